This design comes from an exercise in tuning for small area, a short achievable clock period and few clock cycles per item on the open sky130 flow, not from production work.
RTL that was checked went through simulation tests only; none was proved equivalent to the original.
Order is by start time. A run may have started before the one above it ended, and the first run may already hold edits.
The series may have gaps, and a smaller design here may also do less where the tests do not look.
No functional check of the RTL was part of runs 6, 12 to 14, 19, 20, 25 and 32.
Power figures rest on the tool's default switching activity, not on a simulated workload.

<file path="config.mk">
export PLATFORM = sky130hd
export DESIGN_NAME = mini_gpu
export DESIGN_NICKNAME = mini_gpu
export VERILOG_FILES = /design/flow/design.v
export SDC_FILE = /design/flow/constraint.sdc
export NUM_CORES = 4
export LEC_CHECK = 0
export CAP_MARGIN = 20
export CORE_MARGIN = 2
export CORE_UTILIZATION = 25
export SLEW_MARGIN = 20
</file>
<file path="run.sh">
#!/bin/bash
# synth_recipe.tcl (not shown) runs the flow's synth.tcl, then flattens the netlist and writes it again
# the make line also repeats each setting of config.mk as NAME=value (left out here)
make -C /OpenROAD-flow-scripts/flow DESIGN_CONFIG=/design/flow/config.mk WORK_HOME=/design/flow/orfs CLKGATE_MAP_FILE= SYNTH_SCRIPT=/design/flow/synth_recipe.tcl finish
</file>
<file path="constraint.sdc">
create_clock -name core_clock -period 20.0 [get_ports {i_clk}]
set_input_delay 4.0000 -clock core_clock [delete_from_list [all_inputs] [get_ports {i_clk}]]
set_output_delay 4.0000 -clock core_clock [all_outputs]
set_load 0.01 [all_outputs]
</file>
<file path="design.v">
`timescale 1ns / 1ps
module input_buffer #(
    parameter N = 15
)(
    input              i_clk,
    input      [7:0]   i_mem_pixel,
    output reg [N*8-1:0] o_taps
);
    always @(posedge i_clk) begin
        o_taps <= {o_taps[(N-1)*8-1:0], i_mem_pixel};
    end
endmodule
`timescale 1ns / 1ps
module image_filter #(
    parameter H = 6
)(
    input                i_clk,
    input                i_nrst,
    input      [3:0]     i_mode,           
    input                i_valid,
    input      [(2*H+3)*8-1:0] i_taps,
    output reg           o_wstb,
    output reg [7:0]     o_filtered_pixel
);
    wire ident = i_mode[0];
    wire sharp = i_mode[1];
    wire edged = i_mode[2];
    wire blur  = i_mode[3];
    wire [7:0] p00 = i_taps[(2*H+2)*8 +: 8];
    wire [7:0] p01 = i_taps[(  H+2)*8 +: 8];
    wire [7:0] p02 = i_taps[(    2)*8 +: 8];
    wire [7:0] p10 = i_taps[(2*H+1)*8 +: 8];
    wire [7:0] p11 = i_taps[(  H+1)*8 +: 8];
    wire [7:0] p12 = i_taps[(    1)*8 +: 8];
    wire [7:0] p20 = i_taps[(2*H  )*8 +: 8];
    wire [7:0] p21 = i_taps[(  H  )*8 +: 8];
    wire [7:0] p22 = i_taps[(    0)*8 +: 8];
    reg  [9:0]  x1, d1;
    reg  [7:0]  c1;
    reg         v1;
    reg  [12:0] u2;
    reg  [12:0] m2;
    reg         v2;
    reg  [12:0] s3;
    reg         v3;
    wire [12:0] xs = blur ? {2'b0, x1, 1'b0} : ident ? 13'd0 : {3'b0, x1};
    wire [12:0] dm = (blur | edged) ? {3'b0, d1} : sharp ? -{5'b0, c1} : 13'd0;
    wire [12:0] mm = (blur | edged) ? {2'b0, c1, 3'b0} : sharp ? {3'b0, c1, 2'b0} : {5'b0, c1};
    wire [12:0] uop = blur ? u2 : ~u2;
    wire [3:0]  lo  = {1'b0, m2[2:0]} + {1'b0, uop[2:0]} + {3'b0, ~blur};
    wire [9:0]  hi  = m2[12:3] + uop[12:3] + {9'b0, lo[3] | blur};
    reg  [7:0]  clamped;
    always @(*) begin
        if (blur)
            clamped = s3[12] ? 8'hff : s3[11:4];
        else if (s3[12])
            clamped = 8'h00;
        else if (|s3[11:8])
            clamped = 8'hff;
        else
            clamped = s3[7:0];
    end
    always @(posedge i_clk) begin
        x1 <= p01 + p10 + p12 + p21;
        d1 <= p00 + p02 + p20 + p22;
        c1 <= ident ? p22 : p11;
        u2 <= xs + dm;
        m2 <= mm;
        s3 <= {hi, lo[2:0]};
        o_filtered_pixel <= clamped;
    end
    always @(posedge i_clk or negedge i_nrst) begin
        if (!i_nrst) begin
            v1     <= 1'b0;
            v2     <= 1'b0;
            v3     <= 1'b0;
            o_wstb <= 1'b0;
        end else begin
            v1     <= i_valid;
            v2     <= v1;
            v3     <= v2;
            o_wstb <= v3;
        end
    end
endmodule
`timescale 1ns / 1ps
module gpu_arithmetic #(
    parameter PIXEL_WIDTH           = 8,
    parameter H                     = 6
)(
    input                      i_clk,
    input                      i_nrst,
    input   [PIXEL_WIDTH-1:0]  i_mem_pixel,
    input   [3:0]              i_mode,
    input                      i_valid,
    output                     o_wstb,
    output  [PIXEL_WIDTH-1:0]  o_filtered_pixel
);
    localparam N = 2*H + 3;                  
    wire [N*8-1:0] taps;
    input_buffer #(
        .N                  (N                  )
    ) i_input_buffer (
        .i_clk              (i_clk              ),
        .i_mem_pixel        (i_mem_pixel        ),
        .o_taps             (taps               )
    );
    image_filter #(
        .H                  (H                  )
    ) i_image_filter (
        .i_clk              (i_clk              ),
        .i_nrst             (i_nrst             ),
        .i_mode             (i_mode             ),
        .i_valid            (i_valid            ),
        .i_taps             (taps               ),
        .o_wstb             (o_wstb             ),
        .o_filtered_pixel   (o_filtered_pixel   )
    );
endmodule
`timescale 1ns / 1ps
module gpu_controller #(
    parameter ZP_IMAGE_WIDTH        = 34,
    parameter ZP_IMAGE_HEIGHT       = 34,
    parameter H                     = 6
)(
    input               i_clk,
    input               i_nrst,
    input               i_start_pulse,
    input      [1:0]    i_filter_type,
    output     [17:0]   o_mem_addr,
    output reg [3:0]    o_mode,
    output reg          o_win_valid,
    input               i_wstb,
    output reg          o_finish_pulse,
    output     [17:0]   o_filtered_addr
);
    localparam W    = ZP_IMAGE_WIDTH;
    localparam OW   = ZP_IMAGE_WIDTH - 2;
    localparam OH   = ZP_IMAGE_HEIGHT - 2;
    localparam R    = H - 2;                 
    localparam NS   = OH / R;                
    localparam KB   = 3;
    localparam XB   = 6;
    localparam SB   = 3;
    localparam JB   = 2;
    localparam CB   = 5;
    localparam AB   = 11;
    localparam NB   = SB + CB + JB;          
    reg            start_q;
    reg  [1:0]     ft_q;
    reg            running;
    reg  [KB-1:0]  k;
    reg  [XB-1:0]  x;
    reg  [SB-1:0]  s;
    reg  [AB-1:0]  addr;
    reg  [NB-1:0]  cnt;
    wire ident   = o_mode[0];
    wire k_end   = ident ? (k == R-1)  : (k == H-1);
    wire x_end   = ident ? (x == OW-1) : (x == W-1);
    wire s_end   = (s == NS-1);
    localparam [AB-1:0] STEP_ROW   = W;
    localparam [AB-1:0] STEP_COL_N = 1 - (H-1)*W;
    localparam [AB-1:0] STEP_COL_I = 1 - (R-1)*W;
    localparam [AB-1:0] STEP_STR_N = -W - (W-1);
    localparam [AB-1:0] STEP_STR_I = W - (OW-1);
    reg [AB-1:0] step;
    always @(*) begin
        if (!k_end)      step = STEP_ROW;
        else if (!x_end) step = ident ? STEP_COL_I : STEP_COL_N;
        else             step = ident ? STEP_STR_I : STEP_STR_N;
    end
    assign o_mem_addr      = {{(18-AB){1'b0}}, addr};
    assign o_filtered_addr = {{(18-NB){1'b0}}, cnt[NB-1 -: SB], cnt[JB-1:0], cnt[JB +: CB]};
    always @(posedge i_clk or negedge i_nrst) begin
        if (!i_nrst) begin
            start_q        <= 1'b0;
            running        <= 1'b0;
            o_win_valid    <= 1'b0;
            o_finish_pulse <= 1'b0;
        end else begin
            start_q        <= i_start_pulse;
            if (start_q)
                running    <= 1'b1;
            else if (k_end && x_end && s_end)
                running    <= 1'b0;
            o_win_valid    <= running && (ident || (k >= 2 && x >= 2));
            o_finish_pulse <= i_wstb && (&cnt);
        end
    end
    always @(posedge i_clk) begin
        ft_q <= i_filter_type;
        if (start_q) begin
            o_mode <= 4'b0001 << ft_q;
            k      <= 0;
            x      <= 0;
            s      <= 0;
            addr   <= (ft_q == 2'd0) ? W + 1 : 0;
            cnt    <= 0;
        end else begin
            if (running) begin
                addr <= addr + step;
                if (!k_end) begin
                    k <= k + 1'b1;
                end else begin
                    k <= 0;
                    if (!x_end) begin
                        x <= x + 1'b1;
                    end else begin
                        x <= 0;
                        s <= s + 1'b1;
                    end
                end
            end
            if (i_wstb)
                cnt <= cnt + 1'b1;
        end
    end
endmodule
`timescale 1ns / 1ps
module mini_gpu #(
    parameter PIXEL_WIDTH           = 8,
    parameter ADDR_WIDTH            = 18,
    parameter FILTER_WIDTH          = 2,
    parameter ARRAY_WIDTH           = 4,
    parameter ZP_IMAGE_WIDTH        = 34,
    parameter ZP_IMAGE_HEIGHT       = 34
)(
    input                      i_clk,
    input                      i_nrst,
    input   [PIXEL_WIDTH-1:0]  i_mem_pixel,
    output  [ADDR_WIDTH-1 :0]  o_mem_addr,
    input                      i_start_pulse,
    input   [FILTER_WIDTH-1:0] i_filter_type,
    output                     o_finish_pulse,
    output                     o_filtered_wstb,
    output  [ADDR_WIDTH-1 :0]  o_filtered_addr,
    output  [PIXEL_WIDTH-1:0]  o_filtered_pixel
);
    localparam H = 6;                        
    wire       win_valid;
    wire       last_write;
    wire [3:0] mode;                         
    wire [PIXEL_WIDTH-1:0] pixel;
    gpu_controller #(
        .ZP_IMAGE_WIDTH     (ZP_IMAGE_WIDTH     ),
        .ZP_IMAGE_HEIGHT    (ZP_IMAGE_HEIGHT    ),
        .H                  (H                  )
    ) i_gpu_controller (
        .i_clk              (i_clk              ),
        .i_nrst             (i_nrst             ),
        .i_start_pulse      (i_start_pulse      ),
        .i_filter_type      (i_filter_type      ),
        .o_mem_addr         (o_mem_addr         ),
        .o_mode             (mode               ),
        .o_win_valid        (win_valid          ),
        .i_wstb             (o_filtered_wstb    ),
        .o_finish_pulse     (o_finish_pulse     ),
        .o_filtered_addr    (o_filtered_addr    )
    );
    gpu_arithmetic #(
        .PIXEL_WIDTH        (PIXEL_WIDTH        ),
        .H                  (H                  )
    ) i_gpu_arithmetic (
        .i_clk              (i_clk              ),
        .i_nrst             (i_nrst             ),
        .i_mem_pixel        (i_mem_pixel        ),
        .i_mode             (mode               ),
        .i_valid            (win_valid          ),
        .o_wstb             (o_filtered_wstb    ),
        .o_filtered_pixel   (o_filtered_pixel   )
    );
endmodule
</file>
==> metrics.md, run 1 <==
| Metric | Value |
|---|---|
| CTS Buf Count | 26 |
| 1st-pass router iterations | 4 |
| Largest net degree at the start of global routing | 44 |
| Grt total ovfl | 0 |
| Cell family with most CP delay | buffers and inverters |
| Initial antenna violation count | 0 |
| Reg power frac | 0.417 |
| Boundary pin count | between 50 and 60 |
| ANT cells | 0 |
| Hold buffer count at CTS | 0 |
| Buffers added on ports | 43 |
| Starting Density | 0.254 |
| Status | finished clean |
| Internal | between 1 and 1.5 mW |
| Global placer's final weighted congestion | between 0.7 and 0.8 |
| Buffer and inverter count on the worst path | 1 |
| Number of H-tree levels | 1 |
| Final Setup Violations | 0 |
| Register area | between 4000 and 5000 sq um |
| Finished layout cell area | about 11,000 sq um |
| HPWL after DPL | roughly 12 mm |
| Placed cell count | 1,407 |
| Seq/Total Area, Yosys | 0.522 |
| Clk buf depth | 3 |
| CTS Sinks | 240 |
| Clock slew at reported path FFs | 0.07 ns |
| Critical Path AT | 1.66 ns |
| Reg2reg setup slack | around 16 ns |
| Most frequent cells in the layout | 217 x dfxtp_1, 98 x inv_1, 57 x nor2_1, 55 x ha_1, 45 x o21ai_0 |
| Type of the tightest min-delay check | reg -> reg |
| WHS Endpoint | i_gpu_arithmetic.i_input_buffer.o_taps[85] |
| Clock power frac | 0.353 |
| WL/cell | ~11 um |
| RSZ-0062 raised after global routing | no |
| Max-Cap Viols | 0 |
| Most used DFF post-synth | dfxtp_1 |
| Vias in the first global route | 5,691 |
| Drt total wl | around 16 mm |
| Synthesized area per cell | roughly 11 sq um |
| # Post-CTS Setup Buffers | 0 |
| CTS Root Cell | clkbuf_16 |
| Unique masters post-synth | 63 |
| Post-Syn Area | between 9000 and 10,000 sq um |
| Via/cell ratio | slightly below 4 |
| R2r worst-path depth | 13 |
| Most common cell after layout, fill and taps aside | dfxtp_1 |
| Fmax | ~0.18 GHz |
| Hold path depth | 0 |
| # rows | slightly above 70 |
| Worst IR Drop VDD | between 0.00006 and 0.00007 V |
| TNS Setup | 0 ns |
| NetSw | roughly 410 uW |
| Core area | roughly 38,000 sq um |
| Switch share | 0.283 |
| DP Area | between 10,000 and 15,000 sq um |
| Critical path class | reg -> out |
| Drt drc | 0 |
| R2R Path End | i_gpu_controller.addr[9] |
| Die Y-Extent | between 150 and 200 um |
| Area grow syn2layout | 19.5% |
| Cell leakage power | between 5 and 6 nW |
| Area of the multi-input gates | slightly above 4000 sq um |
| Max Slew Vio Count | 0 |
| CP Launch Type | register |
| FF-to-FF Start | i_gpu_controller.o_mode[0] |
| Clock latency (worst-skew pair) | around 0.54 ns |
| Crit path max fanout | 10 |
| Synth async-reset ratio | 0.0333 |
| Final Hold Vio Count | 0 |
| Minimum clock period | between 5 and 6 ns |
| CP max stage cell | clkdlybuf4s50_1 |
| Final net count | 1,029 |
| Die width | approximately 200 um |
| DRT iter0 DRCs | approximately 210 |
| Power density cells | 127 nW/um^2 |
| Gr usage total | 0.0840 |
| Fin crit share | 0.283 |
| Relative slew slack | 0.464 |
| Final ANT Viol Nets | 0 |
| DR vias | ~5,600 |
| Slew @ Worst Pin | approximately 0.8 ns |
| Layout Skew | about 0.020 ns |
| Worst hold start | i_gpu_arithmetic.i_input_buffer.o_taps[77] |
| Mapped Cells | ~870 |
| Fill cells | just under 4,000 |
| Post-synth EDFFs | 15 |
| Peak per-stage delay on the critical path | just over 0.6 ns |
| Comb pwr share | 0.230 |
| Worst setup EP type | output port |
| CTS tree | yes |
| Share of layout cells above drive strength 1 | 0.0773 |
| Finished Layout Cells | between 1,000 and 1,500 |
| Critical path required time | about 16 ns |
| Cells along the critical path | clkdlybuf4s50_1 |
| Count of state elements after synthesis | between 200 and 250 |
| Post-layout util | 0.304 |
| First-pass GRT wire length | 27.3 mm |
| Yosys warns | 3 |
| Die Area | approximately 40,000 sq um |
| # resized after CTS | 0 |
-- power groups by stage --
stage	Combinational [mW]	Sequential, mW	Clock [mW]
floorplan	0.264	0.606	0
global placement	0.333	0.614	0
detailed placement	0.336	0.615	0
CTS	0.339	0.605	0.529
global route	0.386	0.613	0.548
finish	0.334	0.604	0.511
-- how the worst max path moves through the flow --
stage | startpoint | to | slack (ns) | cells after the start
global placement | i_gpu_controller.addr[8] | o_mem_addr[8] | 14.91 | 1
global route | i_gpu_controller.addr[8] | o_mem_addr[8] | 14.27 | 1
floorplan | i_gpu_controller.addr[1] | o_mem_addr[1] | 15.55 | 0
finish | i_gpu_controller.addr[8] | o_mem_addr[8] | 14.34 | 1
detailed placement | i_gpu_controller.addr[8] | o_mem_addr[8] | 14.89 | 1
CTS | i_gpu_controller.addr[8] | o_mem_addr[8] | 14.31 | 1
-- sequential cells by signal, summed over array words and instances (netlist names) --
signal                                            cells
i_gpu_arithmetic.i_image_filter.c1                    8
i_gpu_arithmetic.i_image_filter.d1                   10
i_gpu_arithmetic.i_image_filter.m2                   11
i_gpu_arithmetic.i_image_filter.o_filtered_pixel      8
i_gpu_arithmetic.i_image_filter.o_wstb                1
i_gpu_arithmetic.i_image_filter.s3                   13
i_gpu_arithmetic.i_image_filter.u2                   13
i_gpu_arithmetic.i_image_filter.v1                    1
i_gpu_arithmetic.i_image_filter.v2                    1
i_gpu_arithmetic.i_image_filter.v3                    1
i_gpu_arithmetic.i_image_filter.x1                   10
i_gpu_arithmetic.i_input_buffer.o_taps              120
i_gpu_controller.addr                                11
i_gpu_controller.cnt                                 10
i_gpu_controller.ft_q                                 2
i_gpu_controller.k                                    3
i_gpu_controller.o_finish_pulse                       1
i_gpu_controller.o_mode                               4
i_gpu_controller.o_win_valid                          1
i_gpu_controller.running                              1
i_gpu_controller.s                                    3
i_gpu_controller.start_q                              1
i_gpu_controller.x                                    6
-- Yosys cell counts (2+ instances only) --
master	count	share of area
a211o_1	2	0.0018
a21o_1	15	0.012
fa_1	37	0.077
or2_2	5	0.0033
o31ai_1	11	0.0086
nor2_1	57	0.022
nand2_1	41	0.016
o21ai_0	45	0.024
xor2_1	25	0.023
and3_1	5	0.0033
nand4_1	6	0.0039
a21oi_1	27	0.014
inv_2	2	0.00078
dfrtp_1	8	0.021
o21bai_1	4	0.0031
nor3_1	13	0.0068
or4_1	3	0.0024
clkbuf_1	15	0.0059
mux2_2	8	0.0094
edfxtp_1	15	0.047
nor2b_1	8	0.0052
o21a_1	7	0.0055
inv_1	98	0.038
buf_4	16	0.013
mux2i_1	10	0.010
xnor2_1	43	0.039
ha_1	55	0.072
nand2b_1	10	0.0065
a22o_1	9	0.0082
buf_1	3	0.0012
or3_1	5	0.0033
nand3_1	9	0.0047
dfxtp_1	217	0.45
a211oi_1	4	0.0031
and2_1	7	0.0046
-- logic make-up after synthesis --
group / count (synthesis) / share of synthesized area
DFF: 240 / 0.522
and+or+nand+nor: 182 / 0.0942
buffers and inverters: 136 / 0.0605
other: 1 / 0.000392
AOI/OAI and AO/OA: 135 / 0.0907
muxes: 18 / 0.0199
adders and majority gates: 93 / 0.150
xor gates and xnor gates: 68 / 0.0622
-- layer usage --
metal | global-route usage | part of all wire
met1 | 0.109 | 0.48
met2 | 0.138 | 0.45
met3 | 0.0160 | 0.039
met4 | 0.0321 | 0.030
met5 | 0 | 0
-- through the flow --
stage / power [mW] / hold WS, ns / worst slack, ns
after floorplan: 0.869 / 0.310 / 15.55
after global placement: 0.946 / 0.310 / 14.91
after detailed placement: 0.952 / 0.312 / 14.89
after CTS: 1.47 / 0.319 / 14.31
after global routing: 1.55 / 0.326 / 14.27
final: 1.45 / 0.320 / 14.34
-- layout make-up --
| type | count | area share |
|---|---|---|
| tap | 511 | 0.0559 |
| clock buffer | 31 | 0.0612 |
| timing repair buffer | 45 | 0.0389 |
| multi-input combinational | 511 | 0.354 |
| clock inverter | 17 | 0.0201 |
| inverter | 100 | 0.0328 |
| sequential | 240 | 0.437 |
Testbench counts, summed over its fixed seeds: cycles 35,712, frames 24.
==> run 2, diff against run 1 <==
--- a/config.mk
+++ b/config.mk
@@ -7,5 +7,6 @@
 export LEC_CHECK = 0
 export CAP_MARGIN = 20
 export CORE_MARGIN = 2
-export CORE_UTILIZATION = 25
+export CORE_UTILIZATION = 50
+export CTS_BUF_LIST = sky130_fd_sc_hd__clkbuf_8
 export SLEW_MARGIN = 20
==> metrics.md, run 2 <==
| Metric | Value |
|---|---|
| TNS Setup | 0 ns (unchanged) |
| Die Area | 20,300 sq um (was 39,900 sq um) |
| Crit path max fanout | 10 (unchanged) |
| CP Launch Type | register (unchanged) |
| Top reg by flops | i_gpu_arithmetic.i_input_buffer.o_taps (unchanged) |
| Top cells by count, synth | 217 x dfxtp_1, 98 x inv_1, 57 x nor2_1, 55 x ha_1, 45 x o21ai_0 (unchanged) |
| CP max stage cell | clkdlybuf4s50_1 (unchanged) |
| # Post-CTS Setup Buffers | 0 (unchanged) |
| Yosys top cell by area | dfxtp_1 (unchanged) |
| Most common cell after layout, fill and taps aside | dfxtp_1 (unchanged) |
| Final worst slack | 14.37 ns (was 14.34 ns) |
| Xor-xnor portion of the synthesized cell area | 0.0622 (unchanged) |
| Global placer's final weighted congestion | 0.793 (was 0.782) |
| Cell leakage power | 5.04 nW (was 5.02 nW) |
| Initial antenna violation count | 0 (unchanged) |
| Reg power frac | 0.439 (was 0.417) |
| 1st-pass router iterations | 4 (unchanged) |
| Share of layout cells above drive strength 1 | 0.0900 (was 0.0773) |
| Compound-cell area share of the yosys netlist | 0.0907 (unchanged) |
| Slew @ Worst Pin | 0.640 ns (was 0.804 ns) |
| RSZ-0062 raised after global routing | no (unchanged) |
| Power Total | 1.37 mW (was 1.45 mW) |
| Final ANT Viol Nets | 0 (unchanged) |
| CTS tree | yes (unchanged) |
| Drt total wl | 15.9 mm (was 16.1 mm) |
| Most frequent cells in the layout | 217 x dfxtp_1, 109 x inv_1, 57 x nor2_1, 55 x ha_1, 48 x clkbuf_8 (was 217 x dfxtp_1, 98 x inv_1, 57 x nor2_1, 55 x ha_1, 45 x o21ai_0) |
| Gr usage total | 0.165 (was 0.0840) |
| Unique masters post-synth | 63 (unchanged) |
| Clock slew at reported path FFs | 0.06 ns (was 0.07 ns) |
| Starting Density | 0.510 (was 0.254) |
| DP Worst Slack | 14.92 ns (was 14.89 ns) |
| Layout Skew | 0.0231 ns (was 0.0196 ns) |
| Yosys warns | 3 (unchanged) |
| Mapped Cells | 873 (unchanged) |
| Post-layout util | 0.586 (was 0.304) |
| Worst setup EP type | output port (unchanged) |
| Post-Syn Area | 9570 sq um (unchanged) |
| Synth top area share | 0.454 (unchanged) |
| Type of the tightest min-delay check | reg -> reg (unchanged) |
| # resized after CTS | 0 (unchanged) |
| Seq/Total Area, Yosys | 0.522 (unchanged) |
| Largest family of logic cells by synthesized area | adder cells (unchanged) |
| Post-synth EDFFs | 15 (unchanged) |
| Synthesized area per cell | 11.0 sq um (unchanged) |
| Max FFs per register | 120 (unchanged) |
| Die width | 142 um (was 200 um) |
| Vias in the first global route | 5,958 (was 5,691) |
| CTS Buf Count | 39 (was 26) |
| Comb pwr share | 0.246 (was 0.230) |
| Reg2reg setup slack | 16.51 ns (was 16.41 ns) |
| Peak per-stage delay on the critical path | 0.59 ns (was 0.62 ns) |
| Biggest regs | i_gpu_arithmetic.i_input_buffer.o_taps x120, i_gpu_arithmetic.i_image_filter.s3 x13, i_gpu_arithmetic.i_image_filter.u2 x13 (unchanged) |
| WL/cell | 13.2 um (was 11.1 um) |
| Largest net degree at the start of global routing | 44 (unchanged) |
| Buffer and inverter count on the worst path | 1 (unchanged) |
| Final Hold Vio Count | 0 (unchanged) |
| Crit path from | i_gpu_controller.addr[8] (unchanged) |
| Clk buf depth | 3 (unchanged) |
| Core area | 18,800 sq um (was 37,700 sq um) |
| Minimum clock period | 5.63 ns (was 5.66 ns) |
| Clock power frac | 0.314 (was 0.353) |
| Boundary pin count | 59 (unchanged) |
| Final net count | 1,043 (was 1,029) |
| Number of H-tree levels | 2 (was 1) |
| Critical Path AT | 1.63 ns (was 1.66 ns) |
| Die Y-Extent | 142 um (was 200 um) |
| Max Slew Vio Count | 0 (unchanged) |
| CTS Root Cell | clkbuf_8 (was clkbuf_16) |
| Fin crit share | 0.281 (was 0.283) |
| Fill cells | 1,617 (was 3,870) |
| Most used DFF post-synth | dfxtp_1 (unchanged) |
| Switch share | 0.287 (was 0.283) |
| Status | finished clean (unchanged) |
| Relative slew slack | 0.571 (was 0.464) |
| Critical path class | reg -> out (unchanged) |
| Final Setup Violations | 0 (unchanged) |
| Worst IR Drop VDD | 0.0000807 V (was 0.0000683 V) |
| First-pass GRT wire length | 27.1 mm (was 27.3 mm) |
| DR vias | 5,807 (was 5,633) |
| ANT cells | 0 (unchanged) |
| Max-Cap Viols | 0 (unchanged) |
| Grt total ovfl | 0 (unchanged) |
| Synth async-reset ratio | 0.0333 (unchanged) |
| Count leader, synth | dfxtp_1 (unchanged) |
| Drt drc | 0 (unchanged) |
| Via/cell ratio | 4.84 (was 3.87) |
| NetSw | 394 uW (was 410 uW) |
| # rows | 50 (was 71) |
| Area grow syn2layout | 14.8% (was 19.5%) |
| Synth area leaders | dfxtp_1 45%, fa_1 7.7%, ha_1 7.2% (unchanged) |
| Internal | 978 uW (was 1.04 mW) |
| HPWL after DPL | 11.3 mm (was 11.6 mm) |
| FF-to-FF Start | i_gpu_controller.x[1] (was i_gpu_controller.o_mode[0]) |
| Count of state elements after synthesis | 240 (unchanged) |
| Simple-Gate Fraction of Synth Area | 0.0942 (unchanged) |
| DRT iter0 DRCs | 147 (was 207) |
| Adder-cell share of the synthesized area | 0.150 (unchanged) |
| CTS Sinks | 240 (unchanged) |
| Power density cells | 125 nW/um^2 (was 127 nW/um^2) |
| Worst hold start | i_gpu_arithmetic.i_input_buffer.o_taps[94] (was i_gpu_arithmetic.i_input_buffer.o_taps[77]) |
| Clock latency (worst-skew pair) | 0.53 ns (was 0.54 ns) |
| Cell family with most CP delay | buffers and inverters (unchanged) |
| Post-synthesis mux area share | 0.0199 (unchanged) |
| Hold buffer count at CTS | 0 (unchanged) |
| Cells along the critical path | clkdlybuf4s50_1 (unchanged) |
| Fmax | 0.178 GHz (was 0.177 GHz) |
| Buffers added on ports | 43 (unchanged) |
| Critical path required time | 16.00 ns (about the same) |
[run 2: path summary, 6_finish.rpt]
path / end / depth (start not counted)
hold / removal: i_gpu_arithmetic.i_input_buffer.o_taps[102] / 0
setup / recovery: o_mem_addr[8] / 1
max in group asynchronous: i_gpu_arithmetic.i_image_filter.v3 / 1
min in group asynchronous: i_gpu_controller.o_win_valid / 1
setup reg to reg: i_gpu_controller.addr[10] / 13
hold reg to reg: i_gpu_arithmetic.i_input_buffer.o_taps[102] / 0
[run 2: final cells by class]
class | instances | area (sq um) | area share
clock inverters | 22 | 164 | 0.0149
well taps | 234 | 293 | 0.0266
repair buffers | 46 | 453 | 0.0412
flip-flops and latches | 240 | 4990 | 0.454
inverters | 100 | 375 | 0.0341
multi-input cells | 511 | 4050 | 0.369
clock buffers | 48 | 661 | 0.0601
[run 2: cells by family after synthesis]
family,count (synthesis)
other cells,1
xor+xnor,68
fa+ha+maj,93
simple gates,182
buf+inv,136
mux,18
flops,240
compound gates,135
[run 2: per-stage QoR]
stage | std cells | hold WS [ns] | instance area (sq um)
2_1_floorplan | 887 | 0.310 | 9630
3_3_place_gp | 1131 | 0.311 | 10200
3_5_place_dp | 1131 | 0.312 | 10200
4_1_cts | 1201 | 0.323 | 11000
5_1_grt | 1201 | 0.325 | 11000
6_report | 1201 | 0.316 | 11000
[run 2: power groups by stage]
| stage | clock network, mW | registers [mW] | logic (mW) |
|---|---|---|---|
| after floorplan | 0 | 0.606 | 0.264 |
| after global placement | 0 | 0.612 | 0.335 |
| after detailed placement | 0 | 0.614 | 0.340 |
| after CTS | 0.445 | 0.604 | 0.342 |
| after global routing | 0.467 | 0.612 | 0.389 |
| final | 0.431 | 0.603 | 0.338 |
[run 2: layer usage]
layer  wire (um)  track usage  vias to the layer above
li1            -            -                     2965
met1        7350        0.205                     2699
met2        7570        0.282                      104
met3         545       0.0353                       39
met4         403       0.0625                        0
met5           0            0                        -
==> run 3, diff against run 2 <==
==> flow/run.sh (new file) <==
#!/bin/bash
# Standard layout, with plain buffers on the ports and a lighter clock tree.
set -euo pipefail
bash standard.sh \
  "BUFFER_PORTS_ARGS=-buffer_cell sky130_fd_sc_hd__buf_1" \
  "CTS_ARGS=-sink_clustering_enable -repair_clock_nets -dont_use_dummy_load -buf_list sky130_fd_sc_hd__clkbuf_8 -sink_clustering_size 24" \
  finish > standard.log 2>&1
==> standard.sh (new file) <==
#!/bin/bash
# synth_recipe.tcl (not shown) runs the flow's synth.tcl, then flattens the netlist and writes it again
# the make line also repeats each setting of config.mk as NAME=value (left out here)
make -C /OpenROAD-flow-scripts/flow DESIGN_CONFIG=/design/flow/config.mk WORK_HOME=/design/flow/orfs CLKGATE_MAP_FILE= SYNTH_SCRIPT=/design/flow/synth_recipe.tcl "${@:-finish}"
--- a/config.mk
+++ b/config.mk
@@ -8,5 +8,4 @@
 export CAP_MARGIN = 20
 export CORE_MARGIN = 2
 export CORE_UTILIZATION = 50
-export CTS_BUF_LIST = sky130_fd_sc_hd__clkbuf_8
 export SLEW_MARGIN = 20
removed: run.sh
==> metrics.md, run 3 <==
| Metric | Value |
|---|---|
| Status | finished clean (unchanged) |
| Most used DFF post-synth | dfxtp_1 (unchanged) |
| Drt drc | 0 (unchanged) |
| Fin Hold WS | 0.309 ns (was 0.316 ns) |
| Simple-Gate Fraction of Synth Area | 0.0942 (unchanged) |
| Synth area leaders | dfxtp_1 45%, fa_1 7.7%, ha_1 7.2% (unchanged) |
| 1st-pass router iterations | 4 (unchanged) |
| CTS Sinks | 240 (unchanged) |
| Critical path class | reg -> out (unchanged) |
| Area grow syn2layout | 9.01% (was 14.8%) |
| WL/cell | 13.6 um (was 13.2 um) |
| HPWL after DPL | 11.5 mm (was 11.3 mm) |
| Starting Density | 0.510 (unchanged) |
| # resized after CTS | 0 (unchanged) |
| Initial antenna violation count | 0 (unchanged) |
| Critical Path AT | 1.20 ns (was 1.63 ns) |
| Via/cell ratio | 4.97 (was 4.84) |
| CTS tree | yes (unchanged) |
| Count of state elements after synthesis | 240 (unchanged) |
| Grt total ovfl | 0 (unchanged) |
| Synth async-reset ratio | 0.0333 (unchanged) |
| Max-Cap Viols | 0 (unchanged) |
| R2R Path End | i_gpu_controller.addr[10] (unchanged) |
| Yosys top cell by area | dfxtp_1 (unchanged) |
| Post-Syn Area | 9570 sq um (unchanged) |
| DRT iter0 DRCs | 223 (was 147) |
| Most frequent cells in the layout | 217 x dfxtp_1, 98 x inv_1, 57 x nor2_1, 55 x ha_1, 45 x o21ai_0 (was 217 x dfxtp_1, 109 x inv_1, 57 x nor2_1, 55 x ha_1, 48 x clkbuf_8) |
| Gr usage total | 0.168 (was 0.165) |
| Slew @ Worst Pin | 0.656 ns (was 0.640 ns) |
| Fin crit share | 0.260 (was 0.281) |
| Crit path max fanout | 10 (unchanged) |
| Critical path required time | 16.00 ns (about the same) |
| RSZ-0062 raised after global routing | no (unchanged) |
| Top reg by flops | i_gpu_arithmetic.i_input_buffer.o_taps (unchanged) |
| Core area | 18,800 sq um (unchanged) |
| Largest family of logic cells by synthesized area | adder cells (unchanged) |
| CTS Root Cell | clkbuf_8 (unchanged) |
| Hold buffer count at CTS | 0 (unchanged) |
| Largest net degree at the start of global routing | 44 (unchanged) |
| Mapped Cells | 873 (unchanged) |
| Most common cell after layout, fill and taps aside | dfxtp_1 (unchanged) |
| Relative slew slack | 0.561 (was 0.571) |
| DR vias | 5,814 (was 5,807) |
| Die Y-Extent | 142 um (unchanged) |
| Yosys warns | 3 (unchanged) |
| Post-synthesis mux area share | 0.0199 (unchanged) |
| Register area | 4990 sq um (unchanged) |
| Number of H-tree levels | 2 (unchanged) |
| Vias in the first global route | 6,028 (was 5,958) |
| Reg2reg setup slack | 16.55 ns (was 16.51 ns) |
| First-pass GRT wire length | 27.6 mm (was 27.1 mm) |
| Clock slew at reported path FFs | 0.06 ns (about the same) |
| Share of layout cells above drive strength 1 | 0.0716 (was 0.0900) |
| Count leader, synth | dfxtp_1 (unchanged) |
| Final Hold Vio Count | 0 (unchanged) |
| CP Capture Point | o_mem_addr[8] (unchanged) |
| Final ANT Viol Nets | 0 (unchanged) |
| Buffers added on ports | 43 (unchanged) |
| Crit. path cell count | 1 (unchanged) |
| Max Slew Vio Count | 0 (unchanged) |
| Top cells by count, synth | 217 x dfxtp_1, 98 x inv_1, 57 x nor2_1, 55 x ha_1, 45 x o21ai_0 (unchanged) |
| Buffer and inverter count on the worst path | 1 (unchanged) |
| Max FFs per register | 120 (unchanged) |
| Worst IR Drop VDD | 0.0000635 V (was 0.0000807 V) |
| Final worst slack | 14.80 ns (was 14.37 ns) |
| Seq/Total Area, Yosys | 0.522 (unchanged) |
| Cells along the critical path | buf_1 (was clkdlybuf4s50_1) |
| Final net count | 1,043 (unchanged) |
| Post-layout util | 0.556 (was 0.586) |
| DP Worst Slack | 15.32 ns (was 14.92 ns) |
| ANT cells | 0 (unchanged) |
| CTS Buf Count | 39 (unchanged) |
| Type of the tightest min-delay check | reg -> reg (unchanged) |
| Cell leakage power | 4.74 nW (was 5.04 nW) |
| Post-synth EDFFs | 15 (unchanged) |
| Adder-cell share of the synthesized area | 0.150 (unchanged) |
| Xor-xnor portion of the synthesized cell area | 0.0622 (unchanged) |
| Worst setup EP type | output port (unchanged) |
| Synthesized area per cell | 11.0 sq um (unchanged) |
| Biggest regs | i_gpu_arithmetic.i_input_buffer.o_taps x120, i_gpu_arithmetic.i_image_filter.s3 x13, i_gpu_arithmetic.i_image_filter.u2 x13 (unchanged) |
| Power density cells | 120 nW/um^2 (was 125 nW/um^2) |
| Clock latency (worst-skew pair) | 0.51 ns (was 0.53 ns) |
| # Post-CTS Setup Buffers | 0 (unchanged) |
| CP max stage cell | edfxtp_1 (was clkdlybuf4s50_1) |
| CP Launch Type | register (unchanged) |
| Minimum clock period | 5.20 ns (was 5.63 ns) |
| Die width | 142 um (unchanged) |
| Boundary pin count | 59 (unchanged) |
| Compound-cell area share of the yosys netlist | 0.0907 (unchanged) |
| Clk buf depth | 3 (unchanged) |
| Drt total wl | 15.9 mm (about the same) |
| FF-to-FF Start | i_gpu_controller.x[1] (unchanged) |
| R2r worst-path depth | 13 (unchanged) |
| Final Setup Violations | 0 (unchanged) |
| Peak per-stage delay on the critical path | 0.51 ns (was 0.59 ns) |
| Area of the multi-input gates | 4050 sq um (unchanged) |
| Cell family with most CP delay | flip-flops (was buffers and inverters) |
| Global placer's final weighted congestion | 0.791 (was 0.793) |
| Fill cells | 1,660 (was 1,617) |
| Die Area | 20,300 sq um (unchanged) |
| Crit path from | i_gpu_controller.addr[8] (unchanged) |
| Layout Skew | 0.0410 ns (was 0.0231 ns) |
| # rows | 50 (unchanged) |
| Fmax | 0.192 GHz (was 0.178 GHz) |
| Unique masters post-synth | 63 (unchanged) |
| TNS Setup | 0 ns (unchanged) |
| Synth top area share | 0.454 (unchanged) |
## run 3: area by class of cell
type,instances,share of cell area
flip-flops and latches,240,0.479
multi-input cells,511,0.388
clock buffers,39,0.0514
inverters,100,0.0360
well taps,234,0.0281
repair buffers,46,0.0176
## run 3: per-layer routing
layer | track usage | up-vias | share of wire | wire, um
met5 | 0 | - | 0 | 0
met4 | 0.0568 | 0 | 0.019 | 302
met3 | 0.0343 | 27 | 0.037 | 592
met2 | 0.286 | 106 | 0.48 | 7670
met1 | 0.213 | 2742 | 0.46 | 7310
li1 | - | 2939 | - | -
## run 3: per-stage QoR
| stage | cell area, sq um | std cells | total power [mW] |
|---|---|---|---|
| after floorplan | 9630 | 887 | 0.869 |
| after global placement | 9900 | 1131 | 0.932 |
| after detailed placement | 9900 | 1131 | 0.939 |
| after CTS | 10400 | 1170 | 1.27 |
| after global routing | 10400 | 1170 | 1.35 |
| final | 10400 | 1170 | 1.26 |
## run 3: logic make-up (layout without fill, tap and decap cells)
group           Yosys count  count (layout)
compound gates          135             135
flops                   240             240
buf+inv                 136             185
other cells               1              15
xor+xnor                 68              68
mux                      18              18
fa+ha+maj                93              93
simple gates            182             182
## run 3: worst min path at each step
stage / start / endpoint / slack [ns] / cells after the start
after floorplan: i_gpu_arithmetic.i_input_buffer.o_taps[92] / i_gpu_arithmetic.i_input_buffer.o_taps[100] / 0.31 / 0
after global placement: i_gpu_arithmetic.i_input_buffer.o_taps[82] / i_gpu_arithmetic.i_input_buffer.o_taps[90] / 0.31 / 0
after detailed placement: i_gpu_arithmetic.i_input_buffer.o_taps[94] / i_gpu_arithmetic.i_input_buffer.o_taps[102] / 0.31 / 0
after CTS: i_gpu_arithmetic.i_input_buffer.o_taps[41] / i_gpu_arithmetic.i_input_buffer.o_taps[49] / 0.31 / 0
after global routing: i_gpu_arithmetic.i_input_buffer.o_taps[41] / i_gpu_arithmetic.i_input_buffer.o_taps[49] / 0.31 / 0
final: i_gpu_arithmetic.i_input_buffer.o_taps[41] / i_gpu_arithmetic.i_input_buffer.o_taps[49] / 0.31 / 0
## run 3: report_power, final
group	total [mW]	switching, mW	internal, mW
clock network	0.329	0.157	0.172
logic	0.323	0.170	0.154
registers	0.604	0.0389	0.565
==> run 4, diff against run 3 <==
==> flow/run.sh (replaced) <==
#!/bin/bash
# Standard layout, with plain buffers on the ports and a lighter clock tree.
set -euo pipefail
bash standard.sh \
  "BUFFER_PORTS_ARGS=-buffer_cell sky130_fd_sc_hd__buf_1" \
  "CTS_ARGS=-sink_clustering_enable -repair_clock_nets -dont_use_dummy_load -buf_list {sky130_fd_sc_hd__clkbuf_4 sky130_fd_sc_hd__clkbuf_8} -sink_clustering_size 20 -sink_clustering_max_diameter 150" \
  finish > standard.log 2>&1
==> metrics.md, run 4 <==
| Metric | Value |
|---|---|
| DP Worst Slack | 15.32 ns (unchanged) |
| Switch share | 0.305 (was 0.291) |
| Cells along the critical path | buf_1 (unchanged) |
| Synth top area share | 0.454 (unchanged) |
| HPWL after DPL | 11.5 mm (unchanged) |
| Clock slew at reported path FFs | 0.12 ns (was 0.06 ns) |
| Worst IR Drop VDD | 0.0000784 V (was 0.0000635 V) |
| DR vias | 5,661 (was 5,814) |
| Peak per-stage delay on the critical path | 0.53 ns (was 0.51 ns) |
| First-pass GRT wire length | 26.9 mm (was 27.6 mm) |
| Post-Syn Area | 9570 sq um (unchanged) |
| Synth async-reset ratio | 0.0333 (unchanged) |
| Boundary pin count | 59 (unchanged) |
| Slew @ Worst Pin | 0.646 ns (was 0.656 ns) |
| Count leader, synth | dfxtp_1 (unchanged) |
| Drt total wl | 15.6 mm (was 15.9 mm) |
| Crit path max fanout | 10 (unchanged) |
| Top reg by flops | i_gpu_arithmetic.i_input_buffer.o_taps (unchanged) |
| Most common cell after layout, fill and taps aside | dfxtp_1 (unchanged) |
| Synthesized area per cell | 11.0 sq um (unchanged) |
| Critical path class | reg -> out (unchanged) |
| Initial antenna violation count | 0 (unchanged) |
| R2r worst-path depth | 13 (unchanged) |
| CTS tree | yes (unchanged) |
| Final ANT Viol Nets | 0 (unchanged) |
| Top cells by count, synth | 217 x dfxtp_1, 98 x inv_1, 57 x nor2_1, 55 x ha_1, 45 x o21ai_0 (unchanged) |
| Die Y-Extent | 142 um (unchanged) |
| ANT cells | 0 (unchanged) |
| Die Area | 20,300 sq um (unchanged) |
| Clock latency (worst-skew pair) | 0.53 ns (was 0.51 ns) |
| Power density cells | 112 nW/um^2 (was 120 nW/um^2) |
| CP max stage cell | edfxtp_1 (unchanged) |
| Max Slew Vio Count | 0 (unchanged) |
| Buffer and inverter count on the worst path | 1 (unchanged) |
| Post-synth EDFFs | 15 (unchanged) |
| Clock power frac | 0.180 (was 0.262) |
| Clk buf depth | 3 (unchanged) |
| Yosys top cell by area | dfxtp_1 (unchanged) |
| Reg2reg setup slack | 16.54 ns (was 16.55 ns) |
| Die width | 142 um (unchanged) |
| 1st-pass router iterations | 4 (unchanged) |
| Relative slew slack | 0.568 (was 0.561) |
| Vias in the first global route | 5,791 (was 6,028) |
| Yosys warns | 3 (unchanged) |
| Area grow syn2layout | 5.55% (was 9.01%) |
| Starting Density | 0.510 (unchanged) |
| Share of layout cells above drive strength 1 | 0.0471 (was 0.0716) |
| Grt total ovfl | 0 (unchanged) |
| Crit. path cell count | 1 (unchanged) |
| # Post-CTS Setup Buffers | 0 (unchanged) |
| Layout Skew | 0.0292 ns (was 0.0410 ns) |
| Gr usage total | 0.162 (was 0.168) |
| Number of H-tree levels | 1 (was 2) |
| # rows | 50 (unchanged) |
| Unique masters post-synth | 63 (unchanged) |
| Fmax | 0.191 GHz (was 0.192 GHz) |
| Seq/Total Area, Yosys | 0.522 (unchanged) |
| Most frequent cells in the layout | 217 x dfxtp_1, 98 x inv_1, 57 x nor2_1, 55 x ha_1, 45 x o21ai_0 (unchanged) |
| Worst hold start | i_gpu_arithmetic.i_input_buffer.o_taps[37] (was i_gpu_arithmetic.i_input_buffer.o_taps[41]) |
| Max FFs per register | 120 (unchanged) |
| Final worst slack | 14.78 ns (was 14.80 ns) |
| Hold buffer count at CTS | 0 (unchanged) |
| CTS Buf Count | 15 (was 39) |
| Fin crit share | 0.261 (was 0.260) |
| Mapped Cells | 873 (unchanged) |
| Largest net degree at the start of global routing | 44 (unchanged) |
| Critical path required time | 16.00 ns (about the same) |
| Most used DFF post-synth | dfxtp_1 (unchanged) |
| Final Setup Violations | 0 (unchanged) |
| Minimum clock period | 5.22 ns (was 5.20 ns) |
| Global placer's final weighted congestion | 0.791 (unchanged) |
| CP Launch Type | register (unchanged) |
| Internal | 785 uW (was 891 uW) |
| TNS Setup | 0 ns (unchanged) |
| WL/cell | 13.6 um (about the same) |
| Count of state elements after synthesis | 240 (unchanged) |
| CTS Root Cell | clkbuf_8 (unchanged) |
| Core area | 18,800 sq um (unchanged) |
| Critical Path AT | 1.22 ns (was 1.20 ns) |
| FF-to-FF Start | i_gpu_controller.x[1] (unchanged) |
| Buffers added on ports | 43 (unchanged) |
| # resized after CTS | 0 (unchanged) |
| Max-Cap Viols | 0 (unchanged) |
| Drt drc | 0 (unchanged) |
| Biggest regs | i_gpu_arithmetic.i_input_buffer.o_taps x120, i_gpu_arithmetic.i_image_filter.s3 x13, i_gpu_arithmetic.i_image_filter.u2 x13 (unchanged) |
| Via/cell ratio | 4.94 (was 4.97) |
| CTS Sinks | 240 (unchanged) |
| Cell leakage power | 4.57 nW (was 4.74 nW) |
| Power Total | 1.13 mW (was 1.26 mW) |
| Reg power frac | 0.533 (was 0.481) |
| Comb pwr share | 0.286 (was 0.257) |
| Worst setup EP type | output port (unchanged) |
| Final net count | 1,019 (was 1,043) |
| Type of the tightest min-delay check | reg -> reg (unchanged) |
| DRT iter0 DRCs | 241 (was 223) |
| Hold path depth | 0 (unchanged) |
| Final Hold Vio Count | 0 (unchanged) |
| Status | finished clean (unchanged) |
| Synth area leaders | dfxtp_1 45%, fa_1 7.7%, ha_1 7.2% (unchanged) |
| Cell family with most CP delay | flip-flops (unchanged) |
| Crit path from | i_gpu_controller.addr[8] (unchanged) |
| RSZ-0062 raised after global routing | no (unchanged) |
| NetSw | 344 uW (was 366 uW) |
run 4: changes by cell type in the layout (fill, tap and decap cells not counted):
cell	before	now
clkbuf_8	39	15
run 4: cell type report:
cell class	instances	area, sq um
fill	1689	8660
timing repair buffer	46	184
tap	234	293
sequential	240	4990
clock buffer	15	206
inverter	100	375
multi-input combinational	511	4050
run 4: final timing paths:
check,to
min,i_gpu_arithmetic.i_input_buffer.o_taps[45]
max in group asynchronous,i_gpu_controller.start_q
max reg2reg,i_gpu_controller.addr[10]
min in group asynchronous,i_gpu_arithmetic.i_image_filter.o_wstb
max,o_mem_addr[8]
min reg2reg,i_gpu_arithmetic.i_input_buffer.o_taps[45]
run 4: cells by family after synthesis:
group	count (synthesis)	synth area share
flops	240	0.522
simple gates	182	0.0942
buf+inv	136	0.0605
compound gates	135	0.0907
fa+ha+maj	93	0.150
xor+xnor	68	0.0622
mux	18	0.0199
other cells	1	0.000392
run 4: power groups by stage:
stage	sequential, mW	clock [mW]	combinational [mW]
final	0.602	0.204	0.324
after global routing	0.612	0.230	0.375
after CTS	0.603	0.214	0.328
after detailed placement	0.614	0	0.325
after global placement	0.612	0	0.320
after floorplan	0.606	0	0.264
run 4: stage by stage:
stage	instances	utilization	hold slack (ns)	cell area, sq um
2_1_floorplan	887	-	0.310	9630
3_3_place_gp	1131	0.527	0.310	9900
3_5_place_dp	1131	0.527	0.313	9900
4_1_cts	1146	0.538	0.330	10100
5_1_grt	1146	0.538	0.333	10100
6_report	1146	0.538	0.335	10100
run 4: layer usage:
metal	wire length, um	track usage	vias up	part of all wire
met5	0	0	-	0
met4	431	0.0453	0	0.028
met3	459	0.0246	23	0.029
met2	7430	0.283	85	0.48
met1	7270	0.211	2669	0.47
li1	-	-	2884	-
==> run 5, diff against run 4 <==
==> flow/run.sh (replaced) <==
#!/bin/bash
# Standard layout, with plain buffers on the ports and a lighter clock tree.
set -euo pipefail
bash standard.sh \
  "BUFFER_PORTS_ARGS=-buffer_cell sky130_fd_sc_hd__buf_1" \
  "CTS_ARGS=-sink_clustering_enable -repair_clock_nets -dont_use_dummy_load -buf_list sky130_fd_sc_hd__clkbuf_8 -sink_clustering_size 20 -sink_clustering_max_diameter 150" \
  finish > standard.log 2>&1
==> metrics.md, run 5 <==
| Metric | Value |
|---|---|
| Type of the tightest min-delay check | reg -> reg (unchanged) |
| Count leader, synth | dfxtp_1 (unchanged) |
| Final ANT Viol Nets | 0 (unchanged) |
| Die Y-Extent | 142 um (unchanged) |
| Mapped Cells | 873 (unchanged) |
| Vias in the first global route | 5,791 (unchanged) |
| Critical Path AT | 1.22 ns (about the same) |
| Yosys warns | 3 (unchanged) |
| Max Slew Vio Count | 0 (unchanged) |
| Share of layout cells above drive strength 1 | 0.0471 (unchanged) |
| Post-Syn Area | 9570 sq um (unchanged) |
| Count of state elements after synthesis | 240 (unchanged) |
| Layout Skew | 0.0292 ns (unchanged) |
| Synthesized area per cell | 11.0 sq um (unchanged) |
| # resized after CTS | 0 (unchanged) |
| Clock latency (worst-skew pair) | 0.53 ns (about the same) |
| Worst setup EP type | output port (unchanged) |
| Final Setup Violations | 0 (unchanged) |
| Max-Cap Viols | 0 (unchanged) |
| DP Worst Slack | 15.32 ns (unchanged) |
| Power density cells | 112 nW/um^2 (unchanged) |
| ANT cells | 0 (unchanged) |
| Relative slew slack | 0.568 (unchanged) |
| # Post-CTS Setup Buffers | 0 (unchanged) |
| Buffer and inverter count on the worst path | 1 (unchanged) |
| Crit path max fanout | 10 (unchanged) |
| Most common cell after layout, fill and taps aside | dfxtp_1 (unchanged) |
| CTS Root Cell | clkbuf_8 (unchanged) |
| Synth top area share | 0.454 (unchanged) |
| Clk buf depth | 3 (unchanged) |
| Clock slew at reported path FFs | 0.12 ns (about the same) |
| RSZ-0062 raised after global routing | no (unchanged) |
| Starting Density | 0.510 (unchanged) |
| Worst IR Drop VDD | 0.0000784 V (unchanged) |
| Boundary pin count | 59 (unchanged) |
| Core area | 18,800 sq um (unchanged) |
| Final Hold Vio Count | 0 (unchanged) |
| Fmax | 0.191 GHz (unchanged) |
| Drt drc | 0 (unchanged) |
| Final net count | 1,019 (unchanged) |
| Biggest regs | i_gpu_arithmetic.i_input_buffer.o_taps x120, i_gpu_arithmetic.i_image_filter.s3 x13, i_gpu_arithmetic.i_image_filter.u2 x13 (unchanged) |
| Gr usage total | 0.162 (unchanged) |
| Via/cell ratio | 4.94 (unchanged) |
| Number of H-tree levels | 1 (unchanged) |
| Minimum clock period | 5.22 ns (unchanged) |
| Post-synth EDFFs | 15 (unchanged) |
| Most frequent cells in the layout | 217 x dfxtp_1, 98 x inv_1, 57 x nor2_1, 55 x ha_1, 45 x o21ai_0 (unchanged) |
| Peak per-stage delay on the critical path | 0.53 ns (about the same) |
| Fin crit share | 0.261 (unchanged) |
| # rows | 50 (unchanged) |
| HPWL after DPL | 11.5 mm (unchanged) |
| Unique masters post-synth | 63 (unchanged) |
| Die width | 142 um (unchanged) |
| First-pass GRT wire length | 26.9 mm (unchanged) |
| Slew @ Worst Pin | 0.646 ns (unchanged) |
| CP Launch Type | register (unchanged) |
| Cell family with most CP delay | flip-flops (unchanged) |
| Critical path class | reg -> out (unchanged) |
| Drt total wl | 15.6 mm (unchanged) |
| Most used DFF post-synth | dfxtp_1 (unchanged) |
| Synth async-reset ratio | 0.0333 (unchanged) |
| Status | finished clean (unchanged) |
| Buffers added on ports | 43 (unchanged) |
| TNS Setup | 0 ns (unchanged) |
| Die Area | 20,300 sq um (unchanged) |
| Fill cells | 1,689 (unchanged) |
| Cells along the critical path | buf_1 (unchanged) |
| Initial antenna violation count | 0 (unchanged) |
| DR vias | 5,661 (unchanged) |
| Cell leakage power | 4.57 nW (unchanged) |
| DP Area | 9900 sq um (unchanged) |
| Top cells by count, synth | 217 x dfxtp_1, 98 x inv_1, 57 x nor2_1, 55 x ha_1, 45 x o21ai_0 (unchanged) |
| Synth area leaders | dfxtp_1 45%, fa_1 7.7%, ha_1 7.2% (unchanged) |
| Final worst slack | 14.78 ns (unchanged) |
| Finished layout cell area | 10,100 sq um (unchanged) |
| 1st-pass router iterations | 4 (unchanged) |
| Max FFs per register | 120 (unchanged) |
| CTS Sinks | 240 (unchanged) |
| CTS Buf Count | 15 (unchanged) |
| Area grow syn2layout | 5.55% (unchanged) |
| CTS tree | yes (unchanged) |
| DRT iter0 DRCs | 241 (unchanged) |
| CP max stage cell | edfxtp_1 (unchanged) |
| Top reg by flops | i_gpu_arithmetic.i_input_buffer.o_taps (unchanged) |
| Global placer's final weighted congestion | 0.791 (unchanged) |
| Yosys top cell by area | dfxtp_1 (unchanged) |
| Hold buffer count at CTS | 0 (unchanged) |
| Seq/Total Area, Yosys | 0.522 (unchanged) |
| Grt total ovfl | 0 (unchanged) |
| Critical path required time | 16.00 ns (about the same) |
| Largest net degree at the start of global routing | 44 (unchanged) |
| WL/cell | 13.6 um (unchanged) |
-- run 5: cell counts in the layout (fill, tap and decap cells not counted) --
Identical to the previous run, type by type.
-- run 5: cells by family (layout without fill, tap and decap cells) --
group	Yosys count	count (layout)	share of synthesized area
AOI/OAI and AO/OA	135	135	0.0907
xor gates and xnor gates	68	68	0.0622
adders and majority gates	93	93	0.150
DFF	240	240	0.522
and+or+nand+nor	182	182	0.0942
buffers and inverters	136	161	0.0605
other	1	15	0.000392
muxes	18	18	0.0199
-- run 5: area by class of cell --
type                       count  area (sq um)  area share
sequential                   240          4990       0.494
multi-input combinational    511          4050       0.401
inverter                     100           375      0.0371
tap                          234           293      0.0290
clock buffer                  15           206      0.0204
timing repair buffer          46           184      0.0182
-- run 5: layer usage --
metal / vias up / GRT usage / wire, um
li1: 2884 / - / -
met1: 2669 / 0.211 / 7270
met2: 85 / 0.283 / 7430
met3: 23 / 0.0246 / 459
met4: 0 / 0.0453 / 431
met5: - / 0 / 0
-- run 5: final timing paths --
check                      cells past startpoint                                        from                                    endpoint  slack (ns)
max                                            1                    i_gpu_controller.addr[8]                               o_mem_addr[8]       14.78
min                                            0  i_gpu_arithmetic.i_input_buffer.o_taps[37]  i_gpu_arithmetic.i_input_buffer.o_taps[45]        0.33
max reg2reg                                   13                       i_gpu_controller.x[1]                   i_gpu_controller.addr[10]       16.54
min reg2reg                                    0  i_gpu_arithmetic.i_input_buffer.o_taps[37]  i_gpu_arithmetic.i_input_buffer.o_taps[45]        0.33
max in group asynchronous                      1                                      i_nrst                    i_gpu_controller.start_q       16.33
min in group asynchronous                      1                                      i_nrst      i_gpu_arithmetic.i_image_filter.o_wstb        3.37
-- run 5: per-stage QoR --
stage | std cells | power [mW] | util | hold WS (ns)
finish | 1146 | 1.13 | 0.538 | 0.335
global route | 1146 | 1.22 | 0.538 | 0.333
CTS | 1146 | 1.14 | 0.538 | 0.330
detailed placement | 1131 | 0.939 | 0.527 | 0.313
global placement | 1131 | 0.932 | 0.527 | 0.310
floorplan | 887 | 0.869 | - | 0.310
-- run 5: report_power, final --
group	leakage [nW]	internal, mW	switching, mW
clock network	0.108	0.0684	0.135
logic	2.37	0.154	0.170
registers	2.09	0.563	0.0390
==> run 6, diff against run 5 <==
--- a/design.v
+++ b/design.v
@@ -38,48 +38,45 @@
     reg  [9:0]  x1, d1;
     reg  [7:0]  c1;
     reg         v1;
-    reg  [12:0] u2;
-    reg  [12:0] m2;
+    reg  [12:0] s2;
     reg         v2;
-    reg  [12:0] s3;
-    reg         v3;
-    wire [12:0] xs = blur ? {2'b0, x1, 1'b0} : ident ? 13'd0 : {3'b0, x1};
-    wire [12:0] dm = (blur | edged) ? {3'b0, d1} : sharp ? -{5'b0, c1} : 13'd0;
-    wire [12:0] mm = (blur | edged) ? {2'b0, c1, 3'b0} : sharp ? {3'b0, c1, 2'b0} : {5'b0, c1};
-    wire [12:0] uop = blur ? u2 : ~u2;
-    wire [3:0]  lo  = {1'b0, m2[2:0]} + {1'b0, uop[2:0]} + {3'b0, ~blur};
-    wire [9:0]  hi  = m2[12:3] + uop[12:3] + {9'b0, lo[3] | blur};
+    wire [12:0] opa = blur  ? {2'b0, c1, 3'b111} :
+                      edged ? {2'b0, c1, 3'b010} :
+                      sharp ? {3'b0, c1, 2'b01}  : {5'b0, c1};
+    wire [12:0] opb = blur  ? {2'b0, x1, 1'b0} :
+                      ident ? 13'd0 : ~{3'b0, x1};
+    wire [12:0] ope = blur  ? {3'b0, d1} :
+                      edged ? ~{3'b0, d1} :
+                      sharp ? {5'b0, c1} : 13'd0;
+    wire [12:0] css = opa ^ opb ^ ope;
+    wire [12:0] csc = {(opa[11:0] & opb[11:0]) | (opa[11:0] & ope[11:0]) | (opb[11:0] & ope[11:0]), blur};
     reg  [7:0]  clamped;
     always @(*) begin
         if (blur)
-            clamped = s3[12] ? 8'hff : s3[11:4];
-        else if (s3[12])
+            clamped = s2[12] ? 8'hff : s2[11:4];
+        else if (s2[12])
             clamped = 8'h00;
-        else if (|s3[11:8])
+        else if (|s2[11:8])
             clamped = 8'hff;
         else
-            clamped = s3[7:0];
+            clamped = s2[7:0];
     end
     always @(posedge i_clk) begin
         x1 <= p01 + p10 + p12 + p21;
         d1 <= p00 + p02 + p20 + p22;
         c1 <= ident ? p22 : p11;
-        u2 <= xs + dm;
-        m2 <= mm;
-        s3 <= {hi, lo[2:0]};
+        s2 <= css + csc;
         o_filtered_pixel <= clamped;
     end
     always @(posedge i_clk or negedge i_nrst) begin
         if (!i_nrst) begin
             v1     <= 1'b0;
             v2     <= 1'b0;
-            v3     <= 1'b0;
             o_wstb <= 1'b0;
         end else begin
             v1     <= i_valid;
             v2     <= v1;
-            v3     <= v2;
-            o_wstb <= v3;
+            o_wstb <= v2;
         end
     end
 endmodule
@@ -197,18 +194,16 @@
             addr   <= (ft_q == 2'd0) ? W + 1 : 0;
             cnt    <= 0;
         end else begin
-            if (running) begin
-                addr <= addr + step;
-                if (!k_end) begin
-                    k <= k + 1'b1;
+            addr <= addr + step;
+            if (!k_end) begin
+                k <= k + 1'b1;
+            end else begin
+                k <= 0;
+                if (!x_end) begin
+                    x <= x + 1'b1;
                 end else begin
-                    k <= 0;
-                    if (!x_end) begin
-                        x <= x + 1'b1;
-                    end else begin
-                        x <= 0;
-                        s <= s + 1'b1;
-                    end
+                    x <= 0;
+                    s <= s + 1'b1;
                 end
             end
             if (i_wstb)
==> metrics.md, run 6 <==
| Metric | Value |
|---|---|
| Status | finished clean (unchanged) |
| Metal2 WL | 6.79 mm (was 7.43 mm) |
| Fmax | 0.193 GHz (was 0.191 GHz) |
| Final ANT Viol Nets | 0 (unchanged) |
| Synth area leaders | dfxtp_1 47%, fa_1 10%, ha_1 6.8% (was dfxtp_1 45%, fa_1 7.7%, ha_1 7.2%) |
| Seq/Total Area, Yosys | 0.508 (was 0.522) |
| Clock slew at reported path FFs | 0.12 ns (about the same) |
| Buffer and inverter count on the worst path | 1 (unchanged) |
| Core area | 17,100 sq um (was 18,800 sq um) |
| Post-Syn Area | 8620 sq um (was 9570 sq um) |
| CTS Root Cell | clkbuf_8 (unchanged) |
| FF-to-FF Start | i_gpu_controller.o_mode[2] (was i_gpu_controller.x[1]) |
| Layout Skew | 0.0216 ns (was 0.0292 ns) |
| Global placer's final weighted congestion | 0.785 (was 0.791) |
| ANT cells | 0 (unchanged) |
| CP max stage cell | dfxtp_1 (was edfxtp_1) |
| RSZ-0062 raised after global routing | no (unchanged) |
| Post-synth EDFFs | 4 (was 15) |
| Critical path class | reg -> out (unchanged) |
| R2r worst-path depth | 12 (was 13) |
| M1 WL | 6.25 mm (was 7.27 mm) |
| Power density cells | 115 nW/um^2 (was 112 nW/um^2) |
| Met3 wirelength from detailed routing | 648 um (was 459 um) |
| Slew @ Worst Pin | 0.792 ns (was 0.646 ns) |
| R2R Path End | i_gpu_arithmetic.i_image_filter.s2[12] (was i_gpu_controller.addr[10]) |
| Clk buf depth | 3 (unchanged) |
| Top reg by flops | i_gpu_arithmetic.i_input_buffer.o_taps (unchanged) |
| HPWL after DPL | 10.3 mm (was 11.5 mm) |
| Worst IR Drop VDD | 0.0000525 V (was 0.0000784 V) |
| DR vias | 5,137 (was 5,661) |
| Number of H-tree levels | 1 (unchanged) |
| Max-Cap Viols | 0 (unchanged) |
| Most used DFF post-synth | dfxtp_1 (unchanged) |
| Die Y-Extent | 135 um (was 142 um) |
| Peak per-stage delay on the critical path | 0.52 ns (was 0.53 ns) |
| Synth top area share | 0.474 (was 0.454) |
| Drt drc | 0 (unchanged) |
| Reg2reg setup slack | 15.94 ns (was 16.54 ns) |
| Unique masters post-synth | 57 (was 63) |
| Fill cells | 1,532 (was 1,689) |
| Most common cell after layout, fill and taps aside | dfxtp_1 (unchanged) |
| Area grow syn2layout | 6.15% (was 5.55%) |
| Placed cell count | 1,041 (was 1,131) |
| CTS Sinks | 215 (was 240) |
| Worst hold start | i_gpu_arithmetic.i_input_buffer.o_taps[39] (was i_gpu_arithmetic.i_input_buffer.o_taps[37]) |
| Max FFs per register | 120 (unchanged) |
| Yosys warns | 3 (unchanged) |
| WHS Endpoint | i_gpu_arithmetic.i_input_buffer.o_taps[47] (was i_gpu_arithmetic.i_input_buffer.o_taps[45]) |
| Boundary pin count | 59 (unchanged) |
| Crit. path cell count | 1 (unchanged) |
| DRT iter0 DRCs | 193 (was 241) |
| Finished Layout Cells | 1,055 (was 1,146) |
| Synthesized area per cell | 10.9 sq um (was 11.0 sq um) |
| Top cells by count, synth | 204 x dfxtp_1, 111 x inv_1, 57 x nor2_1, 47 x ha_1, 45 x fa_1 (was 217 x dfxtp_1, 98 x inv_1, 57 x nor2_1, 55 x ha_1, 45 x o21ai_0) |
| Minimum clock period | 5.19 ns (was 5.22 ns) |
| Biggest regs | i_gpu_arithmetic.i_input_buffer.o_taps x120, i_gpu_arithmetic.i_image_filter.s2 x13, i_gpu_controller.addr x11 (was i_gpu_arithmetic.i_input_buffer.o_taps x120, i_gpu_arithmetic.i_image_filter.s3 x13, i_gpu_arithmetic.i_image_filter.u2 x13) |
| Via/cell ratio | 4.87 (was 4.94) |
| Cell leakage power | 4.19 nW (was 4.57 nW) |
| Crit path max fanout | 11 (was 10) |
| Area of the multi-input gates | 3700 sq um (was 4050 sq um) |
| # Post-CTS Setup Buffers | 0 (unchanged) |
| # rows | 48 (was 50) |
| Buffers added on ports | 43 (unchanged) |
| Cells along the critical path | buf_1 (unchanged) |
| Synth async-reset ratio | 0.0326 (was 0.0333) |
| CP Launch Type | register (unchanged) |
| Drt total wl | 13.8 mm (was 15.6 mm) |
| Die width | 135 um (was 142 um) |
| Gr usage total | 0.160 (was 0.162) |
| Critical Path AT | 1.19 ns (was 1.22 ns) |
| # resized after CTS | 0 (unchanged) |
| First-pass GRT wire length | 24.2 mm (was 26.9 mm) |
| Clock latency (worst-skew pair) | 0.49 ns (was 0.53 ns) |
| Mapped Cells | 788 (was 873) |
| Type of the tightest min-delay check | reg -> reg (unchanged) |
| CTS tree | yes (unchanged) |
| Hold path depth | 0 (unchanged) |
| 1st-pass router iterations | 4 (unchanged) |
| Top Layer Used | met4 (unchanged) |
| Starting Density | 0.506 (was 0.510) |
| Worst setup EP type | output port (unchanged) |
| Register area | 4380 sq um (was 4990 sq um) |
| WL/cell | 13.1 um (was 13.6 um) |
| Largest net degree at the start of global routing | 44 (unchanged) |
| Yosys top cell by area | dfxtp_1 (unchanged) |
| Count of state elements after synthesis | 215 (was 240) |
| Power Total | 1.05 mW (was 1.13 mW) |
| Fin Hold WS | 0.328 ns (was 0.335 ns) |
| Final Setup Violations | 0 (unchanged) |
| Final net count | 937 (was 1,019) |
| Count leader, synth | dfxtp_1 (unchanged) |
| Relative slew slack | 0.470 (was 0.568) |
| Final Hold Vio Count | 0 (unchanged) |
| Hold buffer count at CTS | 0 (unchanged) |
| Max Slew Vio Count | 0 (unchanged) |
| CTS Buf Count | 14 (was 15) |
| Critical path required time | 16.00 ns (about the same) |
| Post-layout util | 0.537 (was 0.538) |
| Vias in the first global route | 5,266 (was 5,791) |
| Fin crit share | 0.260 (was 0.261) |
| Die Area | 18,300 sq um (was 20,300 sq um) |
| Grt total ovfl | 0 (unchanged) |
| Initial antenna violation count | 0 (unchanged) |
| TNS Setup | 0 ns (unchanged) |
| Share of layout cells above drive strength 1 | 0.0482 (was 0.0471) |
| Most frequent cells in the layout | 204 x dfxtp_1, 111 x inv_1, 57 x nor2_1, 47 x ha_1, 45 x fa_1 (was 217 x dfxtp_1, 98 x inv_1, 57 x nor2_1, 55 x ha_1, 45 x o21ai_0) |
| Cell family with most CP delay | flip-flops (unchanged) |
-- run 6: cell count changes in the layout (fill, tap and decap cells not counted), moves of 5 or more --
| cell | before | now |
|---|---|---|
| o21ai_0 | 45 | 30 |
| dfxtp_1 | 217 | 204 |
| xnor2_1 | 43 | 27 |
| mux2i_1 | 10 | 18 |
| xor2_1 | 25 | 17 |
| fa_1 | 37 | 45 |
| ha_1 | 55 | 47 |
| and2_1 | 7 | 2 |
| inv_1 | 98 | 111 |
| nand2_1 | 41 | 33 |
| a22o_1 | 9 | 0 |
| edfxtp_1 | 15 | 4 |
-- run 6: report_power, final --
part,internal [mW],total [mW],switching [mW]
logic,0.156,0.337,0.181
clock network,0.0639,0.186,0.122
registers,0.496,0.531,0.0352
total,0.716,1.05,0.339
-- run 6: cell families (layout without fill, tap and decap cells) --
kind of cell	count (synthesis)	in the layout	share of synthesized area
mux	27	27	0.0327
simple gates	149	149	0.0863
flops	215	215	0.508
xor+xnor	44	44	0.0447
fa+ha+maj	93	93	0.174
other cells	1	15	0.000435
buf+inv	143	171	0.0688
compound gates	116	116	0.0853
-- run 6: how the worst max path moves through the flow --
| stage | from | to |
|---|---|---|
| floorplan | i_gpu_arithmetic.i_image_filter.o_wstb | o_filtered_wstb |
| global placement | i_gpu_controller.addr[8] | o_mem_addr[8] |
| detailed placement | i_gpu_controller.addr[8] | o_mem_addr[8] |
| CTS | i_gpu_controller.addr[8] | o_mem_addr[8] |
| global route | i_gpu_controller.addr[8] | o_mem_addr[8] |
| finish | i_gpu_controller.addr[8] | o_mem_addr[8] |
-- run 6: cell type report --
class,instances,share of cell area
timing repair buffer,45,0.0193
tap,225,0.0308
clock buffer,14,0.0211
multi-input combinational,444,0.405
inverter,112,0.0459
sequential,215,0.478
-- run 6: routing by layer --
layer  global-route usage  up-vias
met3               0.0284       14
met2                0.285      101
met4               0.0341        0
li1                     -     2576
met1                0.204     2446
met5                    0        -
-- run 6: stage by stage --
stage | setup WS, ns | area, sq um
after global placement | 15.35 | 8960
after CTS | 14.77 | 9150
final | 14.81 | 9150
after detailed placement | 15.33 | 8960
after global routing | 14.74 | 9150
after floorplan | 15.55 | 8670
==> run 7, diff against run 6 <==
--- a/design.v
+++ b/design.v
@@ -38,8 +38,7 @@
     reg  [9:0]  x1, d1;
     reg  [7:0]  c1;
     reg         v1;
-    reg  [12:0] s2;
-    reg         v2;
+    wire [12:0] s2;
     wire [12:0] opa = blur  ? {2'b0, c1, 3'b111} :
                       edged ? {2'b0, c1, 3'b010} :
                       sharp ? {3'b0, c1, 2'b01}  : {5'b0, c1};
@@ -50,6 +49,7 @@
                       sharp ? {5'b0, c1} : 13'd0;
     wire [12:0] css = opa ^ opb ^ ope;
     wire [12:0] csc = {(opa[11:0] & opb[11:0]) | (opa[11:0] & ope[11:0]) | (opb[11:0] & ope[11:0]), blur};
+    assign s2 = css + csc;
     reg  [7:0]  clamped;
     always @(*) begin
         if (blur)
@@ -65,18 +65,15 @@
         x1 <= p01 + p10 + p12 + p21;
         d1 <= p00 + p02 + p20 + p22;
         c1 <= ident ? p22 : p11;
-        s2 <= css + csc;
         o_filtered_pixel <= clamped;
     end
     always @(posedge i_clk or negedge i_nrst) begin
         if (!i_nrst) begin
             v1     <= 1'b0;
-            v2     <= 1'b0;
             o_wstb <= 1'b0;
         end else begin
             v1     <= i_valid;
-            v2     <= v1;
-            o_wstb <= v2;
+            o_wstb <= v1;
         end
     end
 endmodule
==> flow/run.sh (replaced) <==
#!/bin/bash
# Standard layout, with plain buffers on the ports and a lighter clock tree.
set -euo pipefail
bash standard.sh \
  "BUFFER_PORTS_ARGS=-buffer_cell sky130_fd_sc_hd__buf_1" \
  "CTS_ARGS=-sink_clustering_enable -repair_clock_nets -dont_use_dummy_load -buf_list sky130_fd_sc_hd__clkbuf_16 -sink_clustering_size 24 -sink_clustering_max_diameter 150" \
  finish > standard.log 2>&1
==> metrics.md, run 7 <==
| Metric | Value |
|---|---|
| Status | finished clean (unchanged) |
| Minimum clock period | 5.12 ns (was 5.19 ns) |
| Vias in the first global route | 4,863 (was 5,266) |
| Final Setup Violations | 0 (unchanged) |
| Boundary pin count | 59 (unchanged) |
| Type of the tightest min-delay check | reg -> reg (unchanged) |
| Most frequent cells in the layout | 191 x dfxtp_1, 59 x nor2_1, 50 x ha_1, 45 x a21oi_1, 45 x fa_1 (was 204 x dfxtp_1, 111 x inv_1, 57 x nor2_1, 47 x ha_1, 45 x fa_1) |
| Biggest regs | i_gpu_arithmetic.i_input_buffer.o_taps x120, i_gpu_controller.addr x11 (was i_gpu_arithmetic.i_input_buffer.o_taps x120, i_gpu_arithmetic.i_image_filter.s2 x13, i_gpu_controller.addr x11) |
| Layout Skew | 0.0278 ns (was 0.0216 ns) |
| Area grow syn2layout | 7.65% (was 6.15%) |
| Clock latency (worst-skew pair) | 0.46 ns (was 0.49 ns) |
| Xor-xnor portion of the synthesized cell area | 0.0479 (was 0.0447) |
| Max FFs per register | 120 (unchanged) |
| Synth top area share | 0.475 (was 0.474) |
| ANT cells | 0 (unchanged) |
| CTS tree | yes (unchanged) |
| Drt drc | 0 (unchanged) |
| Starting Density | 0.509 (was 0.506) |
| Hold path depth | 0 (unchanged) |
| CTS Sinks | 201 (was 215) |
| CP max stage cell | dfrtp_1 (was dfxtp_1) |
| Post-layout util | 0.548 (was 0.537) |
| Power Total | 1.13 mW (was 1.05 mW) |
| Comb pwr share | 0.374 (was 0.320) |
| Power density cells | 130 nW/um^2 (was 115 nW/um^2) |
| Initial antenna violation count | 0 (unchanged) |
| Core area | 15,800 sq um (was 17,100 sq um) |
| CP Launch Type | register (unchanged) |
| Switch share | 0.337 (was 0.321) |
| Fmax | 0.195 GHz (was 0.193 GHz) |
| Cell family with most CP delay | flip-flops (unchanged) |
| Die width | 131 um (was 135 um) |
| Mapped Cells | 706 (was 788) |
| Share of layout cells above drive strength 1 | 0.0455 (was 0.0482) |
| Synthesized area per cell | 11.4 sq um (was 10.9 sq um) |
| Largest net degree at the start of global routing | 30 (was 44) |
| Buffer and inverter count on the worst path | 1 (unchanged) |
| RSZ-0062 raised after global routing | no (unchanged) |
| Most used DFF post-synth | dfxtp_1 (unchanged) |
| Compound-cell area share of the yosys netlist | 0.0968 (was 0.0853) |
| Max Slew Vio Count | 0 (unchanged) |
| Via/cell ratio | 4.92 (was 4.87) |
| Die Area | 17,100 sq um (was 18,300 sq um) |
| # Post-CTS Setup Buffers | 0 (unchanged) |
| Largest family of logic cells by synthesized area | adder cells (unchanged) |
| Clk buf depth | 3 (unchanged) |
| Clock power frac | 0.203 (was 0.176) |
| Post-synthesis mux area share | 0.0275 (was 0.0327) |
| First-pass GRT wire length | 22.7 mm (was 24.2 mm) |
| Simple-Gate Fraction of Synth Area | 0.0873 (was 0.0863) |
| Seq/Total Area, Yosys | 0.508 (about the same) |
| Internal | 747 uW (was 716 uW) |
| Hold buffer count at CTS | 0 (unchanged) |
| Synth area leaders | dfxtp_1 47%, fa_1 11%, ha_1 7.8% (was dfxtp_1 47%, fa_1 10%, ha_1 6.8%) |
| Final net count | 857 (was 937) |
| Critical Path AT | 1.12 ns (was 1.19 ns) |
| Final Hold Vio Count | 0 (unchanged) |
| Final ANT Viol Nets | 0 (unchanged) |
| Crit path max fanout | 7 (was 11) |
| Post-Syn Area | 8050 sq um (was 8620 sq um) |
| Grt total ovfl | 0 (unchanged) |
| Yosys warns | 3 (unchanged) |
| Die Y-Extent | 131 um (was 135 um) |
| Critical path class | reg -> out (unchanged) |
| Top reg by flops | i_gpu_arithmetic.i_input_buffer.o_taps (unchanged) |
| Post-synth EDFFs | 4 (unchanged) |
| WL/cell | 13.9 um (was 13.1 um) |
| Number of H-tree levels | 1 (unchanged) |
| Synth async-reset ratio | 0.0299 (was 0.0326) |
| Buffers added on ports | 43 (unchanged) |
| Critical path required time | 16.00 ns (about the same) |
| Reg power frac | 0.423 (was 0.504) |
| Relative slew slack | 0.581 (was 0.470) |
| TNS Setup | 0 ns (unchanged) |
| # rows | 46 (was 48) |
| 1st-pass router iterations | 4 (unchanged) |
| Adder-cell share of the synthesized area | 0.190 (was 0.174) |
| Cell leakage power | 3.66 nW (was 4.19 nW) |
| Crit. path cell count | 1 (unchanged) |
| CTS Root Cell | clkbuf_16 (was clkbuf_8) |
| Drt total wl | 13.4 mm (was 13.8 mm) |
| Worst setup EP type | output port (unchanged) |
| Most common cell after layout, fill and taps aside | dfxtp_1 (unchanged) |
| Max-Cap Viols | 0 (unchanged) |
| DR vias | 4,739 (was 5,137) |
| Peak per-stage delay on the critical path | 0.50 ns (was 0.52 ns) |
| Yosys top cell by area | dfxtp_1 (unchanged) |
| Fin crit share | 0.256 (was 0.260) |
| Unique masters post-synth | 57 (unchanged) |
| Gr usage total | 0.165 (was 0.160) |
| NetSw | 379 uW (was 339 uW) |
| Cells along the critical path | buf_1 (unchanged) |
| CTS Buf Count | 12 (was 14) |
| Worst IR Drop VDD | 0.0000776 V (was 0.0000525 V) |
| Count leader, synth | dfxtp_1 (unchanged) |
| Clock slew at reported path FFs | 0.09 ns (was 0.12 ns) |
| # resized after CTS | 0 (unchanged) |
| Global placer's final weighted congestion | 0.814 (was 0.785) |
| Slew @ Worst Pin | 0.628 ns (was 0.792 ns) |
| Count of state elements after synthesis | 201 (was 215) |
| DRT iter0 DRCs | 220 (was 193) |
| R2r worst-path depth | 13 (was 12) |
| HPWL after DPL | 10.1 mm (was 10.3 mm) |
| Top cells by count, synth | 191 x dfxtp_1, 59 x nor2_1, 50 x ha_1, 45 x a21oi_1, 45 x fa_1 (was 204 x dfxtp_1, 111 x inv_1, 57 x nor2_1, 47 x ha_1, 45 x fa_1) |
[run 7: cell types whose count changed after synthesis, sizes merged, moves of 3 or more]
cell	delta
dfxtp	-13
o31ai	-8
mux2i	-6
nand2	+5
o221a	+5
ha	+3
nand4	-3
o21ai	-12
a211oi	+3
a21oi	+14
inv	-72
nor3	-4
[run 7: stage by stage]
step / hold WS [ns] / setup WS [ns] / cell area [sq um] / instances
finish: 0.321 / 14.88 / 8670 / 963
global route: 0.335 / 14.83 / 8670 / 963
CTS: 0.328 / 14.85 / 8670 / 963
detailed placement: 0.312 / 15.29 / 8370 / 951
global placement: 0.310 / 15.35 / 8370 / 951
floorplan: 0.310 / 15.59 / 8100 / 720
[run 7: area by class of cell]
class                   instances  area [sq um]
repair buffers                 45           176
well taps                     216           270
flip-flops and latches        201          4090
multi-input cells             448          3670
inverters                      41           154
clock buffers                  12           300
fillers                      1391          7160
[run 7: kinds of logic after synthesis]
family	after synthesis
flip-flops	201
AND/OR/NAND/NOR	152
buffers and inverters	71
multiplexers	21
XOR/XNOR	44
AO/OA/AOI/OAI	121
adder cells (fa/ha/maj)	95
other	1
[run 7: worst paths after layout]
path                                                       startpoint                                                   to  slack, ns
max                            i_gpu_arithmetic.i_image_filter.o_wstb                                      o_filtered_wstb      14.88
min                        i_gpu_arithmetic.i_input_buffer.o_taps[30]           i_gpu_arithmetic.i_input_buffer.o_taps[38]       0.32
max reg2reg                                i_gpu_controller.o_mode[3]  i_gpu_arithmetic.i_image_filter.o_filtered_pixel[3]      15.29
min reg2reg                i_gpu_arithmetic.i_input_buffer.o_taps[30]           i_gpu_arithmetic.i_input_buffer.o_taps[38]       0.32
max in group asynchronous                                      i_nrst                   i_gpu_arithmetic.i_image_filter.v1      16.35
min in group asynchronous                                      i_nrst                      i_gpu_controller.o_finish_pulse       3.40
[run 7: layer usage]
metal	vias up	GRT usage	routed length, um	part of all wire
li1	2420	-	-	-
met1	2228	0.218	6360	0.47
met2	74	0.282	6330	0.47
met3	17	0.0289	514	0.038
met4	0	0.0432	221	0.016
met5	-	0	0	0
[run 7: power by group through the flow]
| stage | logic (mW) | clock network [mW] | registers, mW |
|---|---|---|---|
| after global routing | 0.481 | 0.252 | 0.483 |
| after CTS | 0.424 | 0.237 | 0.477 |
| after detailed placement | 0.422 | 0 | 0.486 |
| after floorplan | 0.339 | 0 | 0.483 |
| final | 0.421 | 0.228 | 0.477 |
| after global placement | 0.416 | 0 | 0.485 |
Testbench counts for the RTL of run 7, summed over its fixed seeds: cycles 35,664, frames 24.
==> run 8, diff against run 7 <==
==> flow/run.sh (replaced) <==
#!/bin/bash
# Standard layout, with plain buffers on the ports and a lighter clock tree.
set -euo pipefail
bash standard.sh \
  "BUFFER_PORTS_ARGS=-buffer_cell sky130_fd_sc_hd__buf_1" \
  "CTS_ARGS=-sink_clustering_enable -repair_clock_nets -dont_use_dummy_load -buf_list sky130_fd_sc_hd__clkbuf_8 -sink_clustering_size 16 -sink_clustering_max_diameter 150" \
  finish > standard.log 2>&1
==> metrics.md, run 8 <==
| Metric | Value |
|---|---|
| Final ANT Viol Nets | 0 (unchanged) |
| Power density cells | 127 nW/um^2 (was 130 nW/um^2) |
| Top reg by flops | i_gpu_arithmetic.i_input_buffer.o_taps (unchanged) |
| Initial antenna violation count | 0 (unchanged) |
| Critical path required time | 16.00 ns (about the same) |
| Critical Path AT | 1.15 ns (was 1.12 ns) |
| Vias in the first global route | 4,852 (was 4,863) |
| Worst setup EP type | output port (unchanged) |
| Synth async-reset ratio | 0.0299 (unchanged) |
| DRT iter0 DRCs | 206 (was 220) |
| CTS tree | yes (unchanged) |
| Relative slew slack | 0.562 (was 0.581) |
| Hold buffer count at CTS | 0 (unchanged) |
| Switch share | 0.345 (was 0.337) |
| Cell leakage power | 3.63 nW (was 3.66 nW) |
| Most common cell after layout, fill and taps aside | dfxtp_1 (unchanged) |
| Share of layout cells above drive strength 1 | 0.0506 (was 0.0455) |
| WL/cell | 13.8 um (was 13.9 um) |
| Post-Syn Area | 8050 sq um (unchanged) |
| CTS Root Cell | clkbuf_8 (was clkbuf_16) |
| Synthesized area per cell | 11.4 sq um (unchanged) |
| Final net count | 861 (was 857) |
| Yosys warns | 3 (unchanged) |
| Internal | 712 uW (was 747 uW) |
| CP Launch Type | register (unchanged) |
| Clock latency (worst-skew pair) | 0.50 ns (was 0.46 ns) |
| ANT cells | 0 (unchanged) |
| Final Setup Violations | 0 (unchanged) |
| Max-Cap Viols | 0 (unchanged) |
| Comb pwr share | 0.388 (was 0.374) |
| Fin crit share | 0.257 (was 0.256) |
| Via/cell ratio | 4.95 (was 4.92) |
| Most frequent cells in the layout | 191 x dfxtp_1, 59 x nor2_1, 50 x ha_1, 45 x a21oi_1, 45 x fa_1 (unchanged) |
| Starting Density | 0.509 (unchanged) |
| Mapped Cells | 706 (unchanged) |
| Biggest regs | i_gpu_arithmetic.i_input_buffer.o_taps x120, i_gpu_controller.addr x11 (unchanged) |
| Clock slew at reported path FFs | 0.09 ns (about the same) |
| Fmax | 0.194 GHz (was 0.195 GHz) |
| Clk buf depth | 3 (unchanged) |
| HPWL after DPL | 10.1 mm (unchanged) |
| Cell family with most CP delay | flip-flops (unchanged) |
| Seq/Total Area, Yosys | 0.508 (unchanged) |
| CP max stage cell | dfrtp_1 (unchanged) |
| DR vias | 4,784 (was 4,739) |
| Grt total ovfl | 0 (unchanged) |
| Critical path class | reg -> out (unchanged) |
| Global placer's final weighted congestion | 0.814 (unchanged) |
| Yosys top cell by area | dfxtp_1 (unchanged) |
| NetSw | 375 uW (was 379 uW) |
| Synth area leaders | dfxtp_1 47%, fa_1 11%, ha_1 7.8% (unchanged) |
| Gr usage total | 0.165 (about the same) |
| Layout Skew | 0.0335 ns (was 0.0278 ns) |
| DP Area | 8370 sq um (unchanged) |
| Reg power frac | 0.438 (was 0.423) |
| Fill cells | 1,407 (was 1,391) |
| # resized after CTS | 0 (unchanged) |
| Number of H-tree levels | 1 (unchanged) |
| Reg2reg setup slack | 15.32 ns (was 15.29 ns) |
| Finished layout cell area | 8590 sq um (was 8670 sq um) |
| Crit path max fanout | 7 (unchanged) |
| Cells along the critical path | buf_1 (unchanged) |
| Type of the tightest min-delay check | reg -> reg (unchanged) |
| Peak per-stage delay on the critical path | 0.50 ns (about the same) |
| Most used DFF post-synth | dfxtp_1 (unchanged) |
| First-pass GRT wire length | 22.7 mm (about the same) |
| Count leader, synth | dfxtp_1 (unchanged) |
| 1st-pass router iterations | 4 (unchanged) |
| TNS Setup | 0 ns (unchanged) |
| Status | finished clean (unchanged) |
| Final Hold Vio Count | 0 (unchanged) |
| Unique masters post-synth | 57 (unchanged) |
| Max Slew Vio Count | 0 (unchanged) |
| Core area | 15,800 sq um (unchanged) |
| Die Y-Extent | 131 um (unchanged) |
| Area grow syn2layout | 6.65% (was 7.65%) |
| Slew @ Worst Pin | 0.658 ns (was 0.628 ns) |
| Die width | 131 um (unchanged) |
| CTS Buf Count | 16 (was 12) |
| Clock power frac | 0.173 (was 0.203) |
| Boundary pin count | 59 (unchanged) |
| Buffers added on ports | 43 (unchanged) |
| Buffer and inverter count on the worst path | 1 (unchanged) |
| Post-synth EDFFs | 4 (unchanged) |
| # Post-CTS Setup Buffers | 0 (unchanged) |
| Die Area | 17,100 sq um (unchanged) |
| Minimum clock period | 5.15 ns (was 5.12 ns) |
| Drt total wl | 13.4 mm (about the same) |
| Worst IR Drop VDD | 0.0000572 V (was 0.0000776 V) |
| Largest net degree at the start of global routing | 30 (unchanged) |
| CTS Sinks | 201 (unchanged) |
| Count of state elements after synthesis | 201 (unchanged) |
| Synth top area share | 0.475 (unchanged) |
| # rows | 46 (unchanged) |
| Drt drc | 0 (unchanged) |
| RSZ-0062 raised after global routing | no (unchanged) |
| Top cells by count, synth | 191 x dfxtp_1, 59 x nor2_1, 50 x ha_1, 45 x a21oi_1, 45 x fa_1 (unchanged) |
| Max FFs per register | 120 (unchanged) |
run 8: cell counts after synthesis:
No cell type changed its count.
run 8: area by class of cell:
cell class	instances	area [sq um]	area share
clock buffers	16	220	0.0256
inverters	41	154	0.0179
multi-input cells	448	3670	0.428
flip-flops and latches	201	4090	0.477
well taps	216	270	0.0315
repair buffers	45	176	0.0205
run 8: cells by family after synthesis:
group           share of synthesized area
flops                               0.508
simple gates                       0.0873
compound gates                     0.0968
fa+ha+maj                           0.190
buf+inv                            0.0420
xor+xnor                           0.0479
mux                                0.0275
other cells                      0.000466
run 8: final timing paths:
kind | endpoint | cells after the start | from
max in group asynchronous | i_gpu_arithmetic.i_image_filter.v1 | 1 | i_nrst
max reg2reg | i_gpu_arithmetic.i_image_filter.o_filtered_pixel[3] | 13 | i_gpu_controller.o_mode[3]
min reg2reg | i_gpu_arithmetic.i_input_buffer.o_taps[42] | 0 | i_gpu_arithmetic.i_input_buffer.o_taps[34]
min in group asynchronous | i_gpu_controller.o_finish_pulse | 1 | i_nrst
max | o_filtered_wstb | 1 | i_gpu_arithmetic.i_image_filter.o_wstb
min | i_gpu_arithmetic.i_input_buffer.o_taps[42] | 0 | i_gpu_arithmetic.i_input_buffer.o_taps[34]
run 8: per-stage QoR:
step | setup WS [ns] | cells | total power, mW | util | hold slack (ns)
after floorplan | 15.59 | 720 | 0.822 | - | 0.310
after global placement | 15.35 | 951 | 0.901 | 0.529 | 0.310
after detailed placement | 15.29 | 951 | 0.908 | 0.529 | 0.312
after CTS | 14.81 | 967 | 1.10 | 0.543 | 0.319
after global routing | 14.78 | 967 | 1.18 | 0.543 | 0.329
final | 14.85 | 967 | 1.09 | 0.543 | 0.316
run 8: routing by layer:
metal | vias up | track usage | wire length (um)
met5 | - | 0 | 0
met4 | 0 | 0.0382 | 166
met3 | 15 | 0.0346 | 610
met2 | 92 | 0.282 | 6330
met1 | 2246 | 0.215 | 6260
li1 | 2431 | - | -
run 8: power groups by stage:
stage	logic, mW	registers (mW)	clock network, mW
CTS	0.425	0.477	0.199
detailed placement	0.422	0.486	0
floorplan	0.339	0.483	0
finish	0.422	0.477	0.189
global placement	0.416	0.485	0
global route	0.481	0.483	0.214
==> run 9, diff against run 8 <==
--- a/flow/run.sh
+++ b/flow/run.sh
@@ -4,4 +4,5 @@
 bash standard.sh \
   "BUFFER_PORTS_ARGS=-buffer_cell sky130_fd_sc_hd__buf_1" \
   "CTS_ARGS=-sink_clustering_enable -repair_clock_nets -dont_use_dummy_load -buf_list sky130_fd_sc_hd__clkbuf_8 -sink_clustering_size 16 -sink_clustering_max_diameter 150" \
+  SETUP_SLACK_MARGIN=15.2 \
   finish > standard.log 2>&1
==> metrics.md, run 9 <==
| Metric | Value |
|---|---|
| Clk buf depth | 3 (unchanged) |
| Die width | 131 um (unchanged) |
| Hold buffer count at CTS | 0 (unchanged) |
| Share of layout cells above drive strength 1 | 0.152 (was 0.0506) |
| Starting Density | 0.509 (unchanged) |
| First-pass GRT wire length | 23.3 mm (was 22.7 mm) |
| Final Setup Violations | 0 (unchanged) |
| Fin crit share | 0.250 (was 0.257) |
| Yosys warns | 3 (unchanged) |
| Gr usage total | 0.170 (was 0.165) |
| CTS Buf Count | 16 (unchanged) |
| Synth area leaders | dfxtp_1 47%, fa_1 11%, ha_1 7.8% (unchanged) |
| CTS Sinks | 201 (unchanged) |
| Buffers added on ports | 43 (unchanged) |
| Drt total wl | 13.9 mm (was 13.4 mm) |
| TNS Setup | 0 ns (unchanged) |
| CP Launch Type | register (unchanged) |
| Grt total ovfl | 0 (unchanged) |
| Final Hold Vio Count | 0 (unchanged) |
| Synth async-reset ratio | 0.0299 (unchanged) |
| Mapped Cells | 706 (unchanged) |
| Max-Cap Viols | 0 (unchanged) |
| Core area | 15,800 sq um (unchanged) |
| Max Slew Vio Count | 0 (unchanged) |
| Cell family with most CP delay | flip-flops (unchanged) |
| Top cells by count, synth | 191 x dfxtp_1, 59 x nor2_1, 50 x ha_1, 45 x a21oi_1, 45 x fa_1 (unchanged) |
| Drt drc | 0 (unchanged) |
| WL/cell | 14.1 um (was 13.8 um) |
| Count leader, synth | dfxtp_1 (unchanged) |
| CTS tree | yes (unchanged) |
| Biggest regs | i_gpu_arithmetic.i_input_buffer.o_taps x120, i_gpu_controller.addr x11 (unchanged) |
| Number of H-tree levels | 1 (unchanged) |
| Power density cells | 123 nW/um^2 (was 127 nW/um^2) |
| DRT iter0 DRCs | 236 (was 206) |
| DP Worst Slack | 15.29 ns (unchanged) |
| Post-Syn Area | 8050 sq um (unchanged) |
| Type of the tightest min-delay check | reg -> reg (unchanged) |
| Largest net degree at the start of global routing | 30 (unchanged) |
| Most frequent cells in the layout | 166 x dfxtp_1, 59 x nor2_1, 50 x ha_1, 45 x a21oi_1, 45 x fa_1 (was 191 x dfxtp_1, 59 x nor2_1, 50 x ha_1, 45 x a21oi_1, 45 x fa_1) |
| DP Area | 8370 sq um (unchanged) |
| Die Area | 17,100 sq um (unchanged) |
| Critical Path AT | 1.00 ns (was 1.15 ns) |
| Via/cell ratio | 4.95 (about the same) |
| Critical path required time | 16.00 ns (about the same) |
| Layout Skew | 0.0333 ns (was 0.0335 ns) |
| Crit path max fanout | 2 (was 7) |
| Buffer and inverter count on the worst path | 1 (unchanged) |
| Synth top area share | 0.475 (unchanged) |
| Worst IR Drop VDD | 0.0000564 V (was 0.0000572 V) |
| Fmax | 0.200 GHz (was 0.194 GHz) |
| Relative slew slack | 0.566 (was 0.562) |
| Fill cells | 1,370 (was 1,407) |
| Unique masters post-synth | 57 (unchanged) |
| Cell leakage power | 3.87 nW (was 3.63 nW) |
| Critical path class | reg -> out (unchanged) |
| Fin Hold WS | 0.319 ns (was 0.316 ns) |
| Most common cell after layout, fill and taps aside | dfxtp_1 (unchanged) |
| Vias in the first global route | 5,003 (was 4,852) |
| Die Y-Extent | 131 um (unchanged) |
| Most used DFF post-synth | dfxtp_1 (unchanged) |
| Yosys top cell by area | dfxtp_1 (unchanged) |
| Top reg by flops | i_gpu_arithmetic.i_input_buffer.o_taps (unchanged) |
| Max FFs per register | 120 (unchanged) |
| Boundary pin count | 59 (unchanged) |
| Worst setup EP type | output port (unchanged) |
| Slew @ Worst Pin | 0.651 ns (was 0.658 ns) |
| # rows | 46 (unchanged) |
| Count of state elements after synthesis | 201 (unchanged) |
| Peak per-stage delay on the critical path | 0.41 ns (was 0.50 ns) |
| Synthesized area per cell | 11.4 sq um (unchanged) |
| Global placer's final weighted congestion | 0.814 (unchanged) |
| Finished layout cell area | 8970 sq um (was 8590 sq um) |
| Initial antenna violation count | 0 (unchanged) |
| Final ANT Viol Nets | 0 (unchanged) |
| RSZ-0062 raised after global routing | yes (was no) |
| Post-synth EDFFs | 4 (unchanged) |
| Seq/Total Area, Yosys | 0.508 (unchanged) |
| Status | finished clean (unchanged) |
| Final worst slack | 15.00 ns (was 14.85 ns) |
| DR vias | 4,882 (was 4,784) |
| Clock slew at reported path FFs | 0.09 ns (about the same) |
| Post-layout util | 0.567 (was 0.543) |
| Minimum clock period | 5.00 ns (was 5.15 ns) |
| 1st-pass router iterations | 4 (unchanged) |
| CP max stage cell | dfrtp_2 (was dfrtp_1) |
| Cells along the critical path | clkbuf_2 (was buf_1) |
| ANT cells | 0 (unchanged) |
| CTS Root Cell | clkbuf_8 (unchanged) |
| Area grow syn2layout | 11.5% (was 6.65%) |
| HPWL after DPL | 10.1 mm (unchanged) |
| Clock latency (worst-skew pair) | 0.50 ns (about the same) |
| Final net count | 881 (was 861) |
==> run 9: cell counts after synthesis <==
No cell type changed its count.
==> run 9: where the power goes <==
part | switching (mW) | internal [mW] | leakage (nW)
clock | 0.117 | 0.0723 | 0.115
sequential | 0.0266 | 0.452 | 1.72
combinational | 0.236 | 0.203 | 2.04
total | 0.380 | 0.728 | 3.87
==> run 9: metal layers <==
layer	global-route usage	routed length, um
met5	0	0
met4	0.0394	180
met3	0.0358	588
met2	0.294	6720
met1	0.219	6430
==> run 9: logic make-up after synthesis <==
| group | synth area share |
|---|---|
| flip-flops | 0.508 |
| AND/OR/NAND/NOR | 0.0873 |
| AO/OA/AOI/OAI | 0.0968 |
| adder cells (fa/ha/maj) | 0.190 |
| buffers and inverters | 0.0420 |
| XOR/XNOR | 0.0479 |
| multiplexers | 0.0275 |
| other | 0.000466 |
==> run 9: final cells by class <==
cell class,count,area (sq um),area share
sequential,201,4130,0.460
multi-input combinational,448,3670,0.410
timing repair buffer,65,522,0.0581
tap,216,270,0.0301
clock buffer,16,220,0.0245
inverter,41,158,0.0176
==> run 9: final timing paths <==
check	from	end	slack, ns	cells past startpoint
min in group asynchronous	i_nrst	i_gpu_controller.o_finish_pulse	3.37	1
setup reg to reg	i_gpu_controller.o_mode[3]	i_gpu_arithmetic.i_image_filter.o_filtered_pixel[3]	15.54	13
max in group asynchronous	i_nrst	i_gpu_arithmetic.i_image_filter.o_wstb	16.35	1
hold / removal	i_gpu_arithmetic.i_input_buffer.o_taps[34]	i_gpu_arithmetic.i_input_buffer.o_taps[42]	0.32	0
hold reg to reg	i_gpu_arithmetic.i_input_buffer.o_taps[34]	i_gpu_arithmetic.i_input_buffer.o_taps[42]	0.32	0
setup / recovery	i_gpu_arithmetic.i_image_filter.o_wstb	o_filtered_wstb	15.00	1
==> run 9: repair_timing <==
action | 4_1_cts | 5_1_grt
setup endpoints to repair | 31 | 39
hold endpoints to repair | 0 | 0
resized for setup | 72 | 13
setup buffers | 16 | 4
==> run 9: through the flow <==
| stage | std cells | total power [mW] |
|---|---|---|
| after detailed placement | 951 | 0.908 |
| after global routing | 987 | 1.20 |
| final | 987 | 1.11 |
| after floorplan | 720 | 0.822 |
| after CTS | 983 | 1.11 |
| after global placement | 951 | 0.901 |
==> run 10, diff against run 9 <==
==> flow/run.sh (replaced) <==
#!/bin/bash
# Standard layout, with plain buffers on the ports, a lighter clock tree, and
# stronger cells on the output paths (flow/pre_dpl.tcl, before detailed
# placement).
set -euo pipefail
bash standard.sh \
  "BUFFER_PORTS_ARGS=-buffer_cell sky130_fd_sc_hd__buf_1" \
  "CTS_ARGS=-sink_clustering_enable -repair_clock_nets -dont_use_dummy_load -buf_list sky130_fd_sc_hd__clkbuf_8 -sink_clustering_size 16 -sink_clustering_max_diameter 150" \
  "PRE_DETAIL_PLACE_TCL=$PWD/flow/pre_dpl.tcl" \
  finish > standard.log 2>&1
==> flow/pre_dpl.tcl (new file) <==
# Before detailed placement: give the output ports stronger port buffers and
# stronger flip-flops to drive them (same cells, higher drive strength).
set up {
  sky130_fd_sc_hd__buf_1   sky130_fd_sc_hd__buf_2
  sky130_fd_sc_hd__dfxtp_1 sky130_fd_sc_hd__dfxtp_2
  sky130_fd_sc_hd__dfrtp_1 sky130_fd_sc_hd__dfrtp_2
}
proc driver_of {net} {
  foreach pin [get_pins -quiet -of_objects $net] {
    if {[get_property $pin direction] == "output"} { return [get_cells -of_objects $pin] }
  }
  return ""
}
set n 0
foreach port [get_ports *] {
  if {[get_property $port direction] != "output"} continue
  set buf [driver_of [get_nets [get_full_name $port]]]
  if {$buf == ""} continue
  set ref [get_property $buf ref_name]
  if {![dict exists $up $ref]} continue
  replace_cell [get_full_name $buf] [dict get $up $ref]
  incr n
  set ff [driver_of [get_nets -of_objects [get_pins [get_full_name $buf]/A]]]
  if {$ff == ""} continue
  set fref [get_property $ff ref_name]
  if {[dict exists $up $fref]} {
    replace_cell [get_full_name $ff] [dict get $up $fref]
    incr n
  }
}
puts "pre_dpl: resized $n cells"
==> metrics.md, run 10 <==
| Metric | Value |
|---|---|
| Post-synthesis mux area share | 0.0275 (unchanged) |
| Initial antenna violation count | 0 (unchanged) |
| Peak per-stage delay on the critical path | 0.47 ns (was 0.41 ns) |
| Cells along the critical path | buf_2 (was clkbuf_2) |
| Post-synth EDFFs | 4 (unchanged) |
| Core area | 15,800 sq um (unchanged) |
| Number of H-tree levels | 1 (unchanged) |
| Slew @ Worst Pin | 0.638 ns (was 0.651 ns) |
| CTS Root Cell | clkbuf_8 (unchanged) |
| Fmax | 0.196 GHz (was 0.200 GHz) |
| Share of layout cells above drive strength 1 | 0.133 (was 0.152) |
| Biggest regs | i_gpu_arithmetic.i_input_buffer.o_taps x120, i_gpu_controller.addr x11 (unchanged) |
| Mapped Cells | 706 (unchanged) |
| Die Y-Extent | 131 um (unchanged) |
| Boundary pin count | 59 (unchanged) |
| Largest family of logic cells by synthesized area | adder cells (unchanged) |
| Critical path class | reg -> out (unchanged) |
| Yosys top cell by area | dfxtp_1 (unchanged) |
| Final Setup Violations | 0 (unchanged) |
| Drt total wl | 13.5 mm (was 13.9 mm) |
| Hold buffer count at CTS | 0 (unchanged) |
| Post-layout util | 0.547 (was 0.567) |
| Minimum clock period | 5.11 ns (was 5.00 ns) |
| Critical Path AT | 1.11 ns (was 1.00 ns) |
| Layout Skew | 0.0323 ns (was 0.0333 ns) |
| Final Hold Vio Count | 0 (unchanged) |
| Max Slew Vio Count | 0 (unchanged) |
| Via/cell ratio | 4.98 (was 4.95) |
| Most common cell after layout, fill and taps aside | dfxtp_1 (unchanged) |
| Synth area leaders | dfxtp_1 47%, fa_1 11%, ha_1 7.8% (unchanged) |
| Fin Hold WS | 0.320 ns (was 0.319 ns) |
| Count leader, synth | dfxtp_1 (unchanged) |
| Final net count | 861 (was 881) |
| RSZ-0062 raised after global routing | no (was yes) |
| Starting Density | 0.509 (unchanged) |
| Fill cells | 1,390 (was 1,370) |
| Seq/Total Area, Yosys | 0.508 (unchanged) |
| # resized after CTS | 0 (was 72) |
| Synth top area share | 0.475 (unchanged) |
| WL/cell | 14.0 um (was 14.1 um) |
| Max-Cap Viols | 0 (unchanged) |
| ANT cells | 0 (unchanged) |
| Top cells by count, synth | 191 x dfxtp_1, 59 x nor2_1, 50 x ha_1, 45 x a21oi_1, 45 x fa_1 (unchanged) |
| Unique masters post-synth | 57 (unchanged) |
| Relative slew slack | 0.575 (was 0.566) |
| Gr usage total | 0.165 (was 0.170) |
| CTS Sinks | 201 (unchanged) |
| Die width | 131 um (unchanged) |
| HPWL after DPL | 10.1 mm (about the same) |
| Buffers added on ports | 43 (unchanged) |
| CTS tree | yes (unchanged) |
| Xor-xnor portion of the synthesized cell area | 0.0479 (unchanged) |
| Most frequent cells in the layout | 162 x dfxtp_1, 59 x nor2_1, 50 x ha_1, 45 x a21oi_1, 45 x fa_1 (was 166 x dfxtp_1, 59 x nor2_1, 50 x ha_1, 45 x a21oi_1, 45 x fa_1) |
| TNS Setup | 0 ns (unchanged) |
| # Post-CTS Setup Buffers | 0 (was 16) |
| Clk buf depth | 3 (unchanged) |
| Simple-Gate Fraction of Synth Area | 0.0873 (unchanged) |
| Vias in the first global route | 4,870 (was 5,003) |
| # rows | 46 (unchanged) |
| Yosys warns | 3 (unchanged) |
| Cell family with most CP delay | flip-flops (unchanged) |
| CP Launch Type | register (unchanged) |
| Most used DFF post-synth | dfxtp_1 (unchanged) |
| Worst IR Drop VDD | 0.0000588 V (was 0.0000564 V) |
| Largest net degree at the start of global routing | 30 (unchanged) |
| CTS Buf Count | 16 (unchanged) |
| First-pass GRT wire length | 22.6 mm (was 23.3 mm) |
| Type of the tightest min-delay check | reg -> reg (unchanged) |
| Compound-cell area share of the yosys netlist | 0.0968 (unchanged) |
| Adder-cell share of the synthesized area | 0.190 (unchanged) |
| DRT iter0 DRCs | 197 (was 236) |
| Synthesized area per cell | 11.4 sq um (unchanged) |
| 1st-pass router iterations | 4 (unchanged) |
| CP max stage cell | dfrtp_2 (unchanged) |
| Post-Syn Area | 8050 sq um (unchanged) |
| Final ANT Viol Nets | 0 (unchanged) |
| Area grow syn2layout | 7.61% (was 11.5%) |
| Critical path required time | 16.00 ns (about the same) |
| Finished layout cell area | 8660 sq um (was 8970 sq um) |
| Cell leakage power | 3.74 nW (was 3.87 nW) |
| Max FFs per register | 120 (unchanged) |
| Crit path max fanout | 7 (was 2) |
| Status | finished clean (unchanged) |
| Worst setup EP type | output port (unchanged) |
| Power density cells | 126 nW/um^2 (was 123 nW/um^2) |
| Power Total | 1.10 mW (was 1.11 mW) |
| Clock latency (worst-skew pair) | 0.50 ns (about the same) |
| Top reg by flops | i_gpu_arithmetic.i_input_buffer.o_taps (unchanged) |
| Count of state elements after synthesis | 201 (unchanged) |
| Drt drc | 0 (unchanged) |
| DR vias | 4,815 (was 4,882) |
| Die Area | 17,100 sq um (unchanged) |
| Global placer's final weighted congestion | 0.814 (unchanged) |
| Synth async-reset ratio | 0.0299 (unchanged) |
| Grt total ovfl | 0 (unchanged) |
| Buffer and inverter count on the worst path | 1 (unchanged) |
| Fin crit share | 0.255 (was 0.250) |
| DP Area | 8440 sq um (was 8370 sq um) |
| Clock slew at reported path FFs | 0.11 ns (was 0.09 ns) |
## run 10: cell counts after synthesis
No cell type changed its count.
## run 10: path summary, 6_finish.rpt
kind | slack [ns] | start | to | cells past startpoint
min in group asynchronous | 3.36 | i_nrst | i_gpu_controller.start_q | 1
hold / removal | 0.32 | i_gpu_arithmetic.i_input_buffer.o_taps[95] | i_gpu_arithmetic.i_input_buffer.o_taps[103] | 0
hold reg to reg | 0.32 | i_gpu_arithmetic.i_input_buffer.o_taps[95] | i_gpu_arithmetic.i_input_buffer.o_taps[103] | 0
setup reg to reg | 15.31 | i_gpu_controller.o_mode[3] | i_gpu_arithmetic.i_image_filter.o_filtered_pixel[3] | 13
setup / recovery | 14.89 | i_gpu_arithmetic.i_image_filter.o_wstb | o_filtered_wstb | 1
max in group asynchronous | 16.35 | i_nrst | i_gpu_arithmetic.i_image_filter.o_wstb | 1
## run 10: cells by family after synthesis
logic type	after synthesis
other cells	1
simple gates	152
fa+ha+maj	95
xor+xnor	44
compound gates	121
flops	201
buf+inv	71
mux	21
## run 10: area by class of cell
type,instances,area (sq um),area share
timing repair buffer,45,215,0.0248
clock buffer,16,220,0.0254
multi-input combinational,448,3670,0.424
inverter,41,154,0.0178
tap,216,270,0.0312
sequential,201,4130,0.477
## run 10: worst register-to-register path, stage by stage (launching register included)
cell,delay [ns]
edfxtp_1,0.37
buf_4,0.23
inv_1,0.41
nand2_1,0.42
nor2_1,0.25
fa_1,0.44
ha_1,0.23
fa_1,0.43
a211o_1,0.31
o211ai_1,0.13
a31oi_2,0.19
o31a_2,0.39
or4_4,0.52
o221a_1,0.27
## run 10: where the power goes
part           internal, mW  leakage, nW  total, mW  switching, mW
Clock                0.0723        0.115      0.192          0.120
Combinational         0.192         1.91      0.425          0.233
Sequential            0.453         1.71      0.479         0.0261
## run 10: metal layers
| metal | wire [um] | vias to the layer above | track usage |
|---|---|---|---|
| met5 | 0 | - | 0 |
| met4 | 244 | 0 | 0.0426 |
| met3 | 616 | 24 | 0.0309 |
| met2 | 6270 | 95 | 0.284 |
| met1 | 6370 | 2273 | 0.215 |
| li1 | - | 2423 | - |
## run 10: per-stage QoR
stage | worst slack (ns) | cells
after floorplan | 15.59 | 720
after global placement | 15.35 | 951
after detailed placement | 15.31 | 951
after CTS | 14.87 | 967
after global routing | 14.86 | 967
final | 14.89 | 967
==> run 11, diff against run 10 <==
==> flow/run.sh (replaced) <==
#!/bin/bash
# Standard layout, with plain buffers on the ports and a lighter clock tree.
set -euo pipefail
bash standard.sh \
  "BUFFER_PORTS_ARGS=-buffer_cell sky130_fd_sc_hd__buf_1" \
  "CTS_ARGS=-sink_clustering_enable -repair_clock_nets -dont_use_dummy_load -buf_list sky130_fd_sc_hd__clkbuf_8 -sink_clustering_size 16 -sink_clustering_max_diameter 150" \
  finish > standard.log 2>&1
--- a/config.mk
+++ b/config.mk
@@ -7,5 +7,5 @@
 export LEC_CHECK = 0
 export CAP_MARGIN = 20
 export CORE_MARGIN = 2
-export CORE_UTILIZATION = 50
+export CORE_UTILIZATION = 65
 export SLEW_MARGIN = 20
removed: flow/pre_dpl.tcl
==> metrics.md, run 11 <==
| Metric | Value |
|---|---|
| Hold buffer count at CTS | 0 (unchanged) |
| Most common cell after layout, fill and taps aside | dfxtp_1 (unchanged) |
| Seq/Total Area, Yosys | 0.508 (unchanged) |
| CTS tree | yes (unchanged) |
| Max FFs per register | 120 (unchanged) |
| Area grow syn2layout | 5.91% (was 7.61%) |
| Synth top area share | 0.475 (unchanged) |
| Starting Density | 0.668 (was 0.509) |
| Boundary pin count | 59 (unchanged) |
| Comb pwr share | 0.390 (was 0.388) |
| Core area | 12,100 sq um (was 15,800 sq um) |
| Vias in the first global route | 5,009 (was 4,870) |
| Status | finished clean (unchanged) |
| Unique masters post-synth | 57 (unchanged) |
| Global placer's final weighted congestion | 0.851 (was 0.814) |
| # Post-CTS Setup Buffers | 0 (unchanged) |
| Synth async-reset ratio | 0.0299 (unchanged) |
| TNS Setup | 0 ns (unchanged) |
| Drt total wl | 13.1 mm (was 13.5 mm) |
| Slew @ Worst Pin | 0.632 ns (was 0.638 ns) |
| Initial antenna violation count | 0 (unchanged) |
| CTS Root Cell | clkbuf_8 (unchanged) |
| Share of layout cells above drive strength 1 | 0.0506 (was 0.133) |
| Buffers added on ports | 43 (unchanged) |
| Buffer and inverter count on the worst path | 1 (unchanged) |
| Biggest regs | i_gpu_arithmetic.i_input_buffer.o_taps x120, i_gpu_controller.addr x11 (unchanged) |
| Clock slew at reported path FFs | 0.09 ns (was 0.11 ns) |
| Final net count | 861 (unchanged) |
| Max-Cap Viols | 0 (unchanged) |
| Cells along the critical path | buf_1 (was buf_2) |
| RSZ-0062 raised after global routing | no (unchanged) |
| Relative slew slack | 0.579 (was 0.575) |
| Drt drc | 0 (unchanged) |
| Register area | 4090 sq um (was 4130 sq um) |
| CP Launch Type | register (unchanged) |
| Largest net degree at the start of global routing | 29 (was 30) |
| Grt total ovfl | 0 (unchanged) |
| Gr usage total | 0.209 (was 0.165) |
| HPWL after DPL | 9.87 mm (was 10.1 mm) |
| Crit path max fanout | 7 (unchanged) |
| Worst IR Drop VDD | 0.0000554 V (was 0.0000588 V) |
| Final ANT Viol Nets | 0 (unchanged) |
| Clock latency (worst-skew pair) | 0.47 ns (was 0.50 ns) |
| Synth area leaders | dfxtp_1 47%, fa_1 11%, ha_1 7.8% (unchanged) |
| Switch share | 0.344 (was 0.346) |
| Clock power frac | 0.170 (was 0.176) |
| First-pass GRT wire length | 22.5 mm (was 22.6 mm) |
| Via/cell ratio | 5.32 (was 4.98) |
| Critical path class | reg -> out (unchanged) |
| Worst setup EP type | output port (unchanged) |
| Layout Skew | 0.0238 ns (was 0.0323 ns) |
| WL/cell | 14.2 um (was 14.0 um) |
| 1st-pass router iterations | 4 (unchanged) |
| Yosys top cell by area | dfxtp_1 (unchanged) |
| Internal | 711 uW (was 717 uW) |
| Power Total | 1.08 mW (was 1.10 mW) |
| NetSw | 373 uW (was 379 uW) |
| Minimum clock period | 5.14 ns (was 5.11 ns) |
| Fmax | 0.195 GHz (was 0.196 GHz) |
| Count of state elements after synthesis | 201 (unchanged) |
| # resized after CTS | 0 (unchanged) |
| Final Setup Violations | 0 (unchanged) |
| Mapped Cells | 706 (unchanged) |
| DRT iter0 DRCs | 260 (was 197) |
| Max Slew Vio Count | 0 (unchanged) |
| Fill cells | 901 (was 1,390) |
| Number of H-tree levels | 1 (unchanged) |
| Fin crit share | 0.257 (was 0.255) |
| Yosys warns | 3 (unchanged) |
| Most used DFF post-synth | dfxtp_1 (unchanged) |
| CTS Sinks | 201 (unchanged) |
| Die Area | 13,300 sq um (was 17,100 sq um) |
| Post-synth EDFFs | 4 (unchanged) |
| Reg2reg setup slack | 15.31 ns (about the same) |
| Area of the multi-input gates | 3670 sq um (unchanged) |
| Top reg by flops | i_gpu_arithmetic.i_input_buffer.o_taps (unchanged) |
| Top cells by count, synth | 191 x dfxtp_1, 59 x nor2_1, 50 x ha_1, 45 x a21oi_1, 45 x fa_1 (unchanged) |
| Synthesized area per cell | 11.4 sq um (unchanged) |
| Cell leakage power | 3.63 nW (was 3.74 nW) |
| Type of the tightest min-delay check | reg -> reg (unchanged) |
| Die width | 115 um (was 131 um) |
| Post-Syn Area | 8050 sq um (unchanged) |
| Critical path required time | 16.00 ns (about the same) |
| Reg power frac | 0.439 (was 0.437) |
| Cell family with most CP delay | flip-flops (unchanged) |
| Clk buf depth | 3 (unchanged) |
| Count leader, synth | dfxtp_1 (unchanged) |
| Final Hold Vio Count | 0 (unchanged) |
| CP max stage cell | dfrtp_1 (was dfrtp_2) |
| Power density cells | 127 nW/um^2 (was 126 nW/um^2) |
| Most frequent cells in the layout | 191 x dfxtp_1, 59 x nor2_1, 50 x ha_1, 45 x a21oi_1, 45 x fa_1 (was 162 x dfxtp_1, 59 x nor2_1, 50 x ha_1, 45 x a21oi_1, 45 x fa_1) |
| # rows | 40 (was 46) |
| Die Y-Extent | 115 um (was 131 um) |
| ANT cells | 0 (unchanged) |
| CTS Buf Count | 16 (unchanged) |
| DR vias | 4,887 (was 4,815) |
| Peak per-stage delay on the critical path | 0.49 ns (was 0.47 ns) |
| Critical Path AT | 1.13 ns (was 1.11 ns) |
## run 11: changes by cell type in the layout (fill, tap and decap cells not counted)
cell	change
dfrtp_1	+2
buf_1	+31
dfxtp_2	-29
dfxtp_1	+29
dfrtp_2	-2
buf_2	-31
## run 11: path summary, 6_finish.rpt
check,start,end,depth (start not counted)
worst min register to register,i_gpu_arithmetic.i_input_buffer.o_taps[91],i_gpu_arithmetic.i_input_buffer.o_taps[99],0
worst max register to register,i_gpu_controller.o_mode[3],i_gpu_arithmetic.i_image_filter.o_filtered_pixel[4],13
max in group asynchronous,i_nrst,i_gpu_controller.o_win_valid,1
min in group asynchronous,i_nrst,i_gpu_controller.start_q,1
worst min-delay path,i_gpu_arithmetic.i_input_buffer.o_taps[91],i_gpu_arithmetic.i_input_buffer.o_taps[99],0
worst max-delay path,i_gpu_arithmetic.i_image_filter.o_wstb,o_filtered_wstb,1
## run 11: stage by stage
stage          instance area, sq um  hold slack [ns]   util  setup slack [ns]  std cells
2_1_floorplan                  8100            0.310      -             15.59        720
3_3_place_gp                   8310            0.311  0.689             15.38        903
3_5_place_dp                   8310            0.314  0.689             15.33        903
4_1_cts                        8530            0.331  0.707             14.84        919
5_1_grt                        8530            0.334  0.707             14.82        919
6_report                       8530            0.330  0.707             14.87        919
## run 11: logic make-up after synthesis
kind of cell / after synthesis / synth area share
AO/OA/AOI/OAI: 121 / 0.0968
buffers and inverters: 71 / 0.0420
other: 1 / 0.000466
adder cells (fa/ha/maj): 95 / 0.190
flip-flops: 201 / 0.508
multiplexers: 21 / 0.0275
AND/OR/NAND/NOR: 152 / 0.0873
XOR/XNOR: 44 / 0.0479
## run 11: per-layer routing
layer,up-vias,GRT usage,routed length (um)
met5,-,0,0
met4,0,0.0586,230
li1,2421,-,-
met1,2327,0.266,5840
met2,117,0.371,6500
met3,22,0.0311,507
## run 11: area by class of cell
| cell class | instances | share of cell area |
|---|---|---|
| clock buffer | 16 | 0.0258 |
| inverter | 41 | 0.0180 |
| multi-input combinational | 448 | 0.431 |
| sequential | 201 | 0.480 |
| tap | 168 | 0.0247 |
| timing repair buffer | 45 | 0.0207 |
## run 11: power groups by stage
stage          Clock, mW  Combinational [mW]  Sequential [mW]
6_report           0.185               0.423            0.477
5_1_grt            0.207               0.479            0.483
4_1_cts            0.193               0.424            0.477
3_5_place_dp           0               0.422            0.486
3_3_place_gp           0               0.413            0.485
2_1_floorplan          0               0.339            0.483
==> run 12, diff against run 11 <==
--- a/design.v
+++ b/design.v
@@ -20,6 +20,7 @@
     input                i_valid,
     input      [(2*H+3)*8-1:0] i_taps,
     output reg           o_wstb,
+    output reg           o_wstb_int,       
     output reg [7:0]     o_filtered_pixel
 );
     wire ident = i_mode[0];
@@ -69,11 +70,13 @@
     end
     always @(posedge i_clk or negedge i_nrst) begin
         if (!i_nrst) begin
-            v1     <= 1'b0;
-            o_wstb <= 1'b0;
+            v1         <= 1'b0;
+            o_wstb     <= 1'b0;
+            o_wstb_int <= 1'b0;
         end else begin
-            v1     <= i_valid;
-            o_wstb <= v1;
+            v1         <= i_valid;
+            o_wstb     <= v1;
+            o_wstb_int <= v1;
         end
     end
 endmodule
@@ -88,6 +91,7 @@
     input   [3:0]              i_mode,
     input                      i_valid,
     output                     o_wstb,
+    output                     o_wstb_int,
     output  [PIXEL_WIDTH-1:0]  o_filtered_pixel
 );
     localparam N = 2*H + 3;                  
@@ -108,6 +112,7 @@
         .i_valid            (i_valid            ),
         .i_taps             (taps               ),
         .o_wstb             (o_wstb             ),
+        .o_wstb_int         (o_wstb_int         ),
         .o_filtered_pixel   (o_filtered_pixel   )
     );
 endmodule
@@ -122,7 +127,7 @@
     input               i_start_pulse,
     input      [1:0]    i_filter_type,
     output     [17:0]   o_mem_addr,
-    output reg [3:0]    o_mode,
+    output reg [3:0]    o_mode,      
     output reg          o_win_valid,
     input               i_wstb,
     output reg          o_finish_pulse,
@@ -141,7 +146,6 @@
     localparam AB   = 11;
     localparam NB   = SB + CB + JB;          
     reg            start_q;
-    reg  [1:0]     ft_q;
     reg            running;
     reg  [KB-1:0]  k;
     reg  [XB-1:0]  x;
@@ -149,9 +153,11 @@
     reg  [AB-1:0]  addr;
     reg  [NB-1:0]  cnt;
     wire ident   = o_mode[0];
-    wire k_end   = ident ? (k == R-1)  : (k == H-1);
-    wire x_end   = ident ? (x == OW-1) : (x == W-1);
+    wire k_end   = (k == H-1);
+    wire x_end   = (x == W-1);
     wire s_end   = (s == NS-1);
+    wire [KB-1:0] k_first = ident ? 2 : 0;
+    wire [XB-1:0] x_first = ident ? 2 : 0;
     localparam [AB-1:0] STEP_ROW   = W;
     localparam [AB-1:0] STEP_COL_N = 1 - (H-1)*W;
     localparam [AB-1:0] STEP_COL_I = 1 - (R-1)*W;
@@ -177,34 +183,33 @@
                 running    <= 1'b1;
             else if (k_end && x_end && s_end)
                 running    <= 1'b0;
-            o_win_valid    <= running && (ident || (k >= 2 && x >= 2));
+            o_win_valid    <= running && (k >= 2 && x >= 2);
             o_finish_pulse <= i_wstb && (&cnt);
         end
     end
     always @(posedge i_clk) begin
-        ft_q <= i_filter_type;
+        if (i_start_pulse)
+            o_mode <= 4'b0001 << i_filter_type;
         if (start_q) begin
-            o_mode <= 4'b0001 << ft_q;
-            k      <= 0;
-            x      <= 0;
+            k      <= k_first;
+            x      <= x_first;
             s      <= 0;
-            addr   <= (ft_q == 2'd0) ? W + 1 : 0;
+            addr   <= ident ? W + 1 : 0;
             cnt    <= 0;
         end else begin
             addr <= addr + step;
             if (!k_end) begin
                 k <= k + 1'b1;
             end else begin
-                k <= 0;
+                k <= k_first;
                 if (!x_end) begin
                     x <= x + 1'b1;
                 end else begin
-                    x <= 0;
+                    x <= x_first;
                     s <= s + 1'b1;
                 end
             end
-            if (i_wstb)
-                cnt <= cnt + 1'b1;
+            cnt <= cnt + i_wstb;
         end
     end
 endmodule
@@ -230,6 +235,7 @@
 );
     localparam H = 6;                        
     wire       win_valid;
+    wire       wstb_int;
     wire       last_write;
     wire [3:0] mode;                         
     wire [PIXEL_WIDTH-1:0] pixel;
@@ -245,7 +251,7 @@
         .o_mem_addr         (o_mem_addr         ),
         .o_mode             (mode               ),
         .o_win_valid        (win_valid          ),
-        .i_wstb             (o_filtered_wstb    ),
+        .i_wstb             (wstb_int           ),
         .o_finish_pulse     (o_finish_pulse     ),
         .o_filtered_addr    (o_filtered_addr    )
     );
@@ -259,6 +265,7 @@
         .i_mode             (mode               ),
         .i_valid            (win_valid          ),
         .o_wstb             (o_filtered_wstb    ),
+        .o_wstb_int         (wstb_int           ),
         .o_filtered_pixel   (o_filtered_pixel   )
     );
 endmodule
==> flow/run.sh (replaced) <==
#!/bin/bash
# Standard layout, with plain buffers on the ports, a lighter clock tree, and
# stronger cells on the output paths (flow/pre_dpl.tcl, before detailed
# placement).
set -euo pipefail
bash standard.sh \
  "BUFFER_PORTS_ARGS=-buffer_cell sky130_fd_sc_hd__buf_1" \
  "CTS_ARGS=-sink_clustering_enable -repair_clock_nets -dont_use_dummy_load -buf_list sky130_fd_sc_hd__clkbuf_8 -sink_clustering_size 16 -sink_clustering_max_diameter 150" \
  "PRE_DETAIL_PLACE_TCL=$PWD/flow/pre_dpl.tcl" \
  finish > standard.log 2>&1
==> flow/pre_dpl.tcl (new file) <==
# Before detailed placement: give the output ports stronger port buffers and
# stronger flip-flops to drive them (same cells, higher drive strength).
set up {
  sky130_fd_sc_hd__buf_1   sky130_fd_sc_hd__buf_2
  sky130_fd_sc_hd__dfxtp_1 sky130_fd_sc_hd__dfxtp_2
  sky130_fd_sc_hd__dfrtp_1 sky130_fd_sc_hd__dfrtp_2
}
proc driver_of {net} {
  foreach pin [get_pins -quiet -of_objects $net] {
    if {[get_property $pin direction] == "output"} { return [get_cells -of_objects $pin] }
  }
  return ""
}
set n 0
foreach port [get_ports *] {
  if {[get_property $port direction] != "output"} continue
  set buf [driver_of [get_nets [get_full_name $port]]]
  if {$buf == ""} continue
  set ref [get_property $buf ref_name]
  if {![dict exists $up $ref]} continue
  replace_cell [get_full_name $buf] [dict get $up $ref]
  incr n
  set ff [driver_of [get_nets -of_objects [get_pins [get_full_name $buf]/A]]]
  if {$ff == ""} continue
  set fref [get_property $ff ref_name]
  if {[dict exists $up $fref]} {
    replace_cell [get_full_name $ff] [dict get $up $fref]
    incr n
  }
}
puts "pre_dpl: resized $n cells"
--- a/config.mk
+++ b/config.mk
@@ -7,5 +7,5 @@
 export LEC_CHECK = 0
 export CAP_MARGIN = 20
 export CORE_MARGIN = 2
-export CORE_UTILIZATION = 65
+export CORE_UTILIZATION = 50
 export SLEW_MARGIN = 20
==> metrics.md, run 12 <==
| Metric | Value |
|---|---|
| Fmax | 0.200 GHz (was 0.195 GHz) |
| Synth area leaders | dfxtp_1 46%, fa_1 11%, ha_1 8.3% (was dfxtp_1 47%, fa_1 11%, ha_1 7.8%) |
| R2r worst-path depth | 13 (unchanged) |
| # resized after CTS | 0 (unchanged) |
| Cell family with most CP delay | flip-flops (unchanged) |
| Slew @ Worst Pin | 0.975 ns (was 0.632 ns) |
| CTS Sinks | 199 (was 201) |
| Seq/Total Area, Yosys | 0.513 (was 0.508) |
| Reg2reg setup slack | 15.82 ns (was 15.31 ns) |
| Clock slew at reported path FFs | 0.09 ns (about the same) |
| Hold buffer count at CTS | 0 (unchanged) |
| Biggest regs | i_gpu_arithmetic.i_input_buffer.o_taps x120, i_gpu_controller.addr x11 (unchanged) |
| DRT iter0 DRCs | 219 (was 260) |
| Grt total ovfl | 0 (unchanged) |
| Starting Density | 0.508 (was 0.668) |
| Critical Path AT | 0.99 ns (was 1.13 ns) |
| Buffer and inverter count on the worst path | 1 (unchanged) |
| Post-Syn Area | 8020 sq um (was 8050 sq um) |
| Power density cells | 125 nW/um^2 (was 127 nW/um^2) |
| Max FFs per register | 120 (unchanged) |
| Initial antenna violation count | 1 (was 0) |
| Synthesized area per cell | 11.6 sq um (was 11.4 sq um) |
| Die width | 131 um (was 115 um) |
| Via/cell ratio | 4.88 (was 5.32) |
| Critical path required time | 16.00 ns (about the same) |
| Clk buf depth | 2 (was 3) |
| Final Hold Vio Count | 0 (unchanged) |
| Final net count | 851 (was 861) |
| Unique masters post-synth | 52 (was 57) |
| Worst IR Drop VDD | 0.0000551 V (was 0.0000554 V) |
| Max-Cap Viols | 0 (unchanged) |
| Synth top area share | 0.457 (was 0.475) |
| CP max stage cell | dfrtp_2 (was dfrtp_1) |
| Count of state elements after synthesis | 199 (was 201) |
| Count leader, synth | dfxtp_1 (unchanged) |
| Largest net degree at the start of global routing | 35 (was 29) |
| Top cells by count, synth | 183 x dfxtp_1, 59 x nor2_1, 53 x ha_1, 45 x fa_1, 43 x a21oi_1 (was 191 x dfxtp_1, 59 x nor2_1, 50 x ha_1, 45 x a21oi_1, 45 x fa_1) |
| DP Area | 8430 sq um (was 8310 sq um) |
| Peak per-stage delay on the critical path | 0.42 ns (was 0.49 ns) |
| Top reg by flops | i_gpu_arithmetic.i_input_buffer.o_taps (unchanged) |
| CTS Root Cell | clkbuf_8 (unchanged) |
| Core area | 15,800 sq um (was 12,100 sq um) |
| DR vias | 4,655 (was 4,887) |
| 1st-pass router iterations | 4 (unchanged) |
| Most used DFF post-synth | dfxtp_1 (unchanged) |
| Crit path max fanout | 3 (was 7) |
| # Post-CTS Setup Buffers | 0 (unchanged) |
| Gr usage total | 0.169 (was 0.209) |
| Most frequent cells in the layout | 154 x dfxtp_1, 59 x nor2_1, 53 x ha_1, 45 x fa_1, 43 x a21oi_1 (was 191 x dfxtp_1, 59 x nor2_1, 50 x ha_1, 45 x a21oi_1, 45 x fa_1) |
| Drt total wl | 13.1 mm (about the same) |
| Global placer's final weighted congestion | 0.814 (was 0.851) |
| Layout Skew | 0.0370 ns (was 0.0238 ns) |
| RSZ-0062 raised after global routing | no (unchanged) |
| Post-synth EDFFs | 10 (was 4) |
| Synth async-reset ratio | 0.0302 (was 0.0299) |
| Finished layout cell area | 8660 sq um (was 8530 sq um) |
| TNS Setup | 0 ns (unchanged) |
| Final ANT Viol Nets | 0 (unchanged) |
| ANT cells | 0 (unchanged) |
| Yosys top cell by area | dfxtp_1 (unchanged) |
| HPWL after DPL | 9.97 mm (was 9.87 mm) |
| Worst setup EP type | output port (unchanged) |
| Power Total | 1.09 mW (was 1.08 mW) |
| Buffers added on ports | 43 (unchanged) |
| First-pass GRT wire length | 22.3 mm (was 22.5 mm) |
| WL/cell | 13.7 um (was 14.2 um) |
| Most common cell after layout, fill and taps aside | dfxtp_1 (unchanged) |
| Critical path class | reg -> out (unchanged) |
| DP Worst Slack | 15.46 ns (was 15.33 ns) |
| CTS Buf Count | 17 (was 16) |
| Status | finished clean (unchanged) |
| Hold path depth | 0 (unchanged) |
| Final Setup Violations | 0 (unchanged) |
| Relative slew slack | 0.350 (was 0.579) |
| # rows | 46 (was 40) |
| Die Area | 17,100 sq um (was 13,300 sq um) |
| Yosys warns | 3 (unchanged) |
| Crit. path cell count | 1 (unchanged) |
| Fin crit share | 0.250 (was 0.257) |
| Cell leakage power | 3.84 nW (was 3.63 nW) |
| Share of layout cells above drive strength 1 | 0.141 (was 0.0506) |
| Final worst slack | 15.01 ns (was 14.87 ns) |
| Boundary pin count | 59 (unchanged) |
| Cells along the critical path | buf_2 (was buf_1) |
| Clock latency (worst-skew pair) | 0.44 ns (was 0.47 ns) |
| Type of the tightest min-delay check | reg -> reg (unchanged) |
| Minimum clock period | 4.99 ns (was 5.14 ns) |
| Number of H-tree levels | 4 (was 1) |
| Max Slew Vio Count | 0 (unchanged) |
| Drt drc | 0 (unchanged) |
| CP Launch Type | register (unchanged) |
| Die Y-Extent | 131 um (was 115 um) |
| Vias in the first global route | 4,756 (was 5,009) |
| CTS tree | yes (unchanged) |
| Mapped Cells | 689 (was 706) |
| Area grow syn2layout | 8.04% (was 5.91%) |
run 12: cell count changes after synthesis, moves of 3 or more:
cell	delta
a211oi_1	-4
a21o_1	+4
a221oi_1	+5
dfxtp_1	-8
edfxtp_1	+6
ha_1	+3
nand3_1	+3
nor3b_1	-3
o221a_1	-3
xnor2_1	-9
xor2_1	+5
run 12: logic make-up (layout without fill, tap and decap cells):
| logic type | count (synthesis) | count (layout) | share of synthesized area |
|---|---|---|---|
| AO/OA/AOI/OAI | 114 | 114 | 0.0907 |
| AND/OR/NAND/NOR | 145 | 145 | 0.0827 |
| flip-flops | 199 | 199 | 0.513 |
| XOR/XNOR | 42 | 42 | 0.0477 |
| other | 1 | 15 | 0.000468 |
| multiplexers | 22 | 22 | 0.0304 |
| adder cells (fa/ha/maj) | 98 | 98 | 0.195 |
| buffers and inverters | 68 | 103 | 0.0399 |
run 12: report_power, final:
group	switching, mW	internal [mW]
combinational	0.233	0.184
sequential	0.0268	0.454
clock	0.113	0.0754
total	0.373	0.713
run 12: path summary, 6_finish.rpt:
check | from | end
max in group asynchronous | i_nrst | i_gpu_controller.o_finish_pulse
min in group asynchronous | i_nrst | i_gpu_arithmetic.i_image_filter.v1
worst min-delay path | i_gpu_arithmetic.i_input_buffer.o_taps[75] | i_gpu_arithmetic.i_input_buffer.o_taps[83]
worst max register to register | i_gpu_controller.o_mode[3] | i_gpu_arithmetic.i_image_filter.o_filtered_pixel[0]
worst max-delay path | i_gpu_arithmetic.i_image_filter.o_wstb_int | o_filtered_wstb
worst min register to register | i_gpu_arithmetic.i_input_buffer.o_taps[75] | i_gpu_arithmetic.i_input_buffer.o_taps[83]
run 12: cell type report:
type / instances / area [sq um]
timing repair buffer: 45 / 215
tap: 216 / 270
multi-input combinational: 436 / 3640
sequential: 199 / 4150
fill: 1389 / 7110
inverter: 41 / 154
clock buffer: 17 / 234
run 12: routing by layer:
| layer | up-vias | track usage | wire [um] |
|---|---|---|---|
| met5 | - | 0 | 13 |
| met4 | 2 | 0.0551 | 171 |
| met2 | 76 | 0.285 | 6200 |
| met3 | 14 | 0.0476 | 477 |
| li1 | 2357 | - | - |
| met1 | 2206 | 0.211 | 6220 |
run 12: stage by stage:
stage / utilization / hold slack, ns / cells
final: 0.549 / 0.307 / 954
after CTS: 0.549 / 0.315 / 954
after floorplan: - / 0.310 / 703
after global routing: 0.549 / 0.315 / 954
after global placement: 0.530 / 0.310 / 937
after detailed placement: 0.535 / 0.312 / 937
run 12: worst reg2reg max path: stages, from the launching register on:
cell and delay, ns:
edfxtp_1 0.37, buf_4 0.26, or2_2 0.46, nor2_1 0.18, fa_1 0.44, ha_1 0.22, fa_1 0.40, a21o_1 0.22
a221oi_2 0.42, o21ai_2 0.14, o31a_4 0.33, xor2_1 0.28, nor2_2 0.12, a221oi_1 0.23
==> run 13, diff against run 12 <==
--- a/design.v
+++ b/design.v
@@ -72,12 +72,13 @@
         if (!i_nrst) begin
             v1         <= 1'b0;
             o_wstb     <= 1'b0;
-            o_wstb_int <= 1'b0;
         end else begin
             v1         <= i_valid;
             o_wstb     <= v1;
-            o_wstb_int <= v1;
         end
+    end
+    always @(posedge i_clk) begin
+        o_wstb_int <= v1;
     end
 endmodule
 `timescale 1ns / 1ps
@@ -129,7 +130,8 @@
     output     [17:0]   o_mem_addr,
     output reg [3:0]    o_mode,      
     output reg          o_win_valid,
-    input               i_wstb,
+    input               i_wstb,          
+    input               i_wstb_int,      
     output reg          o_finish_pulse,
     output     [17:0]   o_filtered_addr
 );
@@ -209,7 +211,7 @@
                     s <= s + 1'b1;
                 end
             end
-            cnt <= cnt + i_wstb;
+            cnt <= cnt + i_wstb_int;
         end
     end
 endmodule
@@ -251,7 +253,8 @@
         .o_mem_addr         (o_mem_addr         ),
         .o_mode             (mode               ),
         .o_win_valid        (win_valid          ),
-        .i_wstb             (wstb_int           ),
+        .i_wstb             (o_filtered_wstb    ),
+        .i_wstb_int         (wstb_int           ),
         .o_finish_pulse     (o_finish_pulse     ),
         .o_filtered_addr    (o_filtered_addr    )
     );
==> flow/run.sh (replaced) <==
#!/bin/bash
# Standard layout, with plain buffers on the ports, a lighter clock tree, and
# stronger cells on the output paths (flow/pre_dpl.tcl, before detailed
# placement).
set -euo pipefail
bash standard.sh \
  "BUFFER_PORTS_ARGS=-buffer_cell sky130_fd_sc_hd__buf_1" \
  "CTS_ARGS=-sink_clustering_enable -repair_clock_nets -dont_use_dummy_load -buf_list sky130_fd_sc_hd__clkbuf_8 -root_buf sky130_fd_sc_hd__clkbuf_16 -sink_clustering_size 16 -sink_clustering_max_diameter 150" \
  "PRE_DETAIL_PLACE_TCL=$PWD/flow/pre_dpl.tcl" \
  finish > standard.log 2>&1
==> metrics.md, run 13 <==
| Metric | Value |
|---|---|
| Fin crit share | 0.245 (was 0.250) |
| CP max stage cell | dfrtp_2 (unchanged) |
| Top cells by count, synth | 184 x dfxtp_1, 59 x nor2_1, 53 x ha_1, 45 x fa_1, 43 x a21oi_1 (was 183 x dfxtp_1, 59 x nor2_1, 53 x ha_1, 45 x fa_1, 43 x a21oi_1) |
| Switch share | 0.343 (about the same) |
| Yosys top cell by area | dfxtp_1 (unchanged) |
| Core area | 15,800 sq um (about the same) |
| Number of H-tree levels | 4 (unchanged) |
| Status | finished clean (unchanged) |
| Drt drc | 0 (unchanged) |
| Max FFs per register | 120 (unchanged) |
| Synth async-reset ratio | 0.0300 (was 0.0302) |
| Gr usage total | 0.170 (was 0.169) |
| Fill cells | 1,397 (was 1,389) |
| Starting Density | 0.508 (about the same) |
| # rows | 46 (unchanged) |
| Type of the tightest min-delay check | reg -> reg (unchanged) |
| Reg2reg setup slack | 15.73 ns (was 15.82 ns) |
| Crit path from | i_gpu_arithmetic.i_image_filter.o_wstb (was i_gpu_arithmetic.i_image_filter.o_wstb_int) |
| Most used DFF post-synth | dfxtp_1 (unchanged) |
| Worst setup EP type | output port (unchanged) |
| Critical Path AT | 0.90 ns (was 0.99 ns) |
| Cell leakage power | 3.85 nW (was 3.84 nW) |
| Power density cells | 126 nW/um^2 (was 125 nW/um^2) |
| Die Area | 17,100 sq um (about the same) |
| Clock slew at reported path FFs | 0.12 ns (was 0.09 ns) |
| Synthesized area per cell | 11.7 sq um (was 11.6 sq um) |
| Clock latency (worst-skew pair) | 0.40 ns (was 0.44 ns) |
| HPWL after DPL | 9.93 mm (was 9.97 mm) |
| Critical path class | reg -> out (unchanged) |
| Comb pwr share | 0.383 (was 0.384) |
| Initial antenna violation count | 1 (unchanged) |
| Final net count | 852 (was 851) |
| Synth top area share | 0.458 (was 0.457) |
| Cell family with most CP delay | flip-flops (unchanged) |
| Relative slew slack | 0.340 (was 0.350) |
| Most common cell after layout, fill and taps aside | dfxtp_1 (unchanged) |
| Die width | 131 um (about the same) |
| Via/cell ratio | 4.97 (was 4.88) |
| CTS Sinks | 200 (was 199) |
| Fin Hold WS | 0.306 ns (was 0.307 ns) |
| Post-Syn Area | 8040 sq um (was 8020 sq um) |
| Final Setup Violations | 0 (unchanged) |
| Reg power frac | 0.440 (was 0.442) |
| Count leader, synth | dfxtp_1 (unchanged) |
| Drt total wl | 13.2 mm (was 13.1 mm) |
| R2R Path End | i_gpu_arithmetic.i_image_filter.o_filtered_pixel[6] (was i_gpu_arithmetic.i_image_filter.o_filtered_pixel[0]) |
| DP Worst Slack | 15.44 ns (was 15.46 ns) |
| Clock power frac | 0.177 (was 0.173) |
| FF-to-FF Start | i_gpu_controller.o_mode[3] (unchanged) |
| Final worst slack | 15.10 ns (was 15.01 ns) |
| CTS tree | yes (unchanged) |
| 1st-pass router iterations | 4 (unchanged) |
| Fmax | 0.204 GHz (was 0.200 GHz) |
| Cells along the critical path | buf_2 (unchanged) |
| Power Total | 1.10 mW (was 1.09 mW) |
| DRT iter0 DRCs | 239 (was 219) |
| Max-Cap Viols | 0 (unchanged) |
| DR vias | 4,749 (was 4,655) |
| Max Slew Vio Count | 0 (unchanged) |
| Synth area leaders | dfxtp_1 46%, fa_1 11%, ha_1 8.2% (was dfxtp_1 46%, fa_1 11%, ha_1 8.3%) |
| Post-layout util | 0.549 (about the same) |
| Area grow syn2layout | 8.19% (was 8.04%) |
| Die Y-Extent | 131 um (about the same) |
| Grt total ovfl | 0 (unchanged) |
| TNS Setup | 0 ns (unchanged) |
| Count of state elements after synthesis | 200 (was 199) |
| # resized after CTS | 0 (unchanged) |
| Worst IR Drop VDD | 0.0000564 V (was 0.0000551 V) |
| Internal | 721 uW (was 713 uW) |
| Buffer and inverter count on the worst path | 1 (unchanged) |
| First-pass GRT wire length | 22.6 mm (was 22.3 mm) |
| Minimum clock period | 4.90 ns (was 4.99 ns) |
| Critical path required time | 16.00 ns (about the same) |
| Vias in the first global route | 4,917 (was 4,756) |
| R2r worst-path depth | 13 (unchanged) |
| CP Capture Point | o_filtered_wstb (unchanged) |
| Buffers added on ports | 43 (unchanged) |
| Unique masters post-synth | 52 (unchanged) |
| Global placer's final weighted congestion | 0.817 (was 0.814) |
| CTS Root Cell | clkbuf_16 (was clkbuf_8) |
| Slew @ Worst Pin | 0.990 ns (was 0.975 ns) |
| Crit. path cell count | 1 (unchanged) |
| NetSw | 376 uW (was 373 uW) |
| RSZ-0062 raised after global routing | no (unchanged) |
| Largest net degree at the start of global routing | 35 (unchanged) |
| Final ANT Viol Nets | 0 (unchanged) |
| Top reg by flops | i_gpu_arithmetic.i_input_buffer.o_taps (unchanged) |
| Post-synth EDFFs | 10 (unchanged) |
| Yosys warns | 3 (unchanged) |
| WL/cell | 13.8 um (was 13.7 um) |
| Crit path max fanout | 2 (was 3) |
| CTS Buf Count | 17 (unchanged) |
| Hold buffer count at CTS | 0 (unchanged) |
| Peak per-stage delay on the critical path | 0.40 ns (was 0.42 ns) |
| Most frequent cells in the layout | 155 x dfxtp_1, 59 x nor2_1, 53 x ha_1, 45 x fa_1, 43 x a21oi_1 (was 154 x dfxtp_1, 59 x nor2_1, 53 x ha_1, 45 x fa_1, 43 x a21oi_1) |
| Boundary pin count | 59 (unchanged) |
| Clk buf depth | 2 (unchanged) |
| # Post-CTS Setup Buffers | 0 (unchanged) |
| Mapped Cells | 690 (was 689) |
| Biggest regs | i_gpu_arithmetic.i_input_buffer.o_taps x120, i_gpu_controller.addr x11 (unchanged) |
| CP Launch Type | register (unchanged) |
| Seq/Total Area, Yosys | 0.514 (was 0.513) |
| Share of layout cells above drive strength 1 | 0.141 (about the same) |
| Final Hold Vio Count | 0 (unchanged) |
| Layout Skew | 0.0349 ns (was 0.0370 ns) |
run 13: changes by cell type in the layout (fill, tap and decap cells not counted), sizes merged:
cell | before | now
diode | 0 | 1
dfxtp | 183 | 184
run 13: cell type report:
| type | instances | area (sq um) | share of cell area |
|---|---|---|---|
| sequential | 200 | 4170 | 0.480 |
| multi-input combinational | 436 | 3640 | 0.418 |
| tap | 216 | 270 | 0.0311 |
| clock buffer | 17 | 245 | 0.0282 |
| timing repair buffer | 45 | 215 | 0.0247 |
| inverter | 41 | 154 | 0.0177 |
| antenna | 1 | 2.50 | 0.000288 |
run 13: cells by family after synthesis:
group,Yosys count,synth area share
simple gates,145,0.0825
buf+inv,68,0.0398
fa+ha+maj,98,0.195
xor+xnor,42,0.0476
other cells,1,0.000466
mux,22,0.0304
flops,200,0.514
compound gates,114,0.0904
run 13: how the worst min path moves through the flow:
stage | startpoint | cells after the start | slack [ns] | to
2_1_floorplan | i_gpu_arithmetic.i_input_buffer.o_taps[92] | 0 | 0.31 | i_gpu_arithmetic.i_input_buffer.o_taps[100]
3_3_place_gp | i_gpu_arithmetic.i_input_buffer.o_taps[94] | 0 | 0.31 | i_gpu_arithmetic.i_input_buffer.o_taps[102]
3_5_place_dp | i_gpu_arithmetic.i_input_buffer.o_taps[95] | 0 | 0.31 | i_gpu_arithmetic.i_input_buffer.o_taps[103]
4_1_cts | i_gpu_arithmetic.i_input_buffer.o_taps[77] | 0 | 0.31 | i_gpu_arithmetic.i_input_buffer.o_taps[85]
5_1_grt | i_gpu_arithmetic.i_input_buffer.o_taps[77] | 0 | 0.31 | i_gpu_arithmetic.i_input_buffer.o_taps[85]
6_report | i_gpu_arithmetic.i_input_buffer.o_taps[77] | 0 | 0.31 | i_gpu_arithmetic.i_input_buffer.o_taps[85]
run 13: stage by stage:
stage / cells / instance area, sq um
final: 956 / 8700
after global routing: 955 / 8690
after CTS: 955 / 8690
after detailed placement: 938 / 8450
after global placement: 938 / 8370
after floorplan: 704 / 8090
run 13: power groups by stage:
stage | clock [mW] | combinational, mW | sequential [mW]
after floorplan | 0 | 0.336 | 0.488
after global placement | 0 | 0.411 | 0.489
after detailed placement | 0 | 0.420 | 0.493
after CTS | 0.204 | 0.424 | 0.484
after global routing | 0.218 | 0.478 | 0.490
final | 0.195 | 0.420 | 0.483
run 13: metal layers:
metal | GRT usage | part of all wire | vias to the layer above
met3 | 0.0460 | 0.047 | 21
met5 | 0 | 0 | -
met1 | 0.211 | 0.46 | 2269
li1 | - | - | 2360
met2 | 0.288 | 0.48 | 99
met4 | 0.0607 | 0.017 | 0
run 13: worst register-to-register path: cells and delay by family (launching register included):
family                     cells  cell delay (ns)
buffers and inverters          1             0.27
AOI/OAI and AO/OA              5             1.38
and+or+nand+nor                3             0.76
xor gates and xnor gates       1             0.29
DFF                            1             0.39
adders and majority gates      3             1.07
==> run 14, diff against run 13 <==
--- a/flow/pre_dpl.tcl
+++ b/flow/pre_dpl.tcl
@@ -1,9 +1,9 @@
 # Before detailed placement: give the output ports stronger port buffers and
 # stronger flip-flops to drive them (same cells, higher drive strength).
 set up {
-  sky130_fd_sc_hd__buf_1   sky130_fd_sc_hd__buf_2
-  sky130_fd_sc_hd__dfxtp_1 sky130_fd_sc_hd__dfxtp_2
-  sky130_fd_sc_hd__dfrtp_1 sky130_fd_sc_hd__dfrtp_2
+  sky130_fd_sc_hd__buf_1   sky130_fd_sc_hd__buf_4
+  sky130_fd_sc_hd__dfxtp_1 sky130_fd_sc_hd__dfxtp_4
+  sky130_fd_sc_hd__dfrtp_1 sky130_fd_sc_hd__dfrtp_4
 }
 proc driver_of {net} {
   foreach pin [get_pins -quiet -of_objects $net] {
==> metrics.md, run 14 <==
| Metric | Value |
|---|---|
| WL/cell | 13.8 um (about the same) |
| Unique masters post-synth | 52 (unchanged) |
| Cells along the critical path | buf_4 (was buf_2) |
| Critical path class | reg -> out (unchanged) |
| Seq/Total Area, Yosys | 0.514 (unchanged) |
| Boundary pin count | 59 (unchanged) |
| Count of state elements after synthesis | 200 (unchanged) |
| Die Area | 17,100 sq um (unchanged) |
| Relative slew slack | 0.372 (was 0.340) |
| Layout Skew | 0.0507 ns (was 0.0349 ns) |
| Worst setup EP type | output port (unchanged) |
| Max FFs per register | 120 (unchanged) |
| Final ANT Viol Nets | 0 (unchanged) |
| Max Slew Vio Count | 0 (unchanged) |
| Worst IR Drop VDD | 0.0000588 V (was 0.0000564 V) |
| Core area | 15,800 sq um (unchanged) |
| Final Setup Violations | 0 (unchanged) |
| Largest net degree at the start of global routing | 35 (unchanged) |
| Max-Cap Viols | 0 (unchanged) |
| Clock latency (worst-skew pair) | 0.40 ns (about the same) |
| CP max stage cell | dfrtp_4 (was dfrtp_2) |
| Finished Layout Cells | 956 (unchanged) |
| Most common cell after layout, fill and taps aside | dfxtp_1 (unchanged) |
| Critical path required time | 16.00 ns (about the same) |
| CTS Sinks | 200 (unchanged) |
| Final net count | 852 (unchanged) |
| # resized after CTS | 0 (unchanged) |
| Type of the tightest min-delay check | reg -> reg (unchanged) |
| Count leader, synth | dfxtp_1 (unchanged) |
| Mapped Cells | 690 (unchanged) |
| # Post-CTS Setup Buffers | 0 (unchanged) |
| Drt total wl | 13.2 mm (about the same) |
| Initial antenna violation count | 1 (unchanged) |
| Gr usage total | 0.172 (was 0.170) |
| Synth async-reset ratio | 0.0300 (unchanged) |
| Number of H-tree levels | 4 (unchanged) |
| Vias in the first global route | 4,965 (was 4,917) |
| CP Launch Type | register (unchanged) |
| DRT iter0 DRCs | 179 (was 239) |
| CTS tree | yes (unchanged) |
| Share of layout cells above drive strength 1 | 0.141 (unchanged) |
| Starting Density | 0.508 (unchanged) |
| Yosys top cell by area | dfxtp_1 (unchanged) |
| Die Y-Extent | 131 um (unchanged) |
| Top cells by count, synth | 184 x dfxtp_1, 59 x nor2_1, 53 x ha_1, 45 x fa_1, 43 x a21oi_1 (unchanged) |
| Fmax | 0.201 GHz (was 0.204 GHz) |
| Via/cell ratio | 4.95 (was 4.97) |
| Most used DFF post-synth | dfxtp_1 (unchanged) |
| Yosys warns | 3 (unchanged) |
| CTS Buf Count | 17 (unchanged) |
| Clock slew at reported path FFs | 0.12 ns (about the same) |
| Power density cells | 125 nW/um^2 (was 126 nW/um^2) |
| Die width | 131 um (unchanged) |
| Top reg by flops | i_gpu_arithmetic.i_input_buffer.o_taps (unchanged) |
| TNS Setup | 0 ns (unchanged) |
| Synth top area share | 0.458 (unchanged) |
| CTS Root Cell | clkbuf_16 (unchanged) |
| # rows | 46 (unchanged) |
| Peak per-stage delay on the critical path | 0.48 ns (was 0.40 ns) |
| Buffers added on ports | 43 (unchanged) |
| Global placer's final weighted congestion | 0.817 (unchanged) |
| Slew @ Worst Pin | 0.941 ns (was 0.990 ns) |
| Buffer and inverter count on the worst path | 1 (unchanged) |
| Post-Syn Area | 8040 sq um (unchanged) |
| Fin Hold WS | 0.314 ns (was 0.306 ns) |
| 1st-pass router iterations | 4 (unchanged) |
| DR vias | 4,735 (was 4,749) |
| Status | finished clean (unchanged) |
| Post-synth EDFFs | 10 (unchanged) |
| Hold buffer count at CTS | 0 (unchanged) |
| Reg2reg setup slack | 15.70 ns (was 15.73 ns) |
| Most frequent cells in the layout | 155 x dfxtp_1, 59 x nor2_1, 53 x ha_1, 45 x fa_1, 43 x a21oi_1 (unchanged) |
| Final Hold Vio Count | 0 (unchanged) |
| Cell leakage power | 3.87 nW (was 3.85 nW) |
| Area grow syn2layout | 10.1% (was 8.19%) |
| Crit path max fanout | 2 (unchanged) |
| Critical Path AT | 0.99 ns (was 0.90 ns) |
| Synth area leaders | dfxtp_1 46%, fa_1 11%, ha_1 8.2% (unchanged) |
| Placed cell count | 938 (unchanged) |
| RSZ-0062 raised after global routing | no (unchanged) |
| Fin crit share | 0.249 (was 0.245) |
| HPWL after DPL | 10.1 mm (was 9.93 mm) |
| Cell family with most CP delay | flip-flops (unchanged) |
| Synthesized area per cell | 11.7 sq um (unchanged) |
| First-pass GRT wire length | 22.9 mm (was 22.6 mm) |
| Minimum clock period | 4.99 ns (was 4.90 ns) |
| Biggest regs | i_gpu_arithmetic.i_input_buffer.o_taps x120, i_gpu_controller.addr x11 (unchanged) |
| Drt drc | 0 (unchanged) |
| Clk buf depth | 2 (unchanged) |
| Grt total ovfl | 0 (unchanged) |
run 14: metrics by stage:
| stage | power, mW | utilization | worst slack [ns] | instance area [sq um] |
|---|---|---|---|---|
| floorplan | 0.824 | - | 15.60 | 8090 |
| finish | 1.10 | 0.559 | 15.01 | 8850 |
| CTS | 1.12 | 0.559 | 14.99 | 8850 |
| global route | 1.19 | 0.559 | 14.98 | 8850 |
| detailed placement | 0.921 | 0.544 | 15.40 | 8600 |
| global placement | 0.899 | 0.529 | 15.45 | 8370 |
run 14: where the power goes:
| part | switching (mW) | leakage [nW] | total [mW] | internal (mW) |
|---|---|---|---|---|
| sequential | 0.0280 | 1.73 | 0.486 | 0.458 |
| combinational | 0.234 | 2.02 | 0.424 | 0.190 |
| clock | 0.113 | 0.127 | 0.194 | 0.0807 |
run 14: cells by family (layout without fill, tap and decap cells):
logic type                 count (synthesis)  in the layout  synth area share
AOI/OAI and AO/OA                        114            114            0.0904
xor gates and xnor gates                  42             42            0.0476
muxes                                     22             22            0.0304
buffers and inverters                     68            103            0.0398
adders and majority gates                 98             98             0.195
other                                      1             16          0.000466
DFF                                      200            200             0.514
and+or+nand+nor                          145            145            0.0825
run 14: worst paths after layout:
path,start,endpoint,cells past startpoint
max,i_gpu_arithmetic.i_image_filter.o_wstb,o_filtered_wstb,1
min,i_gpu_arithmetic.i_input_buffer.o_taps[77],i_gpu_arithmetic.i_input_buffer.o_taps[85],0
max reg2reg,i_gpu_controller.o_mode[3],i_gpu_arithmetic.i_image_filter.o_filtered_pixel[4],13
min reg2reg,i_gpu_arithmetic.i_input_buffer.o_taps[77],i_gpu_arithmetic.i_input_buffer.o_taps[85],0
max in group asynchronous,i_nrst,i_gpu_arithmetic.i_image_filter.o_wstb,1
min in group asynchronous,i_nrst,i_gpu_controller.o_win_valid,1
run 14: layout make-up:
cell class              instances  area [sq um]
diodes                          1          2.50
fillers                      1392          6980
flip-flops and latches        200          4250
clock buffers                  17           245
multi-input cells             436          3640
inverters                      41           154
repair buffers                 45           293
well taps                     216           270
run 14: layer usage:
layer	up-vias	GRT usage	routed length, um
met2	78	0.297	6450
li1	2372	-	-
met4	0	0.0544	146
met1	2271	0.215	6190
met5	-	0	0
met3	14	0.0407	434
==> run 15, diff against run 14 <==
--- a/design.v
+++ b/design.v
@@ -147,7 +147,6 @@
     localparam CB   = 5;
     localparam AB   = 11;
     localparam NB   = SB + CB + JB;          
-    reg            start_q;
     reg            running;
     reg  [KB-1:0]  k;
     reg  [XB-1:0]  x;
@@ -160,6 +159,7 @@
     wire s_end   = (s == NS-1);
     wire [KB-1:0] k_first = ident ? 2 : 0;
     wire [XB-1:0] x_first = ident ? 2 : 0;
+    wire          start_ident = (i_filter_type == 2'd0);
     localparam [AB-1:0] STEP_ROW   = W;
     localparam [AB-1:0] STEP_COL_N = 1 - (H-1)*W;
     localparam [AB-1:0] STEP_COL_I = 1 - (R-1)*W;
@@ -175,13 +175,11 @@
     assign o_filtered_addr = {{(18-NB){1'b0}}, cnt[NB-1 -: SB], cnt[JB-1:0], cnt[JB +: CB]};
     always @(posedge i_clk or negedge i_nrst) begin
         if (!i_nrst) begin
-            start_q        <= 1'b0;
             running        <= 1'b0;
             o_win_valid    <= 1'b0;
             o_finish_pulse <= 1'b0;
         end else begin
-            start_q        <= i_start_pulse;
-            if (start_q)
+            if (i_start_pulse)
                 running    <= 1'b1;
             else if (k_end && x_end && s_end)
                 running    <= 1'b0;
@@ -190,13 +188,12 @@
         end
     end
     always @(posedge i_clk) begin
-        if (i_start_pulse)
+        if (i_start_pulse) begin
             o_mode <= 4'b0001 << i_filter_type;
-        if (start_q) begin
-            k      <= k_first;
-            x      <= x_first;
+            k      <= start_ident ? 2 : 0;
+            x      <= start_ident ? 2 : 0;
             s      <= 0;
-            addr   <= ident ? W + 1 : 0;
+            addr   <= start_ident ? W + 1 : 0;
             cnt    <= 0;
         end else begin
             addr <= addr + step;
--- a/flow/pre_dpl.tcl
+++ b/flow/pre_dpl.tcl
@@ -1,9 +1,9 @@
 # Before detailed placement: give the output ports stronger port buffers and
 # stronger flip-flops to drive them (same cells, higher drive strength).
 set up {
-  sky130_fd_sc_hd__buf_1   sky130_fd_sc_hd__buf_4
-  sky130_fd_sc_hd__dfxtp_1 sky130_fd_sc_hd__dfxtp_4
-  sky130_fd_sc_hd__dfrtp_1 sky130_fd_sc_hd__dfrtp_4
+  sky130_fd_sc_hd__buf_1   sky130_fd_sc_hd__buf_2
+  sky130_fd_sc_hd__dfxtp_1 sky130_fd_sc_hd__dfxtp_2
+  sky130_fd_sc_hd__dfrtp_1 sky130_fd_sc_hd__dfrtp_2
 }
 proc driver_of {net} {
   foreach pin [get_pins -quiet -of_objects $net] {
==> metrics.md, run 15 <==
| Metric | Value |
|---|---|
| Type of the tightest min-delay check | reg -> reg (unchanged) |
| Fin Hold WS | 0.309 ns (was 0.314 ns) |
| Post-Syn Area | 8070 sq um (was 8040 sq um) |
| Area of the multi-input gates | 3690 sq um (was 3640 sq um) |
| Clock latency (worst-skew pair) | 0.39 ns (was 0.40 ns) |
| Finished layout cell area | 8730 sq um (was 8850 sq um) |
| Die width | 131 um (about the same) |
| Initial antenna violation count | 0 (was 1) |
| Worst setup EP type | output port (unchanged) |
| Power Total | 1.13 mW (was 1.10 mW) |
| Top cells by count, synth | 184 x dfxtp_1, 63 x nor2_1, 53 x ha_1, 45 x fa_1, 45 x inv_1 (was 184 x dfxtp_1, 59 x nor2_1, 53 x ha_1, 45 x fa_1, 43 x a21oi_1) |
| Final ANT Viol Nets | 0 (unchanged) |
| Layout Skew | 0.0378 ns (was 0.0507 ns) |
| Synth async-reset ratio | 0.0251 (was 0.0300) |
| Die Y-Extent | 131 um (about the same) |
| CP max stage cell | dfxtp_2 (was dfrtp_4) |
| Register area | 4150 sq um (was 4250 sq um) |
| Hold buffer count at CTS | 0 (unchanged) |
| CTS Sinks | 199 (was 200) |
| Buffer and inverter count on the worst path | 1 (unchanged) |
| Final Setup Violations | 0 (unchanged) |
| CTS tree | yes (unchanged) |
| Boundary pin count | 59 (unchanged) |
| # Post-CTS Setup Buffers | 0 (unchanged) |
| Reg2reg setup slack | 15.62 ns (was 15.70 ns) |
| CP Launch Type | register (unchanged) |
| Power density cells | 129 nW/um^2 (was 125 nW/um^2) |
| # resized after CTS | 0 (unchanged) |
| Buffers added on ports | 43 (unchanged) |
| Gr usage total | 0.169 (was 0.172) |
| Final worst slack | 15.09 ns (was 15.01 ns) |
| Mapped Cells | 705 (was 690) |
| Global placer's final weighted congestion | 0.793 (was 0.817) |
| Drt total wl | 13.0 mm (was 13.2 mm) |
| DP Worst Slack | 14.83 ns (was 15.40 ns) |
| Synthesized area per cell | 11.5 sq um (was 11.7 sq um) |
| Synth top area share | 0.456 (was 0.458) |
| Max-Cap Viols | 0 (unchanged) |
| Vias in the first global route | 4,932 (was 4,965) |
| Cell family with most CP delay | flip-flops (unchanged) |
| Share of layout cells above drive strength 1 | 0.139 (was 0.141) |
| R2R Path End | i_gpu_arithmetic.i_image_filter.o_filtered_pixel[0] (was i_gpu_arithmetic.i_image_filter.o_filtered_pixel[4]) |
| Via/cell ratio | 4.91 (was 4.95) |
| Most common cell after layout, fill and taps aside | dfxtp_1 (unchanged) |
| DP Area | 8490 sq um (was 8600 sq um) |
| Fin crit share | 0.246 (was 0.249) |
| Clock slew at reported path FFs | 0.10 ns (was 0.12 ns) |
| Largest net degree at the start of global routing | 39 (was 35) |
| Starting Density | 0.510 (was 0.508) |
| R2r worst-path depth | 12 (was 13) |
| RSZ-0062 raised after global routing | no (unchanged) |
| Peak per-stage delay on the critical path | 0.38 ns (was 0.48 ns) |
| Top reg by flops | i_gpu_arithmetic.i_input_buffer.o_taps (unchanged) |
| DRT iter0 DRCs | 206 (was 179) |
| DR vias | 4,760 (was 4,735) |
| WHS Endpoint | i_gpu_arithmetic.i_input_buffer.o_taps[44] (was i_gpu_arithmetic.i_input_buffer.o_taps[85]) |
| Post-synth EDFFs | 10 (unchanged) |
| Core area | 15,800 sq um (unchanged) |
| Status | finished clean (unchanged) |
| Number of H-tree levels | 4 (unchanged) |
| ANT cells | 0 (was 1) |
| Fmax | 0.204 GHz (was 0.201 GHz) |
| Max FFs per register | 120 (unchanged) |
| Seq/Total Area, Yosys | 0.509 (was 0.514) |
| WL/cell | 13.4 um (was 13.8 um) |
| Yosys top cell by area | dfxtp_1 (unchanged) |
| FF-to-FF Start | i_gpu_controller.o_mode[0] (was i_gpu_controller.o_mode[3]) |
| Critical Path AT | 0.91 ns (was 0.99 ns) |
| Minimum clock period | 4.91 ns (was 4.99 ns) |
| HPWL after DPL | 9.83 mm (was 10.1 mm) |
| Max Slew Vio Count | 0 (unchanged) |
| Critical path class | reg -> out (unchanged) |
| Count leader, synth | dfxtp_1 (unchanged) |
| Clk buf depth | 2 (unchanged) |
| Unique masters post-synth | 54 (was 52) |
| Count of state elements after synthesis | 199 (was 200) |
| Most frequent cells in the layout | 155 x dfxtp_1, 63 x nor2_1, 53 x ha_1, 45 x inv_1, 45 x fa_1 (was 155 x dfxtp_1, 59 x nor2_1, 53 x ha_1, 45 x fa_1, 43 x a21oi_1) |
| Area grow syn2layout | 8.18% (was 10.1%) |
| 1st-pass router iterations | 5 (was 4) |
| # rows | 46 (unchanged) |
| Final Hold Vio Count | 0 (unchanged) |
| Most used DFF post-synth | dfxtp_1 (unchanged) |
| Fill cells | 1,377 (was 1,392) |
| Relative slew slack | 0.483 (was 0.372) |
| Worst hold start | i_gpu_arithmetic.i_input_buffer.o_taps[36] (was i_gpu_arithmetic.i_input_buffer.o_taps[77]) |
| Biggest regs | i_gpu_arithmetic.i_input_buffer.o_taps x120, i_gpu_controller.addr x11 (unchanged) |
| Yosys warns | 3 (unchanged) |
| Synth area leaders | dfxtp_1 46%, fa_1 11%, ha_1 8.2% (unchanged) |
| Hold path depth | 0 (unchanged) |
| First-pass GRT wire length | 22.8 mm (was 22.9 mm) |
| Die Area | 17,200 sq um (was 17,100 sq um) |
| Slew @ Worst Pin | 0.776 ns (was 0.941 ns) |
| Drt drc | 0 (unchanged) |
| Worst IR Drop VDD | 0.0000674 V (was 0.0000588 V) |
| CTS Root Cell | clkbuf_16 (unchanged) |
| Grt total ovfl | 0 (unchanged) |
| Cells along the critical path | buf_2 (was buf_4) |
| Final net count | 867 (was 852) |
| Crit path max fanout | 5 (was 2) |
| Critical path required time | 16.00 ns (about the same) |
| Cell leakage power | 3.87 nW (about the same) |
| TNS Setup | 0 ns (unchanged) |
| CTS Buf Count | 17 (unchanged) |
## run 15: layout make-up
cell class / instances / share of cell area
clock buffers: 17 / 0.0281
inverters: 45 / 0.0193
multi-input cells: 448 / 0.422
flip-flops and latches: 199 / 0.475
well taps: 216 / 0.0309
repair buffers: 45 / 0.0246
## run 15: report_power, final
group	internal [mW]	total, mW	leakage (nW)	switching [mW]
Combinational	0.203	0.457	2.03	0.254
Clock	0.0807	0.194	0.127	0.113
Sequential	0.454	0.480	1.71	0.0263
Total	0.737	1.13	3.87	0.394
## run 15: how the worst max path moves through the flow
stage	cells past startpoint	endpoint	from	slack, ns
floorplan	3	i_gpu_controller.x[1]	i_start_pulse	15.18
global placement	3	i_gpu_controller.x[2]	i_start_pulse	14.88
detailed placement	3	i_gpu_controller.x[3]	i_start_pulse	14.83
CTS	1	o_filtered_wstb	i_gpu_arithmetic.i_image_filter.o_wstb	15.07
global route	1	o_filtered_addr[3]	i_gpu_controller.cnt[5]	15.03
finish	1	o_filtered_addr[3]	i_gpu_controller.cnt[5]	15.09
## run 15: kinds of logic (layout without fill, tap and decap cells)
family / after synthesis / after routing / synth area share
simple gates: 155 / 155 / 0.0876
flops: 199 / 199 / 0.509
xor+xnor: 40 / 40 / 0.0434
mux: 21 / 21 / 0.0276
fa+ha+maj: 98 / 98 / 0.194
buf+inv: 72 / 107 / 0.0409
compound gates: 119 / 119 / 0.0975
other cells: 1 / 15 / 0.000464
## run 15: stage by stage
stage,std cells,utilization
floorplan,719,-
CTS,970,0.552
detailed placement,953,0.536
global placement,953,0.531
global route,970,0.552
finish,970,0.552
## run 15: metal layers
| layer | vias to the layer above | routed length (um) | share of wire | track usage |
|---|---|---|---|---|
| li1 | 2420 | - | - | - |
| met1 | 2253 | 6140 | 0.47 | 0.212 |
| met2 | 77 | 6210 | 0.48 | 0.290 |
| met3 | 10 | 554 | 0.042 | 0.0430 |
| met4 | 0 | 137 | 0.011 | 0.0513 |
| met5 | - | 0 | 0 | 0 |
## run 15: worst register-to-register path, cell delays in order, from the launching register on
cell	delay, ns
edfxtp_1	0.72
or2_2	0.55
nor2_1	0.17
fa_1	0.45
ha_1	0.24
fa_1	0.41
a21oi_1	0.25
o22ai_2	0.16
o41ai_1	0.32
xnor2_1	0.22
nand3_2	0.14
or3_4	0.38
o221a_1	0.25
Testbench counts for the RTL of run 15, summed over its fixed seeds: cycles 35,640, frames 24.
==> run 16, diff against run 15 <==
--- a/design.v
+++ b/design.v
@@ -21,6 +21,7 @@
     input      [(2*H+3)*8-1:0] i_taps,
     output reg           o_wstb,
     output reg           o_wstb_int,       
+    output reg           o_wstb_next,      
     output reg [7:0]     o_filtered_pixel
 );
     wire ident = i_mode[0];
@@ -38,7 +39,6 @@
     wire [7:0] p22 = i_taps[(    0)*8 +: 8];
     reg  [9:0]  x1, d1;
     reg  [7:0]  c1;
-    reg         v1;
     wire [12:0] s2;
     wire [12:0] opa = blur  ? {2'b0, c1, 3'b111} :
                       edged ? {2'b0, c1, 3'b010} :
@@ -70,15 +70,15 @@
     end
     always @(posedge i_clk or negedge i_nrst) begin
         if (!i_nrst) begin
-            v1         <= 1'b0;
-            o_wstb     <= 1'b0;
+            o_wstb_next <= 1'b0;
+            o_wstb      <= 1'b0;
         end else begin
-            v1         <= i_valid;
-            o_wstb     <= v1;
+            o_wstb_next <= i_valid;
+            o_wstb      <= o_wstb_next;
         end
     end
     always @(posedge i_clk) begin
-        o_wstb_int <= v1;
+        o_wstb_int <= o_wstb_next;
     end
 endmodule
 `timescale 1ns / 1ps
@@ -93,6 +93,7 @@
     input                      i_valid,
     output                     o_wstb,
     output                     o_wstb_int,
+    output                     o_wstb_next,
     output  [PIXEL_WIDTH-1:0]  o_filtered_pixel
 );
     localparam N = 2*H + 3;                  
@@ -114,6 +115,7 @@
         .i_taps             (taps               ),
         .o_wstb             (o_wstb             ),
         .o_wstb_int         (o_wstb_int         ),
+        .o_wstb_next        (o_wstb_next        ),
         .o_filtered_pixel   (o_filtered_pixel   )
     );
 endmodule
@@ -130,8 +132,8 @@
     output     [17:0]   o_mem_addr,
     output reg [3:0]    o_mode,      
     output reg          o_win_valid,
-    input               i_wstb,          
     input               i_wstb_int,      
+    input               i_wstb_next,     
     output reg          o_finish_pulse,
     output     [17:0]   o_filtered_addr
 );
@@ -153,6 +155,7 @@
     reg  [SB-1:0]  s;
     reg  [AB-1:0]  addr;
     reg  [NB-1:0]  cnt;
+    wire [NB-1:0]  cnt_next = cnt + i_wstb_int;
     wire ident   = o_mode[0];
     wire k_end   = (k == H-1);
     wire x_end   = (x == W-1);
@@ -184,7 +187,7 @@
             else if (k_end && x_end && s_end)
                 running    <= 1'b0;
             o_win_valid    <= running && (k >= 2 && x >= 2);
-            o_finish_pulse <= i_wstb && (&cnt);
+            o_finish_pulse <= i_wstb_next && (&cnt_next);
         end
     end
     always @(posedge i_clk) begin
@@ -208,7 +211,7 @@
                     s <= s + 1'b1;
                 end
             end
-            cnt <= cnt + i_wstb_int;
+            cnt <= cnt_next;
         end
     end
 endmodule
@@ -235,6 +238,7 @@
     localparam H = 6;                        
     wire       win_valid;
     wire       wstb_int;
+    wire       wstb_next;
     wire       last_write;
     wire [3:0] mode;                         
     wire [PIXEL_WIDTH-1:0] pixel;
@@ -250,8 +254,8 @@
         .o_mem_addr         (o_mem_addr         ),
         .o_mode             (mode               ),
         .o_win_valid        (win_valid          ),
-        .i_wstb             (o_filtered_wstb    ),
         .i_wstb_int         (wstb_int           ),
+        .i_wstb_next        (wstb_next          ),
         .o_finish_pulse     (o_finish_pulse     ),
         .o_filtered_addr    (o_filtered_addr    )
     );
@@ -266,6 +270,7 @@
         .i_valid            (win_valid          ),
         .o_wstb             (o_filtered_wstb    ),
         .o_wstb_int         (wstb_int           ),
+        .o_wstb_next        (wstb_next          ),
         .o_filtered_pixel   (o_filtered_pixel   )
     );
 endmodule
==> metrics.md, run 16 <==
| Metric | Value |
|---|---|
| Yosys top cell by area | dfxtp_1 (unchanged) |
| Die Area | 17,200 sq um (about the same) |
| Relative slew slack | 0.539 (was 0.483) |
| Clock latency (worst-skew pair) | 0.39 ns (about the same) |
| Count of state elements after synthesis | 199 (unchanged) |
| Synthesized area per cell | 11.4 sq um (was 11.5 sq um) |
| # resized after CTS | 0 (unchanged) |
| Largest net degree at the start of global routing | 39 (unchanged) |
| First-pass GRT wire length | 23.1 mm (was 22.8 mm) |
| HPWL after DPL | 10.0 mm (was 9.83 mm) |
| Unique masters post-synth | 58 (was 54) |
| Fin crit share | 0.246 (about the same) |
| Number of H-tree levels | 4 (unchanged) |
| Vias in the first global route | 4,945 (was 4,932) |
| Starting Density | 0.510 (about the same) |
| CTS Sinks | 199 (unchanged) |
| Critical path class | reg -> out (unchanged) |
| RSZ-0062 raised after global routing | no (unchanged) |
| Slew @ Worst Pin | 0.691 ns (was 0.776 ns) |
| Grt total ovfl | 0 (unchanged) |
| CP max stage cell | dfrtp_2 (was dfxtp_2) |
| Final net count | 871 (was 867) |
| CTS Buf Count | 17 (unchanged) |
| Most frequent cells in the layout | 155 x dfxtp_1, 61 x nor2_1, 53 x ha_1, 46 x inv_1, 45 x fa_1 (was 155 x dfxtp_1, 63 x nor2_1, 53 x ha_1, 45 x inv_1, 45 x fa_1) |
| Reg power frac | 0.429 (was 0.424) |
| Initial antenna violation count | 0 (unchanged) |
| Clock slew at reported path FFs | 0.09 ns (was 0.10 ns) |
| Most common cell after layout, fill and taps aside | dfxtp_1 (unchanged) |
| Final ANT Viol Nets | 0 (unchanged) |
| Max-Cap Viols | 0 (unchanged) |
| Synth async-reset ratio | 0.0251 (unchanged) |
| DP Worst Slack | 14.82 ns (was 14.83 ns) |
| Final Hold Vio Count | 0 (unchanged) |
| Cell leakage power | 3.84 nW (was 3.87 nW) |
| Clk buf depth | 2 (unchanged) |
| Fin Hold WS | 0.307 ns (was 0.309 ns) |
| Seq/Total Area, Yosys | 0.507 (was 0.509) |
| CTS tree | yes (unchanged) |
| Drt total wl | 13.3 mm (was 13.0 mm) |
| # rows | 46 (unchanged) |
| CTS Root Cell | clkbuf_16 (unchanged) |
| DR vias | 4,792 (was 4,760) |
| Clock power frac | 0.172 (about the same) |
| Peak per-stage delay on the critical path | 0.40 ns (was 0.38 ns) |
| Crit path max fanout | 1 (was 5) |
| Switch share | 0.354 (was 0.348) |
| Fmax | 0.203 GHz (was 0.204 GHz) |
| Global placer's final weighted congestion | 0.828 (was 0.793) |
| Critical Path AT | 0.92 ns (was 0.91 ns) |
| Boundary pin count | 59 (unchanged) |
| Top reg by flops | i_gpu_arithmetic.i_input_buffer.o_taps (unchanged) |
| Count leader, synth | dfxtp_1 (unchanged) |
| Layout Skew | 0.0453 ns (was 0.0378 ns) |
| Worst IR Drop VDD | 0.0000588 V (was 0.0000674 V) |
| Share of layout cells above drive strength 1 | 0.132 (was 0.139) |
| Critical path required time | 16.00 ns (about the same) |
| Synth area leaders | dfxtp_1 45%, fa_1 11%, ha_1 8.2% (was dfxtp_1 46%, fa_1 11%, ha_1 8.2%) |
| Hold buffer count at CTS | 0 (unchanged) |
| Top cells by count, synth | 184 x dfxtp_1, 61 x nor2_1, 53 x ha_1, 46 x inv_1, 45 x fa_1 (was 184 x dfxtp_1, 63 x nor2_1, 53 x ha_1, 45 x fa_1, 45 x inv_1) |
| Buffers added on ports | 43 (unchanged) |
| Die width | 131 um (about the same) |
| Post-Syn Area | 8100 sq um (was 8070 sq um) |
| Mapped Cells | 712 (was 705) |
| Final worst slack | 15.08 ns (was 15.09 ns) |
| Status | finished clean (unchanged) |
| Area grow syn2layout | 7.96% (was 8.18%) |
| # Post-CTS Setup Buffers | 0 (unchanged) |
| WL/cell | 13.7 um (was 13.4 um) |
| 1st-pass router iterations | 4 (was 5) |
| Final Setup Violations | 0 (unchanged) |
| Drt drc | 0 (unchanged) |
| Type of the tightest min-delay check | reg -> reg (unchanged) |
| Biggest regs | i_gpu_arithmetic.i_input_buffer.o_taps x120, i_gpu_controller.addr x11 (unchanged) |
| Buffer and inverter count on the worst path | 1 (unchanged) |
| ANT cells | 0 (unchanged) |
| Max FFs per register | 120 (unchanged) |
| Gr usage total | 0.165 (was 0.169) |
| Core area | 15,900 sq um (was 15,800 sq um) |
| Comb pwr share | 0.399 (was 0.404) |
| Most used DFF post-synth | dfxtp_1 (unchanged) |
| Max Slew Vio Count | 0 (unchanged) |
| Cells along the critical path | buf_2 (unchanged) |
| Synth top area share | 0.455 (was 0.456) |
| Internal | 723 uW (was 737 uW) |
| Die Y-Extent | 131 um (about the same) |
| Power density cells | 128 nW/um^2 (was 129 nW/um^2) |
| Via/cell ratio | 4.92 (was 4.91) |
| Yosys warns | 3 (unchanged) |
| Post-synth EDFFs | 10 (unchanged) |
| NetSw | 397 uW (was 394 uW) |
| DRT iter0 DRCs | 210 (was 206) |
| Cell family with most CP delay | flip-flops (unchanged) |
| Minimum clock period | 4.92 ns (was 4.91 ns) |
| TNS Setup | 0 ns (unchanged) |
| CP Launch Type | register (unchanged) |
| Worst setup EP type | output port (unchanged) |
[run 16: layout make-up]
cell class                      count  area [sq um]
Sequential cell                   199          4150
Multi-Input combinational cell    451          3690
Inverter                           46           173
Fill cell                        1427          7140
Timing Repair Buffer               45           215
Clock buffer                       17           245
Tap cell                          216           270
[run 16: final timing paths]
| path | from | to | slack (ns) | cells after the start |
|---|---|---|---|---|
| setup reg to reg | i_gpu_controller.o_mode[0] | i_gpu_arithmetic.i_image_filter.o_filtered_pixel[1] | 15.38 | 12 |
| setup / recovery | i_gpu_arithmetic.i_image_filter.o_wstb | o_filtered_wstb | 15.08 | 1 |
| hold / removal | i_gpu_arithmetic.i_input_buffer.o_taps[33] | i_gpu_arithmetic.i_input_buffer.o_taps[41] | 0.31 | 0 |
| hold reg to reg | i_gpu_arithmetic.i_input_buffer.o_taps[33] | i_gpu_arithmetic.i_input_buffer.o_taps[41] | 0.31 | 0 |
| max in group asynchronous | i_nrst | i_gpu_controller.o_finish_pulse | 16.31 | 1 |
| min in group asynchronous | i_nrst | i_gpu_controller.o_win_valid | 3.45 | 1 |
[run 16: power groups by stage]
stage / combinational, mW / clock, mW / sequential [mW]
after detailed placement: 0.446 / 0 / 0.490
after CTS: 0.449 / 0.201 / 0.481
after global routing: 0.511 / 0.216 / 0.487
after global placement: 0.435 / 0 / 0.487
final: 0.447 / 0.193 / 0.480
after floorplan: 0.358 / 0 / 0.485
[run 16: layer usage]
metal / wire, um / up-vias / global-route usage
met4: 148 / 0 / 0.0537
met3: 437 / 14 / 0.0428
met5: 0 / - / 0
met1: 6240 / 2254 / 0.204
li1: - / 2445 / -
met2: 6500 / 79 / 0.283
[run 16: logic make-up after synthesis]
kind of cell             share of synthesized area
multiplexers                                0.0261
AO/OA/AOI/OAI                               0.0964
buffers and inverters                       0.0433
AND/OR/NAND/NOR                             0.0901
XOR/XNOR                                    0.0433
other                                     0.000463
adder cells (fa/ha/maj)                      0.193
flip-flops                                   0.507
[run 16: per-stage QoR]
step / power [mW] / cell area (sq um) / instances / util
3_5_place_dp: 0.936 / 8500 / 957 / 0.535
3_3_place_gp: 0.922 / 8420 / 957 / 0.530
2_1_floorplan: 0.843 / 8150 / 726 / -
5_1_grt: 1.21 / 8740 / 974 / 0.550
4_1_cts: 1.13 / 8740 / 974 / 0.550
6_report: 1.12 / 8740 / 974 / 0.550
Testbench counts for the RTL of run 16, summed over its fixed seeds: cycles 35,616, frames 24.
==> run 17, diff against run 16 <==
--- a/flow/run.sh
+++ b/flow/run.sh
@@ -7,4 +7,5 @@
   "BUFFER_PORTS_ARGS=-buffer_cell sky130_fd_sc_hd__buf_1" \
   "CTS_ARGS=-sink_clustering_enable -repair_clock_nets -dont_use_dummy_load -buf_list sky130_fd_sc_hd__clkbuf_8 -root_buf sky130_fd_sc_hd__clkbuf_16 -sink_clustering_size 16 -sink_clustering_max_diameter 150" \
   "PRE_DETAIL_PLACE_TCL=$PWD/flow/pre_dpl.tcl" \
+  SKIP_REPAIR_TIE_FANOUT=1 \
   finish > standard.log 2>&1
==> metrics.md, run 17 <==
| Metric | Value |
|---|---|
| Buffers added on ports | 43 (unchanged) |
| Count of state elements after synthesis | 199 (unchanged) |
| Boundary pin count | 59 (unchanged) |
| Relative slew slack | 0.288 (was 0.539) |
| TNS Setup | 0 ns (unchanged) |
| Drt drc | 0 (unchanged) |
| Cell family with most CP delay | flip-flops (unchanged) |
| Clock slew at reported path FFs | 0.09 ns (about the same) |
| Number of H-tree levels | 4 (unchanged) |
| Share of layout cells above drive strength 1 | 0.133 (was 0.132) |
| Final net count | 856 (was 871) |
| # resized after CTS | 0 (unchanged) |
| Type of the tightest min-delay check | reg -> reg (unchanged) |
| Most frequent cells in the layout | 155 x dfxtp_1, 61 x nor2_1, 53 x ha_1, 46 x inv_1, 45 x fa_1 (unchanged) |
| ANT cells | 0 (unchanged) |
| RSZ-0062 raised after global routing | no (unchanged) |
| Power density cells | 129 nW/um^2 (was 128 nW/um^2) |
| Fin Hold WS | 0.312 ns (was 0.307 ns) |
| Synth top area share | 0.455 (unchanged) |
| Die Y-Extent | 131 um (unchanged) |
| WL/cell | 13.9 um (was 13.7 um) |
| Critical path class | reg -> out (unchanged) |
| CTS tree | yes (unchanged) |
| HPWL after DPL | 9.96 mm (was 10.0 mm) |
| Critical Path AT | 0.92 ns (about the same) |
| Die Area | 17,200 sq um (unchanged) |
| Worst setup EP type | output port (unchanged) |
| DP Worst Slack | 14.83 ns (was 14.82 ns) |
| Finished Layout Cells | 959 (was 974) |
| Core area | 15,900 sq um (unchanged) |
| Layout Skew | 0.0256 ns (was 0.0453 ns) |
| Mapped Cells | 712 (unchanged) |
| Starting Density | 0.510 (unchanged) |
| Max Slew Vio Count | 0 (unchanged) |
| CTS Root Cell | clkbuf_16 (unchanged) |
| CP Launch Type | register (unchanged) |
| Fmax | 0.203 GHz (about the same) |
| Max FFs per register | 120 (unchanged) |
| Top cells by count, synth | 184 x dfxtp_1, 61 x nor2_1, 53 x ha_1, 46 x inv_1, 45 x fa_1 (unchanged) |
| Via/cell ratio | 5.04 (was 4.92) |
| Vias in the first global route | 5,037 (was 4,945) |
| Minimum clock period | 4.92 ns (about the same) |
| 1st-pass router iterations | 4 (unchanged) |
| # Post-CTS Setup Buffers | 0 (unchanged) |
| Peak per-stage delay on the critical path | 0.40 ns (about the same) |
| Buffer and inverter count on the worst path | 1 (unchanged) |
| Placed cell count | 942 (was 957) |
| Synth async-reset ratio | 0.0251 (unchanged) |
| Fin crit share | 0.246 (about the same) |
| Crit path max fanout | 1 (unchanged) |
| Most common cell after layout, fill and taps aside | dfxtp_1 (unchanged) |
| CP max stage cell | dfrtp_2 (unchanged) |
| Worst IR Drop VDD | 0.0000565 V (was 0.0000588 V) |
| # rows | 46 (unchanged) |
| Initial antenna violation count | 0 (unchanged) |
| Post-synthesis mux area share | 0.0261 (unchanged) |
| DR vias | 4,831 (was 4,792) |
| Simple-Gate Fraction of Synth Area | 0.0901 (unchanged) |
| Die width | 131 um (unchanged) |
| Biggest regs | i_gpu_arithmetic.i_input_buffer.o_taps x120, i_gpu_controller.addr x11 (unchanged) |
| Post-synth EDFFs | 10 (unchanged) |
| CTS Sinks | 199 (unchanged) |
| Largest family of logic cells by synthesized area | adder cells (unchanged) |
| Synth area leaders | dfxtp_1 45%, fa_1 11%, ha_1 8.2% (unchanged) |
| First-pass GRT wire length | 23.4 mm (was 23.1 mm) |
| Compound-cell area share of the yosys netlist | 0.0964 (unchanged) |
| Cells along the critical path | buf_2 (unchanged) |
| Final worst slack | 15.08 ns (about the same) |
| Synthesized area per cell | 11.4 sq um (unchanged) |
| Final ANT Viol Nets | 0 (unchanged) |
| Seq/Total Area, Yosys | 0.507 (unchanged) |
| Status | finished clean (unchanged) |
| Adder-cell share of the synthesized area | 0.193 (unchanged) |
| Yosys warns | 3 (unchanged) |
| Clock latency (worst-skew pair) | 0.38 ns (was 0.39 ns) |
| Gr usage total | 0.167 (was 0.165) |
| Grt total ovfl | 0 (unchanged) |
| Area grow syn2layout | 7.21% (was 7.96%) |
| Final Hold Vio Count | 0 (unchanged) |
| Yosys top cell by area | dfxtp_1 (unchanged) |
| DRT iter0 DRCs | 207 (was 210) |
| Most used DFF post-synth | dfxtp_1 (unchanged) |
| Critical path required time | 16.00 ns (about the same) |
| Drt total wl | 13.3 mm (about the same) |
| Clk buf depth | 2 (unchanged) |
| Max-Cap Viols | 0 (unchanged) |
| Count leader, synth | dfxtp_1 (unchanged) |
| Slew @ Worst Pin | 1.07 ns (was 0.691 ns) |
| Global placer's final weighted congestion | 0.834 (was 0.828) |
| Final Setup Violations | 0 (unchanged) |
| Unique masters post-synth | 58 (unchanged) |
| CTS Buf Count | 17 (unchanged) |
| Post-Syn Area | 8100 sq um (unchanged) |
| Cell leakage power | 3.79 nW (was 3.84 nW) |
| Top reg by flops | i_gpu_arithmetic.i_input_buffer.o_taps (unchanged) |
| Largest net degree at the start of global routing | 39 (unchanged) |
| Hold buffer count at CTS | 0 (unchanged) |
| Xor-xnor portion of the synthesized cell area | 0.0433 (unchanged) |
-- run 17: cell counts after synthesis --
No cell type changed its count.
-- run 17: final timing paths --
kind                                                             from                                                   to  slack [ns]  cells after the start
setup / recovery               i_gpu_arithmetic.i_image_filter.o_wstb                                      o_filtered_wstb       15.08                      1
hold reg to reg            i_gpu_arithmetic.i_input_buffer.o_taps[84]           i_gpu_arithmetic.i_input_buffer.o_taps[92]        0.31                      0
setup reg to reg                           i_gpu_controller.o_mode[3]  i_gpu_arithmetic.i_image_filter.o_filtered_pixel[3]       15.20                     12
min in group asynchronous                                      i_nrst                         i_gpu_controller.o_win_valid        3.44                      1
max in group asynchronous                                      i_nrst               i_gpu_arithmetic.i_image_filter.o_wstb       16.33                      1
hold / removal             i_gpu_arithmetic.i_input_buffer.o_taps[84]           i_gpu_arithmetic.i_input_buffer.o_taps[92]        0.31                      0
-- run 17: metal layers --
metal	vias to the layer above	track usage	part of all wire
met1	2296	0.215	0.47
met2	81	0.278	0.48
met4	0	0.0465	0.012
li1	2437	-	-
met5	-	0	0
met3	17	0.0455	0.039
-- run 17: kinds of logic (layout without fill, tap and decap cells) --
group                    count (synthesis)  after routing
buffers and inverters                   76            107
flip-flops                             199            199
multiplexers                            20             20
AND/OR/NAND/NOR                        156            156
AO/OA/AOI/OAI                          122            122
other                                    1              1
adder cells (fa/ha/maj)                 98             98
XOR/XNOR                                40             40
-- run 17: area by class of cell --
type                    count  area (sq um)
multi-input cells         437          3640
inverters                  46           173
repair buffers             44           208
clock buffers              17           245
flip-flops and latches    199          4150
fillers                  1414          7200
well taps                 216           270
-- run 17: power breakdown --
part / internal (mW) / switching (mW) / total, mW
clock: 0.0807 / 0.114 / 0.195
sequential: 0.454 / 0.0281 / 0.482
combinational: 0.189 / 0.256 / 0.445
total: 0.723 / 0.398 / 1.12
-- run 17: per-stage QoR --
step | power [mW] | cell area (sq um) | utilization
global placement | 0.922 | 8360 | 0.526
finish | 1.12 | 8680 | 0.547
CTS | 1.13 | 8680 | 0.547
global route | 1.22 | 8680 | 0.547
detailed placement | 0.936 | 8440 | 0.531
floorplan | 0.843 | 8100 | -
==> run 18, diff against run 17 <==
--- a/flow/run.sh
+++ b/flow/run.sh
@@ -8,4 +8,5 @@
   "CTS_ARGS=-sink_clustering_enable -repair_clock_nets -dont_use_dummy_load -buf_list sky130_fd_sc_hd__clkbuf_8 -root_buf sky130_fd_sc_hd__clkbuf_16 -sink_clustering_size 16 -sink_clustering_max_diameter 150" \
   "PRE_DETAIL_PLACE_TCL=$PWD/flow/pre_dpl.tcl" \
   SKIP_REPAIR_TIE_FANOUT=1 \
+  SETUP_SLACK_MARGIN=15.2 \
   finish > standard.log 2>&1
==> metrics.md, run 18 <==
| Metric | Value |
|---|---|
| Synthesized area per cell | 11.4 sq um (unchanged) |
| TNS Setup | 0 ns (unchanged) |
| Seq/Total Area, Yosys | 0.507 (unchanged) |
| Crit. path cell count | 1 (unchanged) |
| Unique masters post-synth | 58 (unchanged) |
| Slew @ Worst Pin | 0.610 ns (was 1.07 ns) |
| Core area | 15,900 sq um (unchanged) |
| Initial antenna violation count | 0 (unchanged) |
| Yosys top cell by area | dfxtp_1 (unchanged) |
| Crit path max fanout | 1 (unchanged) |
| Clock slew at reported path FFs | 0.09 ns (about the same) |
| Most used DFF post-synth | dfxtp_1 (unchanged) |
| Worst hold start | i_gpu_arithmetic.i_input_buffer.o_taps[93] (was i_gpu_arithmetic.i_input_buffer.o_taps[84]) |
| Post-Syn Area | 8100 sq um (unchanged) |
| Yosys warns | 3 (unchanged) |
| Top cells by count, synth | 184 x dfxtp_1, 61 x nor2_1, 53 x ha_1, 46 x inv_1, 45 x fa_1 (unchanged) |
| Count leader, synth | dfxtp_1 (unchanged) |
| Top reg by flops | i_gpu_arithmetic.i_input_buffer.o_taps (unchanged) |
| Reg power frac | 0.423 (was 0.430) |
| CTS Root Cell | clkbuf_16 (unchanged) |
| Mapped Cells | 712 (unchanged) |
| Simple-Gate Fraction of Synth Area | 0.0901 (unchanged) |
| Hold path depth | 0 (unchanged) |
| Drt total wl | 13.9 mm (was 13.3 mm) |
| Most common cell after layout, fill and taps aside | dfxtp_1 (unchanged) |
| Peak per-stage delay on the critical path | 0.41 ns (was 0.40 ns) |
| Largest net degree at the start of global routing | 39 (unchanged) |
| Adder-cell share of the synthesized area | 0.193 (unchanged) |
| Die Y-Extent | 131 um (unchanged) |
| Boundary pin count | 59 (unchanged) |
| Post-synth EDFFs | 10 (unchanged) |
| Synth area leaders | dfxtp_1 45%, fa_1 11%, ha_1 8.2% (unchanged) |
| Buffers added on ports | 43 (unchanged) |
| RSZ-0062 raised after global routing | yes (was no) |
| NetSw | 401 uW (was 398 uW) |
| FF-to-FF Start | i_gpu_controller.o_mode[0] (was i_gpu_controller.o_mode[3]) |
| Status | finished clean (unchanged) |
| Cell family with most CP delay | flip-flops (unchanged) |
| CTS Buf Count | 17 (unchanged) |
| Via/cell ratio | 5.01 (was 5.04) |
| Synth top area share | 0.455 (unchanged) |
| Reg2reg setup slack | 15.64 ns (was 15.20 ns) |
| Vias in the first global route | 5,182 (was 5,037) |
| CP max stage cell | dfrtp_2 (unchanged) |
| 1st-pass router iterations | 4 (unchanged) |
| First-pass GRT wire length | 23.7 mm (was 23.4 mm) |
| Global placer's final weighted congestion | 0.838 (was 0.834) |
| Critical path required time | 16.00 ns (about the same) |
| Fill cells | 1,381 (was 1,414) |
| Share of layout cells above drive strength 1 | 0.165 (was 0.133) |
| Number of H-tree levels | 4 (unchanged) |
| Critical path class | reg -> out (unchanged) |
| Clock latency (worst-skew pair) | 0.39 ns (was 0.38 ns) |
| Final Setup Violations | 0 (unchanged) |
| CTS tree | yes (unchanged) |
| Critical Path AT | 0.90 ns (was 0.92 ns) |
| Die Area | 17,200 sq um (unchanged) |
| Starting Density | 0.510 (unchanged) |
| Hold buffer count at CTS | 0 (unchanged) |
| HPWL after DPL | 9.93 mm (was 9.96 mm) |
| Power density cells | 126 nW/um^2 (was 129 nW/um^2) |
| Max FFs per register | 120 (unchanged) |
| Worst IR Drop VDD | 0.0000687 V (was 0.0000565 V) |
| Area grow syn2layout | 12.2% (was 7.21%) |
| Worst setup EP type | output port (unchanged) |
| Fmax | 0.204 GHz (was 0.203 GHz) |
| Minimum clock period | 4.90 ns (was 4.92 ns) |
| Fin Hold WS | 0.306 ns (was 0.312 ns) |
| ANT cells | 0 (unchanged) |
| Power Total | 1.14 mW (was 1.12 mW) |
| WL/cell | 14.1 um (was 13.9 um) |
| Drt drc | 0 (unchanged) |
| Relative slew slack | 0.588 (was 0.288) |
| Count of state elements after synthesis | 199 (unchanged) |
| Max-Cap Viols | 0 (unchanged) |
| Final Hold Vio Count | 0 (unchanged) |
| DR vias | 4,936 (was 4,831) |
| Die width | 131 um (unchanged) |
| Post-synthesis mux area share | 0.0261 (unchanged) |
| Buffer and inverter count on the worst path | 1 (unchanged) |
| Xor-xnor portion of the synthesized cell area | 0.0433 (unchanged) |
| Layout Skew | 0.0512 ns (was 0.0256 ns) |
| Internal | 740 uW (was 723 uW) |
| Comb pwr share | 0.407 (was 0.397) |
| Type of the tightest min-delay check | reg -> reg (unchanged) |
| Clk buf depth | 2 (unchanged) |
| Final ANT Viol Nets | 0 (unchanged) |
| Compound-cell area share of the yosys netlist | 0.0964 (unchanged) |
| Most frequent cells in the layout | 155 x dfxtp_1, 61 x nor2_1, 53 x ha_1, 46 x inv_1, 45 x fa_1 (unchanged) |
| # rows | 46 (unchanged) |
| DRT iter0 DRCs | 213 (was 207) |
| Switch share | 0.352 (was 0.355) |
| Final net count | 883 (was 856) |
| Grt total ovfl | 0 (unchanged) |
| Synth async-reset ratio | 0.0251 (unchanged) |
| Clock power frac | 0.170 (was 0.174) |
| Crit path from | i_gpu_controller.o_finish_pulse (was i_gpu_arithmetic.i_image_filter.o_wstb) |
| Cells along the critical path | buf_6 (was buf_2) |
| Cell leakage power | 3.98 nW (was 3.79 nW) |
| Gr usage total | 0.170 (was 0.167) |
| CP Launch Type | register (unchanged) |
| CTS Sinks | 199 (unchanged) |
| Fin crit share | 0.245 (was 0.246) |
| Max Slew Vio Count | 0 (unchanged) |
| R2r worst-path depth | 12 (unchanged) |
| Largest family of logic cells by synthesized area | adder cells (unchanged) |
| Biggest regs | i_gpu_arithmetic.i_input_buffer.o_taps x120, i_gpu_controller.addr x11 (unchanged) |
[run 18: final cells by class]
| cell class | count | area, sq um | area share |
|---|---|---|---|
| tap | 216 | 270 | 0.0297 |
| clock buffer | 17 | 245 | 0.0270 |
| inverter | 46 | 173 | 0.0190 |
| sequential | 199 | 4150 | 0.456 |
| multi-input combinational | 437 | 3640 | 0.401 |
| timing repair buffer | 71 | 608 | 0.0669 |
[run 18: worst paths after layout]
check	endpoint
worst max-delay path	o_finish_pulse
worst min-delay path	i_gpu_arithmetic.i_input_buffer.o_taps[101]
worst max register to register	i_gpu_arithmetic.i_image_filter.o_filtered_pixel[0]
worst min register to register	i_gpu_arithmetic.i_input_buffer.o_taps[101]
max in group asynchronous	i_gpu_arithmetic.i_image_filter.o_wstb
min in group asynchronous	i_gpu_controller.o_win_valid
[run 18: per-stage QoR]
step | instances | cell area (sq um) | util | setup slack [ns]
after floorplan | 712 | 8100 | - | 15.20
after global placement | 942 | 8360 | 0.526 | 14.86
after detailed placement | 942 | 8440 | 0.531 | 14.83
after CTS | 973 | 8980 | 0.565 | 15.08
after global routing | 986 | 9090 | 0.572 | 15.05
final | 986 | 9090 | 0.572 | 15.10
[run 18: repair_timing]
| item | 4_1_cts | 5_1_grt |
|---|---|---|
| gates resized for setup | 31 | 1 |
| endpoints found under the setup margin | 31 | 45 |
| gates cloned | 0 | 0 |
| setup buffers | 14 | 13 |
[run 18: kinds of logic after synthesis]
logic type,after synthesis
flops,199
compound gates,122
simple gates,156
xor+xnor,40
other cells,1
mux,20
fa+ha+maj,98
buf+inv,76
[run 18: routing by layer]
metal  global-route usage  part of all wire  up-vias
met1                0.211              0.47     2359
met4               0.0556             0.011        0
met2                0.292              0.49       77
met5                    0                 0        -
met3               0.0413             0.034       11
li1                     -                 -     2489
[run 18: power groups by stage]
stage	Sequential, mW	Combinational, mW	Clock (mW)
after CTS	0.485	0.462	0.203
after floorplan	0.485	0.358	0
after global placement	0.488	0.433	0
final	0.483	0.464	0.194
after global routing	0.489	0.529	0.216
after detailed placement	0.491	0.444	0
==> run 19, diff against run 18 <==
--- a/design.v
+++ b/design.v
@@ -62,9 +62,33 @@
         else
             clamped = s2[7:0];
     end
+    function [8:0] add8(input [7:0] a, input [7:0] b);
+        integer i;
+        reg c;
+        begin
+            c = 1'b0;
+            for (i = 0; i < 8; i = i + 1) begin
+                add8[i] = a[i] ^ b[i] ^ c;
+                c = (a[i] & b[i]) | (a[i] & c) | (b[i] & c);
+            end
+            add8[8] = c;
+        end
+    endfunction
+    function [9:0] add9(input [8:0] a, input [8:0] b);
+        integer i;
+        reg c;
+        begin
+            c = 1'b0;
+            for (i = 0; i < 9; i = i + 1) begin
+                add9[i] = a[i] ^ b[i] ^ c;
+                c = (a[i] & b[i]) | (a[i] & c) | (b[i] & c);
+            end
+            add9[9] = c;
+        end
+    endfunction
     always @(posedge i_clk) begin
-        x1 <= p01 + p10 + p12 + p21;
-        d1 <= p00 + p02 + p20 + p22;
+        x1 <= add9(add8(p01, p21), add8(p10, p12));
+        d1 <= add9(add8(p00, p20), add8(p02, p22));
         c1 <= ident ? p22 : p11;
         o_filtered_pixel <= clamped;
     end
--- a/flow/run.sh
+++ b/flow/run.sh
@@ -8,5 +8,4 @@
   "CTS_ARGS=-sink_clustering_enable -repair_clock_nets -dont_use_dummy_load -buf_list sky130_fd_sc_hd__clkbuf_8 -root_buf sky130_fd_sc_hd__clkbuf_16 -sink_clustering_size 16 -sink_clustering_max_diameter 150" \
   "PRE_DETAIL_PLACE_TCL=$PWD/flow/pre_dpl.tcl" \
   SKIP_REPAIR_TIE_FANOUT=1 \
-  SETUP_SLACK_MARGIN=15.2 \
   finish > standard.log 2>&1
==> metrics.md, run 19 <==
| Metric | Value |
|---|---|
| First-pass GRT wire length | 23.5 mm (was 23.7 mm) |
| Layout Skew | 0.0410 ns (was 0.0512 ns) |
| Clock latency (worst-skew pair) | 0.39 ns (about the same) |
| Via/cell ratio | 5.05 (was 5.01) |
| Count of state elements after synthesis | 199 (unchanged) |
| Yosys warns | 3 (unchanged) |
| Minimum clock period | 4.92 ns (was 4.90 ns) |
| Buffers added on ports | 43 (unchanged) |
| Vias in the first global route | 4,944 (was 5,182) |
| Max Slew Vio Count | 0 (unchanged) |
| HPWL after DPL | 10.4 mm (was 9.93 mm) |
| Fill cells | 1,412 (was 1,381) |
| Die Area | 17,300 sq um (was 17,200 sq um) |
| Area grow syn2layout | 7.11% (was 12.2%) |
| Cell family with most CP delay | flip-flops (unchanged) |
| Final ANT Viol Nets | 0 (unchanged) |
| Post-Syn Area | 8120 sq um (was 8100 sq um) |
| Drt drc | 0 (unchanged) |
| R2r worst-path depth | 10 (was 12) |
| Most used DFF post-synth | dfxtp_1 (unchanged) |
| Crit path max fanout | 8 (was 1) |
| Power density cells | 130 nW/um^2 (was 126 nW/um^2) |
| Grt total ovfl | 0 (unchanged) |
| FF-to-FF Start | i_gpu_arithmetic.i_input_buffer.o_taps[0] (was i_gpu_controller.o_mode[0]) |
| Reg2reg setup slack | 15.15 ns (was 15.64 ns) |
| Share of layout cells above drive strength 1 | 0.154 (was 0.165) |
| Most frequent cells in the layout | 155 x dfxtp_1, 57 x fa_1, 51 x nor2_1, 42 x ha_1, 39 x nand2_1 (was 155 x dfxtp_1, 61 x nor2_1, 53 x ha_1, 46 x inv_1, 45 x fa_1) |
| Type of the tightest min-delay check | reg -> reg (unchanged) |
| WL/cell | 14.6 um (was 14.1 um) |
| Mapped Cells | 686 (was 712) |
| Most common cell after layout, fill and taps aside | dfxtp_1 (unchanged) |
| Top cells by count, synth | 184 x dfxtp_1, 57 x fa_1, 51 x nor2_1, 42 x ha_1, 39 x nand2_1 (was 184 x dfxtp_1, 61 x nor2_1, 53 x ha_1, 46 x inv_1, 45 x fa_1) |
| Initial antenna violation count | 0 (unchanged) |
| Slew @ Worst Pin | 0.852 ns (was 0.610 ns) |
| Synthesized area per cell | 11.8 sq um (was 11.4 sq um) |
| Die Y-Extent | 131 um (about the same) |
| Die width | 131 um (about the same) |
| Clk buf depth | 2 (unchanged) |
| Critical Path AT | 0.92 ns (was 0.90 ns) |
| Fmax | 0.203 GHz (was 0.204 GHz) |
| Yosys top cell by area | dfxtp_1 (unchanged) |
| Worst IR Drop VDD | 0.0000855 V (was 0.0000687 V) |
| CTS Root Cell | clkbuf_16 (unchanged) |
| Largest net degree at the start of global routing | 39 (unchanged) |
| Hold path depth | 0 (unchanged) |
| Count leader, synth | dfxtp_1 (unchanged) |
| # resized after CTS | 0 (was 31) |
| Critical path required time | 16.00 ns (about the same) |
| Biggest regs | i_gpu_arithmetic.i_input_buffer.o_taps x120, i_gpu_controller.addr x11 (unchanged) |
| CP max stage cell | dfxtp_2 (was dfrtp_2) |
| 1st-pass router iterations | 4 (unchanged) |
| Buffer and inverter count on the worst path | 1 (unchanged) |
| Synth area leaders | dfxtp_1 45%, fa_1 14%, ha_1 6.5% (was dfxtp_1 45%, fa_1 11%, ha_1 8.2%) |
| Synth top area share | 0.454 (was 0.455) |
| Relative slew slack | 0.432 (was 0.588) |
| Post-synth EDFFs | 10 (unchanged) |
| Seq/Total Area, Yosys | 0.506 (was 0.507) |
| Max FFs per register | 120 (unchanged) |
| Peak per-stage delay on the critical path | 0.40 ns (was 0.41 ns) |
| Worst hold start | i_gpu_arithmetic.i_input_buffer.o_taps[74] (was i_gpu_arithmetic.i_input_buffer.o_taps[93]) |
| Critical path class | reg -> out (unchanged) |
| Finished layout cell area | 8690 sq um (was 9090 sq um) |
| WHS Endpoint | i_gpu_arithmetic.i_input_buffer.o_taps[82] (was i_gpu_arithmetic.i_input_buffer.o_taps[101]) |
| Gr usage total | 0.170 (about the same) |
| Top reg by flops | i_gpu_arithmetic.i_input_buffer.o_taps (unchanged) |
| R2R Path End | i_gpu_arithmetic.i_image_filter.d1[8] (was i_gpu_arithmetic.i_image_filter.o_filtered_pixel[0]) |
| Status | finished clean (unchanged) |
| Final net count | 829 (was 883) |
| Final Setup Violations | 0 (unchanged) |
| # rows | 46 (unchanged) |
| CTS tree | yes (unchanged) |
| CTS Sinks | 199 (unchanged) |
| Hold buffer count at CTS | 0 (unchanged) |
| Drt total wl | 13.6 mm (was 13.9 mm) |
| Core area | 15,900 sq um (unchanged) |
| # Post-CTS Setup Buffers | 0 (was 14) |
| DRT iter0 DRCs | 141 (was 213) |
| Global placer's final weighted congestion | 0.836 (was 0.838) |
| DP Area | 8450 sq um (was 8440 sq um) |
| Fin crit share | 0.246 (was 0.245) |
| Worst setup EP type | output port (unchanged) |
| Clock slew at reported path FFs | 0.11 ns (was 0.09 ns) |
| Unique masters post-synth | 64 (was 58) |
| RSZ-0062 raised after global routing | no (was yes) |
| Starting Density | 0.511 (was 0.510) |
| Max-Cap Viols | 0 (unchanged) |
| DR vias | 4,701 (was 4,936) |
| TNS Setup | 0 ns (unchanged) |
| ANT cells | 0 (unchanged) |
| Final Hold Vio Count | 0 (unchanged) |
| Cell leakage power | 3.70 nW (was 3.98 nW) |
| Cells along the critical path | buf_2 (was buf_6) |
| Boundary pin count | 59 (unchanged) |
| Number of H-tree levels | 4 (unchanged) |
| CTS Buf Count | 17 (unchanged) |
| CP Launch Type | register (unchanged) |
| Synth async-reset ratio | 0.0251 (unchanged) |
-- run 19: changes by cell type in the layout (fill, tap and decap cells not counted), moves of 5 or more --
cell     before  now
ha_1         53   42
buf_4        27    1
buf_6        32    0
a21oi_1      42   18
nor2_1       61   51
xnor2_1      23   16
inv_1        46   35
buf_2         0   31
o21ai_0      26   33
xor2_1       17   12
fa_1         45   57
-- run 19: cells by family (layout without fill, tap and decap cells) --
family          after synthesis  in the layout  synth area share
flops                       199            199             0.506
simple gates                161            161            0.0951
compound gates              107            107            0.0919
fa+ha+maj                    99             99             0.205
buf+inv                      67             96            0.0390
xor+xnor                     28             28            0.0302
mux                          24             24            0.0316
other cells                   1              1          0.000462
-- run 19: final cells by class --
cell class                 count  area (sq um)  share of cell area
inverter                      35           131              0.0151
tap                          216           270              0.0311
clock buffer                  17           245              0.0282
multi-input combinational    420          3690               0.424
sequential                   199          4150               0.477
timing repair buffer          44           208              0.0239
-- run 19: layer usage --
| metal | wire, um | vias to the layer above | GRT usage | part of all wire |
|---|---|---|---|---|
| met3 | 427 | 12 | 0.0409 | 0.031 |
| met1 | 6390 | 2260 | 0.215 | 0.47 |
| li1 | - | 2355 | - | - |
| met5 | 0 | - | 0 | 0 |
| met2 | 6670 | 74 | 0.287 | 0.49 |
| met4 | 147 | 0 | 0.0568 | 0.011 |
-- run 19: per-stage QoR --
| stage | util | std cells | hold slack (ns) | worst slack (ns) | total power, mW |
|---|---|---|---|---|---|
| 6_report | 0.547 | 931 | 0.294 | 15.08 | 1.13 |
| 5_1_grt | 0.547 | 931 | 0.307 | 14.93 | 1.22 |
| 4_1_cts | 0.547 | 931 | 0.298 | 15.05 | 1.15 |
| 3_5_place_dp | 0.532 | 914 | 0.312 | 14.82 | 0.951 |
| 3_3_place_gp | 0.527 | 914 | 0.310 | 14.85 | 0.938 |
| 2_1_floorplan | - | 686 | 0.310 | 15.17 | 0.848 |
-- run 19: how the worst max path moves through the flow --
stage | from | end | slack [ns] | cells after the start
after floorplan | i_start_pulse | i_gpu_controller.x[1] | 15.17 | 3
after global placement | i_start_pulse | i_gpu_controller.x[2] | 14.85 | 3
final | i_gpu_controller.cnt[6] | o_filtered_addr[4] | 15.08 | 1
after CTS | i_gpu_controller.cnt[6] | o_filtered_addr[4] | 15.05 | 1
after detailed placement | i_start_pulse | i_gpu_controller.x[2] | 14.82 | 3
after global routing | i_gpu_controller.o_mode[3] | i_gpu_arithmetic.i_image_filter.o_filtered_pixel[0] | 14.93 | 16
-- run 19: report_power, final --
group          total [mW]  internal, mW  switching (mW)
clock network       0.194        0.0807           0.113
registers           0.481         0.453          0.0280
logic               0.458         0.201           0.257
==> run 20, diff against run 19 <==
--- a/design.v
+++ b/design.v
@@ -16,7 +16,8 @@
 )(
     input                i_clk,
     input                i_nrst,
-    input      [3:0]     i_mode,           
+    input                i_start,          
+    input      [1:0]     i_filter_type,    
     input                i_valid,
     input      [(2*H+3)*8-1:0] i_taps,
     output reg           o_wstb,
@@ -24,10 +25,15 @@
     output reg           o_wstb_next,      
     output reg [7:0]     o_filtered_pixel
 );
-    wire ident = i_mode[0];
-    wire sharp = i_mode[1];
-    wire edged = i_mode[2];
-    wire blur  = i_mode[3];
+    reg ident, sharp, edged, blur;
+    always @(posedge i_clk) begin
+        if (i_start) begin
+            ident <= (i_filter_type == 2'd0);
+            sharp <= (i_filter_type == 2'd1);
+            edged <= (i_filter_type == 2'd2);
+            blur  <= (i_filter_type == 2'd3);
+        end
+    end
     wire [7:0] p00 = i_taps[(2*H+2)*8 +: 8];
     wire [7:0] p01 = i_taps[(  H+2)*8 +: 8];
     wire [7:0] p02 = i_taps[(    2)*8 +: 8];
@@ -38,8 +44,8 @@
     wire [7:0] p21 = i_taps[(  H  )*8 +: 8];
     wire [7:0] p22 = i_taps[(    0)*8 +: 8];
     reg  [9:0]  x1, d1;
-    reg  [7:0]  c1;
     wire [12:0] s2;
+    wire [7:0]  c1 = ident ? i_taps[1*8 +: 8] : i_taps[(H+2)*8 +: 8];
     wire [12:0] opa = blur  ? {2'b0, c1, 3'b111} :
                       edged ? {2'b0, c1, 3'b010} :
                       sharp ? {3'b0, c1, 2'b01}  : {5'b0, c1};
@@ -62,34 +68,9 @@
         else
             clamped = s2[7:0];
     end
-    function [8:0] add8(input [7:0] a, input [7:0] b);
-        integer i;
-        reg c;
-        begin
-            c = 1'b0;
-            for (i = 0; i < 8; i = i + 1) begin
-                add8[i] = a[i] ^ b[i] ^ c;
-                c = (a[i] & b[i]) | (a[i] & c) | (b[i] & c);
-            end
-            add8[8] = c;
-        end
-    endfunction
-    function [9:0] add9(input [8:0] a, input [8:0] b);
-        integer i;
-        reg c;
-        begin
-            c = 1'b0;
-            for (i = 0; i < 9; i = i + 1) begin
-                add9[i] = a[i] ^ b[i] ^ c;
-                c = (a[i] & b[i]) | (a[i] & c) | (b[i] & c);
-            end
-            add9[9] = c;
-        end
-    endfunction
-    always @(posedge i_clk) begin
-        x1 <= add9(add8(p01, p21), add8(p10, p12));
-        d1 <= add9(add8(p00, p20), add8(p02, p22));
-        c1 <= ident ? p22 : p11;
+    always @(posedge i_clk) begin
+        x1 <= p01 + p10 + p12 + p21;
+        d1 <= p00 + p02 + p20 + p22;
         o_filtered_pixel <= clamped;
     end
     always @(posedge i_clk or negedge i_nrst) begin
@@ -113,7 +94,8 @@
     input                      i_clk,
     input                      i_nrst,
     input   [PIXEL_WIDTH-1:0]  i_mem_pixel,
-    input   [3:0]              i_mode,
+    input                      i_start,
+    input   [1:0]              i_filter_type,
     input                      i_valid,
     output                     o_wstb,
     output                     o_wstb_int,
@@ -134,7 +116,8 @@
     ) i_image_filter (
         .i_clk              (i_clk              ),
         .i_nrst             (i_nrst             ),
-        .i_mode             (i_mode             ),
+        .i_start            (i_start            ),
+        .i_filter_type      (i_filter_type      ),
         .i_valid            (i_valid            ),
         .i_taps             (taps               ),
         .o_wstb             (o_wstb             ),
@@ -154,7 +137,6 @@
     input               i_start_pulse,
     input      [1:0]    i_filter_type,
     output     [17:0]   o_mem_addr,
-    output reg [3:0]    o_mode,      
     output reg          o_win_valid,
     input               i_wstb_int,      
     input               i_wstb_next,     
@@ -179,8 +161,9 @@
     reg  [SB-1:0]  s;
     reg  [AB-1:0]  addr;
     reg  [NB-1:0]  cnt;
+    reg            not_ident;        
     wire [NB-1:0]  cnt_next = cnt + i_wstb_int;
-    wire ident   = o_mode[0];
+    wire ident   = !not_ident;
     wire k_end   = (k == H-1);
     wire x_end   = (x == W-1);
     wire s_end   = (s == NS-1);
@@ -216,7 +199,7 @@
     end
     always @(posedge i_clk) begin
         if (i_start_pulse) begin
-            o_mode <= 4'b0001 << i_filter_type;
+            not_ident <= (i_filter_type != 2'd0);
             k      <= start_ident ? 2 : 0;
             x      <= start_ident ? 2 : 0;
             s      <= 0;
@@ -264,7 +247,6 @@
     wire       wstb_int;
     wire       wstb_next;
     wire       last_write;
-    wire [3:0] mode;                         
     wire [PIXEL_WIDTH-1:0] pixel;
     gpu_controller #(
         .ZP_IMAGE_WIDTH     (ZP_IMAGE_WIDTH     ),
@@ -276,7 +258,6 @@
         .i_start_pulse      (i_start_pulse      ),
         .i_filter_type      (i_filter_type      ),
         .o_mem_addr         (o_mem_addr         ),
-        .o_mode             (mode               ),
         .o_win_valid        (win_valid          ),
         .i_wstb_int         (wstb_int           ),
         .i_wstb_next        (wstb_next          ),
@@ -290,7 +271,8 @@
         .i_clk              (i_clk              ),
         .i_nrst             (i_nrst             ),
         .i_mem_pixel        (i_mem_pixel        ),
-        .i_mode             (mode               ),
+        .i_start            (i_start_pulse      ),
+        .i_filter_type      (i_filter_type      ),
         .i_valid            (win_valid          ),
         .o_wstb             (o_filtered_wstb    ),
         .o_wstb_int         (wstb_int           ),
==> metrics.md, run 20 <==
| Metric | Value |
|---|---|
| Top cells by count, synth | 176 x dfxtp_1, 59 x nor2_1, 54 x ha_1, 47 x inv_1, 45 x fa_1 (was 184 x dfxtp_1, 57 x fa_1, 51 x nor2_1, 42 x ha_1, 39 x nand2_1) |
| R2r worst-path depth | 11 (was 10) |
| Biggest regs | i_gpu_arithmetic.i_input_buffer.o_taps x120, i_gpu_controller.addr x11 (unchanged) |
| Critical path class | reg -> out (unchanged) |
| DRT iter0 DRCs | 248 (was 141) |
| Buffer and inverter count on the worst path | 1 (unchanged) |
| Vias in the first global route | 4,809 (was 4,944) |
| CTS Buf Count | 17 (unchanged) |
| Via/cell ratio | 4.98 (was 5.05) |
| Cell leakage power | 3.71 nW (was 3.70 nW) |
| Seq/Total Area, Yosys | 0.499 (was 0.506) |
| Synthesized area per cell | 11.3 sq um (was 11.8 sq um) |
| ANT cells | 0 (unchanged) |
| Relative slew slack | 0.409 (was 0.432) |
| Layout Skew | 0.0525 ns (was 0.0410 ns) |
| Synth async-reset ratio | 0.0260 (was 0.0251) |
| Top reg by flops | i_gpu_arithmetic.i_input_buffer.o_taps (unchanged) |
| Post-Syn Area | 7970 sq um (was 8120 sq um) |
| Fin Hold WS | 0.306 ns (was 0.294 ns) |
| Die Area | 17,000 sq um (was 17,300 sq um) |
| HPWL after DPL | 10.0 mm (was 10.4 mm) |
| CTS Root Cell | clkbuf_16 (unchanged) |
| Gr usage total | 0.168 (was 0.170) |
| Most frequent cells in the layout | 147 x dfxtp_1, 59 x nor2_1, 54 x ha_1, 47 x inv_1, 45 x fa_1 (was 155 x dfxtp_1, 57 x fa_1, 51 x nor2_1, 42 x ha_1, 39 x nand2_1) |
| Drt total wl | 13.2 mm (was 13.6 mm) |
| Type of the tightest min-delay check | reg -> reg (unchanged) |
| R2R Path End | i_gpu_arithmetic.i_image_filter.o_filtered_pixel[5] (was i_gpu_arithmetic.i_image_filter.d1[8]) |
| Most common cell after layout, fill and taps aside | dfxtp_1 (unchanged) |
| Final Hold Vio Count | 0 (unchanged) |
| CTS Sinks | 192 (was 199) |
| Post-layout util | 0.546 (was 0.547) |
| Synth top area share | 0.442 (was 0.454) |
| TNS Setup | 0 ns (unchanged) |
| Clock latency (worst-skew pair) | 0.40 ns (was 0.39 ns) |
| Global placer's final weighted congestion | 0.782 (was 0.836) |
| Die Y-Extent | 130 um (was 131 um) |
| Largest net degree at the start of global routing | 40 (was 39) |
| Cells along the critical path | buf_2 (unchanged) |
| Worst IR Drop VDD | 0.0000552 V (was 0.0000855 V) |
| Register area | 4020 sq um (was 4150 sq um) |
| Buffers added on ports | 43 (unchanged) |
| # Post-CTS Setup Buffers | 0 (unchanged) |
| WL/cell | 13.8 um (was 14.6 um) |
| Cell family with most CP delay | flip-flops (unchanged) |
| First-pass GRT wire length | 22.2 mm (was 23.5 mm) |
| Worst setup EP type | output port (unchanged) |
| CP Capture Point | o_finish_pulse (was o_filtered_addr[4]) |
| # resized after CTS | 0 (unchanged) |
| Fin crit share | 0.246 (about the same) |
| Slew @ Worst Pin | 0.884 ns (was 0.852 ns) |
| Yosys warns | 3 (unchanged) |
| Final Setup Violations | 0 (unchanged) |
| Count leader, synth | dfxtp_1 (unchanged) |
| Most used DFF post-synth | dfxtp_1 (unchanged) |
| DP Area | 8330 sq um (was 8450 sq um) |
| Minimum clock period | 4.92 ns (about the same) |
| FF-to-FF Start | i_gpu_arithmetic.i_image_filter.ident (was i_gpu_arithmetic.i_input_buffer.o_taps[0]) |
| Drt drc | 0 (unchanged) |
| Starting Density | 0.507 (was 0.511) |
| Number of H-tree levels | 4 (unchanged) |
| Finished layout cell area | 8570 sq um (was 8690 sq um) |
| Core area | 15,700 sq um (was 15,900 sq um) |
| Fmax | 0.203 GHz (about the same) |
| DR vias | 4,763 (was 4,701) |
| CP Launch Type | register (unchanged) |
| Critical path required time | 16.00 ns (about the same) |
| Power density cells | 128 nW/um^2 (was 130 nW/um^2) |
| DP Worst Slack | 14.84 ns (was 14.82 ns) |
| Clock slew at reported path FFs | 0.12 ns (was 0.11 ns) |
| Fill cells | 1,392 (was 1,412) |
| Synth area leaders | dfxtp_1 44%, fa_1 11%, ha_1 8.5% (was dfxtp_1 45%, fa_1 14%, ha_1 6.5%) |
| Die width | 130 um (was 131 um) |
| Max Slew Vio Count | 0 (unchanged) |
| RSZ-0062 raised after global routing | no (unchanged) |
| Count of state elements after synthesis | 192 (was 199) |
| Reg2reg setup slack | 15.64 ns (was 15.15 ns) |
| Area grow syn2layout | 7.63% (was 7.11%) |
| Final worst slack | 15.08 ns (about the same) |
| Clk buf depth | 2 (unchanged) |
| Status | finished clean (unchanged) |
| Final net count | 854 (was 829) |
| Crit path from | i_gpu_controller.o_finish_pulse (was i_gpu_controller.cnt[6]) |
| CP max stage cell | dfrtp_2 (was dfxtp_2) |
| # rows | 46 (unchanged) |
| Grt total ovfl | 0 (unchanged) |
| Hold buffer count at CTS | 0 (unchanged) |
| Yosys top cell by area | dfxtp_1 (unchanged) |
| Area of the multi-input gates | 3650 sq um (was 3690 sq um) |
| Initial antenna violation count | 0 (unchanged) |
| CTS tree | yes (unchanged) |
| Max-Cap Viols | 0 (unchanged) |
| Max FFs per register | 120 (unchanged) |
| Peak per-stage delay on the critical path | 0.40 ns (about the same) |
| Final ANT Viol Nets | 0 (unchanged) |
| Crit path max fanout | 1 (was 8) |
| 1st-pass router iterations | 4 (unchanged) |
| Share of layout cells above drive strength 1 | 0.130 (was 0.154) |
| Boundary pin count | 59 (unchanged) |
| Crit. path cell count | 1 (unchanged) |
| Mapped Cells | 705 (was 686) |
| Critical Path AT | 0.92 ns (about the same) |
| Unique masters post-synth | 53 (was 64) |
| Post-synth EDFFs | 11 (was 10) |
-- run 20: layout make-up --
type / count / area share
sequential: 192 / 0.469
multi-input combinational: 438 / 0.425
tap: 216 / 0.0315
clock buffer: 17 / 0.0286
timing repair buffer: 45 / 0.0251
inverter: 48 / 0.0210
-- run 20: logic make-up after synthesis --
family | after synthesis | share of synthesized area
muxes | 19 | 0.0245
DFF | 192 | 0.499
and+or+nand+nor | 150 | 0.0858
xor gates and xnor gates | 42 | 0.0462
other | 1 | 0.000471
adders and majority gates | 99 | 0.198
buffers and inverters | 75 | 0.0429
AOI/OAI and AO/OA | 127 | 0.103
-- run 20: how the worst min path moves through the flow --
| stage | depth (start not counted) | endpoint | slack [ns] | startpoint |
|---|---|---|---|---|
| after floorplan | 0 | i_gpu_arithmetic.i_input_buffer.o_taps[100] | 0.31 | i_gpu_arithmetic.i_input_buffer.o_taps[92] |
| after global placement | 0 | i_gpu_arithmetic.i_input_buffer.o_taps[69] | 0.31 | i_gpu_arithmetic.i_input_buffer.o_taps[61] |
| after detailed placement | 0 | i_gpu_arithmetic.i_input_buffer.o_taps[53] | 0.31 | i_gpu_arithmetic.i_input_buffer.o_taps[45] |
| after CTS | 0 | i_gpu_arithmetic.i_input_buffer.o_taps[39] | 0.31 | i_gpu_arithmetic.i_input_buffer.o_taps[31] |
| after global routing | 0 | i_gpu_arithmetic.i_input_buffer.o_taps[39] | 0.31 | i_gpu_arithmetic.i_input_buffer.o_taps[31] |
| final | 0 | i_gpu_arithmetic.i_input_buffer.o_taps[39] | 0.31 | i_gpu_arithmetic.i_input_buffer.o_taps[31] |
-- run 20: metal layers --
layer	wire length, um	global-route usage
met1	6400	0.220
met2	6220	0.273
met3	474	0.0443
met4	145	0.0531
met5	0	0
-- run 20: per-stage QoR --
stage | power [mW] | cells
after floorplan | 0.823 | 705
after global placement | 0.906 | 939
after detailed placement | 0.919 | 939
after CTS | 1.11 | 956
after global routing | 1.19 | 956
final | 1.10 | 956
-- run 20: where the power goes --
group          switching (mW)  internal (mW)
logic                   0.252          0.192
clock network           0.108         0.0805
registers              0.0252          0.439
==> run 21, diff against run 20 <==
--- a/design.v
+++ b/design.v
@@ -19,7 +19,7 @@
     input                i_start,          
     input      [1:0]     i_filter_type,    
     input                i_valid,
-    input      [(2*H+3)*8-1:0] i_taps,
+    input      [(2*H+1)*8-1:0] i_taps,
     output reg           o_wstb,
     output reg           o_wstb_int,       
     output reg           o_wstb_next,      
@@ -34,15 +34,13 @@
             blur  <= (i_filter_type == 2'd3);
         end
     end
-    wire [7:0] p00 = i_taps[(2*H+2)*8 +: 8];
     wire [7:0] p01 = i_taps[(  H+2)*8 +: 8];
-    wire [7:0] p02 = i_taps[(    2)*8 +: 8];
-    wire [7:0] p10 = i_taps[(2*H+1)*8 +: 8];
-    wire [7:0] p11 = i_taps[(  H+1)*8 +: 8];
-    wire [7:0] p12 = i_taps[(    1)*8 +: 8];
     wire [7:0] p20 = i_taps[(2*H  )*8 +: 8];
     wire [7:0] p21 = i_taps[(  H  )*8 +: 8];
     wire [7:0] p22 = i_taps[(    0)*8 +: 8];
+    wire [8:0] q  = p20 + p22;
+    wire [8:0] r  = p01 + p21;
+    reg  [8:0] q1, q2;               
     reg  [9:0]  x1, d1;
     wire [12:0] s2;
     wire [7:0]  c1 = ident ? i_taps[1*8 +: 8] : i_taps[(H+2)*8 +: 8];
@@ -69,8 +67,10 @@
             clamped = s2[7:0];
     end
     always @(posedge i_clk) begin
-        x1 <= p01 + p10 + p12 + p21;
-        d1 <= p00 + p02 + p20 + p22;
+        q1 <= q;
+        q2 <= q1;
+        x1 <= r + q1;
+        d1 <= q + q2;
         o_filtered_pixel <= clamped;
     end
     always @(posedge i_clk or negedge i_nrst) begin
@@ -102,7 +102,7 @@
     output                     o_wstb_next,
     output  [PIXEL_WIDTH-1:0]  o_filtered_pixel
 );
-    localparam N = 2*H + 3;                  
+    localparam N = 2*H + 1;                  
     wire [N*8-1:0] taps;
     input_buffer #(
         .N                  (N                  )
==> metrics.md, run 21 <==
| Metric | Value |
|---|---|
| Status | finished clean (unchanged) |
| Clock power frac | 0.166 (was 0.172) |
| Count leader, synth | dfxtp_1 (unchanged) |
| Crit path from | i_gpu_controller.cnt[3] (was i_gpu_controller.o_finish_pulse) |
| Critical Path AT | 0.94 ns (was 0.92 ns) |
| WL/cell | 13.7 um (was 13.8 um) |
| Starting Density | 0.515 (was 0.507) |
| Drt total wl | 13.2 mm (about the same) |
| Most used DFF post-synth | dfxtp_1 (unchanged) |
| Unique masters post-synth | 61 (was 53) |
| Hold path depth | 0 (unchanged) |
| CTS Sinks | 194 (was 192) |
| RSZ-0062 raised after global routing | no (unchanged) |
| Worst setup EP type | output port (unchanged) |
| # rows | 45 (was 46) |
| Final Hold Vio Count | 0 (unchanged) |
| Fin crit share | 0.247 (was 0.246) |
| Share of layout cells above drive strength 1 | 0.141 (was 0.130) |
| Seq/Total Area, Yosys | 0.510 (was 0.499) |
| Max-Cap Viols | 0 (unchanged) |
| Comb pwr share | 0.419 (was 0.405) |
| First-pass GRT wire length | 22.4 mm (was 22.2 mm) |
| Worst hold start | i_gpu_arithmetic.i_input_buffer.o_taps[27] (was i_gpu_arithmetic.i_input_buffer.o_taps[31]) |
| Post-synth EDFFs | 11 (unchanged) |
| Cell family with most CP delay | flip-flops (unchanged) |
| Die Y-Extent | 130 um (about the same) |
| Reg power frac | 0.414 (was 0.423) |
| R2R Path End | i_gpu_arithmetic.i_image_filter.o_filtered_pixel[0] (was i_gpu_arithmetic.i_image_filter.o_filtered_pixel[5]) |
| Number of H-tree levels | 4 (unchanged) |
| Most frequent cells in the layout | 149 x dfxtp_1, 61 x ha_1, 56 x nor2_1, 48 x inv_1, 48 x a21oi_1 (was 147 x dfxtp_1, 59 x nor2_1, 54 x ha_1, 47 x inv_1, 45 x fa_1) |
| Fin Hold WS | 0.303 ns (was 0.306 ns) |
| Cells along the critical path | buf_2 (unchanged) |
| Crit path max fanout | 7 (was 1) |
| Post-Syn Area | 7890 sq um (was 7970 sq um) |
| Max FFs per register | 104 (was 120) |
| FF-to-FF Start | i_gpu_arithmetic.i_image_filter.ident (unchanged) |
| TNS Setup | 0 ns (unchanged) |
| Clock latency (worst-skew pair) | 0.38 ns (was 0.40 ns) |
| # Post-CTS Setup Buffers | 0 (unchanged) |
| Peak per-stage delay on the critical path | 0.41 ns (was 0.40 ns) |
| Post-layout util | 0.554 (was 0.546) |
| NetSw | 418 uW (was 385 uW) |
| Area grow syn2layout | 7.49% (was 7.63%) |
| Top reg by flops | i_gpu_arithmetic.i_input_buffer.o_taps (unchanged) |
| Internal | 732 uW (was 712 uW) |
| ANT cells | 0 (unchanged) |
| Synth async-reset ratio | 0.0258 (was 0.0260) |
| Slew @ Worst Pin | 0.874 ns (was 0.884 ns) |
| Clock slew at reported path FFs | 0.09 ns (was 0.12 ns) |
| Grt total ovfl | 0 (unchanged) |
| Die width | 130 um (about the same) |
| Critical path required time | 16.00 ns (about the same) |
| Mapped Cells | 718 (was 705) |
| Critical path class | reg -> out (unchanged) |
| Minimum clock period | 4.94 ns (was 4.92 ns) |
| Most common cell after layout, fill and taps aside | dfxtp_1 (unchanged) |
| Type of the tightest min-delay check | reg -> reg (unchanged) |
| Count of state elements after synthesis | 194 (was 192) |
| CTS tree | yes (unchanged) |
| Top cells by count, synth | 178 x dfxtp_1, 61 x ha_1, 56 x nor2_1, 48 x a21oi_1, 48 x inv_1 (was 176 x dfxtp_1, 59 x nor2_1, 54 x ha_1, 47 x inv_1, 45 x fa_1) |
| Power density cells | 136 nW/um^2 (was 128 nW/um^2) |
| Yosys warns | 3 (unchanged) |
| Boundary pin count | 59 (unchanged) |
| Initial antenna violation count | 0 (unchanged) |
| CP Capture Point | o_filtered_addr[1] (was o_finish_pulse) |
| Reg2reg setup slack | 15.50 ns (was 15.64 ns) |
| Relative slew slack | 0.415 (was 0.409) |
| CP Launch Type | register (unchanged) |
| Core area | 15,300 sq um (was 15,700 sq um) |
| Fmax | 0.203 GHz (about the same) |
| R2r worst-path depth | 12 (was 11) |
| Synthesized area per cell | 11.0 sq um (was 11.3 sq um) |
| DRT iter0 DRCs | 244 (was 248) |
| Crit. path cell count | 1 (unchanged) |
| Buffer and inverter count on the worst path | 1 (unchanged) |
| Layout Skew | 0.0332 ns (was 0.0525 ns) |
| Global placer's final weighted congestion | 0.770 (was 0.782) |
| Gr usage total | 0.168 (about the same) |
| Via/cell ratio | 5.04 (was 4.98) |
| Biggest regs | i_gpu_arithmetic.i_input_buffer.o_taps x104, i_gpu_controller.addr x11 (was i_gpu_arithmetic.i_input_buffer.o_taps x120, i_gpu_controller.addr x11) |
| Vias in the first global route | 4,716 (was 4,809) |
| Worst IR Drop VDD | 0.0000639 V (was 0.0000552 V) |
| Final ANT Viol Nets | 0 (unchanged) |
| Final net count | 851 (was 854) |
| Drt drc | 0 (unchanged) |
| DR vias | 4,847 (was 4,763) |
| Yosys top cell by area | dfxtp_1 (unchanged) |
| CP max stage cell | dfxtp_2 (was dfrtp_2) |
| Die Area | 16,800 sq um (was 17,000 sq um) |
| Switch share | 0.364 (was 0.351) |
| Buffers added on ports | 43 (unchanged) |
| CTS Root Cell | clkbuf_16 (unchanged) |
| 1st-pass router iterations | 5 (was 4) |
| Synth top area share | 0.452 (was 0.442) |
| HPWL after DPL | 9.86 mm (was 10.0 mm) |
| CTS Buf Count | 17 (unchanged) |
| Hold buffer count at CTS | 0 (unchanged) |
| Final Setup Violations | 0 (unchanged) |
| Max Slew Vio Count | 0 (unchanged) |
| Largest net degree at the start of global routing | 40 (unchanged) |
| # resized after CTS | 0 (unchanged) |
| Synth area leaders | dfxtp_1 45%, ha_1 9.7%, fa_1 6.1% (was dfxtp_1 44%, fa_1 11%, ha_1 8.5%) |
| Clk buf depth | 2 (unchanged) |
| Cell leakage power | 3.71 nW (about the same) |
run 21: changes by cell type after synthesis, sizes merged, moves of 3 or more:
cell / previous run / this run
a21oi: 36 / 49
a211oi: 7 / 3
nor3: 9 / 12
o211ai: 0 / 3
nand2: 41 / 37
xor2: 16 / 25
ha: 54 / 61
fa: 45 / 24
o21bai: 4 / 8
run 21: power groups by stage:
stage	combinational, mW	clock, mW	sequential, mW
4_1_cts	0.485	0.200	0.477
6_report	0.482	0.191	0.476
3_5_place_dp	0.482	0	0.486
3_3_place_gp	0.473	0	0.483
2_1_floorplan	0.384	0	0.480
5_1_grt	0.542	0.215	0.484
run 21: cells by family after synthesis:
group	Yosys count	share of synthesized area
DFF	194	0.510
other	1	0.000475
and+or+nand+nor	155	0.0926
AOI/OAI and AO/OA	138	0.116
adders and majority gates	85	0.158
buffers and inverters	77	0.0447
xor gates and xnor gates	49	0.0544
muxes	19	0.0249
run 21: cell type report:
type	instances	area (sq um)
Sequential cell	194	4060
Timing Repair Buffer	45	215
Clock buffer	17	245
Inverter	48	180
Multi-Input combinational cell	447	3520
Fill cell	1359	6840
Tap cell	211	264
run 21: worst min path at each step:
| stage | end | slack, ns |
|---|---|---|
| after global routing | i_gpu_arithmetic.i_input_buffer.o_taps[35] | 0.32 |
| after CTS | i_gpu_arithmetic.i_input_buffer.o_taps[35] | 0.31 |
| final | i_gpu_arithmetic.i_input_buffer.o_taps[35] | 0.30 |
| after floorplan | i_gpu_arithmetic.i_input_buffer.o_taps[100] | 0.31 |
| after global placement | i_gpu_arithmetic.i_input_buffer.o_taps[52] | 0.31 |
| after detailed placement | i_gpu_arithmetic.i_input_buffer.o_taps[102] | 0.31 |
run 21: routing by layer:
layer | up-vias | global-route usage | routed length, um | part of all wire
met5 | - | 0 | 0 | 0
met4 | 0 | 0.0519 | 136 | 0.010
met3 | 9 | 0.0413 | 452 | 0.034
met2 | 83 | 0.258 | 5930 | 0.45
met1 | 2275 | 0.236 | 6680 | 0.51
li1 | 2480 | - | - | -
run 21: metrics by stage:
step	setup slack (ns)	instance area [sq um]	power, mW	cells
final	15.06	8480	1.15	962
after detailed placement	14.79	8230	0.967	945
after global routing	15.00	8480	1.24	962
after CTS	15.04	8480	1.16	962
after floorplan	15.18	7890	0.864	718
after global placement	14.84	8160	0.956	945
Testbench counts for the RTL of run 21, summed over its fixed seeds: cycles 35,616, frames 24.
==> run 22, diff against run 21 <==
--- a/config.mk
+++ b/config.mk
@@ -7,5 +7,5 @@
 export LEC_CHECK = 0
 export CAP_MARGIN = 20
 export CORE_MARGIN = 2
-export CORE_UTILIZATION = 50
+export CORE_UTILIZATION = 65
 export SLEW_MARGIN = 20
==> metrics.md, run 22 <==
| Metric | Value |
|---|---|
| Fin Hold WS | 0.312 ns (was 0.303 ns) |
| Boundary pin count | 59 (unchanged) |
| Synthesized area per cell | 11.0 sq um (unchanged) |
| Most used DFF post-synth | dfxtp_1 (unchanged) |
| Relative slew slack | 0.470 (was 0.415) |
| Most frequent cells in the layout | 149 x dfxtp_1, 61 x ha_1, 56 x nor2_1, 48 x inv_1, 48 x a21oi_1 (unchanged) |
| Cell leakage power | 3.71 nW (unchanged) |
| Vias in the first global route | 4,896 (was 4,716) |
| Top reg by flops | i_gpu_arithmetic.i_input_buffer.o_taps (unchanged) |
| Worst IR Drop VDD | 0.0000905 V (was 0.0000639 V) |
| Register area | 4060 sq um (unchanged) |
| Layout Skew | 0.0409 ns (was 0.0332 ns) |
| DRT iter0 DRCs | 270 (was 244) |
| Finished Layout Cells | 898 (was 962) |
| Die Area | 13,000 sq um (was 16,800 sq um) |
| Number of H-tree levels | 4 (unchanged) |
| # Post-CTS Setup Buffers | 0 (unchanged) |
| Worst setup EP type | output port (unchanged) |
| Max Slew Vio Count | 0 (unchanged) |
| Peak per-stage delay on the critical path | 0.40 ns (was 0.41 ns) |
| Unique masters post-synth | 61 (unchanged) |
| Most common cell after layout, fill and taps aside | dfxtp_1 (unchanged) |
| Gr usage total | 0.223 (was 0.168) |
| Clk buf depth | 2 (unchanged) |
| Synth top area share | 0.452 (unchanged) |
| Critical path class | reg -> out (unchanged) |
| Drt total wl | 13.6 mm (was 13.2 mm) |
| Fin crit share | 0.246 (was 0.247) |
| Die Y-Extent | 114 um (was 130 um) |
| Biggest regs | i_gpu_arithmetic.i_input_buffer.o_taps x104, i_gpu_controller.addr x11 (unchanged) |
| Buffers added on ports | 43 (unchanged) |
| CP Launch Type | register (unchanged) |
| Crit path max fanout | 7 (unchanged) |
| Area of the multi-input gates | 3520 sq um (unchanged) |
| FF-to-FF Start | i_gpu_arithmetic.i_image_filter.ident (unchanged) |
| Area grow syn2layout | 6.47% (was 7.49%) |
| Max-Cap Viols | 0 (unchanged) |
| Synth async-reset ratio | 0.0258 (unchanged) |
| WL/cell | 15.2 um (was 13.7 um) |
| Post-synth EDFFs | 11 (unchanged) |
| Mapped Cells | 718 (unchanged) |
| R2R Path End | i_gpu_arithmetic.i_image_filter.o_filtered_pixel[0] (unchanged) |
| RSZ-0062 raised after global routing | no (unchanged) |
| Critical path required time | 16.00 ns (about the same) |
| Fmax | 0.203 GHz (about the same) |
| Minimum clock period | 4.93 ns (was 4.94 ns) |
| Worst hold start | i_gpu_arithmetic.i_input_buffer.o_taps[90] (was i_gpu_arithmetic.i_input_buffer.o_taps[27]) |
| Via/cell ratio | 5.46 (was 5.04) |
| TNS Setup | 0 ns (unchanged) |
| Max FFs per register | 104 (unchanged) |
| Buffer and inverter count on the worst path | 1 (unchanged) |
| Status | finished clean (unchanged) |
| Power Total | 1.16 mW (was 1.15 mW) |
| Synth area leaders | dfxtp_1 45%, ha_1 9.7%, fa_1 6.1% (unchanged) |
| Post-Syn Area | 7890 sq um (unchanged) |
| Post-layout util | 0.705 (was 0.554) |
| Power density cells | 138 nW/um^2 (was 136 nW/um^2) |
| WHS Endpoint | i_gpu_arithmetic.i_input_buffer.o_taps[98] (was i_gpu_arithmetic.i_input_buffer.o_taps[35]) |
| Hold buffer count at CTS | 0 (unchanged) |
| Clock slew at reported path FFs | 0.09 ns (about the same) |
| Fill cells | 904 (was 1,359) |
| Count of state elements after synthesis | 194 (unchanged) |
| Core area | 11,900 sq um (was 15,300 sq um) |
| Final ANT Viol Nets | 0 (unchanged) |
| HPWL after DPL | 10.2 mm (was 9.86 mm) |
| R2r worst-path depth | 12 (unchanged) |
| CTS Buf Count | 17 (unchanged) |
| Final Hold Vio Count | 0 (unchanged) |
| Reg2reg setup slack | 15.65 ns (was 15.50 ns) |
| Seq/Total Area, Yosys | 0.510 (unchanged) |
| CTS tree | yes (unchanged) |
| Initial antenna violation count | 0 (unchanged) |
| Count leader, synth | dfxtp_1 (unchanged) |
| Top cells by count, synth | 178 x dfxtp_1, 61 x ha_1, 56 x nor2_1, 48 x a21oi_1, 48 x inv_1 (unchanged) |
| ANT cells | 0 (unchanged) |
| Type of the tightest min-delay check | reg -> reg (unchanged) |
| Final net count | 851 (unchanged) |
| Cell family with most CP delay | flip-flops (unchanged) |
| Die width | 114 um (was 130 um) |
| CTS Sinks | 194 (unchanged) |
| Starting Density | 0.662 (was 0.515) |
| Slew @ Worst Pin | 0.792 ns (was 0.874 ns) |
| Clock latency (worst-skew pair) | 0.39 ns (was 0.38 ns) |
| Cells along the critical path | buf_2 (unchanged) |
| # resized after CTS | 0 (unchanged) |
| Yosys warns | 3 (unchanged) |
| Drt drc | 0 (unchanged) |
| Largest net degree at the start of global routing | 40 (unchanged) |
| DR vias | 4,899 (was 4,847) |
| First-pass GRT wire length | 22.8 mm (was 22.4 mm) |
| CP max stage cell | dfxtp_2 (unchanged) |
| 1st-pass router iterations | 6 (was 5) |
| CTS Root Cell | clkbuf_16 (unchanged) |
| Share of layout cells above drive strength 1 | 0.141 (unchanged) |
| Global placer's final weighted congestion | 0.781 (was 0.770) |
| Final Setup Violations | 0 (unchanged) |
| Critical Path AT | 0.93 ns (was 0.94 ns) |
| Placed cell count | 881 (was 945) |
| Grt total ovfl | 0 (unchanged) |
| Hold path depth | 0 (unchanged) |
| # rows | 40 (was 45) |
| Yosys top cell by area | dfxtp_1 (unchanged) |
run 22: cell counts in the layout (fill, tap and decap cells not counted):
No cell type changed its count.
run 22: cells by family after synthesis:
| kind of cell | after synthesis | synth area share |
|---|---|---|
| DFF | 194 | 0.510 |
| xor gates and xnor gates | 49 | 0.0544 |
| AOI/OAI and AO/OA | 138 | 0.116 |
| buffers and inverters | 77 | 0.0447 |
| other | 1 | 0.000475 |
| adders and majority gates | 85 | 0.158 |
| muxes | 19 | 0.0249 |
| and+or+nand+nor | 155 | 0.0926 |
run 22: layer usage:
| metal | wire [um] | up-vias | part of all wire | global-route usage |
|---|---|---|---|---|
| met5 | 0 | - | 0 | 0 |
| met4 | 201 | 0 | 0.015 | 0.0764 |
| met3 | 472 | 18 | 0.035 | 0.0545 |
| met2 | 6550 | 81 | 0.48 | 0.365 |
| met1 | 6390 | 2324 | 0.47 | 0.292 |
| li1 | - | 2476 | - | - |
run 22: metrics by stage:
| stage | instance area (sq um) | worst slack (ns) |
|---|---|---|
| 6_report | 8400 | 15.07 |
| 4_1_cts | 8400 | 15.06 |
| 3_3_place_gp | 8080 | 14.86 |
| 2_1_floorplan | 7890 | 15.18 |
| 3_5_place_dp | 8150 | 14.82 |
| 5_1_grt | 8400 | 15.03 |
run 22: area by class of cell:
type	instances	share of cell area
inverters	48	0.0215
multi-input cells	447	0.419
well taps	147	0.0219
repair buffers	45	0.0256
clock buffers	17	0.0292
flip-flops and latches	194	0.483
run 22: worst max path at each step:
stage | startpoint | endpoint | slack, ns | cells after the start
3_5_place_dp | i_start_pulse | i_gpu_controller.x[3] | 14.82 | 3
4_1_cts | i_gpu_controller.cnt[2] | o_filtered_addr[0] | 15.06 | 1
5_1_grt | i_gpu_controller.cnt[3] | o_filtered_addr[1] | 15.03 | 1
2_1_floorplan | i_start_pulse | i_gpu_controller.x[1] | 15.18 | 3
3_3_place_gp | i_start_pulse | i_gpu_controller.x[2] | 14.86 | 3
6_report | i_gpu_controller.cnt[3] | o_filtered_addr[1] | 15.07 | 1
run 22: report_power, final:
part           internal, mW  switching (mW)
clock                0.0807           0.112
sequential            0.449          0.0285
combinational         0.202           0.286
==> run 23, diff against run 22 <==
==> flow/run.sh (replaced) <==
#!/bin/bash
# Standard layout, with plain buffers on the ports, a lighter clock tree, and
# stronger cells on the output paths (flow/pre_dpl.tcl, before detailed
# placement).
set -euo pipefail
bash standard.sh \
  "BUFFER_PORTS_ARGS=-buffer_cell sky130_fd_sc_hd__buf_1" \
  "CTS_ARGS=-sink_clustering_enable -repair_clock_nets -dont_use_dummy_load -buf_list sky130_fd_sc_hd__clkbuf_8 -root_buf sky130_fd_sc_hd__clkbuf_16 -sink_clustering_size 18 -sink_clustering_max_diameter 150" \
  "PRE_DETAIL_PLACE_TCL=$PWD/flow/pre_dpl.tcl" \
  SKIP_REPAIR_TIE_FANOUT=1 \
  finish > standard.log 2>&1
--- a/config.mk
+++ b/config.mk
@@ -7,5 +7,5 @@
 export LEC_CHECK = 0
 export CAP_MARGIN = 20
 export CORE_MARGIN = 2
-export CORE_UTILIZATION = 65
+export CORE_UTILIZATION = 50
 export SLEW_MARGIN = 20
==> metrics.md, run 23 <==
| Metric | Value |
|---|---|
| RSZ-0062 raised after global routing | no (unchanged) |
| Area grow syn2layout | 7.49% (was 6.47%) |
| FF-to-FF Start | i_gpu_arithmetic.i_image_filter.ident (unchanged) |
| Boundary pin count | 59 (unchanged) |
| DP Area | 8230 sq um (was 8150 sq um) |
| Max Slew Vio Count | 0 (unchanged) |
| CTS tree | yes (unchanged) |
| Synth area leaders | dfxtp_1 45%, ha_1 9.7%, fa_1 6.1% (unchanged) |
| Clock power frac | 0.166 (about the same) |
| Peak per-stage delay on the critical path | 0.41 ns (was 0.40 ns) |
| Most frequent cells in the layout | 149 x dfxtp_1, 61 x ha_1, 56 x nor2_1, 48 x inv_1, 48 x a21oi_1 (unchanged) |
| Critical Path AT | 0.94 ns (was 0.93 ns) |
| Yosys warns | 3 (unchanged) |
| Synth top area share | 0.452 (unchanged) |
| Seq/Total Area, Yosys | 0.510 (unchanged) |
| Most used DFF post-synth | dfxtp_1 (unchanged) |
| Final Setup Violations | 0 (unchanged) |
| R2R Path End | i_gpu_arithmetic.i_image_filter.o_filtered_pixel[0] (unchanged) |
| R2r worst-path depth | 12 (unchanged) |
| Max-Cap Viols | 0 (unchanged) |
| Starting Density | 0.515 (was 0.662) |
| Crit path max fanout | 7 (unchanged) |
| Die Area | 16,800 sq um (was 13,000 sq um) |
| Crit. path cell count | 1 (unchanged) |
| Post-synth EDFFs | 11 (unchanged) |
| Max FFs per register | 104 (unchanged) |
| Biggest regs | i_gpu_arithmetic.i_input_buffer.o_taps x104, i_gpu_controller.addr x11 (unchanged) |
| Top reg by flops | i_gpu_arithmetic.i_input_buffer.o_taps (unchanged) |
| Count leader, synth | dfxtp_1 (unchanged) |
| Largest net degree at the start of global routing | 40 (unchanged) |
| Worst setup EP type | output port (unchanged) |
| Placed cell count | 945 (was 881) |
| Synthesized area per cell | 11.0 sq um (unchanged) |
| ANT cells | 0 (unchanged) |
| Die Y-Extent | 130 um (was 114 um) |
| Buffer and inverter count on the worst path | 1 (unchanged) |
| Worst IR Drop VDD | 0.0000639 V (was 0.0000905 V) |
| Buffers added on ports | 43 (unchanged) |
| Status | finished clean (unchanged) |
| Vias in the first global route | 4,716 (was 4,896) |
| Share of layout cells above drive strength 1 | 0.141 (unchanged) |
| Clock latency (worst-skew pair) | 0.38 ns (was 0.39 ns) |
| Critical path required time | 16.00 ns (about the same) |
| # resized after CTS | 0 (unchanged) |
| WL/cell | 13.7 um (was 15.2 um) |
| Internal | 732 uW (about the same) |
| Finished layout cell area | 8480 sq um (was 8400 sq um) |
| 1st-pass router iterations | 5 (was 6) |
| Mapped Cells | 718 (unchanged) |
| Cell leakage power | 3.71 nW (unchanged) |
| First-pass GRT wire length | 22.4 mm (was 22.8 mm) |
| DP Worst Slack | 14.79 ns (was 14.82 ns) |
| Fmax | 0.203 GHz (about the same) |
| Hold buffer count at CTS | 0 (unchanged) |
| Top cells by count, synth | 178 x dfxtp_1, 61 x ha_1, 56 x nor2_1, 48 x a21oi_1, 48 x inv_1 (unchanged) |
| Number of H-tree levels | 4 (unchanged) |
| Grt total ovfl | 0 (unchanged) |
| Power density cells | 136 nW/um^2 (was 138 nW/um^2) |
| Reg2reg setup slack | 15.50 ns (was 15.65 ns) |
| DR vias | 4,847 (was 4,899) |
| Final Hold Vio Count | 0 (unchanged) |
| Via/cell ratio | 5.04 (was 5.46) |
| # Post-CTS Setup Buffers | 0 (unchanged) |
| Power Total | 1.15 mW (was 1.16 mW) |
| Comb pwr share | 0.419 (was 0.422) |
| Die width | 130 um (was 114 um) |
| Post-layout util | 0.554 (was 0.705) |
| Global placer's final weighted congestion | 0.770 (was 0.781) |
| Reg power frac | 0.414 (was 0.412) |
| CP max stage cell | dfxtp_2 (unchanged) |
| Layout Skew | 0.0332 ns (was 0.0409 ns) |
| CTS Buf Count | 17 (unchanged) |
| Drt drc | 0 (unchanged) |
| Type of the tightest min-delay check | reg -> reg (unchanged) |
| Unique masters post-synth | 61 (unchanged) |
| Final worst slack | 15.06 ns (was 15.07 ns) |
| NetSw | 418 uW (was 426 uW) |
| CP Launch Type | register (unchanged) |
| Gr usage total | 0.168 (was 0.223) |
| DRT iter0 DRCs | 244 (was 270) |
| Post-Syn Area | 7890 sq um (unchanged) |
| CTS Root Cell | clkbuf_16 (unchanged) |
| Initial antenna violation count | 0 (unchanged) |
| Cells along the critical path | buf_2 (unchanged) |
| Finished Layout Cells | 962 (was 898) |
| Critical path class | reg -> out (unchanged) |
| HPWL after DPL | 9.86 mm (was 10.2 mm) |
| Switch share | 0.364 (was 0.368) |
| Cell family with most CP delay | flip-flops (unchanged) |
| Minimum clock period | 4.94 ns (was 4.93 ns) |
| Core area | 15,300 sq um (was 11,900 sq um) |
| TNS Setup | 0 ns (unchanged) |
| Synth async-reset ratio | 0.0258 (unchanged) |
| Fin Hold WS | 0.303 ns (was 0.312 ns) |
| Yosys top cell by area | dfxtp_1 (unchanged) |
| Most common cell after layout, fill and taps aside | dfxtp_1 (unchanged) |
| Crit path from | i_gpu_controller.cnt[3] (unchanged) |
| Drt total wl | 13.2 mm (was 13.6 mm) |
| Final net count | 851 (unchanged) |
| Count of state elements after synthesis | 194 (unchanged) |
| Clock slew at reported path FFs | 0.09 ns (about the same) |
| Clk buf depth | 2 (unchanged) |
| Final ANT Viol Nets | 0 (unchanged) |
| Slew @ Worst Pin | 0.874 ns (was 0.792 ns) |
| CTS Sinks | 194 (unchanged) |
| # rows | 45 (was 40) |
| Relative slew slack | 0.415 (was 0.470) |
| Fin crit share | 0.247 (was 0.246) |
| CP Capture Point | o_filtered_addr[1] (unchanged) |
[run 23: cells by family after synthesis]
group / synth area share
flip-flops: 0.510
AND/OR/NAND/NOR: 0.0926
multiplexers: 0.0249
XOR/XNOR: 0.0544
AO/OA/AOI/OAI: 0.116
other: 0.000475
adder cells (fa/ha/maj): 0.158
buffers and inverters: 0.0447
[run 23: area by class of cell]
type	instances	area [sq um]
clock buffers	17	245
multi-input cells	447	3520
inverters	48	180
flip-flops and latches	194	4060
repair buffers	45	215
well taps	211	264
fillers	1359	6840
[run 23: power groups by stage]
stage,combinational (mW),sequential (mW),clock (mW)
after global routing,0.542,0.484,0.215
after floorplan,0.384,0.480,0
after global placement,0.473,0.483,0
after CTS,0.485,0.477,0.200
after detailed placement,0.482,0.486,0
final,0.482,0.476,0.191
[run 23: per-layer routing]
metal  wire, um  track usage  up-vias
met5          0            0        -
met4        136       0.0519        0
met3        452       0.0413        9
met2       5930        0.258       83
met1       6680        0.236     2275
li1           -            -     2480
[run 23: how the worst min path moves through the flow]
| stage | startpoint | to | depth (start not counted) |
|---|---|---|---|
| after floorplan | i_gpu_arithmetic.i_input_buffer.o_taps[92] | i_gpu_arithmetic.i_input_buffer.o_taps[100] | 0 |
| after global placement | i_gpu_arithmetic.i_input_buffer.o_taps[44] | i_gpu_arithmetic.i_input_buffer.o_taps[52] | 0 |
| after detailed placement | i_gpu_arithmetic.i_input_buffer.o_taps[94] | i_gpu_arithmetic.i_input_buffer.o_taps[102] | 0 |
| after CTS | i_gpu_arithmetic.i_input_buffer.o_taps[27] | i_gpu_arithmetic.i_input_buffer.o_taps[35] | 0 |
| after global routing | i_gpu_arithmetic.i_input_buffer.o_taps[27] | i_gpu_arithmetic.i_input_buffer.o_taps[35] | 0 |
| final | i_gpu_arithmetic.i_input_buffer.o_taps[27] | i_gpu_arithmetic.i_input_buffer.o_taps[35] | 0 |
==> run 24, diff against run 23 <==
==> flow/run.sh (replaced) <==
#!/bin/bash
# Standard layout, with plain buffers on the ports, a lighter clock tree, and
# stronger cells on the output paths (flow/pre_dpl.tcl, before detailed
# placement).
set -euo pipefail
bash standard.sh \
  "BUFFER_PORTS_ARGS=-buffer_cell sky130_fd_sc_hd__buf_1" \
  "CTS_ARGS=-sink_clustering_enable -repair_clock_nets -dont_use_dummy_load -buf_list sky130_fd_sc_hd__clkbuf_8 -root_buf sky130_fd_sc_hd__clkbuf_16 -sink_clustering_size 16 -sink_clustering_max_diameter 150" \
  "PRE_DETAIL_PLACE_TCL=$PWD/flow/pre_dpl.tcl" \
  SKIP_REPAIR_TIE_FANOUT=1 \
  finish > standard.log 2>&1
--- a/flow/pre_dpl.tcl
+++ b/flow/pre_dpl.tcl
@@ -4,6 +4,11 @@
   sky130_fd_sc_hd__buf_1   sky130_fd_sc_hd__buf_2
   sky130_fd_sc_hd__dfxtp_1 sky130_fd_sc_hd__dfxtp_2
   sky130_fd_sc_hd__dfrtp_1 sky130_fd_sc_hd__dfrtp_2
+}
+# flip-flops that also drive logic of their own
+set up4 {
+  sky130_fd_sc_hd__dfxtp_1 sky130_fd_sc_hd__dfxtp_4
+  sky130_fd_sc_hd__dfrtp_1 sky130_fd_sc_hd__dfrtp_4
 }
 proc driver_of {net} {
   foreach pin [get_pins -quiet -of_objects $net] {
@@ -23,7 +28,11 @@
   set ff [driver_of [get_nets -of_objects [get_pins [get_full_name $buf]/A]]]
   if {$ff == ""} continue
   set fref [get_property $ff ref_name]
-  if {[dict exists $up $fref]} {
+  set loads [llength [get_pins -quiet -of_objects [get_nets -of_objects [get_pins [get_full_name $buf]/A]]]]
+  if {$loads > 3 && [dict exists $up4 $fref]} {
+    replace_cell [get_full_name $ff] [dict get $up4 $fref]
+    incr n
+  } elseif {[dict exists $up $fref]} {
     replace_cell [get_full_name $ff] [dict get $up $fref]
     incr n
   }
==> metrics.md, run 24 <==
| Metric | Value |
|---|---|
| Minimum clock period | 4.91 ns (was 4.94 ns) |
| Comb pwr share | 0.419 (about the same) |
| Fin crit share | 0.245 (was 0.247) |
| Clock slew at reported path FFs | 0.09 ns (about the same) |
| Clock latency (worst-skew pair) | 0.38 ns (about the same) |
| Worst setup EP type | output port (unchanged) |
| Unique masters post-synth | 61 (unchanged) |
| CP Launch Type | register (unchanged) |
| DP Area | 8260 sq um (was 8230 sq um) |
| Finished Layout Cells | 962 (unchanged) |
| Top cells by count, synth | 178 x dfxtp_1, 61 x ha_1, 56 x nor2_1, 48 x a21oi_1, 48 x inv_1 (unchanged) |
| Crit path max fanout | 1 (was 7) |
| Mapped Cells | 718 (unchanged) |
| Finished layout cell area | 8500 sq um (was 8480 sq um) |
| Post-Syn Area | 7890 sq um (unchanged) |
| Cell family with most CP delay | flip-flops (unchanged) |
| Synthesized area per cell | 11.0 sq um (unchanged) |
| Synth area leaders | dfxtp_1 45%, ha_1 9.7%, fa_1 6.1% (unchanged) |
| # Post-CTS Setup Buffers | 0 (unchanged) |
| CP max stage cell | dfrtp_2 (was dfxtp_2) |
| Final ANT Viol Nets | 0 (unchanged) |
| Placed cell count | 945 (unchanged) |
| Max FFs per register | 104 (unchanged) |
| Share of layout cells above drive strength 1 | 0.141 (unchanged) |
| Yosys warns | 3 (unchanged) |
| Die Area | 16,800 sq um (unchanged) |
| Status | finished clean (unchanged) |
| Hold buffer count at CTS | 0 (unchanged) |
| Worst hold start | i_gpu_arithmetic.i_input_buffer.o_taps[81] (was i_gpu_arithmetic.i_input_buffer.o_taps[27]) |
| Clk buf depth | 2 (unchanged) |
| Yosys top cell by area | dfxtp_1 (unchanged) |
| Final Hold Vio Count | 0 (unchanged) |
| Post-synth EDFFs | 11 (unchanged) |
| Internal | 730 uW (was 732 uW) |
| Critical Path AT | 0.91 ns (was 0.94 ns) |
| Drt total wl | 13.3 mm (was 13.2 mm) |
| Core area | 15,300 sq um (unchanged) |
| DRT iter0 DRCs | 203 (was 244) |
| Number of H-tree levels | 4 (unchanged) |
| Boundary pin count | 59 (unchanged) |
| Cells along the critical path | buf_2 (unchanged) |
| Buffer and inverter count on the worst path | 1 (unchanged) |
| Largest net degree at the start of global routing | 40 (unchanged) |
| CTS tree | yes (unchanged) |
| Die Y-Extent | 130 um (unchanged) |
| Clock power frac | 0.167 (was 0.166) |
| Slew @ Worst Pin | 0.867 ns (was 0.874 ns) |
| NetSw | 418 uW (about the same) |
| Critical path required time | 16.00 ns (about the same) |
| Starting Density | 0.515 (unchanged) |
| Synth async-reset ratio | 0.0258 (unchanged) |
| # rows | 45 (unchanged) |
| Register area | 4080 sq um (was 4060 sq um) |
| HPWL after DPL | 9.96 mm (was 9.86 mm) |
| Via/cell ratio | 5.01 (was 5.04) |
| Biggest regs | i_gpu_arithmetic.i_input_buffer.o_taps x104, i_gpu_controller.addr x11 (unchanged) |
| Final Setup Violations | 0 (unchanged) |
| Fill cells | 1,382 (was 1,359) |
| TNS Setup | 0 ns (unchanged) |
| Top reg by flops | i_gpu_arithmetic.i_input_buffer.o_taps (unchanged) |
| Power density cells | 135 nW/um^2 (was 136 nW/um^2) |
| Die width | 130 um (unchanged) |
| Seq/Total Area, Yosys | 0.510 (unchanged) |
| Area of the multi-input gates | 3520 sq um (unchanged) |
| CTS Buf Count | 17 (unchanged) |
| Vias in the first global route | 4,756 (was 4,716) |
| Most used DFF post-synth | dfxtp_1 (unchanged) |
| CTS Root Cell | clkbuf_16 (unchanged) |
| Buffers added on ports | 43 (unchanged) |
| RSZ-0062 raised after global routing | no (unchanged) |
| Peak per-stage delay on the critical path | 0.40 ns (was 0.41 ns) |
| Worst IR Drop VDD | 0.0000654 V (was 0.0000639 V) |
| Count of state elements after synthesis | 194 (unchanged) |
| 1st-pass router iterations | 4 (was 5) |
| Drt drc | 0 (unchanged) |
| Crit path from | i_gpu_controller.o_finish_pulse (was i_gpu_controller.cnt[3]) |
| ANT cells | 0 (unchanged) |
| Relative slew slack | 0.420 (was 0.415) |
| Final net count | 851 (unchanged) |
| Reg power frac | 0.414 (about the same) |
| Fin Hold WS | 0.296 ns (was 0.303 ns) |
| WL/cell | 13.9 um (was 13.7 um) |
| Grt total ovfl | 0 (unchanged) |
| Global placer's final weighted congestion | 0.770 (unchanged) |
| # resized after CTS | 0 (unchanged) |
| Area grow syn2layout | 7.80% (was 7.49%) |
| Fmax | 0.204 GHz (was 0.203 GHz) |
| Max Slew Vio Count | 0 (unchanged) |
| Type of the tightest min-delay check | reg -> reg (unchanged) |
| Synth top area share | 0.452 (unchanged) |
| First-pass GRT wire length | 22.3 mm (was 22.4 mm) |
| Layout Skew | 0.0334 ns (was 0.0332 ns) |
| Critical path class | reg -> out (unchanged) |
| Switch share | 0.364 (about the same) |
| Max-Cap Viols | 0 (unchanged) |
| FF-to-FF Start | i_gpu_arithmetic.i_image_filter.ident (unchanged) |
| Post-layout util | 0.555 (was 0.554) |
| Most common cell after layout, fill and taps aside | dfxtp_1 (unchanged) |
| Count leader, synth | dfxtp_1 (unchanged) |
| CTS Sinks | 194 (unchanged) |
| DR vias | 4,824 (was 4,847) |
| Cell leakage power | 3.71 nW (about the same) |
| Most frequent cells in the layout | 149 x dfxtp_1, 61 x ha_1, 56 x nor2_1, 48 x inv_1, 48 x a21oi_1 (unchanged) |
| Gr usage total | 0.169 (was 0.168) |
| Initial antenna violation count | 0 (unchanged) |
## run 24: power groups by stage
stage / registers (mW) / logic [mW] / clock network (mW)
5_1_grt: 0.483 / 0.537 / 0.216
3_5_place_dp: 0.485 / 0.480 / 0
3_3_place_gp: 0.483 / 0.473 / 0
4_1_cts: 0.476 / 0.484 / 0.200
2_1_floorplan: 0.480 / 0.384 / 0
6_report: 0.476 / 0.481 / 0.192
## run 24: logic make-up (layout without fill, tap and decap cells)
kind of cell | Yosys count | count (layout) | synth area share
xor gates and xnor gates | 49 | 49 | 0.0544
and+or+nand+nor | 155 | 155 | 0.0926
DFF | 194 | 194 | 0.510
adders and majority gates | 85 | 85 | 0.158
buffers and inverters | 77 | 110 | 0.0447
other | 1 | 1 | 0.000475
muxes | 19 | 19 | 0.0249
AOI/OAI and AO/OA | 138 | 138 | 0.116
## run 24: final cells by class
type	count	share of cell area
sequential	194	0.480
multi-input combinational	447	0.413
tap	211	0.0310
clock buffer	17	0.0288
timing repair buffer	45	0.0253
inverter	48	0.0212
## run 24: path summary, 6_finish.rpt
kind / end / slack [ns] / cells past startpoint
max in group asynchronous: i_gpu_arithmetic.i_image_filter.o_wstb / 16.29 / 1
min in group asynchronous: i_gpu_controller.o_finish_pulse / 3.46 / 1
worst max register to register: i_gpu_arithmetic.i_image_filter.o_filtered_pixel[0] / 15.51 / 12
worst min register to register: i_gpu_arithmetic.i_input_buffer.o_taps[89] / 0.30 / 0
worst max-delay path: o_finish_pulse / 15.09 / 1
worst min-delay path: i_gpu_arithmetic.i_input_buffer.o_taps[89] / 0.30 / 0
## run 24: per-layer routing
layer  up-vias  global-route usage  wire [um]
li1       2477                   -          -
met1      2276               0.228       6740
met2        59               0.271       6080
met3        12              0.0434        383
met4         0              0.0474        123
met5         -                   0          0
## run 24: per-stage QoR
stage	setup slack [ns]	total power, mW
CTS	15.06	1.16
global placement	14.84	0.956
global route	15.04	1.24
floorplan	15.18	0.864
finish	15.09	1.15
detailed placement	14.78	0.965
==> run 25, diff against run 24 <==
--- a/design.v
+++ b/design.v
@@ -158,7 +158,6 @@
     reg            running;
     reg  [KB-1:0]  k;
     reg  [XB-1:0]  x;
-    reg  [SB-1:0]  s;
     reg  [AB-1:0]  addr;
     reg  [NB-1:0]  cnt;
     reg            not_ident;        
@@ -166,7 +165,9 @@
     wire ident   = !not_ident;
     wire k_end   = (k == H-1);
     wire x_end   = (x == W-1);
-    wire s_end   = (s == NS-1);
+    localparam [AB-1:0] LAST_N = W*ZP_IMAGE_HEIGHT - 1;
+    localparam [AB-1:0] LAST_I = (ZP_IMAGE_HEIGHT-2)*W + W-2;
+    wire last_read = (addr == (ident ? LAST_I : LAST_N));
     wire [KB-1:0] k_first = ident ? 2 : 0;
     wire [XB-1:0] x_first = ident ? 2 : 0;
     wire          start_ident = (i_filter_type == 2'd0);
@@ -191,7 +192,7 @@
         end else begin
             if (i_start_pulse)
                 running    <= 1'b1;
-            else if (k_end && x_end && s_end)
+            else if (last_read)
                 running    <= 1'b0;
             o_win_valid    <= running && (k >= 2 && x >= 2);
             o_finish_pulse <= i_wstb_next && (&cnt_next);
@@ -202,7 +203,6 @@
             not_ident <= (i_filter_type != 2'd0);
             k      <= start_ident ? 2 : 0;
             x      <= start_ident ? 2 : 0;
-            s      <= 0;
             addr   <= start_ident ? W + 1 : 0;
             cnt    <= 0;
         end else begin
@@ -215,7 +215,6 @@
                     x <= x + 1'b1;
                 end else begin
                     x <= x_first;
-                    s <= s + 1'b1;
                 end
             end
             cnt <= cnt_next;
--- a/flow/pre_dpl.tcl
+++ b/flow/pre_dpl.tcl
@@ -4,11 +4,6 @@
   sky130_fd_sc_hd__buf_1   sky130_fd_sc_hd__buf_2
   sky130_fd_sc_hd__dfxtp_1 sky130_fd_sc_hd__dfxtp_2
   sky130_fd_sc_hd__dfrtp_1 sky130_fd_sc_hd__dfrtp_2
-}
-# flip-flops that also drive logic of their own
-set up4 {
-  sky130_fd_sc_hd__dfxtp_1 sky130_fd_sc_hd__dfxtp_4
-  sky130_fd_sc_hd__dfrtp_1 sky130_fd_sc_hd__dfrtp_4
 }
 proc driver_of {net} {
   foreach pin [get_pins -quiet -of_objects $net] {
@@ -28,11 +23,7 @@
   set ff [driver_of [get_nets -of_objects [get_pins [get_full_name $buf]/A]]]
   if {$ff == ""} continue
   set fref [get_property $ff ref_name]
-  set loads [llength [get_pins -quiet -of_objects [get_nets -of_objects [get_pins [get_full_name $buf]/A]]]]
-  if {$loads > 3 && [dict exists $up4 $fref]} {
-    replace_cell [get_full_name $ff] [dict get $up4 $fref]
-    incr n
-  } elseif {[dict exists $up $fref]} {
+  if {[dict exists $up $fref]} {
     replace_cell [get_full_name $ff] [dict get $up $fref]
     incr n
   }
==> metrics.md, run 25 <==
| Metric | Value |
|---|---|
| Critical path required time | 16.00 ns (about the same) |
| Biggest regs | i_gpu_arithmetic.i_input_buffer.o_taps x104, i_gpu_controller.addr x11 (unchanged) |
| Internal | 732 uW (was 730 uW) |
| Final Hold Vio Count | 0 (unchanged) |
| Status | finished clean (unchanged) |
| CP Launch Type | register (unchanged) |
| Share of layout cells above drive strength 1 | 0.133 (was 0.141) |
| Die Y-Extent | 130 um (about the same) |
| Global placer's final weighted congestion | 0.838 (was 0.770) |
| Mapped Cells | 728 (was 718) |
| Cell leakage power | 3.68 nW (was 3.71 nW) |
| Layout Skew | 0.0457 ns (was 0.0334 ns) |
| Boundary pin count | 59 (unchanged) |
| WL/cell | 13.7 um (was 13.9 um) |
| Starting Density | 0.514 (was 0.515) |
| DRT iter0 DRCs | 259 (was 203) |
| First-pass GRT wire length | 23.0 mm (was 22.3 mm) |
| Die Area | 16,800 sq um (about the same) |
| Clock latency (worst-skew pair) | 0.39 ns (was 0.38 ns) |
| # rows | 45 (unchanged) |
| Clock slew at reported path FFs | 0.10 ns (was 0.09 ns) |
| Post-synth EDFFs | 11 (unchanged) |
| Max Slew Vio Count | 0 (unchanged) |
| Slew @ Worst Pin | 0.892 ns (was 0.867 ns) |
| Synth top area share | 0.445 (was 0.452) |
| TNS Setup | 0 ns (unchanged) |
| Hold buffer count at CTS | 0 (unchanged) |
| CTS tree | yes (unchanged) |
| Cells along the critical path | buf_2 (unchanged) |
| Reg power frac | 0.410 (was 0.414) |
| Yosys warns | 3 (unchanged) |
| Drt drc | 0 (unchanged) |
| Relative slew slack | 0.405 (was 0.420) |
| Most frequent cells in the layout | 146 x dfxtp_1, 59 x ha_1, 58 x nor2_1, 50 x inv_1, 44 x a21oi_1 (was 149 x dfxtp_1, 61 x ha_1, 56 x nor2_1, 48 x inv_1, 48 x a21oi_1) |
| Grt total ovfl | 0 (unchanged) |
| Crit path max fanout | 6 (was 1) |
| Yosys top cell by area | dfxtp_1 (unchanged) |
| Minimum clock period | 4.93 ns (was 4.91 ns) |
| Final ANT Viol Nets | 0 (unchanged) |
| Drt total wl | 13.3 mm (about the same) |
| Final net count | 856 (was 851) |
| Critical Path AT | 0.93 ns (was 0.91 ns) |
| CTS Buf Count | 17 (unchanged) |
| Count of state elements after synthesis | 191 (was 194) |
| Fmax | 0.203 GHz (was 0.204 GHz) |
| NetSw | 417 uW (was 418 uW) |
| Top cells by count, synth | 175 x dfxtp_1, 59 x ha_1, 58 x nor2_1, 50 x inv_1, 44 x a21oi_1 (was 178 x dfxtp_1, 61 x ha_1, 56 x nor2_1, 48 x a21oi_1, 48 x inv_1) |
| Fill cells | 1,360 (was 1,382) |
| HPWL after DPL | 10.1 mm (was 9.96 mm) |
| Most used DFF post-synth | dfxtp_1 (unchanged) |
| DR vias | 4,922 (was 4,824) |
| Buffers added on ports | 43 (unchanged) |
| Type of the tightest min-delay check | reg -> reg (unchanged) |
| Post-layout util | 0.550 (was 0.555) |
| Synth area leaders | dfxtp_1 44%, ha_1 9.4%, fa_1 6.1% (was dfxtp_1 45%, ha_1 9.7%, fa_1 6.1%) |
| Synth async-reset ratio | 0.0262 (was 0.0258) |
| Critical path class | reg -> out (unchanged) |
| Gr usage total | 0.173 (was 0.169) |
| Cell family with most CP delay | flip-flops (unchanged) |
| Post-Syn Area | 7880 sq um (was 7890 sq um) |
| ANT cells | 0 (unchanged) |
| Top reg by flops | i_gpu_arithmetic.i_input_buffer.o_taps (unchanged) |
| Clk buf depth | 2 (unchanged) |
| CTS Sinks | 191 (was 194) |
| Number of H-tree levels | 4 (unchanged) |
| Switch share | 0.363 (was 0.364) |
| # resized after CTS | 0 (unchanged) |
| Max-Cap Viols | 0 (unchanged) |
| CP max stage cell | dfxtp_2 (was dfrtp_2) |
| Die width | 130 um (about the same) |
| Initial antenna violation count | 0 (unchanged) |
| Vias in the first global route | 5,088 (was 4,756) |
| Core area | 15,300 sq um (unchanged) |
| # Post-CTS Setup Buffers | 0 (unchanged) |
| Worst IR Drop VDD | 0.0000548 V (was 0.0000654 V) |
| Area grow syn2layout | 7.01% (was 7.80%) |
| Final Setup Violations | 0 (unchanged) |
| Power density cells | 136 nW/um^2 (was 135 nW/um^2) |
| Comb pwr share | 0.425 (was 0.419) |
| Most common cell after layout, fill and taps aside | dfxtp_1 (unchanged) |
| 1st-pass router iterations | 4 (unchanged) |
| DP Worst Slack | 14.84 ns (was 14.78 ns) |
| Largest net degree at the start of global routing | 37 (was 40) |
| Worst setup EP type | output port (unchanged) |
| Final worst slack | 15.07 ns (was 15.09 ns) |
| Seq/Total Area, Yosys | 0.503 (was 0.510) |
| Via/cell ratio | 5.08 (was 5.01) |
| RSZ-0062 raised after global routing | no (unchanged) |
| Buffer and inverter count on the worst path | 1 (unchanged) |
| CTS Root Cell | clkbuf_16 (unchanged) |
| Synthesized area per cell | 10.8 sq um (was 11.0 sq um) |
| Max FFs per register | 104 (unchanged) |
| Clock power frac | 0.164 (was 0.167) |
| Unique masters post-synth | 65 (was 61) |
| Fin crit share | 0.246 (was 0.245) |
| Peak per-stage delay on the critical path | 0.39 ns (was 0.40 ns) |
| Count leader, synth | dfxtp_1 (unchanged) |
==> run 25: path summary, 6_finish.rpt <==
| check | startpoint | endpoint | slack [ns] | cells past startpoint |
|---|---|---|---|---|
| worst max-delay path | i_gpu_controller.cnt[4] | o_filtered_addr[2] | 15.07 | 1 |
| worst min-delay path | i_gpu_arithmetic.i_input_buffer.o_taps[92] | i_gpu_arithmetic.i_input_buffer.o_taps[100] | 0.31 | 0 |
| worst max register to register | i_gpu_arithmetic.i_image_filter.blur | i_gpu_arithmetic.i_image_filter.o_filtered_pixel[4] | 15.41 | 13 |
| worst min register to register | i_gpu_arithmetic.i_input_buffer.o_taps[92] | i_gpu_arithmetic.i_input_buffer.o_taps[100] | 0.31 | 0 |
| max in group asynchronous | i_nrst | i_gpu_arithmetic.i_image_filter.o_wstb | 16.32 | 1 |
| min in group asynchronous | i_nrst | i_gpu_controller.o_win_valid | 3.45 | 1 |
==> run 25: logic make-up after synthesis <==
group                    Yosys count  share of synthesized area
AO/OA/AOI/OAI                    143                      0.116
XOR/XNOR                          49                     0.0554
adder cells (fa/ha/maj)           83                      0.155
buffers and inverters             81                     0.0497
flip-flops                       191                      0.503
multiplexers                      16                     0.0210
other                              1                   0.000476
AND/OR/NAND/NOR                  164                      0.100
==> run 25: final cells by class <==
class,count,area (sq um),share of cell area
multi-input cells,456,3520,0.418
inverters,50,188,0.0223
flip-flops and latches,191,4000,0.474
repair buffers,44,208,0.0246
clock buffers,17,245,0.0291
well taps,211,264,0.0313
==> run 25: power groups by stage <==
| stage | clock (mW) | combinational, mW | sequential [mW] |
|---|---|---|---|
| after floorplan | 0 | 0.403 | 0.475 |
| after global placement | 0 | 0.479 | 0.477 |
| after detailed placement | 0 | 0.490 | 0.480 |
| after CTS | 0.196 | 0.493 | 0.472 |
| after global routing | 0.212 | 0.557 | 0.479 |
| final | 0.189 | 0.489 | 0.471 |
==> run 25: routing by layer <==
metal	track usage	wire, um	share of wire	up-vias
li1	-	-	-	2506
met1	0.218	6290	0.47	2313
met2	0.295	6330	0.48	91
met3	0.0434	488	0.037	12
met4	0.0531	165	0.012	0
met5	0	0	0	-
==> run 25: metrics by stage <==
stage	hold WS [ns]	power [mW]	instances	area [sq um]
2_1_floorplan	0.310	0.878	728	7880
3_3_place_gp	0.310	0.956	952	8100
4_1_cts	0.306	1.16	969	8430
5_1_grt	0.308	1.25	969	8430
6_report	0.307	1.15	969	8430
3_5_place_dp	0.312	0.970	952	8180
==> run 26, diff against run 25 <==
--- a/design.v
+++ b/design.v
@@ -21,7 +21,6 @@
     input                i_valid,
     input      [(2*H+1)*8-1:0] i_taps,
     output reg           o_wstb,
-    output reg           o_wstb_int,       
     output reg           o_wstb_next,      
     output reg [7:0]     o_filtered_pixel
 );
@@ -82,9 +81,6 @@
             o_wstb      <= o_wstb_next;
         end
     end
-    always @(posedge i_clk) begin
-        o_wstb_int <= o_wstb_next;
-    end
 endmodule
 `timescale 1ns / 1ps
 module gpu_arithmetic #(
@@ -98,7 +94,6 @@
     input   [1:0]              i_filter_type,
     input                      i_valid,
     output                     o_wstb,
-    output                     o_wstb_int,
     output                     o_wstb_next,
     output  [PIXEL_WIDTH-1:0]  o_filtered_pixel
 );
@@ -121,7 +116,6 @@
         .i_valid            (i_valid            ),
         .i_taps             (taps               ),
         .o_wstb             (o_wstb             ),
-        .o_wstb_int         (o_wstb_int         ),
         .o_wstb_next        (o_wstb_next        ),
         .o_filtered_pixel   (o_filtered_pixel   )
     );
@@ -138,7 +132,6 @@
     input      [1:0]    i_filter_type,
     output     [17:0]   o_mem_addr,
     output reg          o_win_valid,
-    input               i_wstb_int,      
     input               i_wstb_next,     
     output reg          o_finish_pulse,
     output     [17:0]   o_filtered_addr
@@ -161,7 +154,7 @@
     reg  [AB-1:0]  addr;
     reg  [NB-1:0]  cnt;
     reg            not_ident;        
-    wire [NB-1:0]  cnt_next = cnt + i_wstb_int;
+    wire [NB-1:0]  cnt_next = cnt + i_wstb_next;
     wire ident   = !not_ident;
     wire k_end   = (k == H-1);
     wire x_end   = (x == W-1);
@@ -204,7 +197,7 @@
             k      <= start_ident ? 2 : 0;
             x      <= start_ident ? 2 : 0;
             addr   <= start_ident ? W + 1 : 0;
-            cnt    <= 0;
+            cnt    <= {NB{1'b1}};
         end else begin
             addr <= addr + step;
             if (!k_end) begin
@@ -243,7 +236,6 @@
 );
     localparam H = 6;                        
     wire       win_valid;
-    wire       wstb_int;
     wire       wstb_next;
     wire       last_write;
     wire [PIXEL_WIDTH-1:0] pixel;
@@ -258,7 +250,6 @@
         .i_filter_type      (i_filter_type      ),
         .o_mem_addr         (o_mem_addr         ),
         .o_win_valid        (win_valid          ),
-        .i_wstb_int         (wstb_int           ),
         .i_wstb_next        (wstb_next          ),
         .o_finish_pulse     (o_finish_pulse     ),
         .o_filtered_addr    (o_filtered_addr    )
@@ -274,7 +265,6 @@
         .i_filter_type      (i_filter_type      ),
         .i_valid            (win_valid          ),
         .o_wstb             (o_filtered_wstb    ),
-        .o_wstb_int         (wstb_int           ),
         .o_wstb_next        (wstb_next          ),
         .o_filtered_pixel   (o_filtered_pixel   )
     );
--- a/flow/pre_dpl.tcl
+++ b/flow/pre_dpl.tcl
@@ -4,6 +4,11 @@
   sky130_fd_sc_hd__buf_1   sky130_fd_sc_hd__buf_2
   sky130_fd_sc_hd__dfxtp_1 sky130_fd_sc_hd__dfxtp_2
   sky130_fd_sc_hd__dfrtp_1 sky130_fd_sc_hd__dfrtp_2
+}
+# flip-flops that also drive logic of their own
+set up4 {
+  sky130_fd_sc_hd__dfxtp_1 sky130_fd_sc_hd__dfxtp_4
+  sky130_fd_sc_hd__dfrtp_1 sky130_fd_sc_hd__dfrtp_4
 }
 proc driver_of {net} {
   foreach pin [get_pins -quiet -of_objects $net] {
@@ -23,7 +28,11 @@
   set ff [driver_of [get_nets -of_objects [get_pins [get_full_name $buf]/A]]]
   if {$ff == ""} continue
   set fref [get_property $ff ref_name]
-  if {[dict exists $up $fref]} {
+  set loads [llength [get_pins -quiet -of_objects [get_nets -of_objects [get_pins [get_full_name $buf]/A]]]]
+  if {$loads > 3 && [dict exists $up4 $fref]} {
+    replace_cell [get_full_name $ff] [dict get $up4 $fref]
+    incr n
+  } elseif {[dict exists $up $fref]} {
     replace_cell [get_full_name $ff] [dict get $up $fref]
     incr n
   }
==> metrics.md, run 26 <==
| Metric | Value |
|---|---|
| Status | finished clean (unchanged) |
| CTS Root Cell | clkbuf_16 (unchanged) |
| Gr usage total | 0.166 (was 0.173) |
| Unique masters post-synth | 56 (was 65) |
| Critical Path AT | 0.90 ns (was 0.93 ns) |
| Max Slew Vio Count | 0 (unchanged) |
| Post-synth EDFFs | 11 (unchanged) |
| Clk buf depth | 2 (unchanged) |
| # resized after CTS | 0 (unchanged) |
| First-pass GRT wire length | 21.5 mm (was 23.0 mm) |
| CP max stage cell | dfrtp_2 (was dfxtp_2) |
| CTS Sinks | 190 (was 191) |
| 1st-pass router iterations | 5 (was 4) |
| Via/cell ratio | 5.16 (was 5.08) |
| Cell leakage power | 3.60 nW (was 3.68 nW) |
| Buffers added on ports | 43 (unchanged) |
| Clock power frac | 0.162 (was 0.164) |
| Final net count | 835 (was 856) |
| Most used DFF post-synth | dfxtp_1 (unchanged) |
| Final ANT Viol Nets | 0 (unchanged) |
| Yosys warns | 3 (unchanged) |
| Clock latency (worst-skew pair) | 0.38 ns (was 0.39 ns) |
| Minimum clock period | 4.90 ns (was 4.93 ns) |
| Power density cells | 139 nW/um^2 (was 136 nW/um^2) |
| Vias in the first global route | 4,655 (was 5,088) |
| DR vias | 4,769 (was 4,922) |
| Worst IR Drop VDD | 0.0000669 V (was 0.0000548 V) |
| HPWL after DPL | 9.63 mm (was 10.1 mm) |
| Relative slew slack | 0.446 (was 0.405) |
| Slew @ Worst Pin | 0.828 ns (was 0.892 ns) |
| Yosys top cell by area | dfxtp_1 (unchanged) |
| Synth async-reset ratio | 0.0263 (was 0.0262) |
| Final Hold Vio Count | 0 (unchanged) |
| Layout Skew | 0.0353 ns (was 0.0457 ns) |
| Boundary pin count | 59 (unchanged) |
| Met2 GRT Util | 0.256 (was 0.295) |
| Grt total ovfl | 0 (unchanged) |
| Cells along the critical path | buf_2 (unchanged) |
| Mapped Cells | 704 (was 728) |
| # Post-CTS Setup Buffers | 0 (unchanged) |
| Comb pwr share | 0.412 (was 0.425) |
| Finished Layout Cells | 925 (was 969) |
| Starting Density | 0.509 (was 0.514) |
| Top Usage Layer GRT | met2 (unchanged) |
| Crit path max fanout | 1 (was 6) |
| CTS Buf Count | 17 (unchanged) |
| Largest net degree at the start of global routing | 37 (unchanged) |
| Cell family with most CP delay | flip-flops (unchanged) |
| Drt drc | 0 (unchanged) |
| Core area | 15,100 sq um (was 15,300 sq um) |
| Post-Syn Area | 7700 sq um (was 7880 sq um) |
| Number of H-tree levels | 4 (unchanged) |
| Switch share | 0.354 (was 0.363) |
| Simple-Gate Fraction of Synth Area | 0.0922 (was 0.100) |
| Placed cell count | 908 (was 952) |
| WL/cell | 13.8 um (was 13.7 um) |
| Clock slew at reported path FFs | 0.10 ns (about the same) |
| Top cells by count, synth | 174 x dfxtp_1, 59 x ha_1, 49 x a21oi_1, 48 x nor2_1, 44 x inv_1 (was 175 x dfxtp_1, 59 x ha_1, 58 x nor2_1, 50 x inv_1, 44 x a21oi_1) |
| Synth top area share | 0.452 (was 0.445) |
| Reg power frac | 0.426 (was 0.410) |
| Hold buffer count at CTS | 0 (unchanged) |
| Die Area | 16,400 sq um (was 16,800 sq um) |
| Area grow syn2layout | 8.02% (was 7.01%) |
| Fmax | 0.204 GHz (was 0.203 GHz) |
| Most common cell after layout, fill and taps aside | dfxtp_1 (unchanged) |
| Fill cells | 1,345 (was 1,360) |
| Drt total wl | 12.8 mm (was 13.3 mm) |
| Met3 usage | 0.0480 (was 0.0434) |
| Compound-cell area share of the yosys netlist | 0.117 (was 0.116) |
| Die width | 128 um (was 130 um) |
| TNS Setup | 0 ns (unchanged) |
| Count of state elements after synthesis | 190 (was 191) |
| Xor-xnor portion of the synthesized cell area | 0.0546 (was 0.0554) |
| Peak per-stage delay on the critical path | 0.39 ns (about the same) |
| CTS tree | yes (unchanged) |
| Power Total | 1.16 mW (was 1.15 mW) |
| RSZ-0062 raised after global routing | no (unchanged) |
| # rows | 45 (unchanged) |
| Initial antenna violation count | 0 (unchanged) |
| Final Setup Violations | 0 (unchanged) |
| Adder-cell share of the synthesized area | 0.158 (was 0.155) |
| Count leader, synth | dfxtp_1 (unchanged) |
| Most frequent cells in the layout | 145 x dfxtp_1, 59 x ha_1, 49 x a21oi_1, 48 x nor2_1, 44 x inv_1 (was 146 x dfxtp_1, 59 x ha_1, 58 x nor2_1, 50 x inv_1, 44 x a21oi_1) |
| ANT cells | 0 (unchanged) |
| Synth area leaders | dfxtp_1 45%, ha_1 9.6%, fa_1 6.2% (was dfxtp_1 44%, ha_1 9.4%, fa_1 6.1%) |
| Global placer's final weighted congestion | 0.849 (was 0.838) |
| Met1 global-route usage | 0.228 (was 0.218) |
| Share of layout cells above drive strength 1 | 0.126 (was 0.133) |
| Synthesized area per cell | 10.9 sq um (was 10.8 sq um) |
| Fin crit share | 0.245 (was 0.246) |
| Internal | 749 uW (was 732 uW) |
| Fin Hold WS | 0.310 ns (was 0.307 ns) |
| Type of the tightest min-delay check | reg -> reg (unchanged) |
| Critical path required time | 16.00 ns (about the same) |
| CP Launch Type | register (unchanged) |
| Die Y-Extent | 128 um (was 130 um) |
| Post-synthesis mux area share | 0.0229 (was 0.0210) |
| Max-Cap Viols | 0 (unchanged) |
| Seq/Total Area, Yosys | 0.511 (was 0.503) |
| Max FFs per register | 104 (unchanged) |
| Critical path class | reg -> out (unchanged) |
| Biggest regs | i_gpu_arithmetic.i_input_buffer.o_taps x104, i_gpu_controller.addr x11 (unchanged) |
| DRT iter0 DRCs | 202 (was 259) |
| Largest family of logic cells by synthesized area | adder cells (unchanged) |
| NetSw | 410 uW (was 417 uW) |
| Worst setup EP type | output port (unchanged) |
| Buffer and inverter count on the worst path | 1 (unchanged) |
| Top reg by flops | i_gpu_arithmetic.i_input_buffer.o_taps (unchanged) |
==> run 26: final timing paths <==
| path | end | cells after the start | startpoint | slack, ns |
|---|---|---|---|---|
| max | o_finish_pulse | 1 | i_gpu_controller.o_finish_pulse | 15.10 |
| min | i_gpu_arithmetic.i_input_buffer.o_taps[80] | 0 | i_gpu_arithmetic.i_input_buffer.o_taps[72] | 0.31 |
| max reg2reg | i_gpu_arithmetic.i_image_filter.o_filtered_pixel[3] | 14 | i_gpu_arithmetic.i_image_filter.ident | 15.33 |
| min reg2reg | i_gpu_arithmetic.i_input_buffer.o_taps[80] | 0 | i_gpu_arithmetic.i_input_buffer.o_taps[72] | 0.31 |
| max in group asynchronous | i_gpu_controller.o_finish_pulse | 1 | i_nrst | 16.29 |
| min in group asynchronous | i_gpu_arithmetic.i_image_filter.o_wstb_next | 1 | i_nrst | 3.47 |
==> run 26: logic make-up (layout without fill, tap and decap cells) <==
| family | count (synthesis) | count (layout) |
|---|---|---|
| xor+xnor | 48 | 48 |
| fa+ha+maj | 83 | 83 |
| buf+inv | 73 | 106 |
| simple gates | 148 | 148 |
| compound gates | 144 | 144 |
| flops | 190 | 190 |
| mux | 17 | 17 |
| other cells | 1 | 1 |
==> run 26: power by group through the flow <==
| stage | registers [mW] | logic [mW] | clock network (mW) |
|---|---|---|---|
| floorplan | 0.494 | 0.370 | 0 |
| global placement | 0.493 | 0.466 | 0 |
| detailed placement | 0.502 | 0.479 | 0 |
| CTS | 0.494 | 0.481 | 0.197 |
| global route | 0.502 | 0.542 | 0.211 |
| finish | 0.494 | 0.478 | 0.187 |
==> run 26: stage by stage <==
stage	util	instance area, sq um	worst slack, ns
final	0.550	8320	15.10
after floorplan	-	7700	15.19
after global routing	0.550	8320	15.05
after detailed placement	0.533	8080	14.84
after CTS	0.550	8320	15.07
after global placement	0.525	7950	14.89
==> run 26: layer usage <==
layer  wire length [um]  up-vias
li1                   -     2445
met1               6430     2249
met2               5790       64
met3                436       11
met4                114        0
met5                  0        -
==> run 26: layout make-up <==
cell class	instances	area, sq um	area share
Clock buffer	17	245	0.0295
Inverter	44	165	0.0198
Multi-Input combinational cell	441	3430	0.413
Timing Repair Buffer	45	215	0.0259
Sequential cell	190	4030	0.484
Tap cell	188	235	0.0283
Testbench counts for the RTL of run 26, summed over its fixed seeds: cycles 35,616, frames 24.
==> run 27, diff against run 26 <==
==> flow/run.sh (replaced) <==
#!/bin/bash
# Standard layout, with plain buffers on the ports, a lighter clock tree, and
# stronger cells on the output paths (flow/pre_dpl.tcl, before detailed
# placement).
set -euo pipefail
bash standard.sh \
  "BUFFER_PORTS_ARGS=-buffer_cell sky130_fd_sc_hd__buf_1" \
  "CTS_ARGS=-sink_clustering_enable -repair_clock_nets -dont_use_dummy_load -buf_list sky130_fd_sc_hd__clkbuf_8 -root_buf sky130_fd_sc_hd__clkbuf_16 -sink_clustering_size 20 -sink_clustering_max_diameter 100" \
  "PRE_DETAIL_PLACE_TCL=$PWD/flow/pre_dpl.tcl" \
  SKIP_REPAIR_TIE_FANOUT=1 \
  finish > standard.log 2>&1
==> metrics.md, run 27 <==
| Metric | Value |
|---|---|
| Status | finished clean (unchanged) |
| ANT cells | 0 (unchanged) |
| Layout Skew | 0.0353 ns (unchanged) |
| Global placer's final weighted congestion | 0.849 (unchanged) |
| Cell family with most CP delay | flip-flops (unchanged) |
| Fin Hold WS | 0.310 ns (unchanged) |
| Max Slew Vio Count | 0 (unchanged) |
| Biggest regs | i_gpu_arithmetic.i_input_buffer.o_taps x104, i_gpu_controller.addr x11 (unchanged) |
| Post-synthesis mux area share | 0.0229 (unchanged) |
| Unique masters post-synth | 56 (unchanged) |
| HPWL after DPL | 9.63 mm (unchanged) |
| Post-synth EDFFs | 11 (unchanged) |
| Cells along the critical path | buf_2 (unchanged) |
| First-pass GRT wire length | 21.5 mm (unchanged) |
| Compound-cell area share of the yosys netlist | 0.117 (unchanged) |
| Final Setup Violations | 0 (unchanged) |
| Minimum clock period | 4.90 ns (unchanged) |
| Vias in the first global route | 4,655 (unchanged) |
| Power density cells | 139 nW/um^2 (unchanged) |
| Core area | 15,100 sq um (unchanged) |
| RSZ-0062 raised after global routing | no (unchanged) |
| DR vias | 4,769 (unchanged) |
| Most frequent cells in the layout | 145 x dfxtp_1, 59 x ha_1, 49 x a21oi_1, 48 x nor2_1, 44 x inv_1 (unchanged) |
| Area grow syn2layout | 8.02% (unchanged) |
| Count leader, synth | dfxtp_1 (unchanged) |
| Die Area | 16,400 sq um (unchanged) |
| Initial antenna violation count | 0 (unchanged) |
| Die Y-Extent | 128 um (unchanged) |
| Peak per-stage delay on the critical path | 0.39 ns (about the same) |
| Final Hold Vio Count | 0 (unchanged) |
| Synthesized area per cell | 10.9 sq um (unchanged) |
| CTS tree | yes (unchanged) |
| Synth top area share | 0.452 (unchanged) |
| Final ANT Viol Nets | 0 (unchanged) |
| Fin crit share | 0.245 (unchanged) |
| CP Launch Type | register (unchanged) |
| # Post-CTS Setup Buffers | 0 (unchanged) |
| FF-to-FF Start | i_gpu_arithmetic.i_image_filter.ident (unchanged) |
| Max FFs per register | 104 (unchanged) |
| Mapped Cells | 704 (unchanged) |
| Slew @ Worst Pin | 0.828 ns (unchanged) |
| Type of the tightest min-delay check | reg -> reg (unchanged) |
| Yosys top cell by area | dfxtp_1 (unchanged) |
| Largest net degree at the start of global routing | 37 (unchanged) |
| Buffer and inverter count on the worst path | 1 (unchanged) |
| # resized after CTS | 0 (unchanged) |
| Critical path required time | 16.00 ns (about the same) |
| Number of H-tree levels | 4 (unchanged) |
| Adder-cell share of the synthesized area | 0.158 (unchanged) |
| Max-Cap Viols | 0 (unchanged) |
| DP Area | 8080 sq um (unchanged) |
| Worst hold start | i_gpu_arithmetic.i_input_buffer.o_taps[72] (unchanged) |
| 1st-pass router iterations | 5 (unchanged) |
| CTS Buf Count | 17 (unchanged) |
| Area of the multi-input gates | 3430 sq um (unchanged) |
| Crit path from | i_gpu_controller.o_finish_pulse (unchanged) |
| Worst setup EP type | output port (unchanged) |
| Most common cell after layout, fill and taps aside | dfxtp_1 (unchanged) |
| TNS Setup | 0 ns (unchanged) |
| Worst IR Drop VDD | 0.0000669 V (unchanged) |
| CP max stage cell | dfrtp_2 (unchanged) |
| Boundary pin count | 59 (unchanged) |
| Hold buffer count at CTS | 0 (unchanged) |
| Top reg by flops | i_gpu_arithmetic.i_input_buffer.o_taps (unchanged) |
| Xor-xnor portion of the synthesized cell area | 0.0546 (unchanged) |
| Seq/Total Area, Yosys | 0.511 (unchanged) |
| # rows | 45 (unchanged) |
| Count of state elements after synthesis | 190 (unchanged) |
| Gr usage total | 0.166 (unchanged) |
| Grt total ovfl | 0 (unchanged) |
| Critical path class | reg -> out (unchanged) |
| Drt total wl | 12.8 mm (unchanged) |
| Crit path max fanout | 1 (unchanged) |
| Top cells by count, synth | 174 x dfxtp_1, 59 x ha_1, 49 x a21oi_1, 48 x nor2_1, 44 x inv_1 (unchanged) |
| Starting Density | 0.509 (unchanged) |
| Die width | 128 um (unchanged) |
| Clock latency (worst-skew pair) | 0.38 ns (about the same) |
| CTS Root Cell | clkbuf_16 (unchanged) |
| Synth area leaders | dfxtp_1 45%, ha_1 9.6%, fa_1 6.2% (unchanged) |
| CTS Sinks | 190 (unchanged) |
| DRT iter0 DRCs | 202 (unchanged) |
| Fmax | 0.204 GHz (unchanged) |
| Via/cell ratio | 5.16 (unchanged) |
| Register area | 4030 sq um (unchanged) |
| Fill cells | 1,345 (unchanged) |
| Share of layout cells above drive strength 1 | 0.126 (unchanged) |
| Clock slew at reported path FFs | 0.10 ns (about the same) |
| Clk buf depth | 2 (unchanged) |
| Drt drc | 0 (unchanged) |
| WL/cell | 13.8 um (unchanged) |
| Critical Path AT | 0.90 ns (about the same) |
| Yosys warns | 3 (unchanged) |
| Finished layout cell area | 8320 sq um (unchanged) |
| Post-Syn Area | 7700 sq um (unchanged) |
| Buffers added on ports | 43 (unchanged) |
| Final net count | 835 (unchanged) |
| Most used DFF post-synth | dfxtp_1 (unchanged) |
| Simple-Gate Fraction of Synth Area | 0.0922 (unchanged) |
| Synth async-reset ratio | 0.0263 (unchanged) |
| Cell leakage power | 3.60 nW (unchanged) |
| Relative slew slack | 0.446 (unchanged) |
| Largest family of logic cells by synthesized area | adder cells (unchanged) |
==> run 27: cell counts after synthesis <==
No cell type changed its count.
==> run 27: logic make-up (layout without fill, tap and decap cells) <==
kind of cell / Yosys count / after routing
multiplexers: 17 / 17
buffers and inverters: 73 / 106
adder cells (fa/ha/maj): 83 / 83
XOR/XNOR: 48 / 48
other: 1 / 1
AO/OA/AOI/OAI: 144 / 144
AND/OR/NAND/NOR: 148 / 148
flip-flops: 190 / 190
==> run 27: per-layer routing <==
layer  GRT usage  wire length [um]  vias up
met5           0                 0        -
met3      0.0480               436       11
met4      0.0504               114        0
met2       0.256              5790       64
li1            -                 -     2445
met1       0.228              6430     2249
==> run 27: layout make-up <==
cell class / count / area share
multi-input cells: 441 / 0.413
flip-flops and latches: 190 / 0.484
repair buffers: 45 / 0.0259
well taps: 188 / 0.0283
clock buffers: 17 / 0.0295
inverters: 44 / 0.0198
==> run 27: worst paths after layout <==
path / end / slack (ns) / cells after the start
worst max-delay path: o_finish_pulse / 15.10 / 1
worst min register to register: i_gpu_arithmetic.i_input_buffer.o_taps[80] / 0.31 / 0
worst min-delay path: i_gpu_arithmetic.i_input_buffer.o_taps[80] / 0.31 / 0
max in group asynchronous: i_gpu_controller.o_finish_pulse / 16.29 / 1
worst max register to register: i_gpu_arithmetic.i_image_filter.o_filtered_pixel[3] / 15.33 / 14
min in group asynchronous: i_gpu_arithmetic.i_image_filter.o_wstb_next / 3.47 / 1
==> run 27: metrics by stage <==
stage                     worst slack, ns  utilization  power, mW  std cells
after floorplan                     15.19            -      0.864        704
after global placement              14.89        0.525      0.960        908
after detailed placement            14.84        0.533      0.981        908
after CTS                           15.07        0.550       1.17        925
after global routing                15.05        0.550       1.25        925
final                               15.10        0.550       1.16        925
==> run 27: power breakdown <==
group	switching, mW	leakage, nW	internal, mW
clock network	0.107	0.127	0.0805
registers	0.0396	1.63	0.454
logic	0.263	1.84	0.214
==> run 28, diff against run 27 <==
==> flow/run.sh (replaced) <==
#!/bin/bash
# Standard layout, with plain buffers on the ports, a lighter clock tree, and
# stronger cells on the output paths (flow/pre_dpl.tcl, before detailed
# placement).
set -euo pipefail
bash standard.sh \
  "BUFFER_PORTS_ARGS=-buffer_cell sky130_fd_sc_hd__buf_1" \
  "CTS_ARGS=-sink_clustering_enable -repair_clock_nets -dont_use_dummy_load -buf_list sky130_fd_sc_hd__clkbuf_8 -root_buf sky130_fd_sc_hd__clkbuf_16 -sink_clustering_size 16 -sink_clustering_max_diameter 80" \
  "PRE_DETAIL_PLACE_TCL=$PWD/flow/pre_dpl.tcl" \
  SKIP_REPAIR_TIE_FANOUT=1 \
  finish > standard.log 2>&1
==> metrics.md, run 28 <==
| Metric | Value |
|---|---|
| Yosys top cell by area | dfxtp_1 (unchanged) |
| Top reg by flops | i_gpu_arithmetic.i_input_buffer.o_taps (unchanged) |
| FF-to-FF Start | i_gpu_arithmetic.i_image_filter.ident (unchanged) |
| Relative slew slack | 0.446 (unchanged) |
| DR vias | 4,769 (unchanged) |
| CTS Buf Count | 17 (unchanged) |
| Starting Density | 0.509 (unchanged) |
| Biggest regs | i_gpu_arithmetic.i_input_buffer.o_taps x104, i_gpu_controller.addr x11 (unchanged) |
| Max-Cap Viols | 0 (unchanged) |
| Hold buffer count at CTS | 0 (unchanged) |
| Critical path required time | 16.00 ns (about the same) |
| Core area | 15,100 sq um (unchanged) |
| Gr usage total | 0.166 (unchanged) |
| Count leader, synth | dfxtp_1 (unchanged) |
| # Post-CTS Setup Buffers | 0 (unchanged) |
| Area grow syn2layout | 8.02% (unchanged) |
| Synth top area share | 0.452 (unchanged) |
| R2R Path End | i_gpu_arithmetic.i_image_filter.o_filtered_pixel[3] (unchanged) |
| Synthesized area per cell | 10.9 sq um (unchanged) |
| CP Launch Type | register (unchanged) |
| CP max stage cell | dfrtp_2 (unchanged) |
| Cell leakage power | 3.60 nW (unchanged) |
| Yosys warns | 3 (unchanged) |
| Drt drc | 0 (unchanged) |
| Clk buf depth | 2 (unchanged) |
| Drt total wl | 12.8 mm (unchanged) |
| Peak per-stage delay on the critical path | 0.39 ns (about the same) |
| Power density cells | 139 nW/um^2 (unchanged) |
| 1st-pass router iterations | 5 (unchanged) |
| Minimum clock period | 4.90 ns (unchanged) |
| Unique masters post-synth | 56 (unchanged) |
| Crit path max fanout | 1 (unchanged) |
| Cells along the critical path | buf_2 (unchanged) |
| Count of state elements after synthesis | 190 (unchanged) |
| CTS Sinks | 190 (unchanged) |
| Synth area leaders | dfxtp_1 45%, ha_1 9.6%, fa_1 6.2% (unchanged) |
| Synth async-reset ratio | 0.0263 (unchanged) |
| R2r worst-path depth | 14 (unchanged) |
| Placed cell count | 908 (unchanged) |
| DP Area | 8080 sq um (unchanged) |
| Most used DFF post-synth | dfxtp_1 (unchanged) |
| First-pass GRT wire length | 21.5 mm (unchanged) |
| # resized after CTS | 0 (unchanged) |
| Post-synth EDFFs | 11 (unchanged) |
| Post-layout util | 0.550 (unchanged) |
| Critical Path AT | 0.90 ns (about the same) |
| Fin crit share | 0.245 (unchanged) |
| CTS tree | yes (unchanged) |
| Crit path from | i_gpu_controller.o_finish_pulse (unchanged) |
| Seq/Total Area, Yosys | 0.511 (unchanged) |
| Finished layout cell area | 8320 sq um (unchanged) |
| Critical path class | reg -> out (unchanged) |
| WL/cell | 13.8 um (unchanged) |
| HPWL after DPL | 9.63 mm (unchanged) |
| # rows | 45 (unchanged) |
| ANT cells | 0 (unchanged) |
| Die Y-Extent | 128 um (unchanged) |
| Final Hold Vio Count | 0 (unchanged) |
| Die Area | 16,400 sq um (unchanged) |
| RSZ-0062 raised after global routing | no (unchanged) |
| Final Setup Violations | 0 (unchanged) |
| Final ANT Viol Nets | 0 (unchanged) |
| Die width | 128 um (unchanged) |
| TNS Setup | 0 ns (unchanged) |
| Mapped Cells | 704 (unchanged) |
| Boundary pin count | 59 (unchanged) |
| Worst setup EP type | output port (unchanged) |
| Worst IR Drop VDD | 0.0000669 V (unchanged) |
| Buffer and inverter count on the worst path | 1 (unchanged) |
| Worst hold start | i_gpu_arithmetic.i_input_buffer.o_taps[72] (unchanged) |
| Fmax | 0.204 GHz (unchanged) |
| Hold path depth | 0 (unchanged) |
| Global placer's final weighted congestion | 0.849 (unchanged) |
| Most frequent cells in the layout | 145 x dfxtp_1, 59 x ha_1, 49 x a21oi_1, 48 x nor2_1, 44 x inv_1 (unchanged) |
| Cell family with most CP delay | flip-flops (unchanged) |
| Max FFs per register | 104 (unchanged) |
| Via/cell ratio | 5.16 (unchanged) |
| Vias in the first global route | 4,655 (unchanged) |
| Slew @ Worst Pin | 0.828 ns (unchanged) |
| Clock slew at reported path FFs | 0.10 ns (about the same) |
| Top cells by count, synth | 174 x dfxtp_1, 59 x ha_1, 49 x a21oi_1, 48 x nor2_1, 44 x inv_1 (unchanged) |
| CTS Root Cell | clkbuf_16 (unchanged) |
| Most common cell after layout, fill and taps aside | dfxtp_1 (unchanged) |
| Share of layout cells above drive strength 1 | 0.126 (unchanged) |
| Number of H-tree levels | 4 (unchanged) |
| Status | finished clean (unchanged) |
| Finished Layout Cells | 925 (unchanged) |
| Final net count | 835 (unchanged) |
| Reg2reg setup slack | 15.33 ns (about the same) |
| Post-Syn Area | 7700 sq um (unchanged) |
| Max Slew Vio Count | 0 (unchanged) |
| Initial antenna violation count | 0 (unchanged) |
| Clock latency (worst-skew pair) | 0.38 ns (about the same) |
| DRT iter0 DRCs | 202 (unchanged) |
| Fin Hold WS | 0.310 ns (unchanged) |
| Grt total ovfl | 0 (unchanged) |
| Buffers added on ports | 43 (unchanged) |
| Type of the tightest min-delay check | reg -> reg (unchanged) |
| Layout Skew | 0.0353 ns (unchanged) |
| WHS Endpoint | i_gpu_arithmetic.i_input_buffer.o_taps[80] (unchanged) |
| Largest net degree at the start of global routing | 37 (unchanged) |
## run 28: cell counts after synthesis
No cell type changed its count.
## run 28: how the worst max path moves through the flow
stage	to	depth (start not counted)
6_report	o_finish_pulse	1
5_1_grt	i_gpu_arithmetic.i_image_filter.o_filtered_pixel[0]	14
4_1_cts	o_finish_pulse	1
3_5_place_dp	i_gpu_controller.x[2]	3
3_3_place_gp	i_gpu_controller.x[2]	3
2_1_floorplan	i_gpu_controller.x[0]	3
## run 28: cells by family (layout without fill, tap and decap cells)
kind of cell	Yosys count	in the layout	synth area share
flip-flops	190	190	0.511
other	1	1	0.000487
AND/OR/NAND/NOR	148	148	0.0922
adder cells (fa/ha/maj)	83	83	0.158
buffers and inverters	73	106	0.0430
XOR/XNOR	48	48	0.0546
multiplexers	17	17	0.0229
AO/OA/AOI/OAI	144	144	0.117
## run 28: power breakdown
part / leakage [nW] / internal [mW] / total (mW) / switching [mW]
sequential: 1.63 / 0.454 / 0.494 / 0.0396
clock: 0.127 / 0.0805 / 0.187 / 0.107
combinational: 1.84 / 0.214 / 0.478 / 0.263
total: 3.60 / 0.749 / 1.16 / 0.410
## run 28: final cells by class
type,count,area [sq um]
fillers,1345,6820
flip-flops and latches,190,4030
multi-input cells,441,3430
clock buffers,17,245
well taps,188,235
repair buffers,45,215
inverters,44,165
## run 28: stage by stage
step / total power, mW / setup WS [ns]
6_report: 1.16 / 15.10
5_1_grt: 1.25 / 15.05
4_1_cts: 1.17 / 15.07
3_5_place_dp: 0.981 / 14.84
3_3_place_gp: 0.960 / 14.89
2_1_floorplan: 0.864 / 15.19
## run 28: per-layer routing
metal | global-route usage | vias up | part of all wire
met5 | 0 | - | 0
met1 | 0.228 | 2249 | 0.50
li1 | - | 2445 | -
met3 | 0.0480 | 11 | 0.034
met2 | 0.256 | 64 | 0.45
met4 | 0.0504 | 0 | 0.0089
==> run 29, diff against run 28 <==
==> design.v (replaced) <==
`timescale 1ns / 1ps
module input_buffer #(
    parameter N = 15
)(
    input              i_clk,
    input      [7:0]   i_mem_pixel,
    output reg [N*8-1:0] o_taps
);
    always @(posedge i_clk) begin
        o_taps <= {o_taps[(N-1)*8-1:0], i_mem_pixel};
    end
endmodule
`timescale 1ns / 1ps
module image_filter #(
    parameter H = 6
)(
    input                i_clk,
    input                i_start,          
    input      [1:0]     i_filter_type,    
    input      [(2*H+1)*8-1:0] i_taps,
    output reg [7:0]     o_filtered_pixel
);
    reg ident, sharp, edged, blur;
    always @(posedge i_clk) begin
        if (i_start) begin
            ident <= (i_filter_type == 2'd0);
            sharp <= (i_filter_type == 2'd1);
            edged <= (i_filter_type == 2'd2);
            blur  <= (i_filter_type == 2'd3);
        end
    end
    wire [7:0] p01 = i_taps[(  H+2)*8 +: 8];
    wire [7:0] p20 = i_taps[(2*H  )*8 +: 8];
    wire [7:0] p21 = i_taps[(  H  )*8 +: 8];
    wire [7:0] p22 = i_taps[(    0)*8 +: 8];
    wire [8:0] q  = p20 + p22;
    wire [8:0] r  = p01 + p21;
    reg  [8:0] q1, q2;               
    reg  [9:0]  x1, d1;
    wire [12:0] s2;
    wire [7:0]  c1 = ident ? i_taps[1*8 +: 8] : i_taps[(H+2)*8 +: 8];
    wire [12:0] opa = blur  ? {2'b0, c1, 3'b111} :
                      edged ? {2'b0, c1, 3'b010} :
                      sharp ? {3'b0, c1, 2'b01}  : {5'b0, c1};
    wire [12:0] opb = blur  ? {2'b0, x1, 1'b0} :
                      ident ? 13'd0 : ~{3'b0, x1};
    wire [12:0] ope = blur  ? {3'b0, d1} :
                      edged ? ~{3'b0, d1} :
                      sharp ? {5'b0, c1} : 13'd0;
    wire [12:0] css = opa ^ opb ^ ope;
    wire [12:0] csc = {(opa[11:0] & opb[11:0]) | (opa[11:0] & ope[11:0]) | (opb[11:0] & ope[11:0]), blur};
    assign s2 = css + csc;
    reg  [7:0]  clamped;
    always @(*) begin
        if (blur)
            clamped = s2[12] ? 8'hff : s2[11:4];
        else if (s2[12])
            clamped = 8'h00;
        else if (|s2[11:8])
            clamped = 8'hff;
        else
            clamped = s2[7:0];
    end
    always @(posedge i_clk) begin
        q1 <= q;
        q2 <= q1;
        x1 <= r + q1;
        d1 <= q + q2;
        o_filtered_pixel <= clamped;
    end
endmodule
`timescale 1ns / 1ps
module gpu_arithmetic #(
    parameter PIXEL_WIDTH           = 8,
    parameter H                     = 6
)(
    input                      i_clk,
    input   [PIXEL_WIDTH-1:0]  i_mem_pixel,
    input                      i_start,
    input   [1:0]              i_filter_type,
    output  [PIXEL_WIDTH-1:0]  o_filtered_pixel
);
    localparam N = 2*H + 1;                  
    wire [N*8-1:0] taps;
    input_buffer #(
        .N                  (N                  )
    ) i_input_buffer (
        .i_clk              (i_clk              ),
        .i_mem_pixel        (i_mem_pixel        ),
        .o_taps             (taps               )
    );
    image_filter #(
        .H                  (H                  )
    ) i_image_filter (
        .i_clk              (i_clk              ),
        .i_start            (i_start            ),
        .i_filter_type      (i_filter_type      ),
        .i_taps             (taps               ),
        .o_filtered_pixel   (o_filtered_pixel   )
    );
endmodule
`timescale 1ns / 1ps
module gpu_controller #(
    parameter ZP_IMAGE_WIDTH        = 34,
    parameter ZP_IMAGE_HEIGHT       = 34,
    parameter H                     = 6
)(
    input               i_clk,
    input               i_nrst,
    input               i_start_pulse,
    input      [1:0]    i_filter_type,
    output     [17:0]   o_mem_addr,
    output reg          o_wstb,
    output reg          o_finish_pulse,
    output     [17:0]   o_filtered_addr
);
    localparam W    = ZP_IMAGE_WIDTH;
    localparam OW   = ZP_IMAGE_WIDTH - 2;
    localparam R    = H - 2;                 
    localparam AB   = 11;                    
    reg  [2:0]     kl;
    reg  [5:0]     xl;
    reg  [2:0]     s;
    reg  [AB-1:0]  addr;
    reg            not_ident;        
    reg            active;           
    wire ident   = !not_ident;
    wire       kl_end   = (kl == R-1);           
    wire       xl_end   = (xl == OW-1);          
    wire [2:0] kl_first = ident ? 3'd0 : 3'd6;   
    wire [5:0] xl_first = ident ? 6'd0 : 6'd62;  
    reg  [2:0] kl_next;
    reg  [5:0] xl_next;
    reg  [2:0] s_next;
    always @(*) begin
        kl_next = kl + 1'b1;
        xl_next = xl;
        s_next  = s;
        if (kl_end) begin
            kl_next = kl_first;
            xl_next = xl + 1'b1;
            if (xl_end) begin
                xl_next = xl_first;
                s_next  = s + 1'b1;
            end
        end
    end
    wire last       = (s == 3'd7) && xl_end && kl_end;    
    wire last_next  = !i_start_pulse && (s_next == 3'd7) && (xl_next == OW-1) && (kl_next == R-1);
    wire write_next = !i_start_pulse && !kl_next[2] && !xl_next[5];
    wire active_next = i_start_pulse || (active && !last);
    wire rk_end = (kl == 3'd0);
    wire rx_end = xl_end;
    localparam [AB-1:0] STEP_ROW   = W;
    localparam [AB-1:0] STEP_COL_N = 1 - (H-1)*W;
    localparam [AB-1:0] STEP_COL_I = 1 - (R-1)*W;
    localparam [AB-1:0] STEP_STR_N = -W - (W-1);
    localparam [AB-1:0] STEP_STR_I = W - (OW-1);
    reg [AB-1:0] step;
    always @(*) begin
        if (!rk_end)      step = STEP_ROW;
        else if (!rx_end) step = ident ? STEP_COL_I : STEP_COL_N;
        else              step = ident ? STEP_STR_I : STEP_STR_N;
    end
    wire start_ident = (i_filter_type == 2'd0);
    assign o_mem_addr      = {{(18-AB){1'b0}}, addr};
    assign o_filtered_addr = {8'd0, s, kl[1:0], xl[4:0]};
    always @(posedge i_clk or negedge i_nrst) begin
        if (!i_nrst) begin
            active         <= 1'b0;
            o_wstb         <= 1'b0;
            o_finish_pulse <= 1'b0;
        end else begin
            active         <= active_next;
            o_wstb         <= active_next && write_next;
            o_finish_pulse <= active_next && last_next;
        end
    end
    always @(posedge i_clk) begin
        if (i_start_pulse) begin
            not_ident <= !start_ident;
            kl        <= 3'd1;
            xl        <= start_ident ? 6'd63 : 6'd61;
            s         <= 3'd0;
            addr      <= start_ident ? W + 1 : 0;
        end else begin
            kl        <= kl_next;
            xl        <= xl_next;
            s         <= s_next;
            addr      <= addr + step;
        end
    end
endmodule
`timescale 1ns / 1ps
module mini_gpu #(
    parameter PIXEL_WIDTH           = 8,
    parameter ADDR_WIDTH            = 18,
    parameter FILTER_WIDTH          = 2,
    parameter ARRAY_WIDTH           = 4,
    parameter ZP_IMAGE_WIDTH        = 34,
    parameter ZP_IMAGE_HEIGHT       = 34
)(
    input                      i_clk,
    input                      i_nrst,
    input   [PIXEL_WIDTH-1:0]  i_mem_pixel,
    output  [ADDR_WIDTH-1 :0]  o_mem_addr,
    input                      i_start_pulse,
    input   [FILTER_WIDTH-1:0] i_filter_type,
    output                     o_finish_pulse,
    output                     o_filtered_wstb,
    output  [ADDR_WIDTH-1 :0]  o_filtered_addr,
    output  [PIXEL_WIDTH-1:0]  o_filtered_pixel
);
    localparam H = 6;                        
    gpu_controller #(
        .ZP_IMAGE_WIDTH     (ZP_IMAGE_WIDTH     ),
        .ZP_IMAGE_HEIGHT    (ZP_IMAGE_HEIGHT    ),
        .H                  (H                  )
    ) i_gpu_controller (
        .i_clk              (i_clk              ),
        .i_nrst             (i_nrst             ),
        .i_start_pulse      (i_start_pulse      ),
        .i_filter_type      (i_filter_type      ),
        .o_mem_addr         (o_mem_addr         ),
        .o_wstb             (o_filtered_wstb    ),
        .o_finish_pulse     (o_finish_pulse     ),
        .o_filtered_addr    (o_filtered_addr    )
    );
    gpu_arithmetic #(
        .PIXEL_WIDTH        (PIXEL_WIDTH        ),
        .H                  (H                  )
    ) i_gpu_arithmetic (
        .i_clk              (i_clk              ),
        .i_mem_pixel        (i_mem_pixel        ),
        .i_start            (i_start_pulse      ),
        .i_filter_type      (i_filter_type      ),
        .o_filtered_pixel   (o_filtered_pixel   )
    );
endmodule
==> flow/run.sh (replaced) <==
#!/bin/bash
# Standard layout, with plain buffers on the ports, a lighter clock tree, and
# stronger cells on the output paths (flow/pre_dpl.tcl, before detailed
# placement).
set -euo pipefail
bash standard.sh \
  "BUFFER_PORTS_ARGS=-buffer_cell sky130_fd_sc_hd__buf_1" \
  "CTS_ARGS=-sink_clustering_enable -repair_clock_nets -dont_use_dummy_load -buf_list sky130_fd_sc_hd__clkbuf_8 -root_buf sky130_fd_sc_hd__clkbuf_16 -sink_clustering_size 16 -sink_clustering_max_diameter 150" \
  "PRE_DETAIL_PLACE_TCL=$PWD/flow/pre_dpl.tcl" \
  SKIP_REPAIR_TIE_FANOUT=1 \
  finish > standard.log 2>&1
==> metrics.md, run 29 <==
| Metric | Value |
|---|---|
| Yosys warns | 3 (unchanged) |
| Simple-Gate Fraction of Synth Area | 0.0901 (was 0.0922) |
| Synth top area share | 0.471 (was 0.452) |
| # Post-CTS Setup Buffers | 0 (unchanged) |
| Relative slew slack | 0.460 (was 0.446) |
| Clock slew at reported path FFs | 0.10 ns (about the same) |
| DRT iter0 DRCs | 191 (was 202) |
| Share of layout cells above drive strength 1 | 0.142 (was 0.126) |
| FF-to-FF Start | i_gpu_arithmetic.i_image_filter.blur (was i_gpu_arithmetic.i_image_filter.ident) |
| Final net count | 806 (was 835) |
| # rows | 44 (was 45) |
| Reg2reg setup slack | 15.69 ns (was 15.33 ns) |
| Final Hold Vio Count | 0 (unchanged) |
| Boundary pin count | 59 (unchanged) |
| Biggest regs | i_gpu_arithmetic.i_input_buffer.o_taps x104, i_gpu_controller.addr x11 (unchanged) |
| Crit path from | i_gpu_controller.o_finish_pulse (unchanged) |
| Hold path depth | 0 (unchanged) |
| CTS Sinks | 181 (was 190) |
| Most used DFF post-synth | dfxtp_1 (unchanged) |
| Global placer's final weighted congestion | 0.806 (was 0.849) |
| R2R Path End | i_gpu_arithmetic.i_image_filter.o_filtered_pixel[0] (was i_gpu_arithmetic.i_image_filter.o_filtered_pixel[3]) |
| Gr usage total | 0.169 (was 0.166) |
| Max-Cap Viols | 0 (unchanged) |
| Post-synth EDFFs | 5 (was 11) |
| Worst setup EP type | output port (unchanged) |
| Drt drc | 0 (unchanged) |
| Top reg by flops | i_gpu_arithmetic.i_input_buffer.o_taps (unchanged) |
| Mapped Cells | 684 (was 704) |
| Peak per-stage delay on the critical path | 0.41 ns (was 0.39 ns) |
| CTS Buf Count | 17 (unchanged) |
| DP Area | 7650 sq um (was 8080 sq um) |
| Vias in the first global route | 4,655 (unchanged) |
| Fmax | 0.203 GHz (was 0.204 GHz) |
| Starting Density | 0.508 (was 0.509) |
| Cell family with most CP delay | flip-flops (unchanged) |
| Crit. path cell count | 1 (unchanged) |
| Yosys top cell by area | dfxtp_1 (unchanged) |
| RSZ-0062 raised after global routing | no (unchanged) |
| CP Launch Type | register (unchanged) |
| Fill cells | 1,303 (was 1,345) |
| TNS Setup | 0 ns (unchanged) |
| Synthesized area per cell | 10.8 sq um (was 10.9 sq um) |
| Clock latency (worst-skew pair) | 0.38 ns (about the same) |
| Clk buf depth | 2 (unchanged) |
| R2r worst-path depth | 13 (was 14) |
| Count leader, synth | dfxtp_1 (unchanged) |
| Critical path required time | 16.00 ns (about the same) |
| Fin crit share | 0.246 (was 0.245) |
| Cells along the critical path | buf_2 (unchanged) |
| Buffers added on ports | 43 (unchanged) |
| Most common cell after layout, fill and taps aside | dfxtp_1 (unchanged) |
| Initial antenna violation count | 0 (unchanged) |
| Largest net degree at the start of global routing | 33 (was 37) |
| Core area | 14,500 sq um (was 15,100 sq um) |
| Post-synthesis mux area share | 0.0253 (was 0.0229) |
| Max Slew Vio Count | 0 (unchanged) |
| Hold buffer count at CTS | 0 (unchanged) |
| Final Setup Violations | 0 (unchanged) |
| Drt total wl | 12.6 mm (was 12.8 mm) |
| Slew @ Worst Pin | 0.808 ns (was 0.828 ns) |
| Largest family of logic cells by synthesized area | adder cells (unchanged) |
| Most frequent cells in the layout | 144 x dfxtp_1, 56 x ha_1, 54 x a21oi_1, 46 x inv_1, 43 x nor2_1 (was 145 x dfxtp_1, 59 x ha_1, 49 x a21oi_1, 48 x nor2_1, 44 x inv_1) |
| Via/cell ratio | 5.13 (was 5.16) |
| Finished layout cell area | 7890 sq um (was 8320 sq um) |
| Power density cells | 145 nW/um^2 (was 139 nW/um^2) |
| Seq/Total Area, Yosys | 0.501 (was 0.511) |
| Number of H-tree levels | 4 (unchanged) |
| Unique masters post-synth | 57 (was 56) |
| Area grow syn2layout | 7.28% (was 8.02%) |
| Status | finished clean (unchanged) |
| Die Area | 15,700 sq um (was 16,400 sq um) |
| Critical path class | reg -> out (unchanged) |
| 1st-pass router iterations | 5 (unchanged) |
| Die Y-Extent | 125 um (was 128 um) |
| Adder-cell share of the synthesized area | 0.161 (was 0.158) |
| CP Capture Point | o_finish_pulse (unchanged) |
| ANT cells | 0 (unchanged) |
| # resized after CTS | 0 (unchanged) |
| Synth async-reset ratio | 0.0166 (was 0.0263) |
| Worst IR Drop VDD | 0.0000618 V (was 0.0000669 V) |
| Cell leakage power | 3.50 nW (was 3.60 nW) |
| Final ANT Viol Nets | 0 (unchanged) |
| Xor-xnor portion of the synthesized cell area | 0.0452 (was 0.0546) |
| Compound-cell area share of the yosys netlist | 0.123 (was 0.117) |
| Buffer and inverter count on the worst path | 1 (unchanged) |
| DR vias | 4,591 (was 4,769) |
| WL/cell | 14.1 um (was 13.8 um) |
| Fin Hold WS | 0.316 ns (was 0.310 ns) |
| CTS Root Cell | clkbuf_16 (unchanged) |
| Power Total | 1.15 mW (was 1.16 mW) |
| Max FFs per register | 104 (unchanged) |
| Top cells by count, synth | 173 x dfxtp_1, 56 x ha_1, 54 x a21oi_1, 46 x inv_1, 43 x nor2_1 (was 174 x dfxtp_1, 59 x ha_1, 49 x a21oi_1, 48 x nor2_1, 44 x inv_1) |
| Type of the tightest min-delay check | reg -> reg (unchanged) |
| Post-Syn Area | 7360 sq um (was 7700 sq um) |
| Grt total ovfl | 0 (unchanged) |
| First-pass GRT wire length | 21.4 mm (was 21.5 mm) |
| Die width | 125 um (was 128 um) |
| Crit path max fanout | 1 (unchanged) |
| HPWL after DPL | 9.53 mm (was 9.63 mm) |
| Count of state elements after synthesis | 181 (was 190) |
| Minimum clock period | 4.92 ns (was 4.90 ns) |
| Critical Path AT | 0.92 ns (was 0.90 ns) |
| Synth area leaders | dfxtp_1 47%, ha_1 9.5%, fa_1 6.5% (was dfxtp_1 45%, ha_1 9.6%, fa_1 6.2%) |
| CTS tree | yes (unchanged) |
| CP max stage cell | dfrtp_2 (unchanged) |
| Layout Skew | 0.0404 ns (was 0.0353 ns) |
-- run 29: stage by stage --
| step | util | setup slack (ns) | instances |
|---|---|---|---|
| 4_1_cts | 0.545 | 15.06 | 895 |
| 3_5_place_dp | 0.528 | 15.17 | 878 |
| 5_1_grt | 0.545 | 15.04 | 895 |
| 2_1_floorplan | - | 15.50 | 684 |
| 6_report | 0.545 | 15.08 | 895 |
| 3_3_place_gp | 0.521 | 15.21 | 878 |
-- run 29: worst min path at each step --
stage,from,to
5_1_grt,i_gpu_arithmetic.i_input_buffer.o_taps[58],i_gpu_arithmetic.i_input_buffer.o_taps[66]
3_3_place_gp,i_gpu_arithmetic.i_input_buffer.o_taps[47],i_gpu_arithmetic.i_input_buffer.o_taps[55]
6_report,i_gpu_arithmetic.i_input_buffer.o_taps[18],i_gpu_arithmetic.i_input_buffer.o_taps[26]
4_1_cts,i_gpu_arithmetic.i_input_buffer.o_taps[18],i_gpu_arithmetic.i_input_buffer.o_taps[26]
2_1_floorplan,i_gpu_arithmetic.i_input_buffer.o_taps[92],i_gpu_arithmetic.i_input_buffer.o_taps[100]
3_5_place_dp,i_gpu_arithmetic.i_input_buffer.o_taps[95],i_gpu_arithmetic.i_input_buffer.o_taps[103]
-- run 29: layer usage --
metal / vias to the layer above / wire [um] / global-route usage
li1: 2349 / - / -
met1: 2153 / 6140 / 0.217
met2: 75 / 5880 / 0.278
met3: 14 / 442 / 0.0432
met4: 0 / 181 / 0.0614
met5: - / 0 / 0
-- run 29: cell type report --
cell class	instances	area, sq um	share of cell area
tap	184	230	0.0292
clock buffer	17	245	0.0311
sequential	181	3750	0.476
multi-input combinational	422	3280	0.415
timing repair buffer	45	215	0.0273
inverter	46	173	0.0219
-- run 29: cell families after synthesis --
kind of cell	count (synthesis)
other	1
AOI/OAI and AO/OA	146
adders and majority gates	80
xor gates and xnor gates	38
muxes	18
DFF	181
buffers and inverters	81
and+or+nand+nor	139
-- run 29: where the power goes --
| part | switching [mW] | internal, mW | leakage [nW] |
|---|---|---|---|
| clock network | 0.104 | 0.0804 | 0.127 |
| logic | 0.290 | 0.216 | 1.83 |
| registers | 0.0291 | 0.426 | 1.54 |
Testbench counts for the RTL of run 29, summed over its fixed seeds: cycles 35,616, frames 24.
==> run 30, diff against run 29 <==
--- a/flow/pre_dpl.tcl
+++ b/flow/pre_dpl.tcl
@@ -1,7 +1,7 @@
 # Before detailed placement: give the output ports stronger port buffers and
 # stronger flip-flops to drive them (same cells, higher drive strength).
 set up {
-  sky130_fd_sc_hd__buf_1   sky130_fd_sc_hd__buf_2
+  sky130_fd_sc_hd__buf_1   sky130_fd_sc_hd__buf_4
   sky130_fd_sc_hd__dfxtp_1 sky130_fd_sc_hd__dfxtp_2
   sky130_fd_sc_hd__dfrtp_1 sky130_fd_sc_hd__dfrtp_2
 }
==> metrics.md, run 30 <==
| Metric | Value |
|---|---|
| Max FFs per register | 104 (unchanged) |
| CP Launch Type | register (unchanged) |
| First-pass GRT wire length | 21.6 mm (was 21.4 mm) |
| DR vias | 4,599 (was 4,591) |
| Crit path max fanout | 1 (unchanged) |
| Post-Syn Area | 7360 sq um (unchanged) |
| Cell leakage power | 3.52 nW (was 3.50 nW) |
| Critical Path AT | 0.94 ns (was 0.92 ns) |
| Fmax | 0.202 GHz (was 0.203 GHz) |
| DP Worst Slack | 15.14 ns (was 15.17 ns) |
| Final worst slack | 15.06 ns (was 15.08 ns) |
| CTS Buf Count | 17 (unchanged) |
| Boundary pin count | 59 (unchanged) |
| Yosys top cell by area | dfxtp_1 (unchanged) |
| R2r worst-path depth | 14 (was 13) |
| Biggest regs | i_gpu_arithmetic.i_input_buffer.o_taps x104, i_gpu_controller.addr x11 (unchanged) |
| Core area | 14,500 sq um (unchanged) |
| RSZ-0062 raised after global routing | no (unchanged) |
| Final ANT Viol Nets | 0 (unchanged) |
| Vias in the first global route | 4,679 (was 4,655) |
| Minimum clock period | 4.94 ns (was 4.92 ns) |
| Layout Skew | 0.0409 ns (was 0.0404 ns) |
| Status | finished clean (unchanged) |
| Met2 GRT Util | 0.289 (was 0.278) |
| Relative slew slack | 0.448 (was 0.460) |
| Cells along the critical path | buf_4 (was buf_2) |
| Worst setup EP type | output port (unchanged) |
| Initial antenna violation count | 0 (unchanged) |
| Crit. path cell count | 1 (unchanged) |
| Fin crit share | 0.247 (was 0.246) |
| Starting Density | 0.508 (unchanged) |
| Peak per-stage delay on the critical path | 0.41 ns (about the same) |
| Max-Cap Viols | 0 (unchanged) |
| Top Usage Layer GRT | met2 (unchanged) |
| Final Hold Vio Count | 0 (unchanged) |
| Critical path class | reg -> out (unchanged) |
| Top reg by flops | i_gpu_arithmetic.i_input_buffer.o_taps (unchanged) |
| Largest net degree at the start of global routing | 33 (unchanged) |
| Buffer and inverter count on the worst path | 1 (unchanged) |
| Number of H-tree levels | 4 (unchanged) |
| CP max stage cell | dfrtp_2 (unchanged) |
| Met1 global-route usage | 0.216 (was 0.217) |
| Final net count | 806 (unchanged) |
| Synth area leaders | dfxtp_1 47%, ha_1 9.5%, fa_1 6.5% (unchanged) |
| Unique masters post-synth | 57 (unchanged) |
| CTS Sinks | 181 (unchanged) |
| Most used DFF post-synth | dfxtp_1 (unchanged) |
| Worst IR Drop VDD | 0.0000610 V (was 0.0000618 V) |
| Area grow syn2layout | 8.33% (was 7.28%) |
| Met3 usage | 0.0462 (was 0.0432) |
| CTS Root Cell | clkbuf_16 (unchanged) |
| Share of layout cells above drive strength 1 | 0.142 (unchanged) |
| Cell family with most CP delay | flip-flops (unchanged) |
| DP Area | 7730 sq um (was 7650 sq um) |
| Hold path depth | 0 (unchanged) |
| Via/cell ratio | 5.14 (was 5.13) |
| Synthesized area per cell | 10.8 sq um (unchanged) |
| Count leader, synth | dfxtp_1 (unchanged) |
| Grt total ovfl | 0 (unchanged) |
| Mapped Cells | 684 (unchanged) |
| Count of state elements after synthesis | 181 (unchanged) |
| Synth top area share | 0.471 (unchanged) |
| Yosys warns | 3 (unchanged) |
| HPWL after DPL | 9.66 mm (was 9.53 mm) |
| Critical path required time | 16.00 ns (about the same) |
| # rows | 44 (unchanged) |
| Most frequent cells in the layout | 144 x dfxtp_1, 56 x ha_1, 54 x a21oi_1, 46 x inv_1, 43 x nor2_1 (unchanged) |
| Global placer's final weighted congestion | 0.806 (unchanged) |
| Die Area | 15,700 sq um (unchanged) |
| Die Y-Extent | 125 um (unchanged) |
| Gr usage total | 0.172 (was 0.169) |
| Top cells by count, synth | 173 x dfxtp_1, 56 x ha_1, 54 x a21oi_1, 46 x inv_1, 43 x nor2_1 (unchanged) |
| DRT iter0 DRCs | 171 (was 191) |
| Drt total wl | 12.7 mm (was 12.6 mm) |
| Most common cell after layout, fill and taps aside | dfxtp_1 (unchanged) |
| Slew @ Worst Pin | 0.825 ns (was 0.808 ns) |
| Clk buf depth | 2 (unchanged) |
| Clock latency (worst-skew pair) | 0.38 ns (about the same) |
| Synth async-reset ratio | 0.0166 (unchanged) |
| # Post-CTS Setup Buffers | 0 (unchanged) |
| WL/cell | 14.2 um (was 14.1 um) |
| ANT cells | 0 (unchanged) |
| # resized after CTS | 0 (unchanged) |
| Final Setup Violations | 0 (unchanged) |
| Seq/Total Area, Yosys | 0.501 (unchanged) |
| 1st-pass router iterations | 4 (was 5) |
| Power density cells | 144 nW/um^2 (was 145 nW/um^2) |
| Type of the tightest min-delay check | reg -> reg (unchanged) |
| Drt drc | 0 (unchanged) |
| Post-synth EDFFs | 5 (unchanged) |
| CTS tree | yes (unchanged) |
| Finished layout cell area | 7970 sq um (was 7890 sq um) |
| Hold buffer count at CTS | 0 (unchanged) |
| Max Slew Vio Count | 0 (unchanged) |
| TNS Setup | 0 ns (unchanged) |
| Clock slew at reported path FFs | 0.10 ns (about the same) |
| Die width | 125 um (unchanged) |
| Buffers added on ports | 43 (unchanged) |
## run 30: per-layer routing
metal / up-vias / share of wire
li1: 2349 / -
met1: 2163 / 0.47
met5: - / 0
met4: 0 / 0.013
met3: 14 / 0.036
met2: 73 / 0.48
## run 30: metrics by stage
step	hold WS, ns	cells	total power [mW]	utilization
global route	0.330	895	1.25	0.551
global placement	0.310	878	0.945	0.521
CTS	0.317	895	1.17	0.551
detailed placement	0.312	878	0.977	0.534
finish	0.317	895	1.15	0.551
floorplan	0.310	684	0.857	-
## run 30: worst paths after layout
check,from,end,slack [ns]
max,i_gpu_controller.o_finish_pulse,o_finish_pulse,15.06
min,i_gpu_arithmetic.i_input_buffer.o_taps[33],i_gpu_arithmetic.i_input_buffer.o_taps[41],0.32
max reg2reg,i_gpu_arithmetic.i_image_filter.ident,i_gpu_arithmetic.i_image_filter.o_filtered_pixel[3],15.67
min reg2reg,i_gpu_arithmetic.i_input_buffer.o_taps[33],i_gpu_arithmetic.i_input_buffer.o_taps[41],0.32
max in group asynchronous,i_nrst,i_gpu_controller.active,16.44
min in group asynchronous,i_nrst,i_gpu_controller.o_wstb,3.39
## run 30: cell type report
type                            count  area, sq um
Clock buffer                       17          245
Fill cell                        1261         6510
Inverter                           46          173
Multi-Input combinational cell    422         3280
Sequential cell                   181         3750
Tap cell                          184          230
Timing Repair Buffer               45          293
## run 30: where the power goes
part	total [mW]	internal, mW	switching [mW]	leakage (nW)
combinational	0.512	0.225	0.287	1.85
clock	0.183	0.0804	0.103	0.127
sequential	0.457	0.426	0.0304	1.54
total	1.15	0.732	0.420	3.52
## run 30: cell families (layout without fill, tap and decap cells)
| logic type | Yosys count | count (layout) | share of synthesized area |
|---|---|---|---|
| AND/OR/NAND/NOR | 139 | 139 | 0.0901 |
| XOR/XNOR | 38 | 38 | 0.0452 |
| buffers and inverters | 81 | 108 | 0.0536 |
| multiplexers | 18 | 18 | 0.0253 |
| other | 1 | 1 | 0.000510 |
| AO/OA/AOI/OAI | 146 | 146 | 0.123 |
| adder cells (fa/ha/maj) | 80 | 80 | 0.161 |
| flip-flops | 181 | 181 | 0.501 |
==> run 31, diff against run 30 <==
--- a/design.v
+++ b/design.v
@@ -38,7 +38,7 @@
     reg  [8:0] q1, q2;               
     reg  [9:0]  x1, d1;
     wire [12:0] s2;
-    wire [7:0]  c1 = ident ? i_taps[1*8 +: 8] : i_taps[(H+2)*8 +: 8];
+    wire [7:0]  c1 = i_taps[(H+2)*8 +: 8];
     wire [12:0] opa = blur  ? {2'b0, c1, 3'b111} :
                       edged ? {2'b0, c1, 3'b010} :
                       sharp ? {3'b0, c1, 2'b01}  : {5'b0, c1};
@@ -149,8 +149,8 @@
     wire last_next  = !i_start_pulse && (s_next == 3'd7) && (xl_next == OW-1) && (kl_next == R-1);
     wire write_next = !i_start_pulse && !kl_next[2] && !xl_next[5];
     wire active_next = i_start_pulse || (active && !last);
-    wire rk_end = (kl == 3'd0);
-    wire rx_end = xl_end;
+    wire rk_end = ident ? (kl == 3'd1) : (kl == 3'd0);
+    wire rx_end = ident ? (xl == OW-3) : xl_end;
     localparam [AB-1:0] STEP_ROW   = W;
     localparam [AB-1:0] STEP_COL_N = 1 - (H-1)*W;
     localparam [AB-1:0] STEP_COL_I = 1 - (R-1)*W;
@@ -179,8 +179,8 @@
     always @(posedge i_clk) begin
         if (i_start_pulse) begin
             not_ident <= !start_ident;
-            kl        <= 3'd1;
-            xl        <= start_ident ? 6'd63 : 6'd61;
+            kl        <= start_ident ? 3'd2 : 3'd1;
+            xl        <= 6'd61;
             s         <= 3'd0;
             addr      <= start_ident ? W + 1 : 0;
         end else begin
--- a/flow/pre_dpl.tcl
+++ b/flow/pre_dpl.tcl
@@ -1,7 +1,7 @@
 # Before detailed placement: give the output ports stronger port buffers and
 # stronger flip-flops to drive them (same cells, higher drive strength).
 set up {
-  sky130_fd_sc_hd__buf_1   sky130_fd_sc_hd__buf_4
+  sky130_fd_sc_hd__buf_1   sky130_fd_sc_hd__buf_2
   sky130_fd_sc_hd__dfxtp_1 sky130_fd_sc_hd__dfxtp_2
   sky130_fd_sc_hd__dfrtp_1 sky130_fd_sc_hd__dfrtp_2
 }
==> metrics.md, run 31 <==
| Metric | Value |
|---|---|
| Status | finished clean (unchanged) |
| Cells along the critical path | buf_2 (was buf_4) |
| Fill cells | 1,321 (was 1,261) |
| Vias in the first global route | 4,592 (was 4,679) |
| Worst hold start | i_gpu_arithmetic.i_input_buffer.o_taps[59] (was i_gpu_arithmetic.i_input_buffer.o_taps[33]) |
| Crit path max fanout | 1 (unchanged) |
| Buffer and inverter count on the worst path | 1 (unchanged) |
| Post-synth EDFFs | 5 (unchanged) |
| HPWL after DPL | 9.20 mm (was 9.66 mm) |
| Critical path class | reg -> out (unchanged) |
| Largest net degree at the start of global routing | 33 (unchanged) |
| Drt total wl | 12.2 mm (was 12.7 mm) |
| ANT cells | 0 (unchanged) |
| Reg2reg setup slack | 15.88 ns (was 15.67 ns) |
| Core area | 14,500 sq um (unchanged) |
| Boundary pin count | 59 (unchanged) |
| Die width | 125 um (about the same) |
| FF-to-FF Start | i_gpu_arithmetic.i_image_filter.edged (was i_gpu_arithmetic.i_image_filter.ident) |
| 1st-pass router iterations | 5 (was 4) |
| Area grow syn2layout | 6.95% (was 8.33%) |
| WL/cell | 13.7 um (was 14.2 um) |
| Type of the tightest min-delay check | reg -> reg (unchanged) |
| Layout Skew | 0.0311 ns (was 0.0409 ns) |
| Top Layer Used | met4 (unchanged) |
| Via/cell ratio | 5.16 (was 5.14) |
| Initial antenna violation count | 0 (unchanged) |
| Biggest regs | i_gpu_arithmetic.i_input_buffer.o_taps x104, i_gpu_controller.addr x11 (unchanged) |
| Finished Layout Cells | 890 (was 895) |
| Clk buf depth | 2 (unchanged) |
| Final ANT Viol Nets | 0 (unchanged) |
| # Post-CTS Setup Buffers | 0 (unchanged) |
| Final Hold Vio Count | 0 (unchanged) |
| Max Slew Vio Count | 0 (unchanged) |
| Final Setup Violations | 0 (unchanged) |
| M1 WL | 5.81 mm (was 6.02 mm) |
| CP max stage cell | dfrtp_2 (unchanged) |
| Fmax | 0.204 GHz (was 0.202 GHz) |
| Clock latency (worst-skew pair) | 0.38 ns (about the same) |
| Top reg by flops | i_gpu_arithmetic.i_input_buffer.o_taps (unchanged) |
| Drt drc | 0 (unchanged) |
| Slew @ Worst Pin | 0.837 ns (was 0.825 ns) |
| Crit path from | i_gpu_controller.o_finish_pulse (unchanged) |
| Met3 wirelength from detailed routing | 451 um (was 461 um) |
| CTS tree | yes (unchanged) |
| Starting Density | 0.509 (was 0.508) |
| Buffers added on ports | 43 (unchanged) |
| R2r worst-path depth | 12 (was 14) |
| # resized after CTS | 0 (unchanged) |
| Relative slew slack | 0.438 (was 0.448) |
| Unique masters post-synth | 65 (was 57) |
| Critical Path AT | 0.89 ns (was 0.94 ns) |
| Die Area | 15,700 sq um (about the same) |
| Number of H-tree levels | 4 (unchanged) |
| Synth area leaders | dfxtp_1 47%, ha_1 9.5%, fa_1 6.5% (unchanged) |
| Count of state elements after synthesis | 181 (unchanged) |
| Most frequent cells in the layout | 144 x dfxtp_1, 56 x ha_1, 53 x a21oi_1, 49 x nor2_1, 45 x inv_1 (was 144 x dfxtp_1, 56 x ha_1, 54 x a21oi_1, 46 x inv_1, 43 x nor2_1) |
| Hold buffer count at CTS | 0 (unchanged) |
| Synth top area share | 0.470 (was 0.471) |
| Final net count | 801 (was 806) |
| Critical path required time | 16.00 ns (about the same) |
| Gr usage total | 0.168 (was 0.172) |
| Power density cells | 143 nW/um^2 (was 144 nW/um^2) |
| RSZ-0062 raised after global routing | no (unchanged) |
| CP Launch Type | register (unchanged) |
| Top cells by count, synth | 173 x dfxtp_1, 56 x ha_1, 53 x a21oi_1, 49 x nor2_1, 45 x inv_1 (was 173 x dfxtp_1, 56 x ha_1, 54 x a21oi_1, 46 x inv_1, 43 x nor2_1) |
| Most used DFF post-synth | dfxtp_1 (unchanged) |
| # rows | 44 (unchanged) |
| Metal2 WL | 5.75 mm (was 6.07 mm) |
| Final worst slack | 15.11 ns (was 15.06 ns) |
| Minimum clock period | 4.89 ns (was 4.94 ns) |
| Grt total ovfl | 0 (unchanged) |
| CP Capture Point | o_finish_pulse (unchanged) |
| Max FFs per register | 104 (unchanged) |
| Worst IR Drop VDD | 0.0000607 V (was 0.0000610 V) |
| Worst setup EP type | output port (unchanged) |
| DP Worst Slack | 15.10 ns (was 15.14 ns) |
| R2R Path End | i_gpu_arithmetic.i_image_filter.o_filtered_pixel[0] (was i_gpu_arithmetic.i_image_filter.o_filtered_pixel[3]) |
| Mapped Cells | 682 (was 684) |
| Count leader, synth | dfxtp_1 (unchanged) |
| Cell leakage power | 3.48 nW (was 3.52 nW) |
| Max-Cap Viols | 0 (unchanged) |
| CTS Buf Count | 17 (unchanged) |
| First-pass GRT wire length | 21.1 mm (was 21.6 mm) |
| Clock slew at reported path FFs | 0.08 ns (was 0.10 ns) |
| DR vias | 4,595 (was 4,599) |
| Crit. path cell count | 1 (unchanged) |
| CTS Root Cell | clkbuf_16 (unchanged) |
| Cell family with most CP delay | flip-flops (unchanged) |
| Synthesized area per cell | 10.8 sq um (about the same) |
| Peak per-stage delay on the critical path | 0.39 ns (was 0.41 ns) |
| Global placer's final weighted congestion | 0.863 (was 0.806) |
| TNS Setup | 0 ns (unchanged) |
| DRT iter0 DRCs | 206 (was 171) |
| Synth async-reset ratio | 0.0166 (unchanged) |
| Yosys top cell by area | dfxtp_1 (unchanged) |
| Share of layout cells above drive strength 1 | 0.140 (was 0.142) |
| Fin crit share | 0.245 (was 0.247) |
| Post-Syn Area | 7370 sq um (was 7360 sq um) |
| Seq/Total Area, Yosys | 0.501 (about the same) |
| CTS Sinks | 181 (unchanged) |
| Yosys warns | 3 (unchanged) |
| Die Y-Extent | 125 um (about the same) |
| Placed cell count | 873 (was 878) |
| Most common cell after layout, fill and taps aside | dfxtp_1 (unchanged) |
run 31: stage by stage:
step	hold slack, ns	instance area, sq um	total power, mW	util
final	0.314	7880	1.12	0.544
after global routing	0.315	7880	1.22	0.544
after CTS	0.315	7880	1.13	0.544
after detailed placement	0.312	7630	0.947	0.527
after global placement	0.310	7530	0.932	0.520
after floorplan	0.310	7370	0.848	-
run 31: power breakdown:
group / switching, mW / leakage, nW / internal, mW / total (mW)
clock: 0.103 / 0.127 / 0.0804 / 0.183
sequential: 0.0283 / 1.54 / 0.424 / 0.452
combinational: 0.277 / 1.81 / 0.211 / 0.488
total: 0.408 / 3.48 / 0.715 / 1.12
run 31: how the worst min path moves through the flow:
stage	to	slack, ns	cells past startpoint
6_report	i_gpu_arithmetic.i_input_buffer.o_taps[67]	0.31	0
4_1_cts	i_gpu_arithmetic.i_input_buffer.o_taps[92]	0.31	0
5_1_grt	i_gpu_arithmetic.i_input_buffer.o_taps[92]	0.32	0
2_1_floorplan	i_gpu_arithmetic.i_input_buffer.o_taps[100]	0.31	0
3_5_place_dp	i_gpu_arithmetic.i_input_buffer.o_taps[17]	0.31	0
3_3_place_gp	i_gpu_arithmetic.i_input_buffer.o_taps[71]	0.31	0
run 31: cells by family after synthesis:
family / Yosys count / share of synthesized area
AOI/OAI and AO/OA: 138 / 0.121
xor gates and xnor gates: 38 / 0.0462
adders and majority gates: 80 / 0.160
muxes: 13 / 0.0180
DFF: 181 / 0.501
buffers and inverters: 84 / 0.0577
other: 1 / 0.000509
and+or+nand+nor: 147 / 0.0961
run 31: layer usage:
layer	up-vias	GRT usage
li1	2330	-
met1	2165	0.212
met2	84	0.270
met3	16	0.0441
met4	0	0.0752
met5	-	0
run 31: area by class of cell:
class / instances / area (sq um) / area share
Tap cell: 184 / 230 / 0.0292
Timing Repair Buffer: 45 / 215 / 0.0273
Multi-Input combinational cell: 417 / 3250 / 0.413
Sequential cell: 181 / 3750 / 0.477
Inverter: 46 / 180 / 0.0229
Clock buffer: 17 / 245 / 0.0311
Testbench counts for the RTL of run 31, summed over its fixed seeds: cycles 35,658, frames 24.
==> run 32, diff against run 31 <==
--- a/design.v
+++ b/design.v
@@ -18,9 +18,11 @@
     input                i_start,          
     input      [1:0]     i_filter_type,    
     input      [(2*H+1)*8-1:0] i_taps,
-    output reg [7:0]     o_filtered_pixel
+    output reg [7:0]     o_filtered_pixel,
+    output               o_ident           
 );
     reg ident, sharp, edged, blur;
+    assign o_ident = ident;
     always @(posedge i_clk) begin
         if (i_start) begin
             ident <= (i_filter_type == 2'd0);
@@ -78,7 +80,8 @@
     input   [PIXEL_WIDTH-1:0]  i_mem_pixel,
     input                      i_start,
     input   [1:0]              i_filter_type,
-    output  [PIXEL_WIDTH-1:0]  o_filtered_pixel
+    output  [PIXEL_WIDTH-1:0]  o_filtered_pixel,
+    output                     o_ident
 );
     localparam N = 2*H + 1;                  
     wire [N*8-1:0] taps;
@@ -96,7 +99,8 @@
         .i_start            (i_start            ),
         .i_filter_type      (i_filter_type      ),
         .i_taps             (taps               ),
-        .o_filtered_pixel   (o_filtered_pixel   )
+        .o_filtered_pixel   (o_filtered_pixel   ),
+        .o_ident            (o_ident            )
     );
 endmodule
 `timescale 1ns / 1ps
@@ -109,6 +113,7 @@
     input               i_nrst,
     input               i_start_pulse,
     input      [1:0]    i_filter_type,
+    input               i_ident,         
     output     [17:0]   o_mem_addr,
     output reg          o_wstb,
     output reg          o_finish_pulse,
@@ -122,9 +127,8 @@
     reg  [5:0]     xl;
     reg  [2:0]     s;
     reg  [AB-1:0]  addr;
-    reg            not_ident;        
     reg            active;           
-    wire ident   = !not_ident;
+    wire ident   = i_ident;
     wire       kl_end   = (kl == R-1);           
     wire       xl_end   = (xl == OW-1);          
     wire [2:0] kl_first = ident ? 3'd0 : 3'd6;   
@@ -178,7 +182,6 @@
     end
     always @(posedge i_clk) begin
         if (i_start_pulse) begin
-            not_ident <= !start_ident;
             kl        <= start_ident ? 3'd2 : 3'd1;
             xl        <= 6'd61;
             s         <= 3'd0;
@@ -212,6 +215,7 @@
     output  [PIXEL_WIDTH-1:0]  o_filtered_pixel
 );
     localparam H = 6;                        
+    wire       ident;                        
     gpu_controller #(
         .ZP_IMAGE_WIDTH     (ZP_IMAGE_WIDTH     ),
         .ZP_IMAGE_HEIGHT    (ZP_IMAGE_HEIGHT    ),
@@ -221,6 +225,7 @@
         .i_nrst             (i_nrst             ),
         .i_start_pulse      (i_start_pulse      ),
         .i_filter_type      (i_filter_type      ),
+        .i_ident            (ident              ),
         .o_mem_addr         (o_mem_addr         ),
         .o_wstb             (o_filtered_wstb    ),
         .o_finish_pulse     (o_finish_pulse     ),
@@ -234,6 +239,7 @@
         .i_mem_pixel        (i_mem_pixel        ),
         .i_start            (i_start_pulse      ),
         .i_filter_type      (i_filter_type      ),
-        .o_filtered_pixel   (o_filtered_pixel   )
-    );
-endmodule
+        .o_filtered_pixel   (o_filtered_pixel   ),
+        .o_ident            (ident              )
+    );
+endmodule
==> metrics.md, run 32 <==
| Metric | Value |
|---|---|
| Buffers added on ports | 43 (unchanged) |
| Most frequent cells in the layout | 144 x dfxtp_1, 67 x nor2_1, 57 x ha_1, 55 x a21oi_1, 42 x inv_1 (was 144 x dfxtp_1, 56 x ha_1, 53 x a21oi_1, 49 x nor2_1, 45 x inv_1) |
| Top reg by flops | i_gpu_arithmetic.i_input_buffer.o_taps (unchanged) |
| Core area | 14,500 sq um (about the same) |
| Most common cell after layout, fill and taps aside | dfxtp_1 (unchanged) |
| Internal | 726 uW (was 715 uW) |
| Critical path required time | 16.00 ns (about the same) |
| Count of state elements after synthesis | 180 (was 181) |
| 1st-pass router iterations | 4 (was 5) |
| Status | finished clean (unchanged) |
| Fill cells | 1,310 (was 1,321) |
| Crit path max fanout | 1 (unchanged) |
| Final net count | 833 (was 801) |
| TNS Setup | 0 ns (unchanged) |
| Via/cell ratio | 5.10 (was 5.16) |
| NetSw | 428 uW (was 408 uW) |
| Final worst slack | 15.10 ns (was 15.11 ns) |
| Switch share | 0.371 (was 0.363) |
| Cell leakage power | 3.48 nW (about the same) |
| Post-Syn Area | 7430 sq um (was 7370 sq um) |
| DR vias | 4,698 (was 4,595) |
| Worst IR Drop VDD | 0.0000587 V (was 0.0000607 V) |
| Critical Path AT | 0.90 ns (was 0.89 ns) |
| Die Area | 15,900 sq um (was 15,700 sq um) |
| Clk buf depth | 2 (unchanged) |
| Final ANT Viol Nets | 0 (unchanged) |
| Most used DFF post-synth | dfxtp_1 (unchanged) |
| DRT iter0 DRCs | 315 (was 206) |
| Grt total ovfl | 0 (unchanged) |
| Type of the tightest min-delay check | reg -> reg (unchanged) |
| Fmax | 0.204 GHz (about the same) |
| Synth area leaders | dfxtp_1 47%, ha_1 9.6%, fa_1 6.5% (was dfxtp_1 47%, ha_1 9.5%, fa_1 6.5%) |
| # Post-CTS Setup Buffers | 0 (unchanged) |
| Largest net degree at the start of global routing | 33 (unchanged) |
| Worst setup EP type | output port (unchanged) |
| Hold path depth | 0 (unchanged) |
| Synthesized area per cell | 10.4 sq um (was 10.8 sq um) |
| Vias in the first global route | 4,664 (was 4,592) |
| DP Worst Slack | 15.10 ns (about the same) |
| CP Launch Type | register (unchanged) |
| Max FFs per register | 104 (unchanged) |
| Synth top area share | 0.466 (was 0.470) |
| CP max stage cell | dfrtp_2 (unchanged) |
| Power Total | 1.15 mW (was 1.12 mW) |
| Mapped Cells | 712 (was 682) |
| Count leader, synth | dfxtp_1 (unchanged) |
| Cells along the critical path | buf_2 (unchanged) |
| HPWL after DPL | 9.47 mm (was 9.20 mm) |
| CTS Buf Count | 17 (unchanged) |
| Synth async-reset ratio | 0.0167 (was 0.0166) |
| Peak per-stage delay on the critical path | 0.40 ns (was 0.39 ns) |
| ANT cells | 0 (unchanged) |
| Max Slew Vio Count | 0 (unchanged) |
| Slew @ Worst Pin | 0.683 ns (was 0.837 ns) |
| Boundary pin count | 59 (unchanged) |
| Gr usage total | 0.171 (was 0.168) |
| Die width | 126 um (was 125 um) |
| Clock latency (worst-skew pair) | 0.38 ns (about the same) |
| Share of layout cells above drive strength 1 | 0.130 (was 0.140) |
| CTS Sinks | 180 (was 181) |
| Minimum clock period | 4.90 ns (was 4.89 ns) |
| Drt total wl | 12.4 mm (was 12.2 mm) |
| Drt drc | 0 (unchanged) |
| WL/cell | 13.5 um (was 13.7 um) |
| Critical path class | reg -> out (unchanged) |
| Crit. path cell count | 1 (unchanged) |
| Global placer's final weighted congestion | 0.893 (was 0.863) |
| Comb pwr share | 0.451 (was 0.434) |
| DP Area | 7710 sq um (was 7630 sq um) |
| Hold buffer count at CTS | 0 (unchanged) |
| Yosys warns | 3 (unchanged) |
| Layout Skew | 0.0366 ns (was 0.0311 ns) |
| Starting Density | 0.511 (was 0.509) |
| Reg power frac | 0.391 (was 0.403) |
| Clock slew at reported path FFs | 0.08 ns (about the same) |
| Seq/Total Area, Yosys | 0.492 (was 0.501) |
| Placed cell count | 904 (was 873) |
| Final Setup Violations | 0 (unchanged) |
| Biggest regs | i_gpu_arithmetic.i_input_buffer.o_taps x104, i_gpu_controller.addr x11 (unchanged) |
| Unique masters post-synth | 57 (was 65) |
| # rows | 44 (unchanged) |
| CTS Root Cell | clkbuf_16 (unchanged) |
| Power density cells | 145 nW/um^2 (was 143 nW/um^2) |
| Finished Layout Cells | 921 (was 890) |
| Top cells by count, synth | 173 x dfxtp_1, 67 x nor2_1, 57 x ha_1, 55 x a21oi_1, 42 x inv_1 (was 173 x dfxtp_1, 56 x ha_1, 53 x a21oi_1, 49 x nor2_1, 45 x inv_1) |
| Final Hold Vio Count | 0 (unchanged) |
| Max-Cap Viols | 0 (unchanged) |
| Die Y-Extent | 126 um (was 125 um) |
| Finished layout cell area | 7960 sq um (was 7880 sq um) |
| Fin crit share | 0.245 (about the same) |
| # resized after CTS | 0 (unchanged) |
| Post-synth EDFFs | 4 (was 5) |
| CTS tree | yes (unchanged) |
| Clock power frac | 0.158 (was 0.163) |
| RSZ-0062 raised after global routing | no (unchanged) |
| R2r worst-path depth | 14 (was 12) |
| Buffer and inverter count on the worst path | 1 (unchanged) |
| Number of H-tree levels | 4 (unchanged) |
| Initial antenna violation count | 0 (unchanged) |
| Cell family with most CP delay | flip-flops (unchanged) |
| Area grow syn2layout | 7.09% (was 6.95%) |
| First-pass GRT wire length | 21.7 mm (was 21.1 mm) |
| Relative slew slack | 0.541 (was 0.438) |
| Yosys top cell by area | dfxtp_1 (unchanged) |
==> run 32: power by group through the flow <==
stage          clock network, mW  logic, mW  registers, mW
4_1_cts                    0.191      0.523          0.452
3_5_place_dp                   0      0.519          0.460
3_3_place_gp                   0      0.509          0.456
2_1_floorplan                  0      0.416          0.457
6_report                   0.182      0.521          0.451
5_1_grt                    0.208      0.592          0.458
==> run 32: cells by family (layout without fill, tap and decap cells) <==
| logic type | Yosys count | in the layout | synth area share |
|---|---|---|---|
| DFF | 180 | 180 | 0.492 |
| and+or+nand+nor | 171 | 171 | 0.109 |
| AOI/OAI and AO/OA | 149 | 149 | 0.124 |
| adders and majority gates | 81 | 81 | 0.161 |
| buffers and inverters | 80 | 105 | 0.0527 |
| xor gates and xnor gates | 36 | 36 | 0.0424 |
| muxes | 14 | 14 | 0.0189 |
| other | 1 | 1 | 0.000505 |
==> run 32: area by class of cell <==
cell class | instances | area [sq um] | area share
Inverter | 43 | 161 | 0.0203
Multi-Input combinational cell | 452 | 3380 | 0.425
Sequential cell | 180 | 3720 | 0.468
Timing Repair Buffer | 45 | 215 | 0.0270
Tap cell | 184 | 230 | 0.0289
Clock buffer | 17 | 245 | 0.0308
==> run 32: routing by layer <==
layer  GRT usage  part of all wire  up-vias
met5           0                 0        -
met2       0.270              0.46       74
li1            -                 -     2423
met1       0.230              0.49     2188
met3      0.0399             0.031       13
met4      0.0627             0.014        0
==> run 32: metrics by stage <==
| step | util | hold slack, ns |
|---|---|---|
| 2_1_floorplan | - | 0.310 |
| 3_3_place_gp | 0.524 | 0.310 |
| 3_5_place_dp | 0.531 | 0.312 |
| 4_1_cts | 0.548 | 0.319 |
| 5_1_grt | 0.548 | 0.324 |
| 6_report | 0.548 | 0.318 |
==> run 32: final timing paths <==
check / startpoint / slack, ns / endpoint
worst max register to register: i_gpu_arithmetic.i_image_filter.blur / 15.66 / i_gpu_arithmetic.i_image_filter.o_filtered_pixel[7]
min in group asynchronous: i_nrst / 3.42 / i_gpu_controller.active
max in group asynchronous: i_nrst / 16.41 / i_gpu_controller.o_finish_pulse
worst min register to register: i_gpu_arithmetic.i_input_buffer.o_taps[82] / 0.32 / i_gpu_arithmetic.i_input_buffer.o_taps[90]
worst max-delay path: i_gpu_controller.o_wstb / 15.10 / o_filtered_wstb
worst min-delay path: i_gpu_arithmetic.i_input_buffer.o_taps[82] / 0.32 / i_gpu_arithmetic.i_input_buffer.o_taps[90]
==> run 33, diff against run 32 <==
==> design.v: back to that of run 31 <==
--- a/config.mk
+++ b/config.mk
@@ -7,5 +7,5 @@
 export LEC_CHECK = 0
 export CAP_MARGIN = 20
 export CORE_MARGIN = 2
-export CORE_UTILIZATION = 50
+export CORE_UTILIZATION = 60
 export SLEW_MARGIN = 20
==> metrics.md, run 33 <==
| Metric | Value |
|---|---|
| Yosys warns | 3 (unchanged) |
| Die width | 115 um (was 126 um) |
| Gr usage total | 0.195 (was 0.171) |
| Max Slew Vio Count | 0 (unchanged) |
| DRT iter0 DRCs | 191 (was 315) |
| Top Usage Layer GRT | met2 (unchanged) |
| # resized after CTS | 0 (unchanged) |
| CTS Root Cell | clkbuf_16 (unchanged) |
| Count of state elements after synthesis | 181 (was 180) |
| Minimum clock period | 4.91 ns (was 4.90 ns) |
| Final ANT Viol Nets | 0 (unchanged) |
| Power Total | 1.12 mW (was 1.15 mW) |
| CTS Buf Count | 17 (unchanged) |
| Most frequent cells in the layout | 144 x dfxtp_1, 56 x ha_1, 53 x a21oi_1, 49 x nor2_1, 45 x inv_1 (was 144 x dfxtp_1, 67 x nor2_1, 57 x ha_1, 55 x a21oi_1, 42 x inv_1) |
| DR vias | 4,517 (was 4,698) |
| Most used DFF post-synth | dfxtp_1 (unchanged) |
| Share of layout cells above drive strength 1 | 0.140 (was 0.130) |
| CP max stage cell | dfrtp_2 (unchanged) |
| Synth top area share | 0.470 (was 0.466) |
| CTS Sinks | 181 (was 180) |
| Type of the tightest min-delay check | reg -> reg (unchanged) |
| Buffers added on ports | 43 (unchanged) |
| Count leader, synth | dfxtp_1 (unchanged) |
| Cells along the critical path | buf_2 (unchanged) |
| Met2 GRT Util | 0.316 (was 0.270) |
| Critical path class | reg -> out (unchanged) |
| Slew @ Worst Pin | 0.935 ns (was 0.683 ns) |
| Unique masters post-synth | 65 (was 57) |
| Max-Cap Viols | 0 (unchanged) |
| Post-Syn Area | 7370 sq um (was 7430 sq um) |
| Boundary pin count | 59 (unchanged) |
| Clock slew at reported path FFs | 0.11 ns (was 0.08 ns) |
| CTS tree | yes (unchanged) |
| Post-synth EDFFs | 5 (was 4) |
| Seq/Total Area, Yosys | 0.501 (was 0.492) |
| ANT cells | 0 (unchanged) |
| DP Worst Slack | 15.08 ns (was 15.10 ns) |
| Final Hold Vio Count | 0 (unchanged) |
| Mapped Cells | 682 (was 712) |
| Met3 usage | 0.0490 (was 0.0399) |
| Fin crit share | 0.246 (was 0.245) |
| Drt total wl | 11.9 mm (was 12.4 mm) |
| Layout Skew | 0.0307 ns (was 0.0366 ns) |
| Crit path max fanout | 1 (unchanged) |
| # rows | 40 (was 44) |
| Status | finished clean (unchanged) |
| Worst IR Drop VDD | 0.0000909 V (was 0.0000587 V) |
| Met1 global-route usage | 0.252 (was 0.230) |
| Global placer's final weighted congestion | 0.841 (was 0.893) |
| Synth area leaders | dfxtp_1 47%, ha_1 9.5%, fa_1 6.5% (was dfxtp_1 47%, ha_1 9.6%, fa_1 6.5%) |
| Biggest regs | i_gpu_arithmetic.i_input_buffer.o_taps x104, i_gpu_controller.addr x11 (unchanged) |
| Yosys top cell by area | dfxtp_1 (unchanged) |
| Cell leakage power | 3.48 nW (about the same) |
| # Post-CTS Setup Buffers | 0 (unchanged) |
| Area grow syn2layout | 6.32% (was 7.09%) |
| Buffer and inverter count on the worst path | 1 (unchanged) |
| Synthesized area per cell | 10.8 sq um (was 10.4 sq um) |
| Synth async-reset ratio | 0.0166 (was 0.0167) |
| Critical path required time | 16.00 ns (about the same) |
| Grt total ovfl | 0 (unchanged) |
| Power density cells | 143 nW/um^2 (was 145 nW/um^2) |
| Number of H-tree levels | 4 (unchanged) |
| Clk buf depth | 2 (unchanged) |
| Relative slew slack | 0.372 (was 0.541) |
| Die Area | 13,200 sq um (was 15,900 sq um) |
| Vias in the first global route | 4,444 (was 4,664) |
| Fmax | 0.204 GHz (about the same) |
| Drt drc | 0 (unchanged) |
| Cell family with most CP delay | flip-flops (unchanged) |
| Clock latency (worst-skew pair) | 0.38 ns (about the same) |
| RSZ-0062 raised after global routing | no (unchanged) |
| HPWL after DPL | 9.05 mm (was 9.47 mm) |
| TNS Setup | 0 ns (unchanged) |
| Starting Density | 0.613 (was 0.511) |
| Top reg by flops | i_gpu_arithmetic.i_input_buffer.o_taps (unchanged) |
| Most common cell after layout, fill and taps aside | dfxtp_1 (unchanged) |
| Fin Hold WS | 0.311 ns (was 0.318 ns) |
| CP Launch Type | register (unchanged) |
| Final worst slack | 15.09 ns (was 15.10 ns) |
| Top cells by count, synth | 173 x dfxtp_1, 56 x ha_1, 53 x a21oi_1, 49 x nor2_1, 45 x inv_1 (was 173 x dfxtp_1, 67 x nor2_1, 57 x ha_1, 55 x a21oi_1, 42 x inv_1) |
| Via/cell ratio | 5.30 (was 5.10) |
| Hold buffer count at CTS | 0 (unchanged) |
| Max FFs per register | 104 (unchanged) |
| WL/cell | 14.0 um (was 13.5 um) |
| 1st-pass router iterations | 6 (was 4) |
| Largest net degree at the start of global routing | 33 (unchanged) |
| Peak per-stage delay on the critical path | 0.39 ns (was 0.40 ns) |
| Die Y-Extent | 115 um (was 126 um) |
| Initial antenna violation count | 0 (unchanged) |
| Final net count | 801 (was 833) |
| Final Setup Violations | 0 (unchanged) |
| Post-layout util | 0.652 (was 0.548) |
| Core area | 12,000 sq um (was 14,500 sq um) |
| Worst setup EP type | output port (unchanged) |
| Critical Path AT | 0.91 ns (was 0.90 ns) |
| First-pass GRT wire length | 19.9 mm (was 21.7 mm) |
[run 33: cell types whose count changed after synthesis, moves of 4 or more]
| cell | before | now |
|---|---|---|
| nor2_1 | 67 | 49 |
| o21ai_0 | 32 | 20 |
| xor2_1 | 10 | 15 |
| xnor2_1 | 26 | 22 |
| a221oi_1 | 1 | 7 |
| nor2b_1 | 6 | 10 |
| nor3_1 | 12 | 8 |
| o21ai_1 | 12 | 6 |
[run 33: report_power, final]
part | switching (mW) | leakage, nW | internal (mW)
combinational | 0.275 | 1.81 | 0.211
sequential | 0.0287 | 1.54 | 0.424
clock | 0.103 | 0.127 | 0.0803
total | 0.407 | 3.48 | 0.715
[run 33: cell families after synthesis]
| logic type | count (synthesis) | share of synthesized area |
|---|---|---|
| flops | 181 | 0.501 |
| buf+inv | 84 | 0.0577 |
| xor+xnor | 38 | 0.0462 |
| compound gates | 138 | 0.121 |
| simple gates | 147 | 0.0961 |
| fa+ha+maj | 80 | 0.160 |
| mux | 13 | 0.0180 |
| other cells | 1 | 0.000509 |
[run 33: per-layer routing]
layer	vias to the layer above	share of wire
li1	2328	-
met1	2087	0.47
met2	82	0.46
met3	20	0.045
met4	0	0.019
met5	-	0
[run 33: metrics by stage]
stage	cells	instance area (sq um)
floorplan	682	7370
global placement	836	7480
detailed placement	836	7590
CTS	853	7830
global route	853	7830
finish	853	7830
[run 33: worst reg2reg max path: stages (launching register included)]
cell,delay [ns]
edfxtp_1,0.39
buf_4,0.26
nand2b_1,0.39
o221ai_1,0.35
fa_1,0.47
ha_1,0.24
fa_1,0.43
a21oi_2,0.21
o2111ai_1,0.21
nand2_1,0.12
xor2_1,0.28
o211ai_2,0.17
nor3_4,0.31
a221oi_1,0.14
[run 33: cell type report]
cell class / count / area [sq um]
fill: 977 / 4180
multi-input combinational: 417 / 3250
inverter: 46 / 180
sequential: 181 / 3750
timing repair buffer: 45 / 215
clock buffer: 17 / 245
tap: 147 / 184
[run 33: path summary, 6_finish.rpt]
path,cells past startpoint,slack (ns),start,endpoint
worst min-delay path,0,0.31,i_gpu_arithmetic.i_input_buffer.o_taps[13],i_gpu_arithmetic.i_input_buffer.o_taps[21]
worst max-delay path,1,15.09,i_gpu_controller.o_finish_pulse,o_finish_pulse
max in group asynchronous,1,16.41,i_nrst,i_gpu_controller.o_wstb
worst min register to register,0,0.31,i_gpu_arithmetic.i_input_buffer.o_taps[13],i_gpu_arithmetic.i_input_buffer.o_taps[21]
worst max register to register,13,15.88,i_gpu_arithmetic.i_image_filter.blur,i_gpu_arithmetic.i_image_filter.o_filtered_pixel[0]
min in group asynchronous,1,3.41,i_nrst,i_gpu_controller.active
Testbench counts for the RTL of run 33, summed over its fixed seeds: cycles 35,658, frames 24.
==> run 34, diff against run 33 <==
--- a/design.v
+++ b/design.v
@@ -146,7 +146,7 @@
         end
     end
     wire last       = (s == 3'd7) && xl_end && kl_end;    
-    wire last_next  = !i_start_pulse && (s_next == 3'd7) && (xl_next == OW-1) && (kl_next == R-1);
+    wire last_next  = !i_start_pulse && (s == 3'd7) && xl_end && (kl == R-2);
     wire write_next = !i_start_pulse && !kl_next[2] && !xl_next[5];
     wire active_next = i_start_pulse || (active && !last);
     wire rk_end = ident ? (kl == 3'd1) : (kl == 3'd0);
--- a/config.mk
+++ b/config.mk
@@ -7,5 +7,5 @@
 export LEC_CHECK = 0
 export CAP_MARGIN = 20
 export CORE_MARGIN = 2
-export CORE_UTILIZATION = 60
+export CORE_UTILIZATION = 50
 export SLEW_MARGIN = 20
==> metrics.md, run 34 <==
| Metric | Value |
|---|---|
| Synth top area share | 0.476 (was 0.470) |
| RSZ-0062 raised after global routing | no (unchanged) |
| Relative slew slack | 0.440 (was 0.372) |
| Clock slew at reported path FFs | 0.09 ns (was 0.11 ns) |
| CP Launch Type | register (unchanged) |
| Comb pwr share | 0.435 (was 0.433) |
| Number of H-tree levels | 4 (unchanged) |
| Global placer's final weighted congestion | 0.794 (was 0.841) |
| Type of the tightest min-delay check | reg -> reg (unchanged) |
| Largest net degree at the start of global routing | 31 (was 33) |
| Critical path required time | 16.00 ns (about the same) |
| Slew @ Worst Pin | 0.834 ns (was 0.935 ns) |
| # Post-CTS Setup Buffers | 0 (unchanged) |
| ANT cells | 0 (unchanged) |
| Worst IR Drop VDD | 0.0000522 V (was 0.0000909 V) |
| Clock latency (worst-skew pair) | 0.38 ns (about the same) |
| Worst setup EP type | output port (unchanged) |
| Finished layout cell area | 7810 sq um (was 7830 sq um) |
| Post-layout util | 0.544 (was 0.652) |
| Biggest regs | i_gpu_arithmetic.i_input_buffer.o_taps x104, i_gpu_controller.addr x11 (unchanged) |
| FF-to-FF Start | i_gpu_arithmetic.i_image_filter.blur (unchanged) |
| Clock power frac | 0.165 (was 0.164) |
| Most used DFF post-synth | dfxtp_1 (unchanged) |
| Vias in the first global route | 4,533 (was 4,444) |
| TNS Setup | 0 ns (unchanged) |
| Count of state elements after synthesis | 181 (unchanged) |
| Reg2reg setup slack | 15.73 ns (was 15.88 ns) |
| Met2 GRT Util | 0.267 (was 0.316) |
| Critical path class | reg -> out (unchanged) |
| Status | finished clean (unchanged) |
| Area of the multi-input gates | 3190 sq um (was 3250 sq um) |
| CTS Sinks | 181 (unchanged) |
| Reg power frac | 0.401 (was 0.404) |
| CP max stage cell | dfxtp_4 (was dfrtp_2) |
| Fill cells | 1,269 (was 977) |
| CTS tree | yes (unchanged) |
| Final ANT Viol Nets | 0 (unchanged) |
| First-pass GRT wire length | 20.6 mm (was 19.9 mm) |
| Switch share | 0.361 (was 0.363) |
| Layout Skew | 0.0359 ns (was 0.0307 ns) |
| Fmax | 0.205 GHz (was 0.204 GHz) |
| Drt total wl | 11.8 mm (was 11.9 mm) |
| NetSw | 408 uW (was 407 uW) |
| Cells along the critical path | buf_2 (unchanged) |
| WHS Endpoint | i_gpu_arithmetic.i_input_buffer.o_taps[94] (was i_gpu_arithmetic.i_input_buffer.o_taps[21]) |
| R2r worst-path depth | 13 (unchanged) |
| Starting Density | 0.507 (was 0.613) |
| Yosys top cell by area | dfxtp_1 (unchanged) |
| Core area | 14,400 sq um (was 12,000 sq um) |
| WL/cell | 13.4 um (was 14.0 um) |
| Final net count | 790 (was 801) |
| Initial antenna violation count | 1 (was 0) |
| Seq/Total Area, Yosys | 0.506 (was 0.501) |
| Met1 global-route usage | 0.206 (was 0.252) |
| Buffers added on ports | 43 (unchanged) |
| Power density cells | 145 nW/um^2 (was 143 nW/um^2) |
| Top cells by count, synth | 173 x dfxtp_1, 56 x ha_1, 49 x nor2_1, 48 x a21oi_1, 46 x inv_1 (was 173 x dfxtp_1, 56 x ha_1, 53 x a21oi_1, 49 x nor2_1, 45 x inv_1) |
| Most common cell after layout, fill and taps aside | dfxtp_1 (unchanged) |
| Clk buf depth | 2 (unchanged) |
| Die Area | 15,500 sq um (was 13,200 sq um) |
| Crit. path cell count | 1 (unchanged) |
| Crit path max fanout | 7 (was 1) |
| Hold buffer count at CTS | 0 (unchanged) |
| Synth area leaders | dfxtp_1 48%, ha_1 9.6%, fa_1 6.6% (was dfxtp_1 47%, ha_1 9.5%, fa_1 6.5%) |
| Register area | 3750 sq um (unchanged) |
| DP Area | 7570 sq um (was 7590 sq um) |
| Share of layout cells above drive strength 1 | 0.137 (was 0.140) |
| Synth async-reset ratio | 0.0166 (unchanged) |
| Cell family with most CP delay | flip-flops (unchanged) |
| Gr usage total | 0.164 (was 0.195) |
| Minimum clock period | 4.89 ns (was 4.91 ns) |
| Buffer and inverter count on the worst path | 1 (unchanged) |
| Cell leakage power | 3.49 nW (was 3.48 nW) |
| Post-Syn Area | 7280 sq um (was 7370 sq um) |
| Peak per-stage delay on the critical path | 0.38 ns (was 0.39 ns) |
| # rows | 44 (was 40) |
| Unique masters post-synth | 59 (was 65) |
| Die width | 125 um (was 115 um) |
| Max Slew Vio Count | 0 (unchanged) |
| Worst hold start | i_gpu_arithmetic.i_input_buffer.o_taps[86] (was i_gpu_arithmetic.i_input_buffer.o_taps[13]) |
| Mapped Cells | 669 (was 682) |
| Fin crit share | 0.244 (was 0.246) |
| 1st-pass router iterations | 4 (was 6) |
| Die Y-Extent | 125 um (was 115 um) |
| Grt total ovfl | 0 (unchanged) |
| CTS Buf Count | 17 (unchanged) |
| Post-synth EDFFs | 5 (unchanged) |
| Final Setup Violations | 0 (unchanged) |
| Critical Path AT | 0.89 ns (was 0.91 ns) |
| Boundary pin count | 59 (unchanged) |
| Drt drc | 0 (unchanged) |
| Yosys warns | 3 (unchanged) |
| Top Usage Layer GRT | met2 (unchanged) |
| HPWL after DPL | 8.99 mm (was 9.05 mm) |
| # resized after CTS | 0 (unchanged) |
| Final Hold Vio Count | 0 (unchanged) |
| Max-Cap Viols | 0 (unchanged) |
| Hold path depth | 0 (unchanged) |
| Met3 usage | 0.0434 (was 0.0490) |
| Area grow syn2layout | 7.25% (was 6.32%) |
| Most frequent cells in the layout | 144 x dfxtp_1, 56 x ha_1, 49 x nor2_1, 48 x a21oi_1, 46 x inv_1 (was 144 x dfxtp_1, 56 x ha_1, 53 x a21oi_1, 49 x nor2_1, 45 x inv_1) |
| Via/cell ratio | 5.10 (was 5.30) |
| DR vias | 4,487 (was 4,517) |
| Internal | 723 uW (was 715 uW) |
| Top reg by flops | i_gpu_arithmetic.i_input_buffer.o_taps (unchanged) |
| Synthesized area per cell | 10.9 sq um (was 10.8 sq um) |
| DRT iter0 DRCs | 227 (was 191) |
| R2R Path End | i_gpu_arithmetic.i_image_filter.o_filtered_pixel[3] (was i_gpu_arithmetic.i_image_filter.o_filtered_pixel[0]) |
| Max FFs per register | 104 (unchanged) |
| CTS Root Cell | clkbuf_16 (unchanged) |
| Count leader, synth | dfxtp_1 (unchanged) |
[run 34: logic make-up (layout without fill, tap and decap cells)]
family	Yosys count	in the layout	share of synthesized area
simple gates	138	138	0.0868
mux	14	14	0.0194
compound gates	130	130	0.119
buf+inv	83	109	0.0557
flops	181	181	0.506
xor+xnor	42	42	0.0505
other cells	1	1	0.000515
fa+ha+maj	80	80	0.162
[run 34: layout make-up]
class | instances | area share
tap | 184 | 0.0295
sequential | 181 | 0.481
clock buffer | 17 | 0.0314
multi-input combinational | 405 | 0.408
timing repair buffer | 45 | 0.0276
inverter | 47 | 0.0226
[run 34: how the worst max path moves through the flow]
| stage | startpoint | endpoint |
|---|---|---|
| 4_1_cts | i_gpu_controller.xl[0] | o_filtered_addr[0] |
| 5_1_grt | i_gpu_controller.xl[0] | o_filtered_addr[0] |
| 3_5_place_dp | i_start_pulse | i_gpu_controller.o_wstb |
| 6_report | i_gpu_controller.xl[0] | o_filtered_addr[0] |
| 3_3_place_gp | i_start_pulse | i_gpu_controller.o_wstb |
| 2_1_floorplan | i_start_pulse | i_gpu_controller.addr[2] |
[run 34: per-layer routing]
layer / part of all wire / wire length (um) / up-vias
met2: 0.47 / 5550 / 72
met3: 0.038 / 450 / 21
met5: 0.00093 / 11 / -
li1: - / - / 2283
met4: 0.019 / 223 / 2
met1: 0.47 / 5590 / 2109
[run 34: per-stage QoR]
stage | hold slack, ns | power [mW] | std cells | setup slack [ns]
2_1_floorplan | 0.310 | 0.857 | 669 | 15.29
3_3_place_gp | 0.310 | 0.938 | 862 | 14.97
3_5_place_dp | 0.312 | 0.955 | 862 | 14.90
4_1_cts | 0.309 | 1.14 | 879 | 15.09
5_1_grt | 0.327 | 1.22 | 879 | 15.06
6_report | 0.310 | 1.13 | 879 | 15.11
[run 34: power by group through the flow]
stage / Clock [mW] / Combinational (mW) / Sequential [mW]
3_3_place_gp: 0 / 0.480 / 0.458
6_report: 0.186 / 0.492 / 0.453
4_1_cts: 0.194 / 0.496 / 0.454
2_1_floorplan: 0 / 0.397 / 0.460
5_1_grt: 0.208 / 0.556 / 0.460
3_5_place_dp: 0 / 0.494 / 0.462
Testbench counts for the RTL of run 34, summed over its fixed seeds: cycles 35,658, frames 24.
==> run 35, diff against run 34 <==
==> flow/run.sh (replaced) <==
#!/bin/bash
# Standard layout, with plain buffers on the ports, a lighter clock tree, and
# stronger cells on the output paths (flow/pre_dpl.tcl, before detailed
# placement).
set -euo pipefail
bash standard.sh \
  "BUFFER_PORTS_ARGS=-buffer_cell sky130_fd_sc_hd__buf_1" \
  "CTS_ARGS=-sink_clustering_enable -repair_clock_nets -dont_use_dummy_load -buf_list sky130_fd_sc_hd__clkbuf_16 -root_buf sky130_fd_sc_hd__clkbuf_16 -sink_clustering_size 24 -sink_clustering_max_diameter 150" \
  "PRE_DETAIL_PLACE_TCL=$PWD/flow/pre_dpl.tcl" \
  SKIP_REPAIR_TIE_FANOUT=1 \
  finish > standard.log 2>&1
==> metrics.md, run 35 <==
| Metric | Value |
|---|---|
| DP Worst Slack | 14.90 ns (unchanged) |
| Crit path from | i_gpu_controller.o_finish_pulse (was i_gpu_controller.xl[0]) |
| Final net count | 790 (unchanged) |
| Starting Density | 0.507 (unchanged) |
| Grt total ovfl | 0 (unchanged) |
| Synth top area share | 0.476 (unchanged) |
| First-pass GRT wire length | 20.8 mm (was 20.6 mm) |
| Initial antenna violation count | 1 (unchanged) |
| DRT iter0 DRCs | 213 (was 227) |
| Slew @ Worst Pin | 0.848 ns (was 0.834 ns) |
| Mapped Cells | 669 (unchanged) |
| Most frequent cells in the layout | 144 x dfxtp_1, 56 x ha_1, 49 x nor2_1, 48 x a21oi_1, 46 x inv_1 (unchanged) |
| Clock slew at reported path FFs | 0.07 ns (was 0.09 ns) |
| HPWL after DPL | 8.99 mm (unchanged) |
| Crit. path cell count | 1 (unchanged) |
| Critical path class | reg -> out (unchanged) |
| Worst hold start | i_gpu_arithmetic.i_input_buffer.o_taps[86] (unchanged) |
| ANT cells | 0 (unchanged) |
| Worst setup EP type | output port (unchanged) |
| Post-Syn Area | 7280 sq um (unchanged) |
| Minimum clock period | 4.93 ns (was 4.89 ns) |
| FF-to-FF Start | i_gpu_arithmetic.i_image_filter.blur (unchanged) |
| Peak per-stage delay on the critical path | 0.39 ns (was 0.38 ns) |
| Cell family with most CP delay | flip-flops (unchanged) |
| Cell leakage power | 3.57 nW (was 3.49 nW) |
| Synth async-reset ratio | 0.0166 (unchanged) |
| CTS tree | yes (unchanged) |
| Clk buf depth | 2 (unchanged) |
| Top cells by count, synth | 173 x dfxtp_1, 56 x ha_1, 49 x nor2_1, 48 x a21oi_1, 46 x inv_1 (unchanged) |
| Yosys warns | 3 (unchanged) |
| Final worst slack | 15.07 ns (was 15.11 ns) |
| Drt drc | 0 (unchanged) |
| Worst IR Drop VDD | 0.0000658 V (was 0.0000522 V) |
| Layout Skew | 0.0174 ns (was 0.0359 ns) |
| Count of state elements after synthesis | 181 (unchanged) |
| Buffer and inverter count on the worst path | 1 (unchanged) |
| Die Area | 15,500 sq um (unchanged) |
| 1st-pass router iterations | 4 (unchanged) |
| Boundary pin count | 59 (unchanged) |
| Relative slew slack | 0.431 (was 0.440) |
| Post-layout util | 0.556 (was 0.544) |
| Max-Cap Viols | 0 (unchanged) |
| CTS Sinks | 181 (unchanged) |
| Buffers added on ports | 43 (unchanged) |
| Fmax | 0.203 GHz (was 0.205 GHz) |
| Most used DFF post-synth | dfxtp_1 (unchanged) |
| RSZ-0062 raised after global routing | no (unchanged) |
| Vias in the first global route | 4,565 (was 4,533) |
| Max FFs per register | 104 (unchanged) |
| Final Hold Vio Count | 0 (unchanged) |
| Synth area leaders | dfxtp_1 48%, ha_1 9.6%, fa_1 6.6% (unchanged) |
| WL/cell | 13.5 um (was 13.4 um) |
| Largest net degree at the start of global routing | 31 (unchanged) |
| Number of H-tree levels | 4 (unchanged) |
| Core area | 14,400 sq um (unchanged) |
| DR vias | 4,494 (was 4,487) |
| R2r worst-path depth | 13 (unchanged) |
| CTS Root Cell | clkbuf_16 (unchanged) |
| Top reg by flops | i_gpu_arithmetic.i_input_buffer.o_taps (unchanged) |
| Most common cell after layout, fill and taps aside | dfxtp_1 (unchanged) |
| Fill cells | 1,252 (was 1,269) |
| Yosys top cell by area | dfxtp_1 (unchanged) |
| # resized after CTS | 0 (unchanged) |
| Hold buffer count at CTS | 0 (unchanged) |
| Power density cells | 151 nW/um^2 (was 145 nW/um^2) |
| Count leader, synth | dfxtp_1 (unchanged) |
| Max Slew Vio Count | 0 (unchanged) |
| Biggest regs | i_gpu_arithmetic.i_input_buffer.o_taps x104, i_gpu_controller.addr x11 (unchanged) |
| CP Launch Type | register (unchanged) |
| Clock latency (worst-skew pair) | 0.42 ns (was 0.38 ns) |
| Gr usage total | 0.166 (was 0.164) |
| Cells along the critical path | buf_2 (unchanged) |
| CTS Buf Count | 17 (unchanged) |
| Share of layout cells above drive strength 1 | 0.137 (unchanged) |
| Hold path depth | 0 (unchanged) |
| Type of the tightest min-delay check | reg -> reg (unchanged) |
| Final ANT Viol Nets | 0 (unchanged) |
| Global placer's final weighted congestion | 0.794 (unchanged) |
| CP max stage cell | dfrtp_2 (was dfxtp_4) |
| Power Total | 1.21 mW (was 1.13 mW) |
| Seq/Total Area, Yosys | 0.506 (unchanged) |
| Die width | 125 um (unchanged) |
| TNS Setup | 0 ns (unchanged) |
| Drt total wl | 11.8 mm (about the same) |
| Status | finished clean (unchanged) |
| Unique masters post-synth | 59 (unchanged) |
| Fin crit share | 0.246 (was 0.244) |
| Crit path max fanout | 1 (was 7) |
| Via/cell ratio | 5.11 (was 5.10) |
| # Post-CTS Setup Buffers | 0 (unchanged) |
| Die Y-Extent | 125 um (unchanged) |
| Critical Path AT | 0.93 ns (was 0.89 ns) |
| Area grow syn2layout | 9.72% (was 7.25%) |
| Final Setup Violations | 0 (unchanged) |
| Post-synth EDFFs | 5 (unchanged) |
| Fin Hold WS | 0.313 ns (was 0.310 ns) |
| # rows | 44 (unchanged) |
| Critical path required time | 16.00 ns (about the same) |
| Synthesized area per cell | 10.9 sq um (unchanged) |
## run 35: path summary, 6_finish.rpt
check / end / slack, ns
worst min-delay path: i_gpu_arithmetic.i_input_buffer.o_taps[94] / 0.31
worst min register to register: i_gpu_arithmetic.i_input_buffer.o_taps[94] / 0.31
max in group asynchronous: i_gpu_controller.o_finish_pulse / 16.41
worst max-delay path: o_finish_pulse / 15.07
min in group asynchronous: i_gpu_controller.active / 3.39
worst max register to register: i_gpu_arithmetic.i_image_filter.o_filtered_pixel[3] / 15.75
## run 35: area by class of cell
cell class              instances  area [sq um]  share of cell area
inverters                      47           176              0.0221
flip-flops and latches        181          3750               0.470
multi-input cells             405          3190               0.399
clock buffers                  17           425              0.0532
repair buffers                 45           215              0.0269
well taps                     184           230              0.0288
## run 35: cells by family (layout without fill, tap and decap cells)
kind of cell | count (synthesis) | in the layout | synth area share
flops | 181 | 181 | 0.506
simple gates | 138 | 138 | 0.0868
compound gates | 130 | 130 | 0.119
buf+inv | 83 | 109 | 0.0557
fa+ha+maj | 80 | 80 | 0.162
xor+xnor | 42 | 42 | 0.0505
mux | 14 | 14 | 0.0194
other cells | 1 | 1 | 0.000515
## run 35: routing by layer
layer / global-route usage / wire length [um]
met2: 0.267 / 5630
met3: 0.0576 / 497
met4: 0.0615 / 142
met5: 0 / 11
met1: 0.207 / 5550
## run 35: where the power goes
part           internal (mW)  leakage, nW  total [mW]  switching, mW
clock network          0.148        0.209       0.262          0.114
registers              0.425         1.54       0.454         0.0286
logic                  0.217         1.82       0.492          0.274
total                  0.790         3.57        1.21          0.417
## run 35: metrics by stage
stage	instances	area, sq um
after CTS	879	7990
after detailed placement	862	7570
after floorplan	669	7280
after global placement	862	7460
final	879	7990
after global routing	879	7990
==> run 36, diff against run 35 <==
==> flow/run.sh (replaced) <==
#!/bin/bash
# Standard layout, with plain buffers on the ports, a lighter clock tree, and
# stronger cells on the output paths (flow/pre_dpl.tcl, before detailed
# placement).
set -euo pipefail
bash standard.sh \
  "BUFFER_PORTS_ARGS=-buffer_cell sky130_fd_sc_hd__buf_1" \
  "CTS_ARGS=-sink_clustering_enable -repair_clock_nets -dont_use_dummy_load -buf_list sky130_fd_sc_hd__clkbuf_8 -root_buf sky130_fd_sc_hd__clkbuf_16 -sink_clustering_size 16 -sink_clustering_max_diameter 150" \
  "PRE_DETAIL_PLACE_TCL=$PWD/flow/pre_dpl.tcl" \
  SKIP_REPAIR_TIE_FANOUT=1 \
  finish > standard.log 2>&1
--- a/config.mk
+++ b/config.mk
@@ -8,4 +8,5 @@
 export CAP_MARGIN = 20
 export CORE_MARGIN = 2
 export CORE_UTILIZATION = 50
+export PLACE_DENSITY = 0.8
 export SLEW_MARGIN = 20
==> metrics.md, run 36 <==
| Metric | Value |
|---|---|
| Synth area leaders | dfxtp_1 48%, ha_1 9.6%, fa_1 6.6% (unchanged) |
| ANT cells | 0 (unchanged) |
| Register area | 3750 sq um (unchanged) |
| Die width | 125 um (unchanged) |
| Initial antenna violation count | 0 (was 1) |
| Worst setup EP type | output port (unchanged) |
| Final Setup Violations | 0 (unchanged) |
| Post-synthesis mux area share | 0.0194 (unchanged) |
| Post-Syn Area | 7280 sq um (unchanged) |
| Yosys top cell by area | dfxtp_1 (unchanged) |
| Global placer's final weighted congestion | 0.824 (was 0.794) |
| Placed cell count | 861 (was 862) |
| Critical Path AT | 0.92 ns (was 0.93 ns) |
| Adder-cell share of the synthesized area | 0.162 (unchanged) |
| Clock latency (worst-skew pair) | 0.38 ns (was 0.42 ns) |
| Max Slew Vio Count | 0 (unchanged) |
| Clock power frac | 0.162 (was 0.217) |
| Critical path required time | 16.00 ns (about the same) |
| Type of the tightest min-delay check | reg -> reg (unchanged) |
| Fin Hold WS | 0.303 ns (was 0.313 ns) |
| NetSw | 409 uW (was 417 uW) |
| Compound-cell area share of the yosys netlist | 0.119 (unchanged) |
| Synthesized area per cell | 10.9 sq um (unchanged) |
| Vias in the first global route | 4,637 (was 4,565) |
| CTS Sinks | 181 (unchanged) |
| Drt total wl | 11.8 mm (about the same) |
| Final net count | 789 (was 790) |
| WL/cell | 13.5 um (about the same) |
| Via/cell ratio | 5.13 (was 5.11) |
| Top cells by count, synth | 173 x dfxtp_1, 56 x ha_1, 49 x nor2_1, 48 x a21oi_1, 46 x inv_1 (unchanged) |
| Max-Cap Viols | 0 (unchanged) |
| Seq/Total Area, Yosys | 0.506 (unchanged) |
| Share of layout cells above drive strength 1 | 0.135 (was 0.137) |
| DRT iter0 DRCs | 203 (was 213) |
| Max FFs per register | 104 (unchanged) |
| Peak per-stage delay on the critical path | 0.41 ns (was 0.39 ns) |
| Gr usage total | 0.163 (was 0.166) |
| Most frequent cells in the layout | 144 x dfxtp_1, 56 x ha_1, 49 x nor2_1, 48 x a21oi_1, 46 x inv_1 (unchanged) |
| Largest family of logic cells by synthesized area | adder cells (unchanged) |
| Simple-Gate Fraction of Synth Area | 0.0868 (unchanged) |
| CP max stage cell | dfrtp_2 (unchanged) |
| Drt drc | 0 (unchanged) |
| Crit path max fanout | 1 (unchanged) |
| Mapped Cells | 669 (unchanged) |
| Fin crit share | 0.246 (about the same) |
| Buffers added on ports | 43 (unchanged) |
| Starting Density | 0.507 (unchanged) |
| 1st-pass router iterations | 5 (was 4) |
| Relative slew slack | 0.414 (was 0.431) |
| CTS Buf Count | 17 (unchanged) |
| Power density cells | 145 nW/um^2 (was 151 nW/um^2) |
| Synth top area share | 0.476 (unchanged) |
| CTS tree | yes (unchanged) |
| Number of H-tree levels | 4 (unchanged) |
| Largest net degree at the start of global routing | 31 (unchanged) |
| Reg2reg setup slack | 15.36 ns (was 15.75 ns) |
| Internal | 723 uW (was 790 uW) |
| Cell leakage power | 3.48 nW (was 3.57 nW) |
| TNS Setup | 0 ns (unchanged) |
| CP Launch Type | register (unchanged) |
| Most common cell after layout, fill and taps aside | dfxtp_1 (unchanged) |
| Grt total ovfl | 0 (unchanged) |
| Yosys warns | 3 (unchanged) |
| Comb pwr share | 0.435 (was 0.407) |
| # Post-CTS Setup Buffers | 0 (unchanged) |
| Fmax | 0.203 GHz (about the same) |
| Critical path class | reg -> out (unchanged) |
| Count of state elements after synthesis | 181 (unchanged) |
| Die Y-Extent | 125 um (unchanged) |
| Fill cells | 1,252 (unchanged) |
| Unique masters post-synth | 59 (unchanged) |
| Final ANT Viol Nets | 0 (unchanged) |
| Finished Layout Cells | 878 (was 879) |
| Count leader, synth | dfxtp_1 (unchanged) |
| Top reg by flops | i_gpu_arithmetic.i_input_buffer.o_taps (unchanged) |
| DR vias | 4,501 (was 4,494) |
| # resized after CTS | 0 (unchanged) |
| First-pass GRT wire length | 20.5 mm (was 20.8 mm) |
| Minimum clock period | 4.92 ns (was 4.93 ns) |
| Buffer and inverter count on the worst path | 1 (unchanged) |
| Status | finished clean (unchanged) |
| Core area | 14,400 sq um (unchanged) |
| Synth async-reset ratio | 0.0166 (unchanged) |
| DP Area | 7560 sq um (was 7570 sq um) |
| HPWL after DPL | 8.99 mm (about the same) |
| Biggest regs | i_gpu_arithmetic.i_input_buffer.o_taps x104, i_gpu_controller.addr x11 (unchanged) |
| Slew @ Worst Pin | 0.873 ns (was 0.848 ns) |
| Die Area | 15,500 sq um (unchanged) |
| Reg power frac | 0.402 (was 0.376) |
| Layout Skew | 0.0337 ns (was 0.0174 ns) |
| Hold buffer count at CTS | 0 (unchanged) |
| Clock slew at reported path FFs | 0.10 ns (was 0.07 ns) |
| Finished layout cell area | 7800 sq um (was 7990 sq um) |
| Cell family with most CP delay | flip-flops (unchanged) |
| Final Hold Vio Count | 0 (unchanged) |
| Most used DFF post-synth | dfxtp_1 (unchanged) |
| Clk buf depth | 2 (unchanged) |
| Boundary pin count | 59 (unchanged) |
| Switch share | 0.361 (was 0.346) |
| Area of the multi-input gates | 3190 sq um (unchanged) |
| Area grow syn2layout | 7.15% (was 9.72%) |
| CTS Root Cell | clkbuf_16 (unchanged) |
| # rows | 44 (unchanged) |
| Cells along the critical path | buf_2 (unchanged) |
| RSZ-0062 raised after global routing | no (unchanged) |
| Worst IR Drop VDD | 0.0000605 V (was 0.0000658 V) |
| Xor-xnor portion of the synthesized cell area | 0.0505 (unchanged) |
| Post-synth EDFFs | 5 (unchanged) |
run 36: cell types whose count changed in the layout (fill, tap and decap cells not counted):
cell / before / now
buf_4: 2 / 1
clkbuf_8: 0 / 16
clkbuf_16: 17 / 1
run 36: layout make-up:
type	instances	area share
clock buffer	17	0.0314
inverter	47	0.0226
multi-input combinational	405	0.409
sequential	181	0.481
tap	184	0.0295
timing repair buffer	44	0.0266
run 36: logic make-up after synthesis:
group	Yosys count
AND/OR/NAND/NOR	138
XOR/XNOR	42
multiplexers	14
adder cells (fa/ha/maj)	80
buffers and inverters	83
flip-flops	181
AO/OA/AOI/OAI	130
other	1
run 36: path summary, 6_finish.rpt:
kind | start | end | cells past startpoint
max in group asynchronous | i_nrst | i_gpu_controller.active | 1
min in group asynchronous | i_nrst | i_gpu_controller.o_wstb | 1
worst max register to register | i_gpu_arithmetic.i_image_filter.blur | i_gpu_arithmetic.i_image_filter.o_filtered_pixel[5] | 13
worst max-delay path | i_gpu_controller.o_wstb | o_filtered_wstb | 1
worst min-delay path | i_gpu_arithmetic.i_input_buffer.o_taps[22] | i_gpu_arithmetic.i_input_buffer.o_taps[30] | 0
worst min register to register | i_gpu_arithmetic.i_input_buffer.o_taps[22] | i_gpu_arithmetic.i_input_buffer.o_taps[30] | 0
run 36: worst reg2reg max path: cells and delay by family (launching register included):
kind,cells,cell delay (ns)
compound gates,5,1.27
flops,1,0.92
buf+inv,1,0.27
mux,1,0.15
fa+ha+maj,3,1.11
simple gates,3,0.77
run 36: per-layer routing:
metal / wire (um) / global-route usage / vias up
met5: 0 / 0 / -
met1: 5340 / 0.196 / 2104
met3: 490 / 0.0455 / 22
met2: 5740 / 0.279 / 90
met4: 246 / 0.0641 / 0
li1: - / - / 2285
run 36: power by group through the flow:
stage	sequential, mW	clock [mW]	combinational, mW
after floorplan	0.460	0	0.397
after global placement	0.458	0	0.472
after detailed placement	0.464	0	0.492
after CTS	0.456	0.190	0.494
after global routing	0.462	0.205	0.564
final	0.455	0.184	0.493
run 36: stage by stage:
stage	setup slack (ns)	util	power [mW]
5_1_grt	15.02	0.543	1.23
4_1_cts	15.05	0.543	1.14
3_3_place_gp	14.98	0.519	0.931
3_5_place_dp	14.88	0.526	0.955
2_1_floorplan	15.29	-	0.857
6_report	15.08	0.543	1.13

[separate check: timing with driven ports]
Ports are ideal in the flow. The routed layouts listed here were re-timed in OpenROAD. Step 1: set_driving_cell puts a clkbuf_16 on i_clk and a buf_2 on each other input, an assumption about the parent block. Step 2 moves the port delays by t, midway between the first and last clock arrival at a register: inputs arrive t later, outputs are due t later. That takes back most of the time a late clock gives input paths. a / b / c = ideal / step 1 / step 2; a / b = the first two.
run | t (ns) | setup WS [ns] | worst hold slack (ns) | worst register clock-pin slew, ns | pins driven straight from the clock port
run 1 | 0.577 | 14.337 / 14.289 / 14.865 | 0.320 / 0.320 / 0.320 | 0.07 / 0.07 | 1
run 2 | 0.558 | 14.374 / 14.335 / 14.893 | 0.316 / 0.316 / 0.316 | 0.06 / 0.06 | 1
run 3 | 0.530 | 14.796 / 14.757 / 15.287 | 0.309 / 0.309 / 0.309 | 0.06 / 0.06 | 1
run 4 | 0.545 | 14.776 / 14.739 / 15.285 | 0.335 / 0.335 / 0.335 | 0.12 / 0.12 | 1
run 5 | 0.545 | 14.776 / 14.739 / 15.285 | 0.335 / 0.335 / 0.335 | 0.12 / 0.12 | 1
run 6 | 0.516 | 14.807 / 14.770 / 15.286 | 0.328 / 0.328 / 0.328 | 0.12 / 0.12 | 1
run 7 | 0.490 | 14.880 / 14.836 / 15.294 | 0.321 / 0.321 / 0.321 | 0.10 / 0.10 | 1
run 8 | 0.519 | 14.854 / 14.815 / 15.319 | 0.316 / 0.316 / 0.316 | 0.11 / 0.11 | 1
run 9 | 0.520 | 14.995 / 14.956 / 15.476 | 0.319 / 0.319 / 0.319 | 0.11 / 0.11 | 1
run 10 | 0.526 | 14.891 / 14.852 / 15.308 | 0.320 / 0.320 / 0.320 | 0.11 / 0.11 | 1
run 11 | 0.494 | 14.865 / 14.828 / 15.310 | 0.330 / 0.330 / 0.330 | 0.10 / 0.10 | 1
run 12 | 0.470 | 15.007 / 14.970 / 15.402 | 0.307 / 0.307 / 0.307 | 0.11 / 0.11 | 1
run 13 | 0.417 | 15.097 / 15.055 / 15.379 | 0.306 / 0.306 / 0.306 | 0.12 / 0.12 | 1
run 14 | 0.410 | 15.015 / 14.973 / 15.382 | 0.314 / 0.314 / 0.314 | 0.12 / 0.12 | 1
run 15 | 0.410 | 15.089 / 15.046 / 14.831 | 0.309 / 0.309 / 0.309 | 0.10 / 0.10 | 1
run 16 | 0.408 | 15.082 / 15.045 / 14.806 | 0.307 / 0.307 / 0.307 | 0.11 / 0.11 | 1
run 17 | 0.405 | 15.080 / 15.042 / 14.813 | 0.312 / 0.312 / 0.312 | 0.10 / 0.10 | 1
run 18 | 0.405 | 15.102 / 15.060 / 14.909 | 0.306 / 0.306 / 0.306 | 0.11 / 0.11 | 1
run 19 | 0.413 | 15.083 / 15.043 / 14.770 | 0.294 / 0.294 / 0.294 | 0.11 / 0.11 | 1
run 20 | 0.411 | 15.084 / 15.041 / 14.834 | 0.306 / 0.306 / 0.306 | 0.12 / 0.12 | 1
run 21 | 0.401 | 15.063 / 15.022 / 14.750 | 0.303 / 0.303 / 0.303 | 0.09 / 0.09 | 1
run 22 | 0.407 | 15.073 / 15.033 / 14.796 | 0.312 / 0.312 / 0.312 | 0.10 / 0.10 | 1
run 23 | 0.401 | 15.063 / 15.022 / 14.750 | 0.303 / 0.303 / 0.303 | 0.09 / 0.09 | 1
run 24 | 0.405 | 15.091 / 15.049 / 14.795 | 0.296 / 0.296 / 0.296 | 0.10 / 0.10 | 1
run 25 | 0.410 | 15.074 / 15.030 / 14.840 | 0.307 / 0.307 / 0.307 | 0.11 / 0.11 | 1
run 26 | 0.407 | 15.105 / 15.064 / 14.836 | 0.310 / 0.310 / 0.310 | 0.10 / 0.10 | 1
run 27 | 0.407 | 15.105 / 15.064 / 14.836 | 0.310 / 0.310 / 0.310 | 0.10 / 0.10 | 1
run 28 | 0.407 | 15.105 / 15.064 / 14.836 | 0.310 / 0.310 / 0.310 | 0.10 / 0.10 | 1
run 29 | 0.400 | 15.077 / 15.038 / 15.191 | 0.316 / 0.316 / 0.316 | 0.10 / 0.10 | 1
run 30 | 0.405 | 15.058 / 15.018 / 15.134 | 0.317 / 0.317 / 0.317 | 0.10 / 0.10 | 1
run 31 | 0.401 | 15.106 / 15.065 / 15.097 | 0.314 / 0.314 / 0.314 | 0.09 / 0.09 | 1
run 32 | 0.398 | 15.104 / 15.064 / 15.107 | 0.318 / 0.318 / 0.318 | 0.09 / 0.09 | 1
run 33 | 0.415 | 15.089 / 15.050 / 15.080 | 0.311 / 0.311 / 0.311 | 0.11 / 0.11 | 1
run 34 | 0.403 | 15.112 / 15.071 / 14.872 | 0.310 / 0.310 / 0.310 | 0.09 / 0.09 | 1
run 35 | 0.452 | 15.074 / 15.032 / 14.867 | 0.313 / 0.313 / 0.313 | 0.07 / 0.07 | 1
run 36 | 0.401 | 15.078 / 15.041 / 14.870 | 0.303 / 0.303 / 0.303 | 0.10 / 0.10 | 1
After both steps setup and hold are still met in every run listed.
